From an optimization exercise on the open Yosys and OpenROAD flow, aimed at small area; shortcuts taken in it are not production practice. Where RTL was checked, it was by simulation tests only, not by an equivalence proof against the original. Runs are listed by start time; runs that overlapped did not see each other's results, and the first one shown may already differ from the original design. The series may have gaps, and a smaller design here may also do less where the tests do not look. The RTL of runs 7, 11, 22, 23 and 34 was laid out without a check of its function. No activity file was given, so power comes from the tool's default toggle rates.

**config.mk**
```make
export PLATFORM = sky130hd
export DESIGN_NAME = Sudoku_Solver
export DESIGN_NICKNAME = Sudoku_Solver
export VERILOG_FILES = /design/flow/design.v
export SDC_FILE = /design/flow/constraint.sdc
export NUM_CORES = 4
export LEC_CHECK = 0
export CAP_MARGIN = 40
export CORE_MARGIN = 2
export CORE_UTILIZATION = 30
export PLACE_DENSITY = 0.5
export SLEW_MARGIN = 20
```
**run.sh**
```bash
#!/bin/bash
# synth_recipe.tcl (not shown) runs the flow's synth.tcl, then flattens the netlist and writes it again
# the make line also repeats each setting of config.mk as NAME=value (left out here)
make -C /OpenROAD-flow-scripts/flow DESIGN_CONFIG=/design/flow/config.mk WORK_HOME=/design/flow/orfs CLKGATE_MAP_FILE= SYNTH_SCRIPT=/design/flow/synth_recipe.tcl finish
```
**constraint.sdc**
```tcl
create_clock -name core_clock -period 10.0 [get_ports {i_Clk}]
set_input_delay 2.0000 -clock core_clock [delete_from_list [all_inputs] [get_ports {i_Clk}]]
set_output_delay 2.0000 -clock core_clock [all_outputs]
set_load 0.01 [all_outputs]
```
**design.v**
```verilog
module Sudoku_Solver
	#(parameter p_CLKs_PB = 16)  
	(input i_Clk,
	 input i_Rx_UART,
	 input i_Switch_1,
	 output logic o_Tx_UART);
	wire rst = i_Switch_1;
	logic [323:0] ring;
	wire [3:0] head = ring[323:320];
	logic [1:0] p_ci, p_cb, p_ri, p_rb;  
	logic [1:0] k_ci, k_cb, k_ri, k_rb;  
	logic [1:0] t_ci, t_cb, t_ri, t_rb;  
	logic [8:0] mask;                    
	logic       s;                       
	logic       ph;                      
	logic       busy;                    
	logic       pend;                    
	logic [3:0] timer, idx, data;
	wire tick = &timer;
	wire at_k = {p_rb, p_ri, p_cb, p_ci} == {k_rb, k_ri, k_cb, k_ci};
	wire e_rb = p_rb == t_rb;
	wire e_ri = p_ri == t_ri;
	wire e_cb = p_cb == t_cb;
	wire e_ci = p_ci == t_ci;
	wire row  = e_rb & e_ri;
	wire col  = e_cb & e_ci;
	wire peer = row | col | (e_rb & e_cb);
	wire at_t = row & col;
	wire empty = head == 4'd0;
	logic [8:0] oh;
	always_comb
		for (int i = 0; i < 9; i++)
			oh[i] = head == 4'(i + 1);
	wire [8:0] z = ~mask;
	wire single = (z & (z - 9'd1)) == 9'd0;
	wire [3:0] digit = {z[7] | z[8],
			    z[3] | z[4] | z[5] | z[6],
			    z[1] | z[2] | z[5] | z[6],
			    z[0] | z[2] | z[4] | z[6] | z[8]};
	wire solve_wr = ph & s & at_t & single;
	wire rx_wr    = !ph & pend & at_k;
	wire tx_go    = ph & !busy & at_k & !empty;
	wire rx_start = !ph & !busy & tick & !i_Rx_UART;
	wire k_inc    = rx_wr | tx_go;
	wire k_done   = k_rb == 2'd3;
	always_ff @(posedge i_Clk)
		ring <= {ring[319:0], rx_wr ? data : (head | (solve_wr ? digit : 4'd0))};
	always_ff @(posedge i_Clk) begin
		p_ci <= p_ci[1] ? 2'd0 : p_ci + 2'd1;
		if (p_ci[1]) begin
			p_cb <= p_cb[1] ? 2'd0 : p_cb + 2'd1;
			if (p_cb[1]) begin
				p_ri <= p_ri[1] ? 2'd0 : p_ri + 2'd1;
				if (p_ri[1])
					p_rb <= p_rb[1] ? 2'd0 : p_rb + 2'd1;
			end
		end
		if (k_inc) begin
			k_ci <= k_ci[1] ? 2'd0 : k_ci + 2'd1;
			if (k_ci[1]) begin
				k_cb <= k_cb[1] ? 2'd0 : k_cb + 2'd1;
				if (k_cb[1]) begin
					k_ri <= k_ri[1] ? 2'd0 : k_ri + 2'd1;
					if (k_ri[1])
						k_rb <= k_rb + 2'd1;
				end
			end
		end
		if (!ph && k_done && !busy) begin
			ph <= 1'b1;
			{k_rb, k_ri, k_cb, k_ci} <= 8'd0;
		end
		s <= ph & (s ? !at_t : empty);
		if (!s)
			{t_rb, t_ri, t_cb, t_ci} <= {p_rb, p_ri, p_cb, p_ci};
		mask <= s ? (mask | (peer ? oh : 9'd0)) : 9'd0;
		timer <= timer + 4'd1;
		if (rx_start) begin
			busy <= 1'b1;
			idx <= 4'd1;
		end else if (tx_go) begin
			busy <= 1'b1;
			idx <= 4'd15;
		end else if (tick && busy) begin
			idx <= idx + 4'd1;
			if (idx == 4'd9)
				busy <= 1'b0;
		end
		if (tx_go)
			data <= head;
		else if (tick && busy && idx >= 4'd1 && idx <= 4'd4)
			data <= {i_Rx_UART, data[3:1]};
		if (tick && busy && idx == 4'd4)
			pend <= 1'b1;
		else if (rx_wr)
			pend <= 1'b0;
		if (rst) begin
			{p_rb, p_ri, p_cb, p_ci} <= 8'd0;
			{k_rb, k_ri, k_cb, k_ci} <= 8'd0;
			ph <= 1'b0;
			busy <= 1'b0;
			pend <= 1'b0;
			timer <= 4'd0;
		end
	end
	always_comb
		if (!(ph && busy) || idx == 4'd15)
			o_Tx_UART = 1'b1;
		else if (idx >= 4'd1 && idx <= 4'd4)
			o_Tx_UART = data[0];
		else
			o_Tx_UART = idx == 4'd5 || idx == 4'd6 || idx == 4'd9;
endmodule
```
==> run_results.csv, run 1 <==
group,metric,value,unit
drt,first_iter_violations,364,
drt,ant_nets,0,
critical_path,cp_max_fo,4,
logic_synthesis,yosysWarnings,1,
clock_network,clock_sinks,373,
sta,final.setup.tns,0,ns
floorplanning,ios,4,
logic_synthesis,syn-cell-area,8951,µm²
power,p_clk_share,46.3,%
critical_path,critPathSlowestCell,"clkdlybuf4s50_1",
floorplanning,dieArea,31240,µm²
clock_network,cts_tree,"yes",
drt,wl_per_cell,11.20,µm
drt,via_count,3998,
worst_hold_path,min_to,"ring[87]",
clock_network,cts_max_level,2,
power,p_total,0.002834,W
floorplanning,start_util,30.36,%
grt,grt_pass1_vias,4055,
critical_path,start_kind,"flop",
drt,firstDrtPassIters,4,
drt,wirelength,11490,µm
clock_network,clockBufferDepth,3,
critical_path,reg2regPathDepth,4,
clock_network,clk_pin_slew_worst_paths,0.06,ns
floorplanning,coreArea,29480,µm²
clock_network,cts_resized,0,
logic_synthesis,synth_cell_types,43,
power,seq_power_share,53.1,%
logic_synthesis,seq_area_frac_synth,84.76,%
critical_path,setup.worst_path.class,"reg -> out",
power,switching_share,19.03,%
layout,fillers,2814,
sta,rsz0062_at_grt,"no",
grt,grt.overflow.total,0,
sta,hold_viol_final,0,
layout,antenna_cells,0,
layout,final_cells,1026,
power,power.leakage,4.095,nW
clock_network,numCtsBuffers,36,
clock_network,cts_hold_buf,0,
layout,fin_nets,622,
logic_synthesis,netlist_instances,583,
layout,fin_util,35.94,%
sta,timing.fmax,221.7,MHz
worst_hold_path,hp-class,"reg -> reg",
critical_path,crit_family,"buffers and inverters",
critical_path,crit_required,8.00,ns
critical_path,r2r_start,"ring[320]",
critical_path,cp_slowest_stage_delay,0.50,ns
grt,grt_pass1_wl,19550,µm
sta,final.period_utilization,45.11,%
sta,setup_viol,0,
power,vdd.ir_drop.worst,0.0001141,V
floorplanning,rows,63,
place,hpwl,6395,µm
power,combPwrFrac,0.6,%
drt,vias_per_cell,3.897,
critical_path,r2r-end,"data[1]",
sta,finClkSkew,0.01292,ns
grt,grt_max_degree,19,
place,dp_cells,964,
sta,worst_hold_slack,0.3210,ns
place,place_congestion,0.7824,
job,drv_cap,0,
critical_path,arrival,2.51,ns
critical_path,crit_path_end_kind,"output port",
logic_synthesis,ys_ff_latch,373,
critical_path,path_buf_inv,3,
power,p_switching,0.0005393,W
worst_hold_path,worst_hold_startpoint,"ring[83]",
logic_synthesis,syn-num-nets,593,
logic_synthesis,syn_avg_cell_area,15.35,µm²
clock_network,clkLatencyLatePin,0.51,ns
clock_network,clock-root-buffer,"clkbuf_16",
clock_network,post-cts-setup-buffers,0,
layout,drive_above_1_share,10.06,%
power,power.internal,0.002294,W
sta,drv_slew,0,
floorplanning,die_w,176.7,µm
critical_path,cp_common_cell,"inv_1",
grt,grt_antenna_before_repair,0,
power,powerDensity,267.4,nW/µm²
sta,period_needed,4.511,ns
sta,relSlewSlack,53.84,%
grt,grt_util_all_layers,7.663,%
logic_synthesis,synth_top_flop_cell,"dfxtp_1",
layout,areaGrowthSynthToFinish,18.38,%
run_status,status,"complete, no violations",
place,port_buffers,3,
drt,route.detailed.drc,0,
worst_hold_path,min_path_cells,0,
floorplanning,die_h,176.7,µm
sta,worstMarginPinSlew,0.6902,ns
logic_synthesis,synth_edf_count,12,
critical_path,cp_cell_sequence,"inv_1, ha_1, inv_1, a221oi_1, mux2i_1, nand4_1, clkdlybuf4s50_1",
critical_path,reg2reg_setup_slack,7.92,ns
logic_synthesis,async_flop_share,0,%
[layout make-up]
cell class	count	area, µm²	share of cell area [%]
sequential	373	7587	71.60
multi-input combinational	191	1282	12.10
clock buffer	54	1059	9.989
tap	390	488.0	4.605
clock inverter	8	123.9	1.169
timing repair buffer	3	30.03	0.2834
inverter	7	26.28	0.2480
[how the worst max path moves through the flow]
| stage | cells after the start | to | slack [ns] | start |
|---|---|---|---|---|
| 2_1_floorplan | 6 | o_Tx_UART | 6.62 | idx[0] |
| 3_3_place_gp | 7 | o_Tx_UART | 6.09 | idx[0] |
| 3_5_place_dp | 7 | o_Tx_UART | 6.02 | idx[0] |
| 4_1_cts | 7 | o_Tx_UART | 5.47 | idx[0] |
| 5_1_grt | 7 | o_Tx_UART | 5.36 | idx[0] |
| 6_report | 7 | o_Tx_UART | 5.49 | idx[0] |
[synth_stat cells, types with 2 or more instances]
| cell | number | area (µm²) |
|---|---|---|
| a21oi_1 | 10 | 50.05 |
| a31oi_1 | 3 | 18.77 |
| and4_1 | 2 | 17.52 |
| buf_2 | 7 | 35.03 |
| clkbuf_1 | 4 | 15.01 |
| dfxtp_1 | 361 | 7227 |
| edfxtp_1 | 12 | 360.4 |
| ha_1 | 7 | 87.58 |
| inv_1 | 7 | 26.28 |
| mux2_2 | 4 | 45.04 |
| mux2i_1 | 14 | 140.1 |
| nand2_1 | 19 | 71.32 |
| nand2b_1 | 7 | 43.79 |
| nand3_1 | 9 | 45.04 |
| nand3b_1 | 2 | 15.01 |
| nand4_1 | 5 | 31.28 |
| nor2_1 | 28 | 105.1 |
| nor2b_1 | 3 | 18.77 |
| nor3_1 | 8 | 40.04 |
| nor3b_1 | 3 | 22.52 |
| nor4_1 | 8 | 50.05 |
| o21a_1 | 9 | 67.56 |
| o21ai_0 | 10 | 50.05 |
| or3_1 | 3 | 18.77 |
| xnor2_1 | 10 | 87.58 |
| xor2_1 | 11 | 96.34 |
[per-layer routing]
| metal | part of all wire, % | global-route usage (%) |
|---|---|---|
| met3 | 5.2 | 2.534 |
| met2 | 40 | 10.92 |
| met4 | 3.5 | 4.132 |
| met1 | 51 | 10.24 |
| met5 | 0 | 0 |
[power by group through the flow]
| stage | Sequential [W] | Combinational [W] | Clock (W) |
|---|---|---|---|
| 6_report | 0.00150 | 0.0000176 | 0.00131 |
| 5_1_grt | 0.00150 | 0.0000195 | 0.00141 |
| 4_1_cts | 0.00150 | 0.0000177 | 0.00136 |
| 3_5_place_dp | 0.00154 | 0.0000176 | 0 |
| 3_3_place_gp | 0.00154 | 0.0000163 | 0 |
| 2_1_floorplan | 0.00153 | 0.0000149 | 0 |
[cell usage in the layout, fill, tap and decap left out, drive strengths merged, types with 2 or more instances in the layout]
cell type,n
dfxtp,361
clkbuf,54
nor2,28
nand2,19
mux2i,14
edfxtp,12
xor2,11
xnor2,10
a21oi,10
o21ai,10
nand3,10
nor4,10
inv,10
o21a,9
nor3,9
nand2b,7
ha,7
nand4,6
mux2,4
a31oi,3
or3,3
nor2b,3
nor3b,3
clkdlybuf4s50,3
clkinv,3
and4,2
nand3b,2
bufinv,2
[cell families (layout without fill, tap and decap cells)]
family | Yosys count | after routing | synth area share, %
buffers and inverters | 19 | 72 | 0.9085
DFF | 373 | 373 | 84.76
AOI/OAI and AO/OA | 38 | 38 | 2.698
xor gates and xnor gates | 21 | 21 | 2.055
muxes | 18 | 18 | 2.069
adders and majority gates | 8 | 8 | 1.090
and+or+nand+nor | 106 | 106 | 6.416
[state kept, by name, indices dropped and copies added (netlist names), 4 cells and up]
register and cells:
ring 324, mask 9, data 4, idx 4, timer 4
[metrics by stage]
step | cell area, µm² | setup WS (ns)
after CTS | 10600 | 5.467
after floorplan | 8951 | 6.619
final | 10600 | 5.489
after detailed placement | 9414 | 6.017
after global placement | 9414 | 6.091
after global routing | 10600 | 5.362
==> run 2, diff against run 1 <==
--- a/config.mk
+++ b/config.mk
@@ -9,4 +9,7 @@
 export CORE_MARGIN = 2
 export CORE_UTILIZATION = 30
+export CTS_BUF_LIST = sky130_fd_sc_hd__clkbuf_8 sky130_fd_sc_hd__clkbuf_16
+export CTS_CLUSTER_DIAMETER = 60
+export CTS_CLUSTER_SIZE = 25
 export PLACE_DENSITY = 0.5
 export SLEW_MARGIN = 20
==> run_results.csv, run 2 <==
group,metric,value,unit
critical_path,reg2regPathDepth,4,
clock_network,post-cts-setup-buffers,0,
layout,fillers,2848,
layout,final_cells,999,
sta,drv_slew,0,
critical_path,crit_path_end_kind,"output port",
power,switching_share,20.63,%
logic_synthesis,synth_commonest_cells,"361 x dfxtp_1, 28 x nor2_1, 19 x nand2_1",
place,place_congestion,0.7824,
logic_synthesis,syn_avg_cell_area,15.35,µm²
place,dp_cells,964,
critical_path,crit_required,8.00,ns
critical_path,cp_max_fo,4,
sta,relSlewSlack,54.03,%
drt,wl_per_cell,11.26,µm
clock_network,clkLatencyLatePin,0.52,ns
clock_network,numCtsBuffers,22,
layout,final_common_cell,"dfxtp_1",
sta,rsz0062_at_grt,"no",
logic_synthesis,synth_top_flop_cell,"dfxtp_1",
sta,setup_viol,0,
clock_network,cts_max_level,1,
layout,fin_nets,608,
place,dpl-instance-area,9414,µm²
critical_path,setup.worst_path.class,"reg -> out",
logic_synthesis,ys_ff_latch,373,
logic_synthesis,syn-cell-area,8951,µm²
floorplanning,die_w,176.7,µm
logic_synthesis,syn-num-nets,593,
critical_path,cp_cell_sequence,"inv_1, ha_1, inv_1, a221oi_1, mux2i_1, nand4_1, clkdlybuf4s50_1",
grt,grt_util_all_layers,7.450,%
worst_hold_path,hp-class,"reg -> reg",
run_status,status,"complete, no violations",
sta,final.setup.tns,0,ns
power,power.internal,0.001955,W
power,seq_power_share,60.9,%
grt,grt_pass1_wl,19220,µm
critical_path,critPathSlowestCell,"clkdlybuf4s50_1",
clock_network,clk_pin_slew_worst_paths,0.09,ns
layout,multi_input_area,1282,µm²
floorplanning,rows,63,
clock_network,clock_sinks,373,
sta,final.period_utilization,45.34,%
layout,drive_above_1_share,7.389,%
critical_path,arrival,2.53,ns
grt,grt_antenna_before_repair,0,
logic_synthesis,async_flop_share,0,%
drt,firstDrtPassIters,4,
logic_synthesis,yosys-top-cells-area,"dfxtp_1 81%, edfxtp_1 4.0%, mux2i_1 1.6%, nor2_1 1.2%, xor2_1 1.1%",
job,drv_cap,0,
clock_network,cts_resized,0,
floorplanning,dieArea,31240,µm²
logic_synthesis,synth.most_common_cell,"dfxtp_1",
floorplanning,start_util,30.36,%
clock_network,clock-root-buffer,"clkbuf_16",
grt,grt_pass1_vias,3912,
critical_path,cp_slowest_stage_delay,0.50,ns
layout,areaGrowthSynthToFinish,13.20,%
logic_synthesis,seq_area_frac_synth,84.76,%
drt,via_count,3892,
sta,fin_ws,5.466,ns
sta,finClkSkew,0.01577,ns
power,p_switching,0.0005080,W
layout,antenna_cells,0,
grt,grt_max_degree,27,
logic_synthesis,synth_cell_types,43,
floorplanning,die_h,176.7,µm
clock_network,cts_tree,"yes",
sta,hold_viol_final,0,
floorplanning,coreArea,29480,µm²
sta,period_needed,4.534,ns
layout,top_register,"ring",
drt,wirelength,11250,µm
layout,largest_reg_flops,324,
drt,first_iter_violations,326,
drt,ant_nets,0,
clock_network,clockBufferDepth,3,
power,vdd.ir_drop.worst,0.0001044,V
layout,design_area,10130,µm²
layout,ff_latch_area,7587,µm²
sta,worstMarginPinSlew,0.6875,ns
place,port_buffers,3,
place,dp_slack,6.017,ns
grt,grt.overflow.total,0,
critical_path,start_kind,"flop",
logic_synthesis,netlist_instances,583,
floorplanning,ios,4,
layout,largestRegisters,"ring (324), mask (9)",
drt,vias_per_cell,3.896,
sta,timing.fmax,220.6,MHz
place,hpwl,6395,µm
logic_synthesis,yosysWarnings,1,
logic_synthesis,synth_top_area_cell,"dfxtp_1",
drt,route.detailed.drc,0,
power,p_clk_share,38.3,%
critical_path,cp_common_cell,"inv_1",
power,combPwrFrac,0.7,%
worst_hold_path,min_path_cells,0,
logic_synthesis,synth_edf_count,12,
power,power.leakage,3.860,nW
logic_synthesis,synth.top_cell.area_share,80.74,%
layout,final_cell_mix,"361 x dfxtp_1, 28 x nor2_1, 22 x clkbuf_16",
clock_network,cts_hold_buf,0,
power,powerDensity,243.1,nW/µm²
[run 2: changes by cell type in the layout (fill, tap and decap cells not counted), sizes merged]
cell / change
clkbuf: -32
inv: +5
clkinvlp: +2
bufinv: -1
clkinv: -1
[run 2: through the flow]
| step | utilization [%] | total power [W] | hold WS (ns) |
|---|---|---|---|
| final | 34.37 | 0.002463 | 0.3235 |
| after global routing | 34.37 | 0.002558 | 0.3247 |
| after CTS | 34.37 | 0.002501 | 0.3218 |
| after detailed placement | 31.93 | 0.001554 | 0.3121 |
| after global placement | 31.93 | 0.001552 | 0.3125 |
| after floorplan | - | 0.001548 | 0.3096 |
[run 2: layout make-up]
class                           instances  area share [%]
Sequential cell                       373           74.88
Multi-Input combinational cell        191           12.66
Clock buffer                           22           5.433
Tap cell                              390           4.816
Clock inverter                         13           1.655
Timing Repair Buffer                    3          0.2964
Inverter                                7          0.2593
[run 2: metal layers]
metal  vias up  global-route usage, %  part of all wire [%]
met5         -                      0                     0
li1       1941                      -                     -
met3        30                  1.933                   3.8
met4         0                  3.134                   3.3
met2        52                  10.94                    41
met1      1869                  10.38                    52
[run 2: path summary, 6_finish.rpt]
| path | slack [ns] | end | startpoint |
|---|---|---|---|
| max | 5.47 | o_Tx_UART | idx[0] |
| max reg2reg | 7.90 | data[1] | ring[320] |
| min reg2reg | 0.32 | ring[55] | ring[51] |
| min | 0.32 | ring[55] | ring[51] |
[run 2: power groups by stage]
stage,Combinational [W],Sequential (W),Clock (W)
2_1_floorplan,0.0000149,0.00153,0
3_3_place_gp,0.0000163,0.00154,0
3_5_place_dp,0.0000176,0.00154,0
4_1_cts,0.0000177,0.00150,0.000982
5_1_grt,0.0000196,0.00150,0.00104
6_report,0.0000175,0.00150,0.000944
[run 2: logic make-up (layout without fill, tap and decap cells)]
family          after synthesis  after routing  share of synthesized area (%)
flops                       373            373                          84.76
simple gates                106            106                          6.416
compound gates               38             38                          2.698
xor+xnor                     21             21                          2.055
buf+inv                      19             45                         0.9085
mux                          18             18                          2.069
fa+ha+maj                     8              8                          1.090
[run 2: critical path: cells and delay by family (launching register included)]
family / cells / cell delay [ns]
AO/OA/AOI/OAI: 1 / 0.42
adder cells (fa/ha/maj): 1 / 0.19
AND/OR/NAND/NOR: 1 / 0.11
buffers and inverters: 3 / 0.70
multiplexers: 1 / 0.24
flip-flops: 1 / 0.35
==> run 3, diff against run 2 <==
--- a/config.mk
+++ b/config.mk
@@ -9,7 +9,7 @@
 export CORE_MARGIN = 2
 export CORE_UTILIZATION = 30
-export CTS_BUF_LIST = sky130_fd_sc_hd__clkbuf_8 sky130_fd_sc_hd__clkbuf_16
+export CTS_BUF_LIST = sky130_fd_sc_hd__clkbuf_8
 export CTS_CLUSTER_DIAMETER = 60
-export CTS_CLUSTER_SIZE = 25
+export CTS_CLUSTER_SIZE = 20
 export PLACE_DENSITY = 0.5
 export SLEW_MARGIN = 20
==> run_results.csv, run 3 <==
group,metric,value,unit
worst_hold_path,worst_hold_startpoint,"ring[16]",
sta,drv_slew,0,
sta,final.setup.tns,0,ns
grt,grt_pass1_wl,19170,µm
power,switching_share,20.24,%
worst_hold_path,hp-class,"reg -> reg",
power,power.leakage,3.729,nW
logic_synthesis,async_flop_share,0,%
layout,areaGrowthSynthToFinish,9.715,%
logic_synthesis,synth_commonest_cells,"361 x dfxtp_1, 28 x nor2_1, 19 x nand2_1",
layout,largestRegisters,"ring (324), mask (9)",
logic_synthesis,ys_ff_latch,373,
critical_path,arrival,2.56,ns
clock_network,cts_resized,0,
worst_hold_path,min_to,"ring[20]",
critical_path,cp_common_cell,"inv_1",
power,powerDensity,222.7,nW/µm²
layout,final_common_cell,"dfxtp_1",
logic_synthesis,synth.top_cell.area_share,80.74,%
drt,vias_per_cell,3.894,
floorplanning,rows,63,
logic_synthesis,synth_top_flop_cell,"dfxtp_1",
critical_path,r2r_start,"ring[320]",
floorplanning,start_util,30.36,%
logic_synthesis,synth.most_common_cell,"dfxtp_1",
power,power.internal,0.001744,W
sta,finClkSkew,0.01014,ns
logic_synthesis,synth_cell_types,43,
drt,via_count,3875,
logic_synthesis,syn-num-nets,593,
power,combPwrFrac,0.8,%
power,p_total,0.002187,W
floorplanning,ios,4,
logic_synthesis,yosysWarnings,1,
sta,relSlewSlack,53.40,%
sta,timing.fmax,219.5,MHz
place,port_buffers,3,
clock_network,clock-root-buffer,"clkbuf_8",
drt,wl_per_cell,11.15,µm
grt,grt_max_degree,22,
power,vdd.ir_drop.worst,0.00007883,V
critical_path,crit_path_end_kind,"output port",
power,p_switching,0.0004426,W
grt,grt_pass1_vias,3939,
layout,antenna_cells,0,
sta,final.period_utilization,45.57,%
critical_path,path_buf_inv,3,
floorplanning,dieArea,31240,µm²
sta,rsz0062_at_grt,"no",
critical_path,cp_cell_sequence,"inv_1, ha_1, inv_1, a221oi_1, mux2i_1, nand4_1, clkdlybuf4s50_1",
layout,largest_reg_flops,324,
layout,final_cell_mix,"361 x dfxtp_1, 28 x nor2_1, 25 x clkbuf_8",
critical_path,setup.worst_path.class,"reg -> out",
layout,fin_util,33.31,%
clock_network,cts_max_level,1,
clock_network,cts_hold_buf,0,
logic_synthesis,syn-cell-area,8951,µm²
clock_network,clockBufferDepth,3,
clock_network,cts_tree,"yes",
clock_network,clkLatencyLatePin,0.54,ns
sta,period_needed,4.557,ns
power,seq_power_share,68.7,%
drt,firstDrtPassIters,4,
sta,hold_viol_final,0,
grt,grt_antenna_before_repair,0,
grt,grt.overflow.total,0,
critical_path,crit_required,8.00,ns
logic_synthesis,synth_edf_count,12,
layout,drive_above_1_share,6.777,%
clock_network,post-cts-setup-buffers,0,
logic_synthesis,synth_top_area_cell,"dfxtp_1",
clock_network,clock_sinks,373,
logic_synthesis,yosys-top-cells-area,"dfxtp_1 81%, edfxtp_1 4.0%, mux2i_1 1.6%, nor2_1 1.2%, xor2_1 1.1%",
drt,route.detailed.drc,0,
critical_path,reg2regPathDepth,4,
place,hpwl,6395,µm
floorplanning,die_h,176.7,µm
floorplanning,coreArea,29480,µm²
critical_path,critPathSlowestCell,"clkdlybuf4s50_1",
drt,wirelength,11100,µm
drt,ant_nets,0,
place,dpl-instance-area,9414,µm²
critical_path,cp_slowest_stage_delay,0.50,ns
clock_network,numCtsBuffers,24,
critical_path,worst-path-stages,7,
job,drv_cap,0,
logic_synthesis,seq_area_frac_synth,84.76,%
critical_path,reg2reg_setup_slack,7.92,ns
layout,top_register,"ring",
sta,worstMarginPinSlew,0.6968,ns
logic_synthesis,netlist_instances,583,
floorplanning,die_w,176.7,µm
clock_network,clk_pin_slew_worst_paths,0.11,ns
critical_path,crit_family,"buffers and inverters",
critical_path,start_kind,"flop",
worst_hold_path,min_path_cells,0,
place,place_congestion,0.7824,
sta,setup_viol,0,
layout,design_area,9821,µm²
grt,grt_util_all_layers,7.396,%
layout,fin_nets,610,
critical_path,cp_max_fo,4,
power,p_clk_share,30.5,%
run_status,status,"complete, no violations",
logic_synthesis,syn_avg_cell_area,15.35,µm²
drt,first_iter_violations,284,
critical_path,r2r-end,"data[1]",
-- run 3: cell counts after synthesis --
No cell type changed its count.
-- run 3: final cells by class --
cell class,count,area [µm²]
fillers,2880,19660
repair buffers,3,30.03
well taps,390,488.0
clock inverters,6,62.56
multi-input cells,191,1282
inverters,7,26.28
flip-flops and latches,373,7587
clock buffers,25,344.1
-- run 3: worst max path at each step --
stage / slack (ns) / start / endpoint
detailed placement: 6.02 / idx[0] / o_Tx_UART
floorplan: 6.62 / idx[0] / o_Tx_UART
global placement: 6.09 / idx[0] / o_Tx_UART
CTS: 5.40 / idx[0] / o_Tx_UART
finish: 5.44 / idx[0] / o_Tx_UART
global route: 5.30 / idx[0] / o_Tx_UART
-- run 3: power by group through the flow --
stage | sequential (W) | clock [W] | combinational, W
after floorplan | 0.00153 | 0 | 0.0000149
after global placement | 0.00154 | 0 | 0.0000163
after detailed placement | 0.00154 | 0 | 0.0000176
after CTS | 0.00150 | 0.000707 | 0.0000177
after global routing | 0.00150 | 0.000761 | 0.0000195
final | 0.00150 | 0.000667 | 0.0000176
-- run 3: kinds of logic after synthesis --
| kind of cell | count (synthesis) | share of synthesized area (%) |
|---|---|---|
| AO/OA/AOI/OAI | 38 | 2.698 |
| multiplexers | 18 | 2.069 |
| buffers and inverters | 19 | 0.9085 |
| flip-flops | 373 | 84.76 |
| AND/OR/NAND/NOR | 106 | 6.416 |
| adder cells (fa/ha/maj) | 8 | 1.090 |
| XOR/XNOR | 21 | 2.055 |
-- run 3: through the flow --
step | worst slack, ns | instances | hold slack (ns)
floorplan | 6.619 | 583 | 0.3096
global placement | 6.091 | 964 | 0.3125
detailed placement | 6.017 | 964 | 0.3121
CTS | 5.402 | 995 | 0.3334
global route | 5.302 | 995 | 0.3350
finish | 5.443 | 995 | 0.3276
-- run 3: routing by layer --
metal,vias to the layer above,GRT usage [%],wire length [µm]
met5,-,0,0
met4,0,2.789,328
met3,30,2.040,463
met2,54,10.90,4530
met1,1860,10.31,5776
li1,1931,-,-
==> run 4, diff against run 3 <==
--- a/config.mk
+++ b/config.mk
@@ -9,7 +9,7 @@
 export CORE_MARGIN = 2
 export CORE_UTILIZATION = 30
-export CTS_BUF_LIST = sky130_fd_sc_hd__clkbuf_8
-export CTS_CLUSTER_DIAMETER = 60
-export CTS_CLUSTER_SIZE = 20
+export CTS_BUF_LIST = sky130_fd_sc_hd__clkbuf_16
+export CTS_CLUSTER_DIAMETER = 80
+export CTS_CLUSTER_SIZE = 30
 export PLACE_DENSITY = 0.5
 export SLEW_MARGIN = 20
==> run_results.csv, run 4 <==
group,metric,value,unit
run_status,status,"complete, no violations",
layout,fin_nets,603,
place,dp_slack,6.017,ns
logic_synthesis,syn-num-nets,593,
logic_synthesis,ys_ff_latch,373,
worst_hold_path,worst_hold_startpoint,"ring[0]",
grt,grt_max_degree,31,
sta,drv_slew,0,
logic_synthesis,yosysWarnings,1,
floorplanning,coreArea,29480,µm²
critical_path,cp_slowest_stage_delay,0.50,ns
critical_path,setup.worst_path.class,"reg -> out",
clock_network,cts_max_level,1,
grt,grt_util_all_layers,7.311,%
logic_synthesis,synth.top_cell.area_share,80.74,%
drt,wirelength,11120,µm
critical_path,r2r-end,"data[1]",
clock_network,clockBufferDepth,3,
logic_synthesis,synth.most_common_cell,"dfxtp_1",
drt,via_count,3817,
clock_network,cts_resized,0,
logic_synthesis,synth_commonest_cells,"361 x dfxtp_1, 28 x nor2_1, 19 x nand2_1",
clock_network,clock_sinks,373,
power,p_total,0.002285,W
sta,finClkSkew,0.03534,ns
place,place_congestion,0.7824,
layout,areaGrowthSynthToFinish,10.62,%
sta,hold_viol_final,0,
layout,antenna_cells,0,
critical_path,crit_required,8.00,ns
place,hpwl,6395,µm
floorplanning,dieArea,31240,µm²
logic_synthesis,async_flop_share,0,%
worst_hold_path,min_path_cells,0,
clock_network,clock-root-buffer,"clkbuf_16",
critical_path,arrival,2.54,ns
critical_path,crit_path_end_kind,"output port",
job,drv_cap,0,
sta,relSlewSlack,52.91,%
place,port_buffers,3,
logic_synthesis,syn_avg_cell_area,15.35,µm²
logic_synthesis,synth_top_area_cell,"dfxtp_1",
floorplanning,ios,4,
drt,first_iter_violations,343,
critical_path,critPathSlowestCell,"clkdlybuf4s50_1",
critical_path,start_kind,"flop",
clock_network,numCtsBuffers,17,
logic_synthesis,yosys-top-cells-area,"dfxtp_1 81%, edfxtp_1 4.0%, mux2i_1 1.6%, nor2_1 1.2%, xor2_1 1.1%",
sta,period_needed,4.537,ns
drt,firstDrtPassIters,4,
power,vdd.ir_drop.worst,0.00009600,V
logic_synthesis,synth_top_flop_cell,"dfxtp_1",
logic_synthesis,netlist_instances,583,
critical_path,cp_cell_sequence,"inv_1, ha_1, nor2_1, a221oi_1, mux2i_1, nand4_1, clkdlybuf4s50_1",
worst_hold_path,hp-class,"reg -> reg",
power,powerDensity,230.8,nW/µm²
floorplanning,die_h,176.7,µm
layout,top_register,"ring",
layout,design_area,9902,µm²
layout,final_common_cell,"dfxtp_1",
drt,route.detailed.drc,0,
floorplanning,start_util,30.36,%
grt,grt_antenna_before_repair,0,
drt,vias_per_cell,3.871,
sta,timing.fmax,220.4,MHz
logic_synthesis,synth_edf_count,12,
critical_path,reg2reg_setup_slack,7.93,ns
worst_hold_path,min_to,"ring[4]",
drt,wl_per_cell,11.28,µm
sta,rsz0062_at_grt,"no",
layout,largest_reg_flops,324,
grt,grt_pass1_vias,3848,
layout,drive_above_1_share,5.537,%
layout,final_cell_mix,"361 x dfxtp_1, 28 x nor2_1, 19 x nand2_1",
sta,final.period_utilization,45.37,%
sta,fin_ws,5.463,ns
clock_network,cts_hold_buf,0,
clock_network,clk_pin_slew_worst_paths,0.11,ns
logic_synthesis,seq_area_frac_synth,84.76,%
critical_path,cp_max_fo,5,
power,power.leakage,3.754,nW
critical_path,reg2regPathDepth,4,
critical_path,crit_path_start,"idx[1]",
critical_path,r2r_start,"ring[320]",
sta,setup_viol,0,
grt,grt_pass1_wl,18890,µm
sta,worstMarginPinSlew,0.7042,ns
clock_network,cts_tree,"yes",
drt,ant_nets,0,
clock_network,clkLatencyLatePin,0.52,ns
floorplanning,rows,63,
clock_network,post-cts-setup-buffers,0,
sta,final.setup.tns,0,ns
logic_synthesis,syn-cell-area,8951,µm²
grt,grt.overflow.total,0,
floorplanning,die_w,176.7,µm
layout,largestRegisters,"ring (324), mask (9)",
place,dpl-instance-area,9414,µm²
logic_synthesis,synth_cell_types,43,
==> run 4: cell counts after synthesis <==
Identical to the previous run, type by type.
==> run 4: cell type report <==
| type | count | area, µm² |
|---|---|---|
| fillers | 2861 | 19580 |
| flip-flops and latches | 373 | 7587 |
| multi-input cells | 191 | 1282 |
| well taps | 390 | 488.0 |
| clock buffers | 17 | 425.4 |
| clock inverters | 5 | 62.56 |
| repair buffers | 3 | 30.03 |
| inverters | 7 | 26.28 |
==> run 4: cell families (layout without fill, tap and decap cells) <==
group	count (synthesis)	in the layout	share of synthesized area [%]
XOR/XNOR	21	21	2.055
AND/OR/NAND/NOR	106	106	6.416
buffers and inverters	19	32	0.9085
flip-flops	373	373	84.76
multiplexers	18	18	2.069
adder cells (fa/ha/maj)	8	8	1.090
AO/OA/AOI/OAI	38	38	2.698
==> run 4: how the worst max path moves through the flow <==
stage                     cells past startpoint   endpoint  slack, ns
final                                         7  o_Tx_UART       5.46
after global placement                        7  o_Tx_UART       6.09
after floorplan                               6  o_Tx_UART       6.62
after global routing                          7  o_Tx_UART       5.32
after detailed placement                      7  o_Tx_UART       6.02
after CTS                                     7  o_Tx_UART       5.43
==> run 4: through the flow <==
| stage | std cells | util (%) | hold WS, ns |
|---|---|---|---|
| final | 986 | 33.59 | 0.3136 |
| after detailed placement | 964 | 31.93 | 0.3121 |
| after global routing | 986 | 33.59 | 0.3151 |
| after CTS | 986 | 33.59 | 0.3081 |
| after floorplan | 583 | - | 0.3096 |
| after global placement | 964 | 31.93 | 0.3125 |
==> run 4: report_power, final <==
part	total (W)	switching, W	internal, W
Clock	0.000766	0.000441	0.000324
Combinational	0.0000175	0.00000995	0.00000758
Sequential	0.00150	0.00000555	0.00150
Total	0.00229	0.000457	0.00183
==> run 4: metal layers <==
layer	track usage (%)	vias to the layer above	wire (µm)
li1	-	1918	-
met1	10.25	1833	5907
met3	1.912	23	433
met5	0	-	0
met4	2.858	0	358
met2	10.74	43	4423
==> run 4: worst max-delay path: cells and delay by family, from the launching register on <==
kind	cells	cell delay, ns
multiplexers	1	0.24
AO/OA/AOI/OAI	1	0.41
flip-flops	1	0.37
buffers and inverters	2	0.62
adder cells (fa/ha/maj)	1	0.21
AND/OR/NAND/NOR	2	0.17
==> run 5, diff against run 4 <==
--- a/config.mk
+++ b/config.mk
@@ -9,7 +9,7 @@
 export CORE_MARGIN = 2
 export CORE_UTILIZATION = 30
-export CTS_BUF_LIST = sky130_fd_sc_hd__clkbuf_16
-export CTS_CLUSTER_DIAMETER = 80
-export CTS_CLUSTER_SIZE = 30
+export CTS_BUF_LIST = sky130_fd_sc_hd__clkbuf_4
+export CTS_CLUSTER_DIAMETER = 30
+export CTS_CLUSTER_SIZE = 10
 export PLACE_DENSITY = 0.5
 export SLEW_MARGIN = 20
==> run_results.csv, run 5 <==
group,metric,value,unit
run_status,status,"complete, no violations",
critical_path,r2r_start,"ring[320]",
drt,via_count,4143,
power,power.leakage,3.968,nW
logic_synthesis,synth_edf_count,12,
clock_network,clkLatencyLatePin,0.68,ns
logic_synthesis,ys_ff_latch,373,
sta,drv_slew,0,
floorplanning,dieArea,31240,µm²
logic_synthesis,async_flop_share,0,%
power,vdd.ir_drop.worst,0.00007878,V
critical_path,setup.worst_path.class,"reg -> out",
worst_hold_path,hp-class,"reg -> reg",
layout,fillers,2881,
drt,ant_nets,0,
place,place_congestion,0.7824,
sta,timing.fmax,215.3,MHz
layout,largestRegisters,"ring (324), mask (9)",
logic_synthesis,seq_area_frac_synth,84.76,%
sta,final.period_utilization,46.46,%
clock_network,clockBufferDepth,3,
grt,grt_pass1_vias,4318,
worst_hold_path,worst_hold_startpoint,"ring[51]",
drt,first_iter_violations,259,
grt,grt_antenna_before_repair,1,
job,drv_cap,0,
clock_network,clock-root-buffer,"clkbuf_4",
grt,grt.overflow.total,0,
critical_path,start_kind,"flop",
layout,areaGrowthSynthToFinish,14.22,%
clock_network,post-cts-setup-buffers,0,
place,port_buffers,3,
clock_network,clock_sinks,373,
logic_synthesis,netlist_instances,583,
sta,period_needed,4.646,ns
logic_synthesis,synth.top_cell.area_share,80.74,%
logic_synthesis,synth_top_flop_cell,"dfxtp_1",
logic_synthesis,yosys-top-cells-area,"dfxtp_1 81%, edfxtp_1 4.0%, mux2i_1 1.6%, nor2_1 1.2%, xor2_1 1.1%",
layout,drive_above_1_share,14.80,%
clock_network,clk_pin_slew_worst_paths,0.10,ns
grt,grt_max_degree,19,
floorplanning,die_w,176.7,µm
logic_synthesis,synth_cell_types,43,
critical_path,cp_max_fo,5,
critical_path,arrival,2.65,ns
logic_synthesis,yosysWarnings,1,
clock_network,cts_hold_buf,0,
sta,worstMarginPinSlew,0.6907,ns
floorplanning,coreArea,29480,µm²
floorplanning,start_util,30.36,%
grt,grt_util_all_layers,7.884,%
sta,fin_ws,5.354,ns
sta,setup_viol,0,
drt,route.detailed.drc,0,
floorplanning,ios,4,
logic_synthesis,synth.most_common_cell,"dfxtp_1",
drt,firstDrtPassIters,4,
sta,rsz0062_at_grt,"no",
place,dp_slack,6.017,ns
layout,final_common_cell,"dfxtp_1",
layout,final_cell_mix,"361 x dfxtp_1, 58 x clkbuf_4, 28 x nor2_1",
clock_network,numCtsBuffers,56,
layout,fin_nets,642,
grt,grt_pass1_wl,20190,µm
clock_network,cts_max_level,2,
floorplanning,rows,63,
drt,vias_per_cell,3.905,
clock_network,cts_tree,"yes",
floorplanning,die_h,176.7,µm
critical_path,crit_path_start,"idx[1]",
drt,wirelength,11680,µm
power,powerDensity,244.7,nW/µm²
critical_path,crit_required,8.00,ns
layout,largest_reg_flops,324,
drt,wl_per_cell,11.01,µm
logic_synthesis,syn-num-nets,593,
sta,final.setup.tns,0,ns
clock_network,cts_resized,0,
logic_synthesis,synth_top_area_cell,"dfxtp_1",
logic_synthesis,synth_commonest_cells,"361 x dfxtp_1, 28 x nor2_1, 19 x nand2_1",
sta,finClkSkew,0.04811,ns
place,hpwl,6395,µm
layout,top_register,"ring",
critical_path,crit_path_end_kind,"output port",
logic_synthesis,syn-cell-area,8951,µm²
sta,hold_viol_final,0,
logic_synthesis,syn_avg_cell_area,15.35,µm²
sta,relSlewSlack,53.81,%
[run 5: cell count changes in the layout (fill, tap and decap cells not counted), sizes merged]
cell      delta
bufinv       +6
clkinv      +23
clkinvlp     +2
clkbuf      +41
diode        +2
inv          +1
[run 5: worst max-delay path: stages, from the launching register on]
cell             delay [ns]
dfxtp_1                0.36
inv_1                  0.12
ha_1                   0.22
nor2_1                 0.06
a221oi_1               0.41
mux2i_1                0.24
nand4_1                0.11
clkdlybuf4s50_1        0.50
[run 5: per-stage QoR]
step | hold WS [ns] | util, % | area, µm² | cells | total power, W
2_1_floorplan | 0.3096 | - | 8951 | 583 | 0.001548
3_3_place_gp | 0.3125 | 31.93 | 9414 | 964 | 0.001552
3_5_place_dp | 0.3121 | 31.93 | 9414 | 964 | 0.001554
4_1_cts | 0.3040 | 34.66 | 10220 | 1059 | 0.002549
5_1_grt | 0.2864 | 34.68 | 10220 | 1061 | 0.002618
6_report | 0.3036 | 34.68 | 10220 | 1061 | 0.002501
[run 5: routing by layer]
layer  GRT usage [%]  part of all wire, %  up-vias
met5               0                    0        -
met4           4.442                  2.6        0
met3           2.964                  5.7       34
met2           11.15                   42       95
met1           10.31                   50     1962
li1                -                    -     2052
[run 5: final cells by class]
type / instances / area, µm² / share of cell area (%)
diodes: 2 / 5.005 / 0.04895
well taps: 390 / 488.0 / 4.773
flip-flops and latches: 373 / 7587 / 74.21
inverters: 7 / 26.28 / 0.2570
clock buffers: 58 / 435.4 / 4.259
clock inverters: 37 / 369.1 / 3.610
repair buffers: 3 / 30.03 / 0.2937
multi-input cells: 191 / 1282 / 12.54
[run 5: final timing paths]
| check | slack (ns) | cells after the start | end |
|---|---|---|---|
| max | 5.35 | 7 | o_Tx_UART |
| min | 0.30 | 0 | ring[55] |
| max reg2reg | 7.93 | 4 | data[3] |
| min reg2reg | 0.30 | 0 | ring[55] |
[run 5: kinds of logic after synthesis]
group                      count (synthesis)  share of synthesized area, %
and+or+nand+nor                          106                         6.416
AOI/OAI and AO/OA                         38                         2.698
adders and majority gates                  8                         1.090
xor gates and xnor gates                  21                         2.055
buffers and inverters                     19                        0.9085
DFF                                      373                         84.76
muxes                                     18                         2.069
[run 5: power breakdown]
| group | internal, W | total [W] | switching (W) |
|---|---|---|---|
| clock network | 0.000460 | 0.000982 | 0.000522 |
| registers | 0.00150 | 0.00150 | 0.00000561 |
| logic | 0.00000758 | 0.0000176 | 0.0000101 |
| total | 0.00196 | 0.00250 | 0.000538 |
==> run 6, diff against run 5 <==
==> design.v (replaced) <==
module Sudoku_Solver
	#(parameter p_CLKs_PB = 16)  
	(input i_Clk,
	 input i_Rx_UART,
	 input i_Switch_1,
	 output logic o_Tx_UART);
	localparam [1:0] INIT = 2'd0, RX = 2'd1, SOLVE = 2'd2, TX = 2'd3;
	wire rst = i_Switch_1;
	logic [323:0] ring;
	wire [3:0] head = ring[323:320];
	logic [1:0] p_ci, p_cb, p_ri, p_rb;  
	logic [1:0] t_ci, t_cb, t_ri, t_rb;  
	logic [8:0] mask;                    
	logic       s;                       
	logic [1:0] ph;
	logic       f;
	logic       busy;                    
	logic       pend;                    
	logic [3:0] timer, idx, data;
	wire tick = &timer;
	wire last = p_rb[1] & p_ri[1] & p_cb[1] & p_ci[1];
	wire e_rb = p_rb == t_rb;
	wire e_ri = p_ri == t_ri;
	wire e_cb = p_cb == t_cb;
	wire e_ci = p_ci == t_ci;
	wire row  = e_rb & e_ri;
	wire col  = e_cb & e_ci;
	wire peer = row | col | (e_rb & e_cb);
	wire at_t = row & col;
	wire empty = head == 4'd0;
	wire unset = head == 4'd15;
	logic [8:0] oh;
	always_comb
		for (int i = 0; i < 9; i++)
			oh[i] = head == 4'(i + 1);
	wire [8:0] z = ~mask;
	wire single = (z & (z - 9'd1)) == 9'd0;
	wire [3:0] digit = {z[7] | z[8],
			    z[3] | z[4] | z[5] | z[6],
			    z[1] | z[2] | z[5] | z[6],
			    z[0] | z[2] | z[4] | z[6] | z[8]};
	logic special;
	always_comb
		case (ph)
			RX:      special = unset;
			SOLVE:   special = empty;
			default: special = !empty;
		endcase
	wire tx_go    = ph == TX & !busy & f & !empty;
	wire rx_start = !ph[1] & !busy & tick & !i_Rx_UART;
	logic       wr;
	logic [3:0] wval;
	always_comb
		case (ph)
			INIT:  begin wr = 1'b1;                  wval = 4'd15; end
			RX:    begin wr = pend & f & unset;      wval = data;  end
			SOLVE: begin wr = s & at_t & single;     wval = digit; end
			TX:    begin wr = tx_go;                 wval = 4'd0;  end
		endcase
	always_ff @(posedge i_Clk)
		ring <= {ring[319:0], wr ? wval : head};
	always_ff @(posedge i_Clk) begin
		p_ci <= p_ci[1] ? 2'd0 : p_ci + 2'd1;
		if (p_ci[1]) begin
			p_cb <= p_cb[1] ? 2'd0 : p_cb + 2'd1;
			if (p_cb[1]) begin
				p_ri <= p_ri[1] ? 2'd0 : p_ri + 2'd1;
				if (p_ri[1])
					p_rb <= p_rb[1] ? 2'd0 : p_rb + 2'd1;
			end
		end
		f <= last | (f & !special);
		if (last && ph != TX && (ph == INIT || (f && !special)))
			ph <= ph + 2'd1;
		s <= ph == SOLVE & (s ? !at_t : empty);
		if (!s)
			{t_rb, t_ri, t_cb, t_ci} <= {p_rb, p_ri, p_cb, p_ci};
		mask <= s ? (mask | (peer ? oh : 9'd0)) : 9'd0;
		timer <= timer + 4'd1;
		if (rx_start) begin
			busy <= 1'b1;
			idx <= 4'd1;
		end else if (tx_go) begin
			busy <= 1'b1;
			idx <= 4'd15;
		end else if (tick && busy) begin
			idx <= idx + 4'd1;
			if (idx == 4'd9)
				busy <= 1'b0;
		end
		if (tx_go)
			data <= head;
		else if (tick && busy && idx >= 4'd1 && idx <= 4'd4)
			data <= {i_Rx_UART, data[3:1]};
		if (tick && busy && idx == 4'd4)
			pend <= 1'b1;
		else if (wr && ph == RX)
			pend <= 1'b0;
		if (rst) begin
			{p_rb, p_ri, p_cb, p_ci} <= 8'd0;
			ph <= INIT;
			busy <= 1'b0;
			pend <= 1'b0;
			timer <= 4'd0;
		end
	end
	always_comb
		if (!(ph == TX && busy) || idx == 4'd15)
			o_Tx_UART = 1'b1;
		else if (idx >= 4'd1 && idx <= 4'd4)
			o_Tx_UART = data[0];
		else
			o_Tx_UART = idx == 4'd5 || idx == 4'd6 || idx == 4'd9;
endmodule
--- a/config.mk
+++ b/config.mk
@@ -9,7 +9,7 @@
 export CORE_MARGIN = 2
 export CORE_UTILIZATION = 30
-export CTS_BUF_LIST = sky130_fd_sc_hd__clkbuf_4
-export CTS_CLUSTER_DIAMETER = 30
-export CTS_CLUSTER_SIZE = 10
+export CTS_BUF_LIST = sky130_fd_sc_hd__clkbuf_8
+export CTS_CLUSTER_DIAMETER = 60
+export CTS_CLUSTER_SIZE = 20
 export PLACE_DENSITY = 0.5
 export SLEW_MARGIN = 20
==> run_results.csv, run 6 <==
group,metric,value,unit
run_status,status,"complete, no violations",
clock_network,post-cts-setup-buffers,0,
floorplanning,dieArea,30260,µm²
logic_synthesis,syn-num-nets,577,
power,vdd.ir_drop.worst,0.0001231,V
power,combPwrFrac,0.7,%
clock_network,cts_tree,"yes",
critical_path,arrival,2.54,ns
place,hpwl,5964,µm
grt,grt.overflow.total,0,
logic_synthesis,synth_top_area_cell,"dfxtp_1",
sta,relSlewSlack,54.29,%
grt,grt_util_all_layers,7.102,%
logic_synthesis,synth_cell_types,48,
layout,final_cell_mix,"355 x dfxtp_1, 31 x nand2_1, 25 x clkbuf_8",
critical_path,crit_family,"buffers and inverters",
critical_path,cp_max_fo,5,
clock_network,numCtsBuffers,24,
sta,final.setup.tns,0,ns
drt,via_count,3796,
logic_synthesis,synth_edf_count,12,
logic_synthesis,async_flop_share,0,%
layout,drive_above_1_share,6.566,%
sta,period_needed,4.540,ns
place,port_buffers,3,
logic_synthesis,seq_area_frac_synth,86.18,%
critical_path,path_buf_inv,3,
logic_synthesis,netlist_instances,563,
layout,areaGrowthSynthToFinish,10.25,%
critical_path,crit_required,8.00,ns
critical_path,cp_slowest_stage_delay,0.51,ns
sta,final.period_utilization,45.40,%
clock_network,cts_hold_buf,0,
power,p_clk_share,30.6,%
clock_network,cts_resized,0,
layout,final_common_cell,"dfxtp_1",
floorplanning,start_util,30.35,%
place,place_congestion,0.7943,
floorplanning,rows,62,
sta,hold_viol_final,0,
floorplanning,die_h,173.9,µm
layout,largest_reg_flops,324,
grt,grt_antenna_before_repair,0,
clock_network,clkLatencyLatePin,0.54,ns
clock_network,clockBufferDepth,3,
drt,route.detailed.drc,0,
floorplanning,coreArea,28550,µm²
layout,fin_nets,598,
clock_network,cts_max_level,1,
critical_path,setup.worst_path.class,"reg -> out",
power,power.leakage,3.618,nW
drt,ant_nets,0,
clock_network,clock-root-buffer,"clkbuf_8",
power,switching_share,20.06,%
logic_synthesis,yosys-top-cells-area,"dfxtp_1 82%, edfxtp_1 4.2%, ha_1 1.6%, nand2_1 1.3%, xnor2_1 1.0%",
logic_synthesis,synth_top_flop_cell,"dfxtp_1",
layout,largestRegisters,"ring (324), mask (9)",
sta,timing.fmax,220.3,MHz
critical_path,critPathSlowestCell,"clkdlybuf4s50_1",
floorplanning,die_w,173.9,µm
logic_synthesis,synth_commonest_cells,"355 x dfxtp_1, 31 x nand2_1, 22 x nor2_1",
power,p_switching,0.0004335,W
drt,wl_per_cell,10.65,µm
logic_synthesis,yosysWarnings,1,
power,power.internal,0.001727,W
layout,antenna_cells,0,
drt,wirelength,10420,µm
floorplanning,ios,4,
sta,setup_viol,0,
drt,firstDrtPassIters,4,
power,seq_power_share,68.7,%
sta,drv_slew,0,
drt,vias_per_cell,3.881,
clock_network,clock_sinks,367,
power,p_total,0.002161,W
logic_synthesis,syn_avg_cell_area,15.39,µm²
layout,top_register,"ring",
drt,first_iter_violations,173,
layout,fillers,2822,
critical_path,crit_path_end_kind,"output port",
critical_path,start_kind,"flop",
sta,finClkSkew,0.01374,ns
power,powerDensity,226.2,nW/µm²
grt,grt_pass1_wl,18160,µm
clock_network,clk_pin_slew_worst_paths,0.11,ns
job,drv_cap,0,
grt,grt_pass1_vias,3830,
worst_hold_path,hp-class,"reg -> reg",
critical_path,cp_common_cell,"inv_1",
grt,grt_max_degree,21,
logic_synthesis,syn-cell-area,8665,µm²
sta,worstMarginPinSlew,0.6793,ns
logic_synthesis,synth.most_common_cell,"dfxtp_1",
logic_synthesis,synth.top_cell.area_share,82.02,%
sta,rsz0062_at_grt,"no",
critical_path,cp_cell_sequence,"inv_1, ha_1, inv_1, a221oi_1, mux2i_1, nand4_1, clkdlybuf4s50_1",
logic_synthesis,ys_ff_latch,367,
run 6: changes by cell type after synthesis, sizes merged, moves of 4 or more:
cell / before / now
nor4: 10 / 3
ha: 7 / 11
nand2: 19 / 31
inv: 7 / 15
mux2i: 14 / 4
nor3: 9 / 2
xor2: 11 / 2
a21oi: 10 / 14
dfxtp: 361 / 355
nand2b: 7 / 1
nor2: 28 / 23
o21a: 9 / 1
run 6: through the flow:
step / instance area (µm²) / instances / hold WS (ns) / worst slack (ns) / utilization (%)
2_1_floorplan: 8665 / 563 / 0.3096 / 6.625 / -
3_3_place_gp: 9130 / 942 / 0.3125 / 6.128 / 31.98
4_1_cts: 9553 / 978 / 0.3267 / 5.428 / 33.46
6_report: 9553 / 978 / 0.3273 / 5.460 / 33.46
3_5_place_dp: 9130 / 942 / 0.3121 / 6.049 / 31.98
5_1_grt: 9553 / 978 / 0.3299 / 5.292 / 33.46
run 6: layer usage:
layer | wire, µm | track usage (%) | vias to the layer above
li1 | - | - | 1883
met1 | 5228 | 9.727 | 1784
met2 | 4358 | 10.74 | 97
met3 | 537 | 1.794 | 32
met4 | 295 | 2.871 | 0
met5 | 0 | 0 | -
run 6: path summary, 6_finish.rpt:
check                                  to      start  slack (ns)  depth (start not counted)
worst max register to register    ring[2]  ring[320]        7.76                          5
worst min register to register   ring[55]   ring[51]        0.33                          0
worst min-delay path             ring[55]   ring[51]        0.33                          0
worst max-delay path            o_Tx_UART     idx[0]        5.46                          7
run 6: final cells by class:
class                           instances  area [µm²]  share of cell area (%)
Inverter                               16       60.06                  0.6287
Sequential cell                       367        7467                   78.17
Clock inverter                         11       78.83                  0.8251
Timing Repair Buffer                    3       30.03                  0.3143
Tap cell                              384       480.5                   5.029
Multi-Input combinational cell        172        1092                   11.43
Clock buffer                           25       344.1                   3.602
run 6: power by group through the flow:
stage	Combinational [W]	Clock [W]	Sequential [W]
after floorplan	0.0000117	0	0.00152
after global placement	0.0000129	0	0.00152
after detailed placement	0.0000143	0	0.00152
after CTS	0.0000143	0.000699	0.00149
after global routing	0.0000161	0.000758	0.00149
final	0.0000141	0.000661	0.00149
run 6: kinds of logic (layout without fill, tap and decap cells):
| kind of cell | after synthesis | count (layout) | synth area share (%) |
|---|---|---|---|
| muxes | 6 | 6 | 0.7220 |
| and+or+nand+nor | 93 | 93 | 5.199 |
| xor gates and xnor gates | 12 | 12 | 1.213 |
| adders and majority gates | 11 | 11 | 1.588 |
| AOI/OAI and AO/OA | 50 | 50 | 3.885 |
| DFF | 367 | 367 | 86.18 |
| buffers and inverters | 24 | 55 | 1.213 |
==> run 7, diff against run 6 <==
==> design.v (replaced) <==
module Sudoku_Solver
	#(parameter p_CLKs_PB = 16)  
	(input i_Clk,
	 input i_Rx_UART,
	 input i_Switch_1,
	 output logic o_Tx_UART);
	localparam [1:0] RX = 2'd0, SOLVE = 2'd1, TX = 2'd2;
	wire rst = i_Switch_1;
	logic [269:0] ring;
	wire [9:0] head = ring[269:260];
	logic [1:0] p_cb, p_ri, p_rb;        
	logic [1:0] t_ci, t_cb, t_ri, t_rb;  
	logic [8:0] mask;                    
	logic       s;                       
	logic [1:0] ph;
	logic       f;
	logic       busy;                    
	logic       pend;                    
	logic [3:0] timer, idx, data;
	function automatic [11:0] dpd_dec(input [9:0] c);
		logic p, q, r, s_, t, u, v, w, x, y;
		{p, q, r, s_, t, u, v, w, x, y} = c;
		if (!v)
			dpd_dec = {1'b0, p, q, r, 1'b0, s_, t, u, 1'b0, w, x, y};
		else case ({w, x})
			2'b00: dpd_dec = {1'b0, p, q, r, 1'b0, s_, t, u, 3'b100, y};
			2'b01: dpd_dec = {1'b0, p, q, r, 3'b100, u, 1'b0, s_, t, y};
			2'b10: dpd_dec = {3'b100, r, 1'b0, s_, t, u, 1'b0, p, q, y};
			default: case ({s_, t})
				2'b00: dpd_dec = {3'b100, r, 3'b100, u, 1'b0, p, q, y};
				2'b01: dpd_dec = {3'b100, r, 1'b0, p, q, u, 3'b100, y};
				2'b10: dpd_dec = {1'b0, p, q, r, 3'b100, u, 3'b100, y};
				default: dpd_dec = {3'b100, r, 3'b100, u, 3'b100, y};
			endcase
		endcase
	endfunction
	function automatic [9:0] dpd_enc(input [11:0] g);
		logic a, b, c, d, e, f_, g_, h, i, j, k, m;
		{a, b, c, d, e, f_, g_, h, i, j, k, m} = g;
		case ({a, e, i})
			3'b000: dpd_enc = {b, c, d, f_, g_, h, 1'b0, j, k, m};
			3'b001: dpd_enc = {b, c, d, f_, g_, h, 3'b100, m};
			3'b010: dpd_enc = {b, c, d, j, k, h, 3'b101, m};
			3'b011: dpd_enc = {b, c, d, 2'b10, h, 3'b111, m};
			3'b100: dpd_enc = {j, k, d, f_, g_, h, 3'b110, m};
			3'b101: dpd_enc = {f_, g_, d, 2'b01, h, 3'b111, m};
			3'b110: dpd_enc = {j, k, d, 2'b00, h, 3'b111, m};
			default: dpd_enc = {2'b00, d, 2'b11, h, 3'b111, m};
		endcase
	endfunction
	wire [11:0] dg = dpd_dec(head);
	wire [3:0] d0 = dg[11:8], d1 = dg[7:4], d2 = dg[3:0];
	wire z0 = d0 == 4'd0, z1 = d1 == 4'd0, z2 = d2 == 4'd0;
	wire tick = &timer;
	wire last = p_rb[1] & p_ri[1] & p_cb[1];
	wire e_rb = p_rb == t_rb;
	wire e_ri = p_ri == t_ri;
	wire e_cb = p_cb == t_cb;
	wire row  = e_rb & e_ri;
	wire at_t = row & e_cb;
	logic [3:0] dj;
	logic       zj;
	always_comb
		case (t_ci)
			2'd0:    begin dj = d0; zj = z0; end
			2'd1:    begin dj = d1; zj = z1; end
			2'd2:    begin dj = d2; zj = z2; end
			default: begin dj = 4'd1; zj = 1'b0; end
		endcase
	function automatic [8:0] onehot(input [3:0] d);
		for (int n = 0; n < 9; n++)
			onehot[n] = d == 4'(n + 1);
	endfunction
	wire all3 = !s | row | (e_rb & e_cb);
	wire [8:0] seen = all3 ? (onehot(d0) | onehot(d1) | onehot(d2))
			       : (e_cb ? onehot(dj) : 9'd0);
	wire [8:0] zm = ~mask;
	wire single = (zm & (zm - 9'd1)) == 9'd0;
	wire [3:0] digit = {zm[7] | zm[8],
			    zm[3] | zm[4] | zm[5] | zm[6],
			    zm[1] | zm[2] | zm[5] | zm[6],
			    zm[0] | zm[2] | zm[4] | zm[6] | zm[8]};
	wire any_z  = z0 | z1 | z2;
	wire any_nz = !(z0 & z1 & z2);
	wire special = ph == SOLVE ? any_z : any_nz;
	wire tx_go    = ph == TX & !busy & f & any_nz;
	wire rx_start = ph == RX & !busy & tick & !i_Rx_UART;
	wire rx_wr    = ph == RX & pend & at_t;
	wire s_next   = ph == SOLVE & (s ? !at_t : zj);
	logic       wr;
	logic [1:0] wsel;
	logic [3:0] wval;
	always_comb begin
		wsel = t_ci;
		case (ph)
			RX:      begin wr = rx_wr;                wval = data;  end
			SOLVE:   begin wr = s & at_t & single;    wval = digit; end
			default: begin wr = tx_go;                wval = 4'd0;
				       wsel = !z0 ? 2'd0 : !z1 ? 2'd1 : 2'd2; end
		endcase
	end
	wire [3:0] n0 = wr && wsel == 2'd0 ? wval : d0;
	wire [3:0] n1 = wr && wsel == 2'd1 ? wval : d1;
	wire [3:0] n2 = wr && wsel == 2'd2 ? wval : d2;
	always_ff @(posedge i_Clk)
		ring <= {ring[259:0], dpd_enc({n0, n1, n2})};
	always_ff @(posedge i_Clk) begin
		p_cb <= p_cb[1] ? 2'd0 : p_cb + 2'd1;
		if (p_cb[1]) begin
			p_ri <= p_ri[1] ? 2'd0 : p_ri + 2'd1;
			if (p_ri[1])
				p_rb <= p_rb[1] ? 2'd0 : p_rb + 2'd1;
		end
		f <= last | (f & !special);
		case (ph)
			RX: begin
				if (rx_wr) begin
					t_ci <= t_ci[1] ? 2'd0 : t_ci + 2'd1;
					if (t_ci[1]) begin
						t_cb <= t_cb[1] ? 2'd0 : t_cb + 2'd1;
						if (t_cb[1]) begin
							t_ri <= t_ri[1] ? 2'd0 : t_ri + 2'd1;
							if (t_ri[1])
								t_rb <= t_rb + 2'd1;
						end
					end
				end
				if (t_rb == 2'd3)
					ph <= SOLVE;
			end
			SOLVE: begin
				if (!s)
					{t_rb, t_ri, t_cb} <= {p_rb, p_ri, p_cb};
				if (last && !s_next)
					t_ci <= t_ci[1] ? 2'd0 : t_ci + 2'd1;
				if (last && f && !special && !busy)
					ph <= TX;
			end
			default: ;
		endcase
		s <= s_next;
		mask <= (s ? mask : 9'd0) | seen;
		timer <= timer + 4'd1;
		if (rx_start) begin
			busy <= 1'b1;
			idx <= 4'd1;
		end else if (tx_go) begin
			busy <= 1'b1;
			idx <= 4'd15;
		end else if (tick && busy) begin
			idx <= idx + 4'd1;
			if (idx == 4'd9)
				busy <= 1'b0;
		end
		if (tx_go)
			data <= !z0 ? d0 : !z1 ? d1 : d2;
		else if (tick && busy && idx >= 4'd1 && idx <= 4'd4)
			data <= {i_Rx_UART, data[3:1]};
		if (tick && busy && idx == 4'd4)
			pend <= 1'b1;
		else if (rx_wr)
			pend <= 1'b0;
		if (rst) begin
			{p_rb, p_ri, p_cb} <= 6'd0;
			{t_rb, t_ri, t_cb, t_ci} <= 8'd0;
			ph <= RX;
			busy <= 1'b0;
			pend <= 1'b0;
			timer <= 4'd0;
		end
	end
	always_comb
		if (!(ph == TX && busy) || idx == 4'd15)
			o_Tx_UART = 1'b1;
		else if (idx >= 4'd1 && idx <= 4'd4)
			o_Tx_UART = data[0];
		else
			o_Tx_UART = idx == 4'd5 || idx == 4'd6 || idx == 4'd9;
endmodule
==> run_results.csv, run 7 <==
group,metric,value,unit
grt,grt_max_degree,22,
logic_synthesis,synth-xor-area-share,1.272,%
grt,grt_pass1_vias,4490,
floorplanning,coreArea,28550,µm²
logic_synthesis,yosys.area_share.simple,10.81,%
place,place_congestion,0.8036,
floorplanning,die_w,173.9,µm
critical_path,setup.worst_path.class,"reg -> out",
worst_hold_path,worst_hold_startpoint,"ring[208]",
clock_network,clkLatencyLatePin,0.56,ns
clock_network,clock-root-buffer,"clkbuf_8",
sta,final.period_utilization,45.61,%
layout,antenna_cells,0,
drt,wirelength,13670,µm
power,power.internal,0.001464,W
sta,relSlewSlack,48.62,%
sta,period_needed,4.561,ns
logic_synthesis,ys_ff_latch,311,
layout,drive_above_1_share,9.626,%
clock_network,cts_tree,"yes",
clock_network,clk_pin_slew_worst_paths,0.12,ns
power,powerDensity,195.3,nW/µm²
place,dpl-instance-area,9045,µm²
floorplanning,die_h,173.9,µm
layout,areaGrowthSynthToFinish,9.076,%
layout,largestRegisters,"ring (270), mask (9)",
logic_synthesis,synth-compound-area-share,9.799,%
logic_synthesis,syn-num-nets,692,
power,combPwrFrac,0.7,%
sta,hold_viol_final,0,
floorplanning,ios,4,
drt,ant_nets,0,
grt,grt.overflow.total,0,
run_status,status,"complete, no violations",
logic_synthesis,synth_top_family_by_area,"simple AND/OR/NAND/NOR gates",
logic_synthesis,synth.top_cell.area_share,70.99,%
sta,setup_viol,0,
clock_network,numCtsBuffers,21,
logic_synthesis,synth_top_area_cell,"dfxtp_1",
clock_network,cts_hold_buf,0,
floorplanning,start_util,30.33,%
job,drv_cap,0,
clock_network,cts_max_level,1,
sta,fin_ws,5.439,ns
sta,rsz0062_at_grt,"no",
power,power.leakage,3.496,nW
critical_path,crit_path_end_kind,"output port",
logic_synthesis,synth_commonest_cells,"307 x dfxtp_1, 43 x nand2_1, 41 x nor2_1",
worst_hold_path,hp-class,"reg -> reg",
layout,final_cell_mix,"307 x dfxtp_1, 43 x nand2_1, 41 x nor2_1",
power,vdd.ir_drop.worst,0.00008141,V
clock_network,post-cts-setup-buffers,0,
drt,wl_per_cell,12.65,µm
layout,final_common_cell,"dfxtp_1",
logic_synthesis,seq_area_frac_synth,72.38,%
logic_synthesis,synth.area.mux_share,2.385,%
place,port_buffers,3,
layout,fillers,2894,
clock_network,clockBufferDepth,3,
power,p_clk_share,31.6,%
floorplanning,rows,62,
drt,first_iter_violations,330,
critical_path,crit_required,8.00,ns
logic_synthesis,syn_avg_cell_area,12.69,µm²
sta,timing.fmax,219.3,MHz
floorplanning,dieArea,30230,µm²
logic_synthesis,synth_edf_count,4,
layout,fin_nets,698,
critical_path,arrival,2.56,ns
logic_synthesis,syn-cell-area,8657,µm²
power,seq_power_share,67.7,%
sta,final.setup.tns,0,ns
logic_synthesis,synthAdderAreaFrac,1.243,%
place,dp_slack,6.054,ns
layout,ff_latch_area,6266,µm²
power,p_total,0.001844,W
logic_synthesis,async_flop_share,0,%
logic_synthesis,netlist_instances,682,
logic_synthesis,yosysWarnings,1,
layout,top_register,"ring",
logic_synthesis,synth_top_flop_cell,"dfxtp_1",
power,p_switching,0.0003806,W
power,switching_share,20.64,%
layout,multi_input_area,2208,µm²
layout,design_area,9443,µm²
drt,route.detailed.drc,0,
critical_path,cp_max_fo,5,
logic_synthesis,synth.most_common_cell,"dfxtp_1",
logic_synthesis,yosys-top-cells-area,"dfxtp_1 71%, nand2_1 1.9%, nor2_1 1.8%, a21oi_1 1.7%, edfxtp_1 1.4%",
grt,grt_pass1_wl,23000,µm
critical_path,start_kind,"flop",
sta,drv_slew,0,
sta,worstMarginPinSlew,0.7707,ns
logic_synthesis,synth_cell_types,82,
drt,via_count,4670,
drt,vias_per_cell,4.324,
place,hpwl,8657,µm
critical_path,r2r_start,"ring[261]",
clock_network,cts_resized,0,
clock_network,clock_sinks,311,
sta,finClkSkew,0.04279,ns
grt,grt_antenna_before_repair,0,
critical_path,crit_path_start,"idx[0]",
drt,firstDrtPassIters,6,
layout,largest_reg_flops,270,
grt,grt_util_all_layers,9.237,%
run 7: logic make-up (layout without fill, tap and decap cells):
logic type | after synthesis | after routing
compound gates | 117 | 117
xor+xnor | 10 | 10
fa+ha+maj | 9 | 9
buf+inv | 36 | 50
flops | 311 | 311
mux | 19 | 19
simple gates | 180 | 180
run 7: path summary, 6_finish.rpt:
path	endpoint	slack, ns	cells after the start
max	o_Tx_UART	5.44	6
max reg2reg	ring[9]	6.81	8
min reg2reg	ring[218]	0.32	0
min	ring[218]	0.32	0
run 7: through the flow:
stage                     std cells  hold slack (ns)  utilization [%]
final                          1080           0.3180            33.08
after global routing           1080           0.3068            33.08
after CTS                      1078           0.3157            33.01
after detailed placement       1047           0.3121            31.68
after global placement         1047           0.3099            31.68
after floorplan                 682           0.3096                -
run 7: per-layer routing:
metal,vias to the layer above,GRT usage (%),part of all wire (%)
li1,2343,-,-
met1,2189,13.64,51
met2,113,13.23,42
met3,25,1.864,4.3
met4,0,3.466,3.0
met5,-,0,0
run 7: power groups by stage:
stage	Combinational (W)	Clock (W)	Sequential, W
global route	0.0000149	0.000659	0.00125
floorplan	0.0000105	0	0.00128
detailed placement	0.0000126	0	0.00128
CTS	0.0000127	0.000616	0.00125
finish	0.0000129	0.000583	0.00125
global placement	0.0000126	0	0.00128
run 7: worst max-delay path: stages, from the launching register on:
cell and delay, ns:
dfxtp_1 0.43, inv_1 0.12, ha_1 0.21, a221oi_1 0.37
mux2i_1 0.23, nand4_1 0.13, clkdlybuf4s50_1 0.51
run 7: cell type report:
class / count / share of cell area, %
clock inverters: 9 / 0.8083
flip-flops and latches: 311 / 66.36
well taps: 384 / 5.088
inverters: 12 / 0.4770
multi-input cells: 335 / 23.39
clock buffers: 22 / 3.207
repair buffers: 7 / 0.6758
==> run 8, diff against run 7 <==
--- a/design.v
+++ b/design.v
@@ -59,12 +59,20 @@
 	wire row  = e_rb & e_ri;
 	wire at_t = row & e_cb;
-	logic [3:0] dj;
-	logic       zj;
+	logic [1:0] r;
+	wire [1:0] rsel = ph == TX ? (!z0 ? 2'd0 : !z1 ? 2'd1 : 2'd2) : r;
+	logic [3:0] dr;
+	always_comb
+		case (rsel)
+			2'd0:    dr = d0;
+			2'd1:    dr = d1;
+			default: dr = d2;
+		endcase
+	logic zj;
 	always_comb
 		case (t_ci)
-			2'd0:    begin dj = d0; zj = z0; end
-			2'd1:    begin dj = d1; zj = z1; end
-			2'd2:    begin dj = d2; zj = z2; end
-			default: begin dj = 4'd1; zj = 1'b0; end
+			2'd0:    zj = z0;
+			2'd1:    zj = z1;
+			2'd2:    zj = z2;
+			default: zj = 1'b0;
 		endcase
 	function automatic [8:0] onehot(input [3:0] d);
@@ -72,7 +80,6 @@
 			onehot[n] = d == 4'(n + 1);
 	endfunction
-	wire all3 = !s | row | (e_rb & e_cb);
-	wire [8:0] seen = all3 ? (onehot(d0) | onehot(d1) | onehot(d2))
-			       : (e_cb ? onehot(dj) : 9'd0);
+	wire peer = !s | row | (e_rb & e_cb) | (e_cb & r == t_ci);
+	wire [8:0] seen = peer ? onehot(dr) : 9'd0;
 	wire [8:0] zm = ~mask;
 	wire single = (zm & (zm - 9'd1)) == 9'd0;
@@ -87,5 +94,6 @@
 	wire rx_start = ph == RX & !busy & tick & !i_Rx_UART;
 	wire rx_wr    = ph == RX & pend & at_t;
-	wire s_next   = ph == SOLVE & (s ? !at_t : zj);
+	wire done_t   = at_t & r[1];
+	wire s_next   = ph == SOLVE & (s ? !done_t : zj);
 	logic       wr;
 	logic [1:0] wsel;
@@ -95,5 +103,5 @@
 		case (ph)
 			RX:      begin wr = rx_wr;                wval = data;  end
-			SOLVE:   begin wr = s & at_t & single;    wval = digit; end
+			SOLVE:   begin wr = s & done_t & single;  wval = digit; end
 			default: begin wr = tx_go;                wval = 4'd0;
 				       wsel = !z0 ? 2'd0 : !z1 ? 2'd1 : 2'd2; end
@@ -140,4 +148,10 @@
 		endcase
 		s <= s_next;
+		if (!s_next)
+			r <= 2'd2;
+		else if (!s)
+			r <= 2'd0;
+		else if (at_t)
+			r <= r + 2'd1;
 		mask <= (s ? mask : 9'd0) | seen;
 		timer <= timer + 4'd1;
@@ -154,5 +168,5 @@
 		end
 		if (tx_go)
-			data <= !z0 ? d0 : !z1 ? d1 : d2;
+			data <= dr;
 		else if (tick && busy && idx >= 4'd1 && idx <= 4'd4)
 			data <= {i_Rx_UART, data[3:1]};
==> run_results.csv, run 8 <==
group,metric,value,unit
clock_network,clk_pin_slew_worst_paths,0.11,ns
worst_hold_path,min_path_cells,0,
drt,first_iter_violations,331,
drt,firstDrtPassIters,4,
power,p_switching,0.0003781,W
critical_path,r2r-end,"ring[5]",
worst_hold_path,min_to,"ring[108]",
layout,final_common_cell,"dfxtp_1",
logic_synthesis,synth_top_area_cell,"dfxtp_1",
clock_network,cts_hold_buf,0,
sta,setup_viol,0,
layout,largest_reg_flops,270,
layout,largestRegisters,"ring (270), mask (9)",
sta,drv_slew,0,
drt,ant_nets,0,
clock_network,clkLatencyLatePin,0.53,ns
drt,wirelength,13320,µm
clock_network,clock-root-buffer,"clkbuf_8",
power,power.leakage,3.616,nW
power,vdd.ir_drop.worst,0.0001073,V
clock_network,post-cts-setup-buffers,0,
power,power.internal,0.001503,W
layout,areaGrowthSynthToFinish,9.735,%
layout,design_area,9492,µm²
critical_path,start_kind,"flop",
clock_network,clockBufferDepth,3,
floorplanning,die_w,173.8,µm
logic_synthesis,synth_commonest_cells,"309 x dfxtp_1, 44 x nor2_1, 37 x nand2_1",
floorplanning,die_h,173.8,µm
power,seq_power_share,66.7,%
logic_synthesis,seq_area_frac_synth,72.91,%
power,combPwrFrac,0.8,%
clock_network,clock_sinks,313,
logic_synthesis,synth.most_common_cell,"dfxtp_1",
grt,grt_util_all_layers,8.990,%
critical_path,cp_cell_sequence,"inv_1, ha_1, inv_1, a221oi_1, mux2i_1, nand4_1, clkdlybuf4s50_1",
sta,final.setup.tns,0,ns
clock_network,numCtsBuffers,21,
grt,grt.overflow.total,0,
logic_synthesis,yosys-top-cells-area,"dfxtp_1 72%, nor2_1 1.9%, nand2_1 1.6%, edfxtp_1 1.4%, mux2i_1 1.3%",
clock_network,cts_max_level,1,
drt,wl_per_cell,12.55,µm
critical_path,setup.worst_path.class,"reg -> out",
drt,vias_per_cell,4.327,
layout,final_cell_mix,"309 x dfxtp_1, 44 x nor2_1, 37 x nand2_1",
clock_network,cts_resized,0,
sta,worstMarginPinSlew,0.7333,ns
logic_synthesis,syn-cell-area,8650,µm²
critical_path,cp_common_cell,"inv_1",
sta,timing.fmax,220.6,MHz
logic_synthesis,syn_avg_cell_area,13.07,µm²
logic_synthesis,ys_ff_latch,313,
critical_path,crit_required,8.00,ns
floorplanning,start_util,30.30,%
sta,worst_hold_slack,0.3306,ns
critical_path,crit_path_end_kind,"output port",
critical_path,critPathSlowestCell,"clkdlybuf4s50_1",
sta,finClkSkew,0.02088,ns
power,switching_share,20.10,%
logic_synthesis,yosysWarnings,1,
sta,relSlewSlack,51.01,%
worst_hold_path,worst_hold_startpoint,"ring[98]",
grt,grt_antenna_before_repair,0,
critical_path,cp_max_fo,5,
clock_network,cts_tree,"yes",
job,drv_cap,0,
drt,via_count,4595,
sta,rsz0062_at_grt,"no",
floorplanning,dieArea,30210,µm²
place,port_buffers,3,
place,place_congestion,0.8296,
floorplanning,coreArea,28550,µm²
layout,antenna_cells,0,
critical_path,r2r_start,"ring[262]",
logic_synthesis,syn-num-nets,672,
layout,drive_above_1_share,8.555,%
place,dpl-instance-area,9081,µm²
drt,route.detailed.drc,0,
worst_hold_path,hp-class,"reg -> reg",
logic_synthesis,synth_edf_count,4,
critical_path,reg2reg_setup_slack,6.73,ns
floorplanning,ios,4,
critical_path,cp_slowest_stage_delay,0.51,ns
power,p_clk_share,32.5,%
logic_synthesis,async_flop_share,0,%
logic_synthesis,synth.top_cell.area_share,71.52,%
power,powerDensity,198.2,nW/µm²
logic_synthesis,synth_top_flop_cell,"dfxtp_1",
grt,grt_pass1_wl,22560,µm
layout,fin_nets,683,
place,hpwl,8650,µm
logic_synthesis,netlist_instances,662,
grt,grt_max_degree,23,
floorplanning,rows,62,
sta,final.period_utilization,45.32,%
sta,hold_viol_final,0,
run_status,status,"complete, no violations",
grt,grt_pass1_vias,4439,
layout,top_register,"ring",
critical_path,arrival,2.53,ns
logic_synthesis,synth_cell_types,76,
critical_path,reg2regPathDepth,8,
sta,period_needed,4.532,ns
run 8: metal layers:
layer	routed length (µm)	track usage, %	up-vias
li1	-	-	2320
met1	7007	12.95	2193
met2	5459	13.48	60
met3	508	1.842	22
met4	348	2.871	0
met5	0	0	-
run 8: cell type report:
class	count	area, µm²
inverter	15	56.30
clock inverter	5	78.83
timing repair buffer	5	52.55
clock buffer	23	316.6
tap	384	480.5
multi-input combinational	317	2201
fill	2898	19060
sequential	313	6306
run 8: worst max path at each step:
stage,startpoint,end,slack (ns),cells past startpoint
5_1_grt,idx[0],o_Tx_UART,5.27,7
4_1_cts,idx[0],o_Tx_UART,5.44,7
2_1_floorplan,idx[0],o_Tx_UART,6.63,6
3_5_place_dp,idx[0],o_Tx_UART,6.05,7
3_3_place_gp,idx[0],o_Tx_UART,6.07,7
6_report,idx[0],o_Tx_UART,5.47,7
run 8: per-stage QoR:
step           utilization [%]  worst slack (ns)  cells  power, W
2_1_floorplan                -             6.627    662  0.001293
3_3_place_gp             31.81             6.067   1033  0.001297
3_5_place_dp             31.81             6.046   1033  0.001298
4_1_cts                  33.20             5.443   1061  0.001914
5_1_grt                  33.25             5.273   1062  0.001964
6_report                 33.25             5.468   1062  0.001881
run 8: logic make-up (layout without fill, tap and decap cells):
logic type | after synthesis | in the layout | synth area share, %
AO/OA/AOI/OAI | 116 | 116 | 10.95
XOR/XNOR | 13 | 13 | 1.316
multiplexers | 18 | 18 | 2.228
buffers and inverters | 32 | 48 | 1.649
flip-flops | 313 | 313 | 72.91
adder cells (fa/ha/maj) | 8 | 8 | 1.128
AND/OR/NAND/NOR | 162 | 162 | 9.822
run 8: power by group through the flow:
stage | Sequential [W] | Combinational, W | Clock [W]
floorplan | 0.00128 | 0.0000117 | 0
global route | 0.00126 | 0.0000172 | 0.000691
CTS | 0.00125 | 0.0000143 | 0.000645
global placement | 0.00128 | 0.0000144 | 0
finish | 0.00125 | 0.0000149 | 0.000612
detailed placement | 0.00128 | 0.0000143 | 0
run 8: worst max-delay path: cells and delay by family (launching register included):
| family | cells | cell delay (ns) |
|---|---|---|
| buffers and inverters | 3 | 0.68 |
| adders and majority gates | 1 | 0.19 |
| DFF | 1 | 0.36 |
| AOI/OAI and AO/OA | 1 | 0.41 |
| muxes | 1 | 0.23 |
| and+or+nand+nor | 1 | 0.12 |
==> run 9, diff against run 8 <==
==> design.v: back to that of run 6 <==
--- a/config.mk
+++ b/config.mk
@@ -6,4 +6,5 @@
 export NUM_CORES = 4
 export LEC_CHECK = 0
+export ABC_AREA = 1
 export CAP_MARGIN = 40
 export CORE_MARGIN = 2
==> run_results.csv, run 9 <==
group,metric,value,unit
power,combPwrFrac,0.6,%
layout,fin_nets,659,
logic_synthesis,yosys-top-cells-area,"dfxtp_1 82%, edfxtp_1 4.1%, nand2_1 2.6%, inv_1 1.9%, nor2_1 1.8%",
worst_hold_path,worst_hold_startpoint,"ring[170]",
drt,vias_per_cell,3.659,
critical_path,start_kind,"flop",
clock_network,clkLatencyLatePin,0.57,ns
power,powerDensity,224.6,nW/µm²
critical_path,arrival,2.36,ns
clock_network,clockBufferDepth,3,
floorplanning,die_h,174.5,µm
layout,drive_above_1_share,7.198,%
power,power.leakage,3.797,nW
critical_path,path_buf_inv,3,
grt,grt_util_all_layers,6.695,%
sta,rsz0062_at_grt,"no",
floorplanning,ios,4,
logic_synthesis,synth_top_area_cell,"dfxtp_1",
sta,timing.fmax,229.3,MHz
sta,period_needed,4.362,ns
place,hpwl,5603,µm
logic_synthesis,synth.top_cell.area_share,81.54,%
logic_synthesis,syn_avg_cell_area,14.10,µm²
critical_path,worst-path-stages,8,
drt,ant_nets,0,
critical_path,crit_required,8.00,ns
critical_path,setup.worst_path.class,"reg -> out",
logic_synthesis,synth-compound-area-share,3.173,%
logic_synthesis,yosysWarnings,1,
logic_synthesis,seq_area_frac_synth,85.67,%
power,p_clk_share,31.5,%
layout,areaGrowthSynthToFinish,10.77,%
power,p_switching,0.0004371,W
power,p_total,0.002169,W
clock_network,clk_pin_slew_worst_paths,0.11,ns
layout,largestRegisters,"ring (324), mask (9)",
worst_hold_path,hp-class,"reg -> reg",
logic_synthesis,yosys.area_share.simple,6.761,%
grt,grt_pass1_wl,16950,µm
floorplanning,die_w,174.5,µm
clock_network,cts_tree,"yes",
critical_path,critPathSlowestCell,"clkdlybuf4s50_1",
logic_synthesis,ys_ff_latch,367,
clock_network,clock_sinks,367,
place,dp_slack,6.238,ns
floorplanning,start_util,30.45,%
floorplanning,rows,62,
logic_synthesis,syn-num-nets,632,
clock_network,numCtsBuffers,24,
place,place_congestion,0.8119,
critical_path,r2r_start,"timer[0]",
grt,grt_antenna_before_repair,0,
place,dpl-instance-area,9219,µm²
layout,antenna_cells,0,
layout,largest_reg_flops,324,
clock_network,cts_hold_buf,0,
power,switching_share,20.15,%
drt,route.detailed.drc,0,
sta,relSlewSlack,54.17,%
critical_path,cp_slowest_stage_delay,0.53,ns
drt,first_iter_violations,162,
logic_synthesis,netlist_instances,618,
sta,drv_slew,0,
layout,top_register,"ring",
sta,hold_viol_final,0,
clock_network,clock-root-buffer,"clkbuf_8",
power,power.internal,0.001732,W
grt,grt_pass1_vias,3602,
grt,grt_max_degree,21,
drt,wirelength,9979,µm
sta,finClkSkew,0.03994,ns
power,vdd.ir_drop.worst,0.00009377,V
logic_synthesis,synth.most_common_cell,"dfxtp_1",
critical_path,crit_path_start,"idx[0]",
logic_synthesis,synth_commonest_cells,"355 x dfxtp_1, 61 x nand2_1, 45 x inv_1",
sta,setup_viol,0,
clock_network,cts_resized,0,
clock_network,post-cts-setup-buffers,0,
run_status,status,"complete, no violations",
clock_network,cts_max_level,1,
place,port_buffers,3,
sta,worstMarginPinSlew,0.6867,ns
sta,final.period_utilization,43.62,%
critical_path,cp_cell_sequence,"inv_1, ha_1, o21ai_0, a31oi_1, inv_1, o221ai_1, nand2_1, clkdlybuf4s50_1",
logic_synthesis,synth.area.mux_share,0,%
floorplanning,coreArea,28630,µm²
power,seq_power_share,68.0,%
drt,via_count,3794,
grt,grt.overflow.total,0,
logic_synthesis,synth_top_flop_cell,"dfxtp_1",
critical_path,crit_path_end_kind,"output port",
logic_synthesis,synth_edf_count,12,
critical_path,crit_family,"buffers and inverters",
worst_hold_path,min_path_cells,0,
drt,wl_per_cell,9.623,µm
sta,final.setup.tns,0,ns
sta,fin_ws,5.638,ns
layout,final_cell_mix,"355 x dfxtp_1, 61 x nand2_1, 46 x inv_1",
logic_synthesis,synth-xor-area-share,0.7034,%
logic_synthesis,syn-cell-area,8716,µm²
logic_synthesis,synth_cell_types,30,
critical_path,cp_max_fo,5,
logic_synthesis,synthAdderAreaFrac,1.579,%
floorplanning,dieArea,30430,µm²
critical_path,cp_common_cell,"inv_1",
job,drv_cap,0,
critical_path,reg2regPathDepth,7,
drt,firstDrtPassIters,4,
logic_synthesis,synth_top_family_by_area,"simple AND/OR/NAND/NOR gates",
logic_synthesis,async_flop_share,0,%
layout,final_common_cell,"dfxtp_1",
layout,design_area,9654,µm²
-- run 9: cell types whose count changed after synthesis, moves of 7 or more --
cell,change
dfxtp_1,+46
inv_1,+30
nand2_1,+24
mux2i_1,-11
o211ai_1,-11
nor3_1,-10
a21oi_1,+9
clkbuf_1,-9
edfxtp_1,+8
a211oi_1,-7
and2_1,-7
nor2b_1,-7
-- run 9: worst paths after layout --
check,to,slack (ns)
setup / recovery,o_Tx_UART,5.64
hold reg to reg,ring[174],0.31
setup reg to reg,data[2],7.93
hold / removal,ring[174],0.31
-- run 9: through the flow --
stage / hold WS (ns) / std cells / util, %
3_3_place_gp: 0.3101 / 1003 / 32.21
6_report: 0.3064 / 1037 / 33.73
3_5_place_dp: 0.3121 / 1003 / 32.21
5_1_grt: 0.3171 / 1037 / 33.73
4_1_cts: 0.3079 / 1037 / 33.73
2_1_floorplan: 0.3096 / 618 / -
-- run 9: area by class of cell --
class | count | area [µm²]
clock buffer | 27 | 371.6
clock inverter | 7 | 63.81
sequential | 367 | 7467
multi-input combinational | 202 | 1065
fill | 2797 | 18970
tap | 384 | 480.5
timing repair buffer | 3 | 30.03
inverter | 47 | 176.4
-- run 9: kinds of logic after synthesis --
logic type               Yosys count
AO/OA/AOI/OAI                     51
XOR/XNOR                           7
adder cells (fa/ha/maj)           11
buffers and inverters             49
flip-flops                       367
AND/OR/NAND/NOR                  133
-- run 9: power groups by stage --
| stage | combinational [W] | sequential, W | clock [W] |
|---|---|---|---|
| 4_1_cts | 0.0000124 | 0.00147 | 0.000720 |
| 3_3_place_gp | 0.0000123 | 0.00151 | 0 |
| 5_1_grt | 0.0000139 | 0.00148 | 0.000770 |
| 3_5_place_dp | 0.0000124 | 0.00151 | 0 |
| 2_1_floorplan | 0.00000912 | 0.00151 | 0 |
| 6_report | 0.0000121 | 0.00147 | 0.000682 |
-- run 9: routing by layer --
metal | GRT usage, % | wire (µm) | vias up
met2 | 9.061 | 3620 | 63
li1 | - | - | 1982
met4 | 2.941 | 341 | 0
met5 | 0 | 0 | -
met1 | 9.904 | 5588 | 1725
met3 | 1.772 | 429 | 24
==> run 10, diff against run 9 <==
==> design.v: back to that of run 8 <==
==> run_results.csv, run 10 <==
group,metric,value,unit
floorplanning,die_h,172.1,µm
power,power.internal,0.001483,W
sta,fin_ws,5.718,ns
drt,firstDrtPassIters,4,
run_status,status,"complete, no violations",
critical_path,reg2reg_setup_slack,7.57,ns
clock_network,numCtsBuffers,21,
drt,wirelength,12370,µm
clock_network,clock_sinks,313,
clock_network,cts_resized,0,
clock_network,clockBufferDepth,3,
logic_synthesis,synth_cell_types,41,
power,p_clk_share,31.3,%
critical_path,cp_max_fo,4,
floorplanning,die_w,172.1,µm
critical_path,start_kind,"flop",
grt,grt_antenna_before_repair,0,
logic_synthesis,syn-num-nets,752,
critical_path,r2r_start,"ph[0]",
floorplanning,ios,4,
logic_synthesis,syn-cell-area,8478,µm²
critical_path,setup.worst_path.class,"reg -> out",
job,drv_cap,0,
grt,grt_util_all_layers,8.765,%
drt,route.detailed.drc,0,
sta,period_needed,4.282,ns
layout,fin_nets,774,
power,seq_power_share,68.0,%
drt,ant_nets,0,
drt,wl_per_cell,10.78,µm
sta,worstMarginPinSlew,0.7569,ns
sta,finClkSkew,0.02169,ns
sta,final.setup.tns,0,ns
place,dp_slack,6.294,ns
floorplanning,dieArea,29620,µm²
logic_synthesis,synth_top_area_cell,"dfxtp_1",
critical_path,reg2regPathDepth,14,
floorplanning,start_util,30.52,%
logic_synthesis,yosys-top-cells-area,"dfxtp_1 73%, nand2_1 5.4%, inv_1 2.8%, o21ai_0 2.5%, nor2_1 1.9%",
layout,drive_above_1_share,10.39,%
grt,grt_pass1_wl,20950,µm
place,place_congestion,0.8114,
power,power.leakage,3.788,nW
logic_synthesis,syn_avg_cell_area,11.43,µm²
power,powerDensity,200.2,nW/µm²
grt,grt_pass1_vias,4295,
logic_synthesis,synth_edf_count,4,
power,vdd.ir_drop.worst,0.0001252,V
sta,final.period_utilization,42.82,%
logic_synthesis,synth_commonest_cells,"309 x dfxtp_1, 123 x nand2_1, 64 x inv_1",
critical_path,arrival,2.28,ns
logic_synthesis,synth.top_cell.area_share,72.96,%
floorplanning,rows,61,
logic_synthesis,netlist_instances,742,
critical_path,r2r-end,"ring[9]",
worst_hold_path,hp-class,"reg -> reg",
logic_synthesis,yosysWarnings,1,
floorplanning,coreArea,27780,µm²
drt,via_count,4596,
layout,antenna_cells,0,
layout,largestRegisters,"ring (270), mask (9)",
critical_path,crit_path_start,"idx[0]",
logic_synthesis,async_flop_share,0,%
power,switching_share,20.65,%
power,p_switching,0.0003860,W
critical_path,crit_path_end_kind,"output port",
sta,drv_slew,0,
layout,largest_reg_flops,270,
worst_hold_path,min_to,"ring[64]",
sta,rsz0062_at_grt,"no",
logic_synthesis,synth_top_flop_cell,"dfxtp_1",
sta,timing.fmax,233.5,MHz
clock_network,post-cts-setup-buffers,0,
clock_network,clkLatencyLatePin,0.55,ns
logic_synthesis,ys_ff_latch,313,
sta,relSlewSlack,49.07,%
logic_synthesis,synth.most_common_cell,"dfxtp_1",
clock_network,cts_tree,"yes",
layout,top_register,"ring",
power,combPwrFrac,0.7,%
layout,fillers,2817,
place,hpwl,8247,µm
clock_network,cts_hold_buf,0,
place,port_buffers,3,
sta,hold_viol_final,0,
logic_synthesis,seq_area_frac_synth,74.38,%
drt,first_iter_violations,211,
clock_network,cts_max_level,1,
sta,setup_viol,0,
layout,final_common_cell,"dfxtp_1",
clock_network,clk_pin_slew_worst_paths,0.11,ns
worst_hold_path,worst_hold_startpoint,"ring[54]",
layout,areaGrowthSynthToFinish,10.11,%
worst_hold_path,min_path_cells,0,
clock_network,clock-root-buffer,"clkbuf_8",
grt,grt_max_degree,21,
drt,vias_per_cell,4.003,
layout,final_cell_mix,"309 x dfxtp_1, 123 x nand2_1, 64 x inv_1",
critical_path,crit_required,8.00,ns
grt,grt.overflow.total,0,
[run 10: changes by cell type after synthesis, sizes merged, moves of 5 or more]
cell / change
dfxtp: -46
a31oi: -5
edfxtp: -8
nand2: +72
o21ai: +34
nor3: +5
o22ai: +6
inv: +24
nand3: +26
[run 10: cell families (layout without fill, tap and decap cells)]
group,count (synthesis),count (layout),share of synthesized area [%]
buf+inv,75,103,3.365
xor+xnor,6,6,0.6198
simple gates,245,245,13.93
compound gates,96,96,6.671
flops,313,313,74.38
fa+ha+maj,7,7,1.033
[run 10: final cells by class]
| class | instances | area, µm² | area share, % |
|---|---|---|---|
| flip-flops and latches | 313 | 6306 | 67.55 |
| multi-input cells | 354 | 1887 | 20.21 |
| well taps | 378 | 473.0 | 5.066 |
| clock buffers | 22 | 302.8 | 3.244 |
| inverters | 71 | 270.3 | 2.895 |
| clock inverters | 7 | 66.31 | 0.7104 |
| repair buffers | 3 | 30.03 | 0.3217 |
[run 10: metrics by stage]
| step | power [W] | util, % | instances | cell area [µm²] | hold WS (ns) |
|---|---|---|---|---|---|
| final | 0.001869 | 33.60 | 1148 | 9335 | 0.3265 |
| after global routing | 0.001953 | 33.60 | 1148 | 9335 | 0.3290 |
| after CTS | 0.001903 | 33.60 | 1148 | 9335 | 0.3306 |
| after detailed placement | 0.001313 | 32.27 | 1119 | 8966 | 0.3121 |
| after global placement | 0.001313 | 32.27 | 1119 | 8966 | 0.3099 |
| after floorplan | 0.001308 | - | 742 | 8478 | 0.3096 |
[run 10: critical path, cell delays in order, from the launching register on]
cell and delay, ns:
dfxtp_1 0.40, inv_1 0.11, ha_1 0.22, o21a_1 0.20, nand2_1 0.08, o221ai_1 0.10
nand3_1 0.09, clkdlybuf4s50_1 0.53
[run 10: metal layers]
| layer | global-route usage (%) | vias up | wire length (µm) |
|---|---|---|---|
| met5 | 0 | - | 0 |
| met4 | 3.106 | 0 | 347 |
| met3 | 2.152 | 26 | 561 |
| met2 | 12.57 | 59 | 4831 |
| li1 | - | 2406 | - |
| met1 | 12.76 | 2105 | 6631 |
[run 10: how the worst max path moves through the flow]
stage,cells past startpoint,to
CTS,7,o_Tx_UART
global placement,7,o_Tx_UART
floorplan,6,o_Tx_UART
finish,7,o_Tx_UART
detailed placement,7,o_Tx_UART
global route,8,o_Tx_UART
[run 10: power by group through the flow]
| stage | logic (W) | clock network [W] | registers [W] |
|---|---|---|---|
| after CTS | 0.0000134 | 0.000618 | 0.00127 |
| after global routing | 0.0000157 | 0.000664 | 0.00127 |
| after detailed placement | 0.0000133 | 0 | 0.00130 |
| final | 0.0000132 | 0.000585 | 0.00127 |
| after global placement | 0.0000131 | 0 | 0.00130 |
| after floorplan | 0.0000103 | 0 | 0.00130 |
==> run 11, diff against run 10 <==
--- a/design.v
+++ b/design.v
@@ -59,20 +59,12 @@
 	wire row  = e_rb & e_ri;
 	wire at_t = row & e_cb;
-	logic [1:0] r;
-	wire [1:0] rsel = ph == TX ? (!z0 ? 2'd0 : !z1 ? 2'd1 : 2'd2) : r;
-	logic [3:0] dr;
-	always_comb
-		case (rsel)
-			2'd0:    dr = d0;
-			2'd1:    dr = d1;
-			default: dr = d2;
-		endcase
-	logic zj;
+	logic [3:0] dj;
+	logic       zj;
 	always_comb
 		case (t_ci)
-			2'd0:    zj = z0;
-			2'd1:    zj = z1;
-			2'd2:    zj = z2;
-			default: zj = 1'b0;
+			2'd0:    begin dj = d0; zj = z0; end
+			2'd1:    begin dj = d1; zj = z1; end
+			2'd2:    begin dj = d2; zj = z2; end
+			default: begin dj = 4'd1; zj = 1'b0; end
 		endcase
 	function automatic [8:0] onehot(input [3:0] d);
@@ -80,6 +72,7 @@
 			onehot[n] = d == 4'(n + 1);
 	endfunction
-	wire peer = !s | row | (e_rb & e_cb) | (e_cb & r == t_ci);
-	wire [8:0] seen = peer ? onehot(dr) : 9'd0;
+	wire all3 = !s | row | (e_rb & e_cb);
+	wire [8:0] seen = all3 ? (onehot(d0) | onehot(d1) | onehot(d2))
+			       : (e_cb ? onehot(dj) : 9'd0);
 	wire [8:0] zm = ~mask;
 	wire single = (zm & (zm - 9'd1)) == 9'd0;
@@ -94,6 +87,5 @@
 	wire rx_start = ph == RX & !busy & tick & !i_Rx_UART;
 	wire rx_wr    = ph == RX & pend & at_t;
-	wire done_t   = at_t & r[1];
-	wire s_next   = ph == SOLVE & (s ? !done_t : zj);
+	wire s_next   = ph == SOLVE & (s ? !at_t : zj);
 	logic       wr;
 	logic [1:0] wsel;
@@ -103,5 +95,5 @@
 		case (ph)
 			RX:      begin wr = rx_wr;                wval = data;  end
-			SOLVE:   begin wr = s & done_t & single;  wval = digit; end
+			SOLVE:   begin wr = s & at_t & single;    wval = digit; end
 			default: begin wr = tx_go;                wval = 4'd0;
 				       wsel = !z0 ? 2'd0 : !z1 ? 2'd1 : 2'd2; end
@@ -148,10 +140,4 @@
 		endcase
 		s <= s_next;
-		if (!s_next)
-			r <= 2'd2;
-		else if (!s)
-			r <= 2'd0;
-		else if (at_t)
-			r <= r + 2'd1;
 		mask <= (s ? mask : 9'd0) | seen;
 		timer <= timer + 4'd1;
@@ -168,5 +154,5 @@
 		end
 		if (tx_go)
-			data <= dr;
+			data <= !z0 ? d0 : !z1 ? d1 : d2;
 		else if (tick && busy && idx >= 4'd1 && idx <= 4'd4)
 			data <= {i_Rx_UART, data[3:1]};
==> run_results.csv, run 11 <==
group,metric,value,unit
run_status,status,"complete, no violations",
critical_path,arrival,2.32,ns
place,port_buffers,3,
layout,final_common_cell,"dfxtp_1",
logic_synthesis,synth-xor-area-share,0.3021,%
layout,fin_nets,836,
clock_network,numCtsBuffers,26,
clock_network,cts_hold_buf,0,
layout,top_register,"ring",
floorplanning,ios,4,
floorplanning,rows,62,
critical_path,start_kind,"flop",
power,switching_share,22.87,%
logic_synthesis,yosys.area_share.simple,15.70,%
sta,fin_ws,5.679,ns
logic_synthesis,synth-compound-area-share,6.790,%
layout,final_cell_mix,"307 x dfxtp_1, 132 x nand2_1, 85 x inv_1",
logic_synthesis,ys_ff_latch,311,
grt,grt_pass1_wl,23810,µm
critical_path,setup.worst_path.class,"reg -> out",
clock_network,clk_pin_slew_worst_paths,0.10,ns
logic_synthesis,yosys-top-cells-area,"dfxtp_1 71%, nand2_1 5.7%, inv_1 3.6%, nand3_1 2.6%, o21ai_0 2.5%",
critical_path,cp_max_fo,4,
logic_synthesis,synth.top_cell.area_share,70.67,%
worst_hold_path,min_path_cells,0,
drt,wl_per_cell,11.39,µm
floorplanning,start_util,30.38,%
sta,period_needed,4.321,ns
logic_synthesis,syn-cell-area,8697,µm²
clock_network,cts_resized,0,
grt,grt_max_degree,21,
critical_path,reg2regPathDepth,13,
power,vdd.ir_drop.worst,0.0001187,V
power,p_clk_share,37.3,%
place,place_congestion,0.8657,
job,drv_cap,0,
logic_synthesis,seq_area_frac_synth,72.05,%
layout,final_cells,1225,
worst_hold_path,hp-class,"reg -> reg",
layout,largestRegisters,"ring (270), mask (9)",
place,dp_cells,1182,
drt,vias_per_cell,4.121,
power,seq_power_share,62.1,%
logic_synthesis,synth_commonest_cells,"307 x dfxtp_1, 132 x nand2_1, 83 x inv_1",
sta,rsz0062_at_grt,"no",
power,p_switching,0.0004600,W
critical_path,cp_cell_sequence,"inv_1, ha_1, o21a_1, nand2_1, o221ai_1, nand3_1, clkdlybuf4s50_1",
critical_path,crit_required,8.00,ns
clock_network,clock_sinks,311,
grt,grt_pass1_vias,4861,
logic_synthesis,syn-num-nets,808,
critical_path,reg2reg_setup_slack,7.45,ns
logic_synthesis,synth_edf_count,4,
place,hpwl,9255,µm
sta,drv_slew,0,
layout,areaGrowthSynthToFinish,12.39,%
power,p_total,0.002011,W
drt,wirelength,13960,µm
critical_path,r2r-end,"ring[5]",
logic_synthesis,syn_avg_cell_area,10.90,µm²
clock_network,clock-root-buffer,"clkbuf_8",
clock_network,clockBufferDepth,3,
logic_synthesis,synth_cell_types,42,
power,combPwrFrac,0.6,%
worst_hold_path,min_to,"ring[246]",
logic_synthesis,netlist_instances,798,
sta,final.setup.tns,0,ns
worst_hold_path,worst_hold_startpoint,"ring[236]",
logic_synthesis,synth.most_common_cell,"dfxtp_1",
logic_synthesis,synth.area.mux_share,0.1295,%
sta,worstMarginPinSlew,0.7972,ns
sta,setup_viol,0,
power,power.leakage,4.097,nW
drt,via_count,5048,
layout,design_area,9774,µm²
sta,final.period_utilization,43.21,%
power,power.internal,0.001551,W
floorplanning,coreArea,28630,µm²
clock_network,cts_tree,"yes",
floorplanning,die_w,174.3,µm
sta,relSlewSlack,46.36,%
critical_path,critPathSlowestCell,"clkdlybuf4s50_1",
sta,finClkSkew,0.02571,ns
logic_synthesis,yosysWarnings,1,
logic_synthesis,synth_top_flop_cell,"dfxtp_1",
grt,grt_util_all_layers,9.433,%
floorplanning,die_h,174.3,µm
layout,largest_reg_flops,270,
floorplanning,dieArea,30370,µm²
logic_synthesis,synth_top_area_cell,"dfxtp_1",
layout,antenna_cells,0,
drt,ant_nets,0,
layout,drive_above_1_share,10.23,%
critical_path,r2r_start,"ph[1]",
logic_synthesis,synth_top_family_by_area,"simple AND/OR/NAND/NOR gates",
power,powerDensity,205.8,nW/µm²
clock_network,clkLatencyLatePin,0.57,ns
sta,hold_viol_final,0,
clock_network,post-cts-setup-buffers,0,
drt,route.detailed.drc,0,
grt,grt_antenna_before_repair,0,
critical_path,crit_path_end_kind,"output port",
clock_network,cts_max_level,1,
place,dpl-instance-area,9196,µm²
place,dp_slack,6.264,ns
drt,firstDrtPassIters,5,
grt,grt.overflow.total,0,
logic_synthesis,synthAdderAreaFrac,1.007,%
drt,first_iter_violations,303,
critical_path,cp_slowest_stage_delay,0.53,ns
logic_synthesis,async_flop_share,0,%
sta,timing.fmax,231.4,MHz
==> run 11: changes by cell type after synthesis, sizes merged, moves of 3 or more <==
cell,before,now
nand2,136,152
o21ai,52,46
nand3,39,50
xor2,6,3
inv,70,89
nor2,53,64
==> run 11: final cells by class <==
type	instances	area, µm²
clock buffers	29	399.1
well taps	384	480.5
repair buffers	3	30.03
inverters	90	339.1
fillers	2896	18850
clock inverters	14	178.9
multi-input cells	394	2081
flip-flops and latches	311	6266
==> run 11: stage by stage <==
step	util (%)	hold WS (ns)
floorplan	-	0.3096
global placement	32.13	0.3097
detailed placement	32.13	0.3121
CTS	34.15	0.3190
global route	34.15	0.3049
finish	34.15	0.3157
==> run 11: worst max-delay path by stage <==
| stage | from | end | slack (ns) | cells after the start |
|---|---|---|---|---|
| finish | idx[0] | o_Tx_UART | 5.68 | 7 |
| global placement | idx[0] | o_Tx_UART | 6.31 | 7 |
| CTS | idx[0] | o_Tx_UART | 5.62 | 7 |
| detailed placement | idx[0] | o_Tx_UART | 6.26 | 7 |
| floorplan | idx[0] | o_Tx_UART | 6.89 | 6 |
| global route | idx[1] | o_Tx_UART | 5.50 | 7 |
==> run 11: logic make-up after synthesis <==
group | Yosys count
AO/OA/AOI/OAI | 102
AND/OR/NAND/NOR | 281
multiplexers | 1
adder cells (fa/ha/maj) | 7
flip-flops | 311
buffers and inverters | 93
XOR/XNOR | 3
==> run 11: power by group through the flow <==
| stage | clock [W] | sequential, W | combinational [W] |
|---|---|---|---|
| floorplan | 0 | 0.00128 | 0.00000914 |
| global placement | 0 | 0.00128 | 0.0000118 |
| detailed placement | 0 | 0.00128 | 0.0000121 |
| CTS | 0.000784 | 0.00125 | 0.0000122 |
| global route | 0.000837 | 0.00125 | 0.0000145 |
| finish | 0.000751 | 0.00125 | 0.0000121 |
==> run 11: routing by layer <==
layer  wire length [µm]  GRT usage (%)
met5                  0              0
met4                342          3.291
met3                651          2.122
met2               5776          14.17
met1               7185          13.32
==> run 11: critical path: cells and delay by family, from the launching register on <==
| family | cells | cell delay [ns] |
|---|---|---|
| buf+inv | 2 | 0.64 |
| flops | 1 | 0.40 |
| compound gates | 2 | 0.33 |
| fa+ha+maj | 1 | 0.23 |
| simple gates | 2 | 0.18 |
==> run 12, diff against run 11 <==
--- a/design.v
+++ b/design.v
@@ -59,12 +59,20 @@
 	wire row  = e_rb & e_ri;
 	wire at_t = row & e_cb;
-	logic [3:0] dj;
-	logic       zj;
+	logic [1:0] r;
+	wire [1:0] rsel = ph == TX ? (!z0 ? 2'd0 : !z1 ? 2'd1 : 2'd2) : r;
+	logic [3:0] dr;
+	always_comb
+		case (rsel)
+			2'd0:    dr = d0;
+			2'd1:    dr = d1;
+			default: dr = d2;
+		endcase
+	logic zj;
 	always_comb
 		case (t_ci)
-			2'd0:    begin dj = d0; zj = z0; end
-			2'd1:    begin dj = d1; zj = z1; end
-			2'd2:    begin dj = d2; zj = z2; end
-			default: begin dj = 4'd1; zj = 1'b0; end
+			2'd0:    zj = z0;
+			2'd1:    zj = z1;
+			2'd2:    zj = z2;
+			default: zj = 1'b0;
 		endcase
 	function automatic [8:0] onehot(input [3:0] d);
@@ -72,7 +80,6 @@
 			onehot[n] = d == 4'(n + 1);
 	endfunction
-	wire all3 = !s | row | (e_rb & e_cb);
-	wire [8:0] seen = all3 ? (onehot(d0) | onehot(d1) | onehot(d2))
-			       : (e_cb ? onehot(dj) : 9'd0);
+	wire peer = !s | row | (e_rb & e_cb) | (e_cb & r == t_ci);
+	wire [8:0] seen = peer ? onehot(dr) : 9'd0;
 	wire [8:0] zm = ~mask;
 	wire single = (zm & (zm - 9'd1)) == 9'd0;
@@ -87,5 +94,6 @@
 	wire rx_start = ph == RX & !busy & tick & !i_Rx_UART;
 	wire rx_wr    = ph == RX & pend & at_t;
-	wire s_next   = ph == SOLVE & (s ? !at_t : zj);
+	wire done_t   = at_t & r[1];
+	wire s_next   = ph == SOLVE & (s ? !done_t : zj);
 	logic       wr;
 	logic [1:0] wsel;
@@ -95,5 +103,5 @@
 		case (ph)
 			RX:      begin wr = rx_wr;                wval = data;  end
-			SOLVE:   begin wr = s & at_t & single;    wval = digit; end
+			SOLVE:   begin wr = s & done_t & single;  wval = digit; end
 			default: begin wr = tx_go;                wval = 4'd0;
 				       wsel = !z0 ? 2'd0 : !z1 ? 2'd1 : 2'd2; end
@@ -140,4 +148,10 @@
 		endcase
 		s <= s_next;
+		if (!s_next)
+			r <= 2'd2;
+		else if (!s)
+			r <= 2'd0;
+		else if (at_t)
+			r <= r + 2'd1;
 		mask <= (s ? mask : 9'd0) | seen;
 		timer <= timer + 4'd1;
@@ -154,5 +168,5 @@
 		end
 		if (tx_go)
-			data <= !z0 ? d0 : !z1 ? d1 : d2;
+			data <= dr;
 		else if (tick && busy && idx >= 4'd1 && idx <= 4'd4)
 			data <= {i_Rx_UART, data[3:1]};
==> flow/run.sh (new file) <==
#!/bin/bash
set -euo pipefail
CTS="-sink_clustering_enable -repair_clock_nets -sink_clustering_size 20 -sink_clustering_max_diameter 60 -buf_list sky130_fd_sc_hd__clkbuf_8 -dont_use_dummy_load"
bash standard.sh "CTS_ARGS=$CTS" finish > standard.log 2>&1
==> standard.sh (new file) <==
#!/bin/bash
# synth_recipe.tcl (not shown) runs the flow's synth.tcl, then flattens the netlist and writes it again
# the make line also repeats each setting of config.mk as NAME=value (left out here)
make -C /OpenROAD-flow-scripts/flow DESIGN_CONFIG=/design/flow/config.mk WORK_HOME=/design/flow/orfs CLKGATE_MAP_FILE= SYNTH_SCRIPT=/design/flow/synth_recipe.tcl "${@:-finish}"
removed: run.sh
==> run_results.csv, run 12 <==
group,metric,value,unit
run_status,status,"complete, no violations",
clock_network,cts_hold_buf,0,
logic_synthesis,synth.most_common_cell,"dfxtp_1",
clock_network,post-cts-setup-buffers,0,
drt,firstDrtPassIters,4,
sta,final.period_utilization,42.62,%
place,port_buffers,3,
layout,fin_nets,774,
critical_path,crit_family,"buffers and inverters",
layout,drive_above_1_share,9.449,%
drt,via_count,4582,
floorplanning,coreArea,27780,µm²
critical_path,crit_path_end_kind,"output port",
layout,final_cell_mix,"309 x dfxtp_1, 123 x nand2_1, 64 x inv_1",
sta,timing.fmax,234.6,MHz
grt,grt.overflow.total,0,
clock_network,cts_max_level,1,
drt,wl_per_cell,10.82,µm
drt,first_iter_violations,229,
logic_synthesis,synth.top_cell.area_share,72.96,%
logic_synthesis,synth_commonest_cells,"309 x dfxtp_1, 123 x nand2_1, 64 x inv_1",
grt,top_usage_layer,"met1",
power,powerDensity,195.9,nW/µm²
layout,largest_reg_flops,270,
grt,grt_max_degree,21,
sta,relSlewSlack,49.06,%
clock_network,cts_resized,0,
sta,drv_slew,0,
logic_synthesis,async_flop_share,0,%
sta,period_needed,4.262,ns
layout,antenna_cells,0,
critical_path,crit_path_start,"idx[0]",
critical_path,path_buf_inv,2,
logic_synthesis,seq_area_frac_synth,74.38,%
clock_network,clk_pin_slew_worst_paths,0.10,ns
logic_synthesis,synth_edf_count,4,
sta,final.setup.tns,0,ns
logic_synthesis,ys_ff_latch,313,
sta,worstMarginPinSlew,0.7571,ns
critical_path,cp_max_fo,4,
critical_path,crit_required,8.00,ns
critical_path,r2r_start,"ph[0]",
grt,met1_usage,12.68,%
clock_network,numCtsBuffers,21,
critical_path,start_kind,"flop",
clock_network,clock-root-buffer,"clkbuf_8",
floorplanning,dieArea,29620,µm²
drt,ant_nets,0,
logic_synthesis,synth_top_area_cell,"dfxtp_1",
logic_synthesis,yosys-top-cells-area,"dfxtp_1 73%, nand2_1 5.4%, inv_1 2.8%, o21ai_0 2.5%, nor2_1 1.9%",
layout,top_register,"ring",
place,hpwl,8247,µm
floorplanning,die_w,172.1,µm
clock_network,clkLatencyLatePin,0.54,ns
grt,grt_pass1_wl,20840,µm
logic_synthesis,netlist_instances,742,
layout,areaGrowthSynthToFinish,9.165,%
floorplanning,rows,61,
logic_synthesis,yosysWarnings,1,
drt,wirelength,12330,µm
layout,largestRegisters,"ring (270), mask (9)",
clock_network,clockBufferDepth,3,
logic_synthesis,syn_avg_cell_area,11.43,µm²
sta,hold_viol_final,0,
logic_synthesis,synth_top_flop_cell,"dfxtp_1",
logic_synthesis,synth_cell_types,41,
critical_path,reg2reg_setup_slack,7.61,ns
critical_path,cp_cell_sequence,"inv_1, ha_1, o21a_1, nand2_1, o221ai_1, nand3_1, clkdlybuf4s50_1",
floorplanning,ios,4,
sta,rsz0062_at_grt,"no",
job,drv_cap,0,
power,p_total,0.001813,W
layout,final_common_cell,"dfxtp_1",
critical_path,setup.worst_path.class,"reg -> out",
sta,finClkSkew,0.05440,ns
drt,vias_per_cell,4.019,
clock_network,cts_tree,"yes",
power,vdd.ir_drop.worst,0.0001253,V
grt,grtUsageMet2,12.57,%
power,power.leakage,3.751,nW
logic_synthesis,syn-num-nets,752,
sta,setup_viol,0,
logic_synthesis,syn-cell-area,8478,µm²
critical_path,critPathSlowestCell,"clkdlybuf4s50_1",
clock_network,clock_sinks,313,
place,place_congestion,0.8114,
critical_path,arrival,2.26,ns
worst_hold_path,worst_hold_startpoint,"ring[54]",
grt,globalRouteMet3Util,1.946,%
drt,route.detailed.drc,0,
critical_path,cp_slowest_stage_delay,0.53,ns
worst_hold_path,hp-class,"reg -> reg",
grt,grt_antenna_before_repair,0,
floorplanning,die_h,172.1,µm
floorplanning,start_util,30.52,%
grt,grt_util_all_layers,8.741,%
grt,grt_pass1_vias,4281,
[run 12: worst paths after layout]
kind / cells past startpoint / to
setup reg to reg: 14 / ring[9]
setup / recovery: 7 / o_Tx_UART
hold reg to reg: 0 / ring[64]
hold / removal: 0 / ring[64]
[run 12: area by class of cell]
class                           instances  area (µm²)
Timing Repair Buffer                    3       30.03
Inverter                               71       270.3
Sequential cell                       313        6306
Clock buffer                           21       289.0
Multi-Input combinational cell        354        1887
Tap cell                              378       473.0
Fill cell                            2819       18530
[run 12: report_power, final]
part	leakage (nW)	switching, W	internal, W	total [W]
clock	0.151	0.000340	0.000190	0.000529
combinational	1.06	0.00000821	0.00000501	0.0000132
sequential	2.54	0.00000546	0.00127	0.00127
total	3.75	0.000353	0.00146	0.00181
[run 12: kinds of logic after synthesis]
family	count (synthesis)	synth area share [%]
DFF	313	74.38
AOI/OAI and AO/OA	96	6.671
and+or+nand+nor	245	13.93
adders and majority gates	7	1.033
xor gates and xnor gates	6	0.6198
buffers and inverters	75	3.365
[run 12: per-stage QoR]
step | utilization, % | cells | setup slack, ns | cell area, µm² | hold WS (ns)
CTS | 33.31 | 1140 | 5.691 | 9255 | 0.2970
global placement | 32.27 | 1119 | 6.325 | 8966 | 0.3099
detailed placement | 32.27 | 1119 | 6.294 | 8966 | 0.3121
global route | 33.31 | 1140 | 5.578 | 9255 | 0.3009
floorplan | - | 742 | 6.885 | 8478 | 0.3096
finish | 33.31 | 1140 | 5.738 | 9255 | 0.2918
[run 12: layer usage]
| layer | routed length (µm) | vias up |
|---|---|---|
| met5 | 0 | - |
| met4 | 433 | 0 |
| met3 | 625 | 24 |
| met2 | 4825 | 67 |
| met1 | 6446 | 2091 |
| li1 | - | 2400 |
==> run 13, diff against run 12 <==
==> flow/run.sh (replaced) <==
#!/bin/bash
set -euo pipefail
CTS="$(cat flow/cts_args.txt)"
bash standard.sh "CTS_ARGS=$CTS" finish > standard.log 2>&1
==> flow/cts_args.txt (new file) <==
-sink_clustering_enable -repair_clock_nets -dont_use_dummy_load -sink_clustering_size 20 -sink_clustering_max_diameter 60 -buf_list sky130_fd_sc_hd__clkbuf_8
--- a/config.mk
+++ b/config.mk
@@ -9,8 +9,5 @@
 export CAP_MARGIN = 40
 export CORE_MARGIN = 2
-export CORE_UTILIZATION = 30
-export CTS_BUF_LIST = sky130_fd_sc_hd__clkbuf_8
-export CTS_CLUSTER_DIAMETER = 60
-export CTS_CLUSTER_SIZE = 20
-export PLACE_DENSITY = 0.5
+export CORE_UTILIZATION = 50
+export PLACE_DENSITY = 0.65
 export SLEW_MARGIN = 20
==> run_results.csv, run 13 <==
group,metric,value,unit
layout,final_common_cell,"dfxtp_1",
critical_path,crit_family,"buffers and inverters",
critical_path,cp_slowest_stage_delay,0.54,ns
power,power.leakage,3.743,nW
sta,relSlewSlack,53.16,%
clock_network,clkLatencyLatePin,0.53,ns
sta,final.setup.tns,0,ns
logic_synthesis,synth_edf_count,4,
critical_path,cp_max_fo,4,
critical_path,r2r-end,"mask[8]",
drt,first_iter_violations,285,
sta,fin_ws,5.597,ns
drt,firstDrtPassIters,5,
drt,ant_nets,0,
grt,grt_pass1_wl,21120,µm
place,port_buffers,3,
drt,vias_per_cell,4.774,
logic_synthesis,yosys-top-cells-area,"dfxtp_1 73%, nand2_1 5.4%, inv_1 2.8%, o21ai_0 2.5%, nor2_1 1.9%",
worst_hold_path,worst_hold_startpoint,"ring[27]",
clock_network,clk_pin_slew_worst_paths,0.11,ns
floorplanning,coreArea,16580,µm²
logic_synthesis,synth_top_area_cell,"dfxtp_1",
grt,grt_pass1_vias,4518,
clock_network,cts_hold_buf,0,
clock_network,clock-root-buffer,"clkbuf_8",
job,drv_cap,0,
sta,finClkSkew,0.03801,ns
logic_synthesis,synth_top_flop_cell,"dfxtp_1",
layout,areaGrowthSynthToFinish,6.671,%
grt,grt_max_degree,21,
clock_network,clock_sinks,313,
sta,rsz0062_at_grt,"no",
layout,fin_util,54.53,%
floorplanning,rows,47,
logic_synthesis,syn-num-nets,752,
power,powerDensity,198.8,nW/µm²
drt,wirelength,12400,µm
critical_path,path_buf_inv,2,
logic_synthesis,yosysWarnings,1,
layout,final_cell_mix,"309 x dfxtp_1, 123 x nand2_1, 64 x inv_1",
clock_network,clockBufferDepth,3,
critical_path,r2r_start,"ring[265]",
place,dp_cells,961,
layout,largestRegisters,"ring (270), mask (9)",
critical_path,crit_path_end_kind,"output port",
grt,grt.overflow.total,0,
layout,top_register,"ring",
run_status,status,"complete, no violations",
logic_synthesis,synth.most_common_cell,"dfxtp_1",
floorplanning,die_h,134.2,µm
place,dp_slack,6.225,ns
critical_path,arrival,2.40,ns
critical_path,setup.worst_path.class,"reg -> out",
logic_synthesis,syn_avg_cell_area,11.43,µm²
place,hpwl,8378,µm
layout,final_cells,981,
layout,antenna_cells,0,
grt,grt_util_all_layers,14.26,%
floorplanning,die_w,134.2,µm
logic_synthesis,synth_commonest_cells,"309 x dfxtp_1, 123 x nand2_1, 64 x inv_1",
logic_synthesis,ys_ff_latch,313,
layout,largest_reg_flops,270,
clock_network,cts_resized,0,
sta,hold_viol_final,0,
sta,setup_viol,0,
clock_network,cts_max_level,1,
logic_synthesis,seq_area_frac_synth,74.38,%
clock_network,cts_tree,"yes",
sta,period_needed,4.403,ns
logic_synthesis,synth.top_cell.area_share,72.96,%
floorplanning,ios,4,
critical_path,crit_required,8.00,ns
drt,route.detailed.drc,0,
clock_network,post-cts-setup-buffers,0,
sta,drv_slew,0,
logic_synthesis,async_flop_share,0,%
place,place_congestion,0.8958,
power,vdd.ir_drop.worst,0.0001406,V
floorplanning,dieArea,18010,µm²
grt,grt_antenna_before_repair,0,
sta,timing.fmax,227.1,MHz
clock_network,numCtsBuffers,20,
drt,wl_per_cell,12.64,µm
critical_path,critPathSlowestCell,"clkdlybuf4s50_1",
worst_hold_path,hp-class,"reg -> reg",
floorplanning,start_util,51.12,%
sta,worstMarginPinSlew,0.6953,ns
logic_synthesis,synth_cell_types,41,
layout,fin_nets,773,
critical_path,cp_cell_sequence,"inv_1, ha_1, o21a_1, nand2_1, o221ai_1, nand3_1, clkdlybuf4s50_1",
layout,drive_above_1_share,9.330,%
worst_hold_path,min_path_cells,0,
logic_synthesis,netlist_instances,742,
sta,final.period_utilization,44.03,%
critical_path,start_kind,"flop",
critical_path,reg2regPathDepth,17,
critical_path,reg2reg_setup_slack,7.64,ns
worst_hold_path,min_to,"ring[37]",
drt,via_count,4683,
logic_synthesis,syn-cell-area,8478,µm²
run 13: worst max path at each step:
stage	end	from	cells after the start	slack, ns
after detailed placement	o_Tx_UART	idx[0]	7	6.22
after global routing	o_Tx_UART	idx[1]	8	5.46
final	o_Tx_UART	idx[0]	7	5.60
after floorplan	o_Tx_UART	idx[0]	6	6.89
after global placement	o_Tx_UART	idx[0]	7	6.33
after CTS	o_Tx_UART	idx[0]	7	5.62
run 13: cell families after synthesis:
logic type               count (synthesis)  synth area share (%)
AO/OA/AOI/OAI                           96                 6.671
XOR/XNOR                                 6                0.6198
adder cells (fa/ha/maj)                  7                 1.033
buffers and inverters                   75                 3.365
flip-flops                             313                 74.38
AND/OR/NAND/NOR                        245                 13.93
run 13: cell type report:
| cell class | count | area [µm²] |
|---|---|---|
| Clock buffer | 20 | 275.3 |
| Multi-Input combinational cell | 354 | 1887 |
| Inverter | 71 | 270.3 |
| Fill cell | 1419 | 7540 |
| Tap cell | 220 | 275.3 |
| Timing Repair Buffer | 3 | 30.03 |
| Sequential cell | 313 | 6306 |
run 13: worst register-to-register path: stages (launching register included):
cell and delay [ns]:
dfxtp_1 0.39, inv_1 0.12, nor2_2 0.14, nand2_1 0.08, nand2_2 0.10, inv_2 0.07
nor2_4 0.11, nand2_1 0.07, nand2_1 0.06, nand2_1 0.04, o21ai_0 0.17, nor2_1 0.16
nand2_1 0.09, nand2_1 0.05, nor2_1 0.26, inv_1 0.10, nand2_1 0.13, o22ai_1 0.08
run 13: per-stage QoR:
step	hold WS (ns)	power [W]	instance area, µm²
after floorplan	0.3096	0.001308	8478
after global placement	0.3100	0.001312	8768
after detailed placement	0.3121	0.001314	8768
after CTS	0.3179	0.001824	9044
after global routing	0.3180	0.001870	9044
final	0.3167	0.001798	9044
run 13: power by group:
| group | internal [W] | switching, W | total, W |
|---|---|---|---|
| sequential | 0.00127 | 0.00000567 | 0.00127 |
| combinational | 0.00000502 | 0.00000896 | 0.0000140 |
| clock | 0.000181 | 0.000332 | 0.000513 |
run 13: per-layer routing:
metal / GRT usage [%] / wire, µm / part of all wire (%) / vias up
met3: 2.646 / 568 / 4.6 / 36
met4: 5.029 / 401 / 3.2 / 0
met1: 19.80 / 6019 / 49 / 2149
met2: 22.51 / 5411 / 44 / 99
met5: 0 / 0 / 0 / -
li1: - / - / - / 2399
==> run 14, diff against run 13 <==
==> flow/cts_args.txt (replaced) <==
-sink_clustering_enable -repair_clock_nets -dont_use_dummy_load -sink_clustering_size 30 -sink_clustering_max_diameter 60 -buf_list sky130_fd_sc_hd__clkbuf_16
--- a/config.mk
+++ b/config.mk
@@ -9,5 +9,5 @@
 export CAP_MARGIN = 40
 export CORE_MARGIN = 2
-export CORE_UTILIZATION = 50
-export PLACE_DENSITY = 0.65
+export CORE_UTILIZATION = 30
+export PLACE_DENSITY = 0.5
 export SLEW_MARGIN = 20
==> run_results.csv, run 14 <==
group,metric,value,unit
grt,grt_util_all_layers,8.687,%
layout,fin_nets,771,
logic_synthesis,async_flop_share,0,%
layout,ff_latch_area,6306,µm²
sta,relSlewSlack,49.05,%
logic_synthesis,syn_avg_cell_area,11.43,µm²
power,p_total,0.001960,W
layout,top_register,"ring",
logic_synthesis,seq_area_frac_synth,74.38,%
sta,finClkSkew,0.05648,ns
place,dp_slack,6.294,ns
logic_synthesis,syn-num-nets,752,
drt,wl_per_cell,10.81,µm
place,dp_cells,1119,
critical_path,path_buf_inv,2,
clock_network,cts_tree,"yes",
floorplanning,die_w,172.1,µm
logic_synthesis,synth.top_cell.area_share,72.96,%
drt,vias_per_cell,4.038,
critical_path,crit_path_end_kind,"output port",
grt,grt_pass1_wl,20760,µm
logic_synthesis,ys_ff_latch,313,
logic_synthesis,netlist_instances,742,
clock_network,clock_sinks,313,
grt,grt_pass1_vias,4242,
drt,route.detailed.drc,0,
drt,first_iter_violations,237,
logic_synthesis,yosysWarnings,1,
logic_synthesis,synth_cell_types,41,
critical_path,cp_max_fo,4,
layout,antenna_cells,0,
layout,areaGrowthSynthToFinish,11.07,%
power,power.leakage,3.821,nW
clock_network,clkLatencyLatePin,0.51,ns
clock_network,numCtsBuffers,18,
layout,final_common_cell,"dfxtp_1",
sta,setup_viol,0,
critical_path,critPathSlowestCell,"clkdlybuf4s50_1",
floorplanning,dieArea,29620,µm²
drt,wirelength,12290,µm
layout,final_cell_mix,"309 x dfxtp_1, 123 x nand2_1, 64 x inv_1",
critical_path,setup.worst_path.class,"reg -> out",
place,port_buffers,3,
clock_network,cts_hold_buf,0,
layout,final_cells,1137,
clock_network,clk_pin_slew_worst_paths,0.10,ns
critical_path,arrival,2.20,ns
sta,final.period_utilization,42.02,%
logic_synthesis,synth_top_flop_cell,"dfxtp_1",
logic_synthesis,yosys-top-cells-area,"dfxtp_1 73%, nand2_1 5.4%, inv_1 2.8%, o21ai_0 2.5%, nor2_1 1.9%",
job,drv_cap,0,
layout,fillers,2791,
place,place_congestion,0.8114,
layout,largest_reg_flops,270,
run_status,status,"complete, no violations",
grt,grt_antenna_before_repair,0,
sta,final.setup.tns,0,ns
clock_network,post-cts-setup-buffers,0,
clock_network,clockBufferDepth,3,
logic_synthesis,synth_commonest_cells,"309 x dfxtp_1, 123 x nand2_1, 64 x inv_1",
worst_hold_path,hp-class,"reg -> reg",
floorplanning,coreArea,27780,µm²
sta,fin_ws,5.798,ns
logic_synthesis,syn-cell-area,8478,µm²
drt,drt-met1-wl,6654,µm
power,powerDensity,208.2,nW/µm²
grt,grt_max_degree,31,
clock_network,cts_resized,0,
logic_synthesis,synth_top_area_cell,"dfxtp_1",
drt,firstDrtPassIters,4,
sta,rsz0062_at_grt,"no",
drt,wl_met2,4818,µm
sta,hold_viol_final,0,
layout,fin_util,33.89,%
clock_network,clock-root-buffer,"clkbuf_16",
sta,drv_slew,0,
power,vdd.ir_drop.worst,0.0001015,V
drt,ant_nets,0,
drt,met3WireLength,456,µm
sta,timing.fmax,238.0,MHz
critical_path,crit_family,"buffers and inverters",
floorplanning,rows,61,
place,hpwl,8247,µm
floorplanning,die_h,172.1,µm
layout,drive_above_1_share,9.091,%
drt,top_layer,"met4",
grt,grt.overflow.total,0,
layout,largestRegisters,"ring (270), mask (9)",
layout,multi_input_area,1887,µm²
critical_path,crit_required,8.00,ns
sta,period_needed,4.202,ns
critical_path,start_kind,"flop",
floorplanning,ios,4,
logic_synthesis,synth.most_common_cell,"dfxtp_1",
drt,via_count,4591,
sta,worstMarginPinSlew,0.7573,ns
critical_path,cp_slowest_stage_delay,0.53,ns
clock_network,cts_max_level,1,
floorplanning,start_util,30.52,%
critical_path,cp_cell_sequence,"inv_1, ha_1, o21a_1, nand2_1, o221ai_1, nand3_1, clkdlybuf4s50_1",
logic_synthesis,synth_edf_count,4,
## run 14: path summary, 6_finish.rpt
check	from	end	slack, ns	cells after the start
worst max-delay path	idx[0]	o_Tx_UART	5.80	7
worst min-delay path	ring[168]	ring[178]	0.29	0
worst max register to register	ring[265]	mask[8]	7.62	17
worst min register to register	ring[168]	ring[178]	0.29	0
## run 14: logic make-up after synthesis
group,Yosys count,share of synthesized area (%)
flops,313,74.38
simple gates,245,13.93
compound gates,96,6.671
buf+inv,75,3.365
fa+ha+maj,7,1.033
xor+xnor,6,0.6198
## run 14: final cells by class
cell class	instances	area share, %
Sequential cell	313	66.97
Tap cell	378	5.023
Multi-Input combinational cell	354	20.04
Timing Repair Buffer	3	0.3189
Inverter	71	2.870
Clock buffer	18	4.783
## run 14: per-stage QoR
step | hold slack [ns] | instance area [µm²]
after floorplan | 0.3096 | 8478
after global placement | 0.3099 | 8966
after detailed placement | 0.3121 | 8966
after CTS | 0.2937 | 9417
after global routing | 0.2952 | 9417
final | 0.2899 | 9417
## run 14: power breakdown
part | internal (W) | switching [W]
sequential | 0.00127 | 0.00000547
combinational | 0.00000501 | 0.00000817
clock | 0.000321 | 0.000355
## run 14: routing by layer
metal  up-vias  global-route usage [%]
li1       2395                       -
met1      2118                   12.89
met2        54                   12.38
met3        24                   1.854
met4         0                   3.069
met5         -                       0
==> run 15, diff against run 14 <==
==> flow/cts_args.txt (replaced) <==
-sink_clustering_enable -repair_clock_nets -dont_use_dummy_load -sink_clustering_size 12 -sink_clustering_max_diameter 40 -buf_list sky130_fd_sc_hd__clkbuf_4
==> run_results.csv, run 15 <==
group,metric,value,unit
logic_synthesis,synthAdderAreaFrac,1.033,%
layout,top_register,"ring",
critical_path,crit_path_end_kind,"output port",
layout,fin_nets,789,
power,powerDensity,194.3,nW/µm²
sta,worstMarginPinSlew,0.7566,ns
grt,grt_pass1_wl,21170,µm
drt,first_iter_violations,281,
clock_network,cts_max_level,2,
sta,period_needed,4.347,ns
floorplanning,dieArea,29620,µm²
sta,relSlewSlack,49.09,%
clock_network,clockBufferDepth,3,
place,hpwl,8247,µm
clock_network,clkLatencyLatePin,0.61,ns
clock_network,clock-root-buffer,"clkbuf_4",
drt,met3WireLength,559,µm
run_status,status,"complete, no violations",
place,dpl-instance-area,8966,µm²
clock_network,numCtsBuffers,36,
sta,setup_viol,0,
sta,final.period_utilization,43.47,%
logic_synthesis,ys_ff_latch,313,
logic_synthesis,syn_avg_cell_area,11.43,µm²
logic_synthesis,syn-num-nets,752,
floorplanning,die_h,172.1,µm
power,power.leakage,3.765,nW
sta,drv_slew,0,
grt,grt_pass1_vias,4441,
floorplanning,rows,61,
place,place_congestion,0.8114,
logic_synthesis,yosys.area_share.simple,13.93,%
critical_path,reg2reg_setup_slack,7.59,ns
logic_synthesis,synth-compound-area-share,6.671,%
logic_synthesis,netlist_instances,742,
sta,hold_viol_final,0,
floorplanning,start_util,30.52,%
place,port_buffers,3,
logic_synthesis,seq_area_frac_synth,74.38,%
logic_synthesis,yosys-top-cells-area,"dfxtp_1 73%, nand2_1 5.4%, inv_1 2.8%, o21ai_0 2.5%, nor2_1 1.9%",
critical_path,arrival,2.35,ns
logic_synthesis,synth.area.mux_share,0,%
job,drv_cap,0,
drt,firstDrtPassIters,4,
layout,final_common_cell,"dfxtp_1",
clock_network,cts_hold_buf,0,
floorplanning,coreArea,27780,µm²
drt,wirelength,12410,µm
logic_synthesis,yosysWarnings,1,
drt,top_layer,"met4",
grt,grt_antenna_before_repair,1,
sta,final.setup.tns,0,ns
logic_synthesis,synth_top_family_by_area,"simple AND/OR/NAND/NOR gates",
sta,rsz0062_at_grt,"no",
logic_synthesis,synth-xor-area-share,0.6198,%
layout,areaGrowthSynthToFinish,8.973,%
clock_network,cts_tree,"yes",
grt,grt.overflow.total,0,
logic_synthesis,synth_top_flop_cell,"dfxtp_1",
logic_synthesis,synth_edf_count,4,
clock_network,cts_resized,0,
layout,drive_above_1_share,11.20,%
drt,ant_nets,0,
drt,vias_per_cell,4.045,
grt,grt_util_all_layers,8.967,%
layout,final_cells,1156,
layout,design_area,9239,µm²
grt,grt_max_degree,20,
logic_synthesis,synth_top_area_cell,"dfxtp_1",
logic_synthesis,synth_commonest_cells,"309 x dfxtp_1, 123 x nand2_1, 64 x inv_1",
worst_hold_path,hp-class,"reg -> reg",
floorplanning,die_w,172.1,µm
drt,route.detailed.drc,0,
drt,wl_per_cell,10.73,µm
clock_network,post-cts-setup-buffers,0,
clock_network,clk_pin_slew_worst_paths,0.11,ns
sta,finClkSkew,0.07283,ns
power,vdd.ir_drop.worst,0.0001020,V
logic_synthesis,syn-cell-area,8478,µm²
logic_synthesis,synth.top_cell.area_share,72.96,%
layout,largestRegisters,"ring (270), mask (9)",
layout,final_cell_mix,"309 x dfxtp_1, 123 x nand2_1, 64 x inv_1",
floorplanning,ios,4,
clock_network,clock_sinks,313,
logic_synthesis,synth.most_common_cell,"dfxtp_1",
critical_path,cp_max_fo,4,
place,dp_cells,1119,
critical_path,setup.worst_path.class,"reg -> out",
drt,wl_met2,4889,µm
drt,via_count,4676,
layout,largest_reg_flops,270,
critical_path,crit_required,8.00,ns
logic_synthesis,synth_cell_types,41,
drt,drt-met1-wl,6640,µm
sta,timing.fmax,230.1,MHz
logic_synthesis,async_flop_share,0,%
critical_path,start_kind,"flop",
[run 15: worst paths after layout]
kind | startpoint | end | cells after the start
max | idx[0] | o_Tx_UART | 7
min | ring[107] | ring[117] | 0
min reg2reg | ring[107] | ring[117] | 0
max reg2reg | ring[261] | mask[8] | 15
[run 15: area by class of cell]
class,instances,area [µm²]
fillers,2815,18540
flip-flops and latches,313,6306
multi-input cells,354,1887
well taps,378,473.0
clock buffers,36,270.3
inverters,71,270.3
repair buffers,3,30.03
diodes,1,2.502
[run 15: worst max-delay path, stage by stage, from the launching register on]
cell and delay, ns:
dfxtp_1 0.41, inv_1 0.11, ha_1 0.23, o21a_1 0.20, nand2_1 0.08, o221ai_1 0.10, nand3_1 0.09, clkdlybuf4s50_1 0.53
[run 15: per-stage QoR]
stage / power, W / util, % / setup WS [ns] / hold WS, ns
after floorplan: 0.001308 / - / 6.885 / 0.3096
after global placement: 0.001313 / 32.27 / 6.325 / 0.3099
after detailed placement: 0.001313 / 32.27 / 6.294 / 0.3121
after CTS: 0.001833 / 33.25 / 5.605 / 0.2847
after global routing: 0.001890 / 33.26 / 5.491 / 0.2799
final: 0.001795 / 33.26 / 5.653 / 0.2786
[run 15: cell families after synthesis]
family          after synthesis
fa+ha+maj                     7
compound gates               96
simple gates                245
buf+inv                      75
xor+xnor                      6
flops                       313
[run 15: layer usage]
layer / up-vias / GRT usage (%)
met4: 0 / 4.056
met1: 2133 / 12.83
met5: - / 0
met3: 28 / 2.518
met2: 68 / 12.47
li1: 2447 / -
[run 15: power breakdown]
part / total (W) / internal [W] / switching (W)
sequential: 0.00127 / 0.00127 / 0.00000548
clock: 0.000511 / 0.000167 / 0.000344
combinational: 0.0000132 / 0.00000501 / 0.00000820
==> run 16, diff against run 15 <==
==> flow/cts_args.txt (replaced) <==
-sink_clustering_enable -repair_clock_nets -dont_use_dummy_load -sink_clustering_size 22 -sink_clustering_max_diameter 50 -buf_list sky130_fd_sc_hd__clkbuf_8
--- a/config.mk
+++ b/config.mk
@@ -9,5 +9,5 @@
 export CAP_MARGIN = 40
 export CORE_MARGIN = 2
-export CORE_UTILIZATION = 30
-export PLACE_DENSITY = 0.5
+export CORE_UTILIZATION = 70
+export PLACE_DENSITY = 0.85
 export SLEW_MARGIN = 20
==> run_results.csv, run 16 <==
group,metric,value,unit
clock_network,cts_max_level,1,
sta,final.setup.tns,0,ns
logic_synthesis,yosys.area_share.simple,13.93,%
sta,setup_viol,0,
clock_network,clockBufferDepth,3,
sta,rsz0062_at_grt,"no",
worst_hold_path,hp-class,"reg -> reg",
sta,worst_hold_slack,0.3124,ns
logic_synthesis,synth.most_common_cell,"dfxtp_1",
sta,hold_viol_final,0,
critical_path,r2r-end,"mask[0]",
critical_path,cp_max_fo,4,
logic_synthesis,synthAdderAreaFrac,1.033,%
layout,drive_above_1_share,9.211,%
logic_synthesis,synth.top_cell.area_share,72.96,%
grt,grt_pass1_vias,4672,
logic_synthesis,synth-xor-area-share,0.6198,%
layout,final_common_cell,"dfxtp_1",
critical_path,crit_path_end_kind,"output port",
sta,relSlewSlack,45.92,%
drt,route.detailed.drc,0,
logic_synthesis,async_flop_share,0,%
clock_network,cts_resized,0,
clock_network,clock-root-buffer,"clkbuf_8",
drt,ant_nets,0,
logic_synthesis,netlist_instances,742,
floorplanning,die_w,114.1,µm
clock_network,clock_sinks,313,
clock_network,cts_hold_buf,0,
place,dpl-instance-area,8677,µm²
floorplanning,ios,4,
layout,fin_nets,772,
grt,grt.overflow.total,0,
layout,areaGrowthSynthToFinish,5.431,%
sta,timing.fmax,231.9,MHz
drt,firstDrtPassIters,5,
grt,grt_pass1_wl,21620,µm
clock_network,clkLatencyLatePin,0.52,ns
sta,drv_slew,0,
layout,antenna_cells,0,
power,vdd.ir_drop.worst,0.0001608,V
drt,via_count,4859,
clock_network,post-cts-setup-buffers,0,
critical_path,start_kind,"flop",
drt,wirelength,13270,µm
layout,design_area,8939,µm²
layout,final_cell_mix,"309 x dfxtp_1, 123 x nand2_1, 64 x inv_1",
power,powerDensity,199.4,nW/µm²
sta,period_needed,4.312,ns
floorplanning,coreArea,11910,µm²
logic_synthesis,seq_area_frac_synth,74.38,%
critical_path,crit_path_end,"o_Tx_UART",
layout,ff_latch_area,6306,µm²
job,drv_cap,0,
logic_synthesis,syn-cell-area,8478,µm²
logic_synthesis,synth_top_flop_cell,"dfxtp_1",
logic_synthesis,synth_top_area_cell,"dfxtp_1",
power,power.leakage,3.736,nW
clock_network,numCtsBuffers,19,
critical_path,reg2regPathDepth,17,
layout,largestRegisters,"ring (270), mask (9)",
logic_synthesis,synth_commonest_cells,"309 x dfxtp_1, 123 x nand2_1, 64 x inv_1",
logic_synthesis,syn-num-nets,752,
critical_path,crit_path_start,"idx[1]",
floorplanning,rows,40,
place,place_congestion,0.9170,
critical_path,setup.worst_path.class,"reg -> out",
layout,fillers,751,
sta,finClkSkew,0.05247,ns
logic_synthesis,synth.area.mux_share,0,%
grt,grt_antenna_before_repair,0,
grt,grt_max_degree,23,
logic_synthesis,yosys-top-cells-area,"dfxtp_1 73%, nand2_1 5.4%, inv_1 2.8%, o21ai_0 2.5%, nor2_1 1.9%",
place,port_buffers,3,
logic_synthesis,synth_edf_count,4,
drt,first_iter_violations,388,
grt,grt_util_all_layers,20.67,%
critical_path,arrival,2.31,ns
power,p_total,0.001782,W
logic_synthesis,synth-compound-area-share,6.671,%
place,hpwl,9251,µm
clock_network,cts_tree,"yes",
clock_network,clk_pin_slew_worst_paths,0.11,ns
layout,top_register,"ring",
logic_synthesis,synth_cell_types,41,
layout,multi_input_area,1887,µm²
logic_synthesis,synth_top_family_by_area,"simple AND/OR/NAND/NOR gates",
critical_path,reg2reg_setup_slack,7.52,ns
run_status,status,"complete, no violations",
layout,largest_reg_flops,270,
floorplanning,die_h,114.1,µm
logic_synthesis,ys_ff_latch,313,
logic_synthesis,syn_avg_cell_area,11.43,µm²
critical_path,r2r_start,"ring[265]",
floorplanning,dieArea,13010,µm²
sta,worstMarginPinSlew,0.8038,ns
drt,vias_per_cell,5.357,
sta,final.period_utilization,43.12,%
floorplanning,start_util,71.18,%
critical_path,crit_required,8.00,ns
logic_synthesis,yosysWarnings,1,
drt,wl_per_cell,14.63,µm
## run 16: routing by layer
metal  vias up  track usage, %  wire [µm]
met5         -               0          0
met4         0           6.911        341
met3        34           3.282        736
met2       136           34.52       6266
met1      2302           27.86       5921
li1       2387               -          -
## run 16: worst min path at each step
stage,from,endpoint,slack (ns),cells past startpoint
floorplan,ring[90],ring[100],0.31,0
global placement,ring[219],ring[229],0.31,0
detailed placement,ring[188],ring[198],0.31,0
CTS,ring[104],ring[114],0.31,0
global route,ring[208],ring[218],0.33,0
finish,ring[78],ring[88],0.31,0
## run 16: metrics by stage
stage               utilization [%]  setup slack, ns  instances
floorplan                         -            6.885        742
global placement              72.85            6.365        888
detailed placement            72.85            6.292        888
CTS                           75.04            5.718        907
global route                  75.04            5.511        907
finish                        75.04            5.688        907
## run 16: kinds of logic (layout without fill, tap and decap cells)
family / after synthesis / in the layout
adder cells (fa/ha/maj): 7 / 7
flip-flops: 313 / 313
AO/OA/AOI/OAI: 96 / 96
buffers and inverters: 75 / 93
XOR/XNOR: 6 / 6
AND/OR/NAND/NOR: 245 / 245
## run 16: layout make-up
cell class                      instances  share of cell area, %
Sequential cell                       313                  70.55
Tap cell                              147                  2.058
Timing Repair Buffer                    3                 0.3359
Inverter                               71                  3.024
Multi-Input combinational cell        354                  21.11
Clock buffer                           19                  2.926
## run 16: critical path, cell delays in order (launching register included)
cell and delay, ns:
dfxtp_1 0.40, inv_1 0.11, ha_1 0.21, inv_1 0.08
nand4_1 0.13, nand2_1 0.11, o221ai_1 0.11, nand3_1 0.10
clkdlybuf4s50_1 0.54
## run 16: where the power goes
| part | internal (W) | switching, W |
|---|---|---|
| Clock | 0.000172 | 0.000324 |
| Sequential | 0.00127 | 0.00000641 |
| Combinational | 0.00000506 | 0.00000891 |
| Total | 0.00144 | 0.000339 |
==> run 17, diff against run 16 <==
==> flow/run.sh (replaced) <==
#!/bin/bash
# The standard layout (standard.sh), with two changes:
#  - synthesis: flow/my_synth.tcl, the standard flow's synthesis script with abc's mapping script
#    replaced by flow/abc_area.script;
#  - clock tree synthesis: the arguments in flow/cts_args.txt (no dummy loads).
# make/ORFS output goes to standard.log; ORFS's per-step logs are under orfs/logs.
set -euo pipefail
W="$(pwd)"
CTS="$(cat flow/cts_args.txt)"
bash standard.sh "SYNTH_SCRIPT=$W/flow/my_synth.tcl" "FLOW_ABC_SCRIPT=$W/flow/abc_area.script" \
  "CTS_ARGS=$CTS" finish > standard.log 2>&1
==> flow/abc_area.script (new file) <==
strash
&get -n
&dch -f
&nf -R 1000
&put
topo
==> flow/cts_args.txt (replaced) <==
-sink_clustering_enable -repair_clock_nets -dont_use_dummy_load -sink_clustering_size 18 -sink_clustering_max_diameter 40 -buf_list sky130_fd_sc_hd__clkbuf_8
==> flow/my_synth.tcl (new file) <==
# The standard synthesis (synth_recipe.tcl), with abc's mapping script replaced by
# flow/abc_area.script (area-oriented &nf mapping). Registers are mapped by ORFS's
# dfflibmap as in the standard synthesis; only the combinational mapping differs.
proc synth {args} { yosys synth -nofsm -noshare {*}$args }
proc abc {args} {
  set i [lsearch -exact $args -script]
  if { $i >= 0 } { lset args [expr { $i + 1 }] $::env(FLOW_ABC_SCRIPT) }
  yosys abc {*}$args
}
source $::env(SCRIPTS_DIR)/synth.tcl
# left out here: clear keep_hierarchy, flatten, clean up, hide names made inside functions, write 1_2_yosys.v
==> run_results.csv, run 17 <==
group,metric,value,unit
sta,final.setup.tns,0,ns
logic_synthesis,synth_top_flop_cell,"dfxtp_1",
logic_synthesis,synth_edf_count,4,
sta,hold_viol_final,0,
layout,final_common_cell,"dfxtp_1",
power,vdd.ir_drop.worst,0.0001896,V
layout,areaGrowthSynthToFinish,7.684,%
clock_network,clockBufferDepth,3,
logic_synthesis,ys_ff_latch,313,
grt,grt_pass1_vias,4328,
grt,grt_util_all_layers,20.85,%
logic_synthesis,syn_avg_cell_area,13.42,µm²
drt,ant_nets,0,
sta,rsz0062_at_grt,"no",
floorplanning,ios,4,
logic_synthesis,synth_commonest_cells,"309 x dfxtp_1, 43 x nand2_1, 40 x nor2_1",
critical_path,r2r_start,"ring[261]",
critical_path,r2r-end,"ring[8]",
floorplanning,die_w,111.0,µm
layout,top_register,"ring",
layout,design_area,8627,µm²
place,port_buffers,3,
critical_path,arrival,2.60,ns
clock_network,cts_hold_buf,0,
critical_path,cp_max_fo,4,
logic_synthesis,seq_area_frac_synth,78.71,%
layout,final_cell_mix,"309 x dfxtp_1, 43 x nand2_1, 40 x nor2_1",
worst_hold_path,min_path_cells,0,
place,dpl-instance-area,8228,µm²
logic_synthesis,synth_top_area_cell,"dfxtp_1",
sta,worstMarginPinSlew,0.8411,ns
clock_network,numCtsBuffers,29,
logic_synthesis,yosysWarnings,1,
worst_hold_path,worst_hold_startpoint,"ring[75]",
grt,grt.overflow.total,0,
layout,antenna_cells,0,
clock_network,clkLatencyLatePin,0.56,ns
worst_hold_path,hp-class,"reg -> reg",
logic_synthesis,yosys-top-cells-area,"dfxtp_1 77%, nand2_1 2.0%, nor2_1 1.9%, o21ai_0 1.6%, edfxtp_1 1.5%",
place,hpwl,7663,µm
power,power.leakage,3.435,nW
critical_path,setup.worst_path.class,"reg -> out",
clock_network,cts_tree,"yes",
grt,grt_max_degree,23,
sta,finClkSkew,0.07670,ns
critical_path,crit_required,8.00,ns
critical_path,reg2reg_setup_slack,5.80,ns
layout,drive_above_1_share,4.762,%
layout,largest_reg_flops,270,
logic_synthesis,syn-num-nets,607,
drt,firstDrtPassIters,6,
logic_synthesis,synth_cell_types,46,
layout,fin_nets,642,
place,place_congestion,0.8891,
clock_network,post-cts-setup-buffers,0,
drt,wl_per_cell,16.14,µm
sta,period_needed,4.596,ns
drt,wirelength,12470,µm
clock_network,cts_max_level,1,
floorplanning,coreArea,11270,µm²
critical_path,start_kind,"flop",
drt,via_count,4214,
floorplanning,start_util,71.07,%
job,drv_cap,0,
worst_hold_path,min_to,"ring[85]",
sta,drv_slew,0,
clock_network,cts_resized,0,
run_status,status,"complete, no violations",
sta,setup_viol,0,
clock_network,clk_pin_slew_worst_paths,0.09,ns
logic_synthesis,synth.most_common_cell,"dfxtp_1",
drt,route.detailed.drc,0,
logic_synthesis,async_flop_share,0,%
logic_synthesis,synth.top_cell.area_share,77.21,%
layout,fillers,654,
sta,worst_hold_slack,0.2619,ns
sta,relSlewSlack,43.93,%
sta,timing.fmax,217.6,MHz
critical_path,reg2regPathDepth,15,
floorplanning,dieArea,12320,µm²
clock_network,clock-root-buffer,"clkbuf_8",
floorplanning,rows,39,
layout,largestRegisters,"ring (270), mask (9)",
drt,vias_per_cell,5.451,
logic_synthesis,netlist_instances,597,
power,powerDensity,217.7,nW/µm²
grt,grt_pass1_wl,20820,µm
clock_network,clock_sinks,313,
logic_synthesis,syn-cell-area,8011,µm²
floorplanning,die_h,111.0,µm
critical_path,crit_path_end_kind,"output port",
sta,final.period_utilization,45.96,%
grt,grt_antenna_before_repair,0,
drt,first_iter_violations,310,
-- run 17: cell types whose count changed after synthesis, moves of 7 or more --
cell      delta
a22o_1       +9
nand2_1     -80
clkinv_1    +12
nand2b_1     +7
o21ai_0     -18
nand3_1     -15
inv_1       -64
mux2i_1      +7
nand3_2      -8
nor2b_1      +9
a211oi_1     +8
nand2_2     -11
-- run 17: cell type report --
| cell class | count | area, µm² | share of cell area [%] |
|---|---|---|---|
| flip-flops and latches | 313 | 6306 | 73.10 |
| multi-input cells | 272 | 1660 | 19.25 |
| clock buffers | 29 | 399.1 | 4.627 |
| well taps | 143 | 178.9 | 2.074 |
| inverters | 12 | 45.04 | 0.5221 |
| repair buffers | 4 | 37.54 | 0.4351 |
-- run 17: worst max-delay path by stage --
stage	from	endpoint	slack, ns	cells past startpoint
after floorplan	p_rb[1]	ring[8]	6.49	12
after global placement	idx[0]	o_Tx_UART	6.13	7
after detailed placement	p_rb[1]	ring[8]	6.01	12
after CTS	idx[0]	o_Tx_UART	5.40	7
after global routing	idx[0]	o_Tx_UART	5.28	7
final	idx[0]	o_Tx_UART	5.40	7
-- run 17: power breakdown --
group	leakage, nW	internal (W)	switching [W]
clock network	0.209	0.000257	0.000353
registers	2.53	0.00125	0.00000411
logic	0.697	0.00000387	0.00000503
-- run 17: critical path, stage by stage (launching register included) --
cell and delay, ns:
dfxtp_1 0.39, clkinv_1 0.15, ha_1 0.23, a211oi_1 0.24, a21oi_1 0.10, and3_1 0.17, o21ai_0 0.23, clkdlybuf4s50_1 0.58
-- run 17: layer usage --
metal  up-vias  wire length (µm)  part of all wire [%]  global-route usage [%]
li1       2103                 -                     -                       -
met1      1966              5874                    47                   27.78
met2       116              5730                    46                   33.87
met3        29               570                   4.6                   4.374
met4         0               297                   2.4                   8.167
met5         -                 0                     0                       0
-- run 17: stage by stage --
stage          std cells  setup slack (ns)  util [%]  power [W]
2_1_floorplan        597             6.494         -   0.001292
3_3_place_gp         744             6.128     72.99   0.001296
3_5_place_dp         744             6.008     72.99   0.001297
4_1_cts              773             5.395     76.53   0.001890
5_1_grt              773             5.275     76.53   0.001938
6_report             773             5.404     76.53   0.001878
-- run 17: kinds of logic (layout without fill, tap and decap cells) --
kind of cell             Yosys count  after routing  synth area share, %
AO/OA/AOI/OAI                     97             97                8.059
XOR/XNOR                          12             12                1.312
adder cells (fa/ha/maj)            8              8                1.218
buffers and inverters             12             45               0.5622
flip-flops                       313            313                78.71
multiplexers                      12             12                1.577
AND/OR/NAND/NOR                  143            143                8.558
==> run 18, diff against run 17 <==
==> flow/cts_args.txt (replaced) <==
-sink_clustering_enable -repair_clock_nets -dont_use_dummy_load -sink_clustering_size 20 -sink_clustering_max_diameter 60 -buf_list sky130_fd_sc_hd__clkbuf_8
--- a/config.mk
+++ b/config.mk
@@ -9,5 +9,5 @@
 export CAP_MARGIN = 40
 export CORE_MARGIN = 2
-export CORE_UTILIZATION = 70
-export PLACE_DENSITY = 0.85
+export CORE_UTILIZATION = 30
+export PLACE_DENSITY = 0.5
 export SLEW_MARGIN = 20
==> run_results.csv, run 18 <==
group,metric,value,unit
sta,final.setup.tns,0,ns
floorplanning,die_w,167.4,µm
clock_network,cts_max_level,1,
power,p_switching,0.0003422,W
critical_path,r2r_start,"ring[265]",
logic_synthesis,synth.area.mux_share,1.577,%
sta,relSlewSlack,47.96,%
logic_synthesis,synth_edf_count,4,
logic_synthesis,yosys.area_share.simple,8.558,%
sta,finClkSkew,0.06159,ns
critical_path,path_buf_inv,2,
grt,grt_pass1_wl,20670,µm
sta,drv_slew,0,
power,combPwrFrac,0.5,%
logic_synthesis,synth-compound-area-share,8.059,%
clock_network,post-cts-setup-buffers,0,
logic_synthesis,synth.top_cell.area_share,77.21,%
critical_path,cp_max_fo,4,
critical_path,cp_cell_sequence,"clkinv_1, ha_1, a211oi_1, a21oi_1, and3_1, o21ai_0, clkdlybuf4s50_1",
floorplanning,start_util,30.66,%
drt,route.detailed.drc,0,
power,p_clk_share,29.5,%
logic_synthesis,synth_top_flop_cell,"dfxtp_1",
layout,fillers,2590,
grt,grt_pass1_vias,4183,
place,dpl-instance-area,8468,µm²
layout,fin_nets,636,
run_status,status,"complete, no violations",
logic_synthesis,syn-cell-area,8011,µm²
clock_network,clock_sinks,313,
sta,timing.fmax,219.7,MHz
layout,design_area,8782,µm²
critical_path,crit_family,"buffers and inverters",
drt,via_count,4167,
clock_network,clock-root-buffer,"clkbuf_8",
layout,areaGrowthSynthToFinish,9.620,%
critical_path,start_kind,"flop",
floorplanning,ios,4,
floorplanning,rows,59,
logic_synthesis,synth_commonest_cells,"309 x dfxtp_1, 43 x nand2_1, 40 x nor2_1",
place,dp_cells,936,
clock_network,cts_tree,"yes",
logic_synthesis,seq_area_frac_synth,78.71,%
job,drv_cap,0,
clock_network,numCtsBuffers,22,
clock_network,cts_resized,0,
logic_synthesis,synth-xor-area-share,1.312,%
layout,multi_input_area,1660,µm²
logic_synthesis,yosys-top-cells-area,"dfxtp_1 77%, nand2_1 2.0%, nor2_1 1.9%, o21ai_0 1.6%, edfxtp_1 1.5%",
logic_synthesis,synth_top_family_by_area,"simple AND/OR/NAND/NOR gates",
worst_hold_path,min_path_cells,0,
logic_synthesis,ys_ff_latch,313,
grt,grt.overflow.total,0,
grt,grt_util_all_layers,8.829,%
critical_path,reg2reg_setup_slack,5.85,ns
drt,vias_per_cell,4.345,
logic_synthesis,syn-num-nets,607,
sta,setup_viol,0,
critical_path,crit_path_end_kind,"output port",
critical_path,reg2regPathDepth,13,
critical_path,critPathSlowestCell,"clkdlybuf4s50_1",
sta,period_needed,4.552,ns
critical_path,setup.worst_path.class,"reg -> out",
layout,antenna_cells,0,
floorplanning,coreArea,26130,µm²
place,place_congestion,0.8603,
sta,rsz0062_at_grt,"no",
critical_path,crit_path_end,"o_Tx_UART",
logic_synthesis,netlist_instances,597,
critical_path,crit_required,8.00,ns
critical_path,arrival,2.55,ns
critical_path,worst-path-stages,7,
floorplanning,die_h,167.4,µm
sta,hold_viol_final,0,
layout,final_common_cell,"dfxtp_1",
clock_network,clk_pin_slew_worst_paths,0.10,ns
layout,largest_reg_flops,270,
floorplanning,dieArea,28030,µm²
layout,largestRegisters,"ring (270), mask (9)",
drt,wirelength,11950,µm
logic_synthesis,synth.most_common_cell,"dfxtp_1",
layout,final_cell_mix,"309 x dfxtp_1, 43 x nand2_1, 40 x nor2_1",
power,power.leakage,3.391,nW
power,vdd.ir_drop.worst,0.0001034,V
drt,ant_nets,0,
logic_synthesis,syn_avg_cell_area,13.42,µm²
power,seq_power_share,70.0,%
grt,grt_max_degree,23,
clock_network,clockBufferDepth,3,
logic_synthesis,async_flop_share,0,%
critical_path,cp_slowest_stage_delay,0.57,ns
logic_synthesis,yosysWarnings,1,
clock_network,cts_hold_buf,0,
place,hpwl,7542,µm
drt,firstDrtPassIters,4,
place,port_buffers,3,
logic_synthesis,synthAdderAreaFrac,1.218,%
logic_synthesis,synth_cell_types,46,
layout,top_register,"ring",
critical_path,crit_path_start,"idx[0]",
layout,drive_above_1_share,3.846,%
power,power.internal,0.001457,W
critical_path,r2r-end,"ring[8]",
layout,ff_latch_area,6306,µm²
logic_synthesis,synth_top_area_cell,"dfxtp_1",
clock_network,clkLatencyLatePin,0.54,ns
layout,final_cells,959,
grt,grt_antenna_before_repair,0,
power,switching_share,19.02,%
drt,first_iter_violations,255,
sta,final.period_utilization,45.52,%
drt,wl_per_cell,12.46,µm
worst_hold_path,hp-class,"reg -> reg",
sta,worstMarginPinSlew,0.7806,ns
power,powerDensity,204.9,nW/µm²
-- run 18: cell counts after synthesis --
Identical to the previous run, type by type.
-- run 18: through the flow --
stage	total power, W	setup slack (ns)	hold WS [ns]	util [%]
6_report	0.001799	5.448	0.2862	33.61
2_1_floorplan	0.001292	6.494	0.3096	-
4_1_cts	0.001838	5.434	0.2886	33.56
3_5_place_dp	0.001297	5.985	0.3121	32.40
3_3_place_gp	0.001296	6.103	0.3114	32.40
5_1_grt	0.001884	5.221	0.2866	33.61
-- run 18: per-layer routing --
layer | share of wire (%) | up-vias | track usage (%)
met4 | 3.3 | 0 | 3.856
li1 | - | 2082 | -
met5 | 0 | - | 0
met3 | 4.5 | 35 | 1.607
met1 | 49 | 1961 | 11.94
met2 | 43 | 89 | 13.89
-- run 18: cell families after synthesis --
group / Yosys count
flip-flops: 313
AND/OR/NAND/NOR: 143
AO/OA/AOI/OAI: 97
XOR/XNOR: 12
buffers and inverters: 12
multiplexers: 12
adder cells (fa/ha/maj): 8
-- run 18: worst min path at each step --
stage	startpoint	end
after floorplan	ring[90]	ring[100]
after global placement	ring[3]	ring[13]
after detailed placement	ring[205]	ring[215]
after CTS	ring[177]	ring[187]
after global routing	ring[180]	ring[190]
final	ring[177]	ring[187]
-- run 18: cell type report --
| cell class | instances | area share, % |
|---|---|---|
| Clock buffer | 22 | 3.448 |
| Inverter | 12 | 0.5129 |
| Timing Repair Buffer | 5 | 0.5556 |
| Tap cell | 335 | 4.773 |
| Multi-Input combinational cell | 272 | 18.91 |
| Sequential cell | 313 | 71.81 |
-- run 18: power groups by stage --
| stage | Sequential (W) | Combinational, W | Clock [W] |
|---|---|---|---|
| finish | 0.00126 | 0.00000941 | 0.000531 |
| global route | 0.00126 | 0.0000106 | 0.000613 |
| CTS | 0.00126 | 0.00000915 | 0.000570 |
| detailed placement | 0.00129 | 0.00000910 | 0 |
| global placement | 0.00129 | 0.00000880 | 0 |
| floorplan | 0.00129 | 0.00000567 | 0 |
==> run 19, diff against run 18 <==
==> flow/abc_area.script (replaced) <==
strash
&get -n
&deepsyn -T 20
&dch -f
&nf -R 1000
&put
strash
&get -n
&dch -f
&nf -R 1000
&put
topo
==> run_results.csv, run 19 <==
group,metric,value,unit
logic_synthesis,synth-compound-area-share,8.523,%
clock_network,cts_tree,"yes",
grt,grt_util_all_layers,8.304,%
clock_network,cts_hold_buf,0,
layout,areaGrowthSynthToFinish,9.261,%
power,power.leakage,3.331,nW
sta,timing.fmax,227.5,MHz
grt,grt.overflow.total,0,
clock_network,clock-root-buffer,"clkbuf_8",
logic_synthesis,synth.most_common_cell,"dfxtp_1",
floorplanning,rows,59,
clock_network,clk_pin_slew_worst_paths,0.11,ns
logic_synthesis,synth_top_flop_cell,"dfxtp_1",
layout,largestRegisters,"ring (270), mask (9)",
place,dp_slack,6.123,ns
logic_synthesis,syn-num-nets,605,
clock_network,post-cts-setup-buffers,0,
run_status,status,"complete, no violations",
grt,grt_antenna_before_repair,0,
logic_synthesis,seq_area_frac_synth,79.11,%
logic_synthesis,ys_ff_latch,313,
critical_path,crit_path_end_kind,"output port",
layout,final_common_cell,"dfxtp_1",
power,vdd.ir_drop.worst,0.0001333,V
logic_synthesis,synth_edf_count,4,
drt,wl_per_cell,12.12,µm
drt,ant_nets,0,
floorplanning,coreArea,26060,µm²
drt,firstDrtPassIters,4,
floorplanning,die_h,167.0,µm
critical_path,crit_required,8.00,ns
sta,finClkSkew,0.04352,ns
critical_path,setup.worst_path.class,"reg -> out",
logic_synthesis,synth.area.mux_share,1.067,%
layout,ff_latch_area,6306,µm²
layout,multi_input_area,1628,µm²
logic_synthesis,synth_top_family_by_area,"compound AO/OA/AOI/OAI gates",
logic_synthesis,async_flop_share,0,%
grt,grt_pass1_vias,4040,
clock_network,numCtsBuffers,21,
sta,hold_viol_final,0,
clock_network,clock_sinks,313,
logic_synthesis,yosysWarnings,1,
power,powerDensity,208.8,nW/µm²
logic_synthesis,syn-cell-area,7971,µm²
floorplanning,die_w,167.0,µm
floorplanning,start_util,30.59,%
sta,final.setup.tns,0,ns
clock_network,cts_resized,0,
logic_synthesis,synthAdderAreaFrac,1.099,%
job,drv_cap,0,
critical_path,arrival,2.40,ns
sta,rsz0062_at_grt,"no",
sta,final.period_utilization,43.95,%
logic_synthesis,yosys.area_share.simple,8.523,%
critical_path,cp_max_fo,4,
drt,route.detailed.drc,0,
clock_network,cts_max_level,1,
logic_synthesis,synth_top_area_cell,"dfxtp_1",
sta,relSlewSlack,47.98,%
drt,first_iter_violations,241,
place,place_congestion,0.8054,
layout,fillers,2542,
sta,setup_viol,0,
worst_hold_path,hp-class,"reg -> reg",
critical_path,start_kind,"flop",
drt,wirelength,11560,µm
layout,final_cell_mix,"309 x dfxtp_1, 41 x nor2_1, 40 x nand2_1",
layout,fin_nets,631,
logic_synthesis,yosys-top-cells-area,"dfxtp_1 78%, nor2_1 1.9%, a21oi_1 1.9%, nand2_1 1.9%, a22o_1 1.6%",
floorplanning,dieArea,27890,µm²
sta,worst_hold_slack,0.3017,ns
clock_network,clkLatencyLatePin,0.52,ns
layout,top_register,"ring",
grt,grt_max_degree,21,
drt,via_count,4079,
place,hpwl,7439,µm
layout,largest_reg_flops,270,
logic_synthesis,netlist_instances,595,
layout,drive_above_1_share,3.393,%
logic_synthesis,synth.top_cell.area_share,77.60,%
logic_synthesis,synth_cell_types,44,
sta,fin_ws,5.605,ns
sta,worstMarginPinSlew,0.7787,ns
logic_synthesis,syn_avg_cell_area,13.40,µm²
logic_synthesis,synth_commonest_cells,"309 x dfxtp_1, 41 x nor2_1, 40 x nand2_1",
sta,period_needed,4.395,ns
drt,vias_per_cell,4.276,
sta,drv_slew,0,
grt,grt_pass1_wl,19490,µm
place,port_buffers,3,
clock_network,clockBufferDepth,3,
floorplanning,ios,4,
logic_synthesis,synth-xor-area-share,1.209,%
layout,antenna_cells,0,
==> run 19: changes by cell type after synthesis, sizes merged, moves of 5 or more <==
cell	delta
a22o	+6
xor2	-5
a211oi	-7
a21oi	+10
or2	+6
==> run 19: report_power, final <==
group,internal (W),total (W),switching [W]
logic,0.0000103,0.0000254,0.0000151
registers,0.00126,0.00126,0.00000826
clock network,0.000190,0.000529,0.000340
total,0.00146,0.00182,0.000363
==> run 19: path summary, 6_finish.rpt <==
path,start,end,slack [ns],depth (start not counted)
worst max-delay path,idx[1],o_Tx_UART,5.60,7
worst min-delay path,ring[220],ring[230],0.30,0
worst max register to register,ring[265],ring[9],5.99,15
worst min register to register,ring[220],ring[230],0.30,0
==> run 19: cells by family (layout without fill, tap and decap cells) <==
| family | after synthesis | after routing |
|---|---|---|
| adder cells (fa/ha/maj) | 7 | 7 |
| multiplexers | 8 | 8 |
| AO/OA/AOI/OAI | 103 | 103 |
| AND/OR/NAND/NOR | 143 | 143 |
| buffers and inverters | 10 | 34 |
| XOR/XNOR | 11 | 11 |
| flip-flops | 313 | 313 |
==> run 19: critical path: stages (launching register included) <==
cell and delay, ns:
dfxtp_1 0.40, clkinv_1 0.15, ha_1 0.25, nor3b_1 0.24, nor2b_1 0.08, a21oi_1 0.18, o21ai_0 0.11, clkdlybuf4s50_1 0.49
==> run 19: stage by stage <==
stage                     util, %  cells  instance area, µm²  total power, W
after floorplan                 -    595                7971        0.001309
after global placement      32.31    933                8421        0.001317
after detailed placement    32.31    933                8421        0.001318
after CTS                   33.42    954                8710        0.001849
after global routing        33.42    954                8710        0.001900
final                       33.42    954                8710        0.001819
==> run 19: final cells by class <==
type                    instances  share of cell area (%)
clock buffers                  21                   3.318
flip-flops and latches        313                   72.40
repair buffers                  3                  0.3448
inverters                      10                  0.4310
multi-input cells             272                   18.69
well taps                     335                   4.813
==> run 19: metal layers <==
metal,routed length [µm],vias up,track usage (%)
li1,-,2057,-
met1,5891,1932,11.57
met2,4835,66,12.56
met3,506,24,2.091
met4,329,0,2.849
met5,0,-,0
==> run 20, diff against run 19 <==
==> flow/cts_args.txt (replaced) <==
-sink_clustering_enable -repair_clock_nets -dont_use_dummy_load -sink_clustering_size 12 -sink_clustering_max_diameter 40 -buf_list sky130_fd_sc_hd__clkbuf_4
==> run_results.csv, run 20 <==
group,metric,value,unit
run_status,status,"complete, no violations",
logic_synthesis,synthAdderAreaFrac,1.099,%
drt,wirelength,11780,µm
grt,grt_antenna_before_repair,1,
floorplanning,start_util,30.59,%
sta,worst_hold_slack,0.2968,ns
floorplanning,die_h,167.0,µm
grt,grt_pass1_vias,4178,
critical_path,setup.worst_path.class,"reg -> out",
power,p_clk_share,28.7,%
logic_synthesis,synth_top_flop_cell,"dfxtp_1",
place,dp_slack,6.123,ns
power,combPwrFrac,1.4,%
logic_synthesis,yosysWarnings,1,
power,power.leakage,3.350,nW
logic_synthesis,syn_avg_cell_area,13.40,µm²
logic_synthesis,synth.top_cell.area_share,77.60,%
floorplanning,die_w,167.0,µm
logic_synthesis,synth_commonest_cells,"309 x dfxtp_1, 41 x nor2_1, 40 x nand2_1",
grt,grt.overflow.total,0,
critical_path,critPathSlowestCell,"clkdlybuf4s50_1",
grt,grt_max_degree,21,
logic_synthesis,yosys-top-cells-area,"dfxtp_1 78%, nor2_1 1.9%, a21oi_1 1.9%, nand2_1 1.9%, a22o_1 1.6%",
grt,grt_util_all_layers,8.679,%
critical_path,path_buf_inv,2,
logic_synthesis,synth-xor-area-share,1.209,%
sta,final.period_utilization,44.35,%
drt,firstDrtPassIters,4,
logic_synthesis,async_flop_share,0,%
logic_synthesis,synth_top_area_cell,"dfxtp_1",
layout,areaGrowthSynthToFinish,9.151,%
sta,worstMarginPinSlew,0.7903,ns
floorplanning,ios,4,
floorplanning,dieArea,27890,µm²
clock_network,clkLatencyLatePin,0.63,ns
logic_synthesis,synth.most_common_cell,"dfxtp_1",
critical_path,reg2regPathDepth,15,
power,seq_power_share,69.9,%
floorplanning,rows,59,
drt,ant_nets,0,
logic_synthesis,yosys.area_share.simple,8.523,%
clock_network,clockBufferDepth,3,
critical_path,worst-path-stages,7,
sta,rsz0062_at_grt,"no",
place,place_congestion,0.8054,
power,power.internal,0.001438,W
sta,fin_ws,5.565,ns
worst_hold_path,hp-class,"reg -> reg",
logic_synthesis,netlist_instances,595,
critical_path,start_kind,"flop",
job,drv_cap,0,
power,powerDensity,207.9,nW/µm²
place,dpl-instance-area,8421,µm²
sta,finClkSkew,0.06609,ns
layout,fillers,2566,
logic_synthesis,synth-compound-area-share,8.523,%
worst_hold_path,min_path_cells,0,
grt,grt_pass1_wl,19880,µm
sta,drv_slew,0,
clock_network,cts_hold_buf,0,
critical_path,crit_family,"buffers and inverters",
critical_path,arrival,2.44,ns
layout,largestRegisters,"ring (270), mask (9)",
clock_network,post-cts-setup-buffers,0,
clock_network,clk_pin_slew_worst_paths,0.11,ns
drt,first_iter_violations,182,
drt,route.detailed.drc,0,
sta,relSlewSlack,47.20,%
layout,fin_nets,647,
clock_network,cts_resized,0,
sta,period_needed,4.435,ns
power,p_switching,0.0003711,W
clock_network,cts_max_level,2,
logic_synthesis,synth.area.mux_share,1.067,%
critical_path,crit_required,8.00,ns
place,port_buffers,3,
logic_synthesis,syn-cell-area,7971,µm²
clock_network,clock-root-buffer,"clkbuf_4",
logic_synthesis,synth_top_family_by_area,"compound AO/OA/AOI/OAI gates",
layout,largest_reg_flops,270,
critical_path,cp_slowest_stage_delay,0.49,ns
logic_synthesis,synth_cell_types,44,
floorplanning,coreArea,26060,µm²
layout,design_area,8701,µm²
clock_network,cts_tree,"yes",
layout,final_common_cell,"dfxtp_1",
logic_synthesis,seq_area_frac_synth,79.11,%
drt,vias_per_cell,4.321,
drt,wl_per_cell,12.13,µm
layout,final_cell_mix,"309 x dfxtp_1, 41 x nor2_1, 40 x nand2_1",
logic_synthesis,synth_edf_count,4,
critical_path,cp_max_fo,4,
sta,timing.fmax,225.5,MHz
critical_path,crit_path_end_kind,"output port",
critical_path,cp_cell_sequence,"clkinv_1, ha_1, nor3b_1, nor2b_1, a21oi_1, o21ai_0, clkdlybuf4s50_1",
power,switching_share,20.51,%
power,vdd.ir_drop.worst,0.0001039,V
drt,via_count,4196,
layout,top_register,"ring",
logic_synthesis,ys_ff_latch,313,
logic_synthesis,syn-num-nets,605,
sta,hold_viol_final,0,
clock_network,clock_sinks,313,
layout,drive_above_1_share,5.827,%
place,hpwl,7439,µm
sta,final.setup.tns,0,ns
sta,setup_viol,0,
clock_network,numCtsBuffers,37,
-- run 20: worst reg2reg max path, stage by stage, from the launching register on --
cell and delay [ns]:
dfxtp_1 0.41, nand2_1 0.07, nor2_1 0.12, or2_0 0.27
nor4b_1 0.61, nand2_1 0.15, or2_0 0.30, nand3_1 0.33
nand2_1 0.10, a21oi_1 0.25, a21o_1 0.13, a21oi_1 0.10
mux2i_1 0.48, nor2b_1 0.13, a221oi_1 0.29, o21ai_0 0.16
-- run 20: logic make-up (layout without fill, tap and decap cells) --
kind of cell             count (synthesis)  count (layout)
multiplexers                             8               8
flip-flops                             313             313
adder cells (fa/ha/maj)                  7               7
buffers and inverters                   10              50
AND/OR/NAND/NOR                        143             143
other                                    0               1
XOR/XNOR                                11              11
AO/OA/AOI/OAI                          103             103
-- run 20: cell type report --
type | instances | area (µm²) | area share, %
sequential | 313 | 6306 | 72.48
multi-input combinational | 272 | 1628 | 18.71
tap | 335 | 419.2 | 4.817
clock buffer | 37 | 277.8 | 3.192
inverter | 10 | 37.54 | 0.4314
timing repair buffer | 3 | 30.03 | 0.3451
antenna | 1 | 2.502 | 0.02876
-- run 20: metrics by stage --
stage                     power (W)  cells  util, %
final                      0.001809    971    33.39
after global routing       0.001904    971    33.39
after CTS                  0.001849    970    33.38
after detailed placement   0.001318    933    32.31
after global placement     0.001317    933    32.31
after floorplan            0.001309    595        -
-- run 20: path summary, 6_finish.rpt --
check | startpoint | endpoint | slack (ns)
max | idx[1] | o_Tx_UART | 5.56
min | ring[227] | ring[237] | 0.30
max reg2reg | ring[265] | ring[9] | 5.91
min reg2reg | ring[227] | ring[237] | 0.30
-- run 20: metal layers --
metal	track usage (%)	up-vias	part of all wire, %
met5	0	-	0
met4	4.423	0	3.2
met3	2.780	40	5.5
met2	12.63	95	42
met1	11.55	1955	50
li1	-	2106	-
-- run 20: power groups by stage --
stage / Combinational [W] / Clock [W] / Sequential (W)
after floorplan: 0.0000182 / 0 / 0.00129
after global placement: 0.0000243 / 0 / 0.00129
after detailed placement: 0.0000252 / 0 / 0.00129
after CTS: 0.0000253 / 0.000560 / 0.00126
after global routing: 0.0000284 / 0.000610 / 0.00127
final: 0.0000253 / 0.000520 / 0.00126
==> run 21, diff against run 20 <==
--- a/design.v
+++ b/design.v
@@ -11,11 +11,14 @@
 	logic [1:0] p_cb, p_ri, p_rb;        
 	logic [1:0] t_ci, t_cb, t_ri, t_rb;  
-	logic [8:0] mask;                    
-	logic       s;                       
 	logic [1:0] ph;
 	logic       f;
-	logic       busy;                    
 	logic       pend;                    
-	logic [3:0] timer, idx, data;
+	logic [3:0] a, b, c;
+	logic       bs;
+	wire [3:0] data = a, idx = b, timer = c;
+	wire       busy = bs;                 
+	wire       s = bs;                    
+	wire [8:0] mask = {c[0], b, a};       
+	wire [1:0] r = c[2:1];
 	function automatic [11:0] dpd_dec(input [9:0] c);
 		logic p, q, r, s_, t, u, v, w, x, y;
@@ -53,4 +56,5 @@
 	wire z0 = d0 == 4'd0, z1 = d1 == 4'd0, z2 = d2 == 4'd0;
 	wire tick = &timer;
+	wire endf = tick & idx == 4'd12;
 	wire last = p_rb[1] & p_ri[1] & p_cb[1];
 	wire e_rb = p_rb == t_rb;
@@ -59,6 +63,5 @@
 	wire row  = e_rb & e_ri;
 	wire at_t = row & e_cb;
-	logic [1:0] r;
-	wire [1:0] rsel = ph == TX ? (!z0 ? 2'd0 : !z1 ? 2'd1 : 2'd2) : r;
+	wire [1:0] rsel = ph == TX ? (!z0 ? 2'd0 : !z1 ? 2'd1 : 2'd2) : s ? r : 2'd2;
 	logic [3:0] dr;
 	always_comb
@@ -134,5 +137,5 @@
 					end
 				end
-				if (t_rb == 2'd3)
+				if (t_rb == 2'd3 && !busy)
 					ph <= SOLVE;
 			end
@@ -147,29 +150,23 @@
 			default: ;
 		endcase
-		s <= s_next;
-		if (!s_next)
-			r <= 2'd2;
-		else if (!s)
-			r <= 2'd0;
-		else if (at_t)
-			r <= r + 2'd1;
-		mask <= (s ? mask : 9'd0) | seen;
-		timer <= timer + 4'd1;
-		if (rx_start) begin
-			busy <= 1'b1;
-			idx <= 4'd1;
-		end else if (tx_go) begin
-			busy <= 1'b1;
-			idx <= 4'd15;
-		end else if (tick && busy) begin
-			idx <= idx + 4'd1;
-			if (idx == 4'd9)
-				busy <= 1'b0;
+		if (ph == SOLVE) begin
+			bs <= s_next;
+			{c[0], b, a} <= (s ? mask : 9'd0) | seen;
+			if (!s_next)
+				c[2:1] <= 2'd2;
+			else if (!s)
+				c[2:1] <= 2'd0;
+			else if (at_t)
+				c[2:1] <= r + 2'd1;
+		end else begin
+			c <= tx_go ? 4'd0 : timer + 4'd1;
+			bs <= rx_start | tx_go | (busy & !endf);
+			b <= (rx_start | tx_go ? 4'd3 : idx) + {3'd0, tick & !tx_go};
+			if (tx_go)
+				a <= dr;
+			else if (tick && busy && idx[3:2] == 2'b01)
+				a <= {i_Rx_UART, data[3:1]};
 		end
-		if (tx_go)
-			data <= dr;
-		else if (tick && busy && idx >= 4'd1 && idx <= 4'd4)
-			data <= {i_Rx_UART, data[3:1]};
-		if (tick && busy && idx == 4'd4)
+		if (tick && busy && idx == 4'd7)
 			pend <= 1'b1;
 		else if (rx_wr)
@@ -179,15 +176,15 @@
 			{t_rb, t_ri, t_cb, t_ci} <= 8'd0;
 			ph <= RX;
-			busy <= 1'b0;
+			bs <= 1'b0;
 			pend <= 1'b0;
-			timer <= 4'd0;
+			c <= 4'd0;
 		end
 	end
 	always_comb
-		if (!(ph == TX && busy) || idx == 4'd15)
+		if (!(ph == TX && busy))
 			o_Tx_UART = 1'b1;
-		else if (idx >= 4'd1 && idx <= 4'd4)
+		else if (idx[3:2] == 2'b01)
 			o_Tx_UART = data[0];
 		else
-			o_Tx_UART = idx == 4'd5 || idx == 4'd6 || idx == 4'd9;
+			o_Tx_UART = idx[3] ? !idx[1] : !idx[0];
 endmodule
==> flow/cts_args.txt (replaced) <==
-sink_clustering_enable -repair_clock_nets -dont_use_dummy_load -sink_clustering_size 20 -sink_clustering_max_diameter 60 -buf_list sky130_fd_sc_hd__clkbuf_8
==> run_results.csv, run 21 <==
group,metric,value,unit
grt,grt_antenna_before_repair,0,
layout,final_common_cell,"dfxtp_1",
clock_network,cts_tree,"yes",
floorplanning,die_h,163.7,µm
clock_network,cts_max_level,1,
worst_hold_path,worst_hold_startpoint,"ring[87]",
logic_synthesis,async_flop_share,0,%
sta,fin_ws,5.762,ns
power,powerDensity,209.9,nW/µm²
floorplanning,rows,58,
logic_synthesis,yosys-top-cells-area,"dfxtp_1 78%, nor2_1 2.5%, a21oi_1 2.4%, nand2_1 1.6%, edfxtp_1 1.6%",
sta,relSlewSlack,53.58,%
critical_path,r2r_start,"ring[261]",
logic_synthesis,yosysWarnings,1,
worst_hold_path,min_path_cells,0,
grt,grt_max_degree,22,
critical_path,r2r-end,"ring[6]",
logic_synthesis,netlist_instances,581,
power,vdd.ir_drop.worst,0.00009120,V
drt,firstDrtPassIters,5,
layout,final_cell_mix,"297 x dfxtp_1, 51 x nor2_1, 36 x a21oi_1",
clock_network,post-cts-setup-buffers,0,
sta,period_needed,4.238,ns
job,drv_cap,0,
clock_network,clk_pin_slew_worst_paths,0.10,ns
grt,grt_pass1_wl,20380,µm
logic_synthesis,synth_commonest_cells,"297 x dfxtp_1, 51 x nor2_1, 36 x a21oi_1",
floorplanning,die_w,163.7,µm
logic_synthesis,syn-cell-area,7655,µm²
drt,wl_per_cell,12.83,µm
logic_synthesis,synth_top_flop_cell,"dfxtp_1",
clock_network,clockBufferDepth,3,
critical_path,cp_max_fo,8,
critical_path,cp_cell_sequence,"clkinv_1, nor2_1, and3_1, o21ai_0, clkdlybuf4s50_1",
clock_network,clock_sinks,301,
critical_path,cp_slowest_stage_delay,0.52,ns
grt,grt.overflow.total,0,
worst_hold_path,hp-class,"reg -> reg",
layout,fin_nets,620,
power,p_total,0.001769,W
layout,antenna_cells,0,
sta,rsz0062_at_grt,"no",
critical_path,crit_path_end_kind,"output port",
logic_synthesis,seq_area_frac_synth,79.24,%
critical_path,reg2reg_setup_slack,6.11,ns
logic_synthesis,synth_top_area_cell,"dfxtp_1",
layout,areaGrowthSynthToFinish,10.10,%
drt,via_count,3969,
logic_synthesis,synth_edf_count,4,
layout,fillers,2506,
sta,final.setup.tns,0,ns
logic_synthesis,ys_ff_latch,301,
drt,ant_nets,0,
power,power.leakage,3.278,nW
clock_network,clkLatencyLatePin,0.54,ns
place,port_buffers,3,
sta,finClkSkew,0.04059,ns
grt,grt_util_all_layers,9.468,%
layout,drive_above_1_share,4.098,%
clock_network,numCtsBuffers,22,
grt,grt_pass1_vias,3990,
critical_path,arrival,2.24,ns
run_status,status,"complete, no violations",
logic_synthesis,syn-num-nets,589,
drt,wirelength,12060,µm
logic_synthesis,syn_avg_cell_area,13.18,µm²
logic_synthesis,synth_cell_types,42,
drt,first_iter_violations,256,
sta,hold_viol_final,0,
critical_path,setup.worst_path.class,"reg -> out",
sta,drv_slew,0,
clock_network,cts_resized,0,
sta,final.period_utilization,42.38,%
worst_hold_path,min_to,"ring[97]",
critical_path,critPathSlowestCell,"clkdlybuf4s50_1",
sta,worstMarginPinSlew,0.6899,ns
clock_network,clock-root-buffer,"clkbuf_8",
critical_path,crit_required,8.00,ns
sta,setup_viol,0,
logic_synthesis,synth.most_common_cell,"dfxtp_1",
layout,largest_reg_flops,270,
place,hpwl,7834,µm
drt,route.detailed.drc,0,
critical_path,reg2regPathDepth,12,
drt,vias_per_cell,4.222,
clock_network,cts_hold_buf,0,
layout,top_register,"ring",
place,dp_slack,6.103,ns
place,place_congestion,0.8644,
floorplanning,dieArea,26810,µm²
floorplanning,ios,4,
logic_synthesis,synth.top_cell.area_share,77.67,%
critical_path,start_kind,"flop",
floorplanning,start_util,30.49,%
floorplanning,coreArea,25110,µm²
sta,timing.fmax,236.0,MHz
-- run 21: logic make-up (layout without fill, tap and decap cells) --
kind of cell / count (synthesis) / after routing / synth area share (%)
AO/OA/AOI/OAI: 91 / 91 / 7.470
XOR/XNOR: 14 / 14 / 1.602
adder cells (fa/ha/maj): 5 / 5 / 0.8173
buffers and inverters: 9 / 38 / 0.4413
flip-flops: 301 / 301 / 79.24
multiplexers: 8 / 8 / 1.111
AND/OR/NAND/NOR: 153 / 153 / 9.317
-- run 21: layout make-up --
type,instances,area (µm²),share of cell area [%]
Timing Repair Buffer,7,57.56,0.6829
Multi-Input combinational cell,271,1555,18.45
Inverter,9,33.78,0.4008
Tap cell,330,412.9,4.899
Sequential cell,301,6066,71.97
Clock buffer,22,302.8,3.593
-- run 21: power breakdown --
group / internal, W / total (W) / switching, W
sequential: 0.00121 / 0.00122 / 0.0000109
combinational: 0.0000112 / 0.0000228 / 0.0000116
clock: 0.000198 / 0.000527 / 0.000330
total: 0.00142 / 0.00177 / 0.000352
-- run 21: how the worst max path moves through the flow --
stage	startpoint	endpoint	slack, ns	depth (start not counted)
6_report	ph[1]	o_Tx_UART	5.76	5
5_1_grt	ph[1]	o_Tx_UART	5.55	5
4_1_cts	ph[1]	o_Tx_UART	5.72	5
3_5_place_dp	i_Rx_UART	b[2]	6.10	9
3_3_place_gp	ring[263]	ring[6]	6.10	12
2_1_floorplan	i_Rx_UART	b[2]	6.86	8
-- run 21: per-stage QoR --
step	utilization, %	cells	cell area (µm²)	hold WS [ns]
2_1_floorplan	-	581	7655	0.3096
3_3_place_gp	32.25	914	8098	0.3102
3_5_place_dp	32.29	916	8107	0.3121
4_1_cts	33.49	938	8409	0.2890
5_1_grt	33.57	940	8428	0.3014
6_report	33.57	940	8428	0.2907
-- run 21: per-layer routing --
layer  vias to the layer above  routed length (µm)  global-route usage (%)
li1                       2017                   -                       -
met1                      1865                6094                   13.38
met2                        62                4979                   13.96
met3                        25                 560                   2.045
met4                         0                 426                   4.027
met5                         -                   0                       0
-- run 21: worst max-delay path: cells and delay by family (launching register included) --
family	cells	cell delay, ns
AND/OR/NAND/NOR	2	0.35
buffers and inverters	2	0.77
AO/OA/AOI/OAI	1	0.12
flip-flops	1	0.49
==> run 22, diff against run 21 <==
--- a/design.v
+++ b/design.v
@@ -12,6 +12,7 @@
 	logic [1:0] t_ci, t_cb, t_ri, t_rb;  
 	logic [1:0] ph;
-	logic       f;
-	logic       pend;                    
+	logic       pf;
+	wire        pend = pf;
+	wire        f = pf;
 	logic [3:0] a, b, c;
 	logic       bs;
@@ -123,5 +124,11 @@
 				p_rb <= p_rb[1] ? 2'd0 : p_rb + 2'd1;
 		end
-		f <= last | (f & !special);
+		if (ph == RX) begin
+			if (tick && busy && idx == 4'd7)
+				pf <= 1'b1;
+			else if (rx_wr)
+				pf <= 1'b0;
+		end else
+			pf <= last | (f & !special);
 		case (ph)
 			RX: begin
@@ -168,8 +175,4 @@
 				a <= {i_Rx_UART, data[3:1]};
 		end
-		if (tick && busy && idx == 4'd7)
-			pend <= 1'b1;
-		else if (rx_wr)
-			pend <= 1'b0;
 		if (rst) begin
 			{p_rb, p_ri, p_cb} <= 6'd0;
@@ -177,5 +180,5 @@
 			ph <= RX;
 			bs <= 1'b0;
-			pend <= 1'b0;
+			pf <= 1'b0;
 			c <= 4'd0;
 		end
==> run_results.csv, run 22 <==
group,metric,value,unit
critical_path,setup.worst_path.class,"reg -> out",
drt,vias_per_cell,4.332,
critical_path,reg2reg_setup_slack,5.91,ns
power,p_total,0.001770,W
clock_network,clk_pin_slew_worst_paths,0.10,ns
clock_network,numCtsBuffers,23,
floorplanning,rows,58,
critical_path,arrival,2.15,ns
drt,first_iter_violations,340,
logic_synthesis,async_flop_share,0,%
run_status,status,"complete, no violations",
layout,top_register,"ring",
layout,fin_nets,613,
logic_synthesis,synth_top_area_cell,"dfxtp_1",
sta,drv_slew,0,
worst_hold_path,min_to,"ring[154]",
floorplanning,start_util,30.53,%
critical_path,reg2regPathDepth,15,
logic_synthesis,synth_top_flop_cell,"dfxtp_1",
logic_synthesis,ys_ff_latch,300,
power,power.leakage,3.267,nW
critical_path,r2r_start,"ring[261]",
grt,grt_antenna_before_repair,0,
clock_network,clkLatencyLatePin,0.55,ns
grt,grt_max_degree,22,
drt,via_count,4042,
logic_synthesis,syn_avg_cell_area,13.35,µm²
logic_synthesis,yosysWarnings,1,
critical_path,crit_required,8.00,ns
layout,final_common_cell,"dfxtp_1",
layout,antenna_cells,0,
logic_synthesis,yosys-top-cells-area,"dfxtp_1 77%, nor2_1 2.3%, nand2_1 2.0%, a21oi_1 1.6%, edfxtp_1 1.6%",
logic_synthesis,seq_area_frac_synth,78.88,%
logic_synthesis,synth.most_common_cell,"dfxtp_1",
floorplanning,dieArea,26840,µm²
drt,firstDrtPassIters,6,
logic_synthesis,netlist_instances,574,
clock_network,clock_sinks,300,
logic_synthesis,synth_commonest_cells,"296 x dfxtp_1, 47 x nor2_1, 41 x nand2_1",
logic_synthesis,syn-cell-area,7665,µm²
place,hpwl,7761,µm
clock_network,cts_max_level,1,
logic_synthesis,synth_cell_types,44,
worst_hold_path,min_path_cells,0,
grt,grt_pass1_vias,4010,
layout,ff_latch_area,6046,µm²
sta,timing.fmax,240.8,MHz
clock_network,cts_hold_buf,0,
logic_synthesis,synth.top_cell.area_share,77.31,%
layout,largest_reg_flops,270,
layout,multi_input_area,1600,µm²
grt,grt_pass1_wl,20440,µm
sta,period_needed,4.153,ns
clock_network,clock-root-buffer,"clkbuf_8",
clock_network,cts_resized,0,
layout,final_cell_mix,"296 x dfxtp_1, 47 x nor2_1, 41 x nand2_1",
floorplanning,coreArea,25110,µm²
grt,grt.overflow.total,0,
clock_network,clockBufferDepth,3,
power,powerDensity,209.4,nW/µm²
worst_hold_path,worst_hold_startpoint,"ring[144]",
place,place_congestion,0.7941,
drt,route.detailed.drc,0,
grt,grt_util_all_layers,9.496,%
critical_path,cp_max_fo,15,
critical_path,r2r-end,"ring[6]",
critical_path,crit_path_start,"ph[1]",
sta,finClkSkew,0.05702,ns
floorplanning,die_h,163.8,µm
critical_path,crit_path_end_kind,"output port",
layout,areaGrowthSynthToFinish,10.25,%
drt,ant_nets,0,
power,vdd.ir_drop.worst,0.00008860,V
floorplanning,die_w,163.8,µm
logic_synthesis,synth_edf_count,4,
sta,worst_hold_slack,0.3006,ns
sta,worstMarginPinSlew,0.8330,ns
drt,wl_per_cell,13.06,µm
clock_network,cts_tree,"yes",
sta,final.period_utilization,41.53,%
sta,final.setup.tns,0,ns
critical_path,start_kind,"flop",
drt,wirelength,12180,µm
layout,drive_above_1_share,4.312,%
logic_synthesis,syn-num-nets,582,
sta,setup_viol,0,
job,drv_cap,0,
layout,fillers,2505,
sta,hold_viol_final,0,
sta,relSlewSlack,44.46,%
sta,rsz0062_at_grt,"no",
floorplanning,ios,4,
worst_hold_path,hp-class,"reg -> reg",
clock_network,post-cts-setup-buffers,0,
place,port_buffers,3,
==> run 22: cell count changes in the layout (fill, tap and decap cells not counted), moves of 4 or more <==
| cell | before | now |
|---|---|---|
| or3_1 | 2 | 6 |
| o21ai_0 | 14 | 18 |
| a21oi_1 | 36 | 24 |
| nor2_1 | 51 | 47 |
| nor2b_1 | 10 | 3 |
| a22oi_1 | 8 | 3 |
| clkinv_1 | 9 | 5 |
| nand2_1 | 33 | 41 |
| mux2_1 | 4 | 10 |
| nand3_1 | 18 | 12 |
==> run 22: stage by stage <==
step	cells	instance area [µm²]	worst slack, ns	util, %
2_1_floorplan	574	7665	5.801	-
3_3_place_gp	908	8115	6.230	32.32
3_5_place_dp	909	8123	6.030	32.35
4_1_cts	932	8439	5.823	33.61
5_1_grt	933	8451	5.495	33.66
6_report	933	8451	5.847	33.66
==> run 22: worst max-delay path, stage by stage (launching register included) <==
cell and delay [ns]:
dfxtp_1 0.63, nand2b_1 0.22, a21oi_1 0.16, o211ai_1 0.12, clkdlybuf4s50_1 0.52
==> run 22: routing by layer <==
| layer | vias to the layer above | routed length (µm) | track usage [%] |
|---|---|---|---|
| li1 | 2008 | - | - |
| met1 | 1920 | 5987 | 13.08 |
| met2 | 86 | 5256 | 14.80 |
| met3 | 28 | 595 | 2.222 |
| met4 | 0 | 342 | 2.951 |
| met5 | - | 0 | 0 |
==> run 22: worst max path at each step <==
stage	slack [ns]	to	cells past startpoint
global placement	6.23	b[1]	7
finish	5.85	o_Tx_UART	4
detailed placement	6.03	ring[6]	15
global route	5.50	ring[6]	15
floorplan	5.80	ring[6]	16
CTS	5.82	o_Tx_UART	4
==> run 22: logic make-up after synthesis <==
logic type               count (synthesis)  share of synthesized area, %
buffers and inverters                    5                        0.2449
adder cells (fa/ha/maj)                  5                        0.8162
XOR/XNOR                                14                         1.600
AND/OR/NAND/NOR                        151                         9.158
AO/OA/AOI/OAI                           82                         6.922
multiplexers                            17                         2.383
flip-flops                             300                         78.88
==> run 22: layout make-up <==
class                           count  share of cell area (%)
Multi-Input combinational cell    269                   18.94
Tap cell                          330                   4.886
Clock buffer                       23                   3.746
Sequential cell                   300                   71.54
Timing Repair Buffer                6                  0.6663
Inverter                            5                  0.2221
==> run 22: report_power, final <==
group | switching (W) | internal [W] | total, W
registers | 0.00000897 | 0.00120 | 0.00121
logic | 0.0000115 | 0.00000984 | 0.0000214
clock network | 0.000331 | 0.000206 | 0.000537
total | 0.000351 | 0.00142 | 0.00177
==> run 23, diff against run 22 <==
==> flow/cts_args.txt (replaced) <==
-sink_clustering_enable -repair_clock_nets -dont_use_dummy_load -sink_clustering_size 12 -sink_clustering_max_diameter 40 -buf_list sky130_fd_sc_hd__clkbuf_4
==> run_results.csv, run 23 <==
group,metric,value,unit
critical_path,cp_slowest_stage_delay,0.62,ns
sta,timing.fmax,238.1,MHz
sta,rsz0062_at_grt,"no",
place,port_buffers,3,
clock_network,cts_resized,0,
sta,worstMarginPinSlew,0.8442,ns
logic_synthesis,syn-num-nets,582,
sta,finClkSkew,0.05761,ns
floorplanning,die_h,163.8,µm
sta,final.period_utilization,42.00,%
place,hpwl,7761,µm
drt,wl_per_cell,13.05,µm
power,power.leakage,3.269,nW
drt,wl_met2,5262,µm
sta,final.setup.tns,0,ns
critical_path,path_buf_inv,1,
job,drv_cap,0,
power,powerDensity,206.5,nW/µm²
clock_network,clock_sinks,300,
clock_network,numCtsBuffers,36,
drt,met3WireLength,764,µm
grt,grt_pass1_vias,4208,
layout,antenna_cells,0,
clock_network,cts_tree,"yes",
logic_synthesis,synth_commonest_cells,"296 x dfxtp_1, 47 x nor2_1, 41 x nand2_1",
drt,drt-met1-wl,5977,µm
critical_path,crit_required,8.00,ns
critical_path,start_kind,"flop",
logic_synthesis,synth_top_area_cell,"dfxtp_1",
critical_path,crit_family,"flip-flops",
sta,worst_hold_slack,0.2896,ns
logic_synthesis,seq_area_frac_synth,78.88,%
drt,vias_per_cell,4.373,
logic_synthesis,synth_cell_types,44,
clock_network,cts_max_level,2,
floorplanning,ios,4,
worst_hold_path,hp-class,"reg -> reg",
critical_path,cp_cell_sequence,"nand2b_1, a21oi_1, o211ai_1, clkdlybuf4s50_1",
logic_synthesis,synth.most_common_cell,"dfxtp_1",
logic_synthesis,synth_top_flop_cell,"dfxtp_1",
drt,first_iter_violations,302,
logic_synthesis,synth_edf_count,4,
logic_synthesis,async_flop_share,0,%
grt,grt_pass1_wl,20940,µm
clock_network,post-cts-setup-buffers,0,
drt,firstDrtPassIters,5,
clock_network,cts_hold_buf,0,
floorplanning,die_w,163.8,µm
layout,final_cells,946,
clock_network,clkLatencyLatePin,0.61,ns
logic_synthesis,ys_ff_latch,300,
floorplanning,coreArea,25110,µm²
layout,design_area,8408,µm²
grt,grt_util_all_layers,9.843,%
drt,ant_nets,0,
layout,drive_above_1_share,6.331,%
floorplanning,dieArea,26840,µm²
grt,grt_max_degree,22,
clock_network,clock-root-buffer,"clkbuf_4",
grt,grt.overflow.total,0,
clock_network,clk_pin_slew_worst_paths,0.10,ns
place,dp_cells,909,
floorplanning,start_util,30.53,%
layout,areaGrowthSynthToFinish,9.696,%
logic_synthesis,synth.top_cell.area_share,77.31,%
critical_path,critPathSlowestCell,"dfxtp_1",
sta,fin_ws,5.800,ns
sta,hold_viol_final,0,
place,dp_slack,6.030,ns
sta,relSlewSlack,43.72,%
critical_path,setup.worst_path.class,"reg -> out",
layout,final_common_cell,"dfxtp_1",
critical_path,arrival,2.20,ns
power,vdd.ir_drop.worst,0.00008534,V
place,place_congestion,0.7941,
sta,drv_slew,0,
critical_path,crit_path_end_kind,"output port",
layout,fin_nets,626,
critical_path,cp_max_fo,15,
drt,route.detailed.drc,0,
drt,wirelength,12350,µm
drt,top_layer,"met4",
clock_network,clockBufferDepth,3,
place,dpl-instance-area,8123,µm²
sta,period_needed,4.200,ns
sta,setup_viol,0,
grt,grt_antenna_before_repair,0,
logic_synthesis,netlist_instances,574,
run_status,status,"complete, no violations",
layout,largest_reg_flops,270,
layout,final_cell_mix,"296 x dfxtp_1, 47 x nor2_1, 41 x nand2_1",
logic_synthesis,syn_avg_cell_area,13.35,µm²
floorplanning,rows,58,
logic_synthesis,yosys-top-cells-area,"dfxtp_1 77%, nor2_1 2.3%, nand2_1 2.0%, a21oi_1 1.6%, edfxtp_1 1.6%",
logic_synthesis,yosysWarnings,1,
logic_synthesis,syn-cell-area,7665,µm²
layout,top_register,"ring",
drt,via_count,4137,
==> run 23: area by class of cell <==
class | count | area (µm²)
clock buffers | 36 | 270.3
flip-flops and latches | 300 | 6046
well taps | 330 | 412.9
repair buffers | 6 | 60.06
fillers | 2512 | 16700
inverters | 5 | 18.77
multi-input cells | 269 | 1600
==> run 23: metrics by stage <==
| step | power, W | utilization [%] |
|---|---|---|
| after floorplan | 0.001251 | - |
| after global placement | 0.001260 | 32.32 |
| after detailed placement | 0.001260 | 32.35 |
| after CTS | 0.001773 | 33.43 |
| after global routing | 0.001825 | 33.49 |
| final | 0.001736 | 33.49 |
==> run 23: kinds of logic (layout without fill, tap and decap cells) <==
kind of cell	Yosys count	after routing	synth area share, %
xor gates and xnor gates	14	14	1.600
and+or+nand+nor	151	151	9.158
DFF	300	300	78.88
muxes	17	17	2.383
adders and majority gates	5	5	0.8162
AOI/OAI and AO/OA	82	82	6.922
buffers and inverters	5	47	0.2449
==> run 23: final timing paths <==
kind                            startpoint   endpoint  slack, ns  depth (start not counted)
worst min register to register   ring[194]  ring[204]       0.29                          0
worst max-delay path                 ph[1]  o_Tx_UART       5.80                          4
worst max register to register   ring[261]    ring[6]       5.97                         15
worst min-delay path             ring[194]  ring[204]       0.29                          0
==> run 23: where the power goes <==
| part | switching [W] | leakage (nW) | internal [W] |
|---|---|---|---|
| clock | 0.000336 | 0.166 | 0.000167 |
| sequential | 0.00000903 | 2.42 | 0.00120 |
| combinational | 0.0000117 | 0.682 | 0.00000999 |
==> run 23: metal layers <==
metal / track usage, % / vias to the layer above
met5: 0 / -
met4: 4.226 / 0
met3: 2.879 / 38
met2: 15.01 / 108
met1: 13.01 / 1950
li1: - / 2041
==> run 24, diff against run 23 <==
--- a/design.v
+++ b/design.v
@@ -12,7 +12,6 @@
 	logic [1:0] t_ci, t_cb, t_ri, t_rb;  
 	logic [1:0] ph;
-	logic       pf;
-	wire        pend = pf;
-	wire        f = pf;
+	logic       f;
+	logic       pend;                    
 	logic [3:0] a, b, c;
 	logic       bs;
@@ -124,11 +123,5 @@
 				p_rb <= p_rb[1] ? 2'd0 : p_rb + 2'd1;
 		end
-		if (ph == RX) begin
-			if (tick && busy && idx == 4'd7)
-				pf <= 1'b1;
-			else if (rx_wr)
-				pf <= 1'b0;
-		end else
-			pf <= last | (f & !special);
+		f <= last | (f & !special);
 		case (ph)
 			RX: begin
@@ -175,4 +168,8 @@
 				a <= {i_Rx_UART, data[3:1]};
 		end
+		if (tick && busy && idx == 4'd7)
+			pend <= 1'b1;
+		else if (rx_wr)
+			pend <= 1'b0;
 		if (rst) begin
 			{p_rb, p_ri, p_cb} <= 6'd0;
@@ -180,5 +177,5 @@
 			ph <= RX;
 			bs <= 1'b0;
-			pf <= 1'b0;
+			pend <= 1'b0;
 			c <= 4'd0;
 		end
==> run_results.csv, run 24 <==
group,metric,value,unit
sta,period_needed,4.349,ns
logic_synthesis,synth_top_flop_cell,"dfxtp_1",
worst_hold_path,hp-class,"reg -> reg",
grt,grt_util_all_layers,9.808,%
critical_path,worst-path-stages,5,
power,power.leakage,3.286,nW
critical_path,reg2reg_setup_slack,6.05,ns
power,seq_power_share,69.9,%
critical_path,reg2regPathDepth,13,
clock_network,cts_max_level,2,
critical_path,cp_max_fo,8,
critical_path,crit_required,8.00,ns
clock_network,post-cts-setup-buffers,0,
clock_network,clock-root-buffer,"clkbuf_4",
power,p_switching,0.0003581,W
clock_network,cts_resized,0,
floorplanning,die_w,163.7,µm
job,drv_cap,0,
layout,largest_reg_flops,270,
logic_synthesis,netlist_instances,581,
power,powerDensity,207.7,nW/µm²
critical_path,critPathSlowestCell,"clkdlybuf4s50_1",
run_status,status,"complete, no violations",
clock_network,clock_sinks,301,
drt,via_count,4082,
clock_network,numCtsBuffers,36,
layout,multi_input_area,1555,µm²
floorplanning,rows,58,
clock_network,clkLatencyLatePin,0.62,ns
sta,worstMarginPinSlew,0.6935,ns
logic_synthesis,syn-num-nets,589,
grt,grt_antenna_before_repair,1,
sta,fin_ws,5.651,ns
logic_synthesis,yosys-top-cells-area,"dfxtp_1 78%, nor2_1 2.5%, a21oi_1 2.4%, nand2_1 1.6%, edfxtp_1 1.6%",
layout,top_register,"ring",
place,dp_slack,6.103,ns
logic_synthesis,synth.top_cell.area_share,77.67,%
logic_synthesis,async_flop_share,0,%
logic_synthesis,ys_ff_latch,301,
place,place_congestion,0.8644,
layout,fillers,2525,
floorplanning,coreArea,25110,µm²
grt,grt_pass1_vias,4099,
floorplanning,dieArea,26810,µm²
logic_synthesis,syn_avg_cell_area,13.18,µm²
sta,relSlewSlack,53.34,%
drt,route.detailed.drc,0,
critical_path,crit_family,"buffers and inverters",
logic_synthesis,synth_cell_types,42,
clock_network,clockBufferDepth,3,
critical_path,cp_slowest_stage_delay,0.52,ns
logic_synthesis,synth_commonest_cells,"297 x dfxtp_1, 51 x nor2_1, 36 x a21oi_1",
logic_synthesis,seq_area_frac_synth,79.24,%
clock_network,clk_pin_slew_worst_paths,0.11,ns
critical_path,path_buf_inv,2,
grt,grt_max_degree,22,
sta,final.setup.tns,0,ns
place,port_buffers,3,
drt,wl_per_cell,12.85,µm
worst_hold_path,min_path_cells,0,
layout,drive_above_1_share,6.250,%
critical_path,cp_cell_sequence,"clkinv_1, nor2_1, and3_1, o21ai_0, clkdlybuf4s50_1",
sta,final.period_utilization,43.49,%
critical_path,start_kind,"flop",
sta,rsz0062_at_grt,"no",
floorplanning,die_h,163.7,µm
layout,ff_latch_area,6066,µm²
power,combPwrFrac,1.3,%
drt,firstDrtPassIters,4,
logic_synthesis,synth_top_area_cell,"dfxtp_1",
grt,grt.overflow.total,0,
sta,drv_slew,0,
power,power.internal,0.001386,W
logic_synthesis,synth_edf_count,4,
layout,areaGrowthSynthToFinish,9.709,%
sta,hold_viol_final,0,
power,switching_share,20.53,%
drt,ant_nets,0,
place,hpwl,7834,µm
critical_path,crit_path_end_kind,"output port",
drt,wirelength,12270,µm
grt,grt_pass1_wl,20890,µm
power,p_clk_share,28.8,%
drt,vias_per_cell,4.274,
drt,first_iter_violations,259,
clock_network,cts_tree,"yes",
sta,finClkSkew,0.09098,ns
sta,timing.fmax,229.9,MHz
power,vdd.ir_drop.worst,0.00008338,V
floorplanning,start_util,30.49,%
layout,final_common_cell,"dfxtp_1",
sta,setup_viol,0,
logic_synthesis,synth.most_common_cell,"dfxtp_1",
layout,final_cell_mix,"297 x dfxtp_1, 51 x nor2_1, 36 x a21oi_1, 36 x clkbuf_4, 33 x nand2_1",
logic_synthesis,yosysWarnings,1,
layout,fin_nets,634,
critical_path,setup.worst_path.class,"reg -> out",
clock_network,cts_hold_buf,0,
floorplanning,ios,4,
logic_synthesis,syn-cell-area,7655,µm²
critical_path,arrival,2.35,ns
## run 24: cell count changes in the layout (fill, tap and decap cells not counted), moves of 4 or more
cell      previous run  this run
o21ai_0             18        14
nand3_1             12        18
nor2b_1              3        10
a21oi_1             24        36
clkinv_1             5         9
nor2_1              47        51
nand2_1             41        33
mux2_1              10         4
or3_1                6         2
a22oi_1              3         8
## run 24: path summary, 6_finish.rpt
path	from	to
setup / recovery	ph[1]	o_Tx_UART
hold / removal	ring[4]	ring[14]
setup reg to reg	ring[263]	ring[9]
hold reg to reg	ring[4]	ring[14]
## run 24: cell families (layout without fill, tap and decap cells)
logic type               Yosys count  count (layout)  share of synthesized area [%]
AO/OA/AOI/OAI                     91              91                          7.470
AND/OR/NAND/NOR                  153             153                          9.317
multiplexers                       8               8                          1.111
adder cells (fa/ha/maj)            5               5                         0.8173
XOR/XNOR                          14              14                          1.602
other                              0               1                              0
flip-flops                       301             301                          79.24
buffers and inverters              9              52                         0.4413
## run 24: through the flow
step	hold slack [ns]	cell area (µm²)	power, W	instances	util (%)
floorplan	0.3096	7655	0.001259	581	-
global placement	0.3102	8098	0.001268	914	32.25
detailed placement	0.3121	8107	0.001269	916	32.29
CTS	0.2573	8377	0.001782	952	33.36
global route	0.2703	8398	0.001840	955	33.45
finish	0.2728	8398	0.001744	955	33.45
## run 24: power groups by stage
| stage | registers [W] | logic, W | clock network [W] |
|---|---|---|---|
| 5_1_grt | 0.00122 | 0.0000265 | 0.000592 |
| 3_5_place_dp | 0.00125 | 0.0000223 | 0 |
| 2_1_floorplan | 0.00124 | 0.0000169 | 0 |
| 3_3_place_gp | 0.00125 | 0.0000220 | 0 |
| 6_report | 0.00122 | 0.0000228 | 0.000503 |
| 4_1_cts | 0.00122 | 0.0000223 | 0.000541 |
## run 24: area by class of cell
| type | count | share of cell area, % |
|---|---|---|
| flip-flops and latches | 301 | 72.23 |
| multi-input cells | 271 | 18.52 |
| well taps | 330 | 4.917 |
| clock buffers | 36 | 3.218 |
| repair buffers | 7 | 0.6853 |
| inverters | 9 | 0.4023 |
| diodes | 1 | 0.02980 |
## run 24: worst reg2reg max path, cell delays in order (launching register included)
cell,delay (ns)
dfxtp_1,0.39
clkinv_1,0.06
o21ai_0,0.10
a31oi_1,0.34
a21oi_1,0.21
nor4_1,0.65
nand3_1,0.24
nand3_1,0.22
nor2_1,0.06
a21oi_1,0.45
mux2i_1,0.52
nand2b_1,0.22
nand2b_1,0.12
nand3_1,0.15
## run 24: layer usage
layer	wire (µm)	track usage, %	vias up
met5	0	0	-
met3	641	2.753	32
met4	425	5.064	0
met2	5047	13.85	94
met1	6153	13.62	1901
li1	-	-	2055
==> run 25, diff against run 24 <==
--- a/design.v
+++ b/design.v
@@ -12,6 +12,7 @@
 	logic [1:0] t_ci, t_cb, t_ri, t_rb;  
 	logic [1:0] ph;
-	logic       f;
-	logic       pend;                    
+	logic       pf;
+	wire        pend = pf;
+	wire        f = pf;
 	logic [3:0] a, b, c;
 	logic       bs;
@@ -63,5 +64,5 @@
 	wire row  = e_rb & e_ri;
 	wire at_t = row & e_cb;
-	wire [1:0] rsel = ph == TX ? (!z0 ? 2'd0 : !z1 ? 2'd1 : 2'd2) : s ? r : 2'd2;
+	wire [1:0] rsel = ph == TX ? t_ci : s ? r : 2'd2;
 	logic [3:0] dr;
 	always_comb
@@ -91,8 +92,6 @@
 			    zm[1] | zm[2] | zm[5] | zm[6],
 			    zm[0] | zm[2] | zm[4] | zm[6] | zm[8]};
-	wire any_z  = z0 | z1 | z2;
-	wire any_nz = !(z0 & z1 & z2);
-	wire special = ph == SOLVE ? any_z : any_nz;
-	wire tx_go    = ph == TX & !busy & f & any_nz;
+	wire special = z0 | z1 | z2;
+	wire tx_go    = ph == TX & !busy & at_t;
 	wire rx_start = ph == RX & !busy & tick & !i_Rx_UART;
 	wire rx_wr    = ph == RX & pend & at_t;
@@ -104,10 +103,11 @@
 	always_comb begin
 		wsel = t_ci;
-		case (ph)
-			RX:      begin wr = rx_wr;                wval = data;  end
-			SOLVE:   begin wr = s & done_t & single;  wval = digit; end
-			default: begin wr = tx_go;                wval = 4'd0;
-				       wsel = !z0 ? 2'd0 : !z1 ? 2'd1 : 2'd2; end
-		endcase
+		if (ph == RX) begin
+			wr = rx_wr;
+			wval = data;
+		end else begin
+			wr = ph == SOLVE & s & done_t & single;
+			wval = digit;
+		end
 	end
 	wire [3:0] n0 = wr && wsel == 2'd0 ? wval : d0;
@@ -123,8 +123,14 @@
 				p_rb <= p_rb[1] ? 2'd0 : p_rb + 2'd1;
 		end
-		f <= last | (f & !special);
+		if (ph == RX) begin
+			if (tick && busy && idx == 4'd7)
+				pf <= 1'b1;
+			else if (rx_wr)
+				pf <= 1'b0;
+		end else
+			pf <= last | (f & !special);
 		case (ph)
-			RX: begin
-				if (rx_wr) begin
+			RX, TX: begin
+				if (rx_wr || tx_go) begin
 					t_ci <= t_ci[1] ? 2'd0 : t_ci + 2'd1;
 					if (t_ci[1]) begin
@@ -137,5 +143,5 @@
 					end
 				end
-				if (t_rb == 2'd3 && !busy)
+				if (t_rb == 2'd3 && !busy && ph == RX)
 					ph <= SOLVE;
 			end
@@ -145,6 +151,8 @@
 				if (last && !s_next)
 					t_ci <= t_ci[1] ? 2'd0 : t_ci + 2'd1;
-				if (last && f && !special && !busy)
+				if (last && f && !special && !busy) begin
 					ph <= TX;
+					{t_rb, t_ri, t_cb, t_ci} <= 8'd0;
+				end
 			end
 			default: ;
@@ -168,8 +176,4 @@
 				a <= {i_Rx_UART, data[3:1]};
 		end
-		if (tick && busy && idx == 4'd7)
-			pend <= 1'b1;
-		else if (rx_wr)
-			pend <= 1'b0;
 		if (rst) begin
 			{p_rb, p_ri, p_cb} <= 6'd0;
@@ -177,5 +181,5 @@
 			ph <= RX;
 			bs <= 1'b0;
-			pend <= 1'b0;
+			pf <= 1'b0;
 			c <= 4'd0;
 		end
==> run_results.csv, run 25 <==
group,metric,value,unit
logic_synthesis,synth_top_flop_cell,"dfxtp_1",
job,drv_cap,0,
clock_network,cts_max_level,2,
layout,design_area,8320,µm²
drt,first_iter_violations,233,
logic_synthesis,synth.area.mux_share,0.5260,%
clock_network,numCtsBuffers,34,
sta,drv_slew,0,
layout,final_cell_mix,"296 x dfxtp_1, 49 x nor2_1, 44 x nand2_1",
floorplanning,dieArea,26670,µm²
clock_network,cts_resized,0,
drt,ant_nets,0,
sta,rsz0062_at_grt,"no",
logic_synthesis,yosys.area_share.simple,10.11,%
clock_network,clockBufferDepth,3,
logic_synthesis,yosysWarnings,1,
clock_network,cts_tree,"yes",
critical_path,start_kind,"flop",
grt,grt_antenna_before_repair,1,
clock_network,post-cts-setup-buffers,0,
place,dpl-instance-area,8063,µm²
critical_path,cp_max_fo,8,
grt,grt_pass1_wl,20000,µm
floorplanning,rows,58,
logic_synthesis,synth-xor-area-share,1.611,%
logic_synthesis,synth_top_family_by_area,"simple AND/OR/NAND/NOR gates",
power,combPwrFrac,1.4,%
logic_synthesis,synth-compound-area-share,7.068,%
sta,timing.fmax,244.8,MHz
clock_network,clk_pin_slew_worst_paths,0.11,ns
sta,relSlewSlack,44.99,%
critical_path,cp_cell_sequence,"clkinv_1, nor2_1, o2111ai_1, clkdlybuf4s50_1",
critical_path,setup.worst_path.class,"reg -> out",
floorplanning,die_w,163.3,µm
critical_path,path_buf_inv,2,
run_status,status,"complete, no violations",
logic_synthesis,synth.most_common_cell,"dfxtp_1",
grt,grt_pass1_vias,4026,
logic_synthesis,synth.top_cell.area_share,77.84,%
layout,final_common_cell,"dfxtp_1",
clock_network,clkLatencyLatePin,0.60,ns
drt,via_count,4097,
logic_synthesis,ys_ff_latch,300,
sta,worstMarginPinSlew,0.8226,ns
drt,firstDrtPassIters,5,
critical_path,crit_family,"buffers and inverters",
power,power.leakage,3.247,nW
sta,period_needed,4.085,ns
power,powerDensity,208.1,nW/µm²
drt,wl_per_cell,12.28,µm
place,hpwl,7201,µm
sta,worst_hold_slack,0.2799,ns
sta,hold_viol_final,0,
grt,grt.overflow.total,0,
clock_network,cts_hold_buf,0,
drt,route.detailed.drc,0,
layout,drive_above_1_share,5.691,%
grt,grt_util_all_layers,9.326,%
layout,largest_reg_flops,270,
critical_path,critPathSlowestCell,"clkdlybuf4s50_1",
logic_synthesis,async_flop_share,0,%
power,p_total,0.001732,W
clock_network,clock_sinks,300,
sta,final.period_utilization,40.85,%
drt,vias_per_cell,4.331,
logic_synthesis,synth_top_area_cell,"dfxtp_1",
logic_synthesis,synth_commonest_cells,"296 x dfxtp_1, 49 x nor2_1, 44 x nand2_1",
logic_synthesis,syn-num-nets,585,
logic_synthesis,seq_area_frac_synth,79.42,%
power,seq_power_share,70.3,%
floorplanning,coreArea,25040,µm²
logic_synthesis,synth_edf_count,4,
sta,finClkSkew,0.05921,ns
power,vdd.ir_drop.worst,0.00008828,V
critical_path,arrival,2.08,ns
logic_synthesis,syn-cell-area,7612,µm²
grt,grt_max_degree,22,
power,p_switching,0.0003555,W
clock_network,clock-root-buffer,"clkbuf_4",
layout,top_register,"ring",
critical_path,crit_required,8.00,ns
floorplanning,die_h,163.3,µm
sta,setup_viol,0,
power,power.internal,0.001376,W
critical_path,cp_slowest_stage_delay,0.53,ns
logic_synthesis,synth_cell_types,44,
place,place_congestion,0.8154,
logic_synthesis,synthAdderAreaFrac,0.8218,%
power,p_clk_share,28.3,%
sta,final.setup.tns,0,ns
place,port_buffers,3,
drt,wirelength,11620,µm
worst_hold_path,hp-class,"reg -> reg",
logic_synthesis,yosys-top-cells-area,"dfxtp_1 78%, nor2_1 2.4%, nand2_1 2.2%, edfxtp_1 1.6%, xor2_1 1.5%",
layout,fin_util,33.23,%
layout,areaGrowthSynthToFinish,9.303,%
power,switching_share,20.53,%
layout,fin_nets,625,
floorplanning,start_util,30.40,%
logic_synthesis,netlist_instances,577,
floorplanning,ios,4,
critical_path,crit_path_end_kind,"output port",
logic_synthesis,syn_avg_cell_area,13.19,µm²
run 25: metal layers:
| layer | share of wire (%) | GRT usage [%] | up-vias |
|---|---|---|---|
| li1 | - | - | 2038 |
| met1 | 50 | 13.07 | 1922 |
| met2 | 41 | 12.91 | 103 |
| met3 | 6.0 | 2.717 | 34 |
| met4 | 3.7 | 4.867 | 0 |
| met5 | 0 | 0 | - |
run 25: cells by family after synthesis:
family          count (synthesis)
simple gates                  165
mux                             4
buf+inv                         9
flops                         300
xor+xnor                       14
compound gates                 80
fa+ha+maj                       5
run 25: cell type report:
class,instances,area (µm²)
antenna,1,2.502
clock buffer,34,255.2
fill,2469,16720
inverter,9,33.78
multi-input combinational,268,1533
sequential,300,6046
tap,330,412.9
timing repair buffer,4,37.54
run 25: power groups by stage:
| stage | registers, W | clock network (W) | logic (W) |
|---|---|---|---|
| after floorplan | 0.00124 | 0 | 0.0000183 |
| after CTS | 0.00122 | 0.000528 | 0.0000243 |
| after detailed placement | 0.00125 | 0 | 0.0000241 |
| after global placement | 0.00124 | 0 | 0.0000234 |
| final | 0.00122 | 0.000490 | 0.0000244 |
| after global routing | 0.00122 | 0.000579 | 0.0000274 |
run 25: per-stage QoR:
stage	worst slack, ns	std cells
floorplan	6.624	577
CTS	5.868	945
global placement	6.073	911
finish	5.915	946
detailed placement	6.010	911
global route	5.749	946
run 25: worst paths after layout:
path	endpoint	startpoint	cells after the start	slack [ns]
setup / recovery	o_Tx_UART	ph[1]	4	5.92
hold reg to reg	ring[144]	ring[134]	0	0.28
setup reg to reg	ring[9]	b[2]	11	6.56
hold / removal	ring[144]	ring[134]	0	0.28
run 25: worst register-to-register path, delay by kind of cell, from the launching register on:
| kind | cells | cell delay (ns) |
|---|---|---|
| compound gates | 5 | 1.50 |
| simple gates | 6 | 1.29 |
| flops | 1 | 0.55 |
==> run 26, diff against run 25 <==
==> flow/run.sh (replaced) <==
#!/bin/bash
# The standard layout (standard.sh), with three changes:
#  - synthesis: flow/my_synth.tcl, the standard flow's synthesis script with abc's mapping script
#    replaced by flow/abc_area.script;
#  - port buffers: sky130_fd_sc_hd__buf_1 (one per input and output port, as before);
#  - clock tree synthesis: the arguments in flow/cts_args.txt (no dummy loads).
# make/ORFS output goes to standard.log; ORFS's per-step logs are under orfs/logs.
set -euo pipefail
W="$(pwd)"
CTS="$(cat flow/cts_args.txt)"
bash standard.sh "SYNTH_SCRIPT=$W/flow/my_synth.tcl" "FLOW_ABC_SCRIPT=$W/flow/abc_area.script" \
  "BUFFER_PORTS_ARGS=-buffer_cell sky130_fd_sc_hd__buf_1" \
  "CTS_ARGS=$CTS" finish > standard.log 2>&1
==> run_results.csv, run 26 <==
group,metric,value,unit
logic_synthesis,synth.top_cell.area_share,77.84,%
critical_path,crit_path_end_kind,"output port",
layout,top_register,"ring",
sta,relSlewSlack,53.03,%
grt,grt_pass1_vias,4018,
critical_path,r2r-end,"ring[9]",
floorplanning,ios,4,
grt,grt_max_degree,22,
clock_network,cts_tree,"yes",
critical_path,worst-path-stages,4,
drt,vias_per_cell,4.348,
worst_hold_path,min_path_cells,0,
logic_synthesis,synth_top_area_cell,"dfxtp_1",
clock_network,clockBufferDepth,3,
logic_synthesis,synth_cell_types,44,
critical_path,path_buf_inv,2,
sta,hold_viol_final,0,
job,drv_cap,0,
drt,firstDrtPassIters,5,
sta,worst_hold_slack,0.2675,ns
sta,period_needed,3.764,ns
power,powerDensity,207.7,nW/µm²
layout,areaGrowthSynthToFinish,9.204,%
worst_hold_path,worst_hold_startpoint,"ring[64]",
power,power.leakage,3.245,nW
critical_path,cp_max_fo,8,
logic_synthesis,synth.most_common_cell,"dfxtp_1",
sta,final.setup.tns,0,ns
drt,via_count,4118,
sta,final.period_utilization,37.64,%
critical_path,crit_required,8.00,ns
logic_synthesis,seq_area_frac_synth,79.42,%
run_status,status,"complete, no violations",
clock_network,cts_resized,0,
drt,ant_nets,0,
critical_path,setup.worst_path.class,"reg -> out",
logic_synthesis,yosys-top-cells-area,"dfxtp_1 78%, nor2_1 2.4%, nand2_1 2.2%, edfxtp_1 1.6%, xor2_1 1.5%",
sta,timing.fmax,265.7,MHz
logic_synthesis,synth_top_flop_cell,"dfxtp_1",
layout,drive_above_1_share,5.844,%
critical_path,crit_family,"flip-flops",
grt,grt.overflow.total,0,
critical_path,cp_cell_sequence,"clkinv_1, nor2_1, o2111ai_1, buf_1",
grt,grt_util_all_layers,9.043,%
clock_network,clock-root-buffer,"clkbuf_4",
sta,rsz0062_at_grt,"no",
floorplanning,die_w,163.3,µm
drt,wl_per_cell,12.32,µm
critical_path,crit_path_start,"ph[1]",
critical_path,start_kind,"flop",
logic_synthesis,syn-cell-area,7612,µm²
critical_path,reg2reg_setup_slack,6.59,ns
logic_synthesis,synth_edf_count,4,
layout,largest_reg_flops,270,
clock_network,clk_pin_slew_worst_paths,0.11,ns
critical_path,cp_slowest_stage_delay,0.50,ns
place,port_buffers,3,
logic_synthesis,synth_commonest_cells,"296 x dfxtp_1, 49 x nor2_1, 44 x nand2_1",
worst_hold_path,min_to,"ring[74]",
floorplanning,start_util,30.40,%
sta,worstMarginPinSlew,0.6992,ns
grt,grt_pass1_wl,19520,µm
drt,wirelength,11670,µm
sta,fin_ws,6.236,ns
worst_hold_path,hp-class,"reg -> reg",
floorplanning,dieArea,26670,µm²
logic_synthesis,yosysWarnings,1,
sta,finClkSkew,0.06876,ns
critical_path,critPathSlowestCell,"dfxtp_1",
logic_synthesis,async_flop_share,0,%
logic_synthesis,netlist_instances,577,
clock_network,clock_sinks,300,
place,hpwl,7288,µm
clock_network,cts_max_level,2,
layout,final_common_cell,"dfxtp_1",
layout,final_cell_mix,"296 x dfxtp_1, 49 x nor2_1, 44 x nand2_1",
layout,fin_util,33.20,%
critical_path,r2r_start,"b[2]",
place,dp_slack,6.365,ns
sta,setup_viol,0,
place,place_congestion,0.8238,
floorplanning,coreArea,25040,µm²
floorplanning,die_h,163.3,µm
clock_network,cts_hold_buf,0,
sta,drv_slew,0,
logic_synthesis,syn-num-nets,585,
critical_path,reg2regPathDepth,11,
clock_network,numCtsBuffers,34,
clock_network,clkLatencyLatePin,0.60,ns
grt,grt_antenna_before_repair,1,
layout,fillers,2486,
layout,fin_nets,626,
logic_synthesis,ys_ff_latch,300,
drt,route.detailed.drc,0,
clock_network,post-cts-setup-buffers,0,
critical_path,arrival,1.76,ns
floorplanning,rows,58,
logic_synthesis,syn_avg_cell_area,13.19,µm²
power,vdd.ir_drop.worst,0.00007441,V
drt,first_iter_violations,245,
## run 26: layout make-up
cell class	instances	area [µm²]	area share [%]
antenna	1	2.502	0.03010
multi-input combinational	268	1533	18.44
timing repair buffer	5	30.03	0.3612
inverter	9	33.78	0.4064
clock buffer	34	255.2	3.070
sequential	300	6046	72.73
tap	330	412.9	4.967
## run 26: metal layers
metal	track usage, %	routed length [µm]	vias up	share of wire [%]
li1	-	-	2036	-
met1	12.17	5731	1914	49
met2	13.02	4760	123	41
met3	2.819	726	45	6.2
met4	4.626	453	0	3.9
met5	0	0	-	0
## run 26: logic make-up (layout without fill, tap and decap cells)
logic type / Yosys count / in the layout / synth area share, %
adder cells (fa/ha/maj): 5 / 5 / 0.8218
AND/OR/NAND/NOR: 165 / 165 / 10.11
buffers and inverters: 9 / 48 / 0.4438
other: 0 / 1 / 0
multiplexers: 4 / 4 / 0.5260
XOR/XNOR: 14 / 14 / 1.611
AO/OA/AOI/OAI: 80 / 80 / 7.068
flip-flops: 300 / 300 / 79.42
## run 26: where the power goes
group          switching [W]  leakage, nW  internal [W]
registers          0.0000115         2.43       0.00121
logic              0.0000131        0.662     0.0000110
clock network       0.000326        0.156      0.000158
total               0.000350         3.24       0.00138
## run 26: per-stage QoR
| stage | area [µm²] | cells | power [W] |
|---|---|---|---|
| 6_report | 8313 | 947 | 0.001726 |
| 5_1_grt | 8313 | 947 | 0.001812 |
| 3_3_place_gp | 8044 | 911 | 0.001268 |
| 2_1_floorplan | 7612 | 577 | 0.001260 |
| 3_5_place_dp | 8044 | 911 | 0.001269 |
| 4_1_cts | 8299 | 945 | 0.001762 |
## run 26: worst max path at each step
stage                      endpoint  slack, ns
after global placement         b[3]       6.46
final                     o_Tx_UART       6.24
after floorplan                b[3]       6.62
after CTS                 o_Tx_UART       6.15
after global routing      o_Tx_UART       6.08
after detailed placement       b[3]       6.36
==> run 27, diff against run 26 <==
==> flow/run.sh (replaced) <==
#!/bin/bash
# The standard layout (standard.sh), with three changes:
#  - synthesis: flow/my_synth.tcl, the standard flow's synthesis script with abc's mapping script
#    replaced by flow/abc_area.script;
#  - port buffers: sky130_fd_sc_hd__buf_2 (one per input and output port, as before);
#  - clock tree synthesis: the arguments in flow/cts_args.txt (no dummy loads).
# make/ORFS output goes to standard.log; ORFS's per-step logs are under orfs/logs.
set -euo pipefail
W="$(pwd)"
CTS="$(cat flow/cts_args.txt)"
bash standard.sh "SYNTH_SCRIPT=$W/flow/my_synth.tcl" "FLOW_ABC_SCRIPT=$W/flow/abc_area.script" \
  "BUFFER_PORTS_ARGS=-buffer_cell sky130_fd_sc_hd__buf_2" \
  "CTS_ARGS=$CTS" finish > standard.log 2>&1
==> flow/my_synth.tcl (replaced) <==
# The standard synthesis (synth_recipe.tcl) with two changes to the combinational
# mapping only: abc's script is flow/abc_area.script (area-oriented &deepsyn/&nf
# mapping), and adders are left to abc instead of ORFS's half/full adder cells.
# Registers are mapped by ORFS's dfflibmap exactly as in the standard synthesis.
proc synth {args} { yosys synth -nofsm -noshare {*}$args }
proc abc {args} {
  set i [lsearch -exact $args -script]
  if { $i >= 0 } { lset args [expr { $i + 1 }] $::env(FLOW_ABC_SCRIPT) }
  yosys abc {*}$args
}
unset -nocomplain ::env(ADDER_MAP_FILE)
source $::env(SCRIPTS_DIR)/synth.tcl
# left out here: clear keep_hierarchy, flatten, clean up, hide names made inside functions, write 1_2_yosys.v
==> run_results.csv, run 27 <==
group,metric,value,unit
critical_path,crit_path_start,"ph[0]",
drt,top_layer,"met4",
drt,ant_nets,0,
layout,drive_above_1_share,6.240,%
logic_synthesis,seq_area_frac_synth,80.03,%
clock_network,clockBufferDepth,3,
clock_network,cts_resized,0,
layout,final_common_cell,"dfxtp_1",
grt,grt_max_degree,18,
worst_hold_path,hp-class,"reg -> reg",
critical_path,worst-path-stages,3,
sta,relSlewSlack,49.17,%
logic_synthesis,syn_avg_cell_area,13.23,µm²
place,hpwl,7602,µm
drt,via_count,4042,
logic_synthesis,syn-num-nets,574,
logic_synthesis,netlist_instances,571,
layout,largest_reg_flops,270,
critical_path,r2r-end,"t_rb[1]",
clock_network,clk_pin_slew_worst_paths,0.11,ns
sta,finClkSkew,0.05445,ns
critical_path,path_buf_inv,1,
floorplanning,dieArea,26470,µm²
sta,rsz0062_at_grt,"no",
layout,areaGrowthSynthToFinish,9.208,%
logic_synthesis,yosysWarnings,1,
place,port_buffers,3,
run_status,status,"complete, no violations",
critical_path,cp_cell_sequence,"nand2b_1, or3_1, buf_2",
critical_path,arrival,1.91,ns
sta,period_needed,3.914,ns
drt,wl_met2,5154,µm
logic_synthesis,synth_cell_types,44,
layout,multi_input_area,1464,µm²
critical_path,cp_max_fo,17,
critical_path,reg2regPathDepth,14,
job,drv_cap,0,
grt,grt_antenna_before_repair,1,
grt,grt_pass1_wl,20640,µm
logic_synthesis,ys_ff_latch,300,
logic_synthesis,synth_top_area_cell,"dfxtp_1",
clock_network,cts_max_level,2,
sta,final.setup.tns,0,ns
critical_path,r2r_start,"p_rb[1]",
clock_network,clock_sinks,300,
logic_synthesis,async_flop_share,0,%
layout,final_cells,941,
layout,ff_latch_area,6046,µm²
clock_network,post-cts-setup-buffers,0,
critical_path,crit_required,8.00,ns
floorplanning,coreArea,24960,µm²
logic_synthesis,yosys-top-cells-area,"dfxtp_1 78%, nor2_1 2.8%, a21oi_1 1.8%, nand2_1 1.8%, edfxtp_1 1.6%",
sta,setup_viol,0,
layout,fin_nets,614,
drt,first_iter_violations,293,
place,dp_cells,904,
logic_synthesis,synth.most_common_cell,"dfxtp_1",
power,powerDensity,213.1,nW/µm²
drt,firstDrtPassIters,5,
power,power.leakage,3.159,nW
grt,grt_util_all_layers,9.728,%
logic_synthesis,synth.top_cell.area_share,78.44,%
critical_path,crit_path_end,"o_Tx_UART",
clock_network,clkLatencyLatePin,0.60,ns
floorplanning,die_h,162.7,µm
sta,final.period_utilization,39.14,%
floorplanning,rows,58,
logic_synthesis,synth_edf_count,4,
grt,grt_pass1_vias,4176,
layout,fillers,2491,
drt,drt-met1-wl,6057,µm
clock_network,numCtsBuffers,35,
layout,top_register,"ring",
critical_path,cp_slowest_stage_delay,0.51,ns
floorplanning,die_w,162.7,µm
clock_network,cts_tree,"yes",
sta,timing.fmax,255.5,MHz
drt,met3WireLength,557,µm
drt,vias_per_cell,4.295,
floorplanning,ios,4,
grt,grt.overflow.total,0,
floorplanning,start_util,30.26,%
logic_synthesis,synth_top_flop_cell,"dfxtp_1",
critical_path,setup.worst_path.class,"reg -> out",
clock_network,cts_hold_buf,0,
place,place_congestion,0.8035,
logic_synthesis,syn-cell-area,7555,µm²
sta,drv_slew,0,
layout,final_cell_mix,"296 x dfxtp_1, 57 x nor2_1, 36 x nand2_1",
power,vdd.ir_drop.worst,0.0001006,V
critical_path,crit_path_end_kind,"output port",
sta,worstMarginPinSlew,0.7566,ns
critical_path,crit_family,"simple AND/OR/NAND/NOR gates",
critical_path,start_kind,"flop",
logic_synthesis,synth_commonest_cells,"296 x dfxtp_1, 57 x nor2_1, 36 x nand2_1",
clock_network,clock-root-buffer,"clkbuf_4",
sta,hold_viol_final,0,
critical_path,critPathSlowestCell,"dfxtp_1",
critical_path,reg2reg_setup_slack,6.51,ns
drt,wirelength,12110,µm
drt,route.detailed.drc,0,
drt,wl_per_cell,12.87,µm
run 27: kinds of logic after synthesis:
logic type      synth area share [%]
compound gates                 8.215
mux                            1.110
simple gates                   8.894
xor+xnor                       1.159
flops                          80.03
buf+inv                       0.5962
run 27: worst min path at each step:
stage | startpoint | end | depth (start not counted)
final | ring[204] | ring[214] | 0
after detailed placement | ring[239] | ring[249] | 0
after global routing | ring[59] | ring[69] | 0
after CTS | ring[59] | ring[69] | 0
after floorplan | ring[90] | ring[100] | 0
after global placement | ring[223] | ring[233] | 0
run 27: layout make-up:
| type | count | share of cell area [%] |
|---|---|---|
| diodes | 2 | 0.06066 |
| flip-flops and latches | 300 | 73.28 |
| inverters | 12 | 0.5460 |
| well taps | 330 | 5.005 |
| repair buffers | 3 | 0.1820 |
| multi-input cells | 259 | 17.74 |
| clock buffers | 35 | 3.185 |
run 27: metal layers:
layer	vias up	global-route usage (%)
met1	1908	13.10
met3	28	2.725
li1	2032	-
met4	0	4.948
met2	74	14.27
met5	-	0
run 27: power breakdown:
part | total (W) | switching, W | internal (W)
Clock | 0.000491 | 0.000329 | 0.000162
Sequential | 0.00123 | 0.0000197 | 0.00121
Combinational | 0.0000377 | 0.0000198 | 0.0000179
Total | 0.00176 | 0.000368 | 0.00139
run 27: per-stage QoR:
| step | worst slack, ns | total power (W) | util (%) | area [µm²] | hold WS [ns] |
|---|---|---|---|---|---|
| finish | 6.086 | 0.001758 | 33.05 | 8250 | 0.3030 |
| global route | 5.919 | 0.001853 | 33.05 | 8250 | 0.3070 |
| CTS | 5.981 | 0.001796 | 33.03 | 8245 | 0.3083 |
| detailed placement | 6.452 | 0.001294 | 31.98 | 7983 | 0.3121 |
| global placement | 6.569 | 0.001295 | 31.98 | 7983 | 0.3098 |
| floorplan | 6.943 | 0.001280 | - | 7555 | 0.3096 |
==> run 28, diff against run 27 <==
==> flow/run.sh (replaced) <==
#!/bin/bash
# The standard layout (standard.sh), with three changes:
#  - synthesis: flow/my_synth.tcl, the standard flow's synthesis script with abc's mapping script
#    replaced by flow/abc_area.script;
#  - port buffers: sky130_fd_sc_hd__buf_1 (one per input and output port, as before);
#  - clock tree synthesis: the arguments in flow/cts_args.txt (no dummy loads).
# make/ORFS output goes to standard.log; ORFS's per-step logs are under orfs/logs.
set -euo pipefail
W="$(pwd)"
CTS="$(cat flow/cts_args.txt)"
bash standard.sh "SYNTH_SCRIPT=$W/flow/my_synth.tcl" "FLOW_ABC_SCRIPT=$W/flow/abc_area.script" \
  "BUFFER_PORTS_ARGS=-buffer_cell sky130_fd_sc_hd__buf_1" \
  "CTS_ARGS=$CTS" finish > standard.log 2>&1
--- a/config.mk
+++ b/config.mk
@@ -9,5 +9,5 @@
 export CAP_MARGIN = 40
 export CORE_MARGIN = 2
-export CORE_UTILIZATION = 30
-export PLACE_DENSITY = 0.5
+export CORE_UTILIZATION = 50
+export PLACE_DENSITY = 0.65
 export SLEW_MARGIN = 20
==> run_results.csv, run 28 <==
group,metric,value,unit
floorplanning,coreArea,14640,µm²
logic_synthesis,synth-compound-area-share,8.215,%
logic_synthesis,yosysWarnings,1,
logic_synthesis,seq_area_frac_synth,80.03,%
logic_synthesis,async_flop_share,0,%
layout,fillers,1211,
place,place_congestion,0.9104,
logic_synthesis,synth.most_common_cell,"dfxtp_1",
clock_network,numCtsBuffers,34,
critical_path,path_buf_inv,1,
drt,firstDrtPassIters,4,
clock_network,clock-root-buffer,"clkbuf_4",
clock_network,cts_resized,0,
logic_synthesis,synth-xor-area-share,1.159,%
logic_synthesis,syn-cell-area,7555,µm²
layout,fin_nets,614,
grt,grt_antenna_before_repair,0,
power,power.leakage,3.153,nW
job,drv_cap,0,
logic_synthesis,synth_commonest_cells,"296 x dfxtp_1, 57 x nor2_1, 36 x nand2_1",
critical_path,crit_required,8.00,ns
critical_path,cp_slowest_stage_delay,0.59,ns
drt,via_count,4052,
layout,areaGrowthSynthToFinish,6.674,%
sta,finClkSkew,0.08915,ns
logic_synthesis,syn_avg_cell_area,13.23,µm²
logic_synthesis,netlist_instances,571,
clock_network,post-cts-setup-buffers,0,
floorplanning,start_util,51.59,%
layout,antenna_cells,0,
clock_network,clkLatencyLatePin,0.61,ns
worst_hold_path,hp-class,"reg -> reg",
critical_path,cp_cell_sequence,"nor2_1, a21oi_1, o21ai_0, or3_1, buf_1",
logic_synthesis,yosys.area_share.simple,8.894,%
sta,final.period_utilization,39.05,%
floorplanning,ios,4,
layout,top_register,"ring",
critical_path,crit_path_end_kind,"output port",
clock_network,clock_sinks,300,
critical_path,setup.worst_path.class,"reg -> out",
clock_network,clk_pin_slew_worst_paths,0.11,ns
logic_synthesis,synth.area.mux_share,1.110,%
critical_path,arrival,1.91,ns
logic_synthesis,synth_top_family_by_area,"simple AND/OR/NAND/NOR gates",
layout,drive_above_1_share,5.747,%
sta,setup_viol,0,
logic_synthesis,yosys-top-cells-area,"dfxtp_1 78%, nor2_1 2.8%, a21oi_1 1.8%, nand2_1 1.8%, edfxtp_1 1.6%",
place,hpwl,7017,µm
logic_synthesis,syn-num-nets,574,
power,vdd.ir_drop.worst,0.0001214,V
drt,route.detailed.drc,0,
logic_synthesis,synthAdderAreaFrac,0,%
drt,vias_per_cell,5.110,
layout,largest_reg_flops,270,
run_status,status,"complete, no violations",
floorplanning,die_h,126.9,µm
grt,grt.overflow.total,0,
floorplanning,die_w,126.9,µm
grt,grt_pass1_vias,4057,
critical_path,start_kind,"flop",
place,dp_slack,6.592,ns
sta,relSlewSlack,47.62,%
sta,rsz0062_at_grt,"no",
layout,final_common_cell,"dfxtp_1",
place,port_buffers,3,
logic_synthesis,synth.top_cell.area_share,78.44,%
sta,drv_slew,0,
power,powerDensity,216.4,nW/µm²
clock_network,clockBufferDepth,3,
drt,ant_nets,0,
floorplanning,dieArea,16110,µm²
clock_network,cts_tree,"yes",
grt,grt_util_all_layers,14.50,%
critical_path,crit_family,"flip-flops",
logic_synthesis,synth_edf_count,4,
logic_synthesis,synth_cell_types,44,
sta,hold_viol_final,0,
drt,wl_per_cell,13.97,µm
critical_path,cp_max_fo,11,
drt,wirelength,11080,µm
logic_synthesis,synth_top_area_cell,"dfxtp_1",
critical_path,critPathSlowestCell,"dfxtp_1",
logic_synthesis,synth_top_flop_cell,"dfxtp_1",
grt,grt_pass1_wl,18840,µm
floorplanning,rows,44,
clock_network,cts_hold_buf,0,
sta,period_needed,3.905,ns
logic_synthesis,ys_ff_latch,300,
sta,worstMarginPinSlew,0.7797,ns
layout,final_cell_mix,"296 x dfxtp_1, 57 x nor2_1, 36 x nand2_1",
grt,grt_max_degree,18,
drt,first_iter_violations,292,
clock_network,cts_max_level,2,
sta,timing.fmax,256.1,MHz
sta,final.setup.tns,0,ns
sta,fin_ws,6.095,ns
==> run 28: cell types whose count changed in the layout (fill, tap and decap cells not counted), sizes merged <==
cell    before  now
diode        2    0
clkbuf      35   34
buf          3    4
==> run 28: worst paths after layout <==
| kind | slack [ns] | depth (start not counted) | startpoint | to |
|---|---|---|---|---|
| max | 6.09 | 5 | b[2] | o_Tx_UART |
| min | 0.30 | 0 | ring[247] | ring[257] |
| max reg2reg | 6.47 | 14 | p_rb[1] | t_rb[1] |
| min reg2reg | 0.30 | 0 | ring[247] | ring[257] |
==> run 28: final cells by class <==
type / count / area, µm² / area share [%]
clock buffers: 34 / 255.2 / 3.167
inverters: 12 / 45.04 / 0.5589
multi-input cells: 259 / 1464 / 18.16
flip-flops and latches: 300 / 6046 / 75.02
well taps: 184 / 230.2 / 2.857
repair buffers: 4 / 18.77 / 0.2329
==> run 28: where the power goes <==
| group | switching (W) | internal [W] |
|---|---|---|
| Combinational | 0.0000191 | 0.0000181 |
| Sequential | 0.0000196 | 0.00121 |
| Clock | 0.000320 | 0.000158 |
==> run 28: stage by stage <==
step / std cells / instance area (µm²) / hold slack (ns) / utilization [%] / power, W
6_report: 793 / 8059 / 0.2981 / 55.03 / 0.001744
5_1_grt: 793 / 8059 / 0.3090 / 55.03 / 0.001832
4_1_cts: 793 / 8059 / 0.3068 / 55.03 / 0.001773
3_5_place_dp: 759 / 7804 / 0.3121 / 53.29 / 0.001293
3_3_place_gp: 759 / 7804 / 0.3100 / 53.29 / 0.001292
2_1_floorplan: 571 / 7555 / 0.3096 / - / 0.001280
==> run 28: layer usage <==
metal | up-vias | wire length [µm] | GRT usage, %
met5 | - | 0 | 0
met4 | 0 | 285 | 6.917
met3 | 27 | 725 | 4.218
met2 | 109 | 4699 | 21.38
met1 | 1900 | 5368 | 19.71
li1 | 2016 | - | -
==> run 28: cell families after synthesis <==
| logic type | count (synthesis) |
|---|---|
| DFF | 300 |
| and+or+nand+nor | 148 |
| AOI/OAI and AO/OA | 93 |
| buffers and inverters | 12 |
| xor gates and xnor gates | 10 |
| muxes | 8 |
==> run 29, diff against run 28 <==
--- a/config.mk
+++ b/config.mk
@@ -9,5 +9,5 @@
 export CAP_MARGIN = 40
 export CORE_MARGIN = 2
-export CORE_UTILIZATION = 50
-export PLACE_DENSITY = 0.65
+export CORE_UTILIZATION = 30
+export PLACE_DENSITY = 0.5
 export SLEW_MARGIN = 20
==> run_results.csv, run 29 <==
group,metric,value,unit
clock_network,post-cts-setup-buffers,0,
drt,wl_per_cell,12.68,µm
grt,met1_usage,13.08,%
drt,vias_per_cell,4.406,
critical_path,setup.worst_path.class,"reg -> out",
grt,top_usage_layer,"met2",
floorplanning,die_h,162.7,µm
sta,rsz0062_at_grt,"no",
place,place_congestion,0.8330,
clock_network,clkLatencyLatePin,0.62,ns
logic_synthesis,netlist_instances,571,
critical_path,arrival,1.93,ns
critical_path,crit_path_start,"ph[0]",
run_status,status,"complete, no violations",
floorplanning,die_w,162.7,µm
grt,grt_pass1_wl,20500,µm
sta,final.period_utilization,39.27,%
sta,final.setup.tns,0,ns
clock_network,cts_tree,"yes",
clock_network,clockBufferDepth,3,
critical_path,start_kind,"flop",
clock_network,cts_resized,0,
place,dp_cells,904,
floorplanning,rows,58,
floorplanning,coreArea,24960,µm²
place,port_buffers,3,
logic_synthesis,synth_edf_count,4,
logic_synthesis,synth.top_cell.area_share,78.44,%
sta,finClkSkew,0.06239,ns
logic_synthesis,synth.most_common_cell,"dfxtp_1",
worst_hold_path,hp-class,"reg -> reg",
layout,fin_util,33.02,%
layout,drive_above_1_share,5.747,%
logic_synthesis,yosys-top-cells-area,"dfxtp_1 78%, nor2_1 2.8%, a21oi_1 1.8%, nand2_1 1.8%, edfxtp_1 1.6%",
job,drv_cap,0,
floorplanning,start_util,30.26,%
clock_network,clk_pin_slew_worst_paths,0.12,ns
clock_network,cts_hold_buf,0,
clock_network,clock_sinks,300,
critical_path,crit_required,8.00,ns
layout,areaGrowthSynthToFinish,9.126,%
power,powerDensity,213.7,nW/µm²
clock_network,clock-root-buffer,"clkbuf_4",
sta,relSlewSlack,49.88,%
drt,via_count,4142,
layout,final_common_cell,"dfxtp_1",
sta,setup_viol,0,
logic_synthesis,synth_top_flop_cell,"dfxtp_1",
critical_path,crit_path_end_kind,"output port",
drt,route.detailed.drc,0,
drt,ant_nets,0,
layout,final_cell_mix,"296 x dfxtp_1, 57 x nor2_1, 36 x nand2_1",
sta,hold_viol_final,0,
power,power.leakage,3.152,nW
layout,design_area,8244,µm²
clock_network,numCtsBuffers,35,
layout,top_register,"ring",
logic_synthesis,async_flop_share,0,%
logic_synthesis,syn-cell-area,7555,µm²
place,hpwl,7366,µm
drt,firstDrtPassIters,5,
drt,first_iter_violations,225,
sta,worstMarginPinSlew,0.7501,ns
grt,grt_util_all_layers,9.617,%
power,vdd.ir_drop.worst,0.00008354,V
clock_network,cts_max_level,2,
grt,grt_pass1_vias,4167,
grt,grt_antenna_before_repair,1,
grt,globalRouteMet3Util,2.903,%
logic_synthesis,ys_ff_latch,300,
logic_synthesis,syn_avg_cell_area,13.23,µm²
sta,drv_slew,0,
critical_path,r2r_start,"p_rb[1]",
grt,grtUsageMet2,13.64,%
sta,worst_hold_slack,0.2927,ns
critical_path,cp_max_fo,17,
logic_synthesis,seq_area_frac_synth,80.03,%
floorplanning,ios,4,
grt,grt_max_degree,18,
logic_synthesis,syn-num-nets,574,
layout,final_cells,940,
sta,timing.fmax,254.6,MHz
layout,largest_reg_flops,270,
sta,period_needed,3.927,ns
grt,grt.overflow.total,0,
layout,fin_nets,614,
logic_synthesis,synth_commonest_cells,"296 x dfxtp_1, 57 x nor2_1, 36 x nand2_1",
floorplanning,dieArea,26470,µm²
logic_synthesis,synth_top_area_cell,"dfxtp_1",
logic_synthesis,synth_cell_types,44,
logic_synthesis,yosysWarnings,1,
place,dpl-instance-area,7979,µm²
worst_hold_path,worst_hold_startpoint,"ring[223]",
drt,wirelength,11920,µm
## run 29: cell counts after synthesis
No cell type changed its count.
## run 29: worst max-delay path, cell delays in order, from the launching register on
cell and delay [ns]:
dfxtp_1 0.53, nand2b_1 0.28, or3_1 0.39, buf_1 0.14
## run 29: kinds of logic (layout without fill, tap and decap cells)
| group | after synthesis | count (layout) | synth area share (%) |
|---|---|---|---|
| AO/OA/AOI/OAI | 93 | 93 | 8.215 |
| XOR/XNOR | 10 | 10 | 1.159 |
| buffers and inverters | 12 | 50 | 0.5962 |
| flip-flops | 300 | 300 | 80.03 |
| multiplexers | 8 | 8 | 1.110 |
| other | 0 | 1 | 0 |
| AND/OR/NAND/NOR | 148 | 148 | 8.894 |
## run 29: metrics by stage
| stage | worst slack (ns) | total power [W] |
|---|---|---|
| 6_report | 6.073 | 0.001761 |
| 5_1_grt | 5.912 | 0.001861 |
| 4_1_cts | 5.965 | 0.001803 |
| 3_5_place_dp | 6.446 | 0.001295 |
| 3_3_place_gp | 6.516 | 0.001295 |
| 2_1_floorplan | 6.943 | 0.001280 |
## run 29: worst paths after layout
check	endpoint	slack [ns]	cells past startpoint
setup / recovery	o_Tx_UART	6.07	3
hold / removal	ring[233]	0.29	0
setup reg to reg	ring[9]	6.47	11
hold reg to reg	ring[233]	0.29	0
## run 29: layer usage
| metal | up-vias | wire (µm) |
|---|---|---|
| met2 | 112 | 5064 |
| met3 | 33 | 667 |
| met4 | 0 | 330 |
| li1 | 2019 | - |
| met5 | - | 0 |
| met1 | 1978 | 5853 |
## run 29: power by group
part	internal [W]	switching [W]
Combinational	0.0000178	0.0000200
Sequential	0.00121	0.0000202
Clock	0.000163	0.000331
## run 29: cell type report
class | count | area, µm²
antenna | 1 | 2.502
clock buffer | 35 | 262.8
fill | 2498 | 16720
inverter | 12 | 45.04
multi-input combinational | 259 | 1464
sequential | 300 | 6046
tap | 330 | 412.9
timing repair buffer | 3 | 11.26
==> run 30, diff against run 29 <==
==> flow/cts_args.txt (replaced) <==
-sink_clustering_enable -repair_clock_nets -dont_use_dummy_load -sink_clustering_size 12 -sink_clustering_max_diameter 50 -buf_list sky130_fd_sc_hd__clkbuf_4
==> run_results.csv, run 30 <==
group,metric,value,unit
layout,final_cell_mix,"296 x dfxtp_1, 57 x nor2_1, 36 x nand2_1",
run_status,status,"complete, no violations",
critical_path,crit_family,"simple AND/OR/NAND/NOR gates",
sta,finClkSkew,0.06862,ns
logic_synthesis,ys_ff_latch,300,
critical_path,path_buf_inv,1,
critical_path,arrival,1.96,ns
logic_synthesis,syn_avg_cell_area,13.23,µm²
floorplanning,die_w,162.7,µm
clock_network,clkLatencyLatePin,0.66,ns
drt,wirelength,11890,µm
critical_path,reg2regPathDepth,10,
logic_synthesis,yosysWarnings,1,
sta,relSlewSlack,47.95,%
sta,period_needed,3.965,ns
sta,worst_hold_slack,0.2946,ns
drt,first_iter_violations,271,
power,power.leakage,3.134,nW
logic_synthesis,async_flop_share,0,%
grt,grt_pass1_vias,4118,
grt,grt.overflow.total,0,
sta,drv_slew,0,
floorplanning,ios,4,
drt,via_count,4111,
place,place_congestion,0.8330,
critical_path,r2r-end,"ring[9]",
critical_path,crit_path_end_kind,"output port",
logic_synthesis,synth_top_area_cell,"dfxtp_1",
logic_synthesis,synth.top_cell.area_share,78.44,%
logic_synthesis,syn-num-nets,574,
logic_synthesis,syn-cell-area,7555,µm²
drt,wl_per_cell,12.71,µm
critical_path,start_kind,"flop",
worst_hold_path,min_to,"ring[114]",
worst_hold_path,hp-class,"reg -> reg",
critical_path,cp_max_fo,17,
floorplanning,coreArea,24960,µm²
place,hpwl,7366,µm
power,p_total,0.001734,W
floorplanning,die_h,162.7,µm
clock_network,post-cts-setup-buffers,0,
drt,ant_nets,0,
sta,hold_viol_final,0,
grt,grt_util_all_layers,9.410,%
critical_path,cp_slowest_stage_delay,0.53,ns
power,powerDensity,211.1,nW/µm²
sta,setup_viol,0,
clock_network,clk_pin_slew_worst_paths,0.11,ns
grt,grt_antenna_before_repair,1,
worst_hold_path,min_path_cells,0,
sta,final.period_utilization,39.65,%
clock_network,numCtsBuffers,31,
drt,vias_per_cell,4.392,
job,drv_cap,0,
logic_synthesis,synth_top_flop_cell,"dfxtp_1",
layout,top_register,"ring",
clock_network,cts_resized,0,
power,vdd.ir_drop.worst,0.00006805,V
logic_synthesis,netlist_instances,571,
layout,areaGrowthSynthToFinish,8.728,%
grt,grt_pass1_wl,20420,µm
drt,firstDrtPassIters,5,
critical_path,critPathSlowestCell,"dfxtp_1",
worst_hold_path,worst_hold_startpoint,"ring[104]",
logic_synthesis,synth_cell_types,44,
logic_synthesis,synth_edf_count,4,
critical_path,setup.worst_path.class,"reg -> out",
floorplanning,rows,58,
floorplanning,dieArea,26470,µm²
critical_path,r2r_start,"p_rb[1]",
logic_synthesis,seq_area_frac_synth,80.03,%
sta,worstMarginPinSlew,0.7791,ns
layout,fin_nets,610,
critical_path,cp_cell_sequence,"nand2b_1, or3_1, buf_1",
sta,rsz0062_at_grt,"no",
critical_path,crit_required,8.00,ns
clock_network,clockBufferDepth,3,
critical_path,reg2reg_setup_slack,6.40,ns
logic_synthesis,synth.most_common_cell,"dfxtp_1",
logic_synthesis,synth_commonest_cells,"296 x dfxtp_1, 57 x nor2_1, 36 x nand2_1",
logic_synthesis,yosys-top-cells-area,"dfxtp_1 78%, nor2_1 2.8%, a21oi_1 1.8%, nand2_1 1.8%, edfxtp_1 1.6%",
clock_network,clock-root-buffer,"clkbuf_4",
floorplanning,start_util,30.26,%
drt,route.detailed.drc,0,
clock_network,cts_max_level,1,
sta,timing.fmax,252.2,MHz
clock_network,cts_tree,"yes",
clock_network,cts_hold_buf,0,
sta,final.setup.tns,0,ns
clock_network,clock_sinks,300,
place,port_buffers,3,
grt,grt_max_degree,18,
layout,largest_reg_flops,270,
layout,final_common_cell,"dfxtp_1",
layout,drive_above_1_share,5.124,%
-- run 30: cell count changes in the layout (fill, tap and decap cells not counted), sizes merged --
| cell | previous run | this run |
|---|---|---|
| clkbuf | 35 | 31 |
-- run 30: worst register-to-register path: cells and delay by family, from the launching register on --
| family | cells | cell delay (ns) |
|---|---|---|
| AND/OR/NAND/NOR | 6 | 1.98 |
| AO/OA/AOI/OAI | 2 | 0.51 |
| flip-flops | 1 | 0.49 |
| multiplexers | 1 | 0.42 |
| XOR/XNOR | 1 | 0.11 |
-- run 30: cells by family (layout without fill, tap and decap cells) --
| logic type | after synthesis | in the layout | share of synthesized area (%) |
|---|---|---|---|
| compound gates | 93 | 93 | 8.215 |
| xor+xnor | 10 | 10 | 1.159 |
| buf+inv | 12 | 46 | 0.5962 |
| flops | 300 | 300 | 80.03 |
| mux | 8 | 8 | 1.110 |
| other cells | 0 | 1 | 0 |
| simple gates | 148 | 148 | 8.894 |
-- run 30: how the worst max path moves through the flow --
| stage | startpoint | end | cells past startpoint |
|---|---|---|---|
| final | ph[0] | o_Tx_UART | 3 |
| after global routing | ph[0] | o_Tx_UART | 3 |
| after CTS | ph[0] | o_Tx_UART | 3 |
| after detailed placement | p_rb[1] | ring[9] | 10 |
| after global placement | i_Switch_1 | t_rb[1] | 6 |
| after floorplan | i_Rx_UART | b[1] | 6 |
-- run 30: area by class of cell --
type / count / area (µm²)
fillers: 2497 / 16750
well taps: 330 / 412.9
flip-flops and latches: 300 / 6046
clock buffers: 31 / 232.7
diodes: 1 / 2.502
repair buffers: 3 / 11.26
multi-input cells: 259 / 1464
inverters: 12 / 45.04
-- run 30: power by group --
part           leakage, nW  switching, W  total (W)  internal (W)
sequential            2.42     0.0000202    0.00123       0.00121
combinational        0.569     0.0000203  0.0000381     0.0000178
clock                0.143      0.000324   0.000466      0.000142
total                 3.13      0.000365    0.00173       0.00137
-- run 30: metal layers --
metal  track usage, %  wire, µm  vias to the layer above
met5                0         0                        -
met4            4.586       400                        0
met3            2.088       634                       38
met2            13.66      4995                      107
met1            13.22      5865                     1958
li1                 -         -                     2008
-- run 30: metrics by stage --
stage,std cells,setup slack [ns],cell area [µm²],utilization (%)
after floorplan,571,6.943,7555,-
after global placement,904,6.516,7979,31.96
after detailed placement,904,6.446,7979,31.96
after CTS,935,5.924,8212,32.89
after global routing,936,5.861,8214,32.90
final,936,6.035,8214,32.90
==> run 31, diff against run 30 <==
==> flow/cts_args.txt (replaced) <==
-sink_clustering_enable -repair_clock_nets -dont_use_dummy_load -sink_clustering_size 12 -sink_clustering_max_diameter 45 -buf_list sky130_fd_sc_hd__clkbuf_4
==> run_results.csv, run 31 <==
group,metric,value,unit
critical_path,r2r_start,"p_rb[1]",
drt,wl_per_cell,12.74,µm
floorplanning,start_util,30.26,%
logic_synthesis,synth_commonest_cells,"296 x dfxtp_1, 57 x nor2_1, 36 x nand2_1",
grt,grt_pass1_wl,20420,µm
logic_synthesis,synth_top_flop_cell,"dfxtp_1",
clock_network,numCtsBuffers,31,
grt,grt.overflow.total,0,
logic_synthesis,syn_avg_cell_area,13.23,µm²
drt,route.detailed.drc,0,
logic_synthesis,ys_ff_latch,300,
critical_path,crit_required,8.00,ns
clock_network,clockBufferDepth,3,
run_status,status,"complete, no violations",
critical_path,setup.worst_path.class,"reg -> out",
place,hpwl,7366,µm
drt,via_count,4126,
sta,rsz0062_at_grt,"no",
power,seq_power_share,70.8,%
worst_hold_path,min_to,"ring[154]",
grt,grt_antenna_before_repair,2,
critical_path,reg2reg_setup_slack,6.42,ns
drt,wirelength,11920,µm
sta,finClkSkew,0.03822,ns
layout,final_common_cell,"dfxtp_1",
sta,final.setup.tns,0,ns
critical_path,arrival,1.99,ns
critical_path,reg2regPathDepth,11,
critical_path,start_kind,"flop",
worst_hold_path,worst_hold_startpoint,"ring[144]",
layout,drive_above_1_share,5.124,%
logic_synthesis,synth.most_common_cell,"dfxtp_1",
clock_network,clk_pin_slew_worst_paths,0.11,ns
logic_synthesis,async_flop_share,0,%
clock_network,clock_sinks,300,
floorplanning,ios,4,
sta,relSlewSlack,50.41,%
logic_synthesis,synth_cell_types,44,
drt,first_iter_violations,255,
grt,grt_util_all_layers,9.410,%
floorplanning,rows,58,
place,port_buffers,3,
logic_synthesis,synth_top_area_cell,"dfxtp_1",
drt,vias_per_cell,4.408,
clock_network,cts_tree,"yes",
place,place_congestion,0.8330,
critical_path,cp_max_fo,17,
layout,top_register,"ring",
place,dp_cells,904,
sta,timing.fmax,250.6,MHz
power,p_switching,0.0003674,W
clock_network,clkLatencyLatePin,0.66,ns
power,power.leakage,3.134,nW
logic_synthesis,synth.top_cell.area_share,78.44,%
grt,grt_pass1_vias,4125,
sta,hold_viol_final,0,
job,drv_cap,0,
sta,final.period_utilization,39.91,%
layout,final_cells,936,
floorplanning,die_w,162.7,µm
floorplanning,dieArea,26470,µm²
clock_network,clock-root-buffer,"clkbuf_4",
sta,worstMarginPinSlew,0.7382,ns
clock_network,cts_resized,0,
power,p_clk_share,27.0,%
power,power.internal,0.001369,W
worst_hold_path,hp-class,"reg -> reg",
logic_synthesis,seq_area_frac_synth,80.03,%
power,powerDensity,211.4,nW/µm²
critical_path,r2r-end,"ring[9]",
clock_network,cts_max_level,1,
power,combPwrFrac,2.2,%
grt,grt_max_degree,18,
drt,firstDrtPassIters,5,
power,switching_share,21.16,%
logic_synthesis,yosysWarnings,1,
worst_hold_path,min_path_cells,0,
clock_network,post-cts-setup-buffers,0,
logic_synthesis,yosys-top-cells-area,"dfxtp_1 78%, nor2_1 2.8%, a21oi_1 1.8%, nand2_1 1.8%, edfxtp_1 1.6%",
layout,areaGrowthSynthToFinish,8.728,%
logic_synthesis,syn-cell-area,7555,µm²
power,vdd.ir_drop.worst,0.00007049,V
logic_synthesis,netlist_instances,571,
layout,fin_nets,610,
sta,period_needed,3.991,ns
logic_synthesis,syn-num-nets,574,
layout,final_cell_mix,"296 x dfxtp_1, 57 x nor2_1, 36 x nand2_1",
floorplanning,coreArea,24960,µm²
floorplanning,die_h,162.7,µm
logic_synthesis,synth_edf_count,4,
critical_path,crit_path_end_kind,"output port",
place,dpl-instance-area,7979,µm²
clock_network,cts_hold_buf,0,
layout,design_area,8214,µm²
layout,largest_reg_flops,270,
drt,ant_nets,0,
layout,fin_util,32.90,%
sta,setup_viol,0,
sta,drv_slew,0,
critical_path,crit_path_start,"ph[0]",
## run 31: cell type report
type | instances | area [µm²]
clock buffers | 31 | 232.7
well taps | 330 | 412.9
repair buffers | 3 | 11.26
multi-input cells | 259 | 1464
flip-flops and latches | 300 | 6046
fillers | 2496 | 16750
inverters | 12 | 45.04
diodes | 1 | 2.502
## run 31: metal layers
metal  GRT usage (%)  vias up  share of wire (%)
li1                -     2013                  -
met1           13.22     1952                 49
met2           13.56      116                 42
met3           2.165       43                5.5
met4           4.666        2                3.7
met5               0        -               0.11
## run 31: worst max-delay path by stage
stage	to	slack, ns
finish	o_Tx_UART	6.01
global route	o_Tx_UART	5.85
CTS	o_Tx_UART	5.91
detailed placement	ring[9]	6.45
global placement	t_rb[1]	6.52
floorplan	b[1]	6.94
## run 31: cells by family after synthesis
group | share of synthesized area (%)
flip-flops | 80.03
AND/OR/NAND/NOR | 8.894
AO/OA/AOI/OAI | 8.215
buffers and inverters | 0.5962
XOR/XNOR | 1.159
multiplexers | 1.110
## run 31: critical path: stages, from the launching register on
cell	delay [ns]
dfxtp_1	0.52
nand2b_1	0.28
or3_1	0.39
buf_1	0.14
## run 31: power groups by stage
stage                     registers (W)  clock network [W]  logic [W]
after floorplan                 0.00125                  0  0.0000303
after global placement          0.00126                  0  0.0000381
after detailed placement        0.00126                  0  0.0000384
after CTS                       0.00123           0.000504  0.0000386
after global routing            0.00123           0.000555  0.0000450
final                           0.00123           0.000469  0.0000379
## run 31: per-stage QoR
step | hold WS (ns) | total power (W) | worst slack, ns
after global routing | 0.2940 | 0.001833 | 5.850
after detailed placement | 0.3121 | 0.001295 | 6.446
after floorplan | 0.3096 | 0.001280 | 6.943
after CTS | 0.2945 | 0.001773 | 5.913
final | 0.2954 | 0.001737 | 6.009
after global placement | 0.3100 | 0.001295 | 6.516
==> run 32, diff against run 31 <==
--- a/config.mk
+++ b/config.mk
@@ -9,5 +9,5 @@
 export CAP_MARGIN = 40
 export CORE_MARGIN = 2
-export CORE_UTILIZATION = 30
-export PLACE_DENSITY = 0.5
+export CORE_UTILIZATION = 45
+export PLACE_DENSITY = 0.6
 export SLEW_MARGIN = 20
==> run_results.csv, run 32 <==
group,metric,value,unit
run_status,status,"complete, no violations",
worst_hold_path,worst_hold_startpoint,"ring[134]",
critical_path,cp_max_fo,10,
floorplanning,ios,4,
logic_synthesis,yosys-top-cells-area,"dfxtp_1 78%, nor2_1 2.8%, a21oi_1 1.8%, nand2_1 1.8%, edfxtp_1 1.6%",
power,vdd.ir_drop.worst,0.0001258,V
power,combPwrFrac,2.1,%
drt,ant_nets,0,
logic_synthesis,synth.top_cell.area_share,78.44,%
clock_network,cts_max_level,2,
critical_path,r2r-end,"t_rb[1]",
clock_network,clockBufferDepth,3,
logic_synthesis,synth_top_flop_cell,"dfxtp_1",
grt,grt_pass1_vias,3915,
sta,finClkSkew,0.07236,ns
layout,largest_reg_flops,270,
power,powerDensity,216.3,nW/µm²
logic_synthesis,syn-num-nets,574,
critical_path,reg2reg_setup_slack,6.54,ns
layout,top_register,"ring",
logic_synthesis,synth_commonest_cells,"296 x dfxtp_1, 57 x nor2_1, 36 x nand2_1",
drt,wl_met2,4786,µm
clock_network,numCtsBuffers,34,
sta,final.period_utilization,38.70,%
place,hpwl,7083,µm
critical_path,reg2regPathDepth,14,
logic_synthesis,syn_avg_cell_area,13.23,µm²
worst_hold_path,min_path_cells,0,
sta,rsz0062_at_grt,"no",
logic_synthesis,async_flop_share,0,%
sta,relSlewSlack,45.59,%
floorplanning,rows,47,
layout,multi_input_area,1464,µm²
power,seq_power_share,70.1,%
power,switching_share,20.93,%
job,drv_cap,0,
layout,areaGrowthSynthToFinish,7.204,%
drt,met3WireLength,628,µm
logic_synthesis,synth_edf_count,4,
clock_network,cts_tree,"yes",
drt,drt-met1-wl,5780,µm
logic_synthesis,synth.most_common_cell,"dfxtp_1",
floorplanning,die_w,133.6,µm
logic_synthesis,synth_cell_types,44,
logic_synthesis,yosysWarnings,1,
clock_network,cts_hold_buf,0,
layout,final_common_cell,"dfxtp_1",
sta,hold_viol_final,0,
worst_hold_path,min_to,"ring[144]",
clock_network,clk_pin_slew_worst_paths,0.11,ns
critical_path,arrival,1.87,ns
critical_path,crit_required,8.00,ns
floorplanning,coreArea,16520,µm²
critical_path,setup.worst_path.class,"reg -> out",
drt,wl_per_cell,13.79,µm
drt,wirelength,11430,µm
drt,route.detailed.drc,0,
power,power.internal,0.001385,W
critical_path,crit_path_end_kind,"output port",
layout,fin_nets,613,
drt,via_count,4078,
place,port_buffers,3,
clock_network,clock-root-buffer,"clkbuf_4",
floorplanning,die_h,133.6,µm
grt,grt.overflow.total,0,
critical_path,critPathSlowestCell,"dfxtp_1",
layout,fillers,1483,
layout,drive_above_1_share,5.592,%
layout,final_cell_mix,"296 x dfxtp_1, 57 x nor2_1, 36 x nand2_1",
power,power.leakage,3.148,nW
grt,grt_antenna_before_repair,1,
clock_network,clkLatencyLatePin,0.61,ns
grt,grt_pass1_wl,19190,µm
layout,ff_latch_area,6046,µm²
clock_network,clock_sinks,300,
grt,grt_util_all_layers,13.41,%
floorplanning,start_util,45.72,%
logic_synthesis,netlist_instances,571,
sta,timing.fmax,258.4,MHz
critical_path,r2r_start,"p_rb[1]",
critical_path,start_kind,"flop",
sta,period_needed,3.870,ns
critical_path,cp_cell_sequence,"nor2_1, a21oi_1, o21ai_0, or3_1, buf_1",
worst_hold_path,hp-class,"reg -> reg",
sta,setup_viol,0,
logic_synthesis,synth_top_area_cell,"dfxtp_1",
logic_synthesis,ys_ff_latch,300,
critical_path,cp_slowest_stage_delay,0.54,ns
logic_synthesis,seq_area_frac_synth,80.03,%
logic_synthesis,syn-cell-area,7555,µm²
power,p_switching,0.0003667,W
floorplanning,dieArea,17840,µm²
sta,worstMarginPinSlew,0.8100,ns
power,p_total,0.001752,W
drt,vias_per_cell,4.919,
clock_network,cts_resized,0,
grt,grt_max_degree,18,
sta,drv_slew,0,
drt,first_iter_violations,216,
clock_network,post-cts-setup-buffers,0,
power,p_clk_share,27.7,%
drt,firstDrtPassIters,5,
sta,final.setup.tns,0,ns
drt,top_layer,"met4",
place,place_congestion,0.8234,
-- run 32: cell counts after synthesis --
No cell type changed its count.
-- run 32: through the flow --
| stage | setup slack, ns | area, µm² | util [%] | hold slack (ns) | std cells |
|---|---|---|---|---|---|
| floorplan | 6.943 | 7555 | - | 0.3096 | 571 |
| global placement | 6.543 | 7841 | 47.45 | 0.3104 | 794 |
| detailed placement | 6.444 | 7841 | 47.45 | 0.3121 | 794 |
| CTS | 6.065 | 8097 | 49.00 | 0.2547 | 828 |
| global route | 5.994 | 8099 | 49.01 | 0.2596 | 829 |
| finish | 6.130 | 8099 | 49.01 | 0.2539 | 829 |
-- run 32: final cells by class --
class,instances,share of cell area (%)
Sequential cell,300,74.65
Multi-Input combinational cell,259,18.08
Tap cell,220,3.399
Clock buffer,34,3.152
Inverter,12,0.5562
Timing Repair Buffer,3,0.1390
Antenna cell,1,0.03090
-- run 32: worst max-delay path by stage --
| stage | from | to | slack [ns] | cells past startpoint |
|---|---|---|---|---|
| 2_1_floorplan | i_Rx_UART | b[1] | 6.94 | 6 |
| 3_3_place_gp | i_Switch_1 | t_rb[1] | 6.54 | 6 |
| 3_5_place_dp | i_Switch_1 | t_rb[1] | 6.44 | 6 |
| 4_1_cts | b[0] | o_Tx_UART | 6.06 | 5 |
| 5_1_grt | b[0] | o_Tx_UART | 5.99 | 5 |
| 6_report | b[0] | o_Tx_UART | 6.13 | 5 |
-- run 32: worst max-delay path, delay by kind of cell (launching register included) --
family                 cells  cell delay, ns
AOI/OAI and AO/OA          2            0.22
buffers and inverters      1            0.13
DFF                        1            0.54
and+or+nand+nor            2            0.41
-- run 32: per-layer routing --
metal | vias up | GRT usage [%]
li1 | 2016 | -
met1 | 1936 | 19.08
met2 | 104 | 18.90
met3 | 22 | 3.919
met4 | 0 | 6.028
met5 | - | 0
-- run 32: cell families (layout without fill, tap and decap cells) --
group	Yosys count	in the layout	share of synthesized area (%)
muxes	8	8	1.110
DFF	300	300	80.03
AOI/OAI and AO/OA	93	93	8.215
xor gates and xnor gates	10	10	1.159
buffers and inverters	12	49	0.5962
and+or+nand+nor	148	148	8.894
other	0	1	0
-- run 32: power by group through the flow --
stage               clock (W)  sequential [W]  combinational [W]
floorplan                   0         0.00125          0.0000303
global placement            0         0.00126          0.0000362
detailed placement          0         0.00126          0.0000367
CTS                  0.000517         0.00123          0.0000371
global route         0.000565         0.00123          0.0000414
finish               0.000486         0.00123          0.0000372
==> run 33, diff against run 32 <==
--- a/config.mk
+++ b/config.mk
@@ -9,5 +9,5 @@
 export CAP_MARGIN = 40
 export CORE_MARGIN = 2
-export CORE_UTILIZATION = 45
-export PLACE_DENSITY = 0.6
+export CORE_UTILIZATION = 20
+export PLACE_DENSITY = 0.4
 export SLEW_MARGIN = 20
==> run_results.csv, run 33 <==
group,metric,value,unit
run_status,status,"complete, no violations",
logic_synthesis,synth.top_cell.area_share,78.44,%
critical_path,cp_max_fo,17,
logic_synthesis,syn-num-nets,574,
logic_synthesis,synth.most_common_cell,"dfxtp_1",
layout,top_register,"ring",
logic_synthesis,synthAdderAreaFrac,0,%
clock_network,clockBufferDepth,3,
clock_network,cts_hold_buf,0,
clock_network,numCtsBuffers,34,
critical_path,crit_path_start,"ph[0]",
layout,final_common_cell,"dfxtp_1",
logic_synthesis,ys_ff_latch,300,
logic_synthesis,syn-cell-area,7555,µm²
floorplanning,rows,71,
place,place_congestion,0.8008,
logic_synthesis,synth-compound-area-share,8.215,%
clock_network,cts_tree,"yes",
logic_synthesis,synth-xor-area-share,1.159,%
sta,period_needed,3.966,ns
floorplanning,coreArea,37400,µm²
sta,drv_slew,0,
critical_path,crit_required,8.00,ns
power,vdd.ir_drop.worst,0.0001009,V
job,drv_cap,0,
logic_synthesis,synth_top_area_cell,"dfxtp_1",
floorplanning,start_util,20.20,%
layout,final_cells,1123,
logic_synthesis,synth_top_flop_cell,"dfxtp_1",
logic_synthesis,async_flop_share,0,%
clock_network,post-cts-setup-buffers,0,
layout,fillers,3997,
drt,vias_per_cell,3.575,
critical_path,crit_path_end_kind,"output port",
drt,first_iter_violations,173,
clock_network,clk_pin_slew_worst_paths,0.12,ns
worst_hold_path,hp-class,"reg -> reg",
floorplanning,dieArea,39340,µm²
logic_synthesis,synth.area.mux_share,1.110,%
logic_synthesis,netlist_instances,571,
drt,wirelength,11820,µm
sta,hold_viol_final,0,
layout,final_cell_mix,"296 x dfxtp_1, 57 x nor2_1, 36 x nand2_1",
clock_network,cts_resized,0,
critical_path,setup.worst_path.class,"reg -> out",
drt,ant_nets,0,
logic_synthesis,yosys-top-cells-area,"dfxtp_1 78%, nor2_1 2.8%, a21oi_1 1.8%, nand2_1 1.8%, edfxtp_1 1.6%",
clock_network,clkLatencyLatePin,0.65,ns
worst_hold_path,min_path_cells,0,
critical_path,crit_path_end,"o_Tx_UART",
place,hpwl,7265,µm
logic_synthesis,seq_area_frac_synth,80.03,%
sta,finClkSkew,0.07388,ns
sta,rsz0062_at_grt,"no",
power,powerDensity,207.8,nW/µm²
critical_path,r2r-end,"t_rb[1]",
critical_path,arrival,1.97,ns
power,power.leakage,3.159,nW
logic_synthesis,synth_cell_types,44,
sta,relSlewSlack,53.72,%
place,dp_cells,1085,
layout,drive_above_1_share,5.902,%
logic_synthesis,synth_top_family_by_area,"simple AND/OR/NAND/NOR gates",
grt,grt_max_degree,18,
clock_network,clock_sinks,300,
critical_path,reg2reg_setup_slack,6.52,ns
clock_network,cts_max_level,2,
logic_synthesis,yosysWarnings,1,
logic_synthesis,synth_commonest_cells,"296 x dfxtp_1, 57 x nor2_1, 36 x nand2_1",
drt,route.detailed.drc,0,
logic_synthesis,syn_avg_cell_area,13.23,µm²
sta,final.setup.tns,0,ns
sta,setup_viol,0,
drt,via_count,4015,
drt,firstDrtPassIters,4,
sta,timing.fmax,252.1,MHz
critical_path,reg2regPathDepth,14,
layout,fin_util,22.66,%
grt,grt.overflow.total,0,
floorplanning,die_w,198.4,µm
layout,largest_reg_flops,270,
grt,grt_util_all_layers,6.413,%
floorplanning,ios,4,
logic_synthesis,synth_edf_count,4,
sta,worstMarginPinSlew,0.6889,ns
grt,grt_pass1_vias,3869,
floorplanning,die_h,198.4,µm
layout,fin_nets,615,
drt,wl_per_cell,10.53,µm
logic_synthesis,yosys.area_share.simple,8.894,%
critical_path,start_kind,"flop",
critical_path,r2r_start,"p_rb[1]",
place,port_buffers,3,
sta,final.period_utilization,39.66,%
grt,grt_antenna_before_repair,1,
clock_network,clock-root-buffer,"clkbuf_4",
layout,areaGrowthSynthToFinish,12.19,%
grt,grt_pass1_wl,19800,µm
-- run 33: cell counts after synthesis --
Identical to the previous run, type by type.
-- run 33: kinds of logic after synthesis --
| kind of cell | after synthesis |
|---|---|
| flip-flops | 300 |
| AO/OA/AOI/OAI | 93 |
| buffers and inverters | 12 |
| XOR/XNOR | 10 |
| multiplexers | 8 |
| AND/OR/NAND/NOR | 148 |
-- run 33: worst min path at each step --
stage	end	from	slack [ns]
final	ring[39]	ring[29]	0.25
after global routing	ring[39]	ring[29]	0.23
after CTS	ring[39]	ring[29]	0.25
after detailed placement	ring[133]	ring[123]	0.31
after global placement	ring[79]	ring[69]	0.31
after floorplan	ring[100]	ring[90]	0.31
-- run 33: area by class of cell --
| class | instances | area, µm² | share of cell area, % |
|---|---|---|---|
| Antenna cell | 2 | 5.005 | 0.05905 |
| Clock buffer | 34 | 255.2 | 3.012 |
| Inverter | 12 | 45.04 | 0.5314 |
| Multi-Input combinational cell | 259 | 1464 | 17.27 |
| Sequential cell | 300 | 6046 | 71.33 |
| Tap cell | 511 | 639.4 | 7.544 |
| Timing Repair Buffer | 5 | 21.27 | 0.2510 |
-- run 33: per-layer routing --
metal,track usage [%],vias to the layer above,share of wire [%]
li1,-,2035,-
met3,2.248,31,5.2
met1,8.893,1887,52
met4,3.425,0,3.4
met2,8.590,62,39
met5,0,-,0
-- run 33: stage by stage --
stage | power, W | setup WS [ns] | cell area (µm²) | hold WS, ns
global route | 0.001865 | 5.886 | 8473 | 0.2343
finish | 0.001761 | 6.034 | 8476 | 0.2476
CTS | 0.001808 | 5.935 | 8461 | 0.2454
detailed placement | 0.001292 | 6.474 | 8205 | 0.3121
global placement | 0.001293 | 6.485 | 8205 | 0.3095
floorplan | 0.001280 | 6.943 | 7555 | 0.3096
-- run 33: power by group --
| group | total (W) | leakage (nW) | internal, W | switching (W) |
|---|---|---|---|---|
| clock network | 0.000496 | 0.156 | 0.000158 | 0.000338 |
| logic | 0.0000369 | 0.580 | 0.0000178 | 0.0000191 |
| registers | 0.00123 | 2.42 | 0.00121 | 0.0000187 |
| total | 0.00176 | 3.16 | 0.00139 | 0.000376 |
-- run 33: critical path, stage by stage, from the launching register on --
cell	delay, ns
dfxtp_1	0.52
nand2b_1	0.26
or3_1	0.40
buf_1	0.14
==> run 34, diff against run 33 <==
--- a/design.v
+++ b/design.v
@@ -111,7 +111,8 @@
 		end
 	end
+	wire clr = rx_wr & t_ci == 2'd0;
 	wire [3:0] n0 = wr && wsel == 2'd0 ? wval : d0;
-	wire [3:0] n1 = wr && wsel == 2'd1 ? wval : d1;
-	wire [3:0] n2 = wr && wsel == 2'd2 ? wval : d2;
+	wire [3:0] n1 = wr && wsel == 2'd1 ? wval : clr ? 4'd0 : d1;
+	wire [3:0] n2 = wr && wsel == 2'd2 ? wval : clr ? 4'd0 : d2;
 	always_ff @(posedge i_Clk)
 		ring <= {ring[259:0], dpd_enc({n0, n1, n2})};
--- a/config.mk
+++ b/config.mk
@@ -9,5 +9,5 @@
 export CAP_MARGIN = 40
 export CORE_MARGIN = 2
-export CORE_UTILIZATION = 20
-export PLACE_DENSITY = 0.4
+export CORE_UTILIZATION = 30
+export PLACE_DENSITY = 0.5
 export SLEW_MARGIN = 20
==> run_results.csv, run 34 <==
group,metric,value,unit
grt,grt_max_degree,22,
critical_path,cp_max_fo,12,
clock_network,cts_hold_buf,0,
logic_synthesis,syn_avg_cell_area,13.00,µm²
logic_synthesis,synth_edf_count,4,
power,power.leakage,3.137,nW
critical_path,cp_slowest_stage_delay,0.56,ns
logic_synthesis,syn-num-nets,586,
critical_path,setup.worst_path.class,"reg -> out",
power,powerDensity,210.6,nW/µm²
place,hpwl,7463,µm
sta,hold_viol_final,0,
critical_path,start_kind,"flop",
sta,worst_hold_slack,0.2410,ns
layout,drive_above_1_share,5.939,%
layout,ff_latch_area,6046,µm²
drt,firstDrtPassIters,5,
floorplanning,rows,58,
critical_path,r2r_start,"ph[0]",
run_status,status,"complete, no violations",
sta,drv_slew,0,
clock_network,clkLatencyLatePin,0.61,ns
clock_network,cts_resized,0,
critical_path,crit_required,8.00,ns
critical_path,critPathSlowestCell,"dfxtp_1",
critical_path,crit_family,"flip-flops",
logic_synthesis,synth_cell_types,45,
worst_hold_path,min_path_cells,0,
logic_synthesis,synth_top_flop_cell,"dfxtp_1",
layout,final_common_cell,"dfxtp_1",
critical_path,r2r-end,"ring[8]",
worst_hold_path,hp-class,"reg -> reg",
layout,fillers,2515,
logic_synthesis,syn-cell-area,7577,µm²
sta,setup_viol,0,
logic_synthesis,synth.top_cell.area_share,78.20,%
logic_synthesis,netlist_instances,583,
critical_path,crit_path_end_kind,"output port",
sta,period_needed,3.709,ns
clock_network,clock-root-buffer,"clkbuf_4",
critical_path,reg2regPathDepth,11,
floorplanning,dieArea,26540,µm²
worst_hold_path,min_to,"ring[29]",
drt,vias_per_cell,4.310,
floorplanning,coreArea,24960,µm²
grt,grt_util_all_layers,9.448,%
grt,grt_antenna_before_repair,1,
clock_network,clockBufferDepth,3,
logic_synthesis,async_flop_share,0,%
job,drv_cap,0,
sta,rsz0062_at_grt,"no",
sta,finClkSkew,0.1014,ns
clock_network,clk_pin_slew_worst_paths,0.10,ns
floorplanning,start_util,30.35,%
layout,final_cell_mix,"296 x dfxtp_1, 58 x nand2_1, 50 x nor2_1",
sta,final.period_utilization,37.09,%
critical_path,path_buf_inv,1,
critical_path,reg2reg_setup_slack,6.79,ns
place,port_buffers,3,
critical_path,cp_cell_sequence,"nand2b_1, a21oi_1, o211ai_1, buf_1",
place,place_congestion,0.8334,
worst_hold_path,worst_hold_startpoint,"ring[19]",
clock_network,cts_tree,"yes",
clock_network,clock_sinks,300,
drt,route.detailed.drc,0,
sta,final.setup.tns,0,ns
drt,via_count,4112,
layout,largest_reg_flops,270,
clock_network,cts_max_level,2,
drt,wirelength,11960,µm
logic_synthesis,synth_top_area_cell,"dfxtp_1",
grt,grt_pass1_vias,4061,
logic_synthesis,seq_area_frac_synth,79.79,%
logic_synthesis,yosysWarnings,1,
sta,relSlewSlack,38.97,%
critical_path,arrival,1.71,ns
logic_synthesis,synth.most_common_cell,"dfxtp_1",
layout,fin_nets,628,
power,vdd.ir_drop.worst,0.00006617,V
sta,worstMarginPinSlew,0.9154,ns
layout,areaGrowthSynthToFinish,9.346,%
drt,wl_per_cell,12.53,µm
logic_synthesis,ys_ff_latch,300,
floorplanning,die_h,162.9,µm
layout,top_register,"ring",
logic_synthesis,synth_commonest_cells,"296 x dfxtp_1, 58 x nand2_1, 50 x nor2_1",
sta,timing.fmax,269.6,MHz
drt,first_iter_violations,226,
floorplanning,die_w,162.9,µm
logic_synthesis,yosys-top-cells-area,"dfxtp_1 78%, nand2_1 2.9%, nor2_1 2.5%, edfxtp_1 1.6%, o21ai_0 1.5%",
floorplanning,ios,4,
clock_network,numCtsBuffers,35,
grt,grt.overflow.total,0,
layout,multi_input_area,1501,µm²
drt,ant_nets,0,
clock_network,post-cts-setup-buffers,0,
grt,grt_pass1_wl,20060,µm
[run 34: cell type report]
class	count	share of cell area, %
sequential	300	72.97
multi-input combinational	275	18.12
tap	330	4.983
clock buffer	35	3.171
timing repair buffer	5	0.3624
inverter	8	0.3624
antenna	1	0.03020
[run 34: kinds of logic (layout without fill, tap and decap cells)]
kind of cell	count (synthesis)	after routing	synth area share [%]
simple gates	173	173	10.44
mux	2	2	0.2642
buf+inv	8	48	0.3963
other cells	0	1	0
flops	300	300	79.79
xor+xnor	10	10	1.156
compound gates	90	90	7.959
[run 34: worst max-delay path by stage]
| stage | start | to | slack (ns) | cells after the start |
|---|---|---|---|---|
| CTS | b[2] | o_Tx_UART | 6.25 | 3 |
| global route | ph[1] | o_Tx_UART | 6.22 | 4 |
| finish | ph[0] | o_Tx_UART | 6.29 | 4 |
| floorplan | i_Rx_UART | b[3] | 7.10 | 6 |
| global placement | i_Switch_1 | t_cb[1] | 6.58 | 5 |
| detailed placement | i_Switch_1 | t_cb[1] | 6.53 | 5 |
[run 34: metal layers]
layer,GRT usage (%),share of wire [%]
met4,4.827,3.1
met3,2.699,5.9
met2,13.41,40
met1,13.05,51
met5,0,0
[run 34: power breakdown]
group | internal (W) | total [W] | switching, W
clock | 0.000162 | 0.000493 | 0.000331
combinational | 0.0000111 | 0.0000256 | 0.0000146
sequential | 0.00121 | 0.00123 | 0.0000163
[run 34: through the flow]
step / cell area [µm²] / cells / setup slack [ns] / util, % / total power [W]
floorplan: 7577 / 583 / 7.096 / - / 0.001267
global placement: 8009 / 917 / 6.577 / 32.08 / 0.001279
detailed placement: 8009 / 917 / 6.526 / 32.08 / 0.001279
CTS: 8272 / 952 / 6.250 / 33.13 / 0.001779
global route: 8285 / 954 / 6.215 / 33.19 / 0.001833
finish: 8285 / 954 / 6.291 / 33.19 / 0.001745
==> run 35, diff against run 34 <==
--- a/design.v
+++ b/design.v
@@ -111,8 +111,7 @@
 		end
 	end
-	wire clr = rx_wr & t_ci == 2'd0;
 	wire [3:0] n0 = wr && wsel == 2'd0 ? wval : d0;
-	wire [3:0] n1 = wr && wsel == 2'd1 ? wval : clr ? 4'd0 : d1;
-	wire [3:0] n2 = wr && wsel == 2'd2 ? wval : clr ? 4'd0 : d2;
+	wire [3:0] n1 = wr && wsel == 2'd1 ? wval : d1;
+	wire [3:0] n2 = wr && wsel == 2'd2 ? wval : d2;
 	always_ff @(posedge i_Clk)
 		ring <= {ring[259:0], dpd_enc({n0, n1, n2})};
==> flow/abc_area.script (replaced) <==
strash
&get -n
&deepsyn -T 20
&dch -f
&nf -R 1000
&put
strash
&get -n
&deepsyn -T 10
&dch -f
&nf -R 1000
&put
topo
--- a/flow/my_synth.tcl
+++ b/flow/my_synth.tcl
@@ -1,4 +1,4 @@
 # The standard synthesis (synth_recipe.tcl) with two changes to the combinational
-# mapping only: abc's script is flow/abc_area.script (area-oriented &deepsyn/&nf
+# mapping only: abc's script is flow/abc_area.script (area-oriented &deepsyn/&nf, two rounds
 # mapping), and adders are left to abc instead of ORFS's half/full adder cells.
 # Registers are mapped by ORFS's dfflibmap exactly as in the standard synthesis.
==> run_results.csv, run 35 <==
group,metric,value,unit
drt,first_iter_violations,235,
sta,timing.fmax,250.0,MHz
logic_synthesis,synth-compound-area-share,7.204,%
sta,fin_ws,6.000,ns
clock_network,post-cts-setup-buffers,0,
power,combPwrFrac,1.2,%
place,dp_slack,6.393,ns
drt,firstDrtPassIters,5,
critical_path,cp_max_fo,8,
critical_path,r2r_start,"ring[265]",
grt,top_usage_layer,"met2",
clock_network,clockBufferDepth,3,
logic_synthesis,synth.top_cell.area_share,78.44,%
layout,final_common_cell,"dfxtp_1",
run_status,status,"complete, no violations",
sta,rsz0062_at_grt,"no",
sta,hold_viol_final,0,
critical_path,start_kind,"flop",
critical_path,arrival,2.00,ns
logic_synthesis,yosys-top-cells-area,"dfxtp_1 78%, nand2_1 2.1%, nor2_1 2.1%, edfxtp_1 1.6%, o21ai_0 1.5%",
worst_hold_path,worst_hold_startpoint,"ring[119]",
drt,vias_per_cell,4.310,
sta,period_needed,4.000,ns
grt,grt.overflow.total,0,
grt,grt_pass1_vias,3959,
sta,drv_slew,0,
power,power.leakage,3.149,nW
drt,route.detailed.drc,0,
logic_synthesis,synth_cell_types,44,
grt,grt_max_degree,19,
floorplanning,ios,4,
sta,setup_viol,0,
logic_synthesis,ys_ff_latch,300,
power,power.internal,0.001372,W
place,place_congestion,0.8491,
power,vdd.ir_drop.worst,0.00009677,V
logic_synthesis,synth_edf_count,4,
sta,worstMarginPinSlew,0.6792,ns
worst_hold_path,hp-class,"reg -> reg",
logic_synthesis,synth_top_family_by_area,"simple AND/OR/NAND/NOR gates",
layout,fin_nets,607,
power,p_switching,0.0003582,W
job,drv_cap,0,
power,powerDensity,209.5,nW/µm²
floorplanning,die_w,162.7,µm
place,port_buffers,3,
sta,relSlewSlack,54.24,%
logic_synthesis,synth_commonest_cells,"296 x dfxtp_1, 42 x nand2_1, 42 x nor2_1",
floorplanning,die_h,162.7,µm
floorplanning,start_util,30.26,%
clock_network,clk_pin_slew_worst_paths,0.11,ns
logic_synthesis,synth.most_common_cell,"dfxtp_1",
layout,areaGrowthSynthToFinish,9.341,%
logic_synthesis,synth-xor-area-share,1.275,%
layout,largest_reg_flops,270,
logic_synthesis,synth.area.mux_share,2.103,%
clock_network,cts_max_level,2,
sta,final.period_utilization,40.00,%
power,seq_power_share,70.3,%
logic_synthesis,netlist_instances,562,
grt,grt_util_all_layers,9.594,%
floorplanning,coreArea,24960,µm²
layout,final_cell_mix,"296 x dfxtp_1, 42 x nand2_1, 42 x nor2_1",
power,switching_share,20.70,%
logic_synthesis,syn_avg_cell_area,13.44,µm²
floorplanning,dieArea,26470,µm²
layout,fin_util,33.09,%
logic_synthesis,syn-cell-area,7555,µm²
logic_synthesis,yosysWarnings,1,
power,p_clk_share,28.5,%
clock_network,cts_hold_buf,0,
critical_path,setup.worst_path.class,"reg -> out",
critical_path,crit_path_end_kind,"output port",
clock_network,clock-root-buffer,"clkbuf_4",
logic_synthesis,synth_top_flop_cell,"dfxtp_1",
clock_network,cts_tree,"yes",
critical_path,crit_path_start,"bs",
sta,final.setup.tns,0,ns
drt,wl_per_cell,12.97,µm
grt,met1_usage,13.02,%
clock_network,numCtsBuffers,34,
grt,grtUsageMet2,13.87,%
logic_synthesis,yosys.area_share.simple,8.844,%
critical_path,crit_required,8.00,ns
grt,globalRouteMet3Util,2.801,%
drt,wirelength,12110,µm
clock_network,cts_resized,0,
layout,drive_above_1_share,6.146,%
clock_network,clock_sinks,300,
grt,grt_pass1_wl,20210,µm
drt,via_count,4026,
grt,grt_antenna_before_repair,1,
logic_synthesis,syn-num-nets,565,
place,hpwl,7668,µm
clock_network,clkLatencyLatePin,0.61,ns
layout,top_register,"ring",
logic_synthesis,synthAdderAreaFrac,0,%
logic_synthesis,seq_area_frac_synth,80.03,%
drt,ant_nets,0,
logic_synthesis,synth_top_area_cell,"dfxtp_1",
sta,finClkSkew,0.08125,ns
logic_synthesis,async_flop_share,0,%
floorplanning,rows,58,
-- run 35: cell count changes in the layout (fill, tap and decap cells not counted), moves of 4 or more --
cell / change
o32ai_1: -4
xor2_1: -5
a211oi_1: -6
mux2_1: +7
nand2_1: -16
mux2i_1: +6
a31oi_1: +4
nor3_1: -6
xnor2_1: +6
nand2b_1: -5
nor2_1: -8
-- run 35: logic make-up after synthesis --
| group | after synthesis |
|---|---|
| flip-flops | 300 |
| multiplexers | 15 |
| buffers and inverters | 11 |
| XOR/XNOR | 11 |
| AO/OA/AOI/OAI | 85 |
| AND/OR/NAND/NOR | 140 |
-- run 35: worst max-delay path, stage by stage, from the launching register on --
cell	delay [ns]
dfxtp_1	0.46
clkinv_1	0.24
or4b_1	0.58
buf_1	0.15
-- run 35: layer usage --
metal / vias up / wire length, µm / part of all wire, %
met5: - / 0 / 0
met4: 0 / 391 / 3.2
met3: 39 / 706 / 5.8
met2: 95 / 5035 / 42
met1: 1884 / 5979 / 49
li1: 2008 / - / -
-- run 35: power groups by stage --
| stage | sequential (W) | clock (W) | combinational, W |
|---|---|---|---|
| floorplan | 0.00124 | 0 | 0.0000152 |
| global placement | 0.00124 | 0 | 0.0000199 |
| detailed placement | 0.00124 | 0 | 0.0000202 |
| CTS | 0.00122 | 0.000526 | 0.0000202 |
| global route | 0.00122 | 0.000580 | 0.0000235 |
| finish | 0.00122 | 0.000494 | 0.0000206 |
-- run 35: stage by stage --
step / hold WS (ns) / cell area (µm²) / total power (W) / std cells
after floorplan: 0.3096 / 7555 / 0.001254 / 562
after detailed placement: 0.3121 / 7984 / 0.001263 / 896
after CTS: 0.2705 / 8239 / 0.001762 / 930
after global placement: 0.3105 / 7979 / 0.001263 / 895
final: 0.2732 / 8260 / 0.001730 / 934
after global routing: 0.2681 / 8260 / 0.001821 / 934
-- run 35: final timing paths --
| check | to | slack [ns] | cells after the start |
|---|---|---|---|
| max | o_Tx_UART | 6.00 | 3 |
| min | ring[129] | 0.27 | 0 |
| min reg2reg | ring[129] | 0.27 | 0 |
| max reg2reg | t_rb[1] | 6.70 | 12 |
-- run 35: layout make-up --
| class | instances | area (µm²) |
|---|---|---|
| multi-input cells | 251 | 1468 |
| inverters | 11 | 41.29 |
| diodes | 2 | 5.005 |
| repair buffers | 6 | 32.53 |
| flip-flops and latches | 300 | 6046 |
| fillers | 2469 | 16700 |
| clock buffers | 34 | 255.2 |
| well taps | 330 | 412.9 |

==> what the ideal ports hide <==
Ports are ideal in the flow. The routed layouts listed here were re-timed in OpenROAD.
Step 1, drivers: a clkbuf_16 drives i_Clk and a buf_2 each remaining input, both assumed.
Step 2, shift: input delay + t, output delay - t, t = (earliest + latest rising clock arrival at the registers) / 2. This alone moves slack from input paths to output paths.
Slacks: no drivers / after step 1 / after step 2; pairs: no drivers / after step 1.
run | t, ns | slack for setup (ns) | latest minus earliest clock arrival (ns) | pins driven straight from the clock port
run 1 | 0.548 | 5.489 / 5.443 / 5.990 | 0.016 / 0.017 | 1
run 2 | 0.562 | 5.466 / 5.420 / 5.982 | 0.018 / 0.019 | 1
run 3 | 0.575 | 5.443 / 5.402 / 5.977 | 0.015 / 0.015 | 1
run 4 | 0.545 | 5.463 / 5.418 / 5.963 | 0.035 / 0.035 | 1
run 5 | 0.699 | 5.354 / 5.315 / 6.014 | 0.061 / 0.062 | 1
run 6 | 0.573 | 5.460 / 5.423 / 5.996 | 0.015 / 0.015 | 1
run 7 | 0.575 | 5.439 / 5.398 / 5.973 | 0.044 / 0.044 | 1
run 8 | 0.562 | 5.468 / 5.429 / 5.992 | 0.021 / 0.021 | 1
run 9 | 0.585 | 5.638 / 5.599 / 6.183 | 0.050 / 0.051 | 1
run 10 | 0.576 | 5.718 / 5.677 / 6.253 | 0.022 / 0.022 | 1
run 11 | 0.597 | 5.679 / 5.636 / 6.233 | 0.031 / 0.030 | 1
run 12 | 0.558 | 5.738 / 5.697 / 6.255 | 0.055 / 0.055 | 1
run 13 | 0.550 | 5.597 / 5.560 / 6.110 | 0.039 / 0.038 | 1
run 14 | 0.525 | 5.798 / 5.755 / 6.280 | 0.057 / 0.056 | 1
run 15 | 0.615 | 5.653 / 5.614 / 6.229 | 0.073 / 0.074 | 1
run 16 | 0.532 | 5.688 / 5.655 / 6.186 | 0.052 / 0.053 | 1
run 17 | 0.560 | 5.404 / 5.367 / 5.800 | 0.078 / 0.078 | 1
run 18 | 0.544 | 5.448 / 5.408 / 5.848 | 0.067 / 0.067 | 1
run 19 | 0.543 | 5.605 / 5.565 / 5.987 | 0.045 / 0.045 | 1
run 20 | 0.631 | 5.565 / 5.524 / 5.907 | 0.071 / 0.071 | 1
run 21 | 0.555 | 5.762 / 5.723 / 6.039 | 0.041 / 0.041 | 1
run 22 | 0.560 | 5.847 / 5.809 / 5.909 | 0.059 / 0.059 | 1
run 23 | 0.623 | 5.800 / 5.762 / 5.967 | 0.058 / 0.057 | 1
run 24 | 0.611 | 5.651 / 5.613 / 6.050 | 0.092 / 0.091 | 1
run 25 | 0.603 | 5.915 / 5.879 / 6.012 | 0.059 / 0.059 | 1
run 26 | 0.603 | 6.236 / 6.200 / 6.330 | 0.069 / 0.069 | 1
run 27 | 0.610 | 6.086 / 6.045 / 6.506 | 0.057 / 0.058 | 1
run 28 | 0.602 | 6.095 / 6.061 / 6.474 | 0.089 / 0.089 | 1
run 29 | 0.625 | 6.073 / 6.034 / 6.467 | 0.062 / 0.063 | 1
run 30 | 0.660 | 6.035 / 5.994 / 6.405 | 0.087 / 0.087 | 1
run 31 | 0.686 | 6.009 / 5.968 / 6.424 | 0.038 / 0.038 | 1
run 32 | 0.611 | 6.130 / 6.097 / 6.437 | 0.073 / 0.073 | 1
run 33 | 0.635 | 6.034 / 5.989 / 6.477 | 0.112 / 0.111 | 1
run 34 | 0.602 | 6.291 / 6.253 / 6.648 | 0.107 / 0.107 | 1
run 35 | 0.608 | 6.000 / 5.961 / 6.569 | 0.081 / 0.082 | 1
After both steps setup and hold are still met in every run listed.
